From an optimization exercise on the open Yosys and OpenROAD flow, aimed at small area, a short achievable clock period and few clock cycles; shortcuts taken in it are not production practice. Where RTL was checked, it was by simulation tests only, not by an equivalence proof against the original. The runs stand in the order in which they began. Some may have run side by side, so a run need not build on the results above it, and the first need not be the original design. Not every run is shown, and edits may drop behaviour that the tests do not exercise. For runs 2, 5 to 9, 12 to 17, 20, 21 and 29, only the layout was checked, not whether the RTL still works.

### flow/run.sh
#!/bin/bash
# synth_recipe.tcl (not shown) runs the flow's synth.tcl, then flattens the netlist and writes it again
# the make line also repeats each setting of config.mk as NAME=value (left out here)
make -C /OpenROAD-flow-scripts/flow DESIGN_CONFIG=/design/flow/config.mk WORK_HOME=/design/flow/orfs CLKGATE_MAP_FILE= SYNTH_SCRIPT=/design/flow/synth_recipe.tcl finish
### flow/design.v
module fp_mult(
    input  logic [31:0] a,
    input  logic [31:0] b,
    output logic [31:0] result
);
    logic sign_a, sign_b;
    logic [7:0] exp_a, exp_b;
    logic [23:0] mant_a, mant_b;
    assign sign_a = a[31];
    assign exp_a = a[30:23];
    assign mant_a = (exp_a == 0) ? {1'b0, a[22:0]} : {1'b1, a[22:0]};
    assign sign_b = b[31];
    assign exp_b = b[30:23];
    assign mant_b = (exp_b == 0) ? {1'b0, b[22:0]} : {1'b1, b[22:0]};
    logic sign_res;
    assign sign_res = sign_a ^ sign_b;
    logic [8:0] exp_sum;
    assign exp_sum = exp_a + exp_b - 8'd127;
    logic [47:0] mant_prod;
    assign mant_prod = mant_a * mant_b;
    logic [7:0] final_exp;
    logic [22:0] final_mant;
    always_comb begin
        if (mant_prod[47]) begin
            final_mant = mant_prod[46:24];
            final_exp  = exp_sum + 1;
        end else begin
            final_mant = mant_prod[45:23];
            final_exp  = exp_sum;
        end
    end
    assign result = {sign_res, final_exp, final_mant};
endmodule
module fp_add(
    input  logic [31:0] a,
    input  logic [31:0] b,
    output logic [31:0] result
);
    logic sign_a, sign_b;
    logic [7:0] exp_a, exp_b;
    logic [23:0] mant_a, mant_b;
    assign sign_a = a[31];
    assign exp_a = a[30:23];
    assign mant_a = (exp_a == 0) ? {1'b0, a[22:0]} : {1'b1, a[22:0]};
    assign sign_b = b[31];
    assign exp_b = b[30:23];
    assign mant_b = (exp_b == 0) ? {1'b0, b[22:0]} : {1'b1, b[22:0]};
    logic [7:0] exp_diff;
    logic [23:0] aligned_a, aligned_b;
    logic [7:0] exp_max;
    always_comb begin
        if (exp_a > exp_b) begin
            exp_diff = exp_a - exp_b;
            aligned_a = mant_a;
            aligned_b = mant_b >> exp_diff;
            exp_max = exp_a;
        end else begin
            exp_diff = exp_b - exp_a;
            aligned_a = mant_a >> exp_diff;
            aligned_b = mant_b;
            exp_max = exp_b;
        end
    end
    logic [24:0] mant_sum;
    logic result_sign;
    always_comb begin
        if (sign_a == sign_b) begin
            mant_sum = aligned_a + aligned_b;
            result_sign = sign_a;
        end else begin
            if (aligned_a > aligned_b) begin
                mant_sum = aligned_a - aligned_b;
                result_sign = sign_a;
            end else begin
                mant_sum = aligned_b - aligned_a;
                result_sign = sign_b;
            end
        end
    end
    logic [7:0] final_exp;
    logic [22:0] final_mant;
    always_comb begin
        final_exp = exp_max;
        if (mant_sum[24]) begin
            final_mant = mant_sum[23:1];
            final_exp = exp_max + 1;
        end else begin
            final_mant = mant_sum[22:0];
        end
    end
    assign result = {result_sign, final_exp, final_mant};
endmodule
module matrix_vector_mul_fp #(
    parameter int M = 2,   
    parameter int N = 4    
)(
    input  logic             clk,
    input  logic             rst,
    input  logic             start,
    input  logic [M*N*32-1:0] matrix,    
    input  logic [N*32-1:0]   vector,    
    output logic [M*32-1:0]   result,    
    output logic             done
);
    logic [31:0] products [M][N];
    logic        compute_pending;
    genvar i, j;
    generate
        for (i = 0; i < M; i++) begin: ROWS
            for (j = 0; j < N; j++) begin: COLS
                fp_mult mul_inst (
                    .a(matrix[(i*N+j)*32 +: 32]),
                    .b(vector[j*32 +: 32]),
                    .result(products[i][j])
                );
            end
        end
    endgenerate
    generate
        for (i = 0; i < M; i++) begin: ADD_ROWS
            logic [31:0] sum0, sum1;
            logic [31:0] sum_final;
            fp_add add0 (.a(products[i][0]), .b(products[i][1]), .result(sum0));
            fp_add add1 (.a(products[i][2]), .b(products[i][3]), .result(sum1));
            fp_add add2 (.a(sum0),           .b(sum1),           .result(sum_final));
            always_ff @(posedge clk or posedge rst) begin
                if (rst)
                    result[i*32 +: 32] <= 32'b0;
                else if (compute_pending)
                    result[i*32 +: 32] <= sum_final;
            end
        end
    endgenerate
    always_ff @(posedge clk or posedge rst) begin
        if (rst) begin
            compute_pending <= 0;
            done <= 0;
        end else begin
            compute_pending <= start;
            done <= compute_pending;  
        end
    end
endmodule
### flow/config.mk
export PLATFORM = sky130hd
export DESIGN_NAME = matrix_vector_mul_fp
export DESIGN_NICKNAME = matrix_vector_mul_fp
export VERILOG_FILES = /design/flow/design.v
export SDC_FILE = /design/flow/constraint.sdc
export NUM_CORES = 8
export LEC_CHECK = 0
export CAP_MARGIN = 20
export CORE_MARGIN = 2
export CORE_UTILIZATION = 40
export SLEW_MARGIN = 20
### flow/constraint.sdc
create_clock -name core_clock -period 30.0 [get_ports {clk}]
set_input_delay 6.0000 -clock core_clock [delete_from_list [all_inputs] [get_ports {clk}]]
set_output_delay 6.0000 -clock core_clock [all_outputs]
set_load 0.01 [all_outputs]
==> results of run 1 <==
-- registers in the layout (all words and copies together) (netlist names) --
signal           count
result              64
compute_pending      1
done                 1
-- cell type report --
type                       instances  area [um^2]  share of cell area, %
timing repair buffer            1233        10100                  4.697
clock buffer                      10        239.0                 0.1111
clock inverter                     6        90.09                0.04188
multi-input combinational      18990       177200                  82.36
inverter                        4652        17460                  8.118
sequential                        66         1655                 0.7695
antenna                           15        37.54                0.01745
tap                             6681         8359                  3.886
-- logic make-up (layout without fill, tap and decap cells) --
family / count (synthesis) / count (layout) / synth area share (%)
adder cells (fa/ha/maj): 5853 / 5853 / 50.87
XOR/XNOR: 544 / 544 / 2.459
multiplexers: 518 / 518 / 2.757
buffers and inverters: 6091 / 5901 / 11.39
other: 0 / 15 / 0
flip-flops: 66 / 66 / 0.8210
AO/OA/AOI/OAI: 3770 / 3770 / 12.39
AND/OR/NAND/NOR: 8305 / 8305 / 19.31
-- layer usage --
metal	vias to the layer above	global-route usage (%)	wire length (um)
li1	78830	-	-
met1	89750	38.13	304800
met2	6754	46.91	335400
met3	1335	4.191	53970
met4	10	11.85	36920
met5	-	0	74
-- worst max-delay path by stage --
stage	from	to	slack, ns	depth (start not counted)
6_report	matrix[133]	result[44]	0.94	82
4_1_cts	vector[24]	result[61]	0.07	84
3_5_place_dp	vector[24]	result[61]	-0.59	84
5_1_grt	vector[94]	result[44]	-0.005	88
2_1_floorplan	vector[9]	result[2]	4.25	83
3_3_place_gp	vector[24]	result[61]	-0.77	83
-- stage by stage --
step	util [%]	cells	hold slack (ns)
finish	42.91	31650	0.5128
floorplan	-	25150	0.3721
global route	42.91	31650	0.5298
global placement	42.79	31610	0.4888
CTS	42.86	31630	0.5146
detailed placement	42.79	31620	0.4865
-- worst register-to-register path, stage by stage, from the launching register on --
cell and delay, ns:
dfrtp_4 0.73, buf_4 0.63, mux2_2 0.49
-- what timing repair did --
action	in CTS	in global routing
buffers inserted	0	4
gates resized for setup	1	34
cloned	0	0
pin swaps	0	2
endpoints found under the setup margin	3	62
-- cell usage after synthesis, types with 112 or more instances --
| library cell | count |
|---|---|
| o21bai_1 | 185 |
| a21o_1 | 240 |
| and3_1 | 112 |
| nor2_1 | 1144 |
| a211oi_1 | 163 |
| xor2_1 | 120 |
| xnor2_1 | 409 |
| o211ai_1 | 151 |
| nand4_1 | 117 |
| o21ai_0 | 712 |
| and2_1 | 1769 |
| nor4_1 | 130 |
| or3_1 | 131 |
| ha_1 | 1972 |
| mux2i_1 | 370 |
| nor3_1 | 302 |
| nand3_1 | 272 |
| mux2_2 | 131 |
| inv_1 | 4638 |
| nand2_1 | 3952 |
| a21oi_1 | 1047 |
| clkbuf_1 | 1333 |
| o21a_1 | 113 |
| fa_1 | 3878 |
==> qor.csv, run 1 <==
metric,value,unit
outcome,"complete, no violations",
critical path peak fanout,27,
Setup WS post-layout,0.9366,ns
First-pass DRT Iterations,8,
Total GRT Usage,28.70,%
final setup TNS,0,ns
Worst Setup Start Kind,primary input,
Reg2Reg Setup Slack,28.04,ns
HP Class,register to register,
Die Area,508600,um^2
Synth top area share,38.59,%
fin area,215100,um^2
"top cells by area, synth","fa_1 39%, ha_1 12%, inv_1 8.7%",
Reg-to-Reg End,result[6],
post-synthesis cell type count,117,
pin count of the biggest net entering global routing,67,
number of synthesized flops with an enable pin,0,
dpl cell area,214500,um^2
DP Worst Slack,-0.5887,ns
hold path startpoint,result[37],
Ys Warns,4,
total clock sinks,66,
"commonest non-fill, non-tap cells in the layout","4637 x inv_1, 3947 x nand2_1, 3878 x fa_1",
CTS root buf,clkbuf_16,
CTS buffer count,9,
routed wire length per instance,23.10,um
initial antenna violation count,40,
Max Clock Freq,0.03441,GHz
CP endpoint kind,register,
estimated wirelength of the detail-placed design,598600,um
routed wire length,731100,um
vias in the first global route,183600,
syn_area_per_cell,8.000,um^2
Max Root-Sink Buffers,2,
Slew HR,11.65,%
post-synthesis async set-or-reset flop share,100.0,%
prevailing post-synth register cell,dfrtp_1,
WP data required,30.29,ns
R2R Path Start,compute_pending,
gp weighted congestion,0.9824,
Final period util,96.88,%
Post-Syn Area,201200,um^2
Hold Crit Endpoint,result[37],
clock latency at the later pin of the worst-skew pair,0.41,ns
core area,501300,um^2
Max Cap Viol,0,
Crit-path slowest cell,clkdlybuf4s50_1,
crit-path max cell delay,1.16,ns
hold_buf cts,0,
synthesized flop and latch total,66,
WP buf/inv,11,
row cnt,260,
Period minus WS final,29.06,ns
Initial DRC Count,14100,
# port buffers,451,
"commonest non-fill, non-tap cell in the layout",inv_1,
"Hold Vio Cnt, Final",0,
DRC,0,
first-pass GRT wire length,1129000,um
die height,713.2,um
Slew Limit Fails,0,
WHS Path Cells,1,
Layout Skew,0.01402,ns
sequential fraction of the synthesis area,0.8210,%
Yosys top cell by area,fa_1,
DRT antenna net count,0,
DR vias/cell,5.582,
H-tree level count,3,
Gate Count Post-Synth,25150,
r2r worst-path depth,2,
FILL cells,50960,
routed vias,176700,
Critical Path AT,29.35,ns
NumNets Final,31190,
Worst-Margin Slew,1.311,ns
Ports,452,
Worst path most repeated cell,fa_1,
"delay-heaviest family, CP",compound AO/OA/AOI/OAI gates,
Setup CP Type,primary input to register,
CTS tree,built,
"Reg clk slew, reported paths",0.06,ns
share of layout cells above drive strength 1,5.233,%
# setup viols final,0,
chip width,713.2,um
total congestion overflow,0,
Initial Util,40.13,%
Area Overhead vs Synth,6.941,%
Testbench counts, summed over its fixed seeds: cycles 64,000.
Power of run 1 is not shown: default switching activity piles up to over one toggle a cycle in this logic, so the estimate is an artifact.
==> inputs of run 2 (changes only) <==
==> flow/design.v (replaced) <==
module fp_booth_enc (
    input  logic [23:0] b,
    output logic [12:0] bo,
    output logic [12:0] bt,
    output logic [12:0] bn,
    output logic        bz
);
    logic [26:0] x;               
    assign x = {2'b00, b, 1'b0};
    always_comb begin
        for (int k = 0; k < 13; k++) begin
            bo[k] = x[2*k+1] ^ x[2*k];
            bt[k] = (x[2*k+2] & ~x[2*k+1] & ~x[2*k]) | (~x[2*k+2] & x[2*k+1] & x[2*k]);
            bn[k] = x[2*k+2];
        end
    end
    assign bz = b[23];
endmodule
module fp_mult (
    input  logic [31:0] a,
    input  logic [7:0]  eb,
    input  logic        sb,
    input  logic [12:0] bo,
    input  logic [12:0] bt,
    input  logic [12:0] bn,
    input  logic        bz,
    output logic        sign,
    output logic [7:0]  ebase,
    output logic [24:0] p
);
    logic [47:0] s0, s1, prod;
    booth_mul u_mul (
        .a({a[30:23] != 8'd0, a[22:0]}),
        .bo(bo), .bt(bt), .bn(bn), .bz(bz),
        .s0(s0), .s1(s1)
    );
    assign prod  = s0 + s1;
    assign p     = prod[47:23];
    assign ebase = a[30:23] + eb - 8'd127;
    assign sign  = a[31] ^ sb;
endmodule
module booth_mul (
  input  logic [23:0] a,
  input  logic [12:0] bo,    
  input  logic [12:0] bt,    
  input  logic [12:0] bn,    
  input  logic        bz,    
  output logic [47:0] s0,
  output logic [47:0] s1
);
  logic t1, t2, t3, t4, t5, t6, t7, t8, t9, t10, t11, t12, t13, t14, t15, t16;
  logic t17, t18, t19, t20, t21, t22, t23, t24, t25, t26, t27, t28, t29, t30, t31, t32;
  logic t33, t34, t35, t36, t37, t38, t39, t40, t41, t42, t43, t44, t45, t46, t47, t48;
  logic t49, t50, t51, t52, t53, t54, t55, t56, t57, t58, t59, t60, t61, t62, t63, t64;
  logic t65, t66, t67, t68, t69, t70, t71, t72, t73, t74, t75, t76, t77, t78, t79, t80;
  logic t81, t82, t83, t84, t85, t86, t87, t88, t89, t90, t91, t92, t93, t94, t95, t96;
  logic t97, t98, t99, t100, t101, t102, t103, t104, t105, t106, t107, t108, t109, t110, t111, t112;
  logic t113, t114, t115, t116, t117, t118, t119, t120, t121, t122, t123, t124, t125, t126, t127, t128;
  logic t129, t130, t131, t132, t133, t134, t135, t136, t137, t138, t139, t140, t141, t142, t143, t144;
  logic t145, t146, t147, t148, t149, t150, t151, t152, t153, t154, t155, t156, t157, t158, t159, t160;
  logic t161, t162, t163, t164, t165, t166, t167, t168, t169, t170, t171, t172, t173, t174, t175, t176;
  logic t177, t178, t179, t180, t181, t182, t183, t184, t185, t186, t187, t188, t189, t190, t191, t192;
  logic t193, t194, t195, t196, t197, t198, t199, t200, t201, t202, t203, t204, t205, t206, t207, t208;
  logic t209, t210, t211, t212, t213, t214, t215, t216, t217, t218, t219, t220, t221, t222, t223, t224;
  logic t225, t226, t227, t228, t229, t230, t231, t232, t233, t234, t235, t236, t237, t238, t239, t240;
  logic t241, t242, t243, t244, t245, t246, t247, t248, t249, t250, t251, t252, t253, t254, t255, t256;
  logic t257, t258, t259, t260, t261, t262, t263, t264, t265, t266, t267, t268, t269, t270, t271, t272;
  logic t273, t274, t275, t276, t277, t278, t279, t280, t281, t282, t283, t284, t285, t286, t287, t288;
  logic t289, t290, t291, t292, t293, t294, t295, t296, t297, t298, t299, t300, t301, t302, t303, t304;
  logic t305, t306, t307, t308, t309, t310, t311, t312, t313, t314, t315, t316, t317, t318, t319, t320;
  logic t321, t322, t323, t324, t325, t326, t327, t328, t329, t330, t331, t332, t333, t334, t335, t336;
  logic t337, t338, t339, t340, t341, t342, t343, t344, t345, t346, t347, t348, t349, t350, t351, t352;
  logic t353, t354, t355, t356, t357, t358, t359, t360, t361, t362, t363, t364, t365, t366, t367, t368;
  logic t369, t370, t371, t372, t373, t374, t375, t376, t377, t378, t379, t380, t381, t382, t383, t384;
  logic t385, t386, t387, t388, t389, t390, t391, t392, t393, t394, t395, t396, t397, t398, t399, t400;
  logic t401, t402, t403, t404, t405, t406, t407, t408, t409, t410, t411, t412, t413, t414, t415, t416;
  logic t417, t418, t419, t420, t421, t422, t423, t424, t425, t426, t427, t428, t429, t430, t431, t432;
  logic t433, t434, t435, t436, t437, t438, t439, t440, t441, t442, t443, t444, t445, t446, t447, t448;
  logic t449, t450, t451, t452, t453, t454, t455, t456, t457, t458, t459, t460, t461, t462, t463, t464;
  logic t465, t466, t467, t468, t469, t470, t471, t472, t473, t474, t475, t476, t477, t478, t479, t480;
  logic t481, t482, t483, t484, t485, t486, t487, t488, t489, t490, t491, t492, t493, t494, t495, t496;
  logic t497, t498, t499, t500, t501, t502, t503, t504, t505, t506, t507, t508, t509, t510, t511, t512;
  logic t513, t514, t515, t516, t517, t518, t519, t520, t521, t522, t523, t524, t525, t526, t527, t528;
  logic t529, t530, t531, t532, t533, t534, t535, t536, t537, t538, t539, t540, t541, t542, t543, t544;
  logic t545, t546, t547, t548, t549, t550, t551, t552, t553, t554, t555, t556, t557, t558, t559, t560;
  logic t561, t562, t563, t564, t565, t566, t567, t568, t569, t570, t571, t572, t573, t574, t575, t576;
  logic t577, t578, t579, t580, t581, t582, t583, t584, t585, t586, t587, t588, t589, t590, t591, t592;
  logic t593, t594, t595, t596, t597, t598, t599, t600, t601, t602, t603, t604, t605, t606, t607, t608;
  logic t609, t610, t611, t612, t613, t614, t615, t616, t617, t618, t619, t620, t621, t622, t623, t624;
  logic t625, t626, t627, t628, t629, t630, t631, t632, t633, t634, t635, t636, t637, t638, t639, t640;
  logic t641, t642, t643, t644, t645, t646, t647, t648, t649, t650, t651, t652, t653, t654, t655, t656;
  logic t657, t658, t659, t660, t661, t662, t663, t664, t665, t666, t667, t668, t669, t670, t671, t672;
  logic t673, t674, t675, t676, t677, t678, t679, t680, t681, t682, t683, t684, t685, t686, t687, t688;
  logic t689, t690, t691, t692, t693, t694, t695, t696, t697, t698, t699, t700, t701, t702, t703, t704;
  logic t705, t706, t707, t708, t709, t710, t711, t712, t713, t714, t715, t716, t717, t718, t719, t720;
  logic t721, t722, t723, t724, t725, t726, t727, t728, t729, t730, t731, t732, t733, t734, t735, t736;
  logic t737, t738, t739, t740, t741, t742, t743, t744, t745, t746, t747, t748, t749, t750, t751, t752;
  logic t753, t754, t755, t756, t757, t758, t759, t760, t761, t762, t763, t764, t765, t766, t767, t768;
  logic t769, t770, t771, t772, t773, t774, t775, t776, t777, t778, t779, t780, t781, t782, t783, t784;
  logic t785, t786, t787, t788, t789, t790, t791, t792, t793, t794, t795, t796, t797, t798, t799, t800;
  logic t801, t802, t803, t804, t805, t806, t807, t808, t809, t810, t811, t812, t813, t814, t815, t816;
  logic t817, t818, t819, t820, t821, t822, t823, t824, t825, t826, t827, t828, t829, t830, t831, t832;
  logic t833, t834, t835, t836, t837, t838, t839, t840, t841, t842, t843, t844, t845, t846, t847, t848;
  logic t849, t850, t851, t852, t853, t854, t855, t856, t857, t858, t859, t860, t861, t862, t863, t864;
  logic t865, t866, t867, t868, t869, t870, t871, t872, t873, t874, t875, t876, t877, t878, t879, t880;
  logic t881, t882, t883, t884, t885, t886, t887, t888, t889, t890, t891, t892, t893, t894, t895, t896;
  logic t897, t898, t899, t900, t901, t902, t903, t904, t905, t906, t907, t908, t909, t910, t911, t912;
  logic t913, t914, t915, t916, t917, t918, t919, t920, t921, t922, t923, t924, t925, t926, t927, t928;
  logic t929, t930, t931, t932;
  assign t1 = ((bo[0] & a[0]) ^ bn[0]);
  assign t2 = bn[0];
  assign t3 = (((bo[0] & a[1]) | (bt[0] & a[0])) ^ bn[0]);
  assign t4 = (((bo[0] & a[2]) | (bt[0] & a[1])) ^ bn[0]);
  assign t5 = ((bo[1] & a[0]) ^ bn[1]);
  assign t6 = bn[1];
  assign t7 = (((bo[0] & a[3]) | (bt[0] & a[2])) ^ bn[0]);
  assign t8 = (((bo[1] & a[1]) | (bt[1] & a[0])) ^ bn[1]);
  assign t9 = (((bo[0] & a[4]) | (bt[0] & a[3])) ^ bn[0]);
  assign t10 = (((bo[1] & a[2]) | (bt[1] & a[1])) ^ bn[1]);
  assign t11 = ((bo[2] & a[0]) ^ bn[2]);
  assign t12 = bn[2];
  assign t13 = (((bo[0] & a[5]) | (bt[0] & a[4])) ^ bn[0]);
  assign t14 = (((bo[1] & a[3]) | (bt[1] & a[2])) ^ bn[1]);
  assign t15 = (((bo[2] & a[1]) | (bt[2] & a[0])) ^ bn[2]);
  assign t16 = (((bo[0] & a[6]) | (bt[0] & a[5])) ^ bn[0]);
  assign t17 = (((bo[1] & a[4]) | (bt[1] & a[3])) ^ bn[1]);
  assign t18 = (((bo[2] & a[2]) | (bt[2] & a[1])) ^ bn[2]);
  assign t19 = ((bo[3] & a[0]) ^ bn[3]);
  assign t20 = bn[3];
  assign t21 = (((bo[0] & a[7]) | (bt[0] & a[6])) ^ bn[0]);
  assign t22 = (((bo[1] & a[5]) | (bt[1] & a[4])) ^ bn[1]);
  assign t23 = (((bo[2] & a[3]) | (bt[2] & a[2])) ^ bn[2]);
  assign t24 = (((bo[3] & a[1]) | (bt[3] & a[0])) ^ bn[3]);
  assign t25 = (((bo[0] & a[8]) | (bt[0] & a[7])) ^ bn[0]);
  assign t26 = (((bo[1] & a[6]) | (bt[1] & a[5])) ^ bn[1]);
  assign t27 = (((bo[2] & a[4]) | (bt[2] & a[3])) ^ bn[2]);
  assign t28 = (((bo[3] & a[2]) | (bt[3] & a[1])) ^ bn[3]);
  assign t29 = ((bo[4] & a[0]) ^ bn[4]);
  assign t30 = bn[4];
  assign t31 = (((bo[0] & a[9]) | (bt[0] & a[8])) ^ bn[0]);
  assign t32 = (((bo[1] & a[7]) | (bt[1] & a[6])) ^ bn[1]);
  assign t33 = (((bo[2] & a[5]) | (bt[2] & a[4])) ^ bn[2]);
  assign t34 = (((bo[3] & a[3]) | (bt[3] & a[2])) ^ bn[3]);
  assign t35 = (((bo[4] & a[1]) | (bt[4] & a[0])) ^ bn[4]);
  assign t36 = (((bo[0] & a[10]) | (bt[0] & a[9])) ^ bn[0]);
  assign t37 = (((bo[1] & a[8]) | (bt[1] & a[7])) ^ bn[1]);
  assign t38 = (((bo[2] & a[6]) | (bt[2] & a[5])) ^ bn[2]);
  assign t39 = (((bo[3] & a[4]) | (bt[3] & a[3])) ^ bn[3]);
  assign t40 = (((bo[4] & a[2]) | (bt[4] & a[1])) ^ bn[4]);
  assign t41 = ((bo[5] & a[0]) ^ bn[5]);
  assign t42 = bn[5];
  assign t43 = (((bo[0] & a[11]) | (bt[0] & a[10])) ^ bn[0]);
  assign t44 = (((bo[1] & a[9]) | (bt[1] & a[8])) ^ bn[1]);
  assign t45 = (((bo[2] & a[7]) | (bt[2] & a[6])) ^ bn[2]);
  assign t46 = (((bo[3] & a[5]) | (bt[3] & a[4])) ^ bn[3]);
  assign t47 = (((bo[4] & a[3]) | (bt[4] & a[2])) ^ bn[4]);
  assign t48 = (((bo[5] & a[1]) | (bt[5] & a[0])) ^ bn[5]);
  assign t49 = (((bo[0] & a[12]) | (bt[0] & a[11])) ^ bn[0]);
  assign t50 = (((bo[1] & a[10]) | (bt[1] & a[9])) ^ bn[1]);
  assign t51 = (((bo[2] & a[8]) | (bt[2] & a[7])) ^ bn[2]);
  assign t52 = (((bo[3] & a[6]) | (bt[3] & a[5])) ^ bn[3]);
  assign t53 = (((bo[4] & a[4]) | (bt[4] & a[3])) ^ bn[4]);
  assign t54 = (((bo[5] & a[2]) | (bt[5] & a[1])) ^ bn[5]);
  assign t55 = ((bo[6] & a[0]) ^ bn[6]);
  assign t56 = bn[6];
  assign t57 = (((bo[0] & a[13]) | (bt[0] & a[12])) ^ bn[0]);
  assign t58 = (((bo[1] & a[11]) | (bt[1] & a[10])) ^ bn[1]);
  assign t59 = (((bo[2] & a[9]) | (bt[2] & a[8])) ^ bn[2]);
  assign t60 = (((bo[3] & a[7]) | (bt[3] & a[6])) ^ bn[3]);
  assign t61 = (((bo[4] & a[5]) | (bt[4] & a[4])) ^ bn[4]);
  assign t62 = (((bo[5] & a[3]) | (bt[5] & a[2])) ^ bn[5]);
  assign t63 = (((bo[6] & a[1]) | (bt[6] & a[0])) ^ bn[6]);
  assign t64 = (((bo[0] & a[14]) | (bt[0] & a[13])) ^ bn[0]);
  assign t65 = (((bo[1] & a[12]) | (bt[1] & a[11])) ^ bn[1]);
  assign t66 = (((bo[2] & a[10]) | (bt[2] & a[9])) ^ bn[2]);
  assign t67 = (((bo[3] & a[8]) | (bt[3] & a[7])) ^ bn[3]);
  assign t68 = (((bo[4] & a[6]) | (bt[4] & a[5])) ^ bn[4]);
  assign t69 = (((bo[5] & a[4]) | (bt[5] & a[3])) ^ bn[5]);
  assign t70 = (((bo[6] & a[2]) | (bt[6] & a[1])) ^ bn[6]);
  assign t71 = ((bo[7] & a[0]) ^ bn[7]);
  assign t72 = bn[7];
  assign t73 = (((bo[0] & a[15]) | (bt[0] & a[14])) ^ bn[0]);
  assign t74 = (((bo[1] & a[13]) | (bt[1] & a[12])) ^ bn[1]);
  assign t75 = (((bo[2] & a[11]) | (bt[2] & a[10])) ^ bn[2]);
  assign t76 = (((bo[3] & a[9]) | (bt[3] & a[8])) ^ bn[3]);
  assign t77 = (((bo[4] & a[7]) | (bt[4] & a[6])) ^ bn[4]);
  assign t78 = (((bo[5] & a[5]) | (bt[5] & a[4])) ^ bn[5]);
  assign t79 = (((bo[6] & a[3]) | (bt[6] & a[2])) ^ bn[6]);
  assign t80 = (((bo[7] & a[1]) | (bt[7] & a[0])) ^ bn[7]);
  assign t81 = (((bo[0] & a[16]) | (bt[0] & a[15])) ^ bn[0]);
  assign t82 = (((bo[1] & a[14]) | (bt[1] & a[13])) ^ bn[1]);
  assign t83 = (((bo[2] & a[12]) | (bt[2] & a[11])) ^ bn[2]);
  assign t84 = (((bo[3] & a[10]) | (bt[3] & a[9])) ^ bn[3]);
  assign t85 = (((bo[4] & a[8]) | (bt[4] & a[7])) ^ bn[4]);
  assign t86 = (((bo[5] & a[6]) | (bt[5] & a[5])) ^ bn[5]);
  assign t87 = (((bo[6] & a[4]) | (bt[6] & a[3])) ^ bn[6]);
  assign t88 = (((bo[7] & a[2]) | (bt[7] & a[1])) ^ bn[7]);
  assign t89 = ((bo[8] & a[0]) ^ bn[8]);
  assign t90 = bn[8];
  assign t91 = (((bo[0] & a[17]) | (bt[0] & a[16])) ^ bn[0]);
  assign t92 = (((bo[1] & a[15]) | (bt[1] & a[14])) ^ bn[1]);
  assign t93 = (((bo[2] & a[13]) | (bt[2] & a[12])) ^ bn[2]);
  assign t94 = (((bo[3] & a[11]) | (bt[3] & a[10])) ^ bn[3]);
  assign t95 = (((bo[4] & a[9]) | (bt[4] & a[8])) ^ bn[4]);
  assign t96 = (((bo[5] & a[7]) | (bt[5] & a[6])) ^ bn[5]);
  assign t97 = (((bo[6] & a[5]) | (bt[6] & a[4])) ^ bn[6]);
  assign t98 = (((bo[7] & a[3]) | (bt[7] & a[2])) ^ bn[7]);
  assign t99 = (((bo[8] & a[1]) | (bt[8] & a[0])) ^ bn[8]);
  assign t100 = (((bo[0] & a[18]) | (bt[0] & a[17])) ^ bn[0]);
  assign t101 = (((bo[1] & a[16]) | (bt[1] & a[15])) ^ bn[1]);
  assign t102 = (((bo[2] & a[14]) | (bt[2] & a[13])) ^ bn[2]);
  assign t103 = (((bo[3] & a[12]) | (bt[3] & a[11])) ^ bn[3]);
  assign t104 = (((bo[4] & a[10]) | (bt[4] & a[9])) ^ bn[4]);
  assign t105 = (((bo[5] & a[8]) | (bt[5] & a[7])) ^ bn[5]);
  assign t106 = (((bo[6] & a[6]) | (bt[6] & a[5])) ^ bn[6]);
  assign t107 = (((bo[7] & a[4]) | (bt[7] & a[3])) ^ bn[7]);
  assign t108 = (((bo[8] & a[2]) | (bt[8] & a[1])) ^ bn[8]);
  assign t109 = ((bo[9] & a[0]) ^ bn[9]);
  assign t110 = bn[9];
  assign t111 = (((bo[0] & a[19]) | (bt[0] & a[18])) ^ bn[0]);
  assign t112 = (((bo[1] & a[17]) | (bt[1] & a[16])) ^ bn[1]);
  assign t113 = (((bo[2] & a[15]) | (bt[2] & a[14])) ^ bn[2]);
  assign t114 = (((bo[3] & a[13]) | (bt[3] & a[12])) ^ bn[3]);
  assign t115 = (((bo[4] & a[11]) | (bt[4] & a[10])) ^ bn[4]);
  assign t116 = (((bo[5] & a[9]) | (bt[5] & a[8])) ^ bn[5]);
  assign t117 = (((bo[6] & a[7]) | (bt[6] & a[6])) ^ bn[6]);
  assign t118 = (((bo[7] & a[5]) | (bt[7] & a[4])) ^ bn[7]);
  assign t119 = (((bo[8] & a[3]) | (bt[8] & a[2])) ^ bn[8]);
  assign t120 = (((bo[9] & a[1]) | (bt[9] & a[0])) ^ bn[9]);
  assign t121 = (((bo[0] & a[20]) | (bt[0] & a[19])) ^ bn[0]);
  assign t122 = (((bo[1] & a[18]) | (bt[1] & a[17])) ^ bn[1]);
  assign t123 = (((bo[2] & a[16]) | (bt[2] & a[15])) ^ bn[2]);
  assign t124 = (((bo[3] & a[14]) | (bt[3] & a[13])) ^ bn[3]);
  assign t125 = (((bo[4] & a[12]) | (bt[4] & a[11])) ^ bn[4]);
  assign t126 = (((bo[5] & a[10]) | (bt[5] & a[9])) ^ bn[5]);
  assign t127 = (((bo[6] & a[8]) | (bt[6] & a[7])) ^ bn[6]);
  assign t128 = (((bo[7] & a[6]) | (bt[7] & a[5])) ^ bn[7]);
  assign t129 = (((bo[8] & a[4]) | (bt[8] & a[3])) ^ bn[8]);
  assign t130 = (((bo[9] & a[2]) | (bt[9] & a[1])) ^ bn[9]);
  assign t131 = ((bo[10] & a[0]) ^ bn[10]);
  assign t132 = bn[10];
  assign t133 = (((bo[0] & a[21]) | (bt[0] & a[20])) ^ bn[0]);
  assign t134 = (((bo[1] & a[19]) | (bt[1] & a[18])) ^ bn[1]);
  assign t135 = (((bo[2] & a[17]) | (bt[2] & a[16])) ^ bn[2]);
  assign t136 = (((bo[3] & a[15]) | (bt[3] & a[14])) ^ bn[3]);
  assign t137 = (((bo[4] & a[13]) | (bt[4] & a[12])) ^ bn[4]);
  assign t138 = (((bo[5] & a[11]) | (bt[5] & a[10])) ^ bn[5]);
  assign t139 = (((bo[6] & a[9]) | (bt[6] & a[8])) ^ bn[6]);
  assign t140 = (((bo[7] & a[7]) | (bt[7] & a[6])) ^ bn[7]);
  assign t141 = (((bo[8] & a[5]) | (bt[8] & a[4])) ^ bn[8]);
  assign t142 = (((bo[9] & a[3]) | (bt[9] & a[2])) ^ bn[9]);
  assign t143 = (((bo[10] & a[1]) | (bt[10] & a[0])) ^ bn[10]);
  assign t144 = (((bo[0] & a[22]) | (bt[0] & a[21])) ^ bn[0]);
  assign t145 = (((bo[1] & a[20]) | (bt[1] & a[19])) ^ bn[1]);
  assign t146 = (((bo[2] & a[18]) | (bt[2] & a[17])) ^ bn[2]);
  assign t147 = (((bo[3] & a[16]) | (bt[3] & a[15])) ^ bn[3]);
  assign t148 = (((bo[4] & a[14]) | (bt[4] & a[13])) ^ bn[4]);
  assign t149 = (((bo[5] & a[12]) | (bt[5] & a[11])) ^ bn[5]);
  assign t150 = (((bo[6] & a[10]) | (bt[6] & a[9])) ^ bn[6]);
  assign t151 = (((bo[7] & a[8]) | (bt[7] & a[7])) ^ bn[7]);
  assign t152 = (((bo[8] & a[6]) | (bt[8] & a[5])) ^ bn[8]);
  assign t153 = (((bo[9] & a[4]) | (bt[9] & a[3])) ^ bn[9]);
  assign t154 = (((bo[10] & a[2]) | (bt[10] & a[1])) ^ bn[10]);
  assign t155 = ((bo[11] & a[0]) ^ bn[11]);
  assign t156 = bn[11];
  assign t157 = (((bo[0] & a[23]) | (bt[0] & a[22])) ^ bn[0]);
  assign t158 = (((bo[1] & a[21]) | (bt[1] & a[20])) ^ bn[1]);
  assign t159 = (((bo[2] & a[19]) | (bt[2] & a[18])) ^ bn[2]);
  assign t160 = (((bo[3] & a[17]) | (bt[3] & a[16])) ^ bn[3]);
  assign t161 = (((bo[4] & a[15]) | (bt[4] & a[14])) ^ bn[4]);
  assign t162 = (((bo[5] & a[13]) | (bt[5] & a[12])) ^ bn[5]);
  assign t163 = (((bo[6] & a[11]) | (bt[6] & a[10])) ^ bn[6]);
  assign t164 = (((bo[7] & a[9]) | (bt[7] & a[8])) ^ bn[7]);
  assign t165 = (((bo[8] & a[7]) | (bt[8] & a[6])) ^ bn[8]);
  assign t166 = (((bo[9] & a[5]) | (bt[9] & a[4])) ^ bn[9]);
  assign t167 = (((bo[10] & a[3]) | (bt[10] & a[2])) ^ bn[10]);
  assign t168 = (((bo[11] & a[1]) | (bt[11] & a[0])) ^ bn[11]);
  assign t169 = ((bt[0] & a[23]) ^ bn[0]);
  assign t170 = (((bo[1] & a[22]) | (bt[1] & a[21])) ^ bn[1]);
  assign t171 = (((bo[2] & a[20]) | (bt[2] & a[19])) ^ bn[2]);
  assign t172 = (((bo[3] & a[18]) | (bt[3] & a[17])) ^ bn[3]);
  assign t173 = (((bo[4] & a[16]) | (bt[4] & a[15])) ^ bn[4]);
  assign t174 = (((bo[5] & a[14]) | (bt[5] & a[13])) ^ bn[5]);
  assign t175 = (((bo[6] & a[12]) | (bt[6] & a[11])) ^ bn[6]);
  assign t176 = (((bo[7] & a[10]) | (bt[7] & a[9])) ^ bn[7]);
  assign t177 = (((bo[8] & a[8]) | (bt[8] & a[7])) ^ bn[8]);
  assign t178 = (((bo[9] & a[6]) | (bt[9] & a[5])) ^ bn[9]);
  assign t179 = (((bo[10] & a[4]) | (bt[10] & a[3])) ^ bn[10]);
  assign t180 = (((bo[11] & a[2]) | (bt[11] & a[1])) ^ bn[11]);
  assign t181 = (a[0] & bz);
  assign t182 = bn[0];
  assign t183 = (((bo[1] & a[23]) | (bt[1] & a[22])) ^ bn[1]);
  assign t184 = (((bo[2] & a[21]) | (bt[2] & a[20])) ^ bn[2]);
  assign t185 = (((bo[3] & a[19]) | (bt[3] & a[18])) ^ bn[3]);
  assign t186 = (((bo[4] & a[17]) | (bt[4] & a[16])) ^ bn[4]);
  assign t187 = (((bo[5] & a[15]) | (bt[5] & a[14])) ^ bn[5]);
  assign t188 = (((bo[6] & a[13]) | (bt[6] & a[12])) ^ bn[6]);
  assign t189 = (((bo[7] & a[11]) | (bt[7] & a[10])) ^ bn[7]);
  assign t190 = (((bo[8] & a[9]) | (bt[8] & a[8])) ^ bn[8]);
  assign t191 = (((bo[9] & a[7]) | (bt[9] & a[6])) ^ bn[9]);
  assign t192 = (((bo[10] & a[5]) | (bt[10] & a[4])) ^ bn[10]);
  assign t193 = (((bo[11] & a[3]) | (bt[11] & a[2])) ^ bn[11]);
  assign t194 = (a[1] & bz);
  assign t195 = bn[0];
  assign t196 = ((bt[1] & a[23]) ^ bn[1]);
  assign t197 = (((bo[2] & a[22]) | (bt[2] & a[21])) ^ bn[2]);
  assign t198 = (((bo[3] & a[20]) | (bt[3] & a[19])) ^ bn[3]);
  assign t199 = (((bo[4] & a[18]) | (bt[4] & a[17])) ^ bn[4]);
  assign t200 = (((bo[5] & a[16]) | (bt[5] & a[15])) ^ bn[5]);
  assign t201 = (((bo[6] & a[14]) | (bt[6] & a[13])) ^ bn[6]);
  assign t202 = (((bo[7] & a[12]) | (bt[7] & a[11])) ^ bn[7]);
  assign t203 = (((bo[8] & a[10]) | (bt[8] & a[9])) ^ bn[8]);
  assign t204 = (((bo[9] & a[8]) | (bt[9] & a[7])) ^ bn[9]);
  assign t205 = (((bo[10] & a[6]) | (bt[10] & a[5])) ^ bn[10]);
  assign t206 = (((bo[11] & a[4]) | (bt[11] & a[3])) ^ bn[11]);
  assign t207 = (a[2] & bz);
  assign t208 = ~bn[0];
  assign t209 = ~bn[1];
  assign t210 = (((bo[2] & a[23]) | (bt[2] & a[22])) ^ bn[2]);
  assign t211 = (((bo[3] & a[21]) | (bt[3] & a[20])) ^ bn[3]);
  assign t212 = (((bo[4] & a[19]) | (bt[4] & a[18])) ^ bn[4]);
  assign t213 = (((bo[5] & a[17]) | (bt[5] & a[16])) ^ bn[5]);
  assign t214 = (((bo[6] & a[15]) | (bt[6] & a[14])) ^ bn[6]);
  assign t215 = (((bo[7] & a[13]) | (bt[7] & a[12])) ^ bn[7]);
  assign t216 = (((bo[8] & a[11]) | (bt[8] & a[10])) ^ bn[8]);
  assign t217 = (((bo[9] & a[9]) | (bt[9] & a[8])) ^ bn[9]);
  assign t218 = (((bo[10] & a[7]) | (bt[10] & a[6])) ^ bn[10]);
  assign t219 = (((bo[11] & a[5]) | (bt[11] & a[4])) ^ bn[11]);
  assign t220 = (a[3] & bz);
  assign t221 = ((bt[2] & a[23]) ^ bn[2]);
  assign t222 = (((bo[3] & a[22]) | (bt[3] & a[21])) ^ bn[3]);
  assign t223 = (((bo[4] & a[20]) | (bt[4] & a[19])) ^ bn[4]);
  assign t224 = (((bo[5] & a[18]) | (bt[5] & a[17])) ^ bn[5]);
  assign t225 = (((bo[6] & a[16]) | (bt[6] & a[15])) ^ bn[6]);
  assign t226 = (((bo[7] & a[14]) | (bt[7] & a[13])) ^ bn[7]);
  assign t227 = (((bo[8] & a[12]) | (bt[8] & a[11])) ^ bn[8]);
  assign t228 = (((bo[9] & a[10]) | (bt[9] & a[9])) ^ bn[9]);
  assign t229 = (((bo[10] & a[8]) | (bt[10] & a[7])) ^ bn[10]);
  assign t230 = (((bo[11] & a[6]) | (bt[11] & a[5])) ^ bn[11]);
  assign t231 = (a[4] & bz);
  assign t232 = ~bn[2];
  assign t233 = (((bo[3] & a[23]) | (bt[3] & a[22])) ^ bn[3]);
  assign t234 = (((bo[4] & a[21]) | (bt[4] & a[20])) ^ bn[4]);
  assign t235 = (((bo[5] & a[19]) | (bt[5] & a[18])) ^ bn[5]);
  assign t236 = (((bo[6] & a[17]) | (bt[6] & a[16])) ^ bn[6]);
  assign t237 = (((bo[7] & a[15]) | (bt[7] & a[14])) ^ bn[7]);
  assign t238 = (((bo[8] & a[13]) | (bt[8] & a[12])) ^ bn[8]);
  assign t239 = (((bo[9] & a[11]) | (bt[9] & a[10])) ^ bn[9]);
  assign t240 = (((bo[10] & a[9]) | (bt[10] & a[8])) ^ bn[10]);
  assign t241 = (((bo[11] & a[7]) | (bt[11] & a[6])) ^ bn[11]);
  assign t242 = (a[5] & bz);
  assign t243 = ((bt[3] & a[23]) ^ bn[3]);
  assign t244 = (((bo[4] & a[22]) | (bt[4] & a[21])) ^ bn[4]);
  assign t245 = (((bo[5] & a[20]) | (bt[5] & a[19])) ^ bn[5]);
  assign t246 = (((bo[6] & a[18]) | (bt[6] & a[17])) ^ bn[6]);
  assign t247 = (((bo[7] & a[16]) | (bt[7] & a[15])) ^ bn[7]);
  assign t248 = (((bo[8] & a[14]) | (bt[8] & a[13])) ^ bn[8]);
  assign t249 = (((bo[9] & a[12]) | (bt[9] & a[11])) ^ bn[9]);
  assign t250 = (((bo[10] & a[10]) | (bt[10] & a[9])) ^ bn[10]);
  assign t251 = (((bo[11] & a[8]) | (bt[11] & a[7])) ^ bn[11]);
  assign t252 = (a[6] & bz);
  assign t253 = ~bn[3];
  assign t254 = (((bo[4] & a[23]) | (bt[4] & a[22])) ^ bn[4]);
  assign t255 = (((bo[5] & a[21]) | (bt[5] & a[20])) ^ bn[5]);
  assign t256 = (((bo[6] & a[19]) | (bt[6] & a[18])) ^ bn[6]);
  assign t257 = (((bo[7] & a[17]) | (bt[7] & a[16])) ^ bn[7]);
  assign t258 = (((bo[8] & a[15]) | (bt[8] & a[14])) ^ bn[8]);
  assign t259 = (((bo[9] & a[13]) | (bt[9] & a[12])) ^ bn[9]);
  assign t260 = (((bo[10] & a[11]) | (bt[10] & a[10])) ^ bn[10]);
  assign t261 = (((bo[11] & a[9]) | (bt[11] & a[8])) ^ bn[11]);
  assign t262 = (a[7] & bz);
  assign t263 = ((bt[4] & a[23]) ^ bn[4]);
  assign t264 = (((bo[5] & a[22]) | (bt[5] & a[21])) ^ bn[5]);
  assign t265 = (((bo[6] & a[20]) | (bt[6] & a[19])) ^ bn[6]);
  assign t266 = (((bo[7] & a[18]) | (bt[7] & a[17])) ^ bn[7]);
  assign t267 = (((bo[8] & a[16]) | (bt[8] & a[15])) ^ bn[8]);
  assign t268 = (((bo[9] & a[14]) | (bt[9] & a[13])) ^ bn[9]);
  assign t269 = (((bo[10] & a[12]) | (bt[10] & a[11])) ^ bn[10]);
  assign t270 = (((bo[11] & a[10]) | (bt[11] & a[9])) ^ bn[11]);
  assign t271 = (a[8] & bz);
  assign t272 = ~bn[4];
  assign t273 = (((bo[5] & a[23]) | (bt[5] & a[22])) ^ bn[5]);
  assign t274 = (((bo[6] & a[21]) | (bt[6] & a[20])) ^ bn[6]);
  assign t275 = (((bo[7] & a[19]) | (bt[7] & a[18])) ^ bn[7]);
  assign t276 = (((bo[8] & a[17]) | (bt[8] & a[16])) ^ bn[8]);
  assign t277 = (((bo[9] & a[15]) | (bt[9] & a[14])) ^ bn[9]);
  assign t278 = (((bo[10] & a[13]) | (bt[10] & a[12])) ^ bn[10]);
  assign t279 = (((bo[11] & a[11]) | (bt[11] & a[10])) ^ bn[11]);
  assign t280 = (a[9] & bz);
  assign t281 = ((bt[5] & a[23]) ^ bn[5]);
  assign t282 = (((bo[6] & a[22]) | (bt[6] & a[21])) ^ bn[6]);
  assign t283 = (((bo[7] & a[20]) | (bt[7] & a[19])) ^ bn[7]);
  assign t284 = (((bo[8] & a[18]) | (bt[8] & a[17])) ^ bn[8]);
  assign t285 = (((bo[9] & a[16]) | (bt[9] & a[15])) ^ bn[9]);
  assign t286 = (((bo[10] & a[14]) | (bt[10] & a[13])) ^ bn[10]);
  assign t287 = (((bo[11] & a[12]) | (bt[11] & a[11])) ^ bn[11]);
  assign t288 = (a[10] & bz);
  assign t289 = ~bn[5];
  assign t290 = (((bo[6] & a[23]) | (bt[6] & a[22])) ^ bn[6]);
  assign t291 = (((bo[7] & a[21]) | (bt[7] & a[20])) ^ bn[7]);
  assign t292 = (((bo[8] & a[19]) | (bt[8] & a[18])) ^ bn[8]);
  assign t293 = (((bo[9] & a[17]) | (bt[9] & a[16])) ^ bn[9]);
  assign t294 = (((bo[10] & a[15]) | (bt[10] & a[14])) ^ bn[10]);
  assign t295 = (((bo[11] & a[13]) | (bt[11] & a[12])) ^ bn[11]);
  assign t296 = (a[11] & bz);
  assign t297 = ((bt[6] & a[23]) ^ bn[6]);
  assign t298 = (((bo[7] & a[22]) | (bt[7] & a[21])) ^ bn[7]);
  assign t299 = (((bo[8] & a[20]) | (bt[8] & a[19])) ^ bn[8]);
  assign t300 = (((bo[9] & a[18]) | (bt[9] & a[17])) ^ bn[9]);
  assign t301 = (((bo[10] & a[16]) | (bt[10] & a[15])) ^ bn[10]);
  assign t302 = (((bo[11] & a[14]) | (bt[11] & a[13])) ^ bn[11]);
  assign t303 = (a[12] & bz);
  assign t304 = ~bn[6];
  assign t305 = (((bo[7] & a[23]) | (bt[7] & a[22])) ^ bn[7]);
  assign t306 = (((bo[8] & a[21]) | (bt[8] & a[20])) ^ bn[8]);
  assign t307 = (((bo[9] & a[19]) | (bt[9] & a[18])) ^ bn[9]);
  assign t308 = (((bo[10] & a[17]) | (bt[10] & a[16])) ^ bn[10]);
  assign t309 = (((bo[11] & a[15]) | (bt[11] & a[14])) ^ bn[11]);
  assign t310 = (a[13] & bz);
  assign t311 = ((bt[7] & a[23]) ^ bn[7]);
  assign t312 = (((bo[8] & a[22]) | (bt[8] & a[21])) ^ bn[8]);
  assign t313 = (((bo[9] & a[20]) | (bt[9] & a[19])) ^ bn[9]);
  assign t314 = (((bo[10] & a[18]) | (bt[10] & a[17])) ^ bn[10]);
  assign t315 = (((bo[11] & a[16]) | (bt[11] & a[15])) ^ bn[11]);
  assign t316 = (a[14] & bz);
  assign t317 = ~bn[7];
  assign t318 = (((bo[8] & a[23]) | (bt[8] & a[22])) ^ bn[8]);
  assign t319 = (((bo[9] & a[21]) | (bt[9] & a[20])) ^ bn[9]);
  assign t320 = (((bo[10] & a[19]) | (bt[10] & a[18])) ^ bn[10]);
  assign t321 = (((bo[11] & a[17]) | (bt[11] & a[16])) ^ bn[11]);
  assign t322 = (a[15] & bz);
  assign t323 = ((bt[8] & a[23]) ^ bn[8]);
  assign t324 = (((bo[9] & a[22]) | (bt[9] & a[21])) ^ bn[9]);
  assign t325 = (((bo[10] & a[20]) | (bt[10] & a[19])) ^ bn[10]);
  assign t326 = (((bo[11] & a[18]) | (bt[11] & a[17])) ^ bn[11]);
  assign t327 = (a[16] & bz);
  assign t328 = ~bn[8];
  assign t329 = (((bo[9] & a[23]) | (bt[9] & a[22])) ^ bn[9]);
  assign t330 = (((bo[10] & a[21]) | (bt[10] & a[20])) ^ bn[10]);
  assign t331 = (((bo[11] & a[19]) | (bt[11] & a[18])) ^ bn[11]);
  assign t332 = (a[17] & bz);
  assign t333 = ((bt[9] & a[23]) ^ bn[9]);
  assign t334 = (((bo[10] & a[22]) | (bt[10] & a[21])) ^ bn[10]);
  assign t335 = (((bo[11] & a[20]) | (bt[11] & a[19])) ^ bn[11]);
  assign t336 = (a[18] & bz);
  assign t337 = ~bn[9];
  assign t338 = (((bo[10] & a[23]) | (bt[10] & a[22])) ^ bn[10]);
  assign t339 = (((bo[11] & a[21]) | (bt[11] & a[20])) ^ bn[11]);
  assign t340 = (a[19] & bz);
  assign t341 = ((bt[10] & a[23]) ^ bn[10]);
  assign t342 = (((bo[11] & a[22]) | (bt[11] & a[21])) ^ bn[11]);
  assign t343 = (a[20] & bz);
  assign t344 = ~bn[10];
  assign t345 = (((bo[11] & a[23]) | (bt[11] & a[22])) ^ bn[11]);
  assign t346 = (a[21] & bz);
  assign t347 = ((bt[11] & a[23]) ^ bn[11]);
  assign t348 = (a[22] & bz);
  assign t349 = ~bn[11];
  assign t350 = (a[23] & bz);
  assign t351 = ~t231;
  assign t352 = ~t252;
  assign t353 = ~t271;
  assign t354 = ~t288;
  assign t355 = ~t303;
  assign t356 = ~t316;
  assign t357 = ~t327;
  assign t358 = ~t336;
  assign t359 = ~t343;
  assign t360 = ~t348;
  assign t361 = t6 ^ t4;
  assign t362 = t6 & t4;
  assign t363 = t7 ^ t8;
  assign t364 = t7 & t8;
  assign t365 = t12 ^ t10 ^ t11;
  assign t366 = (t12 & t10) | (t12 & t11) | (t10 & t11);
  assign t367 = t9 ^ t364;
  assign t368 = t9 & t364;
  assign t369 = t13 ^ t14 ^ t15;
  assign t370 = (t13 & t14) | (t13 & t15) | (t14 & t15);
  assign t371 = t368 ^ t366;
  assign t372 = t368 & t366;
  assign t373 = t20 ^ t16 ^ t17;
  assign t374 = (t20 & t16) | (t20 & t17) | (t16 & t17);
  assign t375 = t18 ^ t19 ^ t370;
  assign t376 = (t18 & t19) | (t18 & t370) | (t19 & t370);
  assign t377 = t373 ^ t372;
  assign t378 = t373 & t372;
  assign t379 = t21 ^ t22 ^ t23;
  assign t380 = (t21 & t22) | (t21 & t23) | (t22 & t23);
  assign t381 = t24 ^ t374 ^ t379;
  assign t382 = (t24 & t374) | (t24 & t379) | (t374 & t379);
  assign t383 = t378 ^ t376;
  assign t384 = t378 & t376;
  assign t385 = t30 ^ t25 ^ t26;
  assign t386 = (t30 & t25) | (t30 & t26) | (t25 & t26);
  assign t387 = t27 ^ t28 ^ t29;
  assign t388 = (t27 & t28) | (t27 & t29) | (t28 & t29);
  assign t389 = t380 ^ t385 ^ t387;
  assign t390 = (t380 & t385) | (t380 & t387) | (t385 & t387);
  assign t391 = t382 ^ t389;
  assign t392 = t382 & t389;
  assign t393 = t31 ^ t32 ^ t33;
  assign t394 = (t31 & t32) | (t31 & t33) | (t32 & t33);
  assign t395 = t34 ^ t35 ^ t386;
  assign t396 = (t34 & t35) | (t34 & t386) | (t35 & t386);
  assign t397 = t388 ^ t393 ^ t390;
  assign t398 = (t388 & t393) | (t388 & t390) | (t393 & t390);
  assign t399 = t395 ^ t392;
  assign t400 = t395 & t392;
  assign t401 = t42 ^ t36 ^ t37;
  assign t402 = (t42 & t36) | (t42 & t37) | (t36 & t37);
  assign t403 = t38 ^ t39 ^ t40;
  assign t404 = (t38 & t39) | (t38 & t40) | (t39 & t40);
  assign t405 = t41 ^ t394 ^ t401;
  assign t406 = (t41 & t394) | (t41 & t401) | (t394 & t401);
  assign t407 = t403 ^ t396 ^ t405;
  assign t408 = (t403 & t396) | (t403 & t405) | (t396 & t405);
  assign t409 = t398 ^ t400;
  assign t410 = t398 & t400;
  assign t411 = t43 ^ t44 ^ t45;
  assign t412 = (t43 & t44) | (t43 & t45) | (t44 & t45);
  assign t413 = t46 ^ t47 ^ t48;
  assign t414 = (t46 & t47) | (t46 & t48) | (t47 & t48);
  assign t415 = t402 ^ t404 ^ t411;
  assign t416 = (t402 & t404) | (t402 & t411) | (t404 & t411);
  assign t417 = t413 ^ t406 ^ t415;
  assign t418 = (t413 & t406) | (t413 & t415) | (t406 & t415);
  assign t419 = t408 ^ t417;
  assign t420 = t408 & t417;
  assign t421 = t56 ^ t49 ^ t50;
  assign t422 = (t56 & t49) | (t56 & t50) | (t49 & t50);
  assign t423 = t51 ^ t52 ^ t53;
  assign t424 = (t51 & t52) | (t51 & t53) | (t52 & t53);
  assign t425 = t54 ^ t55 ^ t412;
  assign t426 = (t54 & t55) | (t54 & t412) | (t55 & t412);
  assign t427 = t414 ^ t421 ^ t423;
  assign t428 = (t414 & t421) | (t414 & t423) | (t421 & t423);
  assign t429 = t416 ^ t425 ^ t427;
  assign t430 = (t416 & t425) | (t416 & t427) | (t425 & t427);
  assign t431 = t418 ^ t429;
  assign t432 = t418 & t429;
  assign t433 = t57 ^ t58 ^ t59;
  assign t434 = (t57 & t58) | (t57 & t59) | (t58 & t59);
  assign t435 = t60 ^ t61 ^ t62;
  assign t436 = (t60 & t61) | (t60 & t62) | (t61 & t62);
  assign t437 = t63 ^ t422 ^ t424;
  assign t438 = (t63 & t422) | (t63 & t424) | (t422 & t424);
  assign t439 = t433 ^ t435 ^ t426;
  assign t440 = (t433 & t435) | (t433 & t426) | (t435 & t426);
  assign t441 = t428 ^ t437 ^ t439;
  assign t442 = (t428 & t437) | (t428 & t439) | (t437 & t439);
  assign t443 = t430 ^ t432;
  assign t444 = t430 & t432;
  assign t445 = t72 ^ t64 ^ t65;
  assign t446 = (t72 & t64) | (t72 & t65) | (t64 & t65);
  assign t447 = t66 ^ t67 ^ t68;
  assign t448 = (t66 & t67) | (t66 & t68) | (t67 & t68);
  assign t449 = t69 ^ t70 ^ t71;
  assign t450 = (t69 & t70) | (t69 & t71) | (t70 & t71);
  assign t451 = t434 ^ t436 ^ t445;
  assign t452 = (t434 & t436) | (t434 & t445) | (t436 & t445);
  assign t453 = t447 ^ t449 ^ t438;
  assign t454 = (t447 & t449) | (t447 & t438) | (t449 & t438);
  assign t455 = t451 ^ t440 ^ t453;
  assign t456 = (t451 & t440) | (t451 & t453) | (t440 & t453);
  assign t457 = t442 ^ t455;
  assign t458 = t442 & t455;
  assign t459 = t73 ^ t74 ^ t75;
  assign t460 = (t73 & t74) | (t73 & t75) | (t74 & t75);
  assign t461 = t76 ^ t77 ^ t78;
  assign t462 = (t76 & t77) | (t76 & t78) | (t77 & t78);
  assign t463 = t79 ^ t80 ^ t446;
  assign t464 = (t79 & t80) | (t79 & t446) | (t80 & t446);
  assign t465 = t448 ^ t450 ^ t459;
  assign t466 = (t448 & t450) | (t448 & t459) | (t450 & t459);
  assign t467 = t461 ^ t452 ^ t463;
  assign t468 = (t461 & t452) | (t461 & t463) | (t452 & t463);
  assign t469 = t465 ^ t454 ^ t467;
  assign t470 = (t465 & t454) | (t465 & t467) | (t454 & t467);
  assign t471 = t456 ^ t469;
  assign t472 = t456 & t469;
  assign t473 = t90 ^ t81 ^ t82;
  assign t474 = (t90 & t81) | (t90 & t82) | (t81 & t82);
  assign t475 = t83 ^ t84 ^ t85;
  assign t476 = (t83 & t84) | (t83 & t85) | (t84 & t85);
  assign t477 = t86 ^ t87 ^ t88;
  assign t478 = (t86 & t87) | (t86 & t88) | (t87 & t88);
  assign t479 = t89 ^ t460 ^ t462;
  assign t480 = (t89 & t460) | (t89 & t462) | (t460 & t462);
  assign t481 = t473 ^ t475 ^ t477;
  assign t482 = (t473 & t475) | (t473 & t477) | (t475 & t477);
  assign t483 = t464 ^ t466 ^ t479;
  assign t484 = (t464 & t466) | (t464 & t479) | (t466 & t479);
  assign t485 = t481 ^ t468 ^ t483;
  assign t486 = (t481 & t468) | (t481 & t483) | (t468 & t483);
  assign t487 = t470 ^ t485;
  assign t488 = t470 & t485;
  assign t489 = t91 ^ t92 ^ t93;
  assign t490 = (t91 & t92) | (t91 & t93) | (t92 & t93);
  assign t491 = t94 ^ t95 ^ t96;
  assign t492 = (t94 & t95) | (t94 & t96) | (t95 & t96);
  assign t493 = t97 ^ t98 ^ t99;
  assign t494 = (t97 & t98) | (t97 & t99) | (t98 & t99);
  assign t495 = t474 ^ t476 ^ t478;
  assign t496 = (t474 & t476) | (t474 & t478) | (t476 & t478);
  assign t497 = t489 ^ t491 ^ t493;
  assign t498 = (t489 & t491) | (t489 & t493) | (t491 & t493);
  assign t499 = t480 ^ t482 ^ t495;
  assign t500 = (t480 & t482) | (t480 & t495) | (t482 & t495);
  assign t501 = t497 ^ t484 ^ t499;
  assign t502 = (t497 & t484) | (t497 & t499) | (t484 & t499);
  assign t503 = t486 ^ t501;
  assign t504 = t486 & t501;
  assign t505 = t110 ^ t100 ^ t101;
  assign t506 = (t110 & t100) | (t110 & t101) | (t100 & t101);
  assign t507 = t102 ^ t103 ^ t104;
  assign t508 = (t102 & t103) | (t102 & t104) | (t103 & t104);
  assign t509 = t105 ^ t106 ^ t107;
  assign t510 = (t105 & t106) | (t105 & t107) | (t106 & t107);
  assign t511 = t108 ^ t109 ^ t490;
  assign t512 = (t108 & t109) | (t108 & t490) | (t109 & t490);
  assign t513 = t492 ^ t494 ^ t505;
  assign t514 = (t492 & t494) | (t492 & t505) | (t494 & t505);
  assign t515 = t507 ^ t509 ^ t496;
  assign t516 = (t507 & t509) | (t507 & t496) | (t509 & t496);
  assign t517 = t498 ^ t511 ^ t513;
  assign t518 = (t498 & t511) | (t498 & t513) | (t511 & t513);
  assign t519 = t500 ^ t515 ^ t517;
  assign t520 = (t500 & t515) | (t500 & t517) | (t515 & t517);
  assign t521 = t502 ^ t519;
  assign t522 = t502 & t519;
  assign t523 = t111 ^ t112 ^ t113;
  assign t524 = (t111 & t112) | (t111 & t113) | (t112 & t113);
  assign t525 = t114 ^ t115 ^ t116;
  assign t526 = (t114 & t115) | (t114 & t116) | (t115 & t116);
  assign t527 = t117 ^ t118 ^ t119;
  assign t528 = (t117 & t118) | (t117 & t119) | (t118 & t119);
  assign t529 = t120 ^ t506 ^ t508;
  assign t530 = (t120 & t506) | (t120 & t508) | (t506 & t508);
  assign t531 = t510 ^ t523 ^ t525;
  assign t532 = (t510 & t523) | (t510 & t525) | (t523 & t525);
  assign t533 = t527 ^ t512 ^ t514;
  assign t534 = (t527 & t512) | (t527 & t514) | (t512 & t514);
  assign t535 = t529 ^ t531 ^ t516;
  assign t536 = (t529 & t531) | (t529 & t516) | (t531 & t516);
  assign t537 = t518 ^ t533 ^ t535;
  assign t538 = (t518 & t533) | (t518 & t535) | (t533 & t535);
  assign t539 = t520 ^ t522;
  assign t540 = t520 & t522;
  assign t541 = t132 ^ t121 ^ t122;
  assign t542 = (t132 & t121) | (t132 & t122) | (t121 & t122);
  assign t543 = t123 ^ t124 ^ t125;
  assign t544 = (t123 & t124) | (t123 & t125) | (t124 & t125);
  assign t545 = t126 ^ t127 ^ t128;
  assign t546 = (t126 & t127) | (t126 & t128) | (t127 & t128);
  assign t547 = t129 ^ t130 ^ t131;
  assign t548 = (t129 & t130) | (t129 & t131) | (t130 & t131);
  assign t549 = t524 ^ t526 ^ t528;
  assign t550 = (t524 & t526) | (t524 & t528) | (t526 & t528);
  assign t551 = t541 ^ t543 ^ t545;
  assign t552 = (t541 & t543) | (t541 & t545) | (t543 & t545);
  assign t553 = t547 ^ t530 ^ t532;
  assign t554 = (t547 & t530) | (t547 & t532) | (t530 & t532);
  assign t555 = t549 ^ t551 ^ t534;
  assign t556 = (t549 & t551) | (t549 & t534) | (t551 & t534);
  assign t557 = t553 ^ t536 ^ t555;
  assign t558 = (t553 & t536) | (t553 & t555) | (t536 & t555);
  assign t559 = t538 ^ t557;
  assign t560 = t538 & t557;
  assign t561 = t133 ^ t134 ^ t135;
  assign t562 = (t133 & t134) | (t133 & t135) | (t134 & t135);
  assign t563 = t136 ^ t137 ^ t138;
  assign t564 = (t136 & t137) | (t136 & t138) | (t137 & t138);
  assign t565 = t139 ^ t140 ^ t141;
  assign t566 = (t139 & t140) | (t139 & t141) | (t140 & t141);
  assign t567 = t142 ^ t143 ^ t542;
  assign t568 = (t142 & t143) | (t142 & t542) | (t143 & t542);
  assign t569 = t544 ^ t546 ^ t548;
  assign t570 = (t544 & t546) | (t544 & t548) | (t546 & t548);
  assign t571 = t561 ^ t563 ^ t565;
  assign t572 = (t561 & t563) | (t561 & t565) | (t563 & t565);
  assign t573 = t550 ^ t552 ^ t567;
  assign t574 = (t550 & t552) | (t550 & t567) | (t552 & t567);
  assign t575 = t569 ^ t571 ^ t554;
  assign t576 = (t569 & t571) | (t569 & t554) | (t571 & t554);
  assign t577 = t573 ^ t556 ^ t575;
  assign t578 = (t573 & t556) | (t573 & t575) | (t556 & t575);
  assign t579 = t558 ^ t577;
  assign t580 = t558 & t577;
  assign t581 = t156 ^ t144 ^ t145;
  assign t582 = (t156 & t144) | (t156 & t145) | (t144 & t145);
  assign t583 = t146 ^ t147 ^ t148;
  assign t584 = (t146 & t147) | (t146 & t148) | (t147 & t148);
  assign t585 = t149 ^ t150 ^ t151;
  assign t586 = (t149 & t150) | (t149 & t151) | (t150 & t151);
  assign t587 = t152 ^ t153 ^ t154;
  assign t588 = (t152 & t153) | (t152 & t154) | (t153 & t154);
  assign t589 = t155 ^ t562 ^ t564;
  assign t590 = (t155 & t562) | (t155 & t564) | (t562 & t564);
  assign t591 = t566 ^ t581 ^ t583;
  assign t592 = (t566 & t581) | (t566 & t583) | (t581 & t583);
  assign t593 = t585 ^ t587 ^ t568;
  assign t594 = (t585 & t587) | (t585 & t568) | (t587 & t568);
  assign t595 = t570 ^ t572 ^ t589;
  assign t596 = (t570 & t572) | (t570 & t589) | (t572 & t589);
  assign t597 = t591 ^ t574 ^ t593;
  assign t598 = (t591 & t574) | (t591 & t593) | (t574 & t593);
  assign t599 = t595 ^ t576 ^ t597;
  assign t600 = (t595 & t576) | (t595 & t597) | (t576 & t597);
  assign t601 = t578 ^ t599;
  assign t602 = t578 & t599;
  assign t603 = t157 ^ t158 ^ t159;
  assign t604 = (t157 & t158) | (t157 & t159) | (t158 & t159);
  assign t605 = t160 ^ t161 ^ t162;
  assign t606 = (t160 & t161) | (t160 & t162) | (t161 & t162);
  assign t607 = t163 ^ t164 ^ t165;
  assign t608 = (t163 & t164) | (t163 & t165) | (t164 & t165);
  assign t609 = t166 ^ t167 ^ t168;
  assign t610 = (t166 & t167) | (t166 & t168) | (t167 & t168);
  assign t611 = t582 ^ t584 ^ t586;
  assign t612 = (t582 & t584) | (t582 & t586) | (t584 & t586);
  assign t613 = t588 ^ t603 ^ t605;
  assign t614 = (t588 & t603) | (t588 & t605) | (t603 & t605);
  assign t615 = t607 ^ t609 ^ t590;
  assign t616 = (t607 & t609) | (t607 & t590) | (t609 & t590);
  assign t617 = t592 ^ t611 ^ t613;
  assign t618 = (t592 & t611) | (t592 & t613) | (t611 & t613);
  assign t619 = t594 ^ t596 ^ t615;
  assign t620 = (t594 & t596) | (t594 & t615) | (t596 & t615);
  assign t621 = t617 ^ t598 ^ t619;
  assign t622 = (t617 & t598) | (t617 & t619) | (t598 & t619);
  assign t623 = t600 ^ t621;
  assign t624 = t600 & t621;
  assign t625 = t181 ^ t169 ^ t170;
  assign t626 = (t181 & t169) | (t181 & t170) | (t169 & t170);
  assign t627 = t171 ^ t172 ^ t173;
  assign t628 = (t171 & t172) | (t171 & t173) | (t172 & t173);
  assign t629 = t174 ^ t175 ^ t176;
  assign t630 = (t174 & t175) | (t174 & t176) | (t175 & t176);
  assign t631 = t177 ^ t178 ^ t179;
  assign t632 = (t177 & t178) | (t177 & t179) | (t178 & t179);
  assign t633 = t180 ^ t604 ^ t606;
  assign t634 = (t180 & t604) | (t180 & t606) | (t604 & t606);
  assign t635 = t608 ^ t610 ^ t625;
  assign t636 = (t608 & t610) | (t608 & t625) | (t610 & t625);
  assign t637 = t627 ^ t629 ^ t631;
  assign t638 = (t627 & t629) | (t627 & t631) | (t629 & t631);
  assign t639 = t612 ^ t614 ^ t633;
  assign t640 = (t612 & t614) | (t612 & t633) | (t614 & t633);
  assign t641 = t635 ^ t637 ^ t616;
  assign t642 = (t635 & t637) | (t635 & t616) | (t637 & t616);
  assign t643 = t618 ^ t639 ^ t641;
  assign t644 = (t618 & t639) | (t618 & t641) | (t639 & t641);
  assign t645 = t620 ^ t643 ^ t622;
  assign t646 = (t620 & t643) | (t620 & t622) | (t643 & t622);
  assign t647 = t182 ^ t194 ^ t183;
  assign t648 = (t182 & t194) | (t182 & t183) | (t194 & t183);
  assign t649 = t184 ^ t185 ^ t186;
  assign t650 = (t184 & t185) | (t184 & t186) | (t185 & t186);
  assign t651 = t187 ^ t188 ^ t189;
  assign t652 = (t187 & t188) | (t187 & t189) | (t188 & t189);
  assign t653 = t190 ^ t191 ^ t192;
  assign t654 = (t190 & t191) | (t190 & t192) | (t191 & t192);
  assign t655 = t193 ^ t626 ^ t628;
  assign t656 = (t193 & t626) | (t193 & t628) | (t626 & t628);
  assign t657 = t630 ^ t632 ^ t647;
  assign t658 = (t630 & t632) | (t630 & t647) | (t632 & t647);
  assign t659 = t649 ^ t651 ^ t653;
  assign t660 = (t649 & t651) | (t649 & t653) | (t651 & t653);
  assign t661 = t634 ^ t636 ^ t638;
  assign t662 = (t634 & t636) | (t634 & t638) | (t636 & t638);
  assign t663 = t655 ^ t657 ^ t659;
  assign t664 = (t655 & t657) | (t655 & t659) | (t657 & t659);
  assign t665 = t640 ^ t661 ^ t663;
  assign t666 = (t640 & t661) | (t640 & t663) | (t661 & t663);
  assign t667 = t642 ^ t665 ^ t644;
  assign t668 = (t642 & t665) | (t642 & t644) | (t665 & t644);
  assign t669 = t195 ^ t207 ^ t196;
  assign t670 = (t195 & t207) | (t195 & t196) | (t207 & t196);
  assign t671 = t197 ^ t198 ^ t199;
  assign t672 = (t197 & t198) | (t197 & t199) | (t198 & t199);
  assign t673 = t200 ^ t201 ^ t202;
  assign t674 = (t200 & t201) | (t200 & t202) | (t201 & t202);
  assign t675 = t203 ^ t204 ^ t205;
  assign t676 = (t203 & t204) | (t203 & t205) | (t204 & t205);
  assign t677 = t206 ^ t648 ^ t650;
  assign t678 = (t206 & t648) | (t206 & t650) | (t648 & t650);
  assign t679 = t652 ^ t654 ^ t669;
  assign t680 = (t652 & t654) | (t652 & t669) | (t654 & t669);
  assign t681 = t671 ^ t673 ^ t675;
  assign t682 = (t671 & t673) | (t671 & t675) | (t673 & t675);
  assign t683 = t656 ^ t658 ^ t660;
  assign t684 = (t656 & t658) | (t656 & t660) | (t658 & t660);
  assign t685 = t677 ^ t679 ^ t681;
  assign t686 = (t677 & t679) | (t677 & t681) | (t679 & t681);
  assign t687 = t662 ^ t664 ^ t683;
  assign t688 = (t662 & t664) | (t662 & t683) | (t664 & t683);
  assign t689 = t685 ^ t666 ^ t687;
  assign t690 = (t685 & t666) | (t685 & t687) | (t666 & t687);
  assign t691 = t208 ^ t209 ^ t220;
  assign t692 = (t208 & t209) | (t208 & t220) | (t209 & t220);
  assign t693 = t210 ^ t211 ^ t212;
  assign t694 = (t210 & t211) | (t210 & t212) | (t211 & t212);
  assign t695 = t213 ^ t214 ^ t215;
  assign t696 = (t213 & t214) | (t213 & t215) | (t214 & t215);
  assign t697 = t216 ^ t217 ^ t218;
  assign t698 = (t216 & t217) | (t216 & t218) | (t217 & t218);
  assign t699 = t219 ^ t691 ^ t670;
  assign t700 = (t219 & t691) | (t219 & t670) | (t691 & t670);
  assign t701 = t672 ^ t674 ^ t676;
  assign t702 = (t672 & t674) | (t672 & t676) | (t674 & t676);
  assign t703 = t693 ^ t695 ^ t697;
  assign t704 = (t693 & t695) | (t693 & t697) | (t695 & t697);
  assign t705 = t678 ^ t680 ^ t682;
  assign t706 = (t678 & t680) | (t678 & t682) | (t680 & t682);
  assign t707 = t699 ^ t701 ^ t703;
  assign t708 = (t699 & t701) | (t699 & t703) | (t701 & t703);
  assign t709 = t684 ^ t686 ^ t705;
  assign t710 = (t684 & t686) | (t684 & t705) | (t686 & t705);
  assign t711 = t707 ^ t688 ^ t709;
  assign t712 = (t707 & t688) | (t707 & t709) | (t688 & t709);
  assign t713 = t351 ^ t221 ^ t222;
  assign t714 = (t351 & t221) | (t351 & t222) | (t221 & t222);
  assign t715 = t223 ^ t224 ^ t225;
  assign t716 = (t223 & t224) | (t223 & t225) | (t224 & t225);
  assign t717 = t226 ^ t227 ^ t228;
  assign t718 = (t226 & t227) | (t226 & t228) | (t227 & t228);
  assign t719 = t229 ^ t230 ^ t692;
  assign t720 = (t229 & t230) | (t229 & t692) | (t230 & t692);
  assign t721 = t694 ^ t696 ^ t698;
  assign t722 = (t694 & t696) | (t694 & t698) | (t696 & t698);
  assign t723 = t713 ^ t715 ^ t717;
  assign t724 = (t713 & t715) | (t713 & t717) | (t715 & t717);
  assign t725 = t719 ^ t700 ^ t702;
  assign t726 = (t719 & t700) | (t719 & t702) | (t700 & t702);
  assign t727 = t704 ^ t721 ^ t723;
  assign t728 = (t704 & t721) | (t704 & t723) | (t721 & t723);
  assign t729 = t706 ^ t725 ^ t708;
  assign t730 = (t706 & t725) | (t706 & t708) | (t725 & t708);
  assign t731 = t727 ^ t710 ^ t729;
  assign t732 = (t727 & t710) | (t727 & t729) | (t710 & t729);
  assign t733 = t232 ^ t231 ^ t242;
  assign t734 = (t232 & t231) | (t232 & t242) | (t231 & t242);
  assign t735 = t233 ^ t234 ^ t235;
  assign t736 = (t233 & t234) | (t233 & t235) | (t234 & t235);
  assign t737 = t236 ^ t237 ^ t238;
  assign t738 = (t236 & t237) | (t236 & t238) | (t237 & t238);
  assign t739 = t239 ^ t240 ^ t241;
  assign t740 = (t239 & t240) | (t239 & t241) | (t240 & t241);
  assign t741 = t733 ^ t714 ^ t716;
  assign t742 = (t733 & t714) | (t733 & t716) | (t714 & t716);
  assign t743 = t718 ^ t735 ^ t737;
  assign t744 = (t718 & t735) | (t718 & t737) | (t735 & t737);
  assign t745 = t739 ^ t720 ^ t722;
  assign t746 = (t739 & t720) | (t739 & t722) | (t720 & t722);
  assign t747 = t724 ^ t741 ^ t743;
  assign t748 = (t724 & t741) | (t724 & t743) | (t741 & t743);
  assign t749 = t726 ^ t745 ^ t728;
  assign t750 = (t726 & t745) | (t726 & t728) | (t745 & t728);
  assign t751 = t747 ^ t730 ^ t749;
  assign t752 = (t747 & t730) | (t747 & t749) | (t730 & t749);
  assign t753 = t352 ^ t243 ^ t244;
  assign t754 = (t352 & t243) | (t352 & t244) | (t243 & t244);
  assign t755 = t245 ^ t246 ^ t247;
  assign t756 = (t245 & t246) | (t245 & t247) | (t246 & t247);
  assign t757 = t248 ^ t249 ^ t250;
  assign t758 = (t248 & t249) | (t248 & t250) | (t249 & t250);
  assign t759 = t251 ^ t734 ^ t736;
  assign t760 = (t251 & t734) | (t251 & t736) | (t734 & t736);
  assign t761 = t738 ^ t740 ^ t753;
  assign t762 = (t738 & t740) | (t738 & t753) | (t740 & t753);
  assign t763 = t755 ^ t757 ^ t742;
  assign t764 = (t755 & t757) | (t755 & t742) | (t757 & t742);
  assign t765 = t744 ^ t759 ^ t761;
  assign t766 = (t744 & t759) | (t744 & t761) | (t759 & t761);
  assign t767 = t746 ^ t763 ^ t748;
  assign t768 = (t746 & t763) | (t746 & t748) | (t763 & t748);
  assign t769 = t765 ^ t750 ^ t767;
  assign t770 = (t765 & t750) | (t765 & t767) | (t750 & t767);
  assign t771 = t253 ^ t252 ^ t262;
  assign t772 = (t253 & t252) | (t253 & t262) | (t252 & t262);
  assign t773 = t254 ^ t255 ^ t256;
  assign t774 = (t254 & t255) | (t254 & t256) | (t255 & t256);
  assign t775 = t257 ^ t258 ^ t259;
  assign t776 = (t257 & t258) | (t257 & t259) | (t258 & t259);
  assign t777 = t260 ^ t261 ^ t771;
  assign t778 = (t260 & t261) | (t260 & t771) | (t261 & t771);
  assign t779 = t754 ^ t756 ^ t758;
  assign t780 = (t754 & t756) | (t754 & t758) | (t756 & t758);
  assign t781 = t773 ^ t775 ^ t777;
  assign t782 = (t773 & t775) | (t773 & t777) | (t775 & t777);
  assign t783 = t760 ^ t762 ^ t779;
  assign t784 = (t760 & t762) | (t760 & t779) | (t762 & t779);
  assign t785 = t781 ^ t764 ^ t766;
  assign t786 = (t781 & t764) | (t781 & t766) | (t764 & t766);
  assign t787 = t783 ^ t768 ^ t785;
  assign t788 = (t783 & t768) | (t783 & t785) | (t768 & t785);
  assign t789 = t353 ^ t263 ^ t264;
  assign t790 = (t353 & t263) | (t353 & t264) | (t263 & t264);
  assign t791 = t265 ^ t266 ^ t267;
  assign t792 = (t265 & t266) | (t265 & t267) | (t266 & t267);
  assign t793 = t268 ^ t269 ^ t270;
  assign t794 = (t268 & t269) | (t268 & t270) | (t269 & t270);
  assign t795 = t772 ^ t774 ^ t776;
  assign t796 = (t772 & t774) | (t772 & t776) | (t774 & t776);
  assign t797 = t789 ^ t791 ^ t793;
  assign t798 = (t789 & t791) | (t789 & t793) | (t791 & t793);
  assign t799 = t778 ^ t780 ^ t795;
  assign t800 = (t778 & t780) | (t778 & t795) | (t780 & t795);
  assign t801 = t797 ^ t782 ^ t784;
  assign t802 = (t797 & t782) | (t797 & t784) | (t782 & t784);
  assign t803 = t799 ^ t786 ^ t801;
  assign t804 = (t799 & t786) | (t799 & t801) | (t786 & t801);
  assign t805 = t272 ^ t271 ^ t280;
  assign t806 = (t272 & t271) | (t272 & t280) | (t271 & t280);
  assign t807 = t273 ^ t274 ^ t275;
  assign t808 = (t273 & t274) | (t273 & t275) | (t274 & t275);
  assign t809 = t276 ^ t277 ^ t278;
  assign t810 = (t276 & t277) | (t276 & t278) | (t277 & t278);
  assign t811 = t279 ^ t805 ^ t790;
  assign t812 = (t279 & t805) | (t279 & t790) | (t805 & t790);
  assign t813 = t792 ^ t794 ^ t807;
  assign t814 = (t792 & t794) | (t792 & t807) | (t794 & t807);
  assign t815 = t809 ^ t796 ^ t798;
  assign t816 = (t809 & t796) | (t809 & t798) | (t796 & t798);
  assign t817 = t811 ^ t813 ^ t800;
  assign t818 = (t811 & t813) | (t811 & t800) | (t813 & t800);
  assign t819 = t815 ^ t802 ^ t817;
  assign t820 = (t815 & t802) | (t815 & t817) | (t802 & t817);
  assign t821 = t354 ^ t281 ^ t282;
  assign t822 = (t354 & t281) | (t354 & t282) | (t281 & t282);
  assign t823 = t283 ^ t284 ^ t285;
  assign t824 = (t283 & t284) | (t283 & t285) | (t284 & t285);
  assign t825 = t286 ^ t287 ^ t806;
  assign t826 = (t286 & t287) | (t286 & t806) | (t287 & t806);
  assign t827 = t808 ^ t810 ^ t821;
  assign t828 = (t808 & t810) | (t808 & t821) | (t810 & t821);
  assign t829 = t823 ^ t825 ^ t812;
  assign t830 = (t823 & t825) | (t823 & t812) | (t825 & t812);
  assign t831 = t814 ^ t827 ^ t816;
  assign t832 = (t814 & t827) | (t814 & t816) | (t827 & t816);
  assign t833 = t829 ^ t818 ^ t831;
  assign t834 = (t829 & t818) | (t829 & t831) | (t818 & t831);
  assign t835 = t289 ^ t288 ^ t296;
  assign t836 = (t289 & t288) | (t289 & t296) | (t288 & t296);
  assign t837 = t290 ^ t291 ^ t292;
  assign t838 = (t290 & t291) | (t290 & t292) | (t291 & t292);
  assign t839 = t293 ^ t294 ^ t295;
  assign t840 = (t293 & t294) | (t293 & t295) | (t294 & t295);
  assign t841 = t835 ^ t822 ^ t824;
  assign t842 = (t835 & t822) | (t835 & t824) | (t822 & t824);
  assign t843 = t837 ^ t839 ^ t826;
  assign t844 = (t837 & t839) | (t837 & t826) | (t839 & t826);
  assign t845 = t828 ^ t841 ^ t843;
  assign t846 = (t828 & t841) | (t828 & t843) | (t841 & t843);
  assign t847 = t830 ^ t845 ^ t832;
  assign t848 = (t830 & t845) | (t830 & t832) | (t845 & t832);
  assign t849 = t355 ^ t297 ^ t298;
  assign t850 = (t355 & t297) | (t355 & t298) | (t297 & t298);
  assign t851 = t299 ^ t300 ^ t301;
  assign t852 = (t299 & t300) | (t299 & t301) | (t300 & t301);
  assign t853 = t302 ^ t836 ^ t838;
  assign t854 = (t302 & t836) | (t302 & t838) | (t836 & t838);
  assign t855 = t840 ^ t849 ^ t851;
  assign t856 = (t840 & t849) | (t840 & t851) | (t849 & t851);
  assign t857 = t842 ^ t853 ^ t855;
  assign t858 = (t842 & t853) | (t842 & t855) | (t853 & t855);
  assign t859 = t844 ^ t857 ^ t846;
  assign t860 = (t844 & t857) | (t844 & t846) | (t857 & t846);
  assign t861 = t304 ^ t303 ^ t310;
  assign t862 = (t304 & t303) | (t304 & t310) | (t303 & t310);
  assign t863 = t305 ^ t306 ^ t307;
  assign t864 = (t305 & t306) | (t305 & t307) | (t306 & t307);
  assign t865 = t308 ^ t309 ^ t861;
  assign t866 = (t308 & t309) | (t308 & t861) | (t309 & t861);
  assign t867 = t850 ^ t852 ^ t863;
  assign t868 = (t850 & t852) | (t850 & t863) | (t852 & t863);
  assign t869 = t865 ^ t854 ^ t856;
  assign t870 = (t865 & t854) | (t865 & t856) | (t854 & t856);
  assign t871 = t867 ^ t858 ^ t869;
  assign t872 = (t867 & t858) | (t867 & t869) | (t858 & t869);
  assign t873 = t356 ^ t311 ^ t312;
  assign t874 = (t356 & t311) | (t356 & t312) | (t311 & t312);
  assign t875 = t313 ^ t314 ^ t315;
  assign t876 = (t313 & t314) | (t313 & t315) | (t314 & t315);
  assign t877 = t862 ^ t864 ^ t873;
  assign t878 = (t862 & t864) | (t862 & t873) | (t864 & t873);
  assign t879 = t875 ^ t866 ^ t868;
  assign t880 = (t875 & t866) | (t875 & t868) | (t866 & t868);
  assign t881 = t877 ^ t870 ^ t879;
  assign t882 = (t877 & t870) | (t877 & t879) | (t870 & t879);
  assign t883 = t317 ^ t316 ^ t322;
  assign t884 = (t317 & t316) | (t317 & t322) | (t316 & t322);
  assign t885 = t318 ^ t319 ^ t320;
  assign t886 = (t318 & t319) | (t318 & t320) | (t319 & t320);
  assign t887 = t321 ^ t883 ^ t874;
  assign t888 = (t321 & t883) | (t321 & t874) | (t883 & t874);
  assign t889 = t876 ^ t885 ^ t878;
  assign t890 = (t876 & t885) | (t876 & t878) | (t885 & t878);
  assign t891 = t887 ^ t880 ^ t889;
  assign t892 = (t887 & t880) | (t887 & t889) | (t880 & t889);
  assign t893 = t357 ^ t323 ^ t324;
  assign t894 = (t357 & t323) | (t357 & t324) | (t323 & t324);
  assign t895 = t325 ^ t326 ^ t884;
  assign t896 = (t325 & t326) | (t325 & t884) | (t326 & t884);
  assign t897 = t886 ^ t893 ^ t895;
  assign t898 = (t886 & t893) | (t886 & t895) | (t893 & t895);
  assign t899 = t888 ^ t897 ^ t890;
  assign t900 = (t888 & t897) | (t888 & t890) | (t897 & t890);
  assign t901 = t328 ^ t327 ^ t332;
  assign t902 = (t328 & t327) | (t328 & t332) | (t327 & t332);
  assign t903 = t329 ^ t330 ^ t331;
  assign t904 = (t329 & t330) | (t329 & t331) | (t330 & t331);
  assign t905 = t901 ^ t894 ^ t903;
  assign t906 = (t901 & t894) | (t901 & t903) | (t894 & t903);
  assign t907 = t896 ^ t905 ^ t898;
  assign t908 = (t896 & t905) | (t896 & t898) | (t905 & t898);
  assign t909 = t358 ^ t333 ^ t334;
  assign t910 = (t358 & t333) | (t358 & t334) | (t333 & t334);
  assign t911 = t335 ^ t902 ^ t904;
  assign t912 = (t335 & t902) | (t335 & t904) | (t902 & t904);
  assign t913 = t909 ^ t906 ^ t911;
  assign t914 = (t909 & t906) | (t909 & t911) | (t906 & t911);
  assign t915 = t337 ^ t336 ^ t340;
  assign t916 = (t337 & t336) | (t337 & t340) | (t336 & t340);
  assign t917 = t338 ^ t339 ^ t915;
  assign t918 = (t338 & t339) | (t338 & t915) | (t339 & t915);
  assign t919 = t910 ^ t917 ^ t912;
  assign t920 = (t910 & t917) | (t910 & t912) | (t917 & t912);
  assign t921 = t359 ^ t341 ^ t342;
  assign t922 = (t359 & t341) | (t359 & t342) | (t341 & t342);
  assign t923 = t916 ^ t921 ^ t918;
  assign t924 = (t916 & t921) | (t916 & t918) | (t921 & t918);
  assign t925 = t344 ^ t343 ^ t346;
  assign t926 = (t344 & t343) | (t344 & t346) | (t343 & t346);
  assign t927 = t345 ^ t925 ^ t922;
  assign t928 = (t345 & t925) | (t345 & t922) | (t925 & t922);
  assign t929 = t360 ^ t347 ^ t926;
  assign t930 = (t360 & t347) | (t360 & t926) | (t347 & t926);
  assign t931 = t349 ^ t348 ^ t350;
  assign t932 = (t349 & t348) | (t349 & t350) | (t348 & t350);
  assign s0 = {t931, t929, t927, t923, t914, t913, t907, t892, t882, t872, t871, t859, t834, t820, t804, t803, t770, t752, t732, t712, t690, t689, t667, t624, t602, t580, t560, t540, t537, t504, t488, t472, t458, t444, t441, t420, t410, t407, t397, t384, t381, t375, t369, t365, t362, t5, t3, t2};
  assign s1 = {t930, t928, t924, t920, t919, t908, t900, t899, t891, t881, t860, t848, t847, t833, t819, t788, t787, t769, t751, t731, t711, t668, t646, t645, t623, t601, t579, t559, t539, t521, t503, t487, t471, t457, t443, t431, t419, t409, t399, t391, t383, t377, t371, t367, t363, t361, 1'b0, t1};
endmodule
module fp_add_exp (
    input  logic [7:0] ba,
    input  logic       ca,
    input  logic [7:0] bb,
    input  logic       cb,
    output logic       gt,      
    output logic       eq,      
    output logic [4:0] d,       
    output logic       dz,      
    output logic [7:0] emax
);
    logic [3:0] gt_v, eq_v, dz_v;
    logic [4:0] d_v [4];
    logic [7:0] emax_v [4];
    genvar k;
    generate
        for (k = 0; k < 4; k++) begin: V
            logic [7:0] ea, eb;
            logic [8:0] dab, dba;
            assign ea = ba + ((k & 2) != 0 ? 8'd1 : 8'd0);
            assign eb = bb + ((k & 1) != 0 ? 8'd1 : 8'd0);
            assign dab = {1'b0, ea} - {1'b0, eb};
            assign dba = {1'b0, eb} - {1'b0, ea};
            assign gt_v[k]   = dba[8];
            assign eq_v[k]   = (ea == eb);
            assign d_v[k]    = dba[8] ? dab[4:0] : dba[4:0];
            assign dz_v[k]   = dba[8] ? (dab[7:0] >= 8'd24) : (dba[7:0] >= 8'd24);
            assign emax_v[k] = dba[8] ? ea : eb;
        end
    endgenerate
    assign gt   = gt_v[{ca, cb}];
    assign eq   = eq_v[{ca, cb}];
    assign d    = d_v[{ca, cb}];
    assign dz   = dz_v[{ca, cb}];
    assign emax = emax_v[{ca, cb}];
endmodule
module fp_add_core (
    input  logic        sa,
    input  logic [23:0] ma,
    input  logic        sb,
    input  logic [23:0] mb,
    input  logic        gt,
    input  logic        eq,
    input  logic [4:0]  d,
    input  logic        dz,
    output logic        sign,
    output logic [24:0] s
);
    logic [23:0] big, sml, sh;
    logic [24:0] far, near;
    logic        same, sel_near;
    assign big   = gt ? ma : mb;
    assign sml = gt ? mb : ma;
    assign sh    = dz ? 24'd0 : (sml >> d);
    assign same  = (sa == sb);
    assign far   = same ? ({1'b0, big} + {1'b0, sh}) : ({1'b0, big} - {1'b0, sh});
    assign sel_near = eq & ~same & (ma > mb);
    assign near  = {1'b0, ma} - {1'b0, mb};
    assign s     = sel_near ? near : far;
    assign sign  = sel_near ? sa : (gt ? sa : sb);
endmodule
module matrix_vector_mul_fp #(
    parameter int M = 2,
    parameter int N = 4
)(
    input  logic              clk,
    input  logic              rst,
    input  logic              start,
    input  logic [M*N*32-1:0] matrix,
    input  logic [N*32-1:0]   vector,
    output logic [M*32-1:0]   result,
    output logic              done
);
    genvar i, j;
    logic [12:0] bo [N], bt [N], bn [N];
    logic        bz [N];
    generate
        for (j = 0; j < N; j++) begin: ENC
            fp_booth_enc u_enc (
                .b({vector[j*32+23 +: 8] != 8'd0, vector[j*32 +: 23]}),
                .bo(bo[j]), .bt(bt[j]), .bn(bn[j]), .bz(bz[j])
            );
        end
    endgenerate
    generate
        for (i = 0; i < M; i++) begin: ROW
            logic        ps [N];
            logic [7:0]  pe [N];      
            logic [24:0] pp [N];      
            logic [7:0]  ee [N];      
            logic [23:0] pm [N];      
            for (j = 0; j < N; j++) begin: COL
                fp_mult u_mul (
                    .a(matrix[(i*N+j)*32 +: 32]),
                    .eb(vector[j*32+23 +: 8]), .sb(vector[j*32+31]),
                    .bo(bo[j]), .bt(bt[j]), .bn(bn[j]), .bz(bz[j]),
                    .sign(ps[j]), .ebase(pe[j]), .p(pp[j])
                );
                assign ee[j] = pe[j] + {7'd0, pp[j][24]};
                assign pm[j] = {ee[j] != 8'd0, pp[j][24] ? pp[j][23:1] : pp[j][22:0]};
            end
            logic       gt1 [2], eq1 [2], dz1 [2];
            logic [4:0] d1 [2];
            logic [7:0] em1 [2];
            for (j = 0; j < 2; j++) begin: X1
                fp_add_exp u_exp (
                    .ba(pe[2*j]), .ca(pp[2*j][24]),
                    .bb(pe[2*j+1]), .cb(pp[2*j+1][24]),
                    .gt(gt1[j]), .eq(eq1[j]), .d(d1[j]), .dz(dz1[j]), .emax(em1[j])
                );
            end
            logic        q_sa [2], q_sb [2], q_gt [2], q_eq [2], q_dz [2];
            logic [23:0] q_ma [2], q_mb [2];
            logic [4:0]  q_d [2];
            logic [7:0]  q_em [2];
            for (j = 0; j < 2; j++) begin: Q
                always_ff @(posedge clk) begin
                    q_sa[j] <= ps[2*j];
                    q_sb[j] <= ps[2*j+1];
                    q_ma[j] <= pm[2*j];
                    q_mb[j] <= pm[2*j+1];
                    q_gt[j] <= gt1[j];
                    q_eq[j] <= eq1[j];
                    q_d[j]  <= d1[j];
                    q_dz[j] <= dz1[j];
                    q_em[j] <= em1[j];
                end
            end
            logic        s1s [2];
            logic [24:0] s1 [2];
            logic [7:0]  e1 [2];
            logic [23:0] m1 [2];
            for (j = 0; j < 2; j++) begin: A1
                fp_add_core u_add (
                    .sa(q_sa[j]), .ma(q_ma[j]), .sb(q_sb[j]), .mb(q_mb[j]),
                    .gt(q_gt[j]), .eq(q_eq[j]), .d(q_d[j]), .dz(q_dz[j]),
                    .sign(s1s[j]), .s(s1[j])
                );
                assign e1[j] = q_em[j] + {7'd0, s1[j][24]};
                assign m1[j] = {e1[j] != 8'd0, s1[j][24] ? s1[j][23:1] : s1[j][22:0]};
            end
            logic       gt2, eq2, dz2;
            logic [4:0] d2;
            logic [7:0] em2;
            fp_add_exp u_exp2 (
                .ba(q_em[0]), .ca(s1[0][24]), .bb(q_em[1]), .cb(s1[1][24]),
                .gt(gt2), .eq(eq2), .d(d2), .dz(dz2), .emax(em2)
            );
            logic        s2s;
            logic [24:0] s2;
            fp_add_core u_add2 (
                .sa(s1s[0]), .ma(m1[0]), .sb(s1s[1]), .mb(m1[1]),
                .gt(gt2), .eq(eq2), .d(d2), .dz(dz2),
                .sign(s2s), .s(s2)
            );
            assign result[i*32 +: 32] = {s2s, em2 + {7'd0, s2[24]},
                                         s2[24] ? s2[23:1] : s2[22:0]};
        end
    endgenerate
    always_ff @(posedge clk or posedge rst) begin
        if (rst) done <= 1'b0;
        else     done <= start;
    end
endmodule
==> run 2 against run 1 <==
Non-clock buffer count shrank 6; synthesized area is 7.3% higher; setup slack improved by 4.7 ns; first-iteration DRC count grew to 2.5 times the previous value; via count increased by 37%; fmax up 19%; critical path depth decreased by 15; cell count increased by 13%; wire length increased by 36%; critical endpoint is now result[29].
==> qor.csv, run 2 <==
metric,value,unit,change
die height,738.7,um,was 713.2 um
RSZ-0062 raised after global routing,no,,
most common cell in the synthesized netlist,a21oi_1,,was inv_1
HP Class,primary input to asynchronous set/reset pin,,was register to register
CTS root buf,clkbuf_16,,unchanged
Setup Buffers After CTS,0,,unchanged
First-pass DRT Iterations,15,,was 8
"commonest non-fill, non-tap cell in the layout",a21oi_1,,was inv_1
Worst Setup Start Kind,register,,was primary input
Setup WS post-layout,5.675,ns,was 0.9366 ns
row cnt,269,,was 260
Post-Syn Area,215900,um^2,was 201200 um^2
# port buffers,451,,unchanged
Largest regs,"ROW.q_ma (96), ROW.q_mb (96), ROW.q_em (32)",,"was result (64), compute_pending (1), done (1)"
sequential fraction of the synthesis area,2.459,%,was 0.8210%
post-synthesis cell type count,125,,was 117
synthesized flop and latch total,265,,was 66
Initial Util,40.20,%,was 40.13%
H-tree level count,2,,was 3
post_cts resized,0,,was 1
vias in the first global route,224000,,was 183600
WP buf/inv,6,,was 11
# setup viols final,0,,unchanged
NumNets Final,32420,,was 31190
number of synthesized flops with an enable pin,0,,unchanged
routed vias,241600,,was 176700
hold_buf cts,0,,unchanged
chip width,738.7,um,was 713.2 um
total congestion overflow,0,,unchanged
Initial DRC Count,35480,,was 14100
Yosys top cell by area,fa_1,,unchanged
"Hold Vio Cnt, Final",0,,unchanged
Slew HR,16.06,%,was 11.65%
DR vias/cell,6.745,,was 5.582
CTS buffer count,36,,was 9
Gate Count Post-Synth,30740,,was 25150
"Reg clk slew, reported paths",0.05,ns,was 0.06 ns
"commonest non-fill, non-tap cells in the layout","3178 x a21oi_1, 2949 x inv_1, 2579 x o21ai_0",,"was 4637 x inv_1, 3947 x nand2_1, 3878 x fa_1"
Final period util,81.08,%,was 96.88%
Critical Path AT,18.32,ns,was 29.35 ns
Synth top area share,20.06,%,was 38.59%
DRC,0,,unchanged
Die Area,545700,um^2,was 508600 um^2
Area Overhead vs Synth,3.451,%,was 6.941%
Ports,452,,unchanged
Max Cap Viol,0,,unchanged
core area,537200,um^2,was 501300 um^2
pin count of the biggest net entering global routing,158,,was 67
DRT antenna net count,0,,unchanged
outcome,"complete, no violations",,unchanged
syn_area_per_cell,7.025,um^2,was 8.000 um^2
gp weighted congestion,1.005,,was 0.9824
Post-synth top cells,"3180 x a21oi_1, 2959 x inv_1, 2842 x clkbuf_1, 2586 x nor2_1, 2585 x o21ai_0",,"was 4638 x inv_1, 3952 x nand2_1, 3878 x fa_1, 1972 x ha_1, 1769 x and2_1"
CTS tree,built,,unchanged
Crit-path slowest cell,mux2i_4,,was clkdlybuf4s50_1
Worst path most repeated cell,a21oi_1,,was fa_1
routed wire length per instance,27.81,um,was 23.10 um
WP data required,24.00,ns,was 30.29 ns
routed wire length,996100,um,was 731100 um
Ys Warns,81,,was 4
initial antenna violation count,83,,was 40
first-pass GRT wire length,1475000,um,was 1129000 um
prevailing post-synth register cell,dfxtp_1,,was dfrtp_1
Slew Limit Fails,0,,unchanged
"delay-heaviest family, CP",compound AO/OA/AOI/OAI gates,,unchanged
total clock sinks,265,,was 66
Total GRT Usage,34.50,%,was 28.70%
Max Clock Freq,0.04111,GHz,was 0.03441 GHz
Max Root-Sink Buffers,3,,was 2
final setup TNS,0,ns,unchanged
Final Core Density,41.58,%,was 42.91%
CP endpoint kind,output pin,,was register
Worst-Margin Slew,1.259,ns,was 1.311 ns
Period minus WS final,24.32,ns,was 29.06 ns
critical path peak fanout,53,,was 27
post-synthesis async set-or-reset flop share,0.3774,%,was 100.0%
Setup CP Type,register to output pin,,was primary input to register
estimated wirelength of the detail-placed design,702900,um,was 598600 um
share of layout cells above drive strength 1,5.818,%,was 5.233%
DP Worst Slack,6.490,ns,was -0.5887 ns
"top cells by area, synth","fa_1 20%, ha_1 7.6%, a21oi_1 7.4%",,"was fa_1 39%, ha_1 12%, inv_1 8.7%"
crit-path max cell delay,0.82,ns,was 1.16 ns
run 2: cell count changes after synthesis, moves of 639 or more:
cell,before,now
a21oi_1,1047,3180
a221oi_1,43,1042
fa_1,3878,2164
nor2_1,1144,2586
nand2_1,3952,2030
inv_1,4638,2959
a22oi_1,55,1354
clkbuf_1,1333,2842
a211oi_1,163,802
and2_1,1769,172
ha_1,1972,1310
o22ai_1,92,876
o21ai_0,712,2585
run 2: kinds of logic (layout without fill, tap and decap cells):
| logic type | Yosys count | in the layout | share of synthesized area (%) |
|---|---|---|---|
| compound gates | 12000 | 12000 | 35.75 |
| xor+xnor | 918 | 918 | 3.727 |
| fa+ha+maj | 3734 | 3734 | 28.86 |
| buf+inv | 6481 | 4328 | 11.39 |
| flops | 265 | 265 | 2.459 |
| mux | 733 | 733 | 4.374 |
| other cells | 0 | 53 | 0 |
| simple gates | 6607 | 6607 | 13.44 |
run 2: final cells by class:
cell class                      count  area [um^2]
Antenna cell                       53        132.6
Clock buffer                       46        988.4
Clock inverter                     18        148.9
Fill cell                       55950       313800
Inverter                         3037        11420
Multi-Input combinational cell  23990       186800
Sequential cell                   265         5333
Tap cell                         7181         8985
Timing Repair Buffer             1227         9619
run 2: metal layers:
| metal | share of wire [%] | routed length [um] | vias up | track usage, % |
|---|---|---|---|---|
| li1 | - | - | 105600 | - |
| met2 | 42 | 415100 | 17060 | 50.86 |
| met5 | 0.036 | 356 | - | 0.04368 |
| met3 | 13 | 126200 | 3245 | 8.788 |
| met4 | 5.2 | 51870 | 46 | 14.88 |
| met1 | 40 | 402600 | 115700 | 47.49 |
run 2: how the worst max path moves through the flow:
| stage | from | end | slack (ns) | depth (start not counted) |
|---|---|---|---|---|
| 6_report | ROW[0].q_gt[1] | result[29] | 5.68 | 67 |
| 5_1_grt | ROW[0].q_gt[1] | result[29] | 4.20 | 67 |
| 4_1_cts | ROW[0].q_gt[1] | result[29] | 5.80 | 67 |
| 3_5_place_dp | ROW[0].q_gt[1] | result[29] | 6.49 | 67 |
| 3_3_place_gp | ROW[0].q_gt[1] | result[29] | 6.43 | 68 |
| 2_1_floorplan | ROW[0].q_gt[0] | result[30] | 9.58 | 79 |
run 2: stage by stage:
| stage | area (um^2) | hold slack [ns] | cells |
|---|---|---|---|
| 2_1_floorplan | 215900 | 5.729 | 30740 |
| 3_3_place_gp | 222100 | 6.140 | 35700 |
| 3_5_place_dp | 222100 | 6.148 | 35700 |
| 4_1_cts | 223200 | 5.434 | 35770 |
| 5_1_grt | 223300 | 5.493 | 35780 |
| 6_report | 223400 | 5.501 | 35820 |
Power of run 2 is left out for the same reason.
==> inputs of run 3 (changes only) <==
--- a/flow/design.v
+++ b/flow/design.v
@@ -16,6 +16,15 @@
     end
     assign bz = b[23];
 endmodule
+module fp_cpa48 (
+    input  logic [47:0] s0,
+    input  logic [47:0] s1,
+    output logic [24:0] p
+);
+    logic [47:0] sum;
+    assign sum = s0 + s1;
+    assign p   = sum[47:23];
+endmodule
 module fp_mult (
     input  logic [31:0] a,
     input  logic [7:0]  eb,
@@ -28,14 +37,13 @@
     output logic [7:0]  ebase,
     output logic [24:0] p
 );
-    logic [47:0] s0, s1, prod;
+    logic [47:0] s0, s1;
     booth_mul u_mul (
         .a({a[30:23] != 8'd0, a[22:0]}),
         .bo(bo), .bt(bt), .bn(bn), .bz(bz),
         .s0(s0), .s1(s1)
     );
-    assign prod  = s0 + s1;
-    assign p     = prod[47:23];
+    fp_cpa48 u_cpa (.s0(s0), .s1(s1), .p(p));
     assign ebase = a[30:23] + eb - 8'd127;
     assign sign  = a[31] ^ sb;
 endmodule
@@ -1047,61 +1055,227 @@
     input  logic       ca,
     input  logic [7:0] bb,
     input  logic       cb,
-    output logic       gt,      
-    output logic       eq,      
-    output logic [4:0] d,       
-    output logic       dz,      
+    output logic       gt,
+    output logic       eq,
+    output logic [4:0] d,
+    output logic       dz,
     output logic [7:0] emax
 );
-    logic [3:0] gt_v, eq_v, dz_v;
-    logic [4:0] d_v [4];
-    logic [7:0] emax_v [4];
-    genvar k;
-    generate
-        for (k = 0; k < 4; k++) begin: V
-            logic [7:0] ea, eb;
-            logic [8:0] dab, dba;
-            assign ea = ba + ((k & 2) != 0 ? 8'd1 : 8'd0);
-            assign eb = bb + ((k & 1) != 0 ? 8'd1 : 8'd0);
-            assign dab = {1'b0, ea} - {1'b0, eb};
-            assign dba = {1'b0, eb} - {1'b0, ea};
-            assign gt_v[k]   = dba[8];
-            assign eq_v[k]   = (ea == eb);
-            assign d_v[k]    = dba[8] ? dab[4:0] : dba[4:0];
-            assign dz_v[k]   = dba[8] ? (dab[7:0] >= 8'd24) : (dba[7:0] >= 8'd24);
-            assign emax_v[k] = dba[8] ? ea : eb;
+    logic [8:0] x, y, xp, xm, yp, ym;
+    assign x  = {1'b0, ba} - {1'b0, bb};
+    assign y  = {1'b0, bb} - {1'b0, ba};
+    assign xp = x + 9'd1;
+    assign xm = x - 9'd1;
+    assign yp = y + 9'd1;
+    assign ym = y - 9'd1;
+    logic xneg, xz, xm1, xp1, xge2;
+    assign xneg = x[8];
+    assign xz   = (x == 9'd0);
+    assign xm1  = (x == 9'h1FF);    
+    assign xp1  = (x == 9'd1);
+    assign xge2 = ~xneg & ~xz & ~xp1;
+    logic [8:0] a0, a1, a2;
+    logic gt0, gt1, gt2, eq0, eq1, eq2;
+    assign a0 = xneg ? y : x;          assign gt0 = ~xneg & ~xz;  assign eq0 = xz;
+    assign a1 = xneg ? ym : xp;        assign gt1 = ~xneg;        assign eq1 = xm1;
+    assign a2 = (xneg | xz) ? yp : xm; assign gt2 = xge2;         assign eq2 = xp1;
+    logic [7:0] bai, bbi;
+    assign bai = ba + 8'd1;
+    assign bbi = bb + 8'd1;
+    logic wa, wb;
+    assign wa = ca & (ba == 8'hFF);
+    assign wb = cb & (bb == 8'hFF);
+    logic [7:0] ea, eb;
+    assign ea = ca ? bai : ba;
+    assign eb = cb ? bbi : bb;
+    logic [8:0] ad;
+    logic gtn, eqn;
+    always_comb begin
+        case ({ca, cb})
+            2'b10:   begin ad = a1; gtn = gt1; eqn = eq1; end
+            2'b01:   begin ad = a2; gtn = gt2; eqn = eq2; end
+            default: begin ad = a0; gtn = gt0; eqn = eq0; end
+        endcase
+        if (wa | wb) begin
+            gt = ~wa & (ea != 8'd0);
+            eq = (ea == eb);
+            ad = {1'b0, wa ? eb : ea};
+        end else begin
+            gt = gtn;
+            eq = eqn;
         end
-    endgenerate
-    assign gt   = gt_v[{ca, cb}];
-    assign eq   = eq_v[{ca, cb}];
-    assign d    = d_v[{ca, cb}];
-    assign dz   = dz_v[{ca, cb}];
-    assign emax = emax_v[{ca, cb}];
+    end
+    assign d    = ad[4:0];
+    assign dz   = (ad >= 9'd24);
+    assign emax = gt ? ea : eb;
 endmodule
-module fp_add_core (
-    input  logic        sa,
+module fp_add_exp_ser (
+    input  logic [7:0] ba, input logic ca, input logic [7:0] bb, input logic cb,
+    output logic gt, output logic eq, output logic [4:0] d, output logic dz, output logic [7:0] emax);
+    logic [7:0] ea, eb; logic [8:0] dab, dba;
+    assign ea = ba + {7'd0, ca};
+    assign eb = bb + {7'd0, cb};
+    assign dab = {1'b0, ea} - {1'b0, eb};
+    assign dba = {1'b0, eb} - {1'b0, ea};
+    assign gt = dba[8];
+    assign eq = (ea == eb);
+    assign d  = dba[8] ? dab[4:0] : dba[4:0];
+    assign dz = dba[8] ? (dab[7:0] >= 8'd24) : (dba[7:0] >= 8'd24);
+    assign emax = dba[8] ? ea : eb;
+endmodule
+module fp_norm (
+    input  logic [7:0]  e,
+    input  logic [24:0] p,
+    output logic [23:0] m
+);
+    assign m = {p[24] ? (e != 8'hFF) : (e != 8'h00), p[24] ? p[23:1] : p[22:0]};
+endmodule
+module fp_mcmp (
     input  logic [23:0] ma,
-    input  logic        sb,
     input  logic [23:0] mb,
-    input  logic        gt,
-    input  logic        eq,
+    output logic        gt
+);
+    assign gt = ma > mb;
+endmodule
+module fp_sub24 (
+    input  logic [23:0] ma,
+    input  logic [23:0] mb,
+    output logic [24:0] s
+);
+    assign s = {1'b0, ma} - {1'b0, mb};
+endmodule
+module fp_add_order (
+    input  logic        sa,
+    input  logic [7:0]  ea,
+    input  logic [24:0] pa,
+    input  logic        sb,
+    input  logic [7:0]  eb,
+    input  logic [24:0] pb,
+    output logic        sbig,
+    output logic        sub,
+    output logic [23:0] big,
+    output logic [23:0] shc,
+    output logic [2:0]  df,
+    output logic [7:0]  emax
+);
+    logic [23:0] ma, mb, sml;
+    logic        gt, eq, mgt, swap, dz;
+    logic [4:0]  d;
+    fp_norm u_na (.e(ea), .p(pa), .m(ma));
+    fp_norm u_nb (.e(eb), .p(pb), .m(mb));
+    fp_add_exp_ser u_exp (
+        .ba(ea), .ca(pa[24]), .bb(eb), .cb(pb[24]),
+        .gt(gt), .eq(eq), .d(d), .dz(dz), .emax(emax)
+    );
+    fp_mcmp u_cmp (.ma(ma), .mb(mb), .gt(mgt));
+    assign swap = gt | (eq & mgt);
+    assign big  = swap ? ma : mb;
+    assign sml  = swap ? mb : ma;
+    assign sbig = swap ? sa : sb;
+    assign sub  = sa ^ sb;
+    fp_shift_coarse u_shc (.m(sml), .sub(sub), .d(d[4:3]), .dz(dz), .y(shc));
+    assign df   = d[2:0];
+endmodule
+module fp_shift_coarse (
+    input  logic [23:0] m,
+    input  logic        sub,
+    input  logic [1:0]  d,
+    input  logic        dz,
+    output logic [23:0] y
+);
+    logic [23:0] x;
+    assign x = m ^ {24{sub}};
+    always_comb begin
+        case (d)
+            2'd0:    y = x;
+            2'd1:    y = {{8{sub}}, x[23:8]};
+            default: y = {{16{sub}}, x[23:16]};
+        endcase
+        if (dz) y = {24{sub}};
+    end
+endmodule
+module fp_shift_fill (
+    input  logic [23:0] m,
+    input  logic        f,
     input  logic [4:0]  d,
     input  logic        dz,
-    output logic        sign,
+    output logic [23:0] y
+);
+    logic [47:0] x;
+    assign x = {{24{f}}, m} >> d;
+    assign y = dz ? {24{f}} : x[23:0];
+endmodule
+module fp_shift_fine (
+    input  logic [23:0] m,
+    input  logic        sub,
+    input  logic [2:0]  d,
+    output logic [23:0] y
+);
+    logic [31:0] x;
+    assign x = {{8{sub}}, m} >> d;
+    assign y = x[23:0];
+endmodule
+module fp_add25 (
+    input  logic [24:0] a,
+    input  logic [24:0] b,
+    input  logic        c,
+    output logic [24:0] s
+);
+    logic [25:0] t;
+    assign t = {a, 1'b1} + {b, c};
+    assign s = t[25:1];
+endmodule
+module fp_add_finish (
+    input  logic [23:0] big,
+    input  logic [23:0] shc,
+    input  logic        sub,
+    input  logic [2:0]  df,
     output logic [24:0] s
 );
-    logic [23:0] big, sml, sh;
-    logic [24:0] far, near;
-    logic        same, sel_near;
-    assign big   = gt ? ma : mb;
-    assign sml = gt ? mb : ma;
-    assign sh    = dz ? 24'd0 : (sml >> d);
-    assign same  = (sa == sb);
-    assign far   = same ? ({1'b0, big} + {1'b0, sh}) : ({1'b0, big} - {1'b0, sh});
-    assign sel_near = eq & ~same & (ma > mb);
-    assign near  = {1'b0, ma} - {1'b0, mb};
-    assign s     = sel_near ? near : far;
-    assign sign  = sel_near ? sa : (gt ? sa : sb);
+    logic [23:0] sh;
+    fp_shift_fine u_sh (.m(shc), .sub(sub), .d(df), .y(sh));
+    fp_add25 u_add (.a({1'b0, big}), .b({sub, sh}), .c(sub), .s(s));
+endmodule
+module fp_add2 (
+    input  logic        sa,
+    input  logic [7:0]  ea,
+    input  logic [24:0] pa,
+    input  logic        sb,
+    input  logic [7:0]  eb,
+    input  logic [24:0] pb,
+    output logic [31:0] y
+);
+    logic [23:0] ma, mb, big, sha, shb, sh;
+    logic        gt, eq, dz, mgt, sub, sel_near, sign;
+    logic [4:0]  d;
+    logic [7:0]  emax;
+    logic [24:0] far, near, s;
+    fp_norm u_na (.e(ea), .p(pa), .m(ma));
+    fp_norm u_nb (.e(eb), .p(pb), .m(mb));
+    fp_add_exp u_exp (
+        .ba(ea), .ca(pa[24]), .bb(eb), .cb(pb[24]),
+        .gt(gt), .eq(eq), .d(d), .dz(dz), .emax(emax)
+    );
+    assign sub = sa ^ sb;
+    fp_shift_fill u_sha (.m(ma ^ {24{sub}}), .f(sub), .d(d), .dz(dz), .y(sha));
+    fp_shift_fill u_shb (.m(mb ^ {24{sub}}), .f(sub), .d(d), .dz(dz), .y(shb));
+    assign big = gt ? ma : mb;
+    assign sh  = gt ? shb : sha;
+    fp_add25 u_as (.a({1'b0, big}), .b({sub, sh}), .c(sub), .s(far));
+    fp_mcmp  u_cmp (.ma(ma), .mb(mb), .gt(mgt));
+    fp_sub24 u_near (.ma(ma), .mb(mb), .s(near));
+    assign sel_near = eq & sub & mgt;
+    assign s    = sel_near ? near : far;
+    assign sign = sel_near ? sa : (gt ? sa : sb);
+    fp_pack u_pack (.sign(sign), .e(emax), .s(s), .y(y));
+endmodule
+module fp_pack (
+    input  logic        sign,
+    input  logic [7:0]  e,
+    input  logic [24:0] s,
+    output logic [31:0] y
+);
+    assign y = {sign, s[24] ? e + 8'd1 : e, s[24] ? s[23:1] : s[22:0]};
 endmodule
 module matrix_vector_mul_fp #(
     parameter int M = 2,
@@ -1131,8 +1305,6 @@
             logic        ps [N];
             logic [7:0]  pe [N];      
             logic [24:0] pp [N];      
-            logic [7:0]  ee [N];      
-            logic [23:0] pm [N];      
             for (j = 0; j < N; j++) begin: COL
                 fp_mult u_mul (
                     .a(matrix[(i*N+j)*32 +: 32]),
@@ -1140,65 +1312,43 @@
                     .bo(bo[j]), .bt(bt[j]), .bn(bn[j]), .bz(bz[j]),
                     .sign(ps[j]), .ebase(pe[j]), .p(pp[j])
                 );
-                assign ee[j] = pe[j] + {7'd0, pp[j][24]};
-                assign pm[j] = {ee[j] != 8'd0, pp[j][24] ? pp[j][23:1] : pp[j][22:0]};
             end
-            logic       gt1 [2], eq1 [2], dz1 [2];
-            logic [4:0] d1 [2];
-            logic [7:0] em1 [2];
-            for (j = 0; j < 2; j++) begin: X1
-                fp_add_exp u_exp (
-                    .ba(pe[2*j]), .ca(pp[2*j][24]),
-                    .bb(pe[2*j+1]), .cb(pp[2*j+1][24]),
-                    .gt(gt1[j]), .eq(eq1[j]), .d(d1[j]), .dz(dz1[j]), .emax(em1[j])
-                );
-            end
-            logic        q_sa [2], q_sb [2], q_gt [2], q_eq [2], q_dz [2];
-            logic [23:0] q_ma [2], q_mb [2];
-            logic [4:0]  q_d [2];
+            logic        o_sbig [2], o_sub [2];
+            logic [23:0] o_big [2], o_shc [2];
+            logic [2:0]  o_d [2];
+            logic [7:0]  o_em [2];
+            logic        q_sbig [2], q_sub [2];
+            logic [23:0] q_big [2], q_shc [2];
+            logic [2:0]  q_d [2];
             logic [7:0]  q_em [2];
-            for (j = 0; j < 2; j++) begin: Q
+            for (j = 0; j < 2; j++) begin: A1
+                fp_add_order u_ord (
+                    .sa(ps[2*j]), .ea(pe[2*j]), .pa(pp[2*j]),
+                    .sb(ps[2*j+1]), .eb(pe[2*j+1]), .pb(pp[2*j+1]),
+                    .sbig(o_sbig[j]), .sub(o_sub[j]), .big(o_big[j]), .shc(o_shc[j]),
+                    .df(o_d[j]), .emax(o_em[j])
+                );
                 always_ff @(posedge clk) begin
-                    q_sa[j] <= ps[2*j];
-                    q_sb[j] <= ps[2*j+1];
-                    q_ma[j] <= pm[2*j];
-                    q_mb[j] <= pm[2*j+1];
-                    q_gt[j] <= gt1[j];
-                    q_eq[j] <= eq1[j];
-                    q_d[j]  <= d1[j];
-                    q_dz[j] <= dz1[j];
-                    q_em[j] <= em1[j];
+                    q_sbig[j] <= o_sbig[j];
+                    q_sub[j]  <= o_sub[j];
+                    q_big[j]  <= o_big[j];
+                    q_shc[j]  <= o_shc[j];
+                    q_d[j]    <= o_d[j];
+                    q_em[j]   <= o_em[j];
                 end
             end
-            logic        s1s [2];
             logic [24:0] s1 [2];
-            logic [7:0]  e1 [2];
-            logic [23:0] m1 [2];
-            for (j = 0; j < 2; j++) begin: A1
-                fp_add_core u_add (
-                    .sa(q_sa[j]), .ma(q_ma[j]), .sb(q_sb[j]), .mb(q_mb[j]),
-                    .gt(q_gt[j]), .eq(q_eq[j]), .d(q_d[j]), .dz(q_dz[j]),
-                    .sign(s1s[j]), .s(s1[j])
+            for (j = 0; j < 2; j++) begin: F1
+                fp_add_finish u_fin (
+                    .big(q_big[j]), .shc(q_shc[j]), .sub(q_sub[j]),
+                    .df(q_d[j]), .s(s1[j])
                 );
-                assign e1[j] = q_em[j] + {7'd0, s1[j][24]};
-                assign m1[j] = {e1[j] != 8'd0, s1[j][24] ? s1[j][23:1] : s1[j][22:0]};
             end
-            logic       gt2, eq2, dz2;
-            logic [4:0] d2;
-            logic [7:0] em2;
-            fp_add_exp u_exp2 (
-                .ba(q_em[0]), .ca(s1[0][24]), .bb(q_em[1]), .cb(s1[1][24]),
-                .gt(gt2), .eq(eq2), .d(d2), .dz(dz2), .emax(em2)
-            );
-            logic        s2s;
-            logic [24:0] s2;
-            fp_add_core u_add2 (
-                .sa(s1s[0]), .ma(m1[0]), .sb(s1s[1]), .mb(m1[1]),
-                .gt(gt2), .eq(eq2), .d(d2), .dz(dz2),
-                .sign(s2s), .s(s2)
+            fp_add2 u_add2 (
+                .sa(q_sbig[0]), .ea(q_em[0]), .pa(s1[0]),
+                .sb(q_sbig[1]), .eb(q_em[1]), .pb(s1[1]),
+                .y(result[i*32 +: 32])
             );
-            assign result[i*32 +: 32] = {s2s, em2 + {7'd0, s2[24]},
-                                         s2[24] ? s2[23:1] : s2[22:0]};
         end
     endgenerate
     always_ff @(posedge clk or posedge rst) begin
--- a/flow/config.mk
+++ b/flow/config.mk
@@ -9,3 +9,4 @@
 export CORE_MARGIN = 2
 export CORE_UTILIZATION = 40
 export SLEW_MARGIN = 20
+export SYNTH_HIERARCHICAL = 1
==> run 3 against run 2 <==
Wire length decreased by 35%; setup slack improved by 4.5 ns; first-iteration DRC count shrank 54%; still clean on timing, DRC and antenna; largest cell class unchanged; global-route usage down 6.6 points; synthesized cell count fell by 33%; count of clock-buffer cells in the layout decreased by 13.
==> qor.csv, run 3 <==
metric,value,unit,change
DRC,0,,unchanged
Slew HR,15.85,%,was 16.06%
Critical Path AT,13.78,ns,was 18.32 ns
Hold WS,5.500,ns,was 5.501 ns
Area Overhead vs Synth,1.197,%,was 3.451%
Die Area,452800,um^2,was 545700 um^2
FILL cells,44750,,was 55950
total congestion overflow,0,,unchanged
HP Class,primary input to asynchronous set/reset pin,,unchanged
Total GRT Usage,27.91,%,was 34.50%
RSZ-0062 raised after global routing,no,,unchanged
H-tree level count,1,,was 2
fin area,181100,um^2,was 223400 um^2
Worst path most repeated cell,a21oi_1,,unchanged
final setup TNS,0,ns,unchanged
Worst-Margin Slew,1.227,ns,was 1.259 ns
Post-Syn Area,179000,um^2,was 215900 um^2
outcome,"complete, no violations",,unchanged
Setup Buffers After CTS,0,,unchanged
Max Cap Viol,0,,unchanged
CTS tree,built,,unchanged
routed wire length per instance,25.95,um,was 27.81 um
Ys Warns,58,,was 81
CTS root buf,clkbuf_16,,unchanged
routed vias,151200,,was 241600
routed wire length,650600,um,was 996100 um
Final period util,65.92,%,was 81.08%
critical path peak fanout,51,,was 53
initial antenna violation count,47,,was 83
Setup WS post-layout,10.22,ns,was 5.675 ns
total clock sinks,245,,was 265
Crit-path slowest cell,dfxtp_1,,was mux2i_4
crit-path max cell delay,0.94,ns,was 0.82 ns
Slew Limit Fails,0,,unchanged
Period minus WS final,19.78,ns,was 24.32 ns
row cnt,245,,was 269
"commonest non-fill, non-tap cell in the layout",inv_1,,was a21oi_1
Gate Count Post-Synth,20610,,was 30740
Max Clock Freq,0.05057,GHz,was 0.04111 GHz
"commonest non-fill, non-tap cells in the layout","2571 x inv_1, 2236 x a22oi_1, 2229 x xnor2_1",,"was 3178 x a21oi_1, 2949 x inv_1, 2579 x o21ai_0"
"Reg clk slew, reported paths",0.09,ns,was 0.05 ns
Max Root-Sink Buffers,3,,unchanged
NumNets Final,22690,,was 32420
Worst Setup Start Kind,register,,unchanged
Largest regs,"ROW.q_big (96), ROW.q_shc (96), ROW.q_em (32)",,"was ROW.q_ma (96), ROW.q_mb (96), ROW.q_em (32)"
first-pass GRT wire length,981300,um,was 1475000 um
"Hold Vio Cnt, Final",0,,unchanged
DR vias/cell,6.033,,was 6.745
core area,445400,um^2,was 537200 um^2
First-pass DRT Iterations,9,,was 15
gp weighted congestion,0.9613,,was 1.005
Initial Util,40.18,%,was 40.20%
dpl cell area,180000,um^2,was 222100 um^2
Ports,452,,unchanged
syn_area_per_cell,8.686,um^2,was 7.025 um^2
post_cts resized,0,,unchanged
chip width,672.9,um,was 738.7 um
CP endpoint kind,output pin,,unchanged
Initial DRC Count,16390,,was 35480
estimated wirelength of the detail-placed design,467400,um,was 702900 um
die height,672.9,um,was 738.7 um
# setup viols final,0,,unchanged
CTS buffer count,28,,was 36
Setup CP Type,register to output pin,,unchanged
hold_buf cts,0,,unchanged
DP Worst Slack,11.04,ns,was 6.490 ns
pin count of the biggest net entering global routing,58,,was 158
# port buffers,451,,unchanged
DRT antenna net count,0,,unchanged
vias in the first global route,153900,,was 224000
WP data required,24.00,ns,about the same
share of layout cells above drive strength 1,9.434,%,was 5.818%
run 3: worst paths after layout:
check                                  from         end
worst max-delay path       ROW[1].q_d[0][0]  result[62]
worst min-delay path                    rst        done
max in group asynchronous               rst        done
min in group core_clock               start        done
run 3: through the flow:
step,instances,utilization (%)
after floorplan,20610,-
after global placement,24980,40.40
after detailed placement,24980,40.41
after CTS,25030,40.64
after global routing,25060,40.66
final,25070,40.66
run 3: critical path, delay by kind of cell (launching register included):
kind                       cells  cell delay [ns]
xor gates and xnor gates       1             0.19
and+or+nand+nor               10             3.11
DFF                            1             0.94
adders and majority gates      2             0.57
muxes                          3             1.50
buffers and inverters          4             1.79
AOI/OAI and AO/OA             20             5.00
run 3: layer usage:
| metal | vias to the layer above | global-route usage (%) | part of all wire, % |
|---|---|---|---|
| li1 | 66370 | - | - |
| met1 | 74890 | 37.03 | 41 |
| met2 | 8274 | 44.43 | 45 |
| met3 | 1657 | 4.601 | 9.2 |
| met4 | 16 | 12.72 | 5.2 |
| met5 | - | 0.07440 | 0.016 |
run 3: final cells by class:
type | count | area (um^2) | share of cell area [%]
Clock buffer | 33 | 760.7 | 0.4200
Antenna cell | 36 | 90.09 | 0.04974
Multi-Input combinational cell | 15330 | 150600 | 83.14
Clock inverter | 19 | 280.3 | 0.1547
Inverter | 2611 | 9806 | 5.414
Sequential cell | 245 | 4910 | 2.711
Tap cell | 5928 | 7417 | 4.095
Timing Repair Buffer | 865 | 7277 | 4.018
Testbench counts for the RTL of run 3, summed over its fixed seeds: cycles 32,000.
Power of run 3 is left out for the same reason.
==> inputs of run 4 (changes only) <==
==> flow/flow/run.sh (new file) <==
#!/bin/bash
# The standard layout, with the buffers of synthesis removed at floorplan
# (the resizer buffers the nets again, with placement known), timing repair
# aiming for 16 ns of setup slack, and buf_4 cells as the port buffers.
# make's output goes to standard.log, each step's tool output to the ORFS
# logs under orfs/logs.
bash standard.sh REMOVE_ABC_BUFFERS=1 SETUP_SLACK_MARGIN=16 BUFFER_PORTS_ARGS="-buffer_cell sky130_fd_sc_hd__buf_4" finish > standard.log 2>&1
==> flow/standard.sh (new file) <==
#!/bin/bash
# synth_recipe.tcl (not shown) runs the flow's synth.tcl, then flattens the netlist and writes it again
# the make line also repeats each setting of config.mk as NAME=value (left out here)
make -C /OpenROAD-flow-scripts/flow DESIGN_CONFIG=/design/flow/config.mk WORK_HOME=/design/flow/orfs CLKGATE_MAP_FILE= SYNTH_SCRIPT=/design/flow/synth_recipe.tcl "${@:-finish}"
removed: flow/run.sh
==> run 4 against run 3 <==
Global-route usage increased by 2.0 points; wire length up 8.7%; synthesized cell count stayed put.
==> qor.csv, run 4 <==
metric,value,unit,change
Initial Util,40.18,%,unchanged
"delay-heaviest family, CP",compound AO/OA/AOI/OAI gates,,unchanged
Max Cap Viol,0,,unchanged
"commonest non-fill, non-tap cells in the layout","2513 x inv_1, 2198 x a22oi_1, 2176 x xnor2_1",,"was 2571 x inv_1, 2236 x a22oi_1, 2229 x xnor2_1"
Crit-path slowest cell,a2111o_1,,was dfxtp_1
NumNets Final,23620,,was 22690
Worst Setup Start Kind,register,,unchanged
HP Class,primary input to asynchronous set/reset pin,,unchanged
chip width,672.9,um,unchanged
Final period util,51.77,%,was 65.92%
hold_buf cts,0,,unchanged
"commonest non-fill, non-tap cell in the layout",inv_1,,unchanged
row cnt,245,,unchanged
Slew Limit Fails,0,,unchanged
share of layout cells above drive strength 1,20.52,%,was 9.434%
CTS tree,built,,unchanged
# port buffers,451,,unchanged
pin count of the biggest net entering global routing,58,,unchanged
total congestion overflow,0,,unchanged
RSZ-0062 raised after global routing,yes,,was no
CP endpoint kind,output pin,,unchanged
Area Overhead vs Synth,13.90,%,was 1.197%
gr busiest metal,met2,,unchanged
met2 Resource Use GR,46.07,%,was 44.43%
FILL cells,41940,,was 44750
final setup TNS,0,ns,unchanged
Max Root-Sink Buffers,3,,unchanged
syn_area_per_cell,8.686,um^2,unchanged
WP buf/inv,7,,was 4
Ports,452,,unchanged
H-tree level count,1,,unchanged
"Hold Vio Cnt, Final",0,,unchanged
Largest regs,"ROW.q_big (96), ROW.q_shc (96), ROW.q_em (32)",,unchanged
routed wire length per instance,27.23,um,was 25.95 um
Max Clock Freq,0.06439,GHz,was 0.05057 GHz
First-pass DRT Iterations,10,,was 9
routed vias,160600,,was 151200
CTS root buf,clkbuf_16,,unchanged
DR vias/cell,6.181,,was 6.033
Levels on crit path,42,,was 40
Period minus WS final,15.53,ns,was 19.78 ns
DRT antenna net count,0,,unchanged
Slew HR,15.33,%,was 15.85%
gp weighted congestion,0.9457,,was 0.9613
CTS buffer count,30,,was 28
initial antenna violation count,26,,was 47
# setup viols final,0,,unchanged
Critical Path AT,9.53,ns,was 13.78 ns
Gate Count Post-Synth,20610,,unchanged
met3 Use GR,8.206,%,was 4.601%
Initial DRC Count,18540,,was 16390
die height,672.9,um,unchanged
Setup CP Type,register to output pin,,unchanged
WP data required,24.00,ns,about the same
Worst-Margin Slew,1.261,ns,was 1.227 ns
Hold WS,5.156,ns,was 5.500 ns
vias in the first global route,163100,,was 153900
DRC,0,,unchanged
Post-Syn Area,179000,um^2,unchanged
outcome,"complete, no violations",,unchanged
crit-path max cell delay,0.49,ns,was 0.94 ns
met1 Usage GRT,38.11,%,was 37.03%
first-pass GRT wire length,1048000,um,was 981300 um
routed wire length,707400,um,was 650600 um
Die Area,452800,um^2,unchanged
Ys Warns,58,,unchanged
Total GRT Usage,29.96,%,was 27.91%
"Reg clk slew, reported paths",0.09,ns,about the same
core area,445400,um^2,unchanged
estimated wirelength of the detail-placed design,451300,um,was 467400 um
total clock sinks,245,,unchanged
critical path peak fanout,7,,was 51
==> run 4: changes by cell type in the layout (fill, tap and decap cells not counted), moves of 88 or more <==
cell and change:
buf_12 +169, buf_16 +88, buf_4 +619, buf_6 +281, bufbuf_16 +124, clkdlybuf4s50_1 -372
ha_1 -138, ha_4 +105, mux2_2 -184, mux2_4 +238
==> run 4: worst paths after layout <==
path	startpoint	end	slack [ns]
hold / removal	rst	done	5.16
max in group asynchronous	rst	done	24.76
min in group core_clock	start	done	5.44
setup / recovery	ROW[1].q_d[0][0]	result[62]	14.47
==> run 4: repair_timing <==
action / in CTS / in global routing
gates resized for setup: 2111 / 560
pin swaps: 566 / 282
buffers inserted: 738 / 152
cloned: 198 / 4
setup endpoints to repair: 302 / 298
==> run 4: metal layers <==
layer | up-vias | share of wire, % | wire (um)
met5 | - | 0.013 | 92
met2 | 10340 | 43 | 306200
met4 | 10 | 6.7 | 47290
li1 | 68380 | - | -
met3 | 2571 | 12 | 82840
met1 | 79290 | 38 | 271000
==> run 4: area by class of cell <==
cell class	instances	area, um^2	area share (%)
Clock buffer	36	824.5	0.4045
Multi-Input combinational cell	15350	158700	77.83
Antenna cell	22	55.05	0.02700
Sequential cell	245	4950	2.428
Timing Repair Buffer	1769	21770	10.68
Tap cell	5928	7417	3.638
Inverter	2611	9935	4.873
Clock inverter	19	237.7	0.1166
==> run 4: metrics by stage <==
step	instance area, um^2	std cells	utilization, %	setup slack (ns)
after global placement	177900	24810	39.93	11.52
after global routing	203800	25970	45.76	14.21
after detailed placement	177900	24810	39.93	11.43
after CTS	199900	25800	44.88	14.72
after floorplan	163400	18180	-	5.051
final	203900	25980	45.77	14.47
Power of run 4 is left out for the same reason.
--- run 5: outline of the changes from run 4 ---
flow/design.v: 1358 -> 1080 lines; modules unchanged: 17
  booth_mul: edited, 1003 -> 717 lines, shown in part
  fp_fa: new, 4 lines
  fp_ha: new, 4 lines
==> module booth_mul as of run 5, first 25 of 717 lines <==
module booth_mul (
  input  logic [23:0] a,
  input  logic [12:0] bo,    
  input  logic [12:0] bt,    
  input  logic [12:0] bn,    
  input  logic        bz,    
  output logic [47:0] s0,
  output logic [47:0] s1
);
  logic t1, t2, t3, t4, t5, t6, t7, t8, t9, t10, t11, t12, t13, t14, t15, t16;
  logic t17, t18, t19, t20, t21, t22, t23, t24, t25, t26, t27, t28, t29, t30, t31, t32;
  logic t33, t34, t35, t36, t37, t38, t39, t40, t41, t42, t43, t44, t45, t46, t47, t48;
  logic t49, t50, t51, t52, t53, t54, t55, t56, t57, t58, t59, t60, t61, t62, t63, t64;
  logic t65, t66, t67, t68, t69, t70, t71, t72, t73, t74, t75, t76, t77, t78, t79, t80;
  logic t81, t82, t83, t84, t85, t86, t87, t88, t89, t90, t91, t92, t93, t94, t95, t96;
  logic t97, t98, t99, t100, t101, t102, t103, t104, t105, t106, t107, t108, t109, t110, t111, t112;
  logic t113, t114, t115, t116, t117, t118, t119, t120, t121, t122, t123, t124, t125, t126, t127, t128;
  logic t129, t130, t131, t132, t133, t134, t135, t136, t137, t138, t139, t140, t141, t142, t143, t144;
  logic t145, t146, t147, t148, t149, t150, t151, t152, t153, t154, t155, t156, t157, t158, t159, t160;
  logic t161, t162, t163, t164, t165, t166, t167, t168, t169, t170, t171, t172, t173, t174, t175, t176;
  logic t177, t178, t179, t180, t181, t182, t183, t184, t185, t186, t187, t188, t189, t190, t191, t192;
  logic t193, t194, t195, t196, t197, t198, t199, t200, t201, t202, t203, t204, t205, t206, t207, t208;
  logic t209, t210, t211, t212, t213, t214, t215, t216, t217, t218, t219, t220, t221, t222, t223, t224;
  logic t225, t226, t227, t228, t229, t230, t231, t232, t233, t234, t235, t236, t237, t238, t239, t240;
  logic t241, t242, t243, t244, t245, t246, t247, t248, t249, t250, t251, t252, t253, t254, t255, t256;
==> module fp_fa as of run 5 <==
module fp_fa (input logic a, input logic b, input logic ci, output logic s, output logic co);
  assign s  = a ^ b ^ ci;
  assign co = (a & b) | (a & ci) | (b & ci);
endmodule
==> module fp_ha as of run 5 <==
module fp_ha (input logic a, input logic b, output logic s, output logic c);
  assign s = a ^ b;
  assign c = a & b;
endmodule
==> flow/flow/run.sh (replaced) <==
#!/bin/bash
# The standard layout with two changes to synthesis and to timing repair:
# synthesis runs flow/synth.tcl (the standard flow's script, with ABC mapping by
# flow/abc_map.script, which does no buffering or sizing), and timing repair
# aims for 16 ns of setup slack, with buf_4 cells as the port buffers.
# make's output goes to synth.log and layout.log, each step's tool output
# to the ORFS logs under orfs/logs.
set -e
export FLOW_ABC_SCRIPT=$PWD/flow/abc_map.script
bash standard.sh SYNTH_SCRIPT=$PWD/flow/synth.tcl synth > synth.log 2>&1
bash standard.sh SETUP_SLACK_MARGIN=16 BUFFER_PORTS_ARGS="-buffer_cell sky130_fd_sc_hd__buf_4" finish > layout.log 2>&1
==> flow/flow/abc_map.script (new file) <==
&get -n
&st
&dch
&nf
&st
&syn2
&if -g -K 6
&synch2
&nf
&st
&syn2
&if -g -K 6
&synch2
&nf
&st
&syn2
&if -g -K 6
&synch2
&nf
&st
&syn2
&if -g -K 6
&synch2
&nf
&st
&syn2
&if -g -K 6
&synch2
&nf
&put
topo
stime -c
==> flow/flow/synth.tcl (new file) <==
# The standard flow's synthesis script (synth_recipe.tcl) with one change: ABC maps with
# flow/abc_map.script, which leaves out the buffering and sizing steps of
# the standard ABC script (the resizer does those after placement).
proc synth {args} { yosys synth -nofsm -noshare {*}$args }
proc abc {args} {
  set i [lsearch -exact $args -script]
  if { $i >= 0 } {
    lset args [expr {$i + 1}] $::env(FLOW_ABC_SCRIPT)
  }
  yosys abc {*}$args
}
source $::env(SCRIPTS_DIR)/synth.tcl
# left out here: clear keep_hierarchy, flatten, clean up, hide names made inside functions, write 1_2_yosys.v
==> run 5 against run 4 <==
Still clean; count of clock-buffer cells in the layout up 4; design area decreased by 4.7%; worst hold slack improved by 0.010 ns; utilization up 3.0 points; synthesized cell count decreased by 18%; via count shrank 6.3%; first-iteration DRC count decreased by 7.0%; critical path depth is 2 lower; sequential share of layout area rose by 0.12 points; non-clock buffer count is 95 lower; wire length down 6.4%; critical endpoint unchanged.
==> qor.csv, run 5 <==
metric,value,unit,change
CTS root buf,clkbuf_16,,unchanged
outcome,"complete, no violations",,unchanged
Initial Util,40.12,%,was 40.18%
DR vias/cell,6.487,,was 6.181
Total GRT Usage,31.32,%,was 29.96%
Die Area,404900,um^2,was 452800 um^2
"Hold Vio Cnt, Final",0,,unchanged
routed wire length,662000,um,was 707400 um
Max Root-Sink Buffers,3,,unchanged
Worst-Margin Slew,1.445,ns,was 1.261 ns
Final period util,51.58,%,was 51.77%
crit-path max cell delay,0.44,ns,was 0.49 ns
Max Cap Viol,0,,unchanged
initial antenna violation count,17,,was 26
Crit-path slowest cell,or3_4,,was a2111o_1
Max Clock Freq,0.06463,GHz,was 0.06439 GHz
WP buf/inv,8,,was 7
NumNets Final,21520,,was 23620
routed wire length per instance,28.54,um,was 27.23 um
syn_area_per_cell,9.416,um^2,was 8.686 um^2
CP endpoint kind,output pin,,unchanged
vias in the first global route,152100,,was 163100
share of layout cells above drive strength 1,20.13,%,was 20.52%
DRC,0,,unchanged
Largest regs,"ROW.q_big (96), ROW.q_shc (96), ROW.q_em (32)",,unchanged
total clock sinks,245,,unchanged
routed vias,150400,,was 160600
Ys Warns,58,,unchanged
# setup viols final,0,,unchanged
Worst path most repeated cell,buf_6,,
estimated wirelength of the detail-placed design,418300,um,was 451300 um
fin area,194200,um^2,was 203900 um^2
"commonest non-fill, non-tap cell in the layout",xnor2_1,,was inv_1
First-pass DRT Iterations,7,,was 10
"delay-heaviest family, CP",compound AO/OA/AOI/OAI gates,,unchanged
Slew HR,3.001,%,was 15.33%
"commonest non-fill, non-tap cells in the layout","2854 x xnor2_1, 2093 x a22oi_1, 2001 x fa_1",,"was 2513 x inv_1, 2198 x a22oi_1, 2176 x xnor2_1"
core area,398600,um^2,was 445400 um^2
total congestion overflow,0,,unchanged
CTS tree,built,,unchanged
Ports,452,,unchanged
Period minus WS final,15.47,ns,was 15.53 ns
Setup CP Type,register to output pin,,unchanged
gp weighted congestion,0.9604,,was 0.9457
Gate Count Post-Synth,16980,,was 20610
chip width,636.3,um,was 672.9 um
Post-Syn Area,159900,um^2,was 179000 um^2
"Reg clk slew, reported paths",0.10,ns,was 0.09 ns
HP Class,primary input to asynchronous set/reset pin,,unchanged
row cnt,232,,was 245
Area Overhead vs Synth,21.43,%,was 13.90%
hold_buf cts,0,,unchanged
RSZ-0062 raised after global routing,yes,,unchanged
pin count of the biggest net entering global routing,59,,was 58
Slew Limit Fails,0,,unchanged
WP data required,24.00,ns,about the same
first-pass GRT wire length,982800,um,was 1048000 um
final setup TNS,0,ns,unchanged
H-tree level count,1,,unchanged
die height,636.3,um,was 672.9 um
DRT antenna net count,0,,unchanged
dpl cell area,169900,um^2,was 177900 um^2
Worst Setup Start Kind,register,,unchanged
CTS buffer count,30,,unchanged
Critical Path AT,9.47,ns,was 9.53 ns
critical path peak fanout,7,,unchanged
Initial DRC Count,17240,,was 18540
# port buffers,451,,unchanged
==> run 5: area by class of cell <==
cell class              instances  area [um^2]
diodes                         15        37.54
flip-flops and latches        245         4955
clock buffers                  40        829.5
fillers                     36680       204400
well taps                    5265         6588
clock inverters                16        202.7
inverters                     677         2673
repair buffers               1674        20330
multi-input cells           15260       158600
==> run 5: worst paths after layout <==
| check | start | endpoint | slack [ns] | cells after the start |
|---|---|---|---|---|
| max | ROW[1].q_d[0][1] | result[62] | 14.53 | 40 |
| min | rst | done | 5.17 | 2 |
| max in group asynchronous | rst | done | 24.75 | 2 |
| min in group core_clock | start | done | 5.45 | 1 |
==> run 5: layer usage <==
metal	GRT usage (%)	vias to the layer above	wire, um
met2	48.42	9236	289300
li1	-	63880	-
met4	17.44	16	43830
met1	40.30	75120	257000
met5	0.1182	-	112
met3	7.199	2202	71750
==> run 5: what timing repair did <==
action / CTS / global route
pin swaps: 443 / 407
buffers inserted: 623 / 218
cloned: 176 / 15
resized for setup: 1890 / 667
endpoints found under the hold margin: 0 / 0
setup endpoints to repair: 302 / 291
==> run 5: per-stage QoR <==
step                worst slack (ns)  std cells  util [%]  hold WS (ns)
floorplan                      14.03      16980         -         5.723
global placement               11.56      22090     42.64         5.840
detailed placement             11.39      22090     42.64         5.842
CTS                            14.72      22940     47.46         5.128
global route                   14.24      23180     48.71         5.158
finish                         14.53      23190     48.72         5.166
Power of run 5 is left out for the same reason.
==> inputs of run 6 (changes only) <==
--- a/flow/design.v
+++ b/flow/design.v
@@ -777,59 +777,75 @@
     input  logic       ca,
     input  logic [7:0] bb,
     input  logic       cb,
-    output logic       gt,
-    output logic       eq,
-    output logic [4:0] d,
-    output logic       dz,
+    output logic       gt,      
+    output logic       eq,      
+    output logic [4:0] d,       
+    output logic       dz,      
     output logic [7:0] emax
 );
-    logic [8:0] x, y, xp, xm, yp, ym;
+    logic [7:0] v [4];
+    fp_add_exp_cases u_cases (.ba(ba), .bb(bb), .v00(v[0]), .v01(v[1]), .v10(v[2]), .v11(v[3]));
+    fp_pick4 #(.W(8)) u_pick (.v0(v[0]), .v1(v[1]), .v2(v[2]), .v3(v[3]), .s({ca, cb}),
+                              .y({gt, eq, d, dz}));
+    logic [7:0] ea, eb;
+    assign ea   = ba + {7'd0, ca};
+    assign eb   = bb + {7'd0, cb};
+    assign emax = gt ? ea : eb;
+endmodule
+module fp_add_exp_cases (
+    input  logic [7:0] ba,
+    input  logic [7:0] bb,
+    output logic [7:0] v00,
+    output logic [7:0] v01,
+    output logic [7:0] v10,
+    output logic [7:0] v11
+);
+    logic [8:0] x, y, a0;
     assign x  = {1'b0, ba} - {1'b0, bb};
     assign y  = {1'b0, bb} - {1'b0, ba};
-    assign xp = x + 9'd1;
-    assign xm = x - 9'd1;
-    assign yp = y + 9'd1;
-    assign ym = y - 9'd1;
-    logic xneg, xz, xm1, xp1, xge2;
+    logic xneg, xz, xpos, xm1, xp1;
     assign xneg = x[8];
     assign xz   = (x == 9'd0);
+    assign xpos = ~xneg & ~xz;
     assign xm1  = (x == 9'h1FF);    
     assign xp1  = (x == 9'd1);
-    assign xge2 = ~xneg & ~xz & ~xp1;
-    logic [8:0] a0, a1, a2;
-    logic gt0, gt1, gt2, eq0, eq1, eq2;
-    assign a0 = xneg ? y : x;          assign gt0 = ~xneg & ~xz;  assign eq0 = xz;
-    assign a1 = xneg ? ym : xp;        assign gt1 = ~xneg;        assign eq1 = xm1;
-    assign a2 = (xneg | xz) ? yp : xm; assign gt2 = xge2;         assign eq2 = xp1;
-    logic [7:0] bai, bbi;
-    assign bai = ba + 8'd1;
-    assign bbi = bb + 8'd1;
-    logic wa, wb;
-    assign wa = ca & (ba == 8'hFF);
-    assign wb = cb & (bb == 8'hFF);
-    logic [7:0] ea, eb;
-    assign ea = ca ? bai : ba;
-    assign eb = cb ? bbi : bb;
-    logic [8:0] ad;
-    logic gtn, eqn;
-    always_comb begin
-        case ({ca, cb})
-            2'b10:   begin ad = a1; gtn = gt1; eqn = eq1; end
-            2'b01:   begin ad = a2; gtn = gt2; eqn = eq2; end
-            default: begin ad = a0; gtn = gt0; eqn = eq0; end
-        endcase
-        if (wa | wb) begin
-            gt = ~wa & (ea != 8'd0);
-            eq = (ea == eb);
-            ad = {1'b0, wa ? eb : ea};
-        end else begin
-            gt = gtn;
-            eq = eqn;
-        end
-    end
-    assign d    = ad[4:0];
-    assign dz   = (ad >= 9'd24);
-    assign emax = gt ? ea : eb;
+    assign a0   = xneg ? y : x;     
+    logic ge23, ge24, ge25;
+    assign ge23 = (a0 >= 9'd23);
+    assign ge24 = (a0 >= 9'd24);
+    assign ge25 = (a0 >= 9'd25);
+    logic [4:0] ainc, adec;
+    assign ainc = a0[4:0] + 5'd1;
+    assign adec = a0[4:0] - 5'd1;
+    logic fa, fb;                   
+    assign fa = (ba == 8'hFF);
+    assign fb = (bb == 8'hFF);
+    logic [4:0] bai, bbi;           
+    assign bai = ba[4:0] + 5'd1;
+    assign bbi = bb[4:0] + 5'd1;
+    logic [7:0] c0, c1, c2;
+    assign c0 = {xpos, xz, a0[4:0], ge24};
+    assign c1 = {~xneg, xm1, xneg ? adec : ainc, xneg ? ge25 : ge23};
+    assign c2 = {xpos & ~xp1, xp1, xpos ? adec : ainc, xpos ? ge25 : ge23};
+    assign v00 = c0;
+    assign v10 = fa ? {1'b0, bb == 8'd0, bb[4:0], bb >= 8'd24} : c1;
+    assign v01 = fb ? {ba != 8'd0, ba == 8'd0, ba[4:0], ba >= 8'd24} : c2;
+    assign v11 = (fa & fb) ? {1'b0, 1'b1, 5'd0, 1'b0}
+               : fa        ? {1'b0, 1'b0, bbi, bb >= 8'd23}
+               : fb        ? {1'b1, 1'b0, bai, ba >= 8'd23}
+                           : c0;
+endmodule
+module fp_pick4 #(
+    parameter int W = 1
+)(
+    input  logic [W-1:0] v0,
+    input  logic [W-1:0] v1,
+    input  logic [W-1:0] v2,
+    input  logic [W-1:0] v3,
+    input  logic [1:0]   s,
+    output logic [W-1:0] y
+);
+    assign y = s[1] ? (s[0] ? v3 : v2) : (s[0] ? v1 : v0);
 endmodule
 module fp_add_exp_ser (
     input  logic [7:0] ba, input logic ca, input logic [7:0] bb, input logic cb,
@@ -873,28 +889,29 @@
     input  logic        sb,
     input  logic [7:0]  eb,
     input  logic [24:0] pb,
-    output logic        sbig,
+    output logic        sign,
     output logic        sub,
+    output logic        neg,
     output logic [23:0] big,
     output logic [23:0] shc,
     output logic [2:0]  df,
     output logic [7:0]  emax
 );
     logic [23:0] ma, mb, sml;
-    logic        gt, eq, mgt, swap, dz;
+    logic        gt, eq, mgt, dz;
     logic [4:0]  d;
     fp_norm u_na (.e(ea), .p(pa), .m(ma));
     fp_norm u_nb (.e(eb), .p(pb), .m(mb));
-    fp_add_exp_ser u_exp (
+    fp_add_exp u_exp (
         .ba(ea), .ca(pa[24]), .bb(eb), .cb(pb[24]),
         .gt(gt), .eq(eq), .d(d), .dz(dz), .emax(emax)
     );
     fp_mcmp u_cmp (.ma(ma), .mb(mb), .gt(mgt));
-    assign swap = gt | (eq & mgt);
-    assign big  = swap ? ma : mb;
-    assign sml  = swap ? mb : ma;
-    assign sbig = swap ? sa : sb;
     assign sub  = sa ^ sb;
+    assign neg  = eq & sub & mgt;
+    assign big  = gt ? ma : mb;
+    assign sml  = gt ? mb : ma;
+    assign sign = (gt | neg) ? sa : sb;
     fp_shift_coarse u_shc (.m(sml), .sub(sub), .d(d[4:3]), .dz(dz), .y(shc));
     assign df   = d[2:0];
 endmodule
@@ -951,12 +968,15 @@
     input  logic [23:0] big,
     input  logic [23:0] shc,
     input  logic        sub,
+    input  logic        neg,
     input  logic [2:0]  df,
     output logic [24:0] s
 );
     logic [23:0] sh;
+    logic [24:0] t;
     fp_shift_fine u_sh (.m(shc), .sub(sub), .d(df), .y(sh));
-    fp_add25 u_add (.a({1'b0, big}), .b({sub, sh}), .c(sub), .s(s));
+    fp_add25 u_add (.a({1'b0, big}), .b({sub, sh}), .c(sub & ~neg), .s(t));
+    assign s = t ^ {25{neg}};
 endmodule
 module fp_add2 (
     input  logic        sa,
@@ -1035,11 +1055,11 @@
                     .sign(ps[j]), .ebase(pe[j]), .p(pp[j])
                 );
             end
-            logic        o_sbig [2], o_sub [2];
+            logic        o_sbig [2], o_sub [2], o_neg [2];
             logic [23:0] o_big [2], o_shc [2];
             logic [2:0]  o_d [2];
             logic [7:0]  o_em [2];
-            logic        q_sbig [2], q_sub [2];
+            logic        q_sbig [2], q_sub [2], q_neg [2];
             logic [23:0] q_big [2], q_shc [2];
             logic [2:0]  q_d [2];
             logic [7:0]  q_em [2];
@@ -1047,12 +1067,13 @@
                 fp_add_order u_ord (
                     .sa(ps[2*j]), .ea(pe[2*j]), .pa(pp[2*j]),
                     .sb(ps[2*j+1]), .eb(pe[2*j+1]), .pb(pp[2*j+1]),
-                    .sbig(o_sbig[j]), .sub(o_sub[j]), .big(o_big[j]), .shc(o_shc[j]),
+                    .sign(o_sbig[j]), .sub(o_sub[j]), .neg(o_neg[j]), .big(o_big[j]), .shc(o_shc[j]),
                     .df(o_d[j]), .emax(o_em[j])
                 );
                 always_ff @(posedge clk) begin
                     q_sbig[j] <= o_sbig[j];
                     q_sub[j]  <= o_sub[j];
+                    q_neg[j]  <= o_neg[j];
                     q_big[j]  <= o_big[j];
                     q_shc[j]  <= o_shc[j];
                     q_d[j]    <= o_d[j];
@@ -1062,7 +1083,7 @@
             logic [24:0] s1 [2];
             for (j = 0; j < 2; j++) begin: F1
                 fp_add_finish u_fin (
-                    .big(q_big[j]), .shc(q_shc[j]), .sub(q_sub[j]),
+                    .big(q_big[j]), .shc(q_shc[j]), .sub(q_sub[j]), .neg(q_neg[j]),
                     .df(q_d[j]), .s(s1[j])
                 );
             end
==> run 6 against run 5 <==
Still clean on timing, DRC and antenna; critical path depth decreased by 4; fmax rose by 2.7%; via count increased by 1.2%; first-iteration DRC count down 2.6%; critical path type unchanged; critical endpoint is now result[33]; largest cell class unchanged.
==> qor.csv, run 6 <==
metric,value,unit,change
Max Used Layer,met5,,unchanged
# setup viols final,0,,unchanged
estimated wirelength of the detail-placed design,418800,um,was 418300 um
Crit-path slowest cell,mux4_4,,was or3_4
final setup TNS,0,ns,unchanged
Worst Setup Start Kind,register,,unchanged
CTS root buf,clkbuf_16,,unchanged
Final period util,50.22,%,was 51.58%
CTS buffer count,31,,was 30
hold_buf cts,0,,unchanged
Slew HR,23.71,%,was 3.001%
Period minus WS final,15.06,ns,was 15.47 ns
routed vias,152200,,was 150400
"commonest non-fill, non-tap cell in the layout",xnor2_1,,unchanged
vias in the first global route,152700,,was 152100
Setup CP Type,register to output pin,,unchanged
Post-Syn Area,164500,um^2,was 159900 um^2
"Hold Vio Cnt, Final",0,,unchanged
core area,409600,um^2,was 398600 um^2
Total GRT Usage,29.49,%,was 31.32%
routed wire length per instance,27.67,um,was 28.54 um
outcome,"complete, no violations",,unchanged
total congestion overflow,0,,unchanged
# port buffers,451,,unchanged
DR vias/cell,6.465,,was 6.487
pin count of the biggest net entering global routing,66,,was 59
Critical path origin,ROW[1].q_d[1][2],,was ROW[1].q_d[0][1]
Ys Warns,65,,was 58
DRT antenna net count,0,,unchanged
routed wl met2,288600,um,was 289300 um
Gate Count Post-Synth,17590,,was 16980
Die Area,416300,um^2,was 404900 um^2
Initial DRC Count,16790,,was 17240
"Reg clk slew, reported paths",0.09,ns,was 0.10 ns
routed wire length,651600,um,was 662000 um
critical path peak fanout,12,,was 7
Initial Util,40.15,%,was 40.12%
gp weighted congestion,0.9464,,was 0.9604
Max Cap Viol,0,,unchanged
Critical Path AT,9.06,ns,was 9.47 ns
H-tree level count,1,,unchanged
crit-path max cell delay,0.72,ns,was 0.44 ns
HP Class,primary input to asynchronous set/reset pin,,unchanged
WP data required,24.00,ns,about the same
row cnt,235,,was 232
Slew Limit Fails,0,,unchanged
DR WL met3,71480,um,was 71750 um
CP endpoint kind,output pin,,unchanged
RSZ-0062 raised after global routing,yes,,unchanged
First-pass DRT Iterations,7,,unchanged
Ports,452,,unchanged
Max Clock Freq,0.06638,GHz,was 0.06463 GHz
NumNets Final,21740,,was 21520
syn_area_per_cell,9.349,um^2,was 9.416 um^2
die height,645.2,um,was 636.3 um
Max Root-Sink Buffers,3,,unchanged
initial antenna violation count,26,,was 17
DRC,0,,unchanged
chip width,645.2,um,was 636.3 um
CTS tree,built,,unchanged
first-pass GRT wire length,962500,um,was 982800 um
total clock sinks,249,,was 245
Area Overhead vs Synth,15.29,%,was 21.43%
met1 WL,258200,um,was 257000 um
"commonest non-fill, non-tap cells in the layout","2829 x xnor2_1, 2006 x fa_1, 1985 x a22oi_1",,"was 2854 x xnor2_1, 2093 x a22oi_1, 2001 x fa_1"
Worst-Margin Slew,1.144,ns,was 1.445 ns
Largest regs,"ROW.q_big (96), ROW.q_shc (96), ROW.q_em (32)",,unchanged
share of layout cells above drive strength 1,15.60,%,was 20.13%
[run 6: final cells by class]
cell class                 count  area [um^2]
clock inverter                16        220.2
inverter                     711         2726
timing repair buffer        1247        14600
clock buffer                  41        854.6
antenna                       14        35.03
multi-input combinational  15820       159300
fill                       38840       220000
tap                         5451         6820
sequential                   249         5084
[run 6: layer usage]
| metal | GRT usage (%) | up-vias |
|---|---|---|
| li1 | - | 65170 |
| met1 | 39.21 | 75850 |
| met2 | 46.45 | 9455 |
| met3 | 6.014 | 1754 |
| met4 | 12.49 | 20 |
| met5 | 0 | - |
[run 6: worst max path at each step]
| stage | endpoint | slack (ns) | cells after the start |
|---|---|---|---|
| 2_1_floorplan | result[60] | 15.38 | 28 |
| 3_3_place_gp | result[60] | 13.04 | 32 |
| 3_5_place_dp | result[62] | 13.01 | 32 |
| 4_1_cts | result[61] | 15.04 | 32 |
| 5_1_grt | result[60] | 14.67 | 35 |
| 6_report | result[33] | 14.94 | 36 |
[run 6: per-stage QoR]
stage / utilization [%] / hold WS [ns] / setup slack, ns / cells / cell area [um^2]
2_1_floorplan: - / 5.723 / 15.38 / 17590 / 168900
3_3_place_gp: 42.68 / 5.841 / 13.04 / 22910 / 174800
3_5_place_dp: 42.69 / 5.843 / 13.01 / 22910 / 174800
4_1_cts: 45.16 / 5.106 / 15.04 / 23310 / 185000
5_1_grt: 46.29 / 5.139 / 14.67 / 23540 / 189600
6_report: 46.29 / 5.158 / 14.94 / 23550 / 189600
[run 6: what timing repair did]
item / 4_1_cts / 5_1_grt
hold endpoints to repair: 0 / 0
gates resized for setup: 1100 / 423
buffers inserted: 261 / 165
gates cloned: 89 / 57
pin swaps: 162 / 204
setup endpoints to repair: 306 / 162
[run 6: critical path, delay by kind of cell, from the launching register on]
kind | cells | cell delay [ns]
adders and majority gates | 2 | 0.57
xor gates and xnor gates | 1 | 0.27
buffers and inverters | 9 | 1.41
and+or+nand+nor | 4 | 0.68
AOI/OAI and AO/OA | 14 | 2.70
DFF | 1 | 0.40
muxes | 6 | 2.35
Power of run 6 is left out for the same reason.
==> inputs of run 7 (changes only) <==
--- a/flow/design.v
+++ b/flow/design.v
@@ -875,13 +875,6 @@
 );
     assign gt = ma > mb;
 endmodule
-module fp_sub24 (
-    input  logic [23:0] ma,
-    input  logic [23:0] mb,
-    output logic [24:0] s
-);
-    assign s = {1'b0, ma} - {1'b0, mb};
-endmodule
 module fp_add_order (
     input  logic        sa,
     input  logic [7:0]  ea,
@@ -988,10 +981,10 @@
     output logic [31:0] y
 );
     logic [23:0] ma, mb, big, sha, shb, sh;
-    logic        gt, eq, dz, mgt, sub, sel_near, sign;
+    logic        gt, eq, dz, mgt, sub, neg, sign;
     logic [4:0]  d;
     logic [7:0]  emax;
-    logic [24:0] far, near, s;
+    logic [24:0] t, s;
     fp_norm u_na (.e(ea), .p(pa), .m(ma));
     fp_norm u_nb (.e(eb), .p(pb), .m(mb));
     fp_add_exp u_exp (
@@ -1003,12 +996,11 @@
     fp_shift_fill u_shb (.m(mb ^ {24{sub}}), .f(sub), .d(d), .dz(dz), .y(shb));
     assign big = gt ? ma : mb;
     assign sh  = gt ? shb : sha;
-    fp_add25 u_as (.a({1'b0, big}), .b({sub, sh}), .c(sub), .s(far));
-    fp_mcmp  u_cmp (.ma(ma), .mb(mb), .gt(mgt));
-    fp_sub24 u_near (.ma(ma), .mb(mb), .s(near));
-    assign sel_near = eq & sub & mgt;
-    assign s    = sel_near ? near : far;
-    assign sign = sel_near ? sa : (gt ? sa : sb);
+    fp_mcmp u_cmp (.ma(ma), .mb(mb), .gt(mgt));
+    assign neg  = eq & sub & mgt;
+    fp_add25 u_as (.a({1'b0, big}), .b({sub, sh}), .c(sub & ~neg), .s(t));
+    assign s    = t ^ {25{neg}};
+    assign sign = (gt | neg) ? sa : sb;
     fp_pack u_pack (.sign(sign), .e(emax), .s(s), .y(y));
 endmodule
 module fp_pack (
==> flow/flow/run.sh (replaced) <==
#!/bin/bash
# The standard layout with two changes to synthesis and to timing repair:
# synthesis runs flow/synth.tcl (the standard flow's script, with ABC mapping by
# flow/abc_map.script, which does no buffering or sizing), and timing repair
# aims for 18 ns of setup slack, with buf_4 cells as the port buffers.
# make's output goes to synth.log and layout.log, each step's tool output
# to the ORFS logs under orfs/logs.
set -e
export FLOW_ABC_SCRIPT=$PWD/flow/abc_map.script
bash standard.sh SYNTH_SCRIPT=$PWD/flow/synth.tcl synth > synth.log 2>&1
bash standard.sh SETUP_SLACK_MARGIN=18 BUFFER_PORTS_ARGS="-buffer_cell sky130_fd_sc_hd__buf_4" finish > layout.log 2>&1
==> run 7 against run 6 <==
Via count rose by 6.0%; global-route usage grew 3.9 points; non-clock buffer count increased by 540; utilization increased by 3.4 points; first-iteration DRC count grew 20%; sequential share of layout area down 0.20 points; wire length increased by 12%; worst hold slack improved by 0.040 ns; design area is 8.2% higher; critical path depth down 5; count of clock-buffer cells in the layout rose by 2; critical endpoint is now result[54]; highest routed layer unchanged.
==> qor.csv, run 7 <==
metric,value,unit,change
Max Cap Viol,0,,unchanged
"commonest non-fill, non-tap cell in the layout",xnor2_1,,unchanged
Worst-Margin Slew,1.134,ns,was 1.144 ns
vias in the first global route,161600,,was 152700
routed wire length,729500,um,was 651600 um
Max Clock Freq,0.06622,GHz,was 0.06638 GHz
pin count of the biggest net entering global routing,61,,was 66
"Hold Vio Cnt, Final",0,,unchanged
CP endpoint kind,output pin,,unchanged
Slew Limit Fails,0,,unchanged
Worst Setup Start Kind,register,,unchanged
Total GRT Usage,33.43,%,was 29.49%
Area Overhead vs Synth,24.06,%,was 15.29%
CTS root buf,clkbuf_16,,unchanged
First-pass DRT Iterations,11,,was 7
row cnt,236,,was 235
DRT antenna net count,0,,unchanged
final setup TNS,0,ns,unchanged
met1 Usage GRT,43.52,%,was 39.21%
H-tree level count,2,,was 1
Die Area,418600,um^2,was 416300 um^2
FILL cells,37400,,was 38840
RSZ-0062 raised after global routing,yes,,unchanged
Gate Count Post-Synth,17960,,was 17590
Critical Path AT,9.10,ns,was 9.06 ns
die height,647.0,um,was 645.2 um
"Reg clk slew, reported paths",0.07,ns,was 0.09 ns
met3 Use GR,10.92,%,was 6.014%
Initial Util,40.09,%,was 40.15%
gp weighted congestion,0.9503,,was 0.9464
Ports,452,,unchanged
critical path peak fanout,8,,was 12
routed vias,161400,,was 152200
# port buffers,451,,unchanged
Slew HR,24.14,%,was 23.71%
estimated wirelength of the detail-placed design,439200,um,was 418800 um
area occupied by multi-input gates,165800,um^2,was 159300 um^2
"commonest non-fill, non-tap cells in the layout","2708 x xnor2_1, 1937 x a22oi_1, 1868 x fa_1",,"was 2829 x xnor2_1, 2006 x fa_1, 1985 x a22oi_1"
DRC,0,,unchanged
CTS tree,built,,unchanged
outcome,"complete, no violations",,unchanged
gr busiest metal,met2,,unchanged
Setup CP Type,register to output pin,,unchanged
initial antenna violation count,47,,was 26
DR vias/cell,6.594,,was 6.465
# setup viols final,0,,unchanged
Period minus WS final,15.10,ns,was 15.06 ns
routed wire length per instance,29.79,um,was 27.67 um
met2 Resource Use GR,49.64,%,was 46.45%
syn_area_per_cell,9.209,um^2,was 9.349 um^2
Max Root-Sink Buffers,3,,unchanged
first-pass GRT wire length,1070000,um,was 962500 um
Largest regs,"ROW.q_big (96), ROW.q_shc (96), ROW.q_em (32)",,unchanged
Post-Syn Area,165400,um^2,was 164500 um^2
CTS buffer count,34,,was 31
crit-path max cell delay,0.66,ns,was 0.72 ns
NumNets Final,22590,,was 21740
Final period util,50.34,%,was 50.22%
Initial DRC Count,20140,,was 16790
total congestion overflow,0,,unchanged
Sequential cell area,5082,um^2,was 5084 um^2
hold_buf cts,0,,unchanged
share of layout cells above drive strength 1,22.02,%,was 15.60%
Ys Warns,65,,unchanged
core area,412500,um^2,was 409600 um^2
chip width,647.0,um,was 645.2 um
Crit-path slowest cell,mux4_4,,unchanged
total clock sinks,249,,unchanged
HP Class,primary input to asynchronous set/reset pin,,unchanged
WP data required,24.00,ns,about the same
run 7: cell count changes in the layout (fill, tap and decap cells not counted), moves of 92 or more:
cell / delta
buf_4: +224
ha_1: -201
mux2_4: +200
mux2_1: -194
fa_1: -138
fa_2: +136
ha_4: +136
xnor2_1: -121
nor2_1: +98
nand2_1: +97
buf_12: +92
run 7: final cells by class:
| type | count | share of cell area (%) |
|---|---|---|
| multi-input combinational | 16160 | 80.82 |
| tap | 5474 | 3.338 |
| clock buffer | 43 | 0.4604 |
| timing repair buffer | 1787 | 11.35 |
| sequential | 249 | 2.477 |
| clock inverter | 19 | 0.1555 |
| inverter | 731 | 1.377 |
| antenna | 23 | 0.02805 |
run 7: through the flow:
stage          instances  utilization (%)  worst slack (ns)  hold slack [ns]  cell area [um^2]
2_1_floorplan      17960                -             14.38            5.723            171400
3_3_place_gp       23300            42.99             13.45            5.842            177300
3_5_place_dp       23300            43.00             13.60            5.845            177400
4_1_cts            24200            48.36             15.11            5.177            199500
5_1_grt            24470            49.73             14.74            5.190            205100
6_report           24480            49.74             14.90            5.198            205200
run 7: worst max-delay path, delay by kind of cell, from the launching register on:
family	cells	cell delay, ns
DFF	1	0.41
muxes	5	2.15
buffers and inverters	5	0.84
and+or+nand+nor	5	1.02
AOI/OAI and AO/OA	12	2.89
xor gates and xnor gates	2	0.48
adders and majority gates	2	0.62
run 7: path summary, 6_finish.rpt:
path | start | endpoint | slack, ns | cells after the start
setup / recovery | ROW[1].q_d[1][1] | result[54] | 14.90 | 31
hold / removal | rst | done | 5.20 | 2
max in group asynchronous | rst | done | 24.72 | 2
min in group core_clock | start | done | 5.47 | 1
run 7: layer usage:
layer	vias to the layer above	part of all wire, %
li1	67520	-
met1	79960	39
met2	11230	42
met3	2681	13
met4	54	6.1
met5	-	0.070
run 7: what timing repair did:
item                       in CTS  in global routing
buffers inserted              611                243
gates resized for setup      1921                726
pin swaps                     518                461
setup endpoints to repair     308                308
cloned                        230                 17
Power of run 7 is left out for the same reason.
==> inputs of run 8 (changes only) <==
--- a/flow/design.v
+++ b/flow/design.v
@@ -882,16 +882,16 @@
     input  logic        sb,
     input  logic [7:0]  eb,
     input  logic [24:0] pb,
-    output logic        sign,
+    output logic        sbig,
     output logic        sub,
-    output logic        neg,
+    output logic        eqsub,
     output logic [23:0] big,
     output logic [23:0] shc,
     output logic [2:0]  df,
     output logic [7:0]  emax
 );
     logic [23:0] ma, mb, sml;
-    logic        gt, eq, mgt, dz;
+    logic        gt, eq, dz;
     logic [4:0]  d;
     fp_norm u_na (.e(ea), .p(pa), .m(ma));
     fp_norm u_nb (.e(eb), .p(pb), .m(mb));
@@ -899,14 +899,13 @@
         .ba(ea), .ca(pa[24]), .bb(eb), .cb(pb[24]),
         .gt(gt), .eq(eq), .d(d), .dz(dz), .emax(emax)
     );
-    fp_mcmp u_cmp (.ma(ma), .mb(mb), .gt(mgt));
-    assign sub  = sa ^ sb;
-    assign neg  = eq & sub & mgt;
-    assign big  = gt ? ma : mb;
-    assign sml  = gt ? mb : ma;
-    assign sign = (gt | neg) ? sa : sb;
+    assign sub   = sa ^ sb;
+    assign eqsub = eq & sub;
+    assign big   = gt ? ma : mb;
+    assign sml   = gt ? mb : ma;
+    assign sbig  = gt ? sa : sb;
     fp_shift_coarse u_shc (.m(sml), .sub(sub), .d(d[4:3]), .dz(dz), .y(shc));
-    assign df   = d[2:0];
+    assign df    = d[2:0];
 endmodule
 module fp_shift_coarse (
     input  logic [23:0] m,
@@ -957,19 +956,50 @@
     assign t = {a, 1'b1} + {b, c};
     assign s = t[25:1];
 endmodule
+module fp_add25cc (
+    input  logic [24:0] a,
+    input  logic [24:0] b,
+    output logic [24:0] s0,
+    output logic [24:0] s1
+);
+    logic [24:0] p, g, gg, pp;
+    assign p = a ^ b;
+    assign g = a & b;
+    always_comb begin
+        gg = g;
+        pp = p;
+        for (int l = 0; l < 5; l++) begin
+            for (int i = 24; i >= 0; i--) begin
+                if (((i >> l) & 1) == 1) begin
+                    gg[i] = gg[i] | (pp[i] & gg[((i >> l) << l) - 1]);
+                    pp[i] = pp[i] & pp[((i >> l) << l) - 1];
+                end
+            end
+        end
+    end
+    assign s0 = p ^ {gg[23:0], 1'b0};
+    assign s1 = p ^ {gg[23:0] | pp[23:0], 1'b1};
+endmodule
 module fp_add_finish (
     input  logic [23:0] big,
     input  logic [23:0] shc,
     input  logic        sub,
-    input  logic        neg,
+    input  logic        eqsub,
+    input  logic        sa,
+    input  logic        sbig,
     input  logic [2:0]  df,
+    output logic        sign,
     output logic [24:0] s
 );
     logic [23:0] sh;
-    logic [24:0] t;
+    logic [24:0] s0, s1;
+    logic        mgt, neg;
     fp_shift_fine u_sh (.m(shc), .sub(sub), .d(df), .y(sh));
-    fp_add25 u_add (.a({1'b0, big}), .b({sub, sh}), .c(sub & ~neg), .s(t));
-    assign s = t ^ {25{neg}};
+    fp_add25cc u_add (.a({1'b0, big}), .b({sub, sh}), .s0(s0), .s1(s1));
+    fp_mcmp u_cmp (.ma(~shc), .mb(big), .gt(mgt));
+    assign neg  = eqsub & mgt;
+    assign s    = neg ? ~s0 : (sub ? s1 : s0);
+    assign sign = neg ? sa : sbig;
 endmodule
 module fp_add2 (
     input  logic        sa,
@@ -1001,15 +1031,16 @@
     fp_add25 u_as (.a({1'b0, big}), .b({sub, sh}), .c(sub & ~neg), .s(t));
     assign s    = t ^ {25{neg}};
     assign sign = (gt | neg) ? sa : sb;
-    fp_pack u_pack (.sign(sign), .e(emax), .s(s), .y(y));
+    fp_pack u_pack (.sign(sign), .e(emax), .e1(emax + 8'd1), .s(s), .y(y));
 endmodule
 module fp_pack (
     input  logic        sign,
     input  logic [7:0]  e,
+    input  logic [7:0]  e1,
     input  logic [24:0] s,
     output logic [31:0] y
 );
-    assign y = {sign, s[24] ? e + 8'd1 : e, s[24] ? s[23:1] : s[22:0]};
+    assign y = {sign, s[24] ? e1 : e, s[24] ? s[23:1] : s[22:0]};
 endmodule
 module matrix_vector_mul_fp #(
     parameter int M = 2,
@@ -1047,11 +1078,11 @@
                     .sign(ps[j]), .ebase(pe[j]), .p(pp[j])
                 );
             end
-            logic        o_sbig [2], o_sub [2], o_neg [2];
+            logic        o_sbig [2], o_sub [2], o_eqs [2];
             logic [23:0] o_big [2], o_shc [2];
             logic [2:0]  o_d [2];
             logic [7:0]  o_em [2];
-            logic        q_sbig [2], q_sub [2], q_neg [2];
+            logic        q_sbig [2], q_sub [2], q_eqs [2], q_sa [2];
             logic [23:0] q_big [2], q_shc [2];
             logic [2:0]  q_d [2];
             logic [7:0]  q_em [2];
@@ -1059,29 +1090,31 @@
                 fp_add_order u_ord (
                     .sa(ps[2*j]), .ea(pe[2*j]), .pa(pp[2*j]),
                     .sb(ps[2*j+1]), .eb(pe[2*j+1]), .pb(pp[2*j+1]),
-                    .sign(o_sbig[j]), .sub(o_sub[j]), .neg(o_neg[j]), .big(o_big[j]), .shc(o_shc[j]),
+                    .sbig(o_sbig[j]), .sub(o_sub[j]), .eqsub(o_eqs[j]), .big(o_big[j]), .shc(o_shc[j]),
                     .df(o_d[j]), .emax(o_em[j])
                 );
                 always_ff @(posedge clk) begin
                     q_sbig[j] <= o_sbig[j];
                     q_sub[j]  <= o_sub[j];
-                    q_neg[j]  <= o_neg[j];
+                    q_eqs[j]  <= o_eqs[j];
+                    q_sa[j]   <= ps[2*j];
                     q_big[j]  <= o_big[j];
                     q_shc[j]  <= o_shc[j];
                     q_d[j]    <= o_d[j];
                     q_em[j]   <= o_em[j];
                 end
             end
+            logic        s1s [2];
             logic [24:0] s1 [2];
             for (j = 0; j < 2; j++) begin: F1
                 fp_add_finish u_fin (
-                    .big(q_big[j]), .shc(q_shc[j]), .sub(q_sub[j]), .neg(q_neg[j]),
-                    .df(q_d[j]), .s(s1[j])
+                    .big(q_big[j]), .shc(q_shc[j]), .sub(q_sub[j]), .eqsub(q_eqs[j]),
+                    .sa(q_sa[j]), .sbig(q_sbig[j]), .df(q_d[j]), .sign(s1s[j]), .s(s1[j])
                 );
             end
             fp_add2 u_add2 (
-                .sa(q_sbig[0]), .ea(q_em[0]), .pa(s1[0]),
-                .sb(q_sbig[1]), .eb(q_em[1]), .pb(s1[1]),
+                .sa(s1s[0]), .ea(q_em[0]), .pa(s1[0]),
+                .sb(s1s[1]), .eb(q_em[1]), .pb(s1[1]),
                 .y(result[i*32 +: 32])
             );
         end
==> flow/flow/run.sh (replaced) <==
#!/bin/bash
# The standard layout with two changes to synthesis and to timing repair:
# synthesis runs flow/synth.tcl (the standard flow's script, with ABC mapping by
# flow/abc_map.script, which does no buffering or sizing), and timing repair
# aims for 15.5 ns of setup slack, with buf_4 cells as the port buffers.
# make's output goes to synth.log and layout.log, each step's tool output
# to the ORFS logs under orfs/logs.
set -e
export FLOW_ABC_SCRIPT=$PWD/flow/abc_map.script
bash standard.sh SYNTH_SCRIPT=$PWD/flow/synth.tcl synth > synth.log 2>&1
bash standard.sh SETUP_SLACK_MARGIN=15.5 BUFFER_PORTS_ARGS="-buffer_cell sky130_fd_sc_hd__buf_4" finish > layout.log 2>&1
==> run 8 against run 7 <==
Largest cell class unchanged; critical path depth increased by 4; first-iteration DRC count decreased by 21%; die area decreased by 0.56%; fmax increased by 0.10%; non-clock buffer count decreased by 776; design area decreased by 11%; synthesized cell count decreased by 1.3%; global-route usage decreased by 4.5 points; setup slack improved by 0.015 ns; critical path type unchanged; synthesized area decreased by 0.57%; count of clock-buffer cells in the layout decreased by 1; cell count decreased by 4.2%.
==> qor.csv, run 8 <==
metric,value,unit,change
Initial DRC Count,15950,,was 20140
DRC,0,,unchanged
DRT antenna net count,0,,unchanged
outcome,"complete, no violations",,unchanged
routed wire length per instance,26.69,um,was 29.79 um
routed vias,150600,,was 161400
critical path peak fanout,13,,was 8
Area Overhead vs Synth,10.94,%,was 24.06%
Setup CP Type,register to output pin,,unchanged
share of layout cells above drive strength 1,11.07,%,was 22.02%
Worst-Margin Slew,1.327,ns,was 1.134 ns
total congestion overflow,0,,unchanged
FILL cells,39640,,was 37400
Total GRT Usage,28.95,%,was 33.43%
Post-Syn Area,164400,um^2,was 165400 um^2
Worst Setup Start Kind,register,,unchanged
Critical Path AT,9.09,ns,was 9.10 ns
# setup viols final,0,,unchanged
vias in the first global route,152000,,was 161600
die height,645.2,um,was 647.0 um
chip width,645.2,um,was 647.0 um
gp weighted congestion,0.9505,,was 0.9503
"commonest non-fill, non-tap cell in the layout",xnor2_1,,unchanged
H-tree level count,2,,unchanged
"Hold Vio Cnt, Final",0,,unchanged
first-pass GRT wire length,947800,um,was 1070000 um
Final period util,50.29,%,was 50.34%
RSZ-0062 raised after global routing,yes,,unchanged
WP data required,24.00,ns,about the same
CTS root buf,clkbuf_16,,unchanged
hold_buf cts,0,,unchanged
HP Class,primary input to asynchronous set/reset pin,,unchanged
First-pass DRT Iterations,7,,was 11
Period minus WS final,15.09,ns,was 15.10 ns
pin count of the biggest net entering global routing,71,,was 61
Crit-path slowest cell,mux4_4,,unchanged
Largest regs,"ROW.q_big (96), ROW.q_shc (96), ROW.q_em (32)",,unchanged
CTS tree,built,,unchanged
Initial Util,40.15,%,was 40.09%
core area,409600,um^2,was 412500 um^2
final setup TNS,0,ns,unchanged
DR vias/cell,6.423,,was 6.594
Max Clock Freq,0.06629,GHz,was 0.06622 GHz
NumNets Final,21610,,was 22590
Slew Limit Fails,0,,unchanged
CTS buffer count,34,,unchanged
estimated wirelength of the detail-placed design,419600,um,was 439200 um
Worst path most repeated cell,buf_12,,
syn_area_per_cell,9.278,um^2,was 9.209 um^2
initial antenna violation count,29,,was 47
Gate Count Post-Synth,17720,,was 17960
Ports,452,,unchanged
row cnt,235,,was 236
Final Core Density,44.54,%,was 49.74%
Max Root-Sink Buffers,3,,unchanged
DP Worst Slack,13.56,ns,was 13.60 ns
Slew HR,10.57,%,was 24.14%
routed wire length,625800,um,was 729500 um
"Reg clk slew, reported paths",0.08,ns,was 0.07 ns
crit-path max cell delay,0.58,ns,was 0.66 ns
CP endpoint kind,output pin,,unchanged
Ys Warns,72,,was 65
Setup WS post-layout,14.91,ns,was 14.90 ns
"commonest non-fill, non-tap cells in the layout","2868 x xnor2_1, 2180 x a22oi_1, 2148 x fa_1",,"was 2708 x xnor2_1, 1937 x a22oi_1, 1868 x fa_1"
total clock sinks,253,,was 249
Max Cap Viol,0,,unchanged
# port buffers,451,,unchanged
Die Area,416300,um^2,was 418600 um^2
run 8: layer usage:
metal  GRT usage, %  vias up  wire, um
li1               -    64970         -
met1          37.94    74900    249700
met2          46.24     8911    281700
met3          5.520     1806     61700
met4          12.98       22     32530
met5              0        -       135
run 8: layout make-up:
type	instances	area [um^2]	share of cell area [%]
Clock inverter	20	272.8	0.1495
Timing Repair Buffer	1011	10140	5.558
Multi-Input combinational cell	15840	156000	85.50
Clock buffer	42	922.1	0.5054
Tap cell	5451	6820	3.738
Sequential cell	253	5164	2.830
Inverter	815	3093	1.695
Antenna cell	14	35.03	0.01920
run 8: stage by stage:
stage / hold WS [ns] / cell area [um^2] / cells
after floorplan: 5.723 / 167000 / 17720
after global placement: 5.841 / 172900 / 23020
after detailed placement: 5.844 / 172900 / 23020
after CTS: 5.141 / 180100 / 23340
after global routing: 5.170 / 182400 / 23440
final: 5.179 / 182400 / 23450
run 8: worst max-delay path, delay by kind of cell (launching register included):
kind	cells	cell delay [ns]
compound gates	13	2.99
xor+xnor	1	0.19
fa+ha+maj	2	0.59
buf+inv	8	1.17
flops	1	0.40
mux	5	1.69
simple gates	6	1.43
run 8: final timing paths:
path                                  start          to  slack (ns)  cells past startpoint
worst max-delay path       ROW[1].q_d[1][1]  result[33]       14.91                     35
worst min-delay path                    rst        done        5.18                      2
max in group asynchronous               rst        done       24.74                      2
min in group core_clock               start        done        5.46                      1
run 8: timing repair:
action,in CTS,in global routing
gates resized for setup,705,324
pin swaps,89,55
setup endpoints to repair,290,169
buffers inserted,203,80
cloned,49,17
Power of run 8 is left out for the same reason.
==> inputs of run 9 (changes only) <==
==> flow/flow/run.sh (replaced) <==
#!/bin/bash
# The standard layout with two changes to synthesis and to timing repair:
# synthesis runs flow/synth.tcl (the standard flow's script, with ABC mapping by
# flow/abc_map.script, which does no buffering or sizing), and timing repair
# aims for 16 ns of setup slack, with buf_4 cells as the port buffers.
# make's output goes to synth.log and layout.log, each step's tool output
# to the ORFS logs under orfs/logs.
set -e
export FLOW_ABC_SCRIPT=$PWD/flow/abc_map.script
bash standard.sh SYNTH_SCRIPT=$PWD/flow/synth.tcl synth > synth.log 2>&1
bash standard.sh SETUP_SLACK_MARGIN=16 BUFFER_PORTS_ARGS="-buffer_cell sky130_fd_sc_hd__buf_4" finish > layout.log 2>&1
==> run 9 against run 8 <==
Sequential share of layout area is 0.076 points lower; worst hold slack better by 0.037 ns; first-iteration DRC count increased by 7.0%; synthesized cell count did not move; highest routed layer unchanged; still clean; count of clock-buffer cells in the layout up 4; fmax shrank 0.88%; global-route usage up 0.96 points; design area grew 2.6%; largest cell class unchanged; sequential cell count is the same; wire length up 5.2%.
==> qor.csv, run 9 <==
metric,value,unit,change
Largest regs,"ROW.q_big (96), ROW.q_shc (96), ROW.q_em (32)",,unchanged
Crit-path slowest cell,mux4_4,,unchanged
Initial DRC Count,17070,,was 15950
Worst Setup Start Kind,register,,unchanged
routed wire length per instance,27.87,um,was 26.69 um
Slew HR,19.11,%,was 10.57%
share of layout cells above drive strength 1,13.60,%,was 11.07%
"commonest non-fill, non-tap cell in the layout",xnor2_1,,unchanged
met3 Use GR,6.143,%,was 5.520%
Max Clock Freq,0.06571,GHz,was 0.06629 GHz
Initial Util,40.15,%,unchanged
routed vias,151800,,was 150600
total clock sinks,253,,unchanged
Setup WS post-layout,14.78,ns,was 14.91 ns
CTS buffer count,35,,was 34
Worst path most repeated cell,buf_12,,unchanged
Gate Count Post-Synth,17720,,unchanged
die height,645.2,um,unchanged
routed wire length,658100,um,was 625800 um
NumNets Final,21750,,was 21610
Max Root-Sink Buffers,3,,unchanged
FILL cells,39220,,was 39640
total congestion overflow,0,,unchanged
DRC,0,,unchanged
HP Class,primary input to asynchronous set/reset pin,,unchanged
Ys Warns,72,,unchanged
RSZ-0062 raised after global routing,yes,,unchanged
Worst-Margin Slew,1.205,ns,was 1.327 ns
CP endpoint kind,output pin,,unchanged
Period minus WS final,15.22,ns,was 15.09 ns
critical path peak fanout,6,,was 13
Sequential cell area,5157,um^2,was 5164 um^2
DP Worst Slack,13.70,ns,was 13.56 ns
Critical path origin,ROW[0].q_d[1][0],,was ROW[1].q_d[1][1]
# port buffers,451,,unchanged
Post-Syn Area,164400,um^2,unchanged
WP buf/inv,10,,was 8
Setup CP Type,register to output pin,,unchanged
# setup viols final,0,,unchanged
met1 Usage GRT,39.30,%,was 37.94%
outcome,"complete, no violations",,unchanged
Hold WS,5.216,ns,was 5.179 ns
CTS tree,built,,unchanged
initial antenna violation count,41,,was 29
vias in the first global route,152500,,was 152000
H-tree level count,2,,unchanged
"delay-heaviest family, CP",compound AO/OA/AOI/OAI gates,,unchanged
Ports,452,,unchanged
Area Overhead vs Synth,13.86,%,was 10.94%
crit-path max cell delay,0.62,ns,was 0.58 ns
syn_area_per_cell,9.278,um^2,unchanged
"Reg clk slew, reported paths",0.06,ns,was 0.08 ns
core area,409600,um^2,unchanged
final setup TNS,0,ns,unchanged
Die Area,416300,um^2,unchanged
DR vias/cell,6.429,,was 6.423
"Hold Vio Cnt, Final",0,,unchanged
DRT antenna net count,0,,unchanged
gp weighted congestion,0.9559,,was 0.9505
WP data required,24.00,ns,about the same
Total GRT Usage,29.91,%,was 28.95%
area occupied by multi-input gates,157500,um^2,was 156000 um^2
Levels on crit path,37,,was 35
first-pass GRT wire length,972500,um,was 947800 um
Critical Path AT,9.22,ns,was 9.09 ns
estimated wirelength of the detail-placed design,424600,um,was 419600 um
"commonest non-fill, non-tap cells in the layout","2850 x xnor2_1, 2064 x fa_1, 2058 x a22oi_1",,"was 2868 x xnor2_1, 2180 x a22oi_1, 2148 x fa_1"
Max Cap Viol,0,,unchanged
Final period util,50.73,%,was 50.29%
chip width,645.2,um,unchanged
gr busiest metal,met2,,unchanged
CTS root buf,clkbuf_16,,unchanged
pin count of the biggest net entering global routing,68,,was 71
met2 Resource Use GR,47.22,%,was 46.24%
row cnt,235,,unchanged
Slew Limit Fails,0,,unchanged
First-pass DRT Iterations,9,,was 7
## run 9: layout make-up
class,instances,area share (%)
diodes,36,0.04811
clock buffers,46,0.5286
clock inverters,16,0.1169
inverters,815,1.659
multi-input cells,15850,84.11
flip-flops and latches,253,2.755
well taps,5451,3.643
repair buffers,1152,7.145
## run 9: routing by layer
metal	part of all wire, %	wire (um)
met1	40	260500
met2	44	292900
met3	11	69660
met4	5.3	34930
met5	0.027	175
## run 9: how the worst max path moves through the flow
stage | endpoint | slack (ns)
CTS | result[26] | 14.95
global placement | ROW[1].q_shc[1][2] | 13.76
floorplan | result[0] | 14.29
finish | result[3] | 14.78
detailed placement | result[0] | 13.70
global route | result[3] | 14.53
## run 9: repair_timing
action | in CTS | in global routing
resized for setup | 916 | 379
hold buffers | 0 | 0
cloned | 74 | 57
buffers inserted | 247 | 117
pin swaps | 111 | 107
endpoints found under the setup margin | 298 | 176
## run 9: through the flow
stage / instance area, um^2 / util (%) / instances
finish: 187200 / 45.71 / 23610
global route: 187200 / 45.70 / 23590
CTS: 183200 / 44.72 / 23400
detailed placement: 174000 / 42.49 / 23020
global placement: 174000 / 42.49 / 23020
floorplan: 168200 / - / 17720
Power of run 9 is left out for the same reason.
==> inputs of run 10 (changes only) <==
--- a/flow/design.v
+++ b/flow/design.v
@@ -886,11 +886,10 @@
     output logic        sub,
     output logic        eqsub,
     output logic [23:0] big,
-    output logic [23:0] shc,
-    output logic [2:0]  df,
+    output logic [23:0] sh,
     output logic [7:0]  emax
 );
-    logic [23:0] ma, mb, sml;
+    logic [23:0] ma, mb, sml, shc;
     logic        gt, eq, dz;
     logic [4:0]  d;
     fp_norm u_na (.e(ea), .p(pa), .m(ma));
@@ -905,7 +904,7 @@
     assign sml   = gt ? mb : ma;
     assign sbig  = gt ? sa : sb;
     fp_shift_coarse u_shc (.m(sml), .sub(sub), .d(d[4:3]), .dz(dz), .y(shc));
-    assign df    = d[2:0];
+    fp_shift_fine   u_shf (.m(shc), .sub(sub), .d(d[2:0]), .y(sh));
 endmodule
 module fp_shift_coarse (
     input  logic [23:0] m,
@@ -982,21 +981,18 @@
 endmodule
 module fp_add_finish (
     input  logic [23:0] big,
-    input  logic [23:0] shc,
+    input  logic [23:0] sh,
     input  logic        sub,
     input  logic        eqsub,
     input  logic        sa,
     input  logic        sbig,
-    input  logic [2:0]  df,
     output logic        sign,
     output logic [24:0] s
 );
-    logic [23:0] sh;
     logic [24:0] s0, s1;
     logic        mgt, neg;
-    fp_shift_fine u_sh (.m(shc), .sub(sub), .d(df), .y(sh));
     fp_add25cc u_add (.a({1'b0, big}), .b({sub, sh}), .s0(s0), .s1(s1));
-    fp_mcmp u_cmp (.ma(~shc), .mb(big), .gt(mgt));
+    fp_mcmp u_cmp (.ma(~sh), .mb(big), .gt(mgt));
     assign neg  = eqsub & mgt;
     assign s    = neg ? ~s0 : (sub ? s1 : s0);
     assign sign = neg ? sa : sbig;
@@ -1079,19 +1075,17 @@
                 );
             end
             logic        o_sbig [2], o_sub [2], o_eqs [2];
-            logic [23:0] o_big [2], o_shc [2];
-            logic [2:0]  o_d [2];
+            logic [23:0] o_big [2], o_sh [2];
             logic [7:0]  o_em [2];
             logic        q_sbig [2], q_sub [2], q_eqs [2], q_sa [2];
-            logic [23:0] q_big [2], q_shc [2];
-            logic [2:0]  q_d [2];
+            logic [23:0] q_big [2], q_sh [2];
             logic [7:0]  q_em [2];
             for (j = 0; j < 2; j++) begin: A1
                 fp_add_order u_ord (
                     .sa(ps[2*j]), .ea(pe[2*j]), .pa(pp[2*j]),
                     .sb(ps[2*j+1]), .eb(pe[2*j+1]), .pb(pp[2*j+1]),
-                    .sbig(o_sbig[j]), .sub(o_sub[j]), .eqsub(o_eqs[j]), .big(o_big[j]), .shc(o_shc[j]),
-                    .df(o_d[j]), .emax(o_em[j])
+                    .sbig(o_sbig[j]), .sub(o_sub[j]), .eqsub(o_eqs[j]), .big(o_big[j]), .sh(o_sh[j]),
+                    .emax(o_em[j])
                 );
                 always_ff @(posedge clk) begin
                     q_sbig[j] <= o_sbig[j];
@@ -1099,8 +1093,7 @@
                     q_eqs[j]  <= o_eqs[j];
                     q_sa[j]   <= ps[2*j];
                     q_big[j]  <= o_big[j];
-                    q_shc[j]  <= o_shc[j];
-                    q_d[j]    <= o_d[j];
+                    q_sh[j]   <= o_sh[j];
                     q_em[j]   <= o_em[j];
                 end
             end
@@ -1108,8 +1101,8 @@
             logic [24:0] s1 [2];
             for (j = 0; j < 2; j++) begin: F1
                 fp_add_finish u_fin (
-                    .big(q_big[j]), .shc(q_shc[j]), .sub(q_sub[j]), .eqsub(q_eqs[j]),
-                    .sa(q_sa[j]), .sbig(q_sbig[j]), .df(q_d[j]), .sign(s1s[j]), .s(s1[j])
+                    .big(q_big[j]), .sh(q_sh[j]), .sub(q_sub[j]), .eqsub(q_eqs[j]),
+                    .sa(q_sa[j]), .sbig(q_sbig[j]), .sign(s1s[j]), .s(s1[j])
                 );
             end
             fp_add2 u_add2 (
==> flow/flow/run.sh (replaced) <==
#!/bin/bash
# The standard layout with two changes to synthesis and to timing repair:
# synthesis runs flow/synth.tcl (the standard flow's script, with ABC mapping by
# flow/abc_map.script, which does no buffering or sizing), and timing repair
# aims for 15.5 ns of setup slack, with buf_4 cells as the port buffers.
# make's output goes to synth.log and layout.log, each step's tool output
# to the ORFS logs under orfs/logs.
set -e
export FLOW_ABC_SCRIPT=$PWD/flow/abc_map.script
bash standard.sh SYNTH_SCRIPT=$PWD/flow/synth.tcl synth > synth.log 2>&1
bash standard.sh SETUP_SLACK_MARGIN=15.5 BUFFER_PORTS_ARGS="-buffer_cell sky130_fd_sc_hd__buf_4" finish > layout.log 2>&1
==> run 10 against run 9 <==
Setup slack improved by 0.81 ns; non-clock buffer count increased by 9; sequential share of layout area fell by 0.11 points; sequential cell count decreased by 12; largest cell class unchanged; synthesized cell count about the same; wire length fell by 2.2%; critical path type unchanged; design area barely moved; fmax rose by 5.6%; synthesized area down 0.15%.
==> qor.csv, run 10 <==
metric,value,unit,change
outcome,"complete, no violations",,unchanged
"commonest non-fill, non-tap cells in the layout","2854 x xnor2_1, 2090 x a22oi_1, 2080 x fa_1",,"was 2850 x xnor2_1, 2064 x fa_1, 2058 x a22oi_1"
"Reg clk slew, reported paths",0.09,ns,was 0.06 ns
routed wire length,644000,um,was 658100 um
estimated wirelength of the detail-placed design,415600,um,was 424600 um
die height,644.7,um,was 645.2 um
DRT antenna net count,0,,unchanged
Gate Count Post-Synth,17710,,was 17720
DR vias/cell,6.425,,was 6.429
critical path peak fanout,10,,was 6
Max Root-Sink Buffers,3,,unchanged
Largest regs,"ROW.q_big (96), ROW.q_sh (96), ROW.q_em (32)",,"was ROW.q_big (96), ROW.q_shc (96), ROW.q_em (32)"
CTS root buf,clkbuf_16,,unchanged
final setup TNS,0,ns,unchanged
total clock sinks,241,,was 253
# port buffers,451,,unchanged
Initial DRC Count,17440,,was 17070
H-tree level count,2,,unchanged
WP data required,24.00,ns,about the same
Ports,452,,unchanged
RSZ-0062 raised after global routing,yes,,unchanged
NumNets Final,21760,,was 21750
Setup CP Type,register to output pin,,unchanged
Levels on crit path,30,,was 37
"delay-heaviest family, CP",compound AO/OA/AOI/OAI gates,,unchanged
chip width,644.7,um,was 645.2 um
FILL cells,39240,,was 39220
hold_buf cts,0,,unchanged
# setup viols final,0,,unchanged
pin count of the biggest net entering global routing,71,,was 68
WP buf/inv,5,,was 10
CTS buffer count,34,,was 35
HP Class,primary input to asynchronous set/reset pin,,unchanged
vias in the first global route,151300,,was 152500
Area Overhead vs Synth,14.01,%,was 13.86%
Ys Warns,66,,was 72
Die Area,415700,um^2,was 416300 um^2
Critical Path AT,8.41,ns,was 9.22 ns
Slew Limit Fails,0,,unchanged
Final period util,48.04,%,was 50.73%
routed wire length per instance,27.28,um,was 27.87 um
Max Clock Freq,0.06938,GHz,was 0.06571 GHz
CP endpoint kind,output pin,,unchanged
DRC,0,,unchanged
Hold WS,5.193,ns,was 5.216 ns
core area,409300,um^2,was 409600 um^2
syn_area_per_cell,9.271,um^2,was 9.278 um^2
Period minus WS final,14.41,ns,was 15.22 ns
initial antenna violation count,23,,was 41
Max Cap Viol,0,,unchanged
Total GRT Usage,29.07,%,was 29.91%
share of layout cells above drive strength 1,13.30,%,was 13.60%
total congestion overflow,0,,unchanged
routed vias,151700,,was 151800
Worst-Margin Slew,1.320,ns,was 1.205 ns
gp weighted congestion,0.9383,,was 0.9559
CTS tree,built,,unchanged
dpl cell area,173900,um^2,was 174000 um^2
first-pass GRT wire length,947600,um,was 972500 um
First-pass DRT Iterations,7,,was 9
row cnt,235,,unchanged
Crit-path slowest cell,mux2_1,,was mux4_4
Post-Syn Area,164200,um^2,was 164400 um^2
Worst Setup Start Kind,register,,unchanged
Final Core Density,45.74,%,was 45.71%
"Hold Vio Cnt, Final",0,,unchanged
Worst path most repeated cell,buf_4,,was buf_12
Initial Util,40.12,%,was 40.15%
Slew HR,11.42,%,was 19.11%
fin area,187200,um^2,about the same
crit-path max cell delay,0.44,ns,was 0.62 ns
"commonest non-fill, non-tap cell in the layout",xnor2_1,,unchanged
[run 10: worst max-delay path by stage]
stage	start	to	slack, ns
3_5_place_dp	vector[73]	ROW[1].q_sh[1][3]	12.98
5_1_grt	ROW[0].q_sh[1][0]	result[12]	15.34
3_3_place_gp	vector[1]	ROW[0].q_sh[0][0]	13.07
6_report	ROW[0].q_sh[0][17]	result[9]	15.59
4_1_cts	ROW[1].q_em[1][2]	result[43]	15.49
2_1_floorplan	ROW[0].q_big[1][16]	result[0]	14.83
[run 10: timing repair]
action                     CTS  global route
resized for setup          630           564
pin swaps                   61           177
setup buffers              125           212
hold endpoints to repair     0             0
setup endpoints to repair  290           158
gates cloned                86            84
[run 10: routing by layer]
metal  vias to the layer above  track usage (%)  wire, um
met4                        12            13.40     37900
met5                         -          0.01156       217
li1                      65290                -         -
met3                      2024            5.698     67590
met1                     75160            38.16    253100
met2                      9163            46.06    285200
[run 10: cell type report]
class | count | area (um^2) | area share, %
Antenna cell | 22 | 55.05 | 0.02941
Clock buffer | 43 | 964.7 | 0.5153
Clock inverter | 17 | 230.2 | 0.1230
Inverter | 815 | 3124 | 1.669
Multi-Input combinational cell | 15860 | 157300 | 84.00
Sequential cell | 241 | 4942 | 2.640
Tap cell | 5451 | 6820 | 3.643
Timing Repair Buffer | 1161 | 13820 | 7.381
[run 10: metrics by stage]
stage,cells,worst slack (ns)
2_1_floorplan,17710,14.83
3_5_place_dp,23020,12.98
4_1_cts,23290,15.49
6_report,23610,15.59
5_1_grt,23590,15.34
3_3_place_gp,23020,13.07
Testbench counts for the RTL of run 10, summed over its fixed seeds: cycles 32,000.
Power of run 10 is left out for the same reason.
==> inputs of run 11 (changes only) <==
==> flow/flow/run.sh (replaced) <==
#!/bin/bash
# The standard layout with two changes to synthesis and to timing repair:
# synthesis runs flow/synth.tcl (the standard flow's script, with ABC mapping by
# flow/abc_map.script, which does no buffering or sizing), and timing repair
# aims for 15 ns of setup slack, with buf_4 cells as the port buffers.
# make's output goes to synth.log and layout.log, each step's tool output
# to the ORFS logs under orfs/logs.
set -e
export FLOW_ABC_SCRIPT=$PWD/flow/abc_map.script
bash standard.sh SYNTH_SCRIPT=$PWD/flow/synth.tcl synth > synth.log 2>&1
bash standard.sh SETUP_SLACK_MARGIN=15 BUFFER_PORTS_ARGS="-buffer_cell sky130_fd_sc_hd__buf_4" finish > layout.log 2>&1
==> run 11 against run 10 <==
Design area is 3.6% lower; wire length down 3.2%; global-route usage down 0.58 points; via count fell by 1.9%; still clean; count of clock-buffer cells in the layout down 6; cell count shrank 1.3%; critical path type is now primary input to register.
==> qor.csv, run 11 <==
metric,value,unit,change
die height,644.7,um,unchanged
Initial Util,40.12,%,unchanged
Initial DRC Count,15830,,was 17440
CP endpoint kind,register,,was output pin
pin count of the biggest net entering global routing,64,,was 71
gp weighted congestion,0.9419,,was 0.9383
share of layout cells above drive strength 1,9.867,%,was 13.30%
final cell count without fillers,23290,,was 23610
CTS buffer count,31,,was 34
syn_area_per_cell,9.271,um^2,unchanged
Worst path most repeated cell,fa_1,,was buf_4
Area Overhead vs Synth,9.944,%,was 14.01%
routed wire length per instance,26.75,um,was 27.28 um
HP Class,primary input to asynchronous set/reset pin,,unchanged
Period minus WS final,14.85,ns,was 14.41 ns
H-tree level count,1,,was 2
CTS tree,built,,unchanged
routed wire length,623200,um,was 644000 um
Worst Setup Start Kind,primary input,,was register
total congestion overflow,0,,unchanged
Ys Warns,66,,unchanged
outcome,"complete, no violations",,unchanged
Hold WS,5.182,ns,was 5.193 ns
"commonest non-fill, non-tap cells in the layout","2887 x xnor2_1, 2094 x a22oi_1, 2088 x fa_1",,"was 2854 x xnor2_1, 2090 x a22oi_1, 2080 x fa_1"
CTS root buf,clkbuf_16,,unchanged
WP buf/inv,3,,was 5
DRC,0,,unchanged
crit-path max cell delay,0.80,ns,was 0.44 ns
DR vias/cell,6.387,,was 6.425
Slew HR,22.96,%,was 11.42%
Max Cap Viol,0,,unchanged
chip width,644.7,um,unchanged
Slew Limit Fails,0,,unchanged
"delay-heaviest family, CP",compound AO/OA/AOI/OAI gates,,unchanged
vias in the first global route,150000,,was 151300
# port buffers,451,,unchanged
initial antenna violation count,26,,was 23
"commonest non-fill, non-tap cell in the layout",xnor2_1,,unchanged
"Hold Vio Cnt, Final",0,,unchanged
Max Clock Freq,0.06733,GHz,was 0.06938 GHz
estimated wirelength of the detail-placed design,417400,um,was 415600 um
Placed Instances,23010,,was 23020
Max Root-Sink Buffers,3,,unchanged
Post-Syn Area,164200,um^2,unchanged
first-pass GRT wire length,933000,um,was 947600 um
total clock sinks,241,,unchanged
hold_buf cts,0,,unchanged
routed vias,148800,,was 151700
Gate Count Post-Synth,17710,,unchanged
Ports,452,,unchanged
critical path peak fanout,48,,was 10
Worst-Margin Slew,1.144,ns,was 1.320 ns
final setup TNS,0,ns,unchanged
First-pass DRT Iterations,8,,was 7
Setup CP Type,primary input to register,,was register to output pin
Die Area,415700,um^2,unchanged
RSZ-0062 raised after global routing,no,,was yes
Crit-path slowest cell,mux4_4,,was mux2_1
Final period util,49.51,%,was 48.04%
core area,409300,um^2,unchanged
Total GRT Usage,28.49,%,was 29.07%
Largest regs,"ROW.q_big (96), ROW.q_sh (96), ROW.q_em (32)",,unchanged
Critical Path AT,15.33,ns,was 8.41 ns
WP data required,30.48,ns,was 24.00 ns
row cnt,235,,unchanged
# setup viols final,0,,unchanged
"Reg clk slew, reported paths",0.08,ns,was 0.09 ns
NumNets Final,21450,,was 21760
DRT antenna net count,0,,unchanged
==> run 11: cell type report <==
class | count | area (um^2)
fill | 39990 | 228800
antenna | 14 | 35.03
clock inverter | 21 | 314.1
sequential | 241 | 4881
inverter | 815 | 3114
tap | 5451 | 6820
clock buffer | 37 | 848.3
multi-input combinational | 15850 | 155500
timing repair buffer | 860 | 9002
==> run 11: final timing paths <==
path / from / endpoint / cells past startpoint
setup / recovery: vector[101] / ROW[0].q_sh[1][0] / 29
max in group asynchronous: rst / done / 2
min in group core_clock: start / done / 1
hold / removal: rst / done / 2
==> run 11: per-layer routing <==
layer | part of all wire, % | GRT usage (%) | vias to the layer above
li1 | - | - | 64620
met1 | 40 | 37.63 | 73650
met2 | 45 | 45.84 | 8748
met3 | 10 | 5.244 | 1752
met4 | 4.8 | 11.55 | 16
met5 | 0.021 | 0.06938 | -
==> run 11: what timing repair did <==
action                                  in CTS  in global routing
setup buffers                               56                 68
cloned                                      34                 54
resized for setup                          347                328
endpoints found under the setup margin     180                158
pin swaps                                   35                 40
==> run 11: metrics by stage <==
stage	area, um^2	util (%)	setup slack (ns)
2_1_floorplan	167800	-	14.83
3_3_place_gp	173600	42.43	13.16
3_5_place_dp	173700	42.43	13.05
4_1_cts	177400	43.34	15.00
5_1_grt	180500	44.10	14.94
6_report	180500	44.11	15.15
Power of run 11 is left out for the same reason.
==> inputs of run 12 (changes only) <==
--- a/flow/design.v
+++ b/flow/design.v
@@ -772,7 +772,9 @@
   assign s = a ^ b;
   assign c = a & b;
 endmodule
-module fp_add_exp (
+module fp_add_exp #(
+    parameter bit FAST = 0      
+)(
     input  logic [7:0] ba,
     input  logic       ca,
     input  logic [7:0] bb,
@@ -784,7 +786,13 @@
     output logic [7:0] emax
 );
     logic [7:0] v [4];
-    fp_add_exp_cases u_cases (.ba(ba), .bb(bb), .v00(v[0]), .v01(v[1]), .v10(v[2]), .v11(v[3]));
+    generate
+        if (FAST) begin: F
+            fp_add_exp_cases_fast u_cases (.ba(ba), .bb(bb), .v00(v[0]), .v01(v[1]), .v10(v[2]), .v11(v[3]));
+        end else begin: S
+            fp_add_exp_cases u_cases (.ba(ba), .bb(bb), .v00(v[0]), .v01(v[1]), .v10(v[2]), .v11(v[3]));
+        end
+    endgenerate
     fp_pick4 #(.W(8)) u_pick (.v0(v[0]), .v1(v[1]), .v2(v[2]), .v3(v[3]), .s({ca, cb}),
                               .y({gt, eq, d, dz}));
     logic [7:0] ea, eb;
@@ -835,6 +843,53 @@
                : fb        ? {1'b1, 1'b0, bai, ba >= 8'd23}
                            : c0;
 endmodule
+module fp_add_exp_cases_fast (
+    input  logic [7:0] ba,
+    input  logic [7:0] bb,
+    output logic [7:0] v00,
+    output logic [7:0] v01,
+    output logic [7:0] v10,
+    output logic [7:0] v11
+);
+    logic [8:0] x, y;
+    assign x  = {1'b0, ba} - {1'b0, bb};
+    assign y  = {1'b0, bb} - {1'b0, ba};
+    logic xneg, xz, xpos, xm1, xp1;
+    assign xneg = x[8];
+    assign xz   = (x == 9'd0);
+    assign xpos = ~xneg & ~xz;
+    assign xm1  = (x == 9'h1FF);
+    assign xp1  = (x == 9'd1);
+    logic [4:0] xi, yd, xd, yi;
+    assign xi = x[4:0] + 5'd1;
+    assign xd = x[4:0] - 5'd1;
+    assign yi = y[4:0] + 5'd1;
+    assign yd = y[4:0] - 5'd1;
+    logic x23, x24, x25, y23, y24, y25;
+    assign x23 = (x[7:0] >= 8'd23);
+    assign x24 = (x[7:0] >= 8'd24);
+    assign x25 = (x[7:0] >= 8'd25);
+    assign y23 = (y[7:0] >= 8'd23);
+    assign y24 = (y[7:0] >= 8'd24);
+    assign y25 = (y[7:0] >= 8'd25);
+    logic fa, fb;
+    assign fa = (ba == 8'hFF);
+    assign fb = (bb == 8'hFF);
+    logic [4:0] bai, bbi;
+    assign bai = ba[4:0] + 5'd1;
+    assign bbi = bb[4:0] + 5'd1;
+    logic [7:0] c0, c1, c2;
+    assign c0 = {xpos, xz, xneg ? y[4:0] : x[4:0], xneg ? y24 : x24};
+    assign c1 = {~xneg, xm1, xneg ? yd : xi, xneg ? y25 : x23};
+    assign c2 = {xpos & ~xp1, xp1, xpos ? xd : yi, xpos ? x25 : y23};
+    assign v00 = c0;
+    assign v10 = fa ? {1'b0, bb == 8'd0, bb[4:0], bb >= 8'd24} : c1;
+    assign v01 = fb ? {ba != 8'd0, ba == 8'd0, ba[4:0], ba >= 8'd24} : c2;
+    assign v11 = (fa & fb) ? {1'b0, 1'b1, 5'd0, 1'b0}
+               : fa        ? {1'b0, 1'b0, bbi, bb >= 8'd23}
+               : fb        ? {1'b1, 1'b0, bai, ba >= 8'd23}
+                           : c0;
+endmodule
 module fp_pick4 #(
     parameter int W = 1
 )(
@@ -1013,7 +1068,7 @@
     logic [24:0] t, s;
     fp_norm u_na (.e(ea), .p(pa), .m(ma));
     fp_norm u_nb (.e(eb), .p(pb), .m(mb));
-    fp_add_exp u_exp (
+    fp_add_exp #(.FAST(1)) u_exp (
         .ba(ea), .ca(pa[24]), .bb(eb), .cb(pb[24]),
         .gt(gt), .eq(eq), .d(d), .dz(dz), .emax(emax)
     );
==> run 12 against run 11 <==
Design area is 1.2% lower; utilization is 0.52 points lower; die area barely moved; sequential cell count stayed put; non-clock buffer count is 26 lower; setup slack improved by 0.080 ns; critical path depth up 2; sequential share of layout area hardly changed; fmax rose by 0.54%; wire length rose by 1.3%; synthesized area is essentially flat.
==> qor.csv, run 12 <==
metric,value,unit,change
outcome,"complete, no violations",,unchanged
"commonest non-fill, non-tap cell in the layout",xnor2_1,,unchanged
Max Root-Sink Buffers,3,,unchanged
# port buffers,451,,unchanged
CTS tree,built,,unchanged
DRC,0,,unchanged
"commonest non-fill, non-tap cells in the layout","2946 x xnor2_1, 2177 x a22oi_1, 2120 x fa_1",,"was 2887 x xnor2_1, 2094 x a22oi_1, 2088 x fa_1"
Total GRT Usage,29.17,%,was 28.49%
crit-path max cell delay,0.78,ns,was 0.80 ns
met1 Usage GRT,37.75,%,was 37.63%
Die Area,415600,um^2,was 415700 um^2
# setup viols final,0,,unchanged
estimated wirelength of the detail-placed design,429000,um,was 417400 um
die height,644.7,um,about the same
core area,409300,um^2,unchanged
first-pass GRT wire length,949600,um,was 933000 um
Final period util,49.24,%,was 49.51%
"Hold Vio Cnt, Final",0,,unchanged
Worst-Margin Slew,1.139,ns,was 1.144 ns
final cell count without fillers,23200,,was 23290
Max Clock Freq,0.06770,GHz,was 0.06733 GHz
Post-Syn Area,164200,um^2,about the same
row cnt,235,,unchanged
Crit-path slowest cell,mux4_4,,unchanged
Largest regs,"ROW.q_big (96), ROW.q_sh (96), ROW.q_em (32)",,unchanged
DR vias/cell,6.415,,was 6.387
NumNets Final,21370,,was 21450
final setup TNS,0,ns,unchanged
routed wire length,631000,um,was 623200 um
total congestion overflow,0,,unchanged
Initial DRC Count,15710,,was 15830
Ys Warns,68,,was 66
routed wire length per instance,27.20,um,was 26.75 um
Critical Path AT,15.29,ns,was 15.33 ns
Gate Count Post-Synth,17650,,was 17710
routed vias,148800,,about the same
met3 Use GR,5.012,%,was 5.244%
share of layout cells above drive strength 1,8.837,%,was 9.867%
gp weighted congestion,0.9519,,was 0.9419
initial antenna violation count,43,,was 26
chip width,644.7,um,about the same
Ports,452,,unchanged
met2 Resource Use GR,47.05,%,was 45.84%
Placed Instances,22960,,was 23010
vias in the first global route,151300,,was 150000
Slew HR,23.53,%,was 22.96%
HP Class,primary input to asynchronous set/reset pin,,unchanged
gr busiest metal,met2,,unchanged
Initial Util,40.12,%,about the same
CP endpoint kind,register,,unchanged
Worst Setup Start Kind,primary input,,unchanged
Critical path origin,vector[35],,was vector[101]
CTS buffer count,30,,was 31
WP data required,30.52,ns,was 30.48 ns
Area Overhead vs Synth,8.663,%,was 9.944%
total clock sinks,241,,unchanged
Slew Limit Fails,0,,unchanged
CTS root buf,clkbuf_16,,unchanged
Max Cap Viol,0,,unchanged
Setup CP Type,primary input to register,,unchanged
DRT antenna net count,0,,unchanged
"Reg clk slew, reported paths",0.08,ns,about the same
pin count of the biggest net entering global routing,61,,was 64
syn_area_per_cell,9.303,um^2,was 9.271 um^2
critical path peak fanout,48,,unchanged
RSZ-0062 raised after global routing,yes,,was no
Worst setup endpoint,ROW[0].q_sh[0][0],,was ROW[0].q_sh[1][0]
H-tree level count,1,,unchanged
First-pass DRT Iterations,7,,was 8
Period minus WS final,14.77,ns,was 14.85 ns
## run 12: metal layers
layer / wire [um] / share of wire [%] / vias up
met5: 345 / 0.055 / -
met4: 34890 / 5.5 / 54
li1: - / - / 64390
met1: 249300 / 40 / 74300
met2: 286300 / 45 / 8368
met3: 60100 / 9.5 / 1718
## run 12: through the flow
step / utilization [%] / setup WS [ns] / area [um^2] / hold WS (ns)
4_1_cts: 43.04 / 15.00 / 176200 / 5.122
2_1_floorplan: - / 14.80 / 166800 / 5.723
3_3_place_gp: 42.21 / 12.88 / 172800 / 5.840
3_5_place_dp: 42.21 / 12.81 / 172800 / 5.841
5_1_grt: 43.59 / 14.95 / 178400 / 5.137
6_report: 43.59 / 15.23 / 178400 / 5.159
## run 12: cell type report
class / count / area, um^2
Sequential cell: 241 / 4883
Inverter: 773 / 2953
Tap cell: 5451 / 6820
Timing Repair Buffer: 834 / 8014
Antenna cell: 19 / 47.55
Multi-Input combinational cell: 15830 / 154600
Clock buffer: 36 / 814.5
Clock inverter: 20 / 254.0
Fill cell: 40090 / 230900
## run 12: repair_timing
item,CTS,global route
gates resized for setup,287,302
pin swaps,31,42
hold buffers,0,0
buffers inserted,50,68
endpoints found under the setup margin,277,155
cloned,32,20
hold endpoints to repair,0,0
## run 12: worst min path at each step
stage / cells past startpoint / slack, ns / end / startpoint
2_1_floorplan: 1 / 5.72 / done / rst
3_3_place_gp: 2 / 5.84 / done / rst
3_5_place_dp: 2 / 5.84 / done / rst
4_1_cts: 2 / 5.12 / done / rst
5_1_grt: 2 / 5.14 / done / rst
6_report: 2 / 5.16 / done / rst
## run 12: critical path: cells and delay by family
| family | cells | cell delay [ns] |
|---|---|---|
| xor gates and xnor gates | 3 | 0.66 |
| AOI/OAI and AO/OA | 8 | 2.06 |
| adders and majority gates | 7 | 2.85 |
| muxes | 3 | 1.49 |
| and+or+nand+nor | 4 | 0.54 |
| buffers and inverters | 6 | 1.56 |
Power of run 12 is left out for the same reason.
==> inputs of run 13 (changes only) <==
--- a/flow/design.v
+++ b/flow/design.v
@@ -21,9 +21,10 @@
     input  logic [47:0] s1,
     output logic [24:0] p
 );
-    logic [47:0] sum;
-    assign sum = s0 + s1;
-    assign p   = sum[47:23];
+    logic [47:0] pr, gg, pp;
+    assign pr = s0 ^ s1;
+    fp_skl #(.W(48)) u_skl (.g(s0 & s1), .p(pr), .G(gg), .P(pp));
+    assign p = pr[47:23] ^ gg[46:22];
 endmodule
 module fp_mult (
     input  logic [31:0] a,
@@ -928,7 +929,33 @@
     input  logic [23:0] mb,
     output logic        gt
 );
-    assign gt = ma > mb;
+    logic [31:0] g0, p0;
+    logic [15:0] g1, p1;
+    logic [7:0]  g2, p2;
+    logic [3:0]  g3, p3;
+    logic [1:0]  g4, p4;
+    assign g0 = {8'd0, ma & ~mb};
+    assign p0 = {8'hFF, ~(ma ^ mb)};
+    genvar i;
+    generate
+        for (i = 0; i < 16; i++) begin: L1
+            assign g1[i] = g0[2*i+1] | (p0[2*i+1] & g0[2*i]);
+            assign p1[i] = p0[2*i+1] & p0[2*i];
+        end
+        for (i = 0; i < 8; i++) begin: L2
+            assign g2[i] = g1[2*i+1] | (p1[2*i+1] & g1[2*i]);
+            assign p2[i] = p1[2*i+1] & p1[2*i];
+        end
+        for (i = 0; i < 4; i++) begin: L3
+            assign g3[i] = g2[2*i+1] | (p2[2*i+1] & g2[2*i]);
+            assign p3[i] = p2[2*i+1] & p2[2*i];
+        end
+        for (i = 0; i < 2; i++) begin: L4
+            assign g4[i] = g3[2*i+1] | (p3[2*i+1] & g3[2*i]);
+            assign p4[i] = p3[2*i+1] & p3[2*i];
+        end
+    endgenerate
+    assign gt = g4[1] | (p4[1] & g4[0]);
 endmodule
 module fp_add_order (
     input  logic        sa,
@@ -1006,9 +1033,11 @@
     input  logic        c,
     output logic [24:0] s
 );
-    logic [25:0] t;
-    assign t = {a, 1'b1} + {b, c};
-    assign s = t[25:1];
+    logic [24:0] p, g, gg, pp;
+    assign p = a ^ b;
+    assign g = {a[24:1] & b[24:1], (a[0] & b[0]) | (p[0] & c)};
+    fp_skl #(.W(25)) u_skl (.g(g), .p(p), .G(gg), .P(pp));
+    assign s = p ^ {gg[23:0], c};
 endmodule
 module fp_add25cc (
     input  logic [24:0] a,
@@ -1016,23 +1045,45 @@
     output logic [24:0] s0,
     output logic [24:0] s1
 );
-    logic [24:0] p, g, gg, pp;
+    logic [24:0] p, gg, pp;
     assign p = a ^ b;
-    assign g = a & b;
-    always_comb begin
-        gg = g;
-        pp = p;
-        for (int l = 0; l < 5; l++) begin
-            for (int i = 24; i >= 0; i--) begin
-                if (((i >> l) & 1) == 1) begin
-                    gg[i] = gg[i] | (pp[i] & gg[((i >> l) << l) - 1]);
-                    pp[i] = pp[i] & pp[((i >> l) << l) - 1];
+    fp_skl #(.W(25)) u_skl (.g(a & b), .p(p), .G(gg), .P(pp));
+    assign s0 = p ^ {gg[23:0], 1'b0};
+    assign s1 = p ^ {gg[23:0] | pp[23:0], 1'b1};
+endmodule
+module fp_skl #(
+    parameter int W = 8
+)(
+    input  logic [W-1:0] g,
+    input  logic [W-1:0] p,
+    output logic [W-1:0] G,
+    output logic [W-1:0] P
+);
+    localparam int L = $clog2(W);
+    wire gl [(L+1)*W];
+    wire pl [(L+1)*W];
+    genvar l, i;
+    generate
+        for (i = 0; i < W; i++) begin: IN
+            assign gl[i] = g[i];
+            assign pl[i] = p[i];
+        end
+        for (l = 0; l < L; l++) begin: LV
+            for (i = 0; i < W; i++) begin: B
+                if (((i >> l) & 1) == 1) begin: C
+                    assign gl[(l+1)*W+i] = gl[l*W+i] | (pl[l*W+i] & gl[l*W+((i >> l) << l)-1]);
+                    assign pl[(l+1)*W+i] = pl[l*W+i] & pl[l*W+((i >> l) << l)-1];
+                end else begin: T
+                    assign gl[(l+1)*W+i] = gl[l*W+i];
+                    assign pl[(l+1)*W+i] = pl[l*W+i];
                 end
             end
         end
-    end
-    assign s0 = p ^ {gg[23:0], 1'b0};
-    assign s1 = p ^ {gg[23:0] | pp[23:0], 1'b1};
+        for (i = 0; i < W; i++) begin: OUT
+            assign G[i] = gl[L*W+i];
+            assign P[i] = pl[L*W+i];
+        end
+    endgenerate
 endmodule
 module fp_add_finish (
     input  logic [23:0] big,
==> run 13 against run 12 <==
Synthesized area shrank 1.3%; worst hold slack gained 0.039 ns; sequential cell count is the same; first-iteration DRC count shrank 5.1%; critical path type unchanged; design area shrank 2.7%; global-route usage shrank 1.0 points; non-clock buffer count grew 21; critical path depth is the same; count of clock-buffer cells in the layout grew 3; sequential share of layout area grew 0.082 points.
==> qor.csv, run 13 <==
metric,value,unit,change
DP Worst Slack,12.67,ns,was 12.81 ns
Crit-path slowest cell,fa_1,,was mux4_4
critical path peak fanout,36,,was 48
vias in the first global route,139700,,was 151300
Critical path origin,vector[7],,was vector[35]
routed wire length,601600,um,was 631000 um
die height,640.5,um,was 644.7 um
Worst Setup Start Kind,primary input,,unchanged
Max Root-Sink Buffers,3,,unchanged
hold_buf cts,0,,unchanged
CP endpoint kind,register,,unchanged
Worst-Margin Slew,1.153,ns,was 1.139 ns
syn_area_per_cell,9.463,um^2,was 9.303 um^2
Initial DRC Count,14900,,was 15710
row cnt,233,,was 235
chip width,640.5,um,was 644.7 um
CTS root buf,clkbuf_16,,unchanged
DR vias/cell,6.277,,was 6.415
First-pass DRT Iterations,8,,was 7
HP Class,primary input to asynchronous set/reset pin,,unchanged
"commonest non-fill, non-tap cell in the layout",xnor2_1,,unchanged
crit-path max cell delay,0.53,ns,was 0.78 ns
FILL cells,39240,,was 40090
share of layout cells above drive strength 1,10.04,%,was 8.837%
initial antenna violation count,64,,was 43
WP buf/inv,6,,unchanged
Final period util,49.34,%,was 49.24%
final setup TNS,0,ns,unchanged
"commonest non-fill, non-tap cells in the layout","2807 x xnor2_1, 2132 x a22oi_1, 2064 x fa_1",,"was 2946 x xnor2_1, 2177 x a22oi_1, 2120 x fa_1"
Period minus WS final,14.80,ns,was 14.77 ns
Setup WS post-layout,15.20,ns,was 15.23 ns
Die Area,410300,um^2,was 415600 um^2
Critical Path AT,15.28,ns,was 15.29 ns
Sequential cell area,4892,um^2,was 4883 um^2
routed vias,139400,,was 148800
NumNets Final,20400,,was 21370
Setup CP Type,primary input to register,,unchanged
Slew Limit Fails,0,,unchanged
"Hold Vio Cnt, Final",0,,unchanged
area occupied by multi-input gates,149500,um^2,was 154600 um^2
total clock sinks,241,,unchanged
Initial Util,40.20,%,was 40.12%
Ports,452,,unchanged
CTS tree,built,,unchanged
Ys Warns,69,,was 68
Post-Syn Area,162100,um^2,was 164200 um^2
CTS buffer count,31,,was 30
# port buffers,451,,unchanged
DRC,0,,unchanged
Max Cap Viol,0,,unchanged
Total GRT Usage,28.14,%,was 29.17%
"delay-heaviest family, CP",adder cells,,unchanged
total congestion overflow,0,,unchanged
routed wire length per instance,27.08,um,was 27.20 um
pin count of the biggest net entering global routing,70,,was 61
first-pass GRT wire length,897200,um,was 949600 um
estimated wirelength of the detail-placed design,411600,um,was 429000 um
outcome,"complete, no violations",,unchanged
H-tree level count,1,,unchanged
gp weighted congestion,0.9662,,was 0.9519
Area Overhead vs Synth,7.082,%,was 8.663%
core area,403200,um^2,was 409300 um^2
DRT antenna net count,0,,unchanged
Gate Count Post-Synth,17130,,was 17650
# setup viols final,0,,unchanged
Max Clock Freq,0.06756,GHz,was 0.06770 GHz
Worst path most repeated cell,fa_1,,
Largest regs,"ROW.q_big (96), ROW.q_sh (96), ROW.q_em (32)",,unchanged
"Reg clk slew, reported paths",0.08,ns,about the same
Slew HR,22.88,%,was 23.53%
WP data required,30.48,ns,was 30.52 ns
RSZ-0062 raised after global routing,no,,was yes
[run 13: per-layer routing]
layer | global-route usage [%] | vias to the layer above | share of wire, %
met4 | 12.80 | 44 | 5.1
met3 | 5.172 | 1475 | 9.7
met2 | 44.48 | 7953 | 45
met1 | 37.28 | 69630 | 40
li1 | - | 60340 | -
met5 | 0 | - | 0.069
[run 13: area by class of cell]
class | count | area share (%)
Antenna cell | 35 | 0.05047
Clock buffer | 39 | 0.4874
Clock inverter | 19 | 0.1853
Inverter | 767 | 1.686
Multi-Input combinational cell | 14850 | 86.17
Sequential cell | 241 | 2.819
Tap cell | 5405 | 3.897
Timing Repair Buffer | 855 | 4.705
[run 13: path summary, 6_finish.rpt]
check	to	slack [ns]	depth (start not counted)
setup / recovery	ROW[1].q_sh[0][2]	15.20	31
hold / removal	done	5.20	2
max in group asynchronous	done	24.72	2
min in group core_clock	done	5.48	1
[run 13: metrics by stage]
step | util (%) | hold slack [ns] | cell area, um^2 | std cells
2_1_floorplan | - | 5.723 | 165600 | 17130
3_3_place_gp | 41.70 | 5.848 | 168100 | 21950
3_5_place_dp | 41.71 | 5.846 | 168200 | 21950
4_1_cts | 42.50 | 5.173 | 171400 | 22090
5_1_grt | 43.04 | 5.185 | 173500 | 22200
6_report | 43.04 | 5.198 | 173500 | 22220
[run 13: repair_timing]
action | in CTS | in global routing
hold endpoints to repair | 0 | 0
cloned | 18 | 25
endpoints found under the setup margin | 278 | 156
buffers inserted | 57 | 69
pin swaps | 28 | 34
gates resized for setup | 271 | 237
Power of run 13 is left out for the same reason.
==> inputs of run 14 (changes only) <==
==> flow/flow/run.sh (replaced) <==
#!/bin/bash
# The standard layout with two changes to synthesis and to timing repair:
# synthesis runs flow/synth.tcl (the standard flow's script, with ABC mapping by
# flow/abc_map.script, which does no buffering or sizing), and timing repair
# aims for 15.5 ns of setup slack, with buf_4 cells as the port buffers.
# make's output goes to synth.log and layout.log, each step's tool output
# to the ORFS logs under orfs/logs.
set -e
export FLOW_ABC_SCRIPT=$PWD/flow/abc_map.script
bash standard.sh SYNTH_SCRIPT=$PWD/flow/synth.tcl synth > synth.log 2>&1
bash standard.sh SETUP_SLACK_MARGIN=15.5 BUFFER_PORTS_ARGS="-buffer_cell sky130_fd_sc_hd__buf_4" finish > layout.log 2>&1
==> run 14 against run 13 <==
Critical path depth up 2; largest cell class unchanged; sequential share of layout area down 0.065 points; count of clock-buffer cells in the layout down 4; cell count grew 0.92%; still clean on timing, DRC and antenna; die area did not move; global-route usage increased by 0.62 points.
==> qor.csv, run 14 <==
metric,value,unit,change
outcome,"complete, no violations",,unchanged
Max Root-Sink Buffers,3,,unchanged
routed vias,142100,,was 139400
"Reg clk slew, reported paths",0.07,ns,was 0.08 ns
CP endpoint kind,output pin,,was register
H-tree level count,1,,unchanged
DRT antenna net count,0,,unchanged
initial antenna violation count,42,,was 64
estimated wirelength of the detail-placed design,410800,um,was 411600 um
Total GRT Usage,28.76,%,was 28.14%
Worst Setup Start Kind,register,,was primary input
# setup viols final,0,,unchanged
First-pass DRT Iterations,7,,was 8
chip width,640.5,um,unchanged
CTS root buf,clkbuf_16,,unchanged
first-pass GRT wire length,915900,um,was 897200 um
met2 Resource Use GR,44.96,%,was 44.48%
Ys Warns,69,,unchanged
Worst-Margin Slew,1.109,ns,was 1.153 ns
HP Class,primary input to asynchronous set/reset pin,,unchanged
crit-path max cell delay,0.67,ns,was 0.53 ns
gr busiest metal,met2,,unchanged
CTS buffer count,31,,unchanged
die height,640.5,um,unchanged
"Hold Vio Cnt, Final",0,,unchanged
Slew Limit Fails,0,,unchanged
critical path peak fanout,8,,was 36
"delay-heaviest family, CP",compound AO/OA/AOI/OAI gates,,was adder cells
# port buffers,451,,unchanged
Initial Util,40.20,%,unchanged
total congestion overflow,0,,unchanged
Max Clock Freq,0.06913,GHz,was 0.06756 GHz
Largest regs,"ROW.q_big (96), ROW.q_sh (96), ROW.q_em (32)",,unchanged
Period minus WS final,14.46,ns,was 14.80 ns
Area Overhead vs Synth,11.14,%,was 7.082%
Critical Path AT,8.46,ns,was 15.28 ns
syn_area_per_cell,9.463,um^2,unchanged
Gate Count Post-Synth,17130,,unchanged
Setup WS post-layout,15.54,ns,was 15.20 ns
row cnt,233,,unchanged
share of layout cells above drive strength 1,14.10,%,was 10.04%
routed wire length per instance,27.77,um,was 27.08 um
vias in the first global route,142000,,was 139700
Slew HR,25.26,%,was 22.88%
DP Worst Slack,12.86,ns,was 12.67 ns
"commonest non-fill, non-tap cells in the layout","2756 x xnor2_1, 2126 x a22oi_1, 2054 x fa_1",,"was 2807 x xnor2_1, 2132 x a22oi_1, 2064 x fa_1"
RSZ-0062 raised after global routing,yes,,was no
Crit-path slowest cell,mux4_4,,was fa_1
gp weighted congestion,0.9648,,was 0.9662
Ports,452,,unchanged
Setup CP Type,register to output pin,,was primary input to register
DRC,0,,unchanged
NumNets Final,20620,,was 20400
pin count of the biggest net entering global routing,56,,was 70
final setup TNS,0,ns,unchanged
WP buf/inv,7,,was 6
WP data required,24.00,ns,was 30.48 ns
Post-Syn Area,162100,um^2,unchanged
"commonest non-fill, non-tap cell in the layout",xnor2_1,,unchanged
core area,403200,um^2,unchanged
Initial DRC Count,16170,,was 14900
met3 Use GR,5.411,%,was 5.172%
met1 Usage GRT,38.88,%,was 37.28%
DR vias/cell,6.336,,was 6.277
Max Cap Viol,0,,unchanged
routed wire length,622500,um,was 601600 um
CTS tree,built,,unchanged
Worst path most repeated cell,a21o_1,,was fa_1
Final period util,48.22,%,was 49.34%
Die Area,410300,um^2,unchanged
total clock sinks,241,,unchanged
## run 14: repair_timing
action / CTS / global route
pin swaps: 68 / 167
gates resized for setup: 587 / 700
hold buffers: 0 / 0
gates cloned: 50 / 58
setup endpoints to repair: 290 / 154
setup buffers: 142 / 147
## run 14: final cells by class
class,count,area (um^2)
Fill cell,38760,223100
Multi-Input combinational cell,14860,152400
Timing Repair Buffer,1073,11850
Tap cell,5405,6763
Sequential cell,241,4961
Inverter,767,2948
Clock buffer,35,820.8
Clock inverter,23,329.1
Antenna cell,20,50.05
## run 14: routing by layer
metal | vias up | share of wire, %
met5 | - | 0.031
met1 | 71140 | 41
met2 | 8503 | 44
li1 | 60800 | -
met4 | 28 | 4.8
met3 | 1590 | 10
## run 14: stage by stage
stage | cell area [um^2] | cells | utilization (%) | hold WS (ns)
after floorplan | 165600 | 17130 | - | 5.723
after global placement | 168200 | 21940 | 41.71 | 5.840
after detailed placement | 168200 | 21950 | 41.72 | 5.843
after CTS | 174400 | 22200 | 43.25 | 5.168
after global routing | 180100 | 22410 | 44.67 | 5.175
final | 180100 | 22420 | 44.68 | 5.177
## run 14: path summary, 6_finish.rpt
kind / from / endpoint / slack, ns / cells after the start
max in group asynchronous: rst / done / 24.74 / 2
worst min-delay path: rst / done / 5.18 / 2
worst max-delay path: ROW[0].q_big[1][7] / result[7] / 15.54 / 33
min in group core_clock: start / done / 5.46 / 1
Power of run 14 is left out for the same reason.
==> inputs of run 15 (changes only) <==
--- a/flow/design.v
+++ b/flow/design.v
@@ -1112,29 +1112,72 @@
     input  logic [24:0] pb,
     output logic [31:0] y
 );
-    logic [23:0] ma, mb, big, sha, shb, sh;
-    logic        gt, eq, dz, mgt, sub, neg, sign;
+    logic [23:0] ma, mb, big, sh;
+    logic        ca, cb, gt, eq, dz, mgt, sub, neg, sign;
     logic [4:0]  d;
     logic [7:0]  emax;
-    logic [24:0] t, s;
+    logic [24:0] s;
+    assign ca = pa[24];
+    assign cb = pb[24];
     fp_norm u_na (.e(ea), .p(pa), .m(ma));
     fp_norm u_nb (.e(eb), .p(pb), .m(mb));
     fp_add_exp #(.FAST(1)) u_exp (
-        .ba(ea), .ca(pa[24]), .bb(eb), .cb(pb[24]),
+        .ba(ea), .ca(ca), .bb(eb), .cb(cb),
         .gt(gt), .eq(eq), .d(d), .dz(dz), .emax(emax)
     );
     assign sub = sa ^ sb;
-    fp_shift_fill u_sha (.m(ma ^ {24{sub}}), .f(sub), .d(d), .dz(dz), .y(sha));
-    fp_shift_fill u_shb (.m(mb ^ {24{sub}}), .f(sub), .d(d), .dz(dz), .y(shb));
+    logic [4:0] da, db;
+    logic       za, zb;
+    fp_add2_dist u_da (.e(ea), .eo(eb), .d(da), .z(za));
+    fp_add2_dist u_db (.e(eb), .eo(ea), .d(db), .z(zb));
+    logic [24:0] ta, tb;
+    fp_shift25 u_sha (.lo(pa[22:0]), .t0(ca ? pa[23] : (ea != 8'h00)), .t1(ca & (ea != 8'hFF)),
+                      .d(da), .z(za), .y(ta));
+    fp_shift25 u_shb (.lo(pb[22:0]), .t0(cb ? pb[23] : (eb != 8'h00)), .t1(cb & (eb != 8'hFF)),
+                      .d(db), .z(zb), .y(tb));
+    logic [23:0] sha, shb;
+    assign sha = cb ? ta[24:1] : ta[23:0];
+    assign shb = ca ? tb[24:1] : tb[23:0];
+    assign sh  = (eq ? ma : (gt ? shb : sha)) ^ {24{sub}};
     assign big = gt ? ma : mb;
-    assign sh  = gt ? shb : sha;
     fp_mcmp u_cmp (.ma(ma), .mb(mb), .gt(mgt));
     assign neg  = eq & sub & mgt;
+    logic [24:0] t;
     fp_add25 u_as (.a({1'b0, big}), .b({sub, sh}), .c(sub & ~neg), .s(t));
     assign s    = t ^ {25{neg}};
     assign sign = (gt | neg) ? sa : sb;
     fp_pack u_pack (.sign(sign), .e(emax), .e1(emax + 8'd1), .s(s), .y(y));
 endmodule
+module fp_add2_dist (
+    input  logic [7:0] e,
+    input  logic [7:0] eo,
+    output logic [4:0] d,
+    output logic       z
+);
+    logic [8:0] t;
+    assign t = {1'b0, eo} - {1'b0, e};
+    assign d = (e == 8'hFF) ? eo[4:0] + 5'd1 : t[4:0];
+    assign z = (e == 8'hFF) ? (eo >= 8'd24) : (~t[8] & (t[7:0] >= 8'd25));
+endmodule
+module fp_shift25 (
+    input  logic [22:0] lo,
+    input  logic        t0,
+    input  logic        t1,
+    input  logic [4:0]  d,
+    input  logic        z,
+    output logic [24:0] y
+);
+    logic [24:0] l, h0, h1;
+    assign l = {2'b00, lo} >> d;
+    genvar k;
+    generate
+        for (k = 0; k < 25; k++) begin: P
+            assign h0[k] = (k <= 23) ? (d == 5'(23 - k)) : 1'b0;
+            assign h1[k] = (d == 5'(24 - k));
+        end
+    endgenerate
+    assign y = z ? 25'd0 : (l | ({25{t0}} & h0) | ({25{t1}} & h1));
+endmodule
 module fp_pack (
     input  logic        sign,
     input  logic [7:0]  e,
==> flow/flow/run.sh (replaced) <==
#!/bin/bash
# The standard layout with two changes to synthesis and to timing repair:
# synthesis runs flow/synth.tcl (the standard flow's script, with ABC mapping by
# flow/abc_map.script, which does no buffering or sizing), and timing repair
# aims for 15 ns of setup slack, with buf_4 cells as the port buffers.
# make's output goes to synth.log and layout.log, each step's tool output
# to the ORFS logs under orfs/logs.
set -e
export FLOW_ABC_SCRIPT=$PWD/flow/abc_map.script
bash standard.sh SYNTH_SCRIPT=$PWD/flow/synth.tcl synth > synth.log 2>&1
bash standard.sh SETUP_SLACK_MARGIN=15 BUFFER_PORTS_ARGS="-buffer_cell sky130_fd_sc_hd__buf_4" finish > layout.log 2>&1
==> run 15 against run 14 <==
First-iteration DRC count shrank 8.0%; synthesized area up 0.47%; still clean; synthesized cell count rose by 0.36%; setup slack got worse by 0.29 ns; design area decreased by 3.3%; global-route usage shrank 1.3 points; sequential share of layout area is essentially flat; wire length is 4.7% lower; non-clock buffer count down 194.
==> qor.csv, run 15 <==
metric,value,unit,change
CTS root buf,clkbuf_16,,unchanged
routed wire length,593000,um,was 622500 um
gp weighted congestion,0.9505,,was 0.9648
Max Root-Sink Buffers,3,,unchanged
Die Area,412200,um^2,was 410300 um^2
Final period util,49.19,%,was 48.22%
first-pass GRT wire length,892500,um,was 915900 um
Initial Util,40.13,%,was 40.20%
total congestion overflow,0,,unchanged
Critical Path AT,15.25,ns,was 8.46 ns
Critical path origin,vector[111],,was ROW[0].q_big[1][7]
initial antenna violation count,47,,was 42
First-pass DRT Iterations,7,,unchanged
crit-path max cell delay,0.74,ns,was 0.67 ns
DRT antenna net count,0,,unchanged
Largest regs,"ROW.q_big (96), ROW.q_sh (96), ROW.q_em (32)",,unchanged
routed vias,140000,,was 142100
total clock sinks,241,,unchanged
"commonest non-fill, non-tap cells in the layout","2739 x xnor2_1, 2160 x a22oi_1, 2066 x fa_1",,"was 2756 x xnor2_1, 2126 x a22oi_1, 2054 x fa_1"
NumNets Final,20510,,was 20620
share of layout cells above drive strength 1,9.674,%,was 14.10%
hold_buf cts,0,,unchanged
DRC,0,,unchanged
Max Clock Freq,0.06776,GHz,was 0.06913 GHz
CTS buffer count,28,,was 31
Initial DRC Count,14880,,was 16170
critical path peak fanout,24,,was 8
Worst setup endpoint,ROW[1].q_sh[1][3],,was result[7]
area occupied by multi-input gates,149900,um^2,was 152400 um^2
"Reg clk slew, reported paths",0.08,ns,was 0.07 ns
WP data required,30.49,ns,was 24.00 ns
CTS tree,built,,unchanged
DR vias/cell,6.273,,was 6.336
Crit-path slowest cell,mux4_4,,unchanged
Period minus WS final,14.76,ns,was 14.46 ns
syn_area_per_cell,9.474,um^2,was 9.463 um^2
Slew HR,21.91,%,was 25.26%
# setup viols final,0,,unchanged
H-tree level count,1,,unchanged
CP endpoint kind,register,,was output pin
Ports,452,,unchanged
Area Overhead vs Synth,6.922,%,was 11.14%
Gate Count Post-Synth,17190,,was 17130
Final Core Density,42.91,%,was 44.68%
HP Class,primary input to asynchronous set/reset pin,,unchanged
Max Cap Viol,0,,unchanged
pin count of the biggest net entering global routing,61,,was 56
vias in the first global route,140900,,was 142000
Total GRT Usage,27.48,%,was 28.76%
Slew Limit Fails,0,,unchanged
outcome,"complete, no violations",,unchanged
Post-Syn Area,162800,um^2,was 162100 um^2
Ys Warns,69,,unchanged
# port buffers,451,,unchanged
chip width,642.0,um,was 640.5 um
"commonest non-fill, non-tap cell in the layout",xnor2_1,,unchanged
core area,405800,um^2,was 403200 um^2
routed wire length per instance,26.58,um,was 27.77 um
Worst Setup Start Kind,primary input,,was register
Sequential cell area,4832,um^2,was 4961 um^2
Worst-Margin Slew,1.166,ns,was 1.109 ns
FILL cells,39670,,was 38760
estimated wirelength of the detail-placed design,400200,um,was 410800 um
final setup TNS,0,ns,unchanged
row cnt,234,,was 233
RSZ-0062 raised after global routing,no,,was yes
Setup CP Type,primary input to register,,was register to output pin
die height,642.0,um,was 640.5 um
"Hold Vio Cnt, Final",0,,unchanged
-- run 15: worst min path at each step --
stage,startpoint,endpoint,depth (start not counted)
finish,rst,done,2
global route,rst,done,2
CTS,rst,done,2
detailed placement,rst,done,2
global placement,rst,done,2
floorplan,rst,done,1
-- run 15: worst max-delay path: cells and delay by family --
family	cells	cell delay [ns]
compound gates	11	2.77
fa+ha+maj	7	2.83
simple gates	2	0.31
xor+xnor	3	0.57
mux	3	1.34
buf+inv	6	1.36
-- run 15: layout make-up --
type                    instances  share of cell area (%)
well taps                    5428                   3.901
clock inverters                21                  0.1480
inverters                     779                   1.679
clock buffers                  31                  0.4147
repair buffers                879                   4.939
flip-flops and latches        241                   2.775
multi-input cells           14910                   86.10
diodes                         28                 0.04024
-- run 15: repair_timing --
item                                    4_1_cts  5_1_grt
pin swaps                                    23       23
hold endpoints to repair                      0        0
cloned                                       29       28
setup buffers                                46       63
gates resized for setup                     269      272
endpoints found under the setup margin      258      156
-- run 15: routing by layer --
layer  up-vias  share of wire [%]  track usage [%]
li1      60630                  -                -
met5         -              0.029           0.1503
met3      1462                 11            6.124
met4        26                4.8            11.50
met2      8089                 45            43.04
met1     69770                 40            36.43
-- run 15: per-stage QoR --
stage | cells | instance area [um^2] | hold WS (ns) | worst slack [ns]
after CTS | 22200 | 171800 | 5.138 | 14.99
after detailed placement | 22070 | 168600 | 5.842 | 12.67
final | 22320 | 174100 | 5.180 | 15.24
after floorplan | 17190 | 165700 | 5.723 | 14.65
after global placement | 22070 | 168600 | 5.840 | 12.79
after global routing | 22310 | 174100 | 5.173 | 14.97
Power of run 15 is left out for the same reason.
==> inputs of run 16 (changes only) <==
==> flow/flow/run.sh (replaced) <==
#!/bin/bash
# The standard layout with two changes to synthesis and to timing repair:
# synthesis runs flow/synth.tcl (the standard flow's script, with ABC mapping by
# flow/abc_map.script, which does no buffering or sizing), and timing repair
# aims for 15.25 ns of setup slack, with buf_4 cells as the port buffers.
# make's output goes to synth.log and layout.log, each step's tool output
# to the ORFS logs under orfs/logs.
set -e
export FLOW_ABC_SCRIPT=$PWD/flow/abc_map.script
bash standard.sh SYNTH_SCRIPT=$PWD/flow/synth.tcl synth > synth.log 2>&1
bash standard.sh SETUP_SLACK_MARGIN=15.25 BUFFER_PORTS_ARGS="-buffer_cell sky130_fd_sc_hd__buf_4" finish > layout.log 2>&1
==> run 16 against run 15 <==
Die area unchanged; fmax increased by 1.2%; non-clock buffer count increased by 84; first-iteration DRC count increased by 8.8%; design area increased by 1.1%; critical path type unchanged; global-route usage increased by 0.70 points; wire length increased by 2.8%.
==> qor.csv, run 16 <==
metric,value,unit,change
routed vias,140800,,was 140000
vias in the first global route,142000,,was 140900
critical path peak fanout,29,,was 24
"Reg clk slew, reported paths",0.08,ns,about the same
HP Class,primary input to asynchronous set/reset pin,,unchanged
outcome,"complete, no violations",,unchanged
Area Overhead vs Synth,8.051,%,was 6.922%
estimated wirelength of the detail-placed design,409700,um,was 400200 um
CTS buffer count,29,,was 28
DR vias/cell,6.288,,was 6.273
"commonest non-fill, non-tap cells in the layout","2742 x xnor2_1, 2156 x a22oi_1, 2063 x fa_1",,"was 2739 x xnor2_1, 2160 x a22oi_1, 2066 x fa_1"
total clock sinks,241,,unchanged
CTS tree,built,,unchanged
Ports,452,,unchanged
pin count of the biggest net entering global routing,58,,was 61
final setup TNS,0,ns,unchanged
DRC,0,,unchanged
crit-path max cell delay,0.65,ns,was 0.74 ns
met2 Resource Use GR,44.19,%,was 43.04%
Slew HR,22.79,%,was 21.91%
die height,642.0,um,unchanged
total congestion overflow,0,,unchanged
Initial Util,40.13,%,unchanged
Crit-path slowest cell,mux4_4,,unchanged
met3 Use GR,5.652,%,was 6.124%
# port buffers,451,,unchanged
# setup viols final,0,,unchanged
"commonest non-fill, non-tap cell in the layout",xnor2_1,,unchanged
WP data required,30.50,ns,was 30.49 ns
DRT antenna net count,0,,unchanged
share of layout cells above drive strength 1,10.62,%,was 9.674%
Initial DRC Count,16190,,was 14880
RSZ-0062 raised after global routing,no,,unchanged
first-pass GRT wire length,910800,um,was 892500 um
dpl cell area,168900,um^2,was 168600 um^2
Max Cap Viol,0,,unchanged
Slew Limit Fails,0,,unchanged
CP endpoint kind,register,,unchanged
FILL cells,39620,,was 39670
core area,405800,um^2,unchanged
row cnt,234,,unchanged
gr busiest metal,met2,,unchanged
First-pass DRT Iterations,8,,was 7
syn_area_per_cell,9.474,um^2,unchanged
met1 Usage GRT,37.66,%,was 36.43%
Period minus WS final,14.58,ns,was 14.76 ns
Worst-Margin Slew,1.152,ns,was 1.166 ns
Worst Setup Start Kind,primary input,,unchanged
Critical Path AT,15.08,ns,was 15.25 ns
NumNets Final,20590,,was 20510
Die Area,412200,um^2,unchanged
H-tree level count,1,,unchanged
Hold WS,5.200,ns,was 5.180 ns
Setup CP Type,primary input to register,,unchanged
initial antenna violation count,49,,was 47
Gate Count Post-Synth,17190,,unchanged
routed wire length per instance,27.22,um,was 26.58 um
Largest regs,"ROW.q_big (96), ROW.q_sh (96), ROW.q_em (32)",,unchanged
CTS root buf,clkbuf_16,,unchanged
Ys Warns,69,,unchanged
chip width,642.0,um,unchanged
Post-Syn Area,162800,um^2,unchanged
routed wire length,609700,um,was 593000 um
gp weighted congestion,0.9390,,was 0.9505
fin area,175900,um^2,was 174100 um^2
Total GRT Usage,28.17,%,was 27.48%
hold_buf cts,0,,unchanged
Max Root-Sink Buffers,3,,unchanged
"Hold Vio Cnt, Final",0,,unchanged
Max Clock Freq,0.06858,GHz,was 0.06776 GHz
Final period util,48.61,%,was 49.19%
run 16: through the flow:
stage	util (%)	std cells	setup slack, ns
global route	43.35	22380	15.20
floorplan	-	17190	14.65
finish	43.36	22390	15.42
detailed placement	41.62	22090	12.71
global placement	41.62	22090	12.75
CTS	42.55	22230	15.25
run 16: how the worst max path moves through the flow:
| stage | from | end | slack, ns | cells past startpoint |
|---|---|---|---|---|
| 3_3_place_gp | vector[15] | ROW[1].q_sh[0][0] | 12.75 | 30 |
| 4_1_cts | vector[57] | ROW[0].q_sh[0][1] | 15.25 | 32 |
| 3_5_place_dp | vector[7] | ROW[1].q_sh[0][0] | 12.71 | 29 |
| 6_report | vector[109] | ROW[0].q_sh[1][1] | 15.42 | 33 |
| 2_1_floorplan | vector[36] | ROW[1].q_sh[0][0] | 14.65 | 28 |
| 5_1_grt | ROW[0].q_big[1][7] | result[10] | 15.20 | 34 |
run 16: routing by layer:
metal | up-vias | routed length [um]
met4 | 34 | 30710
li1 | 60750 | -
met5 | - | 221
met1 | 70240 | 244500
met3 | 1476 | 64040
met2 | 8321 | 270200
run 16: area by class of cell:
class	instances	area, um^2	share of cell area, %
tap	5428	6792	3.860
clock buffer	35	768.2	0.4366
clock inverter	18	207.7	0.1180
antenna	30	75.07	0.04267
multi-input combinational	14900	150200	85.40
inverter	779	2928	1.664
sequential	241	4836	2.749
timing repair buffer	963	10090	5.734
run 16: what timing repair did:
| action | 4_1_cts | 5_1_grt |
|---|---|---|
| setup buffers | 62 | 91 |
| endpoints found under the setup margin | 290 | 154 |
| pin swaps | 30 | 53 |
| gates resized for setup | 334 | 334 |
| cloned | 30 | 39 |
run 16: critical path, delay by kind of cell:
kind / cells / cell delay [ns]
adders and majority gates: 6 / 2.81
AOI/OAI and AO/OA: 11 / 2.46
buffers and inverters: 7 / 1.36
muxes: 3 / 1.22
and+or+nand+nor: 3 / 0.60
xor gates and xnor gates: 3 / 0.52
Power of run 16 is left out for the same reason.
==> inputs of run 17 (changes only) <==
--- a/flow/design.v
+++ b/flow/design.v
@@ -466,15 +466,15 @@
   assign t348 = (a[22] & bz);
   assign t349 = ~bn[11];
   assign t350 = (a[23] & bz);
-  assign t351 = ~t231;
-  assign t352 = ~t252;
-  assign t353 = ~t271;
-  assign t354 = ~t288;
-  assign t355 = ~t303;
-  assign t356 = ~t316;
-  assign t357 = ~t327;
-  assign t358 = ~t336;
-  assign t359 = ~t343;
+  assign t351 = ~t222;
+  assign t352 = ~t244;
+  assign t353 = ~t264;
+  assign t354 = ~t282;
+  assign t355 = ~t298;
+  assign t356 = ~t312;
+  assign t357 = ~t324;
+  assign t358 = ~t334;
+  assign t359 = ~t341;
   assign t360 = ~t348;
   fp_ha u_h0 (.a(t6), .b(t4), .s(t361), .c(t362));
   fp_ha u_h1 (.a(t7), .b(t8), .s(t363), .c(t364));
@@ -586,184 +586,184 @@
   fp_fa u_f88 (.a(t569), .b(t571), .ci(t554), .s(t575), .co(t576));
   fp_fa u_f89 (.a(t573), .b(t556), .ci(t575), .s(t577), .co(t578));
   fp_ha u_h19 (.a(t558), .b(t577), .s(t579), .c(t580));
-  fp_fa u_f90 (.a(t156), .b(t144), .ci(t145), .s(t581), .co(t582));
-  fp_fa u_f91 (.a(t146), .b(t147), .ci(t148), .s(t583), .co(t584));
-  fp_fa u_f92 (.a(t149), .b(t150), .ci(t151), .s(t585), .co(t586));
-  fp_fa u_f93 (.a(t152), .b(t153), .ci(t154), .s(t587), .co(t588));
-  fp_fa u_f94 (.a(t155), .b(t562), .ci(t564), .s(t589), .co(t590));
-  fp_fa u_f95 (.a(t566), .b(t581), .ci(t583), .s(t591), .co(t592));
-  fp_fa u_f96 (.a(t585), .b(t587), .ci(t568), .s(t593), .co(t594));
-  fp_fa u_f97 (.a(t570), .b(t572), .ci(t589), .s(t595), .co(t596));
+  fp_fa u_f90 (.a(t144), .b(t145), .ci(t146), .s(t581), .co(t582));
+  fp_fa u_f91 (.a(t147), .b(t148), .ci(t149), .s(t583), .co(t584));
+  fp_fa u_f92 (.a(t150), .b(t151), .ci(t152), .s(t585), .co(t586));
+  fp_fa u_f93 (.a(t153), .b(t154), .ci(t156), .s(t587), .co(t588));
+  fp_fa u_f94 (.a(t562), .b(t564), .ci(t566), .s(t589), .co(t590));
+  fp_fa u_f95 (.a(t581), .b(t583), .ci(t585), .s(t591), .co(t592));
+  fp_fa u_f96 (.a(t155), .b(t568), .ci(t570), .s(t593), .co(t594));
+  fp_fa u_f97 (.a(t587), .b(t572), .ci(t589), .s(t595), .co(t596));
   fp_fa u_f98 (.a(t591), .b(t574), .ci(t593), .s(t597), .co(t598));
   fp_fa u_f99 (.a(t595), .b(t576), .ci(t597), .s(t599), .co(t600));
   fp_ha u_h20 (.a(t578), .b(t599), .s(t601), .c(t602));
-  fp_fa u_f100 (.a(t157), .b(t158), .ci(t159), .s(t603), .co(t604));
-  fp_fa u_f101 (.a(t160), .b(t161), .ci(t162), .s(t605), .co(t606));
-  fp_fa u_f102 (.a(t163), .b(t164), .ci(t165), .s(t607), .co(t608));
-  fp_fa u_f103 (.a(t166), .b(t167), .ci(t168), .s(t609), .co(t610));
-  fp_fa u_f104 (.a(t582), .b(t584), .ci(t586), .s(t611), .co(t612));
-  fp_fa u_f105 (.a(t588), .b(t603), .ci(t605), .s(t613), .co(t614));
-  fp_fa u_f106 (.a(t607), .b(t609), .ci(t590), .s(t615), .co(t616));
-  fp_fa u_f107 (.a(t592), .b(t611), .ci(t613), .s(t617), .co(t618));
+  fp_fa u_f100 (.a(t158), .b(t159), .ci(t160), .s(t603), .co(t604));
+  fp_fa u_f101 (.a(t161), .b(t162), .ci(t163), .s(t605), .co(t606));
+  fp_fa u_f102 (.a(t164), .b(t165), .ci(t166), .s(t607), .co(t608));
+  fp_fa u_f103 (.a(t167), .b(t582), .ci(t584), .s(t609), .co(t610));
+  fp_fa u_f104 (.a(t586), .b(t157), .ci(t603), .s(t611), .co(t612));
+  fp_fa u_f105 (.a(t605), .b(t607), .ci(t168), .s(t613), .co(t614));
+  fp_fa u_f106 (.a(t588), .b(t590), .ci(t592), .s(t615), .co(t616));
+  fp_fa u_f107 (.a(t609), .b(t611), .ci(t613), .s(t617), .co(t618));
   fp_fa u_f108 (.a(t594), .b(t596), .ci(t615), .s(t619), .co(t620));
   fp_fa u_f109 (.a(t617), .b(t598), .ci(t619), .s(t621), .co(t622));
   fp_ha u_h21 (.a(t600), .b(t621), .s(t623), .c(t624));
-  fp_fa u_f110 (.a(t181), .b(t169), .ci(t170), .s(t625), .co(t626));
-  fp_fa u_f111 (.a(t171), .b(t172), .ci(t173), .s(t627), .co(t628));
-  fp_fa u_f112 (.a(t174), .b(t175), .ci(t176), .s(t629), .co(t630));
-  fp_fa u_f113 (.a(t177), .b(t178), .ci(t179), .s(t631), .co(t632));
-  fp_fa u_f114 (.a(t180), .b(t604), .ci(t606), .s(t633), .co(t634));
-  fp_fa u_f115 (.a(t608), .b(t610), .ci(t625), .s(t635), .co(t636));
-  fp_fa u_f116 (.a(t627), .b(t629), .ci(t631), .s(t637), .co(t638));
-  fp_fa u_f117 (.a(t612), .b(t614), .ci(t633), .s(t639), .co(t640));
-  fp_fa u_f118 (.a(t635), .b(t637), .ci(t616), .s(t641), .co(t642));
-  fp_fa u_f119 (.a(t618), .b(t639), .ci(t641), .s(t643), .co(t644));
-  fp_fa u_f120 (.a(t620), .b(t643), .ci(t622), .s(t645), .co(t646));
-  fp_fa u_f121 (.a(t182), .b(t194), .ci(t183), .s(t647), .co(t648));
-  fp_fa u_f122 (.a(t184), .b(t185), .ci(t186), .s(t649), .co(t650));
-  fp_fa u_f123 (.a(t187), .b(t188), .ci(t189), .s(t651), .co(t652));
-  fp_fa u_f124 (.a(t190), .b(t191), .ci(t192), .s(t653), .co(t654));
-  fp_fa u_f125 (.a(t193), .b(t626), .ci(t628), .s(t655), .co(t656));
-  fp_fa u_f126 (.a(t630), .b(t632), .ci(t647), .s(t657), .co(t658));
-  fp_fa u_f127 (.a(t649), .b(t651), .ci(t653), .s(t659), .co(t660));
-  fp_fa u_f128 (.a(t634), .b(t636), .ci(t638), .s(t661), .co(t662));
-  fp_fa u_f129 (.a(t655), .b(t657), .ci(t659), .s(t663), .co(t664));
-  fp_fa u_f130 (.a(t640), .b(t661), .ci(t663), .s(t665), .co(t666));
-  fp_fa u_f131 (.a(t642), .b(t665), .ci(t644), .s(t667), .co(t668));
-  fp_fa u_f132 (.a(t195), .b(t207), .ci(t196), .s(t669), .co(t670));
-  fp_fa u_f133 (.a(t197), .b(t198), .ci(t199), .s(t671), .co(t672));
-  fp_fa u_f134 (.a(t200), .b(t201), .ci(t202), .s(t673), .co(t674));
-  fp_fa u_f135 (.a(t203), .b(t204), .ci(t205), .s(t675), .co(t676));
-  fp_fa u_f136 (.a(t206), .b(t648), .ci(t650), .s(t677), .co(t678));
-  fp_fa u_f137 (.a(t652), .b(t654), .ci(t669), .s(t679), .co(t680));
-  fp_fa u_f138 (.a(t671), .b(t673), .ci(t675), .s(t681), .co(t682));
-  fp_fa u_f139 (.a(t656), .b(t658), .ci(t660), .s(t683), .co(t684));
-  fp_fa u_f140 (.a(t677), .b(t679), .ci(t681), .s(t685), .co(t686));
-  fp_fa u_f141 (.a(t662), .b(t664), .ci(t683), .s(t687), .co(t688));
+  fp_fa u_f110 (.a(t170), .b(t171), .ci(t172), .s(t625), .co(t626));
+  fp_fa u_f111 (.a(t173), .b(t174), .ci(t175), .s(t627), .co(t628));
+  fp_fa u_f112 (.a(t176), .b(t177), .ci(t178), .s(t629), .co(t630));
+  fp_fa u_f113 (.a(t179), .b(t604), .ci(t606), .s(t631), .co(t632));
+  fp_fa u_f114 (.a(t608), .b(t169), .ci(t625), .s(t633), .co(t634));
+  fp_fa u_f115 (.a(t627), .b(t629), .ci(t181), .s(t635), .co(t636));
+  fp_fa u_f116 (.a(t180), .b(t610), .ci(t612), .s(t637), .co(t638));
+  fp_fa u_f117 (.a(t631), .b(t633), .ci(t635), .s(t639), .co(t640));
+  fp_fa u_f118 (.a(t614), .b(t616), .ci(t637), .s(t641), .co(t642));
+  fp_fa u_f119 (.a(t639), .b(t618), .ci(t620), .s(t643), .co(t644));
+  fp_fa u_f120 (.a(t641), .b(t643), .ci(t622), .s(t645), .co(t646));
+  fp_fa u_f121 (.a(t182), .b(t184), .ci(t185), .s(t647), .co(t648));
+  fp_fa u_f122 (.a(t186), .b(t187), .ci(t188), .s(t649), .co(t650));
+  fp_fa u_f123 (.a(t189), .b(t190), .ci(t191), .s(t651), .co(t652));
+  fp_fa u_f124 (.a(t192), .b(t626), .ci(t628), .s(t653), .co(t654));
+  fp_fa u_f125 (.a(t630), .b(t183), .ci(t647), .s(t655), .co(t656));
+  fp_fa u_f126 (.a(t649), .b(t651), .ci(t194), .s(t657), .co(t658));
+  fp_fa u_f127 (.a(t193), .b(t632), .ci(t634), .s(t659), .co(t660));
+  fp_fa u_f128 (.a(t653), .b(t636), .ci(t655), .s(t661), .co(t662));
+  fp_fa u_f129 (.a(t657), .b(t638), .ci(t659), .s(t663), .co(t664));
+  fp_fa u_f130 (.a(t640), .b(t661), .ci(t642), .s(t665), .co(t666));
+  fp_fa u_f131 (.a(t663), .b(t644), .ci(t665), .s(t667), .co(t668));
+  fp_fa u_f132 (.a(t195), .b(t197), .ci(t198), .s(t669), .co(t670));
+  fp_fa u_f133 (.a(t199), .b(t200), .ci(t201), .s(t671), .co(t672));
+  fp_fa u_f134 (.a(t202), .b(t203), .ci(t204), .s(t673), .co(t674));
+  fp_fa u_f135 (.a(t205), .b(t648), .ci(t650), .s(t675), .co(t676));
+  fp_fa u_f136 (.a(t652), .b(t196), .ci(t669), .s(t677), .co(t678));
+  fp_fa u_f137 (.a(t671), .b(t673), .ci(t207), .s(t679), .co(t680));
+  fp_fa u_f138 (.a(t206), .b(t654), .ci(t656), .s(t681), .co(t682));
+  fp_fa u_f139 (.a(t675), .b(t658), .ci(t677), .s(t683), .co(t684));
+  fp_fa u_f140 (.a(t679), .b(t660), .ci(t662), .s(t685), .co(t686));
+  fp_fa u_f141 (.a(t681), .b(t683), .ci(t664), .s(t687), .co(t688));
   fp_fa u_f142 (.a(t685), .b(t666), .ci(t687), .s(t689), .co(t690));
-  fp_fa u_f143 (.a(t208), .b(t209), .ci(t220), .s(t691), .co(t692));
-  fp_fa u_f144 (.a(t210), .b(t211), .ci(t212), .s(t693), .co(t694));
-  fp_fa u_f145 (.a(t213), .b(t214), .ci(t215), .s(t695), .co(t696));
-  fp_fa u_f146 (.a(t216), .b(t217), .ci(t218), .s(t697), .co(t698));
-  fp_fa u_f147 (.a(t219), .b(t691), .ci(t670), .s(t699), .co(t700));
-  fp_fa u_f148 (.a(t672), .b(t674), .ci(t676), .s(t701), .co(t702));
-  fp_fa u_f149 (.a(t693), .b(t695), .ci(t697), .s(t703), .co(t704));
-  fp_fa u_f150 (.a(t678), .b(t680), .ci(t682), .s(t705), .co(t706));
-  fp_fa u_f151 (.a(t699), .b(t701), .ci(t703), .s(t707), .co(t708));
-  fp_fa u_f152 (.a(t684), .b(t686), .ci(t705), .s(t709), .co(t710));
+  fp_fa u_f143 (.a(t208), .b(t209), .ci(t211), .s(t691), .co(t692));
+  fp_fa u_f144 (.a(t212), .b(t213), .ci(t214), .s(t693), .co(t694));
+  fp_fa u_f145 (.a(t215), .b(t216), .ci(t217), .s(t695), .co(t696));
+  fp_fa u_f146 (.a(t218), .b(t670), .ci(t672), .s(t697), .co(t698));
+  fp_fa u_f147 (.a(t674), .b(t210), .ci(t691), .s(t699), .co(t700));
+  fp_fa u_f148 (.a(t693), .b(t695), .ci(t220), .s(t701), .co(t702));
+  fp_fa u_f149 (.a(t219), .b(t676), .ci(t678), .s(t703), .co(t704));
+  fp_fa u_f150 (.a(t697), .b(t680), .ci(t699), .s(t705), .co(t706));
+  fp_fa u_f151 (.a(t701), .b(t682), .ci(t684), .s(t707), .co(t708));
+  fp_fa u_f152 (.a(t703), .b(t705), .ci(t686), .s(t709), .co(t710));
   fp_fa u_f153 (.a(t707), .b(t688), .ci(t709), .s(t711), .co(t712));
-  fp_fa u_f154 (.a(t351), .b(t221), .ci(t222), .s(t713), .co(t714));
-  fp_fa u_f155 (.a(t223), .b(t224), .ci(t225), .s(t715), .co(t716));
-  fp_fa u_f156 (.a(t226), .b(t227), .ci(t228), .s(t717), .co(t718));
-  fp_fa u_f157 (.a(t229), .b(t230), .ci(t692), .s(t719), .co(t720));
-  fp_fa u_f158 (.a(t694), .b(t696), .ci(t698), .s(t721), .co(t722));
-  fp_fa u_f159 (.a(t713), .b(t715), .ci(t717), .s(t723), .co(t724));
-  fp_fa u_f160 (.a(t719), .b(t700), .ci(t702), .s(t725), .co(t726));
-  fp_fa u_f161 (.a(t704), .b(t721), .ci(t723), .s(t727), .co(t728));
-  fp_fa u_f162 (.a(t706), .b(t725), .ci(t708), .s(t729), .co(t730));
+  fp_fa u_f154 (.a(t223), .b(t224), .ci(t225), .s(t713), .co(t714));
+  fp_fa u_f155 (.a(t226), .b(t227), .ci(t228), .s(t715), .co(t716));
+  fp_fa u_f156 (.a(t229), .b(t351), .ci(t692), .s(t717), .co(t718));
+  fp_fa u_f157 (.a(t694), .b(t696), .ci(t221), .s(t719), .co(t720));
+  fp_fa u_f158 (.a(t713), .b(t715), .ci(t231), .s(t721), .co(t722));
+  fp_fa u_f159 (.a(t230), .b(t698), .ci(t700), .s(t723), .co(t724));
+  fp_fa u_f160 (.a(t717), .b(t702), .ci(t719), .s(t725), .co(t726));
+  fp_fa u_f161 (.a(t721), .b(t704), .ci(t706), .s(t727), .co(t728));
+  fp_fa u_f162 (.a(t723), .b(t725), .ci(t708), .s(t729), .co(t730));
   fp_fa u_f163 (.a(t727), .b(t710), .ci(t729), .s(t731), .co(t732));
-  fp_fa u_f164 (.a(t232), .b(t231), .ci(t242), .s(t733), .co(t734));
-  fp_fa u_f165 (.a(t233), .b(t234), .ci(t235), .s(t735), .co(t736));
-  fp_fa u_f166 (.a(t236), .b(t237), .ci(t238), .s(t737), .co(t738));
-  fp_fa u_f167 (.a(t239), .b(t240), .ci(t241), .s(t739), .co(t740));
-  fp_fa u_f168 (.a(t733), .b(t714), .ci(t716), .s(t741), .co(t742));
-  fp_fa u_f169 (.a(t718), .b(t735), .ci(t737), .s(t743), .co(t744));
-  fp_fa u_f170 (.a(t739), .b(t720), .ci(t722), .s(t745), .co(t746));
-  fp_fa u_f171 (.a(t724), .b(t741), .ci(t743), .s(t747), .co(t748));
+  fp_fa u_f164 (.a(t232), .b(t222), .ci(t234), .s(t733), .co(t734));
+  fp_fa u_f165 (.a(t235), .b(t236), .ci(t237), .s(t735), .co(t736));
+  fp_fa u_f166 (.a(t238), .b(t239), .ci(t240), .s(t737), .co(t738));
+  fp_fa u_f167 (.a(t714), .b(t716), .ci(t233), .s(t739), .co(t740));
+  fp_fa u_f168 (.a(t733), .b(t735), .ci(t737), .s(t741), .co(t742));
+  fp_fa u_f169 (.a(t242), .b(t241), .ci(t718), .s(t743), .co(t744));
+  fp_fa u_f170 (.a(t720), .b(t722), .ci(t739), .s(t745), .co(t746));
+  fp_fa u_f171 (.a(t741), .b(t724), .ci(t743), .s(t747), .co(t748));
   fp_fa u_f172 (.a(t726), .b(t745), .ci(t728), .s(t749), .co(t750));
   fp_fa u_f173 (.a(t747), .b(t730), .ci(t749), .s(t751), .co(t752));
-  fp_fa u_f174 (.a(t352), .b(t243), .ci(t244), .s(t753), .co(t754));
-  fp_fa u_f175 (.a(t245), .b(t246), .ci(t247), .s(t755), .co(t756));
-  fp_fa u_f176 (.a(t248), .b(t249), .ci(t250), .s(t757), .co(t758));
-  fp_fa u_f177 (.a(t251), .b(t734), .ci(t736), .s(t759), .co(t760));
-  fp_fa u_f178 (.a(t738), .b(t740), .ci(t753), .s(t761), .co(t762));
-  fp_fa u_f179 (.a(t755), .b(t757), .ci(t742), .s(t763), .co(t764));
-  fp_fa u_f180 (.a(t744), .b(t759), .ci(t761), .s(t765), .co(t766));
-  fp_fa u_f181 (.a(t746), .b(t763), .ci(t748), .s(t767), .co(t768));
-  fp_fa u_f182 (.a(t765), .b(t750), .ci(t767), .s(t769), .co(t770));
-  fp_fa u_f183 (.a(t253), .b(t252), .ci(t262), .s(t771), .co(t772));
-  fp_fa u_f184 (.a(t254), .b(t255), .ci(t256), .s(t773), .co(t774));
-  fp_fa u_f185 (.a(t257), .b(t258), .ci(t259), .s(t775), .co(t776));
-  fp_fa u_f186 (.a(t260), .b(t261), .ci(t771), .s(t777), .co(t778));
-  fp_fa u_f187 (.a(t754), .b(t756), .ci(t758), .s(t779), .co(t780));
-  fp_fa u_f188 (.a(t773), .b(t775), .ci(t777), .s(t781), .co(t782));
-  fp_fa u_f189 (.a(t760), .b(t762), .ci(t779), .s(t783), .co(t784));
-  fp_fa u_f190 (.a(t781), .b(t764), .ci(t766), .s(t785), .co(t786));
-  fp_fa u_f191 (.a(t783), .b(t768), .ci(t785), .s(t787), .co(t788));
-  fp_fa u_f192 (.a(t353), .b(t263), .ci(t264), .s(t789), .co(t790));
-  fp_fa u_f193 (.a(t265), .b(t266), .ci(t267), .s(t791), .co(t792));
-  fp_fa u_f194 (.a(t268), .b(t269), .ci(t270), .s(t793), .co(t794));
-  fp_fa u_f195 (.a(t772), .b(t774), .ci(t776), .s(t795), .co(t796));
-  fp_fa u_f196 (.a(t789), .b(t791), .ci(t793), .s(t797), .co(t798));
-  fp_fa u_f197 (.a(t778), .b(t780), .ci(t795), .s(t799), .co(t800));
-  fp_fa u_f198 (.a(t797), .b(t782), .ci(t784), .s(t801), .co(t802));
+  fp_fa u_f174 (.a(t245), .b(t246), .ci(t247), .s(t753), .co(t754));
+  fp_fa u_f175 (.a(t248), .b(t249), .ci(t250), .s(t755), .co(t756));
+  fp_fa u_f176 (.a(t352), .b(t734), .ci(t736), .s(t757), .co(t758));
+  fp_fa u_f177 (.a(t738), .b(t243), .ci(t753), .s(t759), .co(t760));
+  fp_fa u_f178 (.a(t755), .b(t252), .ci(t251), .s(t761), .co(t762));
+  fp_fa u_f179 (.a(t740), .b(t742), .ci(t757), .s(t763), .co(t764));
+  fp_fa u_f180 (.a(t759), .b(t761), .ci(t744), .s(t765), .co(t766));
+  fp_fa u_f181 (.a(t746), .b(t763), .ci(t765), .s(t767), .co(t768));
+  fp_fa u_f182 (.a(t748), .b(t767), .ci(t750), .s(t769), .co(t770));
+  fp_fa u_f183 (.a(t253), .b(t244), .ci(t255), .s(t771), .co(t772));
+  fp_fa u_f184 (.a(t256), .b(t257), .ci(t258), .s(t773), .co(t774));
+  fp_fa u_f185 (.a(t259), .b(t260), .ci(t754), .s(t775), .co(t776));
+  fp_fa u_f186 (.a(t756), .b(t254), .ci(t771), .s(t777), .co(t778));
+  fp_fa u_f187 (.a(t773), .b(t262), .ci(t261), .s(t779), .co(t780));
+  fp_fa u_f188 (.a(t758), .b(t760), .ci(t775), .s(t781), .co(t782));
+  fp_fa u_f189 (.a(t777), .b(t762), .ci(t779), .s(t783), .co(t784));
+  fp_fa u_f190 (.a(t764), .b(t781), .ci(t783), .s(t785), .co(t786));
+  fp_fa u_f191 (.a(t766), .b(t785), .ci(t768), .s(t787), .co(t788));
+  fp_fa u_f192 (.a(t265), .b(t266), .ci(t267), .s(t789), .co(t790));
+  fp_fa u_f193 (.a(t268), .b(t269), .ci(t353), .s(t791), .co(t792));
+  fp_fa u_f194 (.a(t772), .b(t774), .ci(t263), .s(t793), .co(t794));
+  fp_fa u_f195 (.a(t789), .b(t791), .ci(t271), .s(t795), .co(t796));
+  fp_fa u_f196 (.a(t270), .b(t776), .ci(t778), .s(t797), .co(t798));
+  fp_fa u_f197 (.a(t793), .b(t795), .ci(t780), .s(t799), .co(t800));
+  fp_fa u_f198 (.a(t782), .b(t797), .ci(t784), .s(t801), .co(t802));
   fp_fa u_f199 (.a(t799), .b(t786), .ci(t801), .s(t803), .co(t804));
-  fp_fa u_f200 (.a(t272), .b(t271), .ci(t280), .s(t805), .co(t806));
-  fp_fa u_f201 (.a(t273), .b(t274), .ci(t275), .s(t807), .co(t808));
-  fp_fa u_f202 (.a(t276), .b(t277), .ci(t278), .s(t809), .co(t810));
-  fp_fa u_f203 (.a(t279), .b(t805), .ci(t790), .s(t811), .co(t812));
-  fp_fa u_f204 (.a(t792), .b(t794), .ci(t807), .s(t813), .co(t814));
-  fp_fa u_f205 (.a(t809), .b(t796), .ci(t798), .s(t815), .co(t816));
-  fp_fa u_f206 (.a(t811), .b(t813), .ci(t800), .s(t817), .co(t818));
-  fp_fa u_f207 (.a(t815), .b(t802), .ci(t817), .s(t819), .co(t820));
-  fp_fa u_f208 (.a(t354), .b(t281), .ci(t282), .s(t821), .co(t822));
-  fp_fa u_f209 (.a(t283), .b(t284), .ci(t285), .s(t823), .co(t824));
-  fp_fa u_f210 (.a(t286), .b(t287), .ci(t806), .s(t825), .co(t826));
-  fp_fa u_f211 (.a(t808), .b(t810), .ci(t821), .s(t827), .co(t828));
-  fp_fa u_f212 (.a(t823), .b(t825), .ci(t812), .s(t829), .co(t830));
+  fp_fa u_f200 (.a(t272), .b(t264), .ci(t274), .s(t805), .co(t806));
+  fp_fa u_f201 (.a(t275), .b(t276), .ci(t277), .s(t807), .co(t808));
+  fp_fa u_f202 (.a(t278), .b(t790), .ci(t792), .s(t809), .co(t810));
+  fp_fa u_f203 (.a(t273), .b(t805), .ci(t807), .s(t811), .co(t812));
+  fp_fa u_f204 (.a(t280), .b(t279), .ci(t794), .s(t813), .co(t814));
+  fp_fa u_f205 (.a(t809), .b(t796), .ci(t811), .s(t815), .co(t816));
+  fp_fa u_f206 (.a(t798), .b(t813), .ci(t815), .s(t817), .co(t818));
+  fp_fa u_f207 (.a(t800), .b(t817), .ci(t802), .s(t819), .co(t820));
+  fp_fa u_f208 (.a(t283), .b(t284), .ci(t285), .s(t821), .co(t822));
+  fp_fa u_f209 (.a(t286), .b(t354), .ci(t806), .s(t823), .co(t824));
+  fp_fa u_f210 (.a(t808), .b(t281), .ci(t821), .s(t825), .co(t826));
+  fp_fa u_f211 (.a(t288), .b(t287), .ci(t810), .s(t827), .co(t828));
+  fp_fa u_f212 (.a(t812), .b(t823), .ci(t825), .s(t829), .co(t830));
   fp_fa u_f213 (.a(t814), .b(t827), .ci(t816), .s(t831), .co(t832));
   fp_fa u_f214 (.a(t829), .b(t818), .ci(t831), .s(t833), .co(t834));
-  fp_fa u_f215 (.a(t289), .b(t288), .ci(t296), .s(t835), .co(t836));
-  fp_fa u_f216 (.a(t290), .b(t291), .ci(t292), .s(t837), .co(t838));
-  fp_fa u_f217 (.a(t293), .b(t294), .ci(t295), .s(t839), .co(t840));
-  fp_fa u_f218 (.a(t835), .b(t822), .ci(t824), .s(t841), .co(t842));
-  fp_fa u_f219 (.a(t837), .b(t839), .ci(t826), .s(t843), .co(t844));
-  fp_fa u_f220 (.a(t828), .b(t841), .ci(t843), .s(t845), .co(t846));
-  fp_fa u_f221 (.a(t830), .b(t845), .ci(t832), .s(t847), .co(t848));
-  fp_fa u_f222 (.a(t355), .b(t297), .ci(t298), .s(t849), .co(t850));
-  fp_fa u_f223 (.a(t299), .b(t300), .ci(t301), .s(t851), .co(t852));
-  fp_fa u_f224 (.a(t302), .b(t836), .ci(t838), .s(t853), .co(t854));
-  fp_fa u_f225 (.a(t840), .b(t849), .ci(t851), .s(t855), .co(t856));
-  fp_fa u_f226 (.a(t842), .b(t853), .ci(t855), .s(t857), .co(t858));
-  fp_fa u_f227 (.a(t844), .b(t857), .ci(t846), .s(t859), .co(t860));
-  fp_fa u_f228 (.a(t304), .b(t303), .ci(t310), .s(t861), .co(t862));
-  fp_fa u_f229 (.a(t305), .b(t306), .ci(t307), .s(t863), .co(t864));
-  fp_fa u_f230 (.a(t308), .b(t309), .ci(t861), .s(t865), .co(t866));
-  fp_fa u_f231 (.a(t850), .b(t852), .ci(t863), .s(t867), .co(t868));
-  fp_fa u_f232 (.a(t865), .b(t854), .ci(t856), .s(t869), .co(t870));
+  fp_fa u_f215 (.a(t289), .b(t282), .ci(t291), .s(t835), .co(t836));
+  fp_fa u_f216 (.a(t292), .b(t293), .ci(t294), .s(t837), .co(t838));
+  fp_fa u_f217 (.a(t822), .b(t290), .ci(t835), .s(t839), .co(t840));
+  fp_fa u_f218 (.a(t837), .b(t296), .ci(t295), .s(t841), .co(t842));
+  fp_fa u_f219 (.a(t824), .b(t826), .ci(t839), .s(t843), .co(t844));
+  fp_fa u_f220 (.a(t841), .b(t828), .ci(t830), .s(t845), .co(t846));
+  fp_fa u_f221 (.a(t843), .b(t832), .ci(t845), .s(t847), .co(t848));
+  fp_fa u_f222 (.a(t299), .b(t300), .ci(t301), .s(t849), .co(t850));
+  fp_fa u_f223 (.a(t355), .b(t836), .ci(t838), .s(t851), .co(t852));
+  fp_fa u_f224 (.a(t297), .b(t849), .ci(t303), .s(t853), .co(t854));
+  fp_fa u_f225 (.a(t302), .b(t840), .ci(t851), .s(t855), .co(t856));
+  fp_fa u_f226 (.a(t853), .b(t842), .ci(t844), .s(t857), .co(t858));
+  fp_fa u_f227 (.a(t855), .b(t846), .ci(t857), .s(t859), .co(t860));
+  fp_fa u_f228 (.a(t304), .b(t298), .ci(t306), .s(t861), .co(t862));
+  fp_fa u_f229 (.a(t307), .b(t308), .ci(t850), .s(t863), .co(t864));
+  fp_fa u_f230 (.a(t305), .b(t861), .ci(t310), .s(t865), .co(t866));
+  fp_fa u_f231 (.a(t309), .b(t852), .ci(t863), .s(t867), .co(t868));
+  fp_fa u_f232 (.a(t854), .b(t865), .ci(t856), .s(t869), .co(t870));
   fp_fa u_f233 (.a(t867), .b(t858), .ci(t869), .s(t871), .co(t872));
-  fp_fa u_f234 (.a(t356), .b(t311), .ci(t312), .s(t873), .co(t874));
-  fp_fa u_f235 (.a(t313), .b(t314), .ci(t315), .s(t875), .co(t876));
-  fp_fa u_f236 (.a(t862), .b(t864), .ci(t873), .s(t877), .co(t878));
-  fp_fa u_f237 (.a(t875), .b(t866), .ci(t868), .s(t879), .co(t880));
+  fp_fa u_f234 (.a(t313), .b(t314), .ci(t356), .s(t873), .co(t874));
+  fp_fa u_f235 (.a(t862), .b(t311), .ci(t873), .s(t875), .co(t876));
+  fp_fa u_f236 (.a(t316), .b(t315), .ci(t864), .s(t877), .co(t878));
+  fp_fa u_f237 (.a(t866), .b(t875), .ci(t868), .s(t879), .co(t880));
   fp_fa u_f238 (.a(t877), .b(t870), .ci(t879), .s(t881), .co(t882));
-  fp_fa u_f239 (.a(t317), .b(t316), .ci(t322), .s(t883), .co(t884));
-  fp_fa u_f240 (.a(t318), .b(t319), .ci(t320), .s(t885), .co(t886));
-  fp_fa u_f241 (.a(t321), .b(t883), .ci(t874), .s(t887), .co(t888));
-  fp_fa u_f242 (.a(t876), .b(t885), .ci(t878), .s(t889), .co(t890));
-  fp_fa u_f243 (.a(t887), .b(t880), .ci(t889), .s(t891), .co(t892));
-  fp_fa u_f244 (.a(t357), .b(t323), .ci(t324), .s(t893), .co(t894));
-  fp_fa u_f245 (.a(t325), .b(t326), .ci(t884), .s(t895), .co(t896));
-  fp_fa u_f246 (.a(t886), .b(t893), .ci(t895), .s(t897), .co(t898));
-  fp_fa u_f247 (.a(t888), .b(t897), .ci(t890), .s(t899), .co(t900));
-  fp_fa u_f248 (.a(t328), .b(t327), .ci(t332), .s(t901), .co(t902));
-  fp_fa u_f249 (.a(t329), .b(t330), .ci(t331), .s(t903), .co(t904));
-  fp_fa u_f250 (.a(t901), .b(t894), .ci(t903), .s(t905), .co(t906));
+  fp_fa u_f239 (.a(t317), .b(t312), .ci(t319), .s(t883), .co(t884));
+  fp_fa u_f240 (.a(t320), .b(t874), .ci(t318), .s(t885), .co(t886));
+  fp_fa u_f241 (.a(t883), .b(t322), .ci(t321), .s(t887), .co(t888));
+  fp_fa u_f242 (.a(t876), .b(t885), .ci(t887), .s(t889), .co(t890));
+  fp_fa u_f243 (.a(t878), .b(t889), .ci(t880), .s(t891), .co(t892));
+  fp_fa u_f244 (.a(t325), .b(t357), .ci(t884), .s(t893), .co(t894));
+  fp_fa u_f245 (.a(t323), .b(t327), .ci(t326), .s(t895), .co(t896));
+  fp_fa u_f246 (.a(t886), .b(t893), .ci(t888), .s(t897), .co(t898));
+  fp_fa u_f247 (.a(t895), .b(t890), .ci(t897), .s(t899), .co(t900));
+  fp_fa u_f248 (.a(t328), .b(t324), .ci(t330), .s(t901), .co(t902));
+  fp_fa u_f249 (.a(t329), .b(t901), .ci(t332), .s(t903), .co(t904));
+  fp_fa u_f250 (.a(t331), .b(t894), .ci(t903), .s(t905), .co(t906));
   fp_fa u_f251 (.a(t896), .b(t905), .ci(t898), .s(t907), .co(t908));
-  fp_fa u_f252 (.a(t358), .b(t333), .ci(t334), .s(t909), .co(t910));
-  fp_fa u_f253 (.a(t335), .b(t902), .ci(t904), .s(t911), .co(t912));
+  fp_fa u_f252 (.a(t358), .b(t902), .ci(t333), .s(t909), .co(t910));
+  fp_fa u_f253 (.a(t336), .b(t335), .ci(t904), .s(t911), .co(t912));
   fp_fa u_f254 (.a(t909), .b(t906), .ci(t911), .s(t913), .co(t914));
-  fp_fa u_f255 (.a(t337), .b(t336), .ci(t340), .s(t915), .co(t916));
-  fp_fa u_f256 (.a(t338), .b(t339), .ci(t915), .s(t917), .co(t918));
-  fp_fa u_f257 (.a(t910), .b(t917), .ci(t912), .s(t919), .co(t920));
-  fp_fa u_f258 (.a(t359), .b(t341), .ci(t342), .s(t921), .co(t922));
+  fp_fa u_f255 (.a(t337), .b(t334), .ci(t338), .s(t915), .co(t916));
+  fp_fa u_f256 (.a(t340), .b(t339), .ci(t910), .s(t917), .co(t918));
+  fp_fa u_f257 (.a(t915), .b(t912), .ci(t917), .s(t919), .co(t920));
+  fp_fa u_f258 (.a(t359), .b(t343), .ci(t342), .s(t921), .co(t922));
   fp_fa u_f259 (.a(t916), .b(t921), .ci(t918), .s(t923), .co(t924));
-  fp_fa u_f260 (.a(t344), .b(t343), .ci(t346), .s(t925), .co(t926));
+  fp_fa u_f260 (.a(t344), .b(t341), .ci(t346), .s(t925), .co(t926));
   fp_fa u_f261 (.a(t345), .b(t925), .ci(t922), .s(t927), .co(t928));
   fp_fa u_f262 (.a(t360), .b(t347), .ci(t926), .s(t929), .co(t930));
   fp_fa u_f263 (.a(t349), .b(t348), .ci(t350), .s(t931), .co(t932));
-  assign s0 = {t931, t929, t927, t923, t914, t913, t907, t892, t882, t872, t871, t859, t834, t820, t804, t803, t770, t752, t732, t712, t690, t689, t667, t624, t602, t580, t560, t540, t537, t504, t488, t472, t458, t444, t441, t420, t410, t407, t397, t384, t381, t375, t369, t365, t362, t5, t3, t2};
-  assign s1 = {t930, t928, t924, t920, t919, t908, t900, t899, t891, t881, t860, t848, t847, t833, t819, t788, t787, t769, t751, t731, t711, t668, t646, t645, t623, t601, t579, t559, t539, t521, t503, t487, t471, t457, t443, t431, t419, t409, t399, t391, t383, t377, t371, t367, t363, t361, 1'b0, t1};
+  assign s0 = {t931, t929, t927, t920, t914, t913, t907, t899, t882, t872, t871, t848, t834, t833, t804, t803, t787, t752, t732, t712, t690, t668, t646, t624, t602, t580, t560, t540, t537, t504, t488, t472, t458, t444, t441, t420, t410, t407, t397, t384, t381, t375, t369, t365, t362, t5, t3, t2};
+  assign s1 = {t930, t928, t924, t923, t919, t908, t900, t892, t891, t881, t860, t859, t847, t820, t819, t788, t770, t769, t751, t731, t711, t689, t667, t645, t623, t601, t579, t559, t539, t521, t503, t487, t471, t457, t443, t431, t419, t409, t399, t391, t383, t377, t371, t367, t363, t361, 1'b0, t1};
 endmodule
 module fp_fa (input logic a, input logic b, input logic ci, output logic s, output logic co);
   assign s  = a ^ b ^ ci;
==> flow/flow/run.sh (replaced) <==
#!/bin/bash
# The standard layout with two changes to synthesis and to timing repair:
# synthesis runs flow/synth.tcl (the standard flow's script, with ABC mapping by
# flow/abc_map.script, which does no buffering or sizing), and timing repair
# aims for 15 ns of setup slack, with buf_4 cells as the port buffers.
# make's output goes to synth.log and layout.log, each step's tool output
# to the ORFS logs under orfs/logs.
set -e
export FLOW_ABC_SCRIPT=$PWD/flow/abc_map.script
bash standard.sh SYNTH_SCRIPT=$PWD/flow/synth.tcl synth > synth.log 2>&1
bash standard.sh SETUP_SLACK_MARGIN=15 BUFFER_PORTS_ARGS="-buffer_cell sky130_fd_sc_hd__buf_4" finish > layout.log 2>&1
==> run 17 against run 16 <==
Die area grew 0.33%; via count is essentially flat; worst hold slack gained 0.0062 ns; synthesized cell count is the same; critical path depth shrank 3; first-iteration DRC count shrank 6.1%; cell count shrank 0.41%; setup slack lost 0.20 ns; design area shrank 0.68%; wire length shrank 2.4%; count of clock-buffer cells in the layout shrank 6; still clean.
==> qor.csv, run 17 <==
metric,value,unit,change
Crit-path slowest cell,mux4_4,,unchanged
Worst Setup Start Kind,primary input,,unchanged
total clock sinks,241,,unchanged
Final Core Density,43.00,%,was 43.36%
Max Root-Sink Buffers,3,,unchanged
met1 WL,238900,um,was 244500 um
Max Clock Freq,0.06765,GHz,was 0.06858 GHz
CP endpoint kind,register,,unchanged
chip width,643.1,um,was 642.0 um
vias in the first global route,141800,,was 142000
routed wl met2,264800,um,was 270200 um
# setup viols final,0,,unchanged
"commonest non-fill, non-tap cell in the layout",xnor2_1,,unchanged
DR vias/cell,6.312,,was 6.288
first-pass GRT wire length,888200,um,was 910800 um
RSZ-0062 raised after global routing,no,,unchanged
HP Class,primary input to asynchronous set/reset pin,,unchanged
Max Cap Viol,0,,unchanged
Largest regs,"ROW.q_big (96), ROW.q_sh (96), ROW.q_em (32)",,unchanged
DR WL met3,62450,um,was 64040 um
Critical Path AT,15.27,ns,was 15.08 ns
final cell count without fillers,22300,,was 22390
Setup CP Type,primary input to register,,unchanged
Slew HR,16.57,%,was 22.79%
routed vias,140800,,about the same
core area,406400,um^2,was 405800 um^2
share of layout cells above drive strength 1,9.542,%,was 10.62%
Initial Util,40.20,%,was 40.13%
FILL cells,39750,,was 39620
final setup TNS,0,ns,unchanged
initial antenna violation count,48,,was 49
Worst path most repeated cell,fa_1,,
routed wire length per instance,26.67,um,was 27.22 um
Placed Instances,22070,,was 22090
pin count of the biggest net entering global routing,63,,was 58
Gate Count Post-Synth,17190,,unchanged
Critical path origin,vector[81],,was vector[109]
crit-path max cell delay,0.58,ns,was 0.65 ns
First-pass DRT Iterations,7,,was 8
Hold WS,5.206,ns,was 5.200 ns
Period minus WS final,14.78,ns,was 14.58 ns
Total GRT Usage,27.25,%,was 28.17%
H-tree level count,1,,unchanged
syn_area_per_cell,9.505,um^2,was 9.474 um^2
row cnt,234,,unchanged
outcome,"complete, no violations",,unchanged
Area Overhead vs Synth,6.961,%,was 8.051%
Die Area,413600,um^2,was 412200 um^2
"Hold Vio Cnt, Final",0,,unchanged
CTS tree,built,,unchanged
Slew Limit Fails,0,,unchanged
Ys Warns,69,,unchanged
"commonest non-fill, non-tap cells in the layout","2823 x xnor2_1, 2202 x a22oi_1, 2075 x fa_1",,"was 2742 x xnor2_1, 2156 x a22oi_1, 2063 x fa_1"
Ports,452,,unchanged
routed wire length,594700,um,was 609700 um
Initial DRC Count,15200,,was 16190
Final period util,49.27,%,was 48.61%
WP data required,30.49,ns,was 30.50 ns
CTS buffer count,26,,was 29
die height,643.1,um,was 642.0 um
NumNets Final,20510,,was 20590
"Reg clk slew, reported paths",0.07,ns,was 0.08 ns
CTS root buf,clkbuf_16,,unchanged
DRT antenna net count,0,,unchanged
Max Used Layer,met5,,unchanged
Worst-Margin Slew,1.238,ns,was 1.152 ns
estimated wirelength of the detail-placed design,401200,um,was 409700 um
Post-Syn Area,163400,um^2,was 162800 um^2
total congestion overflow,0,,unchanged
critical path peak fanout,48,,was 29
gp weighted congestion,0.9459,,was 0.9390
DRC,0,,unchanged
# port buffers,451,,unchanged
## run 17: changes by cell type in the layout (fill, tap and decap cells not counted), sizes merged, moves of 2 or more
cell    delta
bufbuf     -4
clkbuf    -10
nand2     -71
inv        -2
xor2       +2
o21ai      +3
clkinv    -70
buf       -78
and2      +72
xnor2     +72
diode      -6
## run 17: layout make-up
type | instances | area [um^2] | area share [%]
multi-input cells | 14980 | 150500 | 86.12
repair buffers | 877 | 9067 | 5.189
well taps | 5428 | 6792 | 3.886
flip-flops and latches | 241 | 4832 | 2.765
inverters | 707 | 2654 | 1.519
clock buffers | 29 | 661.9 | 0.3788
clock inverters | 18 | 195.2 | 0.1117
diodes | 24 | 60.06 | 0.03437
## run 17: critical path, delay by kind of cell
kind	cells	cell delay, ns
AO/OA/AOI/OAI	9	2.24
XOR/XNOR	4	0.69
buffers and inverters	5	1.50
AND/OR/NAND/NOR	2	0.41
multiplexers	3	1.18
adder cells (fa/ha/maj)	7	3.10
## run 17: timing repair
item	4_1_cts	5_1_grt
cloned	32	40
hold buffers	0	0
pin swaps	30	42
gates resized for setup	274	323
setup buffers	52	42
endpoints found under the setup margin	284	157
## run 17: worst max path at each step
stage,to,slack (ns),cells past startpoint
2_1_floorplan,ROW[0].q_sh[0][0],14.50,29
3_5_place_dp,ROW[0].q_sh[1][1],12.64,32
4_1_cts,ROW[0].q_sh[1][1],14.99,32
5_1_grt,result[33],14.94,32
3_3_place_gp,ROW[0].q_sh[1][1],12.80,32
6_report,ROW[0].q_sh[1][0],15.22,30
## run 17: per-stage QoR
stage | area (um^2) | setup WS (ns)
CTS | 172100 | 14.99
floorplan | 165900 | 14.50
finish | 174700 | 15.22
global placement | 168900 | 12.80
detailed placement | 168900 | 12.64
global route | 174700 | 14.94
## run 17: per-layer routing
layer | global-route usage [%] | vias up
met3 | 5.268 | 1606
met1 | 36.49 | 70290
met4 | 11.23 | 44
met5 | 0 | -
li1 | - | 60680
met2 | 42.98 | 8168
Power of run 17 is left out for the same reason.
==> run 18: too many edits to list; what changed since run 17 <==
flow/design.v: 1268 -> 1268 lines; modules unchanged: 24
  booth_mul: edited, 717 -> 717 lines, shown in part
  fp_skl: edited, 34 -> 34 lines
==> module booth_mul, changes in run 18, first 42 of 364 lines <==
@@ -416,15 +416,15 @@
   assign t348 = (a[22] & bz);
   assign t349 = ~bn[11];
   assign t350 = (a[23] & bz);
-  assign t351 = ~t222;
-  assign t352 = ~t244;
-  assign t353 = ~t264;
-  assign t354 = ~t282;
-  assign t355 = ~t298;
-  assign t356 = ~t312;
-  assign t357 = ~t324;
-  assign t358 = ~t334;
-  assign t359 = ~t341;
+  assign t351 = ~t231;
+  assign t352 = ~t252;
+  assign t353 = ~t271;
+  assign t354 = ~t288;
+  assign t355 = ~t303;
+  assign t356 = ~t316;
+  assign t357 = ~t327;
+  assign t358 = ~t336;
+  assign t359 = ~t343;
   assign t360 = ~t348;
   fp_ha u_h0 (.a(t6), .b(t4), .s(t361), .c(t362));
   fp_ha u_h1 (.a(t7), .b(t8), .s(t363), .c(t364));
@@ -536,182 +536,182 @@
   fp_fa u_f88 (.a(t569), .b(t571), .ci(t554), .s(t575), .co(t576));
   fp_fa u_f89 (.a(t573), .b(t556), .ci(t575), .s(t577), .co(t578));
   fp_ha u_h19 (.a(t558), .b(t577), .s(t579), .c(t580));
-  fp_fa u_f90 (.a(t144), .b(t145), .ci(t146), .s(t581), .co(t582));
-  fp_fa u_f91 (.a(t147), .b(t148), .ci(t149), .s(t583), .co(t584));
-  fp_fa u_f92 (.a(t150), .b(t151), .ci(t152), .s(t585), .co(t586));
-  fp_fa u_f93 (.a(t153), .b(t154), .ci(t156), .s(t587), .co(t588));
-  fp_fa u_f94 (.a(t562), .b(t564), .ci(t566), .s(t589), .co(t590));
-  fp_fa u_f95 (.a(t581), .b(t583), .ci(t585), .s(t591), .co(t592));
-  fp_fa u_f96 (.a(t155), .b(t568), .ci(t570), .s(t593), .co(t594));
-  fp_fa u_f97 (.a(t587), .b(t572), .ci(t589), .s(t595), .co(t596));
+  fp_fa u_f90 (.a(t156), .b(t144), .ci(t145), .s(t581), .co(t582));
+  fp_fa u_f91 (.a(t146), .b(t147), .ci(t148), .s(t583), .co(t584));
+  fp_fa u_f92 (.a(t149), .b(t150), .ci(t151), .s(t585), .co(t586));
+  fp_fa u_f93 (.a(t152), .b(t153), .ci(t154), .s(t587), .co(t588));
+  fp_fa u_f94 (.a(t155), .b(t562), .ci(t564), .s(t589), .co(t590));
==> module fp_skl, changes in run 18 <==
@@ -6,7 +6,7 @@
     output logic [W-1:0] G,
     output logic [W-1:0] P
 );
-    localparam int L = $clog2(W);
+    localparam int L = (W > 32) ? 6 : (W > 16) ? 5 : (W > 8) ? 4 : (W > 4) ? 3 : (W > 2) ? 2 : 1;
     wire gl [(L+1)*W];
     wire pl [(L+1)*W];
     genvar l, i;
==> flow/flow/run.sh (replaced) <==
#!/bin/bash
# The standard layout with two changes to synthesis and to timing repair:
# synthesis runs flow/synth.tcl (the standard flow's script, with ABC mapping by
# flow/abc_map.script, which does no buffering or sizing), and timing repair
# aims for 15.25 ns of setup slack, with buf_4 cells as the port buffers.
# make's output goes to synth.log and layout.log, each step's tool output
# to the ORFS logs under orfs/logs.
set -e
export FLOW_ABC_SCRIPT=$PWD/flow/abc_map.script
bash standard.sh SYNTH_SCRIPT=$PWD/flow/synth.tcl synth > synth.log 2>&1
bash standard.sh SETUP_SLACK_MARGIN=15.25 BUFFER_PORTS_ARGS="-buffer_cell sky130_fd_sc_hd__buf_4" finish > layout.log 2>&1
==> run 18 against run 17 <==
Still clean; synthesized area down 0.33%; synthesized cell count unchanged; largest cell class unchanged; non-clock buffer count up 86; utilization up 0.36 points; global-route usage up 0.92 points.
==> qor.csv, run 18 <==
metric,value,unit,change
Crit-path slowest cell,mux4_4,,unchanged
pin count of the biggest net entering global routing,58,,was 63
Critical Path AT,15.08,ns,was 15.27 ns
Total GRT Usage,28.17,%,was 27.25%
NumNets Final,20590,,was 20510
CP endpoint kind,register,,unchanged
Post-Syn Area,162800,um^2,was 163400 um^2
# setup viols final,0,,unchanged
outcome,"complete, no violations",,unchanged
routed vias,140800,,about the same
Max Cap Viol,0,,unchanged
Ys Warns,69,,unchanged
gp weighted congestion,0.9390,,was 0.9459
critical path peak fanout,29,,was 48
Slew Limit Fails,0,,unchanged
vias in the first global route,142000,,was 141800
Initial DRC Count,16190,,was 15200
# port buffers,451,,unchanged
final setup TNS,0,ns,unchanged
First-pass DRT Iterations,8,,was 7
RSZ-0062 raised after global routing,no,,unchanged
routed wire length,609700,um,was 594700 um
Die Area,412200,um^2,was 413600 um^2
total clock sinks,241,,unchanged
DRC,0,,unchanged
DR vias/cell,6.288,,was 6.312
Setup CP Type,primary input to register,,unchanged
syn_area_per_cell,9.474,um^2,was 9.505 um^2
WP data required,30.50,ns,was 30.49 ns
core area,405800,um^2,was 406400 um^2
CTS tree,built,,unchanged
Largest regs,"ROW.q_big (96), ROW.q_sh (96), ROW.q_em (32)",,unchanged
Initial Util,40.13,%,was 40.20%
crit-path max cell delay,0.65,ns,was 0.58 ns
Max Root-Sink Buffers,3,,unchanged
die height,642.0,um,was 643.1 um
"commonest non-fill, non-tap cell in the layout",xnor2_1,,unchanged
H-tree level count,1,,unchanged
DRT antenna net count,0,,unchanged
row cnt,234,,unchanged
estimated wirelength of the detail-placed design,409700,um,was 401200 um
chip width,642.0,um,was 643.1 um
Period minus WS final,14.58,ns,was 14.78 ns
Critical path origin,vector[109],,was vector[81]
Gate Count Post-Synth,17190,,unchanged
"Hold Vio Cnt, Final",0,,unchanged
"commonest non-fill, non-tap cells in the layout","2742 x xnor2_1, 2156 x a22oi_1, 2063 x fa_1",,"was 2823 x xnor2_1, 2202 x a22oi_1, 2075 x fa_1"
routed wire length per instance,27.22,um,was 26.67 um
Ports,452,,unchanged
total congestion overflow,0,,unchanged
HP Class,primary input to asynchronous set/reset pin,,unchanged
Max Clock Freq,0.06858,GHz,was 0.06765 GHz
CTS buffer count,29,,was 26
CTS root buf,clkbuf_16,,unchanged
"Reg clk slew, reported paths",0.08,ns,was 0.07 ns
Worst-Margin Slew,1.152,ns,was 1.238 ns
Area Overhead vs Synth,8.051,%,was 6.961%
Final period util,48.61,%,was 49.27%
first-pass GRT wire length,910800,um,was 888200 um
Slew HR,22.79,%,was 16.57%
initial antenna violation count,49,,was 48
Worst Setup Start Kind,primary input,,unchanged
share of layout cells above drive strength 1,10.62,%,was 9.542%
-- run 18: final cells by class --
type / count / area [um^2]
Timing Repair Buffer: 963 / 10090
Inverter: 779 / 2928
Clock buffer: 35 / 768.2
Antenna cell: 30 / 75.07
Multi-Input combinational cell: 14900 / 150200
Tap cell: 5428 / 6792
Clock inverter: 18 / 207.7
Fill cell: 39620 / 229900
Sequential cell: 241 / 4836
-- run 18: through the flow --
| step | std cells | hold WS (ns) | cell area [um^2] | utilization (%) | setup slack [ns] |
|---|---|---|---|---|---|
| 5_1_grt | 22380 | 5.201 | 175900 | 43.35 | 15.20 |
| 3_3_place_gp | 22090 | 5.840 | 168900 | 41.62 | 12.75 |
| 3_5_place_dp | 22090 | 5.842 | 168900 | 41.62 | 12.71 |
| 4_1_cts | 22230 | 5.181 | 172700 | 42.55 | 15.25 |
| 6_report | 22390 | 5.200 | 175900 | 43.36 | 15.42 |
| 2_1_floorplan | 17190 | 5.723 | 165700 | - | 14.65 |
-- run 18: layer usage --
metal	vias to the layer above	GRT usage [%]	part of all wire, %
met4	34	11.95	5.0
met5	-	0	0.036
met3	1476	5.652	11
met1	70240	37.66	40
li1	60750	-	-
met2	8321	44.19	44
-- run 18: worst max-delay path: cells and delay by family --
| family | cells | cell delay [ns] |
|---|---|---|
| AO/OA/AOI/OAI | 11 | 2.46 |
| XOR/XNOR | 3 | 0.52 |
| adder cells (fa/ha/maj) | 6 | 2.81 |
| buffers and inverters | 7 | 1.36 |
| multiplexers | 3 | 1.22 |
| AND/OR/NAND/NOR | 3 | 0.60 |
-- run 18: final timing paths --
kind	endpoint	depth (start not counted)
max in group asynchronous	done	2
worst min-delay path	done	2
min in group core_clock	done	1
worst max-delay path	ROW[0].q_sh[1][1]	33
-- run 18: timing repair --
action | 4_1_cts | 5_1_grt
resized for setup | 334 | 334
setup buffers | 62 | 91
gates cloned | 30 | 39
pin swaps | 30 | 53
hold buffers | 0 | 0
setup endpoints to repair | 290 | 154
Testbench counts for the RTL of run 18, summed over its fixed seeds: cycles 32,000.
Power of run 18 is left out for the same reason.
==> inputs of run 19 (changes only) <==
--- a/flow/config.mk
+++ b/flow/config.mk
@@ -7,6 +7,6 @@
 export LEC_CHECK = 0
 export CAP_MARGIN = 20
 export CORE_MARGIN = 2
-export CORE_UTILIZATION = 40
+export CORE_UTILIZATION = 50
 export SLEW_MARGIN = 20
 export SYNTH_HIERARCHICAL = 1
==> run 19 against run 18 <==
Utilization increased by 10 points; cell count fell by 5.1%; synthesized area did not move; first-iteration DRC count is 8.1% lower; wire length is 2.9% lower; worst hold slack gained 0.0011 ns; fmax is 0.18% higher; sequential share of layout area hardly changed; non-clock buffer count down 31; largest cell class unchanged.
==> qor.csv, run 19 <==
metric,value,unit,change
Gate Count Post-Synth,17190,,unchanged
syn_area_per_cell,9.474,um^2,unchanged
"commonest non-fill, non-tap cells in the layout","2745 x xnor2_1, 2158 x a22oi_1, 2064 x fa_1",,"was 2742 x xnor2_1, 2156 x a22oi_1, 2063 x fa_1"
die height,574.7,um,was 642.0 um
Slew HR,21.62,%,was 22.79%
met2 Resource Use GR,53.77,%,was 44.19%
Critical Path AT,15.04,ns,was 15.08 ns
"Reg clk slew, reported paths",0.09,ns,was 0.08 ns
hold_buf cts,0,,unchanged
Worst-Margin Slew,1.170,ns,was 1.152 ns
WP data required,30.48,ns,was 30.50 ns
final setup TNS,0,ns,unchanged
RSZ-0062 raised after global routing,no,,unchanged
crit-path max cell delay,0.82,ns,was 0.65 ns
Ports,452,,unchanged
"delay-heaviest family, CP",compound AO/OA/AOI/OAI gates,,was adder cells
"commonest non-fill, non-tap cell in the layout",xnor2_1,,unchanged
routed wire length,592200,um,was 609700 um
Setup CP Type,primary input to register,,unchanged
Slew Limit Fails,0,,unchanged
vias in the first global route,139100,,was 142000
Worst Setup Start Kind,primary input,,unchanged
CTS root buf,clkbuf_16,,unchanged
gp weighted congestion,0.9781,,was 0.9390
CP endpoint kind,register,,unchanged
DR vias/cell,6.569,,was 6.288
DRC,0,,unchanged
NumNets Final,20560,,was 20590
critical path peak fanout,28,,was 29
First-pass DRT Iterations,7,,was 8
HP Class,primary input to asynchronous set/reset pin,,unchanged
Largest regs,"ROW.q_big (96), ROW.q_sh (96), ROW.q_em (32)",,unchanged
WP buf/inv,4,,was 7
pin count of the biggest net entering global routing,62,,was 58
Initial Util,50.26,%,was 40.13%
gr busiest metal,met2,,unchanged
total clock sinks,241,,unchanged
met3 Use GR,6.178,%,was 5.652%
Area Overhead vs Synth,7.073,%,was 8.051%
Ys Warns,69,,unchanged
core area,324000,um^2,was 405800 um^2
# setup viols final,0,,unchanged
row cnt,209,,was 234
DRT antenna net count,0,,unchanged
first-pass GRT wire length,880600,um,was 910800 um
outcome,"complete, no violations",,unchanged
Max Clock Freq,0.06870,GHz,was 0.06858 GHz
routed vias,139700,,was 140800
"Hold Vio Cnt, Final",0,,unchanged
# port buffers,451,,unchanged
share of layout cells above drive strength 1,10.48,%,was 10.62%
Crit-path slowest cell,mux4_4,,unchanged
Period minus WS final,14.56,ns,was 14.58 ns
total congestion overflow,0,,unchanged
Initial DRC Count,14890,,was 16190
H-tree level count,1,,unchanged
routed wire length per instance,27.86,um,was 27.22 um
initial antenna violation count,23,,was 49
estimated wirelength of the detail-placed design,392300,um,was 409700 um
Max Cap Viol,0,,unchanged
Post-Syn Area,162800,um^2,unchanged
met1 Usage GRT,46.36,%,was 37.66%
Total GRT Usage,34.13,%,was 28.17%
Final period util,48.52,%,was 48.61%
Max Root-Sink Buffers,3,,unchanged
chip width,574.7,um,was 642.0 um
Die Area,330300,um^2,was 412200 um^2
CTS buffer count,29,,unchanged
CTS tree,built,,unchanged
==> run 19: final cells by class <==
type                       instances  area [um^2]
sequential                       241         4835
fill                           29730       149600
timing repair buffer             932         9937
inverter                         779         2924
antenna                           26        65.06
tap                             4325         5411
multi-input combinational      14900       150200
clock inverter                    20        198.9
clock buffer                      33        770.7
==> run 19: path summary, 6_finish.rpt <==
check / from / endpoint / slack [ns] / depth (start not counted)
worst min-delay path: rst / done / 5.20 / 2
worst max-delay path: vector[105] / ROW[0].q_sh[1][0] / 15.44 / 31
max in group asynchronous: rst / done / 24.72 / 2
min in group core_clock: start / done / 5.49 / 1
==> run 19: metal layers <==
layer,routed length (um),vias to the layer above,share of wire [%]
met5,46,-,0.0078
met4,28130,6,4.8
met3,60640,1417,10
met2,263900,8036,45
met1,239500,69510,40
li1,-,60690,-
==> run 19: per-stage QoR <==
stage / util, % / setup WS, ns / instance area (um^2) / hold WS (ns) / instances
floorplan: - / 14.65 / 165700 / 5.723 / 17190
global placement: 51.63 / 12.73 / 167300 / 5.844 / 20960
detailed placement: 51.63 / 12.64 / 167300 / 5.847 / 20960
CTS: 52.85 / 15.24 / 171200 / 5.173 / 21120
global route: 53.81 / 15.17 / 174300 / 5.194 / 21250
finish: 53.81 / 15.44 / 174400 / 5.201 / 21260
==> run 19: timing repair <==
action / in CTS / in global routing
setup endpoints to repair: 290 / 156
pin swaps: 33 / 55
gates resized for setup: 331 / 337
gates cloned: 37 / 46
buffers inserted: 64 / 71
Power of run 19 is left out for the same reason.
==> inputs of run 20 (changes only) <==
--- a/flow/design.v
+++ b/flow/design.v
@@ -964,9 +964,9 @@
     input  logic        sb,
     input  logic [7:0]  eb,
     input  logic [24:0] pb,
-    output logic        sbig,
+    output logic        sign,
     output logic        sub,
-    output logic        eqsub,
+    output logic        neg,
     output logic [23:0] big,
     output logic [23:0] sh,
     output logic [7:0]  emax
@@ -980,11 +980,13 @@
         .ba(ea), .ca(pa[24]), .bb(eb), .cb(pb[24]),
         .gt(gt), .eq(eq), .d(d), .dz(dz), .emax(emax)
     );
+    logic mgt;
+    fp_mcmp u_cmp (.ma(ma), .mb(mb), .gt(mgt));
     assign sub   = sa ^ sb;
-    assign eqsub = eq & sub;
+    assign neg   = eq & sub & mgt;
     assign big   = gt ? ma : mb;
     assign sml   = gt ? mb : ma;
-    assign sbig  = gt ? sa : sb;
+    assign sign  = (gt | neg) ? sa : sb;
     fp_shift_coarse u_shc (.m(sml), .sub(sub), .d(d[4:3]), .dz(dz), .y(shc));
     fp_shift_fine   u_shf (.m(shc), .sub(sub), .d(d[2:0]), .y(sh));
 endmodule
@@ -1089,19 +1091,12 @@
     input  logic [23:0] big,
     input  logic [23:0] sh,
     input  logic        sub,
-    input  logic        eqsub,
-    input  logic        sa,
-    input  logic        sbig,
-    output logic        sign,
+    input  logic        neg,
     output logic [24:0] s
 );
     logic [24:0] s0, s1;
-    logic        mgt, neg;
     fp_add25cc u_add (.a({1'b0, big}), .b({sub, sh}), .s0(s0), .s1(s1));
-    fp_mcmp u_cmp (.ma(~sh), .mb(big), .gt(mgt));
-    assign neg  = eqsub & mgt;
-    assign s    = neg ? ~s0 : (sub ? s1 : s0);
-    assign sign = neg ? sa : sbig;
+    assign s = neg ? ~s0 : (sub ? s1 : s0);
 endmodule
 module fp_add2 (
     input  logic        sa,
@@ -1223,40 +1218,37 @@
                     .sign(ps[j]), .ebase(pe[j]), .p(pp[j])
                 );
             end
-            logic        o_sbig [2], o_sub [2], o_eqs [2];
+            logic        o_sign [2], o_sub [2], o_neg [2];
             logic [23:0] o_big [2], o_sh [2];
             logic [7:0]  o_em [2];
-            logic        q_sbig [2], q_sub [2], q_eqs [2], q_sa [2];
+            logic        q_sign [2], q_sub [2], q_neg [2];
             logic [23:0] q_big [2], q_sh [2];
             logic [7:0]  q_em [2];
             for (j = 0; j < 2; j++) begin: A1
                 fp_add_order u_ord (
                     .sa(ps[2*j]), .ea(pe[2*j]), .pa(pp[2*j]),
                     .sb(ps[2*j+1]), .eb(pe[2*j+1]), .pb(pp[2*j+1]),
-                    .sbig(o_sbig[j]), .sub(o_sub[j]), .eqsub(o_eqs[j]), .big(o_big[j]), .sh(o_sh[j]),
+                    .sign(o_sign[j]), .sub(o_sub[j]), .neg(o_neg[j]), .big(o_big[j]), .sh(o_sh[j]),
                     .emax(o_em[j])
                 );
                 always_ff @(posedge clk) begin
-                    q_sbig[j] <= o_sbig[j];
+                    q_sign[j] <= o_sign[j];
                     q_sub[j]  <= o_sub[j];
-                    q_eqs[j]  <= o_eqs[j];
-                    q_sa[j]   <= ps[2*j];
+                    q_neg[j]  <= o_neg[j];
                     q_big[j]  <= o_big[j];
                     q_sh[j]   <= o_sh[j];
                     q_em[j]   <= o_em[j];
                 end
             end
-            logic        s1s [2];
             logic [24:0] s1 [2];
             for (j = 0; j < 2; j++) begin: F1
                 fp_add_finish u_fin (
-                    .big(q_big[j]), .sh(q_sh[j]), .sub(q_sub[j]), .eqsub(q_eqs[j]),
-                    .sa(q_sa[j]), .sbig(q_sbig[j]), .sign(s1s[j]), .s(s1[j])
+                    .big(q_big[j]), .sh(q_sh[j]), .sub(q_sub[j]), .neg(q_neg[j]), .s(s1[j])
                 );
             end
             fp_add2 u_add2 (
-                .sa(s1s[0]), .ea(q_em[0]), .pa(s1[0]),
-                .sb(s1s[1]), .eb(q_em[1]), .pb(s1[1]),
+                .sa(q_sign[0]), .ea(q_em[0]), .pa(s1[0]),
+                .sb(q_sign[1]), .eb(q_em[1]), .pb(s1[1]),
                 .y(result[i*32 +: 32])
             );
         end
==> flow/flow/run.sh (replaced) <==
#!/bin/bash
# The standard layout with two changes to synthesis and to timing repair:
# synthesis runs flow/synth.tcl (the standard flow's script, with ABC mapping by
# flow/abc_map.script, which does no buffering or sizing), and timing repair
# aims for 15.25 ns of setup slack, with buf_2 cells as the port buffers.
# make's output goes to synth.log and layout.log, each step's tool output
# to the ORFS logs under orfs/logs.
set -e
export FLOW_ABC_SCRIPT=$PWD/flow/abc_map.script
bash standard.sh SYNTH_SCRIPT=$PWD/flow/synth.tcl synth > synth.log 2>&1
bash standard.sh SETUP_SLACK_MARGIN=15.25 BUFFER_PORTS_ARGS="-buffer_cell sky130_fd_sc_hd__buf_2" finish > layout.log 2>&1
--- a/flow/config.mk
+++ b/flow/config.mk
@@ -7,6 +7,6 @@
 export LEC_CHECK = 0
 export CAP_MARGIN = 20
 export CORE_MARGIN = 2
-export CORE_UTILIZATION = 50
+export CORE_UTILIZATION = 40
 export SLEW_MARGIN = 20
 export SYNTH_HIERARCHICAL = 1
==> run 20 against run 19 <==
Critical path type unchanged; first-iteration DRC count up 3.2%; synthesized area is 0.24% lower; setup slack got worse by 0.0078 ns; non-clock buffer count rose by 10; wire length fell by 0.17%; sequential cell count decreased by 4; worst hold slack better by 0.015 ns; sequential share of layout area barely moved; still clean; synthesized cell count is 1.2% lower; fmax about the same.
==> qor.csv, run 20 <==
metric,value,unit,change
pin count of the biggest net entering global routing,64,,was 62
routed wire length per instance,26.68,um,was 27.86 um
CTS root buf,clkbuf_16,,unchanged
Max Clock Freq,0.06866,GHz,was 0.06870 GHz
Setup CP Type,primary input to register,,unchanged
Initial DRC Count,15360,,was 14890
Ys Warns,63,,was 69
die height,641.3,um,was 574.7 um
First-pass DRT Iterations,9,,was 7
initial antenna violation count,69,,was 23
DRC,0,,unchanged
CTS tree,built,,unchanged
# setup viols final,0,,unchanged
syn_area_per_cell,9.565,um^2,was 9.474 um^2
Area Overhead vs Synth,7.169,%,was 7.073%
Crit-path slowest cell,mux4_4,,unchanged
routed vias,139500,,was 139700
"commonest non-fill, non-tap cell in the layout",xnor2_1,,unchanged
chip width,641.3,um,was 574.7 um
Gate Count Post-Synth,16980,,was 17190
Slew HR,28.13,%,was 21.62%
DR WL met3,66120,um,was 60640 um
crit-path max cell delay,0.76,ns,was 0.82 ns
"commonest non-fill, non-tap cells in the layout","2742 x xnor2_1, 2157 x a22oi_1, 2066 x fa_1",,"was 2745 x xnor2_1, 2158 x a22oi_1, 2064 x fa_1"
DRT antenna net count,0,,unchanged
DR vias/cell,6.292,,was 6.569
routed wl met2,264100,um,was 263900 um
CTS buffer count,29,,unchanged
NumNets Final,20370,,was 20560
Die Area,411200,um^2,was 330300 um^2
total congestion overflow,0,,unchanged
WP buf/inv,5,,was 4
estimated wirelength of the detail-placed design,388000,um,was 392300 um
Initial Util,40.09,%,was 50.26%
outcome,"complete, no violations",,unchanged
Worst Setup Start Kind,primary input,,unchanged
RSZ-0062 raised after global routing,no,,unchanged
dpl cell area,167500,um^2,was 167300 um^2
final cell count without fillers,22160,,was 21260
H-tree level count,1,,unchanged
Max Root-Sink Buffers,3,,unchanged
HP Class,primary input to asynchronous set/reset pin,,unchanged
Max Used Layer,met5,,unchanged
"Reg clk slew, reported paths",0.07,ns,was 0.09 ns
Final period util,48.55,%,was 48.52%
WP data required,30.50,ns,was 30.48 ns
Critical Path AT,15.06,ns,was 15.04 ns
FILL cells,39510,,was 29730
Largest regs,"ROW.q_big (96), ROW.q_sh (96), ROW.q_em (32)",,unchanged
Worst-Margin Slew,1.070,ns,was 1.170 ns
"Hold Vio Cnt, Final",0,,unchanged
Max Cap Viol,0,,unchanged
core area,405200,um^2,was 324000 um^2
total clock sinks,237,,was 241
first-pass GRT wire length,885700,um,was 880600 um
vias in the first global route,141200,,was 139100
# port buffers,451,,unchanged
Total GRT Usage,27.50,%,was 34.13%
row cnt,234,,was 209
"delay-heaviest family, CP",adder cells,,was compound AO/OA/AOI/OAI gates
CP endpoint kind,register,,unchanged
share of layout cells above drive strength 1,10.35,%,was 10.48%
final setup TNS,0,ns,unchanged
DP Worst Slack,12.70,ns,was 12.64 ns
Placed Instances,21890,,was 20960
routed wire length,591200,um,was 592200 um
Setup WS post-layout,15.44,ns,about the same
gp weighted congestion,0.9584,,was 0.9781
Post-Syn Area,162400,um^2,was 162800 um^2
met1 WL,236600,um,was 239500 um
Slew Limit Fails,0,,unchanged
Period minus WS final,14.56,ns,about the same
fin area,174100,um^2,was 174400 um^2
critical path peak fanout,24,,was 28
Ports,452,,unchanged
==> run 20: metrics by stage <==
stage	hold WS, ns	util (%)
2_1_floorplan	5.723	-
3_3_place_gp	5.830	41.33
3_5_place_dp	5.831	41.33
4_1_cts	5.182	42.22
5_1_grt	5.212	42.96
6_report	5.217	42.96
==> run 20: path summary, 6_finish.rpt <==
check | startpoint | endpoint | depth (start not counted)
max | vector[49] | ROW[0].q_sh[0][3] | 31
min | rst | done | 2
max in group asynchronous | rst | done | 2
min in group core_clock | start | done | 1
==> run 20: cell type report <==
| type | instances | area [um^2] | area share (%) |
|---|---|---|---|
| Multi-Input combinational cell | 14800 | 150100 | 86.24 |
| Timing Repair Buffer | 942 | 8830 | 5.072 |
| Tap cell | 5428 | 6792 | 3.901 |
| Sequential cell | 237 | 4750 | 2.728 |
| Inverter | 675 | 2541 | 1.460 |
| Clock buffer | 37 | 795.8 | 0.4571 |
| Clock inverter | 17 | 193.9 | 0.1114 |
| Antenna cell | 24 | 60.06 | 0.03450 |
==> run 20: metal layers <==
metal  GRT usage (%)  vias up
li1                -    60070
met1           36.99    69490
met2           43.57     8314
met3           5.695     1520
met4           9.719       58
met5               0        -
==> run 20: what timing repair did <==
action                     in CTS  in global routing
pin swaps                      20                 51
hold buffers                    0                  0
setup endpoints to repair     293                160
buffers inserted               45                 82
resized for setup             344                323
cloned                         27                 41
Power of run 20 is left out for the same reason.
==> inputs of run 21 (changes only) <==
--- a/flow/config.mk
+++ b/flow/config.mk
@@ -7,6 +7,6 @@
 export LEC_CHECK = 0
 export CAP_MARGIN = 20
 export CORE_MARGIN = 2
-export CORE_UTILIZATION = 40
+export CORE_UTILIZATION = 50
 export SLEW_MARGIN = 20
 export SYNTH_HIERARCHICAL = 1
==> run 21 against run 20 <==
Non-clock buffer count down 22; first-iteration DRC count up 0.21%; count of clock-buffer cells in the layout down 5; largest cell class unchanged; critical path type unchanged; critical path depth down 2; highest routed layer unchanged; critical endpoint is now ROW[0].q_sh[0][1]; setup slack worse by 0.015 ns.
==> qor.csv, run 21 <==
metric,value,unit,change
DR vias/cell,6.623,,was 6.292
routed vias,139500,,about the same
FILL cells,30120,,was 39510
Post-Syn Area,162400,um^2,unchanged
dpl cell area,166100,um^2,was 167500 um^2
core area,323700,um^2,was 405200 um^2
H-tree level count,1,,unchanged
Max Clock Freq,0.06859,GHz,was 0.06866 GHz
WP data required,30.50,ns,about the same
routed wire length per instance,27.86,um,was 26.68 um
Worst path most repeated cell,fa_1,,
routed wire length,586700,um,was 591200 um
Initial Util,50.18,%,was 40.09%
total congestion overflow,0,,unchanged
die height,574.0,um,was 641.3 um
Ports,452,,unchanged
Largest regs,"ROW.q_big (96), ROW.q_sh (96), ROW.q_em (32)",,unchanged
"commonest non-fill, non-tap cells in the layout","2743 x xnor2_1, 2162 x a22oi_1, 2066 x fa_1",,"was 2742 x xnor2_1, 2157 x a22oi_1, 2066 x fa_1"
CP endpoint kind,register,,unchanged
Setup CP Type,primary input to register,,unchanged
Gate Count Post-Synth,16980,,unchanged
Worst-Margin Slew,1.184,ns,was 1.070 ns
Max Cap Viol,0,,unchanged
CTS buffer count,30,,was 29
"Reg clk slew, reported paths",0.09,ns,was 0.07 ns
Period minus WS final,14.58,ns,was 14.56 ns
RSZ-0062 raised after global routing,yes,,was no
Area Overhead vs Synth,5.921,%,was 7.169%
Slew HR,20.48,%,was 28.13%
Max Root-Sink Buffers,3,,unchanged
chip width,574.0,um,was 641.3 um
Initial DRC Count,15390,,was 15360
CTS root buf,clkbuf_16,,unchanged
critical path peak fanout,35,,was 24
row cnt,209,,was 234
HP Class,primary input to asynchronous set/reset pin,,unchanged
vias in the first global route,139900,,was 141200
initial antenna violation count,61,,was 69
# port buffers,451,,unchanged
"commonest non-fill, non-tap cell in the layout",xnor2_1,,unchanged
first-pass GRT wire length,883500,um,was 885700 um
pin count of the biggest net entering global routing,58,,was 64
Ys Warns,63,,unchanged
crit-path max cell delay,0.78,ns,was 0.76 ns
DRT antenna net count,0,,unchanged
# setup viols final,0,,unchanged
hold_buf cts,0,,unchanged
Total GRT Usage,34.23,%,was 27.50%
final setup TNS,0,ns,unchanged
First-pass DRT Iterations,9,,unchanged
DRC,0,,unchanged
Worst Setup Start Kind,primary input,,unchanged
Crit-path slowest cell,mux4_4,,unchanged
"Hold Vio Cnt, Final",0,,unchanged
NumNets Final,20350,,was 20370
total clock sinks,237,,unchanged
gp weighted congestion,0.9595,,was 0.9584
outcome,"complete, no violations",,unchanged
syn_area_per_cell,9.565,um^2,unchanged
CTS tree,built,,unchanged
estimated wirelength of the detail-placed design,388400,um,was 388000 um
Die Area,329500,um^2,was 411200 um^2
fin area,172100,um^2,was 174100 um^2
Critical Path AT,15.08,ns,was 15.06 ns
Slew Limit Fails,0,,unchanged
Final period util,48.60,%,was 48.55%
share of layout cells above drive strength 1,10.16,%,was 10.35%
==> run 21: cell count changes in the layout (fill, tap and decap cells not counted), sizes merged <==
| cell | previous run | this run |
|---|---|---|
| clkbuf | 90 | 69 |
| diode | 24 | 38 |
| nand2 | 758 | 762 |
| buf | 878 | 875 |
| bufbuf | 11 | 8 |
| bufinv | 3 | 6 |
| inv | 2 | 5 |
| o21ai | 420 | 422 |
| nor2 | 503 | 502 |
==> run 21: critical path, delay by kind of cell <==
kind	cells	cell delay (ns)
adder cells (fa/ha/maj)	6	2.86
AO/OA/AOI/OAI	11	2.58
buffers and inverters	3	0.93
AND/OR/NAND/NOR	3	0.67
multiplexers	3	1.39
XOR/XNOR	3	0.60
==> run 21: repair_timing <==
item | in CTS | in global routing
resized for setup | 292 | 285
endpoints found under the setup margin | 284 | 161
gates cloned | 29 | 29
buffers inserted | 61 | 62
pin swaps | 39 | 41
==> run 21: metal layers <==
metal	global-route usage [%]	up-vias	part of all wire [%]
li1	-	60070	-
met1	47.48	69540	41
met2	53.50	8476	45
met3	5.907	1349	11
met4	12.25	24	3.8
met5	0	-	0.029
==> run 21: how the worst max path moves through the flow <==
stage               start                end  slack (ns)  cells past startpoint
2_1_floorplan  vector[36]  ROW[1].q_sh[0][0]       14.65                     28
3_3_place_gp   vector[73]  ROW[0].q_sh[1][0]       13.02                     31
3_5_place_dp   vector[73]  ROW[0].q_sh[1][0]       12.90                     30
4_1_cts         vector[3]   ROW[0].q_sign[0]       15.25                     32
5_1_grt        vector[57]  ROW[1].q_sh[0][3]       15.23                     33
6_report       vector[39]  ROW[0].q_sh[0][1]       15.42                     29
==> run 21: cell type report <==
cell class                 count  area, um^2  share of cell area (%)
multi-input combinational  14810      150000                   87.19
timing repair buffer         920        8140                   4.731
tap                         4325        5411                   3.145
sequential                   237        4751                   2.761
inverter                     675        2537                   1.475
clock buffer                  32       779.5                  0.4530
clock inverter                23       321.6                  0.1869
antenna                       38       95.09                 0.05526
==> run 21: per-stage QoR <==
step | instances | hold WS (ns) | util, % | worst slack, ns
2_1_floorplan | 16980 | 5.723 | - | 14.65
3_5_place_dp | 20780 | 5.831 | 51.30 | 12.90
5_1_grt | 21050 | 5.159 | 53.14 | 15.23
4_1_cts | 20930 | 5.123 | 52.40 | 15.25
6_report | 21060 | 5.172 | 53.15 | 15.42
3_3_place_gp | 20780 | 5.829 | 51.29 | 13.02
Power of run 21 is left out for the same reason.
==> inputs of run 22 (changes only) <==
--- a/flow/design.v
+++ b/flow/design.v
@@ -903,20 +903,6 @@
 );
     assign y = s[1] ? (s[0] ? v3 : v2) : (s[0] ? v1 : v0);
 endmodule
-module fp_add_exp_ser (
-    input  logic [7:0] ba, input logic ca, input logic [7:0] bb, input logic cb,
-    output logic gt, output logic eq, output logic [4:0] d, output logic dz, output logic [7:0] emax);
-    logic [7:0] ea, eb; logic [8:0] dab, dba;
-    assign ea = ba + {7'd0, ca};
-    assign eb = bb + {7'd0, cb};
-    assign dab = {1'b0, ea} - {1'b0, eb};
-    assign dba = {1'b0, eb} - {1'b0, ea};
-    assign gt = dba[8];
-    assign eq = (ea == eb);
-    assign d  = dba[8] ? dab[4:0] : dba[4:0];
-    assign dz = dba[8] ? (dab[7:0] >= 8'd24) : (dba[7:0] >= 8'd24);
-    assign emax = dba[8] ? ea : eb;
-endmodule
 module fp_norm (
     input  logic [7:0]  e,
     input  logic [24:0] p,
@@ -1008,17 +994,6 @@
         if (dz) y = {24{sub}};
     end
 endmodule
-module fp_shift_fill (
-    input  logic [23:0] m,
-    input  logic        f,
-    input  logic [4:0]  d,
-    input  logic        dz,
-    output logic [23:0] y
-);
-    logic [47:0] x;
-    assign x = {{24{f}}, m} >> d;
-    assign y = dz ? {24{f}} : x[23:0];
-endmodule
 module fp_shift_fine (
     input  logic [23:0] m,
     input  logic        sub,
==> run 22 against run 21 <==
Cell count barely moved; global-route usage fell by 0.17 points; critical path type unchanged; die area did not move; first-iteration DRC count fell by 0.85%; count of clock-buffer cells in the layout rose by 5; sequential share of layout area barely moved; via count fell by 0.37%.
==> qor.csv, run 22 <==
metric,value,unit,change
total clock sinks,237,,unchanged
Max Clock Freq,0.06868,GHz,was 0.06859 GHz
Slew Limit Fails,0,,unchanged
"Hold Vio Cnt, Final",0,,unchanged
RSZ-0062 raised after global routing,no,,was yes
Period minus WS final,14.56,ns,was 14.58 ns
DRC,0,,unchanged
Ys Warns,63,,unchanged
H-tree level count,1,,unchanged
WP data required,30.50,ns,about the same
Total GRT Usage,34.06,%,was 34.23%
Worst-Margin Slew,1.143,ns,was 1.184 ns
die height,574.0,um,unchanged
dpl cell area,166100,um^2,about the same
core area,323700,um^2,unchanged
routed wire length,582800,um,was 586700 um
"commonest non-fill, non-tap cells in the layout","2739 x xnor2_1, 2159 x a22oi_1, 2065 x fa_1",,"was 2743 x xnor2_1, 2162 x a22oi_1, 2066 x fa_1"
Slew HR,23.28,%,was 20.48%
outcome,"complete, no violations",,unchanged
"commonest non-fill, non-tap cell in the layout",xnor2_1,,unchanged
Ports,452,,unchanged
Initial DRC Count,15260,,was 15390
Placed Instances,20790,,was 20780
met1 WL,238000,um,was 239700 um
hold_buf cts,0,,unchanged
Largest regs,"ROW.q_big (96), ROW.q_sh (96), ROW.q_em (32)",,unchanged
# port buffers,451,,unchanged
First-pass DRT Iterations,7,,was 9
final setup TNS,0,ns,unchanged
share of layout cells above drive strength 1,10.28,%,was 10.16%
chip width,574.0,um,unchanged
Post-Syn Area,162400,um^2,unchanged
first-pass GRT wire length,881700,um,was 883500 um
# setup viols final,0,,unchanged
HP Class,primary input to asynchronous set/reset pin,,unchanged
total congestion overflow,0,,unchanged
Worst setup endpoint,ROW[0].q_sh[0][0],,was ROW[0].q_sh[0][1]
Critical path origin,vector[43],,was vector[39]
Max Cap Viol,0,,unchanged
Worst Setup Start Kind,primary input,,unchanged
Die Area,329500,um^2,unchanged
gp weighted congestion,0.9379,,was 0.9595
CTS tree,built,,unchanged
Gate Count Post-Synth,16980,,unchanged
CTS root buf,clkbuf_16,,unchanged
Area Overhead vs Synth,5.871,%,was 5.921%
routed wire length per instance,27.66,um,was 27.86 um
"Reg clk slew, reported paths",0.09,ns,about the same
Initial Util,50.18,%,unchanged
vias in the first global route,140500,,was 139900
final cell count without fillers,21070,,was 21060
fin area,172000,um^2,was 172100 um^2
DR vias/cell,6.594,,was 6.623
routed vias,138900,,was 139500
critical path peak fanout,48,,was 35
pin count of the biggest net entering global routing,56,,was 58
row cnt,209,,unchanged
NumNets Final,20360,,was 20350
Critical Path AT,15.06,ns,was 15.08 ns
CP endpoint kind,register,,unchanged
CTS buffer count,30,,unchanged
Final period util,48.54,%,was 48.60%
initial antenna violation count,54,,was 61
DR WL met3,62540,um,was 62370 um
Max Used Layer,met5,,unchanged
routed wl met2,259800,um,was 262000 um
syn_area_per_cell,9.565,um^2,unchanged
DRT antenna net count,0,,unchanged
Setup CP Type,primary input to register,,unchanged
estimated wirelength of the detail-placed design,389200,um,was 388400 um
Max Root-Sink Buffers,3,,unchanged
-- run 22: changes by cell type in the layout (fill, tap and decap cells not counted), sizes merged, moves of 2 or more --
| cell | delta |
|---|---|
| buf | +27 |
| bufbuf | -3 |
| bufinv | -3 |
| clkbuf | +3 |
| clkinvlp | -2 |
| nand2 | -3 |
| o21ai | -2 |
-- run 22: worst min path at each step --
stage                      end  slack [ns]  cells after the start
final                     done        5.17                      2
after floorplan           done        5.72                      1
after CTS                 done        5.13                      2
after detailed placement  done        5.83                      2
after global placement    done        5.83                      2
after global routing      done        5.15                      2
-- run 22: per-layer routing --
layer,vias up,track usage [%]
met5,-,0.05739
met3,1338,6.591
met4,20,11.84
li1,60120,-
met2,8133,53.33
met1,69340,46.82
-- run 22: critical path, cell delays in order --
cell,delay (ns)
buf_12,0.27
xor2_4,0.18
buf_8,0.46
a22oi_1,0.19
xnor2_1,0.20
fa_1,0.48
fa_1,0.45
fa_1,0.43
fa_1,0.51
fa_1,0.42
ha_1,0.29
ha_1,0.32
and4_1,0.24
a221oi_4,0.40
o22ai_1,0.19
a311oi_4,0.42
o31a_1,0.31
o211a_1,0.20
a21oi_2,0.07
xor2_4,0.33
mux4_4,0.80
mux2_1,0.39
xor2_1,0.15
a211o_1,0.32
a221o_1,0.37
mux2_1,0.32
a221o_1,0.29
-- run 22: what timing repair did --
item / 4_1_cts / 5_1_grt
endpoints found under the setup margin: 289 / 160
gates resized for setup: 277 / 323
endpoints found under the hold margin: 0 / 0
pin swaps: 22 / 49
gates cloned: 20 / 24
setup buffers: 52 / 90
-- run 22: final cells by class --
cell class                      instances  area [um^2]
Clock inverter                         18        217.7
Clock buffer                           37        818.3
Inverter                              675         2534
Timing Repair Buffer                  942         8125
Tap cell                             4325         5411
Antenna cell                           38        95.09
Sequential cell                       237         4750
Multi-Input combinational cell      14800       150000
Fill cell                           29970       151800
-- run 22: stage by stage --
step	hold WS, ns	worst slack [ns]	utilization, %
3_3_place_gp	5.830	12.92	51.31
4_1_cts	5.130	15.24	52.30
3_5_place_dp	5.831	12.79	51.32
2_1_floorplan	5.723	14.65	-
5_1_grt	5.154	15.18	53.12
6_report	5.173	15.44	53.12
Testbench counts for the RTL of run 22, summed over its fixed seeds: cycles 32,000.
Power of run 22 is left out for the same reason.
==> inputs of run 23 (changes only) <==
==> flow/flow/run.sh (replaced) <==
#!/bin/bash
# The standard layout with two changes to synthesis and to timing repair:
# synthesis runs flow/synth.tcl (the standard flow's script, with ABC mapping by
# flow/abc_map.script, which does no buffering or sizing), and timing repair
# aims for 15 ns of setup slack, with buf_2 cells as the port buffers.
# make's output goes to synth.log and layout.log, each step's tool output
# to the ORFS logs under orfs/logs.
set -e
export FLOW_ABC_SCRIPT=$PWD/flow/abc_map.script
bash standard.sh SYNTH_SCRIPT=$PWD/flow/synth.tcl synth > synth.log 2>&1
bash standard.sh SETUP_SLACK_MARGIN=15 BUFFER_PORTS_ARGS="-buffer_cell sky130_fd_sc_hd__buf_2" finish > layout.log 2>&1
==> run 23 against run 22 <==
Critical path depth grew 5; first-iteration DRC count rose by 2.9%; sequential cell count stayed put; via count shrank 0.45%; worst hold slack better by 0.062 ns; design area fell by 0.49%; sequential share of layout area hardly changed; fmax down 1.7%; critical path type unchanged; highest routed layer unchanged.
==> qor.csv, run 23 <==
metric,value,unit,change
Area Overhead vs Synth,5.352,%,was 5.871%
fin area,171100,um^2,was 172000 um^2
core area,323700,um^2,unchanged
Gate Count Post-Synth,16980,,unchanged
Die Area,329500,um^2,unchanged
"Reg clk slew, reported paths",0.06,ns,was 0.09 ns
H-tree level count,1,,unchanged
# setup viols final,0,,unchanged
estimated wirelength of the detail-placed design,390700,um,was 389200 um
Initial DRC Count,15700,,was 15260
routed vias,138300,,was 138900
DR vias/cell,6.593,,was 6.594
Slew HR,18.58,%,was 23.28%
Slew Limit Fails,0,,unchanged
crit-path max cell delay,0.59,ns,was 0.80 ns
HP Class,primary input to asynchronous set/reset pin,,unchanged
Worst-Margin Slew,1.209,ns,was 1.143 ns
first-pass GRT wire length,874800,um,was 881700 um
chip width,574.0,um,unchanged
# port buffers,451,,unchanged
Max Root-Sink Buffers,3,,unchanged
"commonest non-fill, non-tap cells in the layout","2734 x xnor2_1, 2162 x a22oi_1, 2066 x fa_1",,"was 2739 x xnor2_1, 2159 x a22oi_1, 2065 x fa_1"
CTS root buf,clkbuf_16,,unchanged
Ys Warns,63,,unchanged
Crit-path slowest cell,mux4_4,,unchanged
Max Clock Freq,0.06754,GHz,was 0.06868 GHz
Period minus WS final,14.81,ns,was 14.56 ns
Largest regs,"ROW.q_big (96), ROW.q_sh (96), ROW.q_em (32)",,unchanged
RSZ-0062 raised after global routing,no,,unchanged
Max Cap Viol,0,,unchanged
final setup TNS,0,ns,unchanged
Worst Setup Start Kind,primary input,,unchanged
DRC,0,,unchanged
die height,574.0,um,unchanged
Worst path most repeated cell,fa_1,,unchanged
total congestion overflow,0,,unchanged
Critical Path AT,15.28,ns,was 15.06 ns
CP endpoint kind,register,,unchanged
share of layout cells above drive strength 1,9.448,%,was 10.28%
syn_area_per_cell,9.565,um^2,unchanged
Total GRT Usage,33.85,%,was 34.06%
critical path peak fanout,48,,unchanged
Worst setup endpoint,ROW[0].q_sh[0][1],,was ROW[0].q_sh[0][0]
vias in the first global route,139000,,was 140500
Setup CP Type,primary input to register,,unchanged
CTS buffer count,28,,was 30
row cnt,209,,unchanged
CTS tree,built,,unchanged
First-pass DRT Iterations,9,,was 7
Ports,452,,unchanged
hold_buf cts,0,,unchanged
routed wire length,580700,um,was 582800 um
Initial Util,50.18,%,unchanged
"commonest non-fill, non-tap cell in the layout",xnor2_1,,unchanged
Critical path origin,vector[13],,was vector[43]
outcome,"complete, no violations",,unchanged
"Hold Vio Cnt, Final",0,,unchanged
NumNets Final,20280,,was 20360
Post-Syn Area,162400,um^2,unchanged
Final period util,49.35,%,was 48.54%
gp weighted congestion,0.9713,,was 0.9379
initial antenna violation count,28,,was 54
WP data required,30.47,ns,was 30.50 ns
total clock sinks,237,,unchanged
routed wire length per instance,27.68,um,was 27.66 um
DRT antenna net count,0,,unchanged
pin count of the biggest net entering global routing,62,,was 56
dpl cell area,165800,um^2,was 166100 um^2
==> run 23: worst min path at each step <==
stage | start | endpoint | slack [ns] | cells after the start
after global routing | rst | done | 5.23 | 2
final | rst | done | 5.24 | 2
after CTS | rst | done | 5.22 | 2
after detailed placement | rst | done | 5.84 | 2
after global placement | rst | done | 5.83 | 2
after floorplan | rst | done | 5.72 | 1
==> run 23: routing by layer <==
| layer | GRT usage [%] | vias up | wire length (um) |
|---|---|---|---|
| met5 | 0 | - | 72 |
| met2 | 52.12 | 7932 | 255400 |
| met3 | 6.624 | 1232 | 61290 |
| met4 | 11.78 | 12 | 22400 |
| met1 | 47.23 | 69300 | 241500 |
| li1 | - | 59850 | - |
==> run 23: through the flow <==
stage | instances | hold WS, ns | setup WS, ns | utilization, %
floorplan | 16980 | 5.723 | 14.65 | -
global placement | 20760 | 5.829 | 12.79 | 51.22
detailed placement | 20760 | 5.839 | 12.80 | 51.22
CTS | 20870 | 5.217 | 15.00 | 52.15
global route | 20970 | 5.227 | 14.99 | 52.85
finish | 20980 | 5.235 | 15.19 | 52.86
==> run 23: repair_timing <==
action | in CTS | in global routing
resized for setup | 284 | 249
endpoints found under the setup margin | 245 | 160
buffers inserted | 46 | 44
gates cloned | 20 | 36
pin swaps | 24 | 34
==> run 23: area by class of cell <==
cell class,instances,area (um^2)
fillers,30150,152600
multi-input cells,14810,149800
repair buffers,859,7682
well taps,4325,5411
flip-flops and latches,237,4751
inverters,675,2534
clock buffers,34,743.2
clock inverters,18,196.4
diodes,29,72.57
==> run 23: worst max-delay path, delay by kind of cell <==
family / cells / cell delay (ns)
adders and majority gates: 7 / 2.95
AOI/OAI and AO/OA: 12 / 2.74
buffers and inverters: 5 / 1.58
muxes: 3 / 1.20
xor gates and xnor gates: 3 / 0.51
and+or+nand+nor: 2 / 0.20
Power of run 23 is left out for the same reason.
==> inputs of run 24 (changes only) <==
==> flow/flow/run.sh (replaced) <==
#!/bin/bash
# The standard layout with two changes to synthesis and to timing repair:
# synthesis runs flow/synth.tcl (the standard flow's script, with ABC mapping by
# flow/abc_map.script, which does no buffering or sizing), and timing repair
# aims for 15.5 ns of setup slack, with buf_2 cells as the port buffers.
# make's output goes to synth.log and layout.log, each step's tool output
# to the ORFS logs under orfs/logs.
set -e
export FLOW_ABC_SCRIPT=$PWD/flow/abc_map.script
bash standard.sh SYNTH_SCRIPT=$PWD/flow/synth.tcl synth > synth.log 2>&1
bash standard.sh SETUP_SLACK_MARGIN=15.5 BUFFER_PORTS_ARGS="-buffer_cell sky130_fd_sc_hd__buf_2" finish > layout.log 2>&1
==> run 24 against run 23 <==
Die area did not move; setup slack improved by 0.43 ns; via count rose by 1.9%; critical endpoint is now ROW[0].q_sh[1][0]; sequential cell count did not move; still clean; critical path type unchanged.
==> qor.csv, run 24 <==
metric,value,unit,change
outcome,"complete, no violations",,unchanged
Ys Warns,63,,unchanged
row cnt,209,,unchanged
chip width,574.0,um,unchanged
Max Cap Viol,0,,unchanged
Worst Setup Start Kind,primary input,,unchanged
DRC,0,,unchanged
core area,323700,um^2,unchanged
routed vias,140900,,was 138300
initial antenna violation count,71,,was 28
CTS buffer count,29,,was 28
# port buffers,451,,unchanged
Post-Syn Area,162400,um^2,unchanged
final setup TNS,0,ns,unchanged
Area Overhead vs Synth,7.868,%,was 5.352%
RSZ-0062 raised after global routing,yes,,was no
"Reg clk slew, reported paths",0.07,ns,was 0.06 ns
critical path peak fanout,48,,unchanged
Initial DRC Count,16200,,was 15700
Critical path origin,vector[107],,was vector[13]
Period minus WS final,14.38,ns,was 14.81 ns
estimated wirelength of the detail-placed design,392900,um,was 390700 um
syn_area_per_cell,9.565,um^2,unchanged
First-pass DRT Iterations,8,,was 9
hold_buf cts,0,,unchanged
pin count of the biggest net entering global routing,56,,was 62
share of layout cells above drive strength 1,11.41,%,was 9.448%
NumNets Final,20480,,was 20280
# setup viols final,0,,unchanged
routed wire length per instance,28.65,um,was 27.68 um
gp weighted congestion,0.9515,,was 0.9713
HP Class,primary input to asynchronous set/reset pin,,unchanged
CTS tree,built,,unchanged
Initial Util,50.18,%,unchanged
"commonest non-fill, non-tap cells in the layout","2730 x xnor2_1, 2161 x a22oi_1, 2056 x fa_1",,"was 2734 x xnor2_1, 2162 x a22oi_1, 2066 x fa_1"
WP data required,30.48,ns,was 30.47 ns
Setup CP Type,primary input to register,,unchanged
Max Root-Sink Buffers,3,,unchanged
Total GRT Usage,34.99,%,was 33.85%
Largest regs,"ROW.q_big (96), ROW.q_sh (96), ROW.q_em (32)",,unchanged
DRT antenna net count,0,,unchanged
Ports,452,,unchanged
"Hold Vio Cnt, Final",0,,unchanged
die height,574.0,um,unchanged
total clock sinks,237,,unchanged
H-tree level count,1,,unchanged
Critical Path AT,14.86,ns,was 15.28 ns
Gate Count Post-Synth,16980,,unchanged
CP endpoint kind,register,,unchanged
CTS root buf,clkbuf_16,,unchanged
Slew HR,23.23,%,was 18.58%
Final period util,47.92,%,was 49.35%
Worst-Margin Slew,1.143,ns,was 1.209 ns
Slew Limit Fails,0,,unchanged
DR vias/cell,6.650,,was 6.593
Die Area,329500,um^2,unchanged
total congestion overflow,0,,unchanged
Worst setup endpoint,ROW[0].q_sh[1][0],,was ROW[0].q_sh[0][1]
first-pass GRT wire length,899800,um,was 874800 um
vias in the first global route,140700,,was 139000
"commonest non-fill, non-tap cell in the layout",xnor2_1,,unchanged
Max Clock Freq,0.06956,GHz,was 0.06754 GHz
routed wire length,607100,um,was 580700 um
## run 24: worst max-delay path, stage by stage
cell	delay, ns
buf_12	0.26
xor2_4	0.18
buf_8	0.42
a22oi_1	0.19
xnor2_1	0.20
fa_1	0.49
fa_1	0.43
fa_1	0.42
fa_1	0.52
fa_1	0.42
ha_1	0.30
ha_1	0.31
and4_1	0.22
a221oi_2	0.41
o22ai_2	0.14
a311oi_4	0.33
o31a_1	0.30
o211a_1	0.24
a21oi_4	0.05
xor2_4	0.19
buf_12	0.17
mux4_4	0.79
mux2_4	0.36
xor2_1	0.14
a211o_1	0.29
a221o_1	0.40
mux2_1	0.34
a221o_1	0.31
## run 24: worst min-delay path by stage
stage / startpoint / to / slack (ns) / depth (start not counted)
finish: rst / done / 5.22 / 2
detailed placement: rst / done / 5.83 / 2
global route: rst / done / 5.20 / 2
floorplan: rst / done / 5.72 / 1
global placement: rst / done / 5.83 / 2
CTS: rst / done / 5.19 / 2
## run 24: area by class of cell
type / instances / area [um^2]
Clock inverter: 21 / 227.7
Tap cell: 4325 / 5411
Multi-Input combinational cell: 14810 / 150700
Timing Repair Buffer: 1052 / 10780
Sequential cell: 237 / 4752
Antenna cell: 39 / 97.59
Fill cell: 29760 / 148500
Clock buffer: 30 / 739.5
Inverter: 675 / 2541
## run 24: per-layer routing
layer | vias up | part of all wire [%] | track usage (%)
li1 | 60350 | - | -
met1 | 70370 | 40 | 48.04
met2 | 8664 | 45 | 54.71
met3 | 1491 | 11 | 7.123
met4 | 32 | 4.0 | 12.00
met5 | - | 0.038 | 0.1004
## run 24: repair_timing
| item | in CTS | in global routing |
|---|---|---|
| setup buffers | 98 | 129 |
| resized for setup | 430 | 389 |
| endpoints found under the setup margin | 294 | 161 |
| pin swaps | 55 | 122 |
| gates cloned | 54 | 50 |
## run 24: metrics by stage
stage	instance area, um^2	instances	worst slack, ns	hold WS, ns	util, %
floorplan	165400	16980	14.65	5.723	-
detailed placement	166000	20770	12.73	5.831	51.27
global placement	166000	20770	12.74	5.831	51.27
global route	175200	21180	15.45	5.202	54.12
finish	175200	21190	15.62	5.224	54.13
CTS	171200	20970	15.50	5.192	52.88
Power of run 24 is left out for the same reason.
==> inputs of run 25 (changes only) <==
==> flow/flow/run.sh (replaced) <==
#!/bin/bash
# The standard layout with two changes to synthesis and to timing repair:
# synthesis runs flow/synth.tcl (the standard flow's script, with ABC mapping by
# flow/abc_map.script, which does no buffering or sizing), and timing repair
# aims for 15.25 ns of setup slack, with buf_2 cells as the port buffers.
# make's output goes to synth.log and layout.log, each step's tool output
# to the ORFS logs under orfs/logs.
set -e
export FLOW_ABC_SCRIPT=$PWD/flow/abc_map.script
bash standard.sh SYNTH_SCRIPT=$PWD/flow/synth.tcl synth > synth.log 2>&1
bash standard.sh SETUP_SLACK_MARGIN=15.25 BUFFER_PORTS_ARGS="-buffer_cell sky130_fd_sc_hd__buf_2" finish > layout.log 2>&1
--- a/flow/config.mk
+++ b/flow/config.mk
@@ -7,6 +7,6 @@
 export LEC_CHECK = 0
 export CAP_MARGIN = 20
 export CORE_MARGIN = 2
-export CORE_UTILIZATION = 50
+export CORE_UTILIZATION = 55
 export SLEW_MARGIN = 20
 export SYNTH_HIERARCHICAL = 1
==> run 25 against run 24 <==
Sequential share of layout area up 0.060 points; via count down 1.3%; wire length down 2.7%; worst hold slack worse by 0.011 ns; synthesized cell count unchanged; design area down 2.1%; critical path depth up 2; cell count down 2.5%; sequential cell count unchanged; first-iteration DRC count down 2.5%; synthesized area unchanged; utilization up 4.2 points; critical path type unchanged; highest routed layer unchanged.
==> qor.csv, run 25 <==
metric,value,unit,change
hold_buf cts,0,,unchanged
Sequential cell area,4755,um^2,was 4752 um^2
CTS root buf,clkbuf_16,,unchanged
Max Cap Viol,0,,unchanged
met2 Resource Use GR,58.86,%,was 54.71%
die height,547.5,um,was 574.0 um
syn_area_per_cell,9.565,um^2,unchanged
CTS tree,built,,unchanged
outcome,"complete, no violations",,unchanged
Final period util,48.54,%,was 47.92%
HP Class,primary input to asynchronous set/reset pin,,unchanged
DRC,0,,unchanged
vias in the first global route,139400,,was 140700
routed wire length,590600,um,was 607100 um
Ports,452,,unchanged
area occupied by multi-input gates,150000,um^2,was 150700 um^2
DP Worst Slack,12.81,ns,was 12.73 ns
crit-path max cell delay,0.76,ns,was 0.79 ns
Crit-path slowest cell,mux4_2,,was mux4_4
critical path peak fanout,37,,was 48
gr busiest metal,met2,,unchanged
RSZ-0062 raised after global routing,yes,,unchanged
DRT antenna net count,0,,unchanged
Die Area,299700,um^2,was 329500 um^2
total congestion overflow,0,,unchanged
First-pass DRT Iterations,21,,was 8
H-tree level count,1,,unchanged
# port buffers,451,,unchanged
DR vias/cell,6.729,,was 6.650
Worst Setup Start Kind,primary input,,unchanged
Period minus WS final,14.56,ns,was 14.38 ns
Initial DRC Count,15800,,was 16200
Slew HR,10.16,%,was 23.23%
met3 Use GR,8.906,%,was 7.123%
Setup CP Type,primary input to register,,unchanged
final setup TNS,0,ns,unchanged
total clock sinks,237,,unchanged
FILL cells,26410,,was 29760
routed wire length per instance,28.58,um,was 28.65 um
"commonest non-fill, non-tap cell in the layout",xnor2_1,,unchanged
estimated wirelength of the detail-placed design,395900,um,was 392900 um
chip width,547.5,um,was 574.0 um
Worst-Margin Slew,1.334,ns,was 1.143 ns
# setup viols final,0,,unchanged
Initial Util,55.29,%,was 50.18%
Ys Warns,63,,unchanged
met1 Usage GRT,51.61,%,was 48.04%
Setup WS post-layout,15.44,ns,was 15.62 ns
"commonest non-fill, non-tap cells in the layout","2741 x xnor2_1, 2160 x a22oi_1, 2064 x fa_1",,"was 2730 x xnor2_1, 2161 x a22oi_1, 2056 x fa_1"
Area Overhead vs Synth,5.574,%,was 7.868%
Worst path most repeated cell,fa_1,,unchanged
routed vias,139100,,was 140900
CTS buffer count,28,,was 29
Total GRT Usage,38.08,%,was 34.99%
Largest regs,"ROW.q_big (96), ROW.q_sh (96), ROW.q_em (32)",,unchanged
pin count of the biggest net entering global routing,56,,unchanged
CP endpoint kind,register,,unchanged
Max Root-Sink Buffers,3,,unchanged
"Hold Vio Cnt, Final",0,,unchanged
initial antenna violation count,71,,unchanged
Max Clock Freq,0.06867,GHz,was 0.06956 GHz
row cnt,199,,was 209
core area,293800,um^2,was 323700 um^2
Final Core Density,58.37,%,was 54.13%
share of layout cells above drive strength 1,10.27,%,was 11.41%
gp weighted congestion,0.9702,,was 0.9515
"Reg clk slew, reported paths",0.06,ns,was 0.07 ns
NumNets Final,20370,,was 20480
Critical Path AT,15.03,ns,was 14.86 ns
first-pass GRT wire length,885400,um,was 899800 um
Gate Count Post-Synth,16980,,unchanged
Post-Syn Area,162400,um^2,unchanged
WP data required,30.47,ns,was 30.48 ns
Slew Limit Fails,0,,unchanged
## run 25: worst max-delay path: cells and delay by family
family | cells | cell delay [ns]
and+or+nand+nor | 6 | 1.40
adders and majority gates | 6 | 2.90
AOI/OAI and AO/OA | 7 | 2.14
muxes | 2 | 1.06
buffers and inverters | 8 | 1.27
xor gates and xnor gates | 1 | 0.21
## run 25: routing by layer
metal  vias up  part of all wire [%]
met5         -                 0.041
met3      1436                    11
met1     69250                    40
met2      8273                    44
met4        36                   4.2
li1      60060                     -
## run 25: area by class of cell
| class | instances | area share [%] |
|---|---|---|
| Multi-Input combinational cell | 14810 | 87.46 |
| Clock buffer | 32 | 0.4231 |
| Tap cell | 3919 | 2.859 |
| Inverter | 675 | 1.477 |
| Clock inverter | 19 | 0.1320 |
| Sequential cell | 237 | 2.772 |
| Antenna cell | 35 | 0.05107 |
| Timing Repair Buffer | 941 | 4.827 |
## run 25: repair_timing
action	CTS	global route
setup buffers	78	83
gates resized for setup	267	282
pin swaps	49	38
cloned	29	25
setup endpoints to repair	294	161
endpoints found under the hold margin	0	0
## run 25: worst paths after layout
| kind | start | endpoint | slack (ns) | cells after the start |
|---|---|---|---|---|
| max in group asynchronous | rst | done | 24.71 | 2 |
| hold / removal | rst | done | 5.21 | 2 |
| setup / recovery | vector[125] | ROW[1].q_sh[1][2] | 15.44 | 30 |
| min in group core_clock | start | done | 5.50 | 1 |
## run 25: metrics by stage
step | instances | cell area, um^2 | hold slack [ns]
2_1_floorplan | 16980 | 165400 | 5.723
3_3_place_gp | 20360 | 165400 | 5.830
3_5_place_dp | 20360 | 165400 | 5.834
4_1_cts | 20520 | 168900 | 5.183
5_1_grt | 20660 | 171500 | 5.199
6_report | 20660 | 171500 | 5.212
Power of run 25 is left out for the same reason.
==> inputs of run 26 (changes only) <==
--- a/flow/config.mk
+++ b/flow/config.mk
@@ -7,6 +7,7 @@
 export LEC_CHECK = 0
 export CAP_MARGIN = 20
 export CORE_MARGIN = 2
-export CORE_UTILIZATION = 55
+export CORE_UTILIZATION = 50
+export PLACE_DENSITY = 0.7
 export SLEW_MARGIN = 20
 export SYNTH_HIERARCHICAL = 1
==> run 26 against run 25 <==
Still clean; die area increased by 9.9%; setup slack got worse by 0.051 ns; sequential share of layout area about the same; count of clock-buffer cells in the layout increased by 1; non-clock buffer count decreased by 17; wire length decreased by 2.9%; synthesized area unchanged; critical path depth increased by 1; worst hold slack got worse by 0.0076 ns; sequential cell count unchanged; utilization decreased by 5.2 points; synthesized cell count unchanged; critical endpoint is now ROW[1].q_sh[0][0]; highest routed layer unchanged.
==> qor.csv, run 26 <==
metric,value,unit,change
CTS tree,built,,unchanged
total clock sinks,237,,unchanged
Initial DRC Count,17500,,was 15800
"Reg clk slew, reported paths",0.07,ns,was 0.06 ns
"commonest non-fill, non-tap cell in the layout",xnor2_1,,unchanged
Ports,452,,unchanged
vias in the first global route,143400,,was 139400
DRC,0,,unchanged
WP data required,30.50,ns,was 30.47 ns
syn_area_per_cell,9.565,um^2,unchanged
die height,574.0,um,was 547.5 um
First-pass DRT Iterations,9,,was 21
Setup CP Type,primary input to register,,unchanged
critical path peak fanout,48,,was 37
Crit-path slowest cell,mux4_4,,was mux4_2
NumNets Final,20360,,was 20370
pin count of the biggest net entering global routing,56,,unchanged
final setup TNS,0,ns,unchanged
"Hold Vio Cnt, Final",0,,unchanged
Post-Syn Area,162400,um^2,unchanged
final cell count without fillers,21070,,was 20660
Gate Count Post-Synth,16980,,unchanged
Slew HR,23.64,%,was 10.16%
Area Overhead vs Synth,6.039,%,was 5.574%
total congestion overflow,0,,unchanged
gp weighted congestion,0.9571,,was 0.9702
DRT antenna net count,0,,unchanged
Max Clock Freq,0.06843,GHz,was 0.06867 GHz
Period minus WS final,14.61,ns,was 14.56 ns
routed wire length per instance,27.22,um,was 28.58 um
Worst path most repeated cell,fa_1,,unchanged
CTS root buf,clkbuf_16,,unchanged
HP Class,primary input to asynchronous set/reset pin,,unchanged
CP endpoint kind,register,,unchanged
CTS buffer count,31,,was 28
Total GRT Usage,33.26,%,was 38.08%
met2 Resource Use GR,51.41,%,was 58.86%
RSZ-0062 raised after global routing,no,,was yes
Max Cap Viol,0,,unchanged
share of layout cells above drive strength 1,10.35,%,was 10.27%
Die Area,329500,um^2,was 299700 um^2
gr busiest metal,met2,,unchanged
Worst-Margin Slew,1.141,ns,was 1.334 ns
Worst Setup Start Kind,primary input,,unchanged
core area,323700,um^2,was 293800 um^2
Critical Path AT,15.12,ns,was 15.03 ns
hold_buf cts,0,,unchanged
Max Root-Sink Buffers,3,,unchanged
met3 Use GR,8.644,%,was 8.906%
Initial Util,50.18,%,was 55.29%
Final period util,48.71,%,was 48.54%
fin area,172300,um^2,was 171500 um^2
first-pass GRT wire length,869100,um,was 885400 um
routed vias,141900,,was 139100
# port buffers,451,,unchanged
"commonest non-fill, non-tap cells in the layout","2742 x xnor2_1, 2161 x a22oi_1, 2065 x fa_1",,"was 2741 x xnor2_1, 2160 x a22oi_1, 2064 x fa_1"
outcome,"complete, no violations",,unchanged
routed wire length,573400,um,was 590600 um
met1 Usage GRT,43.45,%,was 51.61%
Slew Limit Fails,0,,unchanged
Ys Warns,63,,unchanged
estimated wirelength of the detail-placed design,376400,um,was 395900 um
# setup viols final,0,,unchanged
dpl cell area,165800,um^2,was 165400 um^2
initial antenna violation count,53,,was 71
crit-path max cell delay,0.58,ns,was 0.76 ns
Largest regs,"ROW.q_big (96), ROW.q_sh (96), ROW.q_em (32)",,unchanged
chip width,574.0,um,was 547.5 um
row cnt,209,,was 199
Final Core Density,53.21,%,was 58.37%
Placed Instances,20750,,was 20360
DR vias/cell,6.738,,was 6.729
H-tree level count,1,,unchanged
run 26: path summary, 6_finish.rpt:
kind / startpoint / endpoint / slack, ns / cells after the start
min in group core_clock: start / done / 5.49 / 1
setup / recovery: vector[7] / ROW[1].q_sh[0][0] / 15.39 / 31
hold / removal: rst / done / 5.20 / 2
max in group asynchronous: rst / done / 24.71 / 2
run 26: area by class of cell:
class | instances | area [um^2]
fill | 29410 | 151500
multi-input combinational | 14810 | 150200
tap | 4325 | 5411
timing repair buffer | 924 | 8158
clock inverter | 25 | 306.5
sequential | 237 | 4755
antenna | 37 | 92.59
inverter | 675 | 2537
clock buffer | 33 | 793.3
run 26: per-stage QoR:
step	hold slack [ns]	setup WS, ns
after floorplan	5.723	14.65
after global placement	5.830	12.97
after detailed placement	5.831	12.82
after CTS	5.172	15.25
after global routing	5.191	15.18
final	5.205	15.39
run 26: critical path: cells and delay by family:
| family | cells | cell delay, ns |
|---|---|---|
| fa+ha+maj | 7 | 3.06 |
| compound gates | 13 | 2.81 |
| mux | 3 | 1.28 |
| buf+inv | 4 | 1.14 |
| xor+xnor | 3 | 0.59 |
| simple gates | 1 | 0.16 |
run 26: timing repair:
action,in CTS,in global routing
gates resized for setup,302,302
endpoints found under the setup margin,274,163
cloned,28,30
pin swaps,26,45
hold endpoints to repair,0,0
buffers inserted,58,101
run 26: routing by layer:
layer / up-vias / share of wire [%]
li1: 60080 / -
met1: 69890 / 38
met2: 9970 / 44
met3: 1977 / 13
met4: 28 / 5.3
met5: - / 0.028
Power of run 26 is left out for the same reason.
==> inputs of run 27 (changes only) <==
--- a/flow/flow/run.sh
+++ b/flow/flow/run.sh
@@ -1,5 +1,5 @@
 #!/bin/bash
-# The standard layout with two changes to synthesis and to timing repair:
+# The standard layout with changes to synthesis and to timing repair:
 # synthesis runs flow/synth.tcl (the standard flow's script, with ABC mapping by
 # flow/abc_map.script, which does no buffering or sizing), and timing repair
 # aims for 15.25 ns of setup slack, with buf_2 cells as the port buffers.
==> flow/flow/synth.tcl (replaced) <==
# The standard flow's synthesis script (synth_recipe.tcl) with two changes: ABC maps with
# flow/abc_map.script, which leaves out the buffering and sizing steps of
# the standard ABC script (the resizer does those after placement), and
# adder cells are extracted only in the fp_fa and fp_ha modules and the
# carry-propagate adders (elsewhere ABC maps the logic smaller without them).
proc synth {args} { yosys synth -nofsm -noshare {*}$args }
proc abc {args} {
  set i [lsearch -exact $args -script]
  if { $i >= 0 } {
    lset args [expr {$i + 1}] $::env(FLOW_ABC_SCRIPT)
  }
  yosys abc {*}$args
}
# Full and half adder cells only in the adders.
proc extract_fa {args} {
  yosys extract_fa {*}$args fp_fa fp_ha fp_add25 fp_add25cc fp_cpa48
}
source $::env(SCRIPTS_DIR)/synth.tcl
# left out here: clear keep_hierarchy, flatten, clean up, hide names made inside functions, write 1_2_yosys.v
--- a/flow/config.mk
+++ b/flow/config.mk
@@ -8,6 +8,5 @@
 export CAP_MARGIN = 20
 export CORE_MARGIN = 2
 export CORE_UTILIZATION = 50
-export PLACE_DENSITY = 0.7
 export SLEW_MARGIN = 20
 export SYNTH_HIERARCHICAL = 1
==> run 27 against run 26 <==
First-iteration DRC count decreased by 15%; sequential cell count did not move; fmax grew 0.54%; die area shrank 0.87%; cell count increased by 0.29%; via count fell by 1.3%; global-route usage grew 1.1 points; wire length rose by 2.1%; synthesized area fell by 0.87%.
==> qor.csv, run 27 <==
metric,value,unit,change
Levels on crit path,31,,unchanged
Max Cap Viol,0,,unchanged
vias in the first global route,141000,,was 143400
die height,571.5,um,was 574.0 um
total clock sinks,237,,unchanged
CP endpoint kind,register,,unchanged
Critical path origin,vector[41],,was vector[7]
crit-path max cell delay,0.78,ns,was 0.58 ns
Max Root-Sink Buffers,3,,unchanged
"delay-heaviest family, CP",compound AO/OA/AOI/OAI gates,,was adder cells
Max Clock Freq,0.06880,GHz,was 0.06843 GHz
Placed Instances,20810,,was 20750
"Hold Vio Cnt, Final",0,,unchanged
first-pass GRT wire length,877100,um,was 869100 um
chip width,571.5,um,was 574.0 um
Slew HR,20.48,%,was 23.64%
Post-Syn Area,161000,um^2,was 162400 um^2
Initial Util,50.18,%,about the same
core area,320900,um^2,was 323700 um^2
Final period util,48.45,%,was 48.71%
final setup TNS,0,ns,unchanged
final cell count without fillers,21130,,was 21070
Period minus WS final,14.54,ns,was 14.61 ns
total congestion overflow,0,,unchanged
WP data required,30.48,ns,was 30.50 ns
initial antenna violation count,49,,was 53
routed vias,140200,,was 141900
DRT antenna net count,0,,unchanged
NumNets Final,19980,,was 20360
Die Area,326600,um^2,was 329500 um^2
CTS buffer count,31,,unchanged
Crit-path slowest cell,mux4_4,,unchanged
DRC,0,,unchanged
estimated wirelength of the detail-placed design,377200,um,was 376400 um
# port buffers,451,,unchanged
"commonest non-fill, non-tap cells in the layout","2854 x xnor2_1, 2185 x a22oi_1, 2043 x fa_1",,"was 2742 x xnor2_1, 2161 x a22oi_1, 2065 x fa_1"
H-tree level count,1,,unchanged
Critical Path AT,15.01,ns,was 15.12 ns
pin count of the biggest net entering global routing,56,,unchanged
syn_area_per_cell,9.458,um^2,was 9.565 um^2
DP Worst Slack,12.74,ns,was 12.82 ns
# setup viols final,0,,unchanged
row cnt,208,,was 209
Slew Limit Fails,0,,unchanged
outcome,"complete, no violations",,unchanged
gp weighted congestion,0.9455,,was 0.9571
CTS root buf,clkbuf_16,,unchanged
routed wire length,585400,um,was 573400 um
Ports,452,,unchanged
Worst-Margin Slew,1.160,ns,was 1.141 ns
Initial DRC Count,14810,,was 17500
CTS tree,built,,unchanged
Gate Count Post-Synth,17030,,was 16980
"commonest non-fill, non-tap cell in the layout",xnor2_1,,unchanged
First-pass DRT Iterations,7,,was 9
Setup CP Type,primary input to register,,unchanged
WP buf/inv,3,,was 4
"Reg clk slew, reported paths",0.06,ns,was 0.07 ns
FILL cells,29730,,was 29410
Total GRT Usage,34.32,%,was 33.26%
RSZ-0062 raised after global routing,no,,unchanged
DR vias/cell,6.635,,was 6.738
Worst Setup Start Kind,primary input,,unchanged
Worst setup endpoint,ROW[0].q_sh[0][1],,was ROW[1].q_sh[0][0]
share of layout cells above drive strength 1,10.61,%,was 10.35%
HP Class,primary input to asynchronous set/reset pin,,unchanged
Ys Warns,63,,unchanged
Setup WS post-layout,15.46,ns,was 15.39 ns
critical path peak fanout,48,,unchanged
routed wire length per instance,27.71,um,was 27.22 um
hold_buf cts,0,,unchanged
Area Overhead vs Synth,6.784,%,was 6.039%
Largest regs,"ROW.q_big (96), ROW.q_sh (96), ROW.q_em (32)",,unchanged
-- run 27: how the worst min path moves through the flow --
stage               depth (start not counted)   end
finish                                      2  done
global route                                2  done
CTS                                         2  done
detailed placement                          2  done
global placement                            2  done
floorplan                                   1  done
-- run 27: metrics by stage --
| stage | instance area, um^2 | utilization, % | hold slack (ns) |
|---|---|---|---|
| global route | 171900 | 53.57 | 5.161 |
| detailed placement | 164800 | 51.36 | 5.833 |
| floorplan | 163900 | - | 5.723 |
| finish | 172000 | 53.59 | 5.169 |
| global placement | 164800 | 51.36 | 5.844 |
| CTS | 168600 | 52.55 | 5.133 |
-- run 27: cell type report --
class	instances	area (um^2)	share of cell area, %
Inverter	473	1779	1.035
Clock inverter	20	277.8	0.1615
Timing Repair Buffer	975	9355	5.441
Clock buffer	37	828.3	0.4817
Antenna cell	30	75.07	0.04366
Sequential cell	237	4750	2.762
Tap cell	4305	5386	3.133
Multi-Input combinational cell	15050	149500	86.94
-- run 27: what timing repair did --
item / in CTS / in global routing
pin swaps: 26 / 61
gates cloned: 28 / 49
resized for setup: 344 / 337
setup endpoints to repair: 294 / 162
setup buffers: 64 / 85
-- run 27: layer usage --
layer | part of all wire, % | up-vias | global-route usage (%)
li1 | - | 60490 | -
met1 | 40 | 69820 | 45.70
met2 | 46 | 8100 | 55.40
met3 | 10 | 1713 | 6.114
met4 | 4.6 | 42 | 12.97
met5 | 0.045 | - | 0.01470
Power of run 27 is left out for the same reason.
==> inputs of run 28 (changes only) <==
==> flow/flow/run.sh (replaced) <==
#!/bin/bash
# The standard layout with two changes to synthesis and to timing repair:
# synthesis runs flow/synth.tcl (the standard flow's script, with ABC mapping by
# flow/abc_map.script, which does no buffering or sizing), and timing repair
# aims for 15.35 ns of setup slack, with buf_2 cells as the port buffers.
# make's output goes to synth.log and layout.log, each step's tool output
# to the ORFS logs under orfs/logs.
set -e
export FLOW_ABC_SCRIPT=$PWD/flow/abc_map.script
bash standard.sh SYNTH_SCRIPT=$PWD/flow/synth.tcl synth > synth.log 2>&1
bash standard.sh SETUP_SLACK_MARGIN=15.35 BUFFER_PORTS_ARGS="-buffer_cell sky130_fd_sc_hd__buf_2" finish > layout.log 2>&1
==> flow/flow/synth.tcl (replaced) <==
# The standard flow's synthesis script (synth_recipe.tcl) with one change: ABC maps with
# flow/abc_map.script, which leaves out the buffering and sizing steps of
# the standard ABC script (the resizer does those after placement).
proc synth {args} { yosys synth -nofsm -noshare {*}$args }
proc abc {args} {
  set i [lsearch -exact $args -script]
  if { $i >= 0 } {
    lset args [expr {$i + 1}] $::env(FLOW_ABC_SCRIPT)
  }
  yosys abc {*}$args
}
source $::env(SCRIPTS_DIR)/synth.tcl
# left out here: clear keep_hierarchy, flatten, clean up, hide names made inside functions, write 1_2_yosys.v
==> run 28 against run 27 <==
Critical endpoint is now ROW[0].q_sh[1][3]; design area increased by 1.3%; die area increased by 0.88%; worst hold slack improved by 0.041 ns; sequential share of layout area about the same; non-clock buffer count increased by 22; first-iteration DRC count increased by 11%; setup slack improved by 0.076 ns.
==> qor.csv, run 28 <==
metric,value,unit,change
CTS buffer count,29,,was 31
vias in the first global route,140700,,was 141000
"delay-heaviest family, CP",adder cells,,was compound AO/OA/AOI/OAI gates
Gate Count Post-Synth,16980,,was 17030
WP buf/inv,4,,was 3
Critical Path AT,14.92,ns,was 15.01 ns
RSZ-0062 raised after global routing,no,,unchanged
pin count of the biggest net entering global routing,64,,was 56
FILL cells,29730,,about the same
Sequential cell area,4750,um^2,unchanged
initial antenna violation count,88,,was 49
row cnt,209,,was 208
Ys Warns,63,,unchanged
chip width,574.0,um,was 571.5 um
CTS root buf,clkbuf_16,,unchanged
share of layout cells above drive strength 1,10.69,%,was 10.61%
fin area,174200,um^2,was 172000 um^2
Max Clock Freq,0.06916,GHz,was 0.06880 GHz
DRC,0,,unchanged
CTS tree,built,,unchanged
syn_area_per_cell,9.565,um^2,was 9.458 um^2
routed vias,140900,,was 140200
Slew HR,27.14,%,was 20.48%
first-pass GRT wire length,895000,um,was 877100 um
"commonest non-fill, non-tap cell in the layout",xnor2_1,,unchanged
Largest regs,"ROW.q_big (96), ROW.q_sh (96), ROW.q_em (32)",,unchanged
total clock sinks,237,,unchanged
Worst Setup Start Kind,primary input,,unchanged
"Hold Vio Cnt, Final",0,,unchanged
total congestion overflow,0,,unchanged
Initial DRC Count,16450,,was 14810
Period minus WS final,14.46,ns,was 14.54 ns
CP endpoint kind,register,,unchanged
Crit-path slowest cell,fa_1,,was mux4_4
final setup TNS,0,ns,unchanged
WP data required,30.46,ns,was 30.48 ns
HP Class,primary input to asynchronous set/reset pin,,unchanged
Ports,452,,unchanged
dpl cell area,166000,um^2,was 164800 um^2
DRT antenna net count,0,,unchanged
core area,323700,um^2,was 320900 um^2
Final period util,48.20,%,was 48.45%
estimated wirelength of the detail-placed design,388500,um,was 377200 um
"commonest non-fill, non-tap cells in the layout","2732 x xnor2_1, 2161 x a22oi_1, 2063 x fa_1",,"was 2854 x xnor2_1, 2185 x a22oi_1, 2043 x fa_1"
hold_buf cts,0,,unchanged
NumNets Final,20430,,was 19980
Post-Syn Area,162400,um^2,was 161000 um^2
First-pass DRT Iterations,9,,was 7
routed wire length per instance,28.70,um,was 27.71 um
"Reg clk slew, reported paths",0.06,ns,about the same
area occupied by multi-input gates,150200,um^2,was 149500 um^2
Area Overhead vs Synth,7.216,%,was 6.784%
crit-path max cell delay,0.61,ns,was 0.78 ns
Max Cap Viol,0,,unchanged
Max Root-Sink Buffers,3,,unchanged
DR vias/cell,6.663,,was 6.635
die height,574.0,um,was 571.5 um
gp weighted congestion,0.9522,,was 0.9455
Initial Util,50.18,%,about the same
outcome,"complete, no violations",,unchanged
# setup viols final,0,,unchanged
Total GRT Usage,34.80,%,was 34.32%
H-tree level count,1,,unchanged
Setup CP Type,primary input to register,,unchanged
Worst path most repeated cell,fa_1,,
Die Area,329500,um^2,was 326600 um^2
Slew Limit Fails,0,,unchanged
critical path peak fanout,31,,was 48
# port buffers,451,,unchanged
Worst-Margin Slew,1.063,ns,was 1.160 ns
routed wire length,606800,um,was 585400 um
## run 28: changes by cell type in the layout (fill, tap and decap cells not counted), sizes merged, moves of 89 or more
cell / change
clkinv: +198
ha: +446
maj3: -90
nand2b: -112
nor2: -89
nor2b: -96
xnor2: -132
## run 28: timing repair
action	4_1_cts	5_1_grt
pin swaps	37	80
setup buffers	83	88
resized for setup	392	290
endpoints found under the setup margin	294	161
cloned	48	57
## run 28: final cells by class
type | count | share of cell area [%]
Clock buffer | 35 | 0.4526
Tap cell | 4325 | 3.107
Clock inverter | 16 | 0.1272
Antenna cell | 50 | 0.07184
Multi-Input combinational cell | 14810 | 86.24
Inverter | 675 | 1.459
Timing Repair Buffer | 997 | 5.815
Sequential cell | 237 | 2.727
## run 28: metal layers
| metal | track usage [%] | part of all wire [%] | vias up |
|---|---|---|---|
| li1 | - | - | 60260 |
| met3 | 7.445 | 12 | 1689 |
| met4 | 13.80 | 4.7 | 40 |
| met2 | 53.77 | 44 | 8977 |
| met5 | 0.1148 | 0.046 | - |
| met1 | 47.36 | 40 | 69910 |
## run 28: metrics by stage
stage                     worst slack [ns]  cells  utilization (%)  hold slack [ns]
after floorplan                      14.65  16980                -            5.723
after global placement               12.88  20770            51.26            5.831
after detailed placement             12.77  20770            51.26            5.833
after CTS                            15.34  20950            52.73            5.177
after global routing                 15.26  21130            53.79            5.200
final                                15.54  21140            53.80            5.210
## run 28: path summary, 6_finish.rpt
check	from	endpoint	slack [ns]	cells after the start
setup / recovery	vector[83]	ROW[0].q_sh[1][3]	15.54	29
hold / removal	rst	done	5.21	2
max in group asynchronous	rst	done	24.71	2
min in group core_clock	start	done	5.50	1
Power of run 28 is left out for the same reason.
==> inputs of run 29 (changes only) <==
--- a/flow/design.v
+++ b/flow/design.v
@@ -466,15 +466,15 @@
   assign t348 = (a[22] & bz);
   assign t349 = ~bn[11];
   assign t350 = (a[23] & bz);
-  assign t351 = ~t231;
-  assign t352 = ~t252;
-  assign t353 = ~t271;
-  assign t354 = ~t288;
-  assign t355 = ~t303;
-  assign t356 = ~t316;
-  assign t357 = ~t327;
-  assign t358 = ~t336;
-  assign t359 = ~t343;
+  assign t351 = ~t222;
+  assign t352 = ~t244;
+  assign t353 = ~t264;
+  assign t354 = ~t282;
+  assign t355 = ~t298;
+  assign t356 = ~t312;
+  assign t357 = ~t324;
+  assign t358 = ~t334;
+  assign t359 = ~t341;
   assign t360 = ~t348;
   fp_ha u_h0 (.a(t6), .b(t4), .s(t361), .c(t362));
   fp_ha u_h1 (.a(t7), .b(t8), .s(t363), .c(t364));
@@ -586,184 +586,184 @@
   fp_fa u_f88 (.a(t569), .b(t571), .ci(t554), .s(t575), .co(t576));
   fp_fa u_f89 (.a(t573), .b(t556), .ci(t575), .s(t577), .co(t578));
   fp_ha u_h19 (.a(t558), .b(t577), .s(t579), .c(t580));
-  fp_fa u_f90 (.a(t156), .b(t144), .ci(t145), .s(t581), .co(t582));
-  fp_fa u_f91 (.a(t146), .b(t147), .ci(t148), .s(t583), .co(t584));
-  fp_fa u_f92 (.a(t149), .b(t150), .ci(t151), .s(t585), .co(t586));
-  fp_fa u_f93 (.a(t152), .b(t153), .ci(t154), .s(t587), .co(t588));
-  fp_fa u_f94 (.a(t155), .b(t562), .ci(t564), .s(t589), .co(t590));
-  fp_fa u_f95 (.a(t566), .b(t581), .ci(t583), .s(t591), .co(t592));
-  fp_fa u_f96 (.a(t585), .b(t587), .ci(t568), .s(t593), .co(t594));
-  fp_fa u_f97 (.a(t570), .b(t572), .ci(t589), .s(t595), .co(t596));
+  fp_fa u_f90 (.a(t144), .b(t145), .ci(t146), .s(t581), .co(t582));
+  fp_fa u_f91 (.a(t147), .b(t148), .ci(t149), .s(t583), .co(t584));
+  fp_fa u_f92 (.a(t150), .b(t151), .ci(t152), .s(t585), .co(t586));
+  fp_fa u_f93 (.a(t153), .b(t154), .ci(t156), .s(t587), .co(t588));
+  fp_fa u_f94 (.a(t562), .b(t564), .ci(t566), .s(t589), .co(t590));
+  fp_fa u_f95 (.a(t581), .b(t583), .ci(t585), .s(t591), .co(t592));
+  fp_fa u_f96 (.a(t155), .b(t568), .ci(t570), .s(t593), .co(t594));
+  fp_fa u_f97 (.a(t587), .b(t572), .ci(t589), .s(t595), .co(t596));
   fp_fa u_f98 (.a(t591), .b(t574), .ci(t593), .s(t597), .co(t598));
   fp_fa u_f99 (.a(t595), .b(t576), .ci(t597), .s(t599), .co(t600));
   fp_ha u_h20 (.a(t578), .b(t599), .s(t601), .c(t602));
-  fp_fa u_f100 (.a(t157), .b(t158), .ci(t159), .s(t603), .co(t604));
-  fp_fa u_f101 (.a(t160), .b(t161), .ci(t162), .s(t605), .co(t606));
-  fp_fa u_f102 (.a(t163), .b(t164), .ci(t165), .s(t607), .co(t608));
-  fp_fa u_f103 (.a(t166), .b(t167), .ci(t168), .s(t609), .co(t610));
-  fp_fa u_f104 (.a(t582), .b(t584), .ci(t586), .s(t611), .co(t612));
-  fp_fa u_f105 (.a(t588), .b(t603), .ci(t605), .s(t613), .co(t614));
-  fp_fa u_f106 (.a(t607), .b(t609), .ci(t590), .s(t615), .co(t616));
-  fp_fa u_f107 (.a(t592), .b(t611), .ci(t613), .s(t617), .co(t618));
+  fp_fa u_f100 (.a(t158), .b(t159), .ci(t160), .s(t603), .co(t604));
+  fp_fa u_f101 (.a(t161), .b(t162), .ci(t163), .s(t605), .co(t606));
+  fp_fa u_f102 (.a(t164), .b(t165), .ci(t166), .s(t607), .co(t608));
+  fp_fa u_f103 (.a(t167), .b(t582), .ci(t584), .s(t609), .co(t610));
+  fp_fa u_f104 (.a(t586), .b(t157), .ci(t603), .s(t611), .co(t612));
+  fp_fa u_f105 (.a(t605), .b(t607), .ci(t168), .s(t613), .co(t614));
+  fp_fa u_f106 (.a(t588), .b(t590), .ci(t592), .s(t615), .co(t616));
+  fp_fa u_f107 (.a(t609), .b(t611), .ci(t613), .s(t617), .co(t618));
   fp_fa u_f108 (.a(t594), .b(t596), .ci(t615), .s(t619), .co(t620));
   fp_fa u_f109 (.a(t617), .b(t598), .ci(t619), .s(t621), .co(t622));
   fp_ha u_h21 (.a(t600), .b(t621), .s(t623), .c(t624));
-  fp_fa u_f110 (.a(t181), .b(t169), .ci(t170), .s(t625), .co(t626));
-  fp_fa u_f111 (.a(t171), .b(t172), .ci(t173), .s(t627), .co(t628));
-  fp_fa u_f112 (.a(t174), .b(t175), .ci(t176), .s(t629), .co(t630));
-  fp_fa u_f113 (.a(t177), .b(t178), .ci(t179), .s(t631), .co(t632));
-  fp_fa u_f114 (.a(t180), .b(t604), .ci(t606), .s(t633), .co(t634));
-  fp_fa u_f115 (.a(t608), .b(t610), .ci(t625), .s(t635), .co(t636));
-  fp_fa u_f116 (.a(t627), .b(t629), .ci(t631), .s(t637), .co(t638));
-  fp_fa u_f117 (.a(t612), .b(t614), .ci(t633), .s(t639), .co(t640));
-  fp_fa u_f118 (.a(t635), .b(t637), .ci(t616), .s(t641), .co(t642));
-  fp_fa u_f119 (.a(t618), .b(t639), .ci(t641), .s(t643), .co(t644));
-  fp_fa u_f120 (.a(t620), .b(t643), .ci(t622), .s(t645), .co(t646));
-  fp_fa u_f121 (.a(t182), .b(t194), .ci(t183), .s(t647), .co(t648));
-  fp_fa u_f122 (.a(t184), .b(t185), .ci(t186), .s(t649), .co(t650));
-  fp_fa u_f123 (.a(t187), .b(t188), .ci(t189), .s(t651), .co(t652));
-  fp_fa u_f124 (.a(t190), .b(t191), .ci(t192), .s(t653), .co(t654));
-  fp_fa u_f125 (.a(t193), .b(t626), .ci(t628), .s(t655), .co(t656));
-  fp_fa u_f126 (.a(t630), .b(t632), .ci(t647), .s(t657), .co(t658));
-  fp_fa u_f127 (.a(t649), .b(t651), .ci(t653), .s(t659), .co(t660));
-  fp_fa u_f128 (.a(t634), .b(t636), .ci(t638), .s(t661), .co(t662));
-  fp_fa u_f129 (.a(t655), .b(t657), .ci(t659), .s(t663), .co(t664));
-  fp_fa u_f130 (.a(t640), .b(t661), .ci(t663), .s(t665), .co(t666));
-  fp_fa u_f131 (.a(t642), .b(t665), .ci(t644), .s(t667), .co(t668));
-  fp_fa u_f132 (.a(t195), .b(t207), .ci(t196), .s(t669), .co(t670));
-  fp_fa u_f133 (.a(t197), .b(t198), .ci(t199), .s(t671), .co(t672));
-  fp_fa u_f134 (.a(t200), .b(t201), .ci(t202), .s(t673), .co(t674));
-  fp_fa u_f135 (.a(t203), .b(t204), .ci(t205), .s(t675), .co(t676));
-  fp_fa u_f136 (.a(t206), .b(t648), .ci(t650), .s(t677), .co(t678));
-  fp_fa u_f137 (.a(t652), .b(t654), .ci(t669), .s(t679), .co(t680));
-  fp_fa u_f138 (.a(t671), .b(t673), .ci(t675), .s(t681), .co(t682));
-  fp_fa u_f139 (.a(t656), .b(t658), .ci(t660), .s(t683), .co(t684));
-  fp_fa u_f140 (.a(t677), .b(t679), .ci(t681), .s(t685), .co(t686));
-  fp_fa u_f141 (.a(t662), .b(t664), .ci(t683), .s(t687), .co(t688));
+  fp_fa u_f110 (.a(t170), .b(t171), .ci(t172), .s(t625), .co(t626));
+  fp_fa u_f111 (.a(t173), .b(t174), .ci(t175), .s(t627), .co(t628));
+  fp_fa u_f112 (.a(t176), .b(t177), .ci(t178), .s(t629), .co(t630));
+  fp_fa u_f113 (.a(t179), .b(t604), .ci(t606), .s(t631), .co(t632));
+  fp_fa u_f114 (.a(t608), .b(t169), .ci(t625), .s(t633), .co(t634));
+  fp_fa u_f115 (.a(t627), .b(t629), .ci(t181), .s(t635), .co(t636));
+  fp_fa u_f116 (.a(t180), .b(t610), .ci(t612), .s(t637), .co(t638));
+  fp_fa u_f117 (.a(t631), .b(t633), .ci(t635), .s(t639), .co(t640));
+  fp_fa u_f118 (.a(t614), .b(t616), .ci(t637), .s(t641), .co(t642));
+  fp_fa u_f119 (.a(t639), .b(t618), .ci(t620), .s(t643), .co(t644));
+  fp_fa u_f120 (.a(t641), .b(t643), .ci(t622), .s(t645), .co(t646));
+  fp_fa u_f121 (.a(t182), .b(t184), .ci(t185), .s(t647), .co(t648));
+  fp_fa u_f122 (.a(t186), .b(t187), .ci(t188), .s(t649), .co(t650));
+  fp_fa u_f123 (.a(t189), .b(t190), .ci(t191), .s(t651), .co(t652));
+  fp_fa u_f124 (.a(t192), .b(t626), .ci(t628), .s(t653), .co(t654));
+  fp_fa u_f125 (.a(t630), .b(t183), .ci(t647), .s(t655), .co(t656));
+  fp_fa u_f126 (.a(t649), .b(t651), .ci(t194), .s(t657), .co(t658));
+  fp_fa u_f127 (.a(t193), .b(t632), .ci(t634), .s(t659), .co(t660));
+  fp_fa u_f128 (.a(t653), .b(t636), .ci(t655), .s(t661), .co(t662));
+  fp_fa u_f129 (.a(t657), .b(t638), .ci(t659), .s(t663), .co(t664));
+  fp_fa u_f130 (.a(t640), .b(t661), .ci(t642), .s(t665), .co(t666));
+  fp_fa u_f131 (.a(t663), .b(t644), .ci(t665), .s(t667), .co(t668));
+  fp_fa u_f132 (.a(t195), .b(t197), .ci(t198), .s(t669), .co(t670));
+  fp_fa u_f133 (.a(t199), .b(t200), .ci(t201), .s(t671), .co(t672));
+  fp_fa u_f134 (.a(t202), .b(t203), .ci(t204), .s(t673), .co(t674));
+  fp_fa u_f135 (.a(t205), .b(t648), .ci(t650), .s(t675), .co(t676));
+  fp_fa u_f136 (.a(t652), .b(t196), .ci(t669), .s(t677), .co(t678));
+  fp_fa u_f137 (.a(t671), .b(t673), .ci(t207), .s(t679), .co(t680));
+  fp_fa u_f138 (.a(t206), .b(t654), .ci(t656), .s(t681), .co(t682));
+  fp_fa u_f139 (.a(t675), .b(t658), .ci(t677), .s(t683), .co(t684));
+  fp_fa u_f140 (.a(t679), .b(t660), .ci(t662), .s(t685), .co(t686));
+  fp_fa u_f141 (.a(t681), .b(t683), .ci(t664), .s(t687), .co(t688));
   fp_fa u_f142 (.a(t685), .b(t666), .ci(t687), .s(t689), .co(t690));
-  fp_fa u_f143 (.a(t208), .b(t209), .ci(t220), .s(t691), .co(t692));
-  fp_fa u_f144 (.a(t210), .b(t211), .ci(t212), .s(t693), .co(t694));
-  fp_fa u_f145 (.a(t213), .b(t214), .ci(t215), .s(t695), .co(t696));
-  fp_fa u_f146 (.a(t216), .b(t217), .ci(t218), .s(t697), .co(t698));
-  fp_fa u_f147 (.a(t219), .b(t691), .ci(t670), .s(t699), .co(t700));
-  fp_fa u_f148 (.a(t672), .b(t674), .ci(t676), .s(t701), .co(t702));
-  fp_fa u_f149 (.a(t693), .b(t695), .ci(t697), .s(t703), .co(t704));
-  fp_fa u_f150 (.a(t678), .b(t680), .ci(t682), .s(t705), .co(t706));
-  fp_fa u_f151 (.a(t699), .b(t701), .ci(t703), .s(t707), .co(t708));
-  fp_fa u_f152 (.a(t684), .b(t686), .ci(t705), .s(t709), .co(t710));
+  fp_fa u_f143 (.a(t208), .b(t209), .ci(t211), .s(t691), .co(t692));
+  fp_fa u_f144 (.a(t212), .b(t213), .ci(t214), .s(t693), .co(t694));
+  fp_fa u_f145 (.a(t215), .b(t216), .ci(t217), .s(t695), .co(t696));
+  fp_fa u_f146 (.a(t218), .b(t670), .ci(t672), .s(t697), .co(t698));
+  fp_fa u_f147 (.a(t674), .b(t210), .ci(t691), .s(t699), .co(t700));
+  fp_fa u_f148 (.a(t693), .b(t695), .ci(t220), .s(t701), .co(t702));
+  fp_fa u_f149 (.a(t219), .b(t676), .ci(t678), .s(t703), .co(t704));
+  fp_fa u_f150 (.a(t697), .b(t680), .ci(t699), .s(t705), .co(t706));
+  fp_fa u_f151 (.a(t701), .b(t682), .ci(t684), .s(t707), .co(t708));
+  fp_fa u_f152 (.a(t703), .b(t705), .ci(t686), .s(t709), .co(t710));
   fp_fa u_f153 (.a(t707), .b(t688), .ci(t709), .s(t711), .co(t712));
-  fp_fa u_f154 (.a(t351), .b(t221), .ci(t222), .s(t713), .co(t714));
-  fp_fa u_f155 (.a(t223), .b(t224), .ci(t225), .s(t715), .co(t716));
-  fp_fa u_f156 (.a(t226), .b(t227), .ci(t228), .s(t717), .co(t718));
-  fp_fa u_f157 (.a(t229), .b(t230), .ci(t692), .s(t719), .co(t720));
-  fp_fa u_f158 (.a(t694), .b(t696), .ci(t698), .s(t721), .co(t722));
-  fp_fa u_f159 (.a(t713), .b(t715), .ci(t717), .s(t723), .co(t724));
-  fp_fa u_f160 (.a(t719), .b(t700), .ci(t702), .s(t725), .co(t726));
-  fp_fa u_f161 (.a(t704), .b(t721), .ci(t723), .s(t727), .co(t728));
-  fp_fa u_f162 (.a(t706), .b(t725), .ci(t708), .s(t729), .co(t730));
+  fp_fa u_f154 (.a(t223), .b(t224), .ci(t225), .s(t713), .co(t714));
+  fp_fa u_f155 (.a(t226), .b(t227), .ci(t228), .s(t715), .co(t716));
+  fp_fa u_f156 (.a(t229), .b(t351), .ci(t692), .s(t717), .co(t718));
+  fp_fa u_f157 (.a(t694), .b(t696), .ci(t221), .s(t719), .co(t720));
+  fp_fa u_f158 (.a(t713), .b(t715), .ci(t231), .s(t721), .co(t722));
+  fp_fa u_f159 (.a(t230), .b(t698), .ci(t700), .s(t723), .co(t724));
+  fp_fa u_f160 (.a(t717), .b(t702), .ci(t719), .s(t725), .co(t726));
+  fp_fa u_f161 (.a(t721), .b(t704), .ci(t706), .s(t727), .co(t728));
+  fp_fa u_f162 (.a(t723), .b(t725), .ci(t708), .s(t729), .co(t730));
   fp_fa u_f163 (.a(t727), .b(t710), .ci(t729), .s(t731), .co(t732));
-  fp_fa u_f164 (.a(t232), .b(t231), .ci(t242), .s(t733), .co(t734));
-  fp_fa u_f165 (.a(t233), .b(t234), .ci(t235), .s(t735), .co(t736));
-  fp_fa u_f166 (.a(t236), .b(t237), .ci(t238), .s(t737), .co(t738));
-  fp_fa u_f167 (.a(t239), .b(t240), .ci(t241), .s(t739), .co(t740));
-  fp_fa u_f168 (.a(t733), .b(t714), .ci(t716), .s(t741), .co(t742));
-  fp_fa u_f169 (.a(t718), .b(t735), .ci(t737), .s(t743), .co(t744));
-  fp_fa u_f170 (.a(t739), .b(t720), .ci(t722), .s(t745), .co(t746));
-  fp_fa u_f171 (.a(t724), .b(t741), .ci(t743), .s(t747), .co(t748));
+  fp_fa u_f164 (.a(t232), .b(t222), .ci(t234), .s(t733), .co(t734));
+  fp_fa u_f165 (.a(t235), .b(t236), .ci(t237), .s(t735), .co(t736));
+  fp_fa u_f166 (.a(t238), .b(t239), .ci(t240), .s(t737), .co(t738));
+  fp_fa u_f167 (.a(t714), .b(t716), .ci(t233), .s(t739), .co(t740));
+  fp_fa u_f168 (.a(t733), .b(t735), .ci(t737), .s(t741), .co(t742));
+  fp_fa u_f169 (.a(t242), .b(t241), .ci(t718), .s(t743), .co(t744));
+  fp_fa u_f170 (.a(t720), .b(t722), .ci(t739), .s(t745), .co(t746));
+  fp_fa u_f171 (.a(t741), .b(t724), .ci(t743), .s(t747), .co(t748));
   fp_fa u_f172 (.a(t726), .b(t745), .ci(t728), .s(t749), .co(t750));
   fp_fa u_f173 (.a(t747), .b(t730), .ci(t749), .s(t751), .co(t752));
-  fp_fa u_f174 (.a(t352), .b(t243), .ci(t244), .s(t753), .co(t754));
-  fp_fa u_f175 (.a(t245), .b(t246), .ci(t247), .s(t755), .co(t756));
-  fp_fa u_f176 (.a(t248), .b(t249), .ci(t250), .s(t757), .co(t758));
-  fp_fa u_f177 (.a(t251), .b(t734), .ci(t736), .s(t759), .co(t760));
-  fp_fa u_f178 (.a(t738), .b(t740), .ci(t753), .s(t761), .co(t762));
-  fp_fa u_f179 (.a(t755), .b(t757), .ci(t742), .s(t763), .co(t764));
-  fp_fa u_f180 (.a(t744), .b(t759), .ci(t761), .s(t765), .co(t766));
-  fp_fa u_f181 (.a(t746), .b(t763), .ci(t748), .s(t767), .co(t768));
-  fp_fa u_f182 (.a(t765), .b(t750), .ci(t767), .s(t769), .co(t770));
-  fp_fa u_f183 (.a(t253), .b(t252), .ci(t262), .s(t771), .co(t772));
-  fp_fa u_f184 (.a(t254), .b(t255), .ci(t256), .s(t773), .co(t774));
-  fp_fa u_f185 (.a(t257), .b(t258), .ci(t259), .s(t775), .co(t776));
-  fp_fa u_f186 (.a(t260), .b(t261), .ci(t771), .s(t777), .co(t778));
-  fp_fa u_f187 (.a(t754), .b(t756), .ci(t758), .s(t779), .co(t780));
-  fp_fa u_f188 (.a(t773), .b(t775), .ci(t777), .s(t781), .co(t782));
-  fp_fa u_f189 (.a(t760), .b(t762), .ci(t779), .s(t783), .co(t784));
-  fp_fa u_f190 (.a(t781), .b(t764), .ci(t766), .s(t785), .co(t786));
-  fp_fa u_f191 (.a(t783), .b(t768), .ci(t785), .s(t787), .co(t788));
-  fp_fa u_f192 (.a(t353), .b(t263), .ci(t264), .s(t789), .co(t790));
-  fp_fa u_f193 (.a(t265), .b(t266), .ci(t267), .s(t791), .co(t792));
-  fp_fa u_f194 (.a(t268), .b(t269), .ci(t270), .s(t793), .co(t794));
-  fp_fa u_f195 (.a(t772), .b(t774), .ci(t776), .s(t795), .co(t796));
-  fp_fa u_f196 (.a(t789), .b(t791), .ci(t793), .s(t797), .co(t798));
-  fp_fa u_f197 (.a(t778), .b(t780), .ci(t795), .s(t799), .co(t800));
-  fp_fa u_f198 (.a(t797), .b(t782), .ci(t784), .s(t801), .co(t802));
+  fp_fa u_f174 (.a(t245), .b(t246), .ci(t247), .s(t753), .co(t754));
+  fp_fa u_f175 (.a(t248), .b(t249), .ci(t250), .s(t755), .co(t756));
+  fp_fa u_f176 (.a(t352), .b(t734), .ci(t736), .s(t757), .co(t758));
+  fp_fa u_f177 (.a(t738), .b(t243), .ci(t753), .s(t759), .co(t760));
+  fp_fa u_f178 (.a(t755), .b(t252), .ci(t251), .s(t761), .co(t762));
+  fp_fa u_f179 (.a(t740), .b(t742), .ci(t757), .s(t763), .co(t764));
+  fp_fa u_f180 (.a(t759), .b(t761), .ci(t744), .s(t765), .co(t766));
+  fp_fa u_f181 (.a(t746), .b(t763), .ci(t765), .s(t767), .co(t768));
+  fp_fa u_f182 (.a(t748), .b(t767), .ci(t750), .s(t769), .co(t770));
+  fp_fa u_f183 (.a(t253), .b(t244), .ci(t255), .s(t771), .co(t772));
+  fp_fa u_f184 (.a(t256), .b(t257), .ci(t258), .s(t773), .co(t774));
+  fp_fa u_f185 (.a(t259), .b(t260), .ci(t754), .s(t775), .co(t776));
+  fp_fa u_f186 (.a(t756), .b(t254), .ci(t771), .s(t777), .co(t778));
+  fp_fa u_f187 (.a(t773), .b(t262), .ci(t261), .s(t779), .co(t780));
+  fp_fa u_f188 (.a(t758), .b(t760), .ci(t775), .s(t781), .co(t782));
+  fp_fa u_f189 (.a(t777), .b(t762), .ci(t779), .s(t783), .co(t784));
+  fp_fa u_f190 (.a(t764), .b(t781), .ci(t783), .s(t785), .co(t786));
+  fp_fa u_f191 (.a(t766), .b(t785), .ci(t768), .s(t787), .co(t788));
+  fp_fa u_f192 (.a(t265), .b(t266), .ci(t267), .s(t789), .co(t790));
+  fp_fa u_f193 (.a(t268), .b(t269), .ci(t353), .s(t791), .co(t792));
+  fp_fa u_f194 (.a(t772), .b(t774), .ci(t263), .s(t793), .co(t794));
+  fp_fa u_f195 (.a(t789), .b(t791), .ci(t271), .s(t795), .co(t796));
+  fp_fa u_f196 (.a(t270), .b(t776), .ci(t778), .s(t797), .co(t798));
+  fp_fa u_f197 (.a(t793), .b(t795), .ci(t780), .s(t799), .co(t800));
+  fp_fa u_f198 (.a(t782), .b(t797), .ci(t784), .s(t801), .co(t802));
   fp_fa u_f199 (.a(t799), .b(t786), .ci(t801), .s(t803), .co(t804));
-  fp_fa u_f200 (.a(t272), .b(t271), .ci(t280), .s(t805), .co(t806));
-  fp_fa u_f201 (.a(t273), .b(t274), .ci(t275), .s(t807), .co(t808));
-  fp_fa u_f202 (.a(t276), .b(t277), .ci(t278), .s(t809), .co(t810));
-  fp_fa u_f203 (.a(t279), .b(t805), .ci(t790), .s(t811), .co(t812));
-  fp_fa u_f204 (.a(t792), .b(t794), .ci(t807), .s(t813), .co(t814));
-  fp_fa u_f205 (.a(t809), .b(t796), .ci(t798), .s(t815), .co(t816));
-  fp_fa u_f206 (.a(t811), .b(t813), .ci(t800), .s(t817), .co(t818));
-  fp_fa u_f207 (.a(t815), .b(t802), .ci(t817), .s(t819), .co(t820));
-  fp_fa u_f208 (.a(t354), .b(t281), .ci(t282), .s(t821), .co(t822));
-  fp_fa u_f209 (.a(t283), .b(t284), .ci(t285), .s(t823), .co(t824));
-  fp_fa u_f210 (.a(t286), .b(t287), .ci(t806), .s(t825), .co(t826));
-  fp_fa u_f211 (.a(t808), .b(t810), .ci(t821), .s(t827), .co(t828));
-  fp_fa u_f212 (.a(t823), .b(t825), .ci(t812), .s(t829), .co(t830));
+  fp_fa u_f200 (.a(t272), .b(t264), .ci(t274), .s(t805), .co(t806));
+  fp_fa u_f201 (.a(t275), .b(t276), .ci(t277), .s(t807), .co(t808));
+  fp_fa u_f202 (.a(t278), .b(t790), .ci(t792), .s(t809), .co(t810));
+  fp_fa u_f203 (.a(t273), .b(t805), .ci(t807), .s(t811), .co(t812));
+  fp_fa u_f204 (.a(t280), .b(t279), .ci(t794), .s(t813), .co(t814));
+  fp_fa u_f205 (.a(t809), .b(t796), .ci(t811), .s(t815), .co(t816));
+  fp_fa u_f206 (.a(t798), .b(t813), .ci(t815), .s(t817), .co(t818));
+  fp_fa u_f207 (.a(t800), .b(t817), .ci(t802), .s(t819), .co(t820));
+  fp_fa u_f208 (.a(t283), .b(t284), .ci(t285), .s(t821), .co(t822));
+  fp_fa u_f209 (.a(t286), .b(t354), .ci(t806), .s(t823), .co(t824));
+  fp_fa u_f210 (.a(t808), .b(t281), .ci(t821), .s(t825), .co(t826));
+  fp_fa u_f211 (.a(t288), .b(t287), .ci(t810), .s(t827), .co(t828));
+  fp_fa u_f212 (.a(t812), .b(t823), .ci(t825), .s(t829), .co(t830));
   fp_fa u_f213 (.a(t814), .b(t827), .ci(t816), .s(t831), .co(t832));
   fp_fa u_f214 (.a(t829), .b(t818), .ci(t831), .s(t833), .co(t834));
-  fp_fa u_f215 (.a(t289), .b(t288), .ci(t296), .s(t835), .co(t836));
-  fp_fa u_f216 (.a(t290), .b(t291), .ci(t292), .s(t837), .co(t838));
-  fp_fa u_f217 (.a(t293), .b(t294), .ci(t295), .s(t839), .co(t840));
-  fp_fa u_f218 (.a(t835), .b(t822), .ci(t824), .s(t841), .co(t842));
-  fp_fa u_f219 (.a(t837), .b(t839), .ci(t826), .s(t843), .co(t844));
-  fp_fa u_f220 (.a(t828), .b(t841), .ci(t843), .s(t845), .co(t846));
-  fp_fa u_f221 (.a(t830), .b(t845), .ci(t832), .s(t847), .co(t848));
-  fp_fa u_f222 (.a(t355), .b(t297), .ci(t298), .s(t849), .co(t850));
-  fp_fa u_f223 (.a(t299), .b(t300), .ci(t301), .s(t851), .co(t852));
-  fp_fa u_f224 (.a(t302), .b(t836), .ci(t838), .s(t853), .co(t854));
-  fp_fa u_f225 (.a(t840), .b(t849), .ci(t851), .s(t855), .co(t856));
-  fp_fa u_f226 (.a(t842), .b(t853), .ci(t855), .s(t857), .co(t858));
-  fp_fa u_f227 (.a(t844), .b(t857), .ci(t846), .s(t859), .co(t860));
-  fp_fa u_f228 (.a(t304), .b(t303), .ci(t310), .s(t861), .co(t862));
-  fp_fa u_f229 (.a(t305), .b(t306), .ci(t307), .s(t863), .co(t864));
-  fp_fa u_f230 (.a(t308), .b(t309), .ci(t861), .s(t865), .co(t866));
-  fp_fa u_f231 (.a(t850), .b(t852), .ci(t863), .s(t867), .co(t868));
-  fp_fa u_f232 (.a(t865), .b(t854), .ci(t856), .s(t869), .co(t870));
+  fp_fa u_f215 (.a(t289), .b(t282), .ci(t291), .s(t835), .co(t836));
+  fp_fa u_f216 (.a(t292), .b(t293), .ci(t294), .s(t837), .co(t838));
+  fp_fa u_f217 (.a(t822), .b(t290), .ci(t835), .s(t839), .co(t840));
+  fp_fa u_f218 (.a(t837), .b(t296), .ci(t295), .s(t841), .co(t842));
+  fp_fa u_f219 (.a(t824), .b(t826), .ci(t839), .s(t843), .co(t844));
+  fp_fa u_f220 (.a(t841), .b(t828), .ci(t830), .s(t845), .co(t846));
+  fp_fa u_f221 (.a(t843), .b(t832), .ci(t845), .s(t847), .co(t848));
+  fp_fa u_f222 (.a(t299), .b(t300), .ci(t301), .s(t849), .co(t850));
+  fp_fa u_f223 (.a(t355), .b(t836), .ci(t838), .s(t851), .co(t852));
+  fp_fa u_f224 (.a(t297), .b(t849), .ci(t303), .s(t853), .co(t854));
+  fp_fa u_f225 (.a(t302), .b(t840), .ci(t851), .s(t855), .co(t856));
+  fp_fa u_f226 (.a(t853), .b(t842), .ci(t844), .s(t857), .co(t858));
+  fp_fa u_f227 (.a(t855), .b(t846), .ci(t857), .s(t859), .co(t860));
+  fp_fa u_f228 (.a(t304), .b(t298), .ci(t306), .s(t861), .co(t862));
+  fp_fa u_f229 (.a(t307), .b(t308), .ci(t850), .s(t863), .co(t864));
+  fp_fa u_f230 (.a(t305), .b(t861), .ci(t310), .s(t865), .co(t866));
+  fp_fa u_f231 (.a(t309), .b(t852), .ci(t863), .s(t867), .co(t868));
+  fp_fa u_f232 (.a(t854), .b(t865), .ci(t856), .s(t869), .co(t870));
   fp_fa u_f233 (.a(t867), .b(t858), .ci(t869), .s(t871), .co(t872));
-  fp_fa u_f234 (.a(t356), .b(t311), .ci(t312), .s(t873), .co(t874));
-  fp_fa u_f235 (.a(t313), .b(t314), .ci(t315), .s(t875), .co(t876));
-  fp_fa u_f236 (.a(t862), .b(t864), .ci(t873), .s(t877), .co(t878));
-  fp_fa u_f237 (.a(t875), .b(t866), .ci(t868), .s(t879), .co(t880));
+  fp_fa u_f234 (.a(t313), .b(t314), .ci(t356), .s(t873), .co(t874));
+  fp_fa u_f235 (.a(t862), .b(t311), .ci(t873), .s(t875), .co(t876));
+  fp_fa u_f236 (.a(t316), .b(t315), .ci(t864), .s(t877), .co(t878));
+  fp_fa u_f237 (.a(t866), .b(t875), .ci(t868), .s(t879), .co(t880));
   fp_fa u_f238 (.a(t877), .b(t870), .ci(t879), .s(t881), .co(t882));
-  fp_fa u_f239 (.a(t317), .b(t316), .ci(t322), .s(t883), .co(t884));
-  fp_fa u_f240 (.a(t318), .b(t319), .ci(t320), .s(t885), .co(t886));
-  fp_fa u_f241 (.a(t321), .b(t883), .ci(t874), .s(t887), .co(t888));
-  fp_fa u_f242 (.a(t876), .b(t885), .ci(t878), .s(t889), .co(t890));
-  fp_fa u_f243 (.a(t887), .b(t880), .ci(t889), .s(t891), .co(t892));
-  fp_fa u_f244 (.a(t357), .b(t323), .ci(t324), .s(t893), .co(t894));
-  fp_fa u_f245 (.a(t325), .b(t326), .ci(t884), .s(t895), .co(t896));
-  fp_fa u_f246 (.a(t886), .b(t893), .ci(t895), .s(t897), .co(t898));
-  fp_fa u_f247 (.a(t888), .b(t897), .ci(t890), .s(t899), .co(t900));
-  fp_fa u_f248 (.a(t328), .b(t327), .ci(t332), .s(t901), .co(t902));
-  fp_fa u_f249 (.a(t329), .b(t330), .ci(t331), .s(t903), .co(t904));
-  fp_fa u_f250 (.a(t901), .b(t894), .ci(t903), .s(t905), .co(t906));
+  fp_fa u_f239 (.a(t317), .b(t312), .ci(t319), .s(t883), .co(t884));
+  fp_fa u_f240 (.a(t320), .b(t874), .ci(t318), .s(t885), .co(t886));
+  fp_fa u_f241 (.a(t883), .b(t322), .ci(t321), .s(t887), .co(t888));
+  fp_fa u_f242 (.a(t876), .b(t885), .ci(t887), .s(t889), .co(t890));
+  fp_fa u_f243 (.a(t878), .b(t889), .ci(t880), .s(t891), .co(t892));
+  fp_fa u_f244 (.a(t325), .b(t357), .ci(t884), .s(t893), .co(t894));
+  fp_fa u_f245 (.a(t323), .b(t327), .ci(t326), .s(t895), .co(t896));
+  fp_fa u_f246 (.a(t886), .b(t893), .ci(t888), .s(t897), .co(t898));
+  fp_fa u_f247 (.a(t895), .b(t890), .ci(t897), .s(t899), .co(t900));
+  fp_fa u_f248 (.a(t328), .b(t324), .ci(t330), .s(t901), .co(t902));
+  fp_fa u_f249 (.a(t329), .b(t901), .ci(t332), .s(t903), .co(t904));
+  fp_fa u_f250 (.a(t331), .b(t894), .ci(t903), .s(t905), .co(t906));
   fp_fa u_f251 (.a(t896), .b(t905), .ci(t898), .s(t907), .co(t908));
-  fp_fa u_f252 (.a(t358), .b(t333), .ci(t334), .s(t909), .co(t910));
-  fp_fa u_f253 (.a(t335), .b(t902), .ci(t904), .s(t911), .co(t912));
+  fp_fa u_f252 (.a(t358), .b(t902), .ci(t333), .s(t909), .co(t910));
+  fp_fa u_f253 (.a(t336), .b(t335), .ci(t904), .s(t911), .co(t912));
   fp_fa u_f254 (.a(t909), .b(t906), .ci(t911), .s(t913), .co(t914));
-  fp_fa u_f255 (.a(t337), .b(t336), .ci(t340), .s(t915), .co(t916));
-  fp_fa u_f256 (.a(t338), .b(t339), .ci(t915), .s(t917), .co(t918));
-  fp_fa u_f257 (.a(t910), .b(t917), .ci(t912), .s(t919), .co(t920));
-  fp_fa u_f258 (.a(t359), .b(t341), .ci(t342), .s(t921), .co(t922));
+  fp_fa u_f255 (.a(t337), .b(t334), .ci(t338), .s(t915), .co(t916));
+  fp_fa u_f256 (.a(t340), .b(t339), .ci(t910), .s(t917), .co(t918));
+  fp_fa u_f257 (.a(t915), .b(t912), .ci(t917), .s(t919), .co(t920));
+  fp_fa u_f258 (.a(t359), .b(t343), .ci(t342), .s(t921), .co(t922));
   fp_fa u_f259 (.a(t916), .b(t921), .ci(t918), .s(t923), .co(t924));
-  fp_fa u_f260 (.a(t344), .b(t343), .ci(t346), .s(t925), .co(t926));
+  fp_fa u_f260 (.a(t344), .b(t341), .ci(t346), .s(t925), .co(t926));
   fp_fa u_f261 (.a(t345), .b(t925), .ci(t922), .s(t927), .co(t928));
   fp_fa u_f262 (.a(t360), .b(t347), .ci(t926), .s(t929), .co(t930));
   fp_fa u_f263 (.a(t349), .b(t348), .ci(t350), .s(t931), .co(t932));
-  assign s0 = {t931, t929, t927, t923, t914, t913, t907, t892, t882, t872, t871, t859, t834, t820, t804, t803, t770, t752, t732, t712, t690, t689, t667, t624, t602, t580, t560, t540, t537, t504, t488, t472, t458, t444, t441, t420, t410, t407, t397, t384, t381, t375, t369, t365, t362, t5, t3, t2};
-  assign s1 = {t930, t928, t924, t920, t919, t908, t900, t899, t891, t881, t860, t848, t847, t833, t819, t788, t787, t769, t751, t731, t711, t668, t646, t645, t623, t601, t579, t559, t539, t521, t503, t487, t471, t457, t443, t431, t419, t409, t399, t391, t383, t377, t371, t367, t363, t361, 1'b0, t1};
+  assign s0 = {t931, t929, t927, t920, t914, t913, t907, t899, t882, t872, t871, t848, t834, t833, t804, t803, t787, t752, t732, t712, t690, t668, t646, t624, t602, t580, t560, t540, t537, t504, t488, t472, t458, t444, t441, t420, t410, t407, t397, t384, t381, t375, t369, t365, t362, t5, t3, t2};
+  assign s1 = {t930, t928, t924, t923, t919, t908, t900, t892, t891, t881, t860, t859, t847, t820, t819, t788, t770, t769, t751, t731, t711, t689, t667, t645, t623, t601, t579, t559, t539, t521, t503, t487, t471, t457, t443, t431, t419, t409, t399, t391, t383, t377, t371, t367, t363, t361, 1'b0, t1};
 endmodule
 module fp_fa (input logic a, input logic b, input logic ci, output logic s, output logic co);
   assign s  = a ^ b ^ ci;
==> flow/flow/run.sh (replaced) <==
#!/bin/bash
# The standard layout with two changes to synthesis and to timing repair:
# synthesis runs flow/synth.tcl (the standard flow's script, with ABC mapping by
# flow/abc_map.script, which does no buffering or sizing), and timing repair
# aims for 15.25 ns of setup slack, with buf_2 cells as the port buffers.
# make's output goes to synth.log and layout.log, each step's tool output
# to the ORFS logs under orfs/logs.
set -e
export FLOW_ABC_SCRIPT=$PWD/flow/abc_map.script
bash standard.sh SYNTH_SCRIPT=$PWD/flow/synth.tcl synth > synth.log 2>&1
bash standard.sh SETUP_SLACK_MARGIN=15.25 BUFFER_PORTS_ARGS="-buffer_cell sky130_fd_sc_hd__buf_2" finish > layout.log 2>&1
==> run 29 against run 28 <==
Utilization about the same; still clean; critical endpoint is now ROW[0].q_sign[0]; worst hold slack worse by 0.015 ns; critical path depth grew 4; cell count shrank 0.17%; die area rose by 0.33%; sequential share of layout area about the same; largest cell class unchanged; synthesized area grew 0.33%.
==> qor.csv, run 29 <==
metric,value,unit,change
Area Overhead vs Synth,7.009,%,was 7.216%
routed wire length,590100,um,was 606800 um
Ys Warns,63,,unchanged
vias in the first global route,140900,,was 140700
final cell count without fillers,21110,,was 21140
Placed Instances,20760,,was 20770
CTS root buf,clkbuf_16,,unchanged
Ports,452,,unchanged
routed vias,139600,,was 140900
total congestion overflow,0,,unchanged
# setup viols final,0,,unchanged
Total GRT Usage,33.99,%,was 34.80%
Die Area,330600,um^2,was 329500 um^2
row cnt,209,,unchanged
estimated wirelength of the detail-placed design,381300,um,was 388500 um
# port buffers,451,,unchanged
Slew HR,15.61,%,was 27.14%
"Hold Vio Cnt, Final",0,,unchanged
met3 Use GR,6.050,%,was 7.445%
gp weighted congestion,0.9367,,was 0.9522
CTS buffer count,29,,unchanged
crit-path max cell delay,0.81,ns,was 0.61 ns
Post-Syn Area,163000,um^2,was 162400 um^2
Max Root-Sink Buffers,3,,unchanged
chip width,574.9,um,was 574.0 um
First-pass DRT Iterations,15,,was 9
Largest regs,"ROW.q_big (96), ROW.q_sh (96), ROW.q_em (32)",,unchanged
gr busiest metal,met2,,unchanged
Worst-Margin Slew,1.262,ns,was 1.063 ns
DR vias/cell,6.614,,was 6.663
Setup CP Type,primary input to register,,unchanged
Initial Util,50.26,%,was 50.18%
initial antenna violation count,46,,was 88
critical path peak fanout,25,,was 31
Max Cap Viol,0,,unchanged
DRC,0,,unchanged
"commonest non-fill, non-tap cells in the layout","2814 x xnor2_1, 2202 x a22oi_1, 2070 x fa_1",,"was 2732 x xnor2_1, 2161 x a22oi_1, 2063 x fa_1"
Max Clock Freq,0.06860,GHz,was 0.06916 GHz
CP endpoint kind,register,,unchanged
NumNets Final,20410,,was 20430
HP Class,primary input to asynchronous set/reset pin,,unchanged
Slew Limit Fails,0,,unchanged
Final Core Density,53.79,%,was 53.80%
die height,574.9,um,was 574.0 um
Initial DRC Count,15100,,was 16450
fin area,174400,um^2,was 174200 um^2
routed wire length per instance,27.96,um,was 28.70 um
total clock sinks,237,,unchanged
Gate Count Post-Synth,16980,,unchanged
"Reg clk slew, reported paths",0.07,ns,was 0.06 ns
first-pass GRT wire length,879800,um,was 895000 um
Worst Setup Start Kind,primary input,,unchanged
core area,324300,um^2,was 323700 um^2
outcome,"complete, no violations",,unchanged
"commonest non-fill, non-tap cell in the layout",xnor2_1,,unchanged
Period minus WS final,14.58,ns,was 14.46 ns
WP data required,30.49,ns,was 30.46 ns
Critical Path AT,15.07,ns,was 14.92 ns
syn_area_per_cell,9.597,um^2,was 9.565 um^2
dpl cell area,166100,um^2,was 166000 um^2
Final period util,48.59,%,was 48.20%
CTS tree,built,,unchanged
final setup TNS,0,ns,unchanged
Crit-path slowest cell,xor2_1,,was fa_1
hold_buf cts,0,,unchanged
share of layout cells above drive strength 1,10.25,%,was 10.69%
DRT antenna net count,0,,unchanged
met2 Resource Use GR,54.91,%,was 53.77%
pin count of the biggest net entering global routing,56,,was 64
H-tree level count,1,,unchanged
met1 Usage GRT,44.95,%,was 47.36%
RSZ-0062 raised after global routing,no,,unchanged
-- run 29: layout make-up --
type | instances | area [um^2]
timing repair buffer | 985 | 10190
clock inverter | 19 | 203.9
tap | 4325 | 5411
inverter | 603 | 2267
antenna | 23 | 57.56
fill | 29920 | 149800
sequential | 237 | 4750
clock buffer | 34 | 784.5
multi-input combinational | 14880 | 150700
-- run 29: worst max-delay path by stage --
| stage | cells after the start | to | startpoint | slack [ns] |
|---|---|---|---|---|
| after floorplan | 29 | ROW[0].q_sh[0][0] | vector[36] | 14.51 |
| after global placement | 30 | ROW[0].q_sh[0][0] | vector[13] | 12.51 |
| after detailed placement | 30 | ROW[0].q_sh[0][1] | vector[13] | 12.44 |
| after CTS | 30 | ROW[0].q_sh[1][0] | vector[75] | 15.25 |
| after global routing | 33 | ROW[1].q_sh[0][1] | vector[39] | 15.20 |
| final | 33 | ROW[0].q_sign[0] | vector[47] | 15.42 |
-- run 29: worst max-delay path: cells and delay by family --
family                     cells  cell delay [ns]
adders and majority gates      8             3.00
AOI/OAI and AO/OA             14             3.21
muxes                          2             0.72
buffers and inverters          5             0.84
and+or+nand+nor                2             0.22
xor gates and xnor gates       2             1.05
-- run 29: what timing repair did --
action | 4_1_cts | 5_1_grt
pin swaps | 40 | 64
endpoints found under the setup margin | 294 | 159
buffers inserted | 79 | 80
gates resized for setup | 385 | 293
gates cloned | 53 | 60
-- run 29: per-stage QoR --
step | hold slack (ns) | worst slack [ns]
6_report | 5.195 | 15.42
3_3_place_gp | 5.830 | 12.51
5_1_grt | 5.172 | 15.20
4_1_cts | 5.155 | 15.25
3_5_place_dp | 5.832 | 12.44
2_1_floorplan | 5.723 | 14.51
-- run 29: per-layer routing --
layer	part of all wire [%]	vias up
met3	10	1739
li1	-	60290
met1	39	69350
met2	45	8182
met4	5.0	42
met5	0.046	-
Power of run 29 is left out for the same reason.
==> inputs of run 30 (changes only) <==
==> flow/design.v: back to that of run 22 <==
--- a/flow/flow/run.sh
+++ b/flow/flow/run.sh
@@ -7,5 +7,6 @@
 # to the ORFS logs under orfs/logs.
 set -e
 export FLOW_ABC_SCRIPT=$PWD/flow/abc_map.script
+export FLOW_ABC_AREA_SCRIPT=$PWD/flow/abc_area.script
 bash standard.sh SYNTH_SCRIPT=$PWD/flow/synth.tcl synth > synth.log 2>&1
 bash standard.sh SETUP_SLACK_MARGIN=15.25 BUFFER_PORTS_ARGS="-buffer_cell sky130_fd_sc_hd__buf_2" finish > layout.log 2>&1
==> flow/flow/abc_area.script (new file) <==
strash
dch
amap
topo
==> flow/flow/synth.tcl (replaced) <==
# The standard flow's synthesis script (synth_recipe.tcl) with one change: ABC maps with
# flow/abc_map.script, which leaves out the buffering and sizing steps of
# the standard ABC script (the resizer does those after placement), except
# for the exponent-compare modules fp_add_exp_cases, fp_add_exp_cases_fast
# and fp_add2_dist, whose inputs come early: those it maps for area with
# flow/abc_area.script, and without adder cells.
proc synth {args} { yosys synth -nofsm -noshare {*}$args }
proc abc {args} {
  set i [lsearch -exact $args -script]
  set speed $args
  set area $args
  if { $i >= 0 } {
    lset speed [expr {$i + 1}] $::env(FLOW_ABC_SCRIPT)
    lset area [expr {$i + 1}] $::env(FLOW_ABC_AREA_SCRIPT)
  }
  # the exponent compares have time to spare: map them for area
  yosys abc {*}$area fp_add_exp_cases fp_add_exp_cases_fast fp_add2_dist
  yosys abc {*}$speed * fp_add_exp_cases fp_add_exp_cases_fast fp_add2_dist %u %u %d
}
proc extract_fa {args} {
  yosys extract_fa {*}$args * fp_add_exp_cases fp_add_exp_cases_fast fp_add2_dist %u %u %d
}
source $::env(SCRIPTS_DIR)/synth.tcl
# left out here: clear keep_hierarchy, flatten, clean up, hide names made inside functions, write 1_2_yosys.v
==> run 30 against run 29 <==
Sequential share of layout area increased by 0.10 points; setup slack worse by 0.017 ns; utilization decreased by 0.47 points; critical path depth grew 1; cell count down 2.0%; global-route usage down 0.25 points; worst hold slack worse by 0.013 ns; die area shrank 2.5%; design area down 3.6%; via count is 2.4% lower; fmax down 0.11%; critical endpoint is now ROW[0].q_sign[1].
==> qor.csv, run 30 <==
metric,value,unit,change
outcome,"complete, no violations",,unchanged
gp weighted congestion,0.9699,,was 0.9367
total clock sinks,237,,unchanged
vias in the first global route,136300,,was 140900
hold_buf cts,0,,unchanged
Initial DRC Count,14880,,was 15100
"commonest non-fill, non-tap cells in the layout","2655 x xnor2_1, 2160 x a22oi_1, 2051 x fa_1",,"was 2814 x xnor2_1, 2202 x a22oi_1, 2070 x fa_1"
crit-path max cell delay,0.70,ns,was 0.81 ns
Die Area,322200,um^2,was 330600 um^2
Slew Limit Fails,0,,unchanged
Ys Warns,63,,unchanged
Final period util,48.65,%,was 48.59%
critical path peak fanout,37,,was 25
"Hold Vio Cnt, Final",0,,unchanged
Crit-path slowest cell,a31oi_1,,was xor2_1
Slew HR,20.85,%,was 15.61%
Worst Setup Start Kind,primary input,,unchanged
Largest regs,"ROW.q_big (96), ROW.q_sh (96), ROW.q_em (32)",,unchanged
pin count of the biggest net entering global routing,56,,unchanged
Critical Path AT,15.07,ns,about the same
Initial Util,50.35,%,was 50.26%
# port buffers,451,,unchanged
WP data required,30.48,ns,was 30.49 ns
row cnt,206,,was 209
DR vias/cell,6.586,,was 6.614
First-pass DRT Iterations,9,,was 15
Setup CP Type,primary input to register,,unchanged
Max Clock Freq,0.06852,GHz,was 0.06860 GHz
FILL cells,29300,,was 29920
DRT antenna net count,0,,unchanged
core area,315500,um^2,was 324300 um^2
RSZ-0062 raised after global routing,yes,,was no
# setup viols final,0,,unchanged
DRC,0,,unchanged
Worst path most repeated cell,fa_1,,
Area Overhead vs Synth,5.884,%,was 7.009%
share of layout cells above drive strength 1,10.06,%,was 10.25%
CTS buffer count,30,,was 29
routed wire length,569800,um,was 590100 um
Ports,452,,unchanged
"delay-heaviest family, CP",adder cells,,was compound AO/OA/AOI/OAI gates
"commonest non-fill, non-tap cell in the layout",xnor2_1,,unchanged
die height,567.7,um,was 574.9 um
first-pass GRT wire length,851800,um,was 879800 um
Max Root-Sink Buffers,3,,unchanged
final setup TNS,0,ns,unchanged
Total GRT Usage,33.73,%,was 33.99%
"Reg clk slew, reported paths",0.07,ns,about the same
Worst-Margin Slew,1.154,ns,was 1.262 ns
Period minus WS final,14.59,ns,was 14.58 ns
CTS root buf,clkbuf_16,,unchanged
WP buf/inv,6,,was 5
HP Class,primary input to asynchronous set/reset pin,,unchanged
Gate Count Post-Synth,16840,,was 16980
syn_area_per_cell,9.431,um^2,was 9.597 um^2
CP endpoint kind,register,,unchanged
CTS tree,built,,unchanged
Post-Syn Area,158900,um^2,was 163000 um^2
chip width,567.7,um,was 574.9 um
H-tree level count,1,,unchanged
NumNets Final,19980,,was 20410
routed wire length per instance,27.53,um,was 27.96 um
routed vias,136300,,was 139600
Max Cap Viol,0,,unchanged
estimated wirelength of the detail-placed design,379700,um,was 381300 um
Critical path origin,vector[88],,was vector[47]
initial antenna violation count,44,,was 46
total congestion overflow,0,,unchanged
-- run 30: metal layers --
metal  routed length (um)  track usage [%]  vias up
met1               230700            45.41    67650
met4                23620            12.42       52
li1                     -                -    59280
met2               257600            53.75     7782
met3                57440            6.399     1528
met5                  350                0        -
-- run 30: final timing paths --
| path | endpoint | slack, ns | cells past startpoint |
|---|---|---|---|
| min in group core_clock | done | 5.47 | 1 |
| max in group asynchronous | done | 24.74 | 2 |
| min | done | 5.18 | 2 |
| max | ROW[0].q_sign[1] | 15.41 | 34 |
-- run 30: final cells by class --
cell class	instances	area [um^2]	area share, %
multi-input combinational	14590	146100	86.83
timing repair buffer	893	8270	4.917
tap	4160	5205	3.094
sequential	237	4753	2.826
inverter	743	2789	1.658
clock buffer	30	750.7	0.4463
clock inverter	26	331.6	0.1971
antenna	20	50.05	0.02975
-- run 30: timing repair --
| item | in CTS | in global routing |
|---|---|---|
| gates resized for setup | 304 | 297 |
| endpoints found under the setup margin | 288 | 161 |
| pin swaps | 31 | 35 |
| cloned | 28 | 38 |
| buffers inserted | 54 | 56 |
-- run 30: metrics by stage --
step | util (%) | worst slack (ns) | cell area [um^2] | instances | hold slack [ns]
final | 53.32 | 15.41 | 168200 | 20690 | 5.183
after global routing | 53.31 | 15.22 | 168200 | 20680 | 5.159
after CTS | 52.47 | 15.25 | 165500 | 20580 | 5.134
after detailed placement | 51.34 | 12.89 | 162000 | 20440 | 5.832
after global placement | 51.34 | 12.92 | 162000 | 20440 | 5.830
after floorplan | - | 14.65 | 161800 | 16840 | 5.723
Testbench counts for the RTL of run 30, summed over its fixed seeds: cycles 32,000.
Power of run 30 is left out for the same reason.
==> inputs of run 31 (changes only) <==
--- a/flow/design.v
+++ b/flow/design.v
@@ -45,9 +45,16 @@
         .s0(s0), .s1(s1)
     );
     fp_cpa48 u_cpa (.s0(s0), .s1(s1), .p(p));
-    assign ebase = a[30:23] + eb - 8'd127;
+    fp_ebase u_eb (.ea(a[30:23]), .eb(eb), .e(ebase));
     assign sign  = a[31] ^ sb;
 endmodule
+module fp_ebase (
+    input  logic [7:0] ea,
+    input  logic [7:0] eb,
+    output logic [7:0] e
+);
+    assign e = ea + eb - 8'd127;
+endmodule
 module booth_mul (
   input  logic [23:0] a,
   input  logic [12:0] bo,    
@@ -796,6 +803,16 @@
     endgenerate
     fp_pick4 #(.W(8)) u_pick (.v0(v[0]), .v1(v[1]), .v2(v[2]), .v3(v[3]), .s({ca, cb}),
                               .y({gt, eq, d, dz}));
+    fp_add_emax u_emax (.ba(ba), .ca(ca), .bb(bb), .cb(cb), .gt(gt), .emax(emax));
+endmodule
+module fp_add_emax (
+    input  logic [7:0] ba,
+    input  logic       ca,
+    input  logic [7:0] bb,
+    input  logic       cb,
+    input  logic       gt,
+    output logic [7:0] emax
+);
     logic [7:0] ea, eb;
     assign ea   = ba + {7'd0, ca};
     assign eb   = bb + {7'd0, cb};
==> flow/flow/synth.tcl (replaced) <==
# The standard flow's synthesis script (synth_recipe.tcl) with one change: ABC maps with
# flow/abc_map.script, which leaves out the buffering and sizing steps of
# the standard ABC script (the resizer does those after placement), except
# for the exponent modules fp_add_exp_cases, fp_add_exp_cases_fast,
# fp_add2_dist, fp_ebase and fp_add_emax, which have time to spare: those it
# maps for area with flow/abc_area.script, and without adder cells.
proc synth {args} { yosys synth -nofsm -noshare {*}$args }
proc abc {args} {
  set i [lsearch -exact $args -script]
  set speed $args
  set area $args
  if { $i >= 0 } {
    lset speed [expr {$i + 1}] $::env(FLOW_ABC_SCRIPT)
    lset area [expr {$i + 1}] $::env(FLOW_ABC_AREA_SCRIPT)
  }
  # the exponent modules have time to spare: map them for area
  yosys abc {*}$area fp_add_exp_cases fp_add_exp_cases_fast fp_add2_dist fp_ebase fp_add_emax
  yosys abc {*}$speed * fp_add_exp_cases fp_add_exp_cases_fast fp_add2_dist fp_ebase fp_add_emax %u %u %u %u %d
}
proc extract_fa {args} {
  yosys extract_fa {*}$args * fp_add_exp_cases fp_add_exp_cases_fast fp_add2_dist fp_ebase fp_add_emax %u %u %u %u %d
}
source $::env(SCRIPTS_DIR)/synth.tcl
# left out here: clear keep_hierarchy, flatten, clean up, hide names made inside functions, write 1_2_yosys.v
==> run 31 against run 30 <==
Synthesized area down 0.56%; design area shrank 0.43%; wire length is 0.25% lower; worst hold slack worse by 0.0050 ns; critical path depth decreased by 4; fmax decreased by 0.19%; setup slack worse by 0.028 ns.
==> qor.csv, run 31 <==
metric,value,unit,change
Worst Setup Start Kind,primary input,,unchanged
"commonest non-fill, non-tap cell in the layout",xnor2_1,,unchanged
die height,566.1,um,was 567.7 um
chip width,566.1,um,was 567.7 um
DRC,0,,unchanged
First-pass DRT Iterations,7,,was 9
DRT antenna net count,0,,unchanged
outcome,"complete, no violations",,unchanged
Largest regs,"ROW.q_big (96), ROW.q_sh (96), ROW.q_em (32)",,unchanged
first-pass GRT wire length,854900,um,was 851800 um
Ports,452,,unchanged
Critical Path AT,15.13,ns,was 15.07 ns
CTS buffer count,29,,was 30
Area Overhead vs Synth,6.021,%,was 5.884%
core area,314700,um^2,was 315500 um^2
Final Core Density,53.22,%,was 53.32%
Post-Syn Area,158000,um^2,was 158900 um^2
routed wire length,568300,um,was 569800 um
CTS tree,built,,unchanged
row cnt,206,,unchanged
Hold WS,5.178,ns,was 5.183 ns
Die Area,320500,um^2,was 322200 um^2
Final period util,48.74,%,was 48.65%
RSZ-0062 raised after global routing,yes,,unchanged
Initial Util,50.20,%,was 50.35%
total congestion overflow,0,,unchanged
"Hold Vio Cnt, Final",0,,unchanged
gp weighted congestion,0.9480,,was 0.9699
crit-path max cell delay,0.63,ns,was 0.70 ns
syn_area_per_cell,9.285,um^2,was 9.431 um^2
Sequential cell area,4758,um^2,was 4753 um^2
fin area,167500,um^2,was 168200 um^2
area occupied by multi-input gates,145100,um^2,was 146100 um^2
H-tree level count,1,,unchanged
Worst-Margin Slew,1.182,ns,was 1.154 ns
Total GRT Usage,33.82,%,was 33.73%
Period minus WS final,14.62,ns,was 14.59 ns
routed wl met2,255100,um,was 257600 um
Max Clock Freq,0.06839,GHz,was 0.06852 GHz
Slew Limit Fails,0,,unchanged
critical path peak fanout,47,,was 37
# port buffers,451,,unchanged
estimated wirelength of the detail-placed design,377900,um,was 379700 um
HP Class,primary input to asynchronous set/reset pin,,unchanged
# setup viols final,0,,unchanged
initial antenna violation count,31,,was 44
Ys Warns,63,,unchanged
CP endpoint kind,register,,unchanged
dpl cell area,161000,um^2,was 162000 um^2
"commonest non-fill, non-tap cells in the layout","2575 x xnor2_1, 2158 x a22oi_1, 2042 x fa_1",,"was 2655 x xnor2_1, 2160 x a22oi_1, 2051 x fa_1"
DR vias/cell,6.588,,was 6.586
Max Root-Sink Buffers,3,,unchanged
final setup TNS,0,ns,unchanged
share of layout cells above drive strength 1,10.06,%,about the same
Initial DRC Count,15530,,was 14880
Setup CP Type,primary input to register,,unchanged
NumNets Final,20020,,was 19980
Max Cap Viol,0,,unchanged
pin count of the biggest net entering global routing,103,,was 56
Worst path most repeated cell,fa_1,,unchanged
CTS root buf,clkbuf_16,,unchanged
met1 WL,232700,um,was 230700 um
routed vias,137500,,was 136300
Max Used Layer,met5,,unchanged
FILL cells,29200,,was 29300
total clock sinks,237,,unchanged
DR WL met3,56220,um,was 57440 um
"Reg clk slew, reported paths",0.07,ns,about the same
Crit-path slowest cell,buf_4,,was a31oi_1
Slew HR,21.18,%,was 20.85%
Gate Count Post-Synth,17010,,was 16840
routed wire length per instance,27.23,um,was 27.53 um
vias in the first global route,136700,,was 136300
WP data required,30.51,ns,was 30.48 ns
## run 31: worst max-delay path by stage
stage               startpoint           endpoint  slack (ns)  cells past startpoint
finish              vector[64]   ROW[1].q_sign[1]       15.38                     30
global route        vector[97]  ROW[0].q_sh[1][1]       15.18                     34
CTS                 vector[92]  ROW[0].q_sh[1][1]       15.25                     33
detailed placement  vector[97]  ROW[0].q_sh[1][1]       12.68                     32
global placement    vector[97]  ROW[0].q_sh[1][0]       12.73                     31
floorplan           vector[36]  ROW[1].q_sh[0][0]       14.64                     28
## run 31: cell type report
cell class | instances | area share [%]
diodes | 15 | 0.02241
clock buffers | 35 | 0.4766
clock inverters | 18 | 0.1404
inverters | 763 | 1.710
multi-input cells | 14740 | 86.65
flip-flops and latches | 237 | 2.841
well taps | 4160 | 3.108
repair buffers | 906 | 5.053
## run 31: per-layer routing
metal	up-vias	GRT usage (%)
met4	36	12.38
met1	67970	46.55
li1	59960	-
met3	1501	5.413
met2	8028	53.48
met5	-	0
## run 31: what timing repair did
action                                 in CTS  in global routing
endpoints found under the hold margin       0                  0
hold buffers                                0                  0
pin swaps                                  44                 47
cloned                                     33                 37
setup buffers                              80                 60
resized for setup                         330                270
setup endpoints to repair                 290                160
## run 31: worst max-delay path: cells and delay by family
family / cells / cell delay (ns)
compound gates: 10 / 2.31
xor+xnor: 2 / 0.43
fa+ha+maj: 8 / 3.41
buf+inv: 4 / 1.26
mux: 2 / 0.75
simple gates: 4 / 0.90
## run 31: per-stage QoR
step,setup slack (ns),std cells
after floorplan,14.64,17010
after global placement,12.73,20590
after detailed placement,12.68,20590
after CTS,15.25,20760
after global routing,15.18,20860
final,15.38,20870
Testbench counts for the RTL of run 31, summed over its fixed seeds: cycles 32,000.
Power of run 31 is left out for the same reason.
==> inputs of run 32 (changes only) <==
==> flow/flow/run.sh (replaced) <==
#!/bin/bash
# The standard layout with changes to synthesis and to timing repair:
# synthesis runs flow/synth.tcl (the standard flow's script, with ABC mapping by
# flow/abc_map.script, which does no buffering or sizing, and by
# flow/abc_area.script for a few exponent modules that have time to spare),
# and timing repair aims for 15.25 ns of setup slack, with buf_2 cells as
# the port buffers.
# make's output goes to synth.log and layout.log, each step's tool output
# to the ORFS logs under orfs/logs.
set -e
export FLOW_ABC_SCRIPT=$PWD/flow/abc_map.script
export FLOW_ABC_AREA_SCRIPT=$PWD/flow/abc_area.script
bash standard.sh SYNTH_SCRIPT=$PWD/flow/synth.tcl synth > synth.log 2>&1
bash standard.sh SETUP_SLACK_MARGIN=15.25 BUFFER_PORTS_ARGS="-buffer_cell sky130_fd_sc_hd__buf_2" finish > layout.log 2>&1
==> run 32 against run 31 <==
Still clean on timing, DRC and antenna; setup slack unchanged; non-clock buffer count unchanged; cell count unchanged; critical path depth unchanged; wire length unchanged; sequential cell count unchanged; utilization unchanged; sequential share of layout area unchanged; first-iteration DRC count unchanged.
==> qor.csv, run 32 <==
metric,value,unit,change
estimated wirelength of the detail-placed design,377900,um,unchanged
Ys Warns,63,,unchanged
Worst path most repeated cell,fa_1,,unchanged
RSZ-0062 raised after global routing,yes,,unchanged
gp weighted congestion,0.9480,,unchanged
routed wire length per instance,27.23,um,unchanged
# port buffers,451,,unchanged
total clock sinks,237,,unchanged
core area,314700,um^2,unchanged
"Hold Vio Cnt, Final",0,,unchanged
Initial Util,50.20,%,unchanged
routed vias,137500,,unchanged
Ports,452,,unchanged
Critical Path AT,15.13,ns,about the same
pin count of the biggest net entering global routing,103,,unchanged
DRT antenna net count,0,,unchanged
Area Overhead vs Synth,6.021,%,unchanged
HP Class,primary input to asynchronous set/reset pin,,unchanged
"Reg clk slew, reported paths",0.07,ns,about the same
DRC,0,,unchanged
share of layout cells above drive strength 1,10.06,%,unchanged
syn_area_per_cell,9.285,um^2,unchanged
Period minus WS final,14.62,ns,unchanged
Slew Limit Fails,0,,unchanged
final cell count without fillers,20870,,unchanged
initial antenna violation count,31,,unchanged
Worst-Margin Slew,1.182,ns,unchanged
total congestion overflow,0,,unchanged
"commonest non-fill, non-tap cell in the layout",xnor2_1,,unchanged
row cnt,206,,unchanged
Placed Instances,20590,,unchanged
Post-Syn Area,158000,um^2,unchanged
Max Cap Viol,0,,unchanged
hold_buf cts,0,,unchanged
Die Area,320500,um^2,unchanged
Final period util,48.74,%,unchanged
# setup viols final,0,,unchanged
vias in the first global route,136700,,unchanged
CP endpoint kind,register,,unchanged
CTS root buf,clkbuf_16,,unchanged
critical path peak fanout,47,,unchanged
first-pass GRT wire length,854900,um,unchanged
Total GRT Usage,33.82,%,unchanged
crit-path max cell delay,0.63,ns,about the same
"commonest non-fill, non-tap cells in the layout","2575 x xnor2_1, 2158 x a22oi_1, 2042 x fa_1",,unchanged
CTS tree,built,,unchanged
First-pass DRT Iterations,7,,unchanged
DR vias/cell,6.588,,unchanged
Worst Setup Start Kind,primary input,,unchanged
Max Clock Freq,0.06839,GHz,unchanged
Crit-path slowest cell,buf_4,,unchanged
Setup CP Type,primary input to register,,unchanged
Slew HR,21.18,%,unchanged
WP data required,30.51,ns,about the same
FILL cells,29200,,unchanged
Largest regs,"ROW.q_big (96), ROW.q_sh (96), ROW.q_em (32)",,unchanged
final setup TNS,0,ns,unchanged
NumNets Final,20020,,unchanged
outcome,"complete, no violations",,unchanged
CTS buffer count,29,,unchanged
Initial DRC Count,15530,,unchanged
die height,566.1,um,unchanged
H-tree level count,1,,unchanged
routed wire length,568300,um,unchanged
Max Root-Sink Buffers,3,,unchanged
Gate Count Post-Synth,17010,,unchanged
chip width,566.1,um,unchanged
## run 32: worst max-delay path, delay by kind of cell
kind	cells	cell delay [ns]
multiplexers	2	0.75
adder cells (fa/ha/maj)	8	3.41
AND/OR/NAND/NOR	4	0.90
AO/OA/AOI/OAI	10	2.31
XOR/XNOR	2	0.43
buffers and inverters	4	1.26
## run 32: through the flow
step	cell area [um^2]	utilization, %	setup slack, ns	hold WS [ns]
after global placement	161000	51.15	12.73	5.829
after global routing	167500	53.21	15.18	5.166
final	167500	53.22	15.38	5.178
after CTS	164900	52.41	15.25	5.140
after detailed placement	161000	51.15	12.68	5.831
after floorplan	160900	-	14.64	5.723
## run 32: worst max-delay path by stage
stage               start                 to  slack (ns)  depth (start not counted)
5_1_grt        vector[97]  ROW[0].q_sh[1][1]       15.18                         34
4_1_cts        vector[92]  ROW[0].q_sh[1][1]       15.25                         33
6_report       vector[64]   ROW[1].q_sign[1]       15.38                         30
2_1_floorplan  vector[36]  ROW[1].q_sh[0][0]       14.64                         28
3_3_place_gp   vector[97]  ROW[0].q_sh[1][0]       12.73                         31
3_5_place_dp   vector[97]  ROW[0].q_sh[1][1]       12.68                         32
## run 32: what timing repair did
action,CTS,global route
gates cloned,33,37
pin swaps,44,47
setup buffers,80,60
setup endpoints to repair,290,160
gates resized for setup,330,270
endpoints found under the hold margin,0,0
## run 32: area by class of cell
cell class              count  area (um^2)  share of cell area, %
multi-input cells       14740       145100                  86.65
repair buffers            906         8463                  5.053
well taps                4160         5205                  3.108
flip-flops and latches    237         4758                  2.841
inverters                 763         2864                  1.710
clock buffers              35        798.3                 0.4766
clock inverters            18        235.2                 0.1404
diodes                     15        37.54                0.02241
## run 32: routing by layer
layer | track usage (%) | routed length, um
met3 | 5.413 | 56220
met4 | 12.38 | 23990
met1 | 46.55 | 232700
met5 | 0 | 254
met2 | 53.48 | 255100
Power of run 32 is left out for the same reason.

## what the ideal ports hide
No port has a modelled driver above. Below, the same layouts with a new extraction and two added sets of constraints. Step 1 (the two cells are an assumption about what drives the block):
set clk [get_ports {clk}]
set_driving_cell -lib_cell sky130_fd_sc_hd__clkbuf_16 $clk
set_driving_cell -lib_cell sky130_fd_sc_hd__buf_2 [delete_from_list [all_inputs] $clk]
Step 2 adds t to the input delays and takes it off the output delays; t is the mean of the earliest and latest rising clock arrival at the registers after step 1. Input paths then give back, and output paths get back, about the clock's delay inside the block. Three values: no drivers, after step 1, after step 2; two values: the first two.
run | shift t [ns] | setup slack, ns | slew at the worst register clock pin (ns)
run 1 | 0.465 | 0.937 / 0.975 / 0.510 | 0.08 / 0.08
run 2 | 0.715 | 5.675 / 5.584 / 6.299 | 0.09 / 0.09
run 3 | 0.698 | 10.224 / 10.129 / 10.826 | 0.09 / 0.09
run 4 | 0.732 | 14.469 / 14.362 / 14.066 | 0.09 / 0.09
run 5 | 0.707 | 14.527 / 14.449 / 14.229 | 0.10 / 0.10
run 6 | 0.725 | 14.935 / 14.853 / 15.295 | 0.09 / 0.09
run 7 | 0.698 | 14.899 / 14.800 / 15.498 | 0.07 / 0.07
run 8 | 0.693 | 14.915 / 14.834 / 15.027 | 0.08 / 0.08
run 9 | 0.678 | 14.781 / 14.698 / 15.376 | 0.07 / 0.07
run 10 | 0.686 | 15.587 / 15.493 / 14.897 | 0.09 / 0.09
run 11 | 0.706 | 15.148 / 15.120 / 14.414 | 0.08 / 0.08
run 12 | 0.706 | 15.228 / 15.204 / 14.539 | 0.08 / 0.08
run 13 | 0.682 | 15.198 / 15.198 / 14.515 | 0.08 / 0.08
run 14 | 0.716 | 15.535 / 15.455 / 14.947 | 0.08 / 0.08
run 15 | 0.704 | 15.242 / 15.225 / 14.564 | 0.08 / 0.08
run 16 | 0.680 | 15.418 / 15.415 / 14.735 | 0.08 / 0.08
run 17 | 0.700 | 15.219 / 15.166 / 14.466 | 0.08 / 0.08
run 18 | 0.680 | 15.418 / 15.415 / 14.735 | 0.08 / 0.08
run 19 | 0.676 | 15.443 / 15.439 / 14.763 | 0.09 / 0.09
run 20 | 0.706 | 15.436 / 15.464 / 14.758 | 0.07 / 0.07
run 21 | 0.696 | 15.421 / 15.411 / 14.715 | 0.09 / 0.09
run 22 | 0.698 | 15.439 / 15.417 / 14.719 | 0.09 / 0.09
run 23 | 0.669 | 15.194 / 15.190 / 14.564 | 0.07 / 0.07
run 24 | 0.667 | 15.625 / 15.525 / 14.858 | 0.08 / 0.08
run 25 | 0.672 | 15.437 / 15.357 / 14.685 | 0.07 / 0.07
run 26 | 0.700 | 15.386 / 15.379 / 14.680 | 0.08 / 0.08
run 27 | 0.694 | 15.464 / 15.442 / 14.748 | 0.07 / 0.07
run 28 | 0.665 | 15.541 / 15.358 / 14.693 | 0.07 / 0.07
run 29 | 0.686 | 15.422 / 15.290 / 14.603 | 0.08 / 0.08
run 30 | 0.689 | 15.406 / 15.296 / 14.607 | 0.07 / 0.07
run 31 | 0.692 | 15.378 / 15.403 / 14.711 | 0.07 / 0.07
run 32 | 0.692 | 15.378 / 15.403 / 14.711 | 0.07 / 0.07
After both steps setup and hold are still met in every run listed. For run 28, which loses most, drivers alone change the setup slack by -0.183 ns; drivers and shift together by -0.848 ns.
